What follows belongs to an exercise in optimizing a design on an open flow for small area; a production flow would make more cautious choices. Where RTL was checked, it was by simulation tests only, not by an equivalence proof against the original. Order is by start time. A run may have started before the one above it ended, and the first run may already hold edits. Not every run is shown, and edits may drop behaviour that the tests do not exercise. No functional check of the RTL was part of run 12. The clock cells of runs 8 to 18 come from the design's own scripts or RTL, not from TritonCTS. No driver is modelled on the clock port, so clock power and skew are understated where the tree is cut down; a real chip needs a root buffer or a tree. Power and IR drop assume default switching activity.

`flow/design.v`:
```
module clk_slow (
    input  logic clk_in,
    input  logic rst,
    output logic tick_380,
    output logic tick_190,
    output logic tick_95,
    output logic tick_48
);
logic [7:0] clk_cntr;
always_ff @(posedge clk_in) begin
    if (rst) begin
        clk_cntr <= 8'h00;
    end else begin
        clk_cntr <= clk_cntr + 1;
    end
end
assign tick_380 = ~rst & (clk_cntr[4:0] == 5'b01111);
assign tick_190 = ~rst & (clk_cntr[5:0] == 6'b011111);
assign tick_95  = ~rst & (clk_cntr[6:0] == 7'b0111111);
assign tick_48  = ~rst & (clk_cntr[7:0] == 8'b01111111);
endmodule
module distortion (
    input  logic [31:0] x,
    output logic [31:0] y,
    input  logic clk_48,
    input  logic rst,
    input  logic [3:0] options,
    input  logic [3:0] en
);
always_ff @(posedge clk_48) begin
    if (rst) begin
        y <= 32'h00000000;
    end else if (en[0] == 1'b1) begin
        case (options)
            4'b1000: begin  
                if (signed'(x[23:0]) >= 70000) begin
                    y <= 32'(signed'(70000));
                end else if (signed'(x[23:0]) <= -70000) begin
                    y <= 32'(signed'(-70000));
                end else begin
                    y <= x;
                end
            end
            4'b0100: begin  
                if (signed'(x[23:0]) >= 70000) begin
                    y <= 32'(signed'(90000));
                end else if (signed'(x[23:0]) <= -70000) begin
                    y <= 32'(signed'(-90000));
                end else begin
                    y <= x;
                end
            end
            4'b0010: begin  
                if (signed'(x[23:0]) >= 50000) begin
                    y <= 32'(signed'(50000));
                end else if (signed'(x[23:0]) <= -50000) begin
                    y <= 32'(signed'(-50000));
                end else begin
                    y <= x;
                end
            end
            4'b0001: begin  
                if (signed'(x[23:0]) >= 0 && signed'(x[23:0]) < 50) begin
                    y <= 32'(signed'(200));
                end else if (signed'(x[23:0]) >= 50 && signed'(x[23:0]) < 100) begin
                    y <= 32'(signed'(500));
                end else if (signed'(x[23:0]) >= 100 && signed'(x[23:0]) < 200) begin
                    y <= 32'(signed'(1000));
                end else if (signed'(x[23:0]) >= 200 && signed'(x[23:0]) < 500) begin
                    y <= 32'(signed'(2000));
                end else if (signed'(x[23:0]) >= 500 && signed'(x[23:0]) < 1000) begin
                    y <= 32'(signed'(3000));
                end else if (signed'(x[23:0]) >= 1000 && signed'(x[23:0]) < 2000) begin
                    y <= 32'(signed'(4000));
                end else if (signed'(x[23:0]) >= 2000 && signed'(x[23:0]) < 3000) begin
                    y <= 32'(signed'(5000));
                end else if (signed'(x[23:0]) >= 3000 && signed'(x[23:0]) < 4500) begin
                    y <= 32'(signed'(5500));
                end else if (signed'(x[23:0]) >= 4000 && signed'(x[23:0]) < 5000) begin
                    y <= 32'(signed'(6000));
                end else if (signed'(x[23:0]) >= 5000 && signed'(x[23:0]) < 5500) begin
                    y <= 32'(signed'(7000));
                end else if (signed'(x[23:0]) >= 5500 && signed'(x[23:0]) < 6000) begin
                    y <= 32'(signed'(8000));
                end else if (signed'(x[23:0]) >= 6000 && signed'(x[23:0]) < 6500) begin
                    y <= 32'(signed'(9000));
                end else if (signed'(x[23:0]) >= 6500 && signed'(x[23:0]) < 7000) begin
                    y <= 32'(signed'(10000));
                end else if (signed'(x[23:0]) >= 7000 && signed'(x[23:0]) < 7500) begin
                    y <= 32'(signed'(20000));
                end else if (signed'(x[23:0]) >= 7500 && signed'(x[23:0]) < 8000) begin
                    y <= 32'(signed'(30000));
                end else if (signed'(x[23:0]) >= 8000 && signed'(x[23:0]) < 8500) begin
                    y <= 32'(signed'(50000));
                end else if (signed'(x[23:0]) >= 8500 && signed'(x[23:0]) < 9000) begin
                    y <= 32'(signed'(70000));
                end else if (signed'(x[23:0]) >= 9000 && signed'(x[23:0]) < 9500) begin
                    y <= 32'(signed'(95000));
                end else if (signed'(x[23:0]) >= 9500 && signed'(x[23:0]) < 10000) begin
                    y <= 32'(signed'(105000));
                end else if (signed'(x[23:0]) >= 10000 && signed'(x[23:0]) < 15000) begin
                    y <= 32'(signed'(110000));
                end else if (signed'(x[23:0]) >= 15000 && signed'(x[23:0]) < 20000) begin
                    y <= 32'(signed'(115000));
                end else if (signed'(x[23:0]) >= 20000 && signed'(x[23:0]) < 25000) begin
                    y <= 32'(signed'(120000));
                end else if (signed'(x[23:0]) >= 25000 && signed'(x[23:0]) < 30000) begin
                    y <= 32'(signed'(125000));
                end else if (signed'(x[23:0]) >= 30000 && signed'(x[23:0]) < 35000) begin
                    y <= 32'(signed'(130000));
                end else if (signed'(x[23:0]) >= 35000 && signed'(x[23:0]) < 40000) begin
                    y <= 32'(signed'(135000));
                end else if (signed'(x[23:0]) >= 40000 && signed'(x[23:0]) < 45000) begin
                    y <= 32'(signed'(140000));
                end else if (signed'(x[23:0]) >= 45000 && signed'(x[23:0]) < 50000) begin
                    y <= 32'(signed'(145000));
                end else if (signed'(x[23:0]) >= 50000 && signed'(x[23:0]) < 60000) begin
                    y <= 32'(signed'(150000));
                end else if (signed'(x[23:0]) >= 60000 && signed'(x[23:0]) < 70000) begin
                    y <= 32'(signed'(160000));
                end else if (signed'(x[23:0]) >= 70000 && signed'(x[23:0]) < 80000) begin
                    y <= 32'(signed'(170000));
                end else if (signed'(x[23:0]) >= 80000 && signed'(x[23:0]) < 90000) begin
                    y <= 32'(signed'(180000));
                end else if (signed'(x[23:0]) >= 90000 && signed'(x[23:0]) < 100000) begin
                    y <= 32'(signed'(190000));
                end else if (signed'(x[23:0]) >= 100000 && signed'(x[23:0]) < 120000) begin
                    y <= 32'(signed'(200000));
                end else if (signed'(x[23:0]) >= 120000 && signed'(x[23:0]) < 140000) begin
                    y <= 32'(signed'(220000));
                end else if (signed'(x[23:0]) >= 140000 && signed'(x[23:0]) < 160000) begin
                    y <= 32'(signed'(240000));
                end else if (signed'(x[23:0]) >= 160000 && signed'(x[23:0]) < 170000) begin
                    y <= 32'(signed'(260000));
                end else if (signed'(x[23:0]) >= 170000 && signed'(x[23:0]) < 190000) begin
                    y <= 32'(signed'(270000));
                end else if (signed'(x[23:0]) >= 190000 && signed'(x[23:0]) < 200000) begin
                    y <= 32'(signed'(290000));
                end else if (signed'(x[23:0]) >= 200000 && signed'(x[23:0]) < 220000) begin
                    y <= 32'(signed'(300000));
                end else if (signed'(x[23:0]) >= 220000 && signed'(x[23:0]) < 240000) begin
                    y <= 32'(signed'(320000));
                end else if (signed'(x[23:0]) >= 240000 && signed'(x[23:0]) < 260000) begin
                    y <= 32'(signed'(340000));
                end else if (signed'(x[23:0]) >= 260000 && signed'(x[23:0]) < 280000) begin
                    y <= 32'(signed'(360000));
                end else if (signed'(x[23:0]) >= 280000 && signed'(x[23:0]) < 300000) begin
                    y <= 32'(signed'(380000));
                end else if (signed'(x[23:0]) >= 300000) begin
                    y <= 32'(signed'(400000));
                end else if (signed'(x[23:0]) <= 0 && signed'(x[23:0]) > -50) begin
                    y <= 32'(signed'(-200));
                end else if (signed'(x[23:0]) <= -50 && signed'(x[23:0]) > -100) begin
                    y <= 32'(signed'(-500));
                end else if (signed'(x[23:0]) <= -100 && signed'(x[23:0]) > -200) begin
                    y <= 32'(signed'(-1000));
                end else if (signed'(x[23:0]) <= -200 && signed'(x[23:0]) > -500) begin
                    y <= 32'(signed'(-2000));
                end else if (signed'(x[23:0]) <= -500 && signed'(x[23:0]) > -1000) begin
                    y <= 32'(signed'(-3000));
                end else if (signed'(x[23:0]) <= -1000 && signed'(x[23:0]) > -2000) begin
                    y <= 32'(signed'(-4000));
                end else if (signed'(x[23:0]) <= -2000 && signed'(x[23:0]) > -3000) begin
                    y <= 32'(signed'(-5000));
                end else if (signed'(x[23:0]) <= -3000 && signed'(x[23:0]) > -4500) begin
                    y <= 32'(signed'(-5500));
                end else if (signed'(x[23:0]) <= -4000 && signed'(x[23:0]) > -5000) begin
                    y <= 32'(signed'(-6000));
                end else if (signed'(x[23:0]) <= -5000 && signed'(x[23:0]) > -5500) begin
                    y <= 32'(signed'(-7000));
                end else if (signed'(x[23:0]) <= -5500 && signed'(x[23:0]) > -6000) begin
                    y <= 32'(signed'(-8000));
                end else if (signed'(x[23:0]) <= -6000 && signed'(x[23:0]) > -6500) begin
                    y <= 32'(signed'(-9000));
                end else if (signed'(x[23:0]) <= -6500 && signed'(x[23:0]) > -7000) begin
                    y <= 32'(signed'(-10000));
                end else if (signed'(x[23:0]) <= -7000 && signed'(x[23:0]) > -7500) begin
                    y <= 32'(signed'(-20000));
                end else if (signed'(x[23:0]) <= -7500 && signed'(x[23:0]) > -8000) begin
                    y <= 32'(signed'(-30000));
                end else if (signed'(x[23:0]) <= -8000 && signed'(x[23:0]) > -8500) begin
                    y <= 32'(signed'(-50000));
                end else if (signed'(x[23:0]) <= -8500 && signed'(x[23:0]) > -9000) begin
                    y <= 32'(signed'(-70000));
                end else if (signed'(x[23:0]) <= -9000 && signed'(x[23:0]) > -9500) begin
                    y <= 32'(signed'(-95000));
                end else if (signed'(x[23:0]) <= -9500 && signed'(x[23:0]) > -10000) begin
                    y <= 32'(signed'(-105000));
                end else if (signed'(x[23:0]) <= -10000 && signed'(x[23:0]) > -15000) begin
                    y <= 32'(signed'(-110000));
                end else if (signed'(x[23:0]) <= -15000 && signed'(x[23:0]) > -20000) begin
                    y <= 32'(signed'(-115000));
                end else if (signed'(x[23:0]) <= -20000 && signed'(x[23:0]) > -25000) begin
                    y <= 32'(signed'(-120000));
                end else if (signed'(x[23:0]) <= -25000 && signed'(x[23:0]) > -30000) begin
                    y <= 32'(signed'(-125000));
                end else if (signed'(x[23:0]) <= -30000 && signed'(x[23:0]) > -35000) begin
                    y <= 32'(signed'(-130000));
                end else if (signed'(x[23:0]) <= -35000 && signed'(x[23:0]) > -40000) begin
                    y <= 32'(signed'(-135000));
                end else if (signed'(x[23:0]) <= -40000 && signed'(x[23:0]) > -45000) begin
                    y <= 32'(signed'(-140000));
                end else if (signed'(x[23:0]) <= -45000 && signed'(x[23:0]) > -50000) begin
                    y <= 32'(signed'(-145000));
                end else if (signed'(x[23:0]) <= -50000 && signed'(x[23:0]) > -60000) begin
                    y <= 32'(signed'(-150000));
                end else if (signed'(x[23:0]) <= -60000 && signed'(x[23:0]) > -70000) begin
                    y <= 32'(signed'(-160000));
                end else if (signed'(x[23:0]) <= -70000 && signed'(x[23:0]) > -80000) begin
                    y <= 32'(signed'(-170000));
                end else if (signed'(x[23:0]) <= -80000 && signed'(x[23:0]) > -90000) begin
                    y <= 32'(signed'(-180000));
                end else if (signed'(x[23:0]) <= -90000 && signed'(x[23:0]) > -100000) begin
                    y <= 32'(signed'(-190000));
                end else if (signed'(x[23:0]) <= -100000 && signed'(x[23:0]) > -120000) begin
                    y <= 32'(signed'(-200000));
                end else if (signed'(x[23:0]) <= -120000 && signed'(x[23:0]) > -140000) begin
                    y <= 32'(signed'(-240000));
                end else if (signed'(x[23:0]) <= -140000 && signed'(x[23:0]) > -160000) begin
                    y <= 32'(signed'(-240000));
                end else if (signed'(x[23:0]) <= -160000 && signed'(x[23:0]) > -170000) begin
                    y <= 32'(signed'(-260000));
                end else if (signed'(x[23:0]) <= -170000 && signed'(x[23:0]) > -190000) begin
                    y <= 32'(signed'(-270000));
                end else if (signed'(x[23:0]) <= -190000 && signed'(x[23:0]) > -200000) begin
                    y <= 32'(signed'(-290000));
                end else if (signed'(x[23:0]) <= -200000 && signed'(x[23:0]) > -220000) begin
                    y <= 32'(signed'(-300000));
                end else if (signed'(x[23:0]) <= -220000 && signed'(x[23:0]) > -240000) begin
                    y <= 32'(signed'(-320000));
                end else if (signed'(x[23:0]) <= -240000 && signed'(x[23:0]) > -260000) begin
                    y <= 32'(signed'(-340000));
                end else if (signed'(x[23:0]) <= -260000 && signed'(x[23:0]) > -280000) begin
                    y <= 32'(signed'(-360000));
                end else if (signed'(x[23:0]) <= -280000 && signed'(x[23:0]) > -300000) begin
                    y <= 32'(signed'(-380000));
                end else if (signed'(x[23:0]) <= -300000) begin
                    y <= 32'(signed'(-400000));
                end else begin
                    y <= x;
                end
            end
            default: y <= x;
        endcase
    end else begin
        y <= x;
    end
end
endmodule
module trem (
    input  logic [31:0] x,
    output logic [31:0] y,
    input  logic clk_48,
    input  logic rst,
    input  logic clk_190,
    input  logic clk_380,
    input  logic clk_95,
    input  logic clk_48hz,
    input  logic [3:0] options,
    input  logic [3:0] en
);
logic [63:0] temp_vec_64;
int count_int;
int count_int2;
int count_int4;
int count_int6;
logic direction_q;
logic direction_s2_q;
logic direction_s4_q;
logic direction_s6_q;
logic direction;
logic direction_s2;
logic direction_s4;
logic direction_s6;
always_comb begin
    if (count_int == 30) begin
        direction = 1'b1;
    end else if (count_int == 1) begin
        direction = 1'b0;
    end else begin
        direction = direction_q;
    end
end
always_ff @(posedge clk_48) begin
    if (rst) begin
        count_int <= 0;
        direction_q <= 1'b0;
    end else if (clk_95) begin
        direction_q <= direction;
        if (direction == 1'b0) begin
            count_int <= count_int + 1;
        end else begin
            count_int <= count_int - 1;
        end
    end
end
always_comb begin
    if (count_int2 == 30) begin
        direction_s2 = 1'b1;
    end else if (count_int2 == 1) begin
        direction_s2 = 1'b0;
    end else begin
        direction_s2 = direction_s2_q;
    end
end
always_ff @(posedge clk_48) begin
    if (rst) begin
        count_int2 <= 0;
        direction_s2_q <= 1'b0;
    end else if (clk_190) begin
        direction_s2_q <= direction_s2;
        if (direction_s2 == 1'b0) begin
            count_int2 <= count_int2 + 1;
        end else begin
            count_int2 <= count_int2 - 1;
        end
    end
end
always_comb begin
    if (count_int4 == 30) begin
        direction_s4 = 1'b1;
    end else if (count_int4 == 1) begin
        direction_s4 = 1'b0;
    end else begin
        direction_s4 = direction_s4_q;
    end
end
always_ff @(posedge clk_48) begin
    if (rst) begin
        count_int4 <= 0;
        direction_s4_q <= 1'b0;
    end else if (clk_380) begin
        direction_s4_q <= direction_s4;
        if (direction_s4 == 1'b0) begin
            count_int4 <= count_int4 + 1;
        end else begin
            count_int4 <= count_int4 - 1;
        end
    end
end
always_comb begin
    if (count_int6 == 30) begin
        direction_s6 = 1'b1;
    end else if (count_int6 == 1) begin
        direction_s6 = 1'b0;
    end else begin
        direction_s6 = direction_s6_q;
    end
end
always_ff @(posedge clk_48) begin
    if (rst) begin
        count_int6 <= 0;
        direction_s6_q <= 1'b0;
    end else if (clk_48hz) begin
        direction_s6_q <= direction_s6;
        if (direction_s6 == 1'b0) begin
            count_int6 <= count_int6 + 1;
        end else begin
            count_int6 <= count_int6 - 1;
        end
    end
end
always_ff @(posedge clk_48) begin
    if (rst) begin
        temp_vec_64 <= 64'h0;
        y <= 32'h00000000;
    end else if (en[2] == 1'b1) begin
        case (options)
            4'b1000: begin  
                temp_vec_64 <= signed'(x) * count_int;
                y <= {8'h00, temp_vec_64[23:0] >>> 4};
            end
            4'b0100: begin  
                temp_vec_64 <= signed'(x) * count_int2;
                y <= {8'h00, temp_vec_64[23:0] >>> 4};
            end
            4'b0010: begin  
                temp_vec_64 <= signed'(x) * count_int4;
                y <= {8'h00, temp_vec_64[23:0] >>> 4};
            end
            4'b0001: begin  
                temp_vec_64 <= signed'(x) * count_int6;
                y <= {8'h00, temp_vec_64[23:0] >>> 4};
            end
            default: y <= x;
        endcase
    end else begin
        y <= x;
    end
end
endmodule
module pedal (
    input  logic        clk,
    input  logic        rst,
    input  logic [31:0] x,
    input  logic [1:0]  en,
    input  logic [3:0]  dist_options,
    input  logic [3:0]  trem_options,
    output logic [31:0] y
);
logic [31:0] y_dist;
logic tick_380, tick_190, tick_95, tick_48;
clk_slow u_clk_slow (
    .clk_in   (clk),
    .rst      (rst),
    .tick_380 (tick_380),
    .tick_190 (tick_190),
    .tick_95  (tick_95),
    .tick_48  (tick_48)
);
distortion u_distortion (
    .x       (x),
    .y       (y_dist),
    .clk_48  (clk),
    .rst     (rst),
    .options (dist_options),
    .en      ({3'b000, en[0]})
);
trem u_trem (
    .x        (y_dist),
    .y        (y),
    .clk_48   (clk),
    .rst      (rst),
    .clk_190  (tick_190),
    .clk_380  (tick_380),
    .clk_95   (tick_95),
    .clk_48hz (tick_48),
    .options  (trem_options),
    .en       ({1'b0, en[1], 2'b00})
);
endmodule
```
`flow/run.sh`:
```
#!/bin/bash
# synth_recipe.tcl (not shown) runs the flow's synth.tcl, then flattens the netlist and writes it again
# the make line also repeats each setting of config.mk as NAME=value (left out here)
make -C /OpenROAD-flow-scripts/flow DESIGN_CONFIG=/design/flow/config.mk WORK_HOME=/design/flow/orfs CLKGATE_MAP_FILE= SYNTH_SCRIPT=/design/flow/synth_recipe.tcl finish
```
`flow/config.mk`:
```
export PLATFORM = sky130hd
export DESIGN_NAME = pedal
export DESIGN_NICKNAME = pedal
export VERILOG_FILES = /design/flow/design.v
export SDC_FILE = /design/flow/constraint.sdc
export NUM_CORES = 4
export LEC_CHECK = 0
export CAP_MARGIN = 20
export CORE_MARGIN = 2
export CORE_UTILIZATION = 40
export SLEW_MARGIN = 20
```
`flow/constraint.sdc`:
```
create_clock -name core_clock -period 10.0 [get_ports {clk}]
set_input_delay 2.0000 -clock core_clock [delete_from_list [all_inputs] [get_ports {clk}]]
set_output_delay 2.0000 -clock core_clock [all_outputs]
set_load 0.01 [all_outputs]
```
==> results of run 1 <==
## worst max path at each step
stage	slack, ps	startpoint	to
after CTS	2420	u_distortion.y[4]$_SDFF_PP0_	u_trem.temp_vec_64[23]$_SDFFE_PP0P_
after detailed placement	2440	u_distortion.y[4]$_SDFF_PP0_	u_trem.temp_vec_64[23]$_SDFFE_PP0P_
final	2360	u_distortion.y[4]$_SDFF_PP0_	u_trem.temp_vec_64[23]$_SDFFE_PP0P_
after global routing	1940	u_distortion.y[9]$_SDFF_PP0_	u_trem.temp_vec_64[22]$_SDFFE_PP0P_
after floorplan	3130	u_distortion.y[6]$_SDFF_PP0_	u_trem.temp_vec_64[22]$_SDFFE_PP0P_
after global placement	2540	u_distortion.y[9]$_SDFF_PP0_	u_trem.temp_vec_64[22]$_SDFFE_PP0P_
## final cells by class
cell class	count	area, µm²	area share [%]
inverters	998	3750	6.36
clock buffers	35	810	1.37
flip-flops and latches	224	4520	7.67
clock inverters	17	170	0.289
repair buffers	215	1820	3.09
diodes	8	20.0	0.0340
multi-input cells	5261	45600	77.4
well taps	1794	2240	3.81
## cells in the final DEF (no fill, tap or decap), types with 18 or more instances in the layout
master and n:
nor4b_1 19, nand4b_1 22, o31ai_1 25, a21oi_1 227
nor3_1 137, xnor2_1 252, or4_1 41, nor2b_1 35
nand4_1 86, nand2_1 947, fa_1 848, a221oi_1 21
and4_1 23, xor2_1 116, clkbuf_16 30, a31oi_1 39
and2_1 578, ha_1 414, or3_1 75, nor4_1 96
clkdlybuf4s50_1 67, nand3_1 107, nor2_1 350, o21a_1 25
or2_2 28, dfxtp_1 207, nand2b_1 41, buf_4 136
a21o_1 35, nand3b_1 18, o21ai_0 176, a211oi_1 33
and3_1 58, inv_1 996, o211ai_1 24
## per-layer routing
metal | vias up | global-route usage (%) | routed length, µm
li1 | 22000 | - | -
met1 | 25200 | 38.2 | 85800
met2 | 2293 | 47.7 | 95300
met3 | 576 | 4.08 | 15600
met4 | 10 | 13.2 | 10900
met5 | - | 0 | 82
## state kept, by name, indices dropped and copies added, names as in the netlist
signal,flops
u_trem.direction_s2_q,1
u_trem.count_int2,32
u_trem.temp_vec_64,20
u_trem.direction_q,1
u_trem.count_int,32
u_trem.y,32
u_trem.direction_s6_q,1
u_trem.direction_s4_q,1
u_clk_slow.clk_cntr,8
u_trem.count_int6,32
u_trem.count_int4,32
u_distortion.y,32
## worst max-delay path: stages, from the launching register on
cell      delay (ps)
dfxtp_4          770
buf_4            660
nand2_1          170
fa_1             580
inv_1             50
fa_1             480
fa_1             520
ha_1             150
inv_1             50
fa_1             540
fa_1             440
fa_1             550
inv_1             40
ha_1             220
or4_1            560
a221o_1          380
a311oi_1         380
o31ai_1          160
o22ai_1          390
xnor2_1          170
nand2_1           70
a41oi_1          180
## where the power goes
group / switching (mW) / total [mW] / internal, mW / leakage [nW]
Clock: 0.483 / 1.11 / 0.632 / 0.485
Combinational: 0.465 / 0.617 / 0.153 / 25.0
Sequential: 0.0709 / 0.987 / 0.916 / 1.83
## metrics by stage
stage                     util (%)  setup WS, ps  cell area (µm²)
final                         42.8          2360            58900
after global routing          42.7          1940            58900
after CTS                     42.7          2420            58900
after detailed placement      42.0          2440            57900
after global placement        42.0          2540            57900
after floorplan                  -          3130            55700
## kinds of logic (layout without fill, tap and decap cells)
family | after synthesis | count (layout) | share of synthesized area [%]
multiplexers | 8 | 8 | 0.166
adder cells (fa/ha/maj) | 1262 | 1262 | 39.8
AO/OA/AOI/OAI | 864 | 864 | 10.3
flip-flops | 224 | 224 | 8.06
buffers and inverters | 1462 | 1265 | 10.1
XOR/XNOR | 368 | 368 | 5.79
AND/OR/NAND/NOR | 2759 | 2759 | 25.7
other | 0 | 8 | 0
==> impl_results.md, run 1 <==
* Reg2reg setup slack at 2360 ps
* Skew-Pair Late Insertion Delay at 640 ps
* Port Buffer Count at 75
* Post-synth EDFFs at 0
* RR Endpoint: u_trem.temp_vec_64[23]$_SDFFE_PP0P_
* Layout cells sized above 1 at ~4.7%
* Setup Fix Bufs, Post-CTS at 0
* Layout Nets at ~8k
* Sequential element share of the synthesized area at under 10%
* Crit path required time at 10550 ps
* Total grt overflow at 0
* Number of antenna-violating nets in the routed design at 0
* Vias in the first global route at 51.0k
* Hold path start: u_distortion.y[30]$_SDFF_PP0_
* Gr usage total at 29.2%
* Area growth syn-to-layout at 5.85%
* Largest net degree at the start of global routing at 68
* Yosys top cell by area: fa_1
* Vias at 50.1k
* Worst-path clk slew at roughly 80 ps
* Top cells by area, synth: fa_1 30%, ha_1 9.3%, dfxtp_1 8.1%
* Arrival time of the worst setup path at 8190 ps
* DRC at 0
* Total power at around 2.7 mW
* Post-CTS Resized at 0
* Initial antenna violation count at 10
* # rows at approximately 140
* Root Buffer: clkbuf_16
* Max-slew violation count at 0
* Peak supply drop at around 0.13 mV
* Synth async-reset ratio at 0%
* Final Hold Fails at 0
* Ports at 76
* Core Area at around 140000 µm²
* Leakage at 27.3 nW
* Avg WL per Cell at around 24 µm
* Area of the mapped netlist at ~56000 µm²
* FF+latch count, synth at ~220
* RSZ-0062 raised after global routing: false
* Top-area cell type share of the netlist area at a little under a third
* Setup crit end kind: flop
* Maximum buffer depth of the clock tree at 3
* Min cycle time layout at ~7600 ps
* Worst Skew at between 50 and 60 ps
* Cts bufs inserted at 28
* Reg-to-reg startpoint: u_distortion.y[4]$_SDFF_PP0_
* Die area at between 100000 and 150000 µm²
* Routed vias/inst at between 5 and 6
* Status: finished clean
* CTS Hold Bufs at 0
* Initial Util at between 40% and 50%
* Count leader, synth: inv_1
* Synth unique cells at about 110
* Power Density at 46.1 nW/µm²
* FF-to-FF path depth at 21
* Final WL at between 200 and 250 mm
* Hold WS at around 450 ps
* Fmax at between 100 and 150 MHz
* Die X at approximately 380 µm
* Synth Flop Type: dfxtp_1
* Placed insts at 8492
* Hold Crit Endpoint: u_trem.y[30]$_SDFF_PP0_
* First-pass DRT Iterations at 6
* Placer congestion estimate at around 1.0
* # clock sinks at 224
* Htree depth at 1
* Syn avg cell area at 8.01 µm²
* First DRT Iteration DRCs at between 4k and 5k
* Crit Path Class: reg -> reg
* FILL cells at ~14k
* Synth top cells by count: 997 x inv_1, 947 x nand2_1, 848 x fa_1, 578 x and2_1, 414 x ha_1
* Max cap viols at 0
* Cell count after synthesis at between 6k and 7k
* Worst Max-Slew Pin Slew at roughly 1200 ps
* Syn nets at ~8.3k
* Crit-path max FO at 45
* Final setup fails at 0
* HPWL after detailed placement at 159 mm
* Synthesis warning total at 3
* Die height at ~380 µm
* Fin crit share at about 76%
* TNS Setup at 0 ps
* Slew HR at 21.8%
* First-pass GRT wire length at ~320 mm
* Worst Hold Class: reg -> reg
* Critical Path Start Type: flop
* Post-Layout Cell Count at 8552
* Worst hold path depth at 1
* CTS tree: done
==> run 2, diff against run 1 <==
==> flow/design.v (replaced) <==
module clk_slow (
    input  logic clk_in,
    input  logic rst,
    output logic tick_380,
    output logic tick_190,
    output logic tick_95,
    output logic tick_48
);
logic [7:0] clk_cntr;
always_ff @(posedge clk_in) begin
    if (rst) clk_cntr <= 8'h00;
    else     clk_cntr <= clk_cntr + 8'd1;
end
assign tick_380 = (clk_cntr[4:0] == 5'b01111);
assign tick_190 = (clk_cntr[5:0] == 6'b011111);
assign tick_95  = (clk_cntr[6:0] == 7'b0111111);
assign tick_48  = (clk_cntr[7:0] == 8'b01111111);
endmodule
module distortion (
    input  logic [31:0] x,
    output logic [31:0] y,
    input  logic clk_48,
    input  logic rst,
    input  logic [3:0] options,
    input  logic en
);
function automatic logic [31:0] dist_table(input logic signed [23:0] s);
    logic [31:0] v;
    if (!s[23]) begin
        if      (s < 50)     v = 200;
        else if (s < 100)    v = 500;
        else if (s < 200)    v = 1000;
        else if (s < 500)    v = 2000;
        else if (s < 1000)   v = 3000;
        else if (s < 2000)   v = 4000;
        else if (s < 3000)   v = 5000;
        else if (s < 4500)   v = 5500;
        else if (s < 5000)   v = 6000;
        else if (s < 5500)   v = 7000;
        else if (s < 6000)   v = 8000;
        else if (s < 6500)   v = 9000;
        else if (s < 7000)   v = 10000;
        else if (s < 7500)   v = 20000;
        else if (s < 8000)   v = 30000;
        else if (s < 8500)   v = 50000;
        else if (s < 9000)   v = 70000;
        else if (s < 9500)   v = 95000;
        else if (s < 10000)  v = 105000;
        else if (s < 15000)  v = 110000;
        else if (s < 20000)  v = 115000;
        else if (s < 25000)  v = 120000;
        else if (s < 30000)  v = 125000;
        else if (s < 35000)  v = 130000;
        else if (s < 40000)  v = 135000;
        else if (s < 45000)  v = 140000;
        else if (s < 50000)  v = 145000;
        else if (s < 60000)  v = 150000;
        else if (s < 70000)  v = 160000;
        else if (s < 80000)  v = 170000;
        else if (s < 90000)  v = 180000;
        else if (s < 100000) v = 190000;
        else if (s < 120000) v = 200000;
        else if (s < 140000) v = 220000;
        else if (s < 160000) v = 240000;
        else if (s < 170000) v = 260000;
        else if (s < 190000) v = 270000;
        else if (s < 200000) v = 290000;
        else if (s < 220000) v = 300000;
        else if (s < 240000) v = 320000;
        else if (s < 260000) v = 340000;
        else if (s < 280000) v = 360000;
        else if (s < 300000) v = 380000;
        else                 v = 400000;
    end else begin
        if      (s > -50)     v = -200;
        else if (s > -100)    v = -500;
        else if (s > -200)    v = -1000;
        else if (s > -500)    v = -2000;
        else if (s > -1000)   v = -3000;
        else if (s > -2000)   v = -4000;
        else if (s > -3000)   v = -5000;
        else if (s > -4500)   v = -5500;
        else if (s > -5000)   v = -6000;
        else if (s > -5500)   v = -7000;
        else if (s > -6000)   v = -8000;
        else if (s > -6500)   v = -9000;
        else if (s > -7000)   v = -10000;
        else if (s > -7500)   v = -20000;
        else if (s > -8000)   v = -30000;
        else if (s > -8500)   v = -50000;
        else if (s > -9000)   v = -70000;
        else if (s > -9500)   v = -95000;
        else if (s > -10000)  v = -105000;
        else if (s > -15000)  v = -110000;
        else if (s > -20000)  v = -115000;
        else if (s > -25000)  v = -120000;
        else if (s > -30000)  v = -125000;
        else if (s > -35000)  v = -130000;
        else if (s > -40000)  v = -135000;
        else if (s > -45000)  v = -140000;
        else if (s > -50000)  v = -145000;
        else if (s > -60000)  v = -150000;
        else if (s > -70000)  v = -160000;
        else if (s > -80000)  v = -170000;
        else if (s > -90000)  v = -180000;
        else if (s > -100000) v = -190000;
        else if (s > -120000) v = -200000;
        else if (s > -140000) v = -240000;
        else if (s > -160000) v = -240000;
        else if (s > -170000) v = -260000;
        else if (s > -190000) v = -270000;
        else if (s > -200000) v = -290000;
        else if (s > -220000) v = -300000;
        else if (s > -240000) v = -320000;
        else if (s > -260000) v = -340000;
        else if (s > -280000) v = -360000;
        else if (s > -300000) v = -380000;
        else                  v = -400000;
    end
    dist_table = v;
endfunction
logic signed [23:0] s;
assign s = x[23:0];
always_ff @(posedge clk_48) begin
    if (rst) begin
        y <= 32'h00000000;
    end else if (en) begin
        case (options)
            4'b1000: y <= (s >= 70000) ? 32'd70000 : (s <= -70000) ? -32'sd70000 : x;
            4'b0100: y <= (s >= 70000) ? 32'd90000 : (s <= -70000) ? -32'sd90000 : x;
            4'b0010: y <= (s >= 50000) ? 32'd50000 : (s <= -50000) ? -32'sd50000 : x;
            4'b0001: y <= dist_table(s);
            default: y <= x;
        endcase
    end else begin
        y <= x;
    end
end
endmodule
module tri_osc (
    input  logic       clk,
    input  logic       rst,
    input  logic       tick,
    output logic [4:0] count
);
logic dir_q;
logic dir;
assign dir = (count == 5'd30) ? 1'b1 : (count == 5'd1) ? 1'b0 : dir_q;
always_ff @(posedge clk) begin
    if (rst) begin
        count <= 5'd0;
        dir_q <= 1'b0;
    end else if (tick) begin
        dir_q <= dir;
        count <= dir ? count - 5'd1 : count + 5'd1;
    end
end
endmodule
module trem (
    input  logic [31:0] x,
    output logic [31:0] y,
    input  logic clk_48,
    input  logic rst,
    input  logic clk_190,
    input  logic clk_380,
    input  logic clk_95,
    input  logic clk_48hz,
    input  logic [3:0] options,
    input  logic en
);
logic [4:0] count_int, count_int2, count_int4, count_int6;
tri_osc u_osc1 (.clk(clk_48), .rst(rst), .tick(clk_95),   .count(count_int));
tri_osc u_osc2 (.clk(clk_48), .rst(rst), .tick(clk_190),  .count(count_int2));
tri_osc u_osc4 (.clk(clk_48), .rst(rst), .tick(clk_380),  .count(count_int4));
tri_osc u_osc6 (.clk(clk_48), .rst(rst), .tick(clk_48hz), .count(count_int6));
logic [4:0]  c;
logic        active;
logic [23:0] prod;
logic [19:0] p;
always_comb begin
    active = en;
    c = 5'd0;
    case (options)
        4'b1000: c = count_int;
        4'b0100: c = count_int2;
        4'b0010: c = count_int4;
        4'b0001: c = count_int6;
        default: active = 1'b0;
    endcase
end
assign prod = x[23:0] * c;
always_ff @(posedge clk_48) begin
    if (rst) begin
        p <= 20'h0;
        y <= 32'h0;
    end else if (active) begin
        p <= prod[23:4];
        y <= {12'h000, p};
    end else begin
        y <= x;
    end
end
endmodule
module pedal (
    input  logic        clk,
    input  logic        rst,
    input  logic [31:0] x,
    input  logic [1:0]  en,
    input  logic [3:0]  dist_options,
    input  logic [3:0]  trem_options,
    output logic [31:0] y
);
logic [31:0] y_dist;
logic tick_380, tick_190, tick_95, tick_48;
clk_slow u_clk_slow (
    .clk_in   (clk),
    .rst      (rst),
    .tick_380 (tick_380),
    .tick_190 (tick_190),
    .tick_95  (tick_95),
    .tick_48  (tick_48)
);
distortion u_distortion (
    .x       (x),
    .y       (y_dist),
    .clk_48  (clk),
    .rst     (rst),
    .options (dist_options),
    .en      (en[0])
);
trem u_trem (
    .x        (y_dist),
    .y        (y),
    .clk_48   (clk),
    .rst      (rst),
    .clk_190  (tick_190),
    .clk_380  (tick_380),
    .clk_95   (tick_95),
    .clk_48hz (tick_48),
    .options  (trem_options),
    .en       (en[1])
);
endmodule
==> impl_results.md, run 2 <==
* Crit Path Class: in -> reg
* Max-slew violation count at 0 (unchanged)
* Fin crit share at 76.7% (+0.30 points)
* Crit path required time at 10310 ps (-240 ps)
* Die area at 35300 µm² (-75%)
* Post-CTS Resized at 0 (unchanged)
* Largest net degree at the start of global routing at 81 (+19%)
* Vias in the first global route at 15.4k (-70%)
* Gr usage total at 36.8% (+7.6 points)
* CTS tree: done
* Peak supply drop at 0.118 mV (-7.3%)
* First DRT Iteration DRCs at 1952 (-60%)
* Worst stage delay on the critical path at 650 ps (-120 ps)
* Core Area at 33400 µm² (-76%)
* Synth async-reset ratio at 0% (unchanged)
* TNS Setup at 0 ps (unchanged)
* Routed vias/inst at 6.80 (+16%)
* Layout cells sized above 1 at 6.38% (+1.6 points)
* Area growth syn-to-layout at 13.2%
* Synth unique cells at 83 (-24%)
* Cts bufs inserted at 17 (-39%)
* Leakage at 5.80 nW (-79%)
* Die X at 188 µm (-50%)
* Root Buffer: clkbuf_16
* Vias at 16.1k (-68%)
* Status: finished clean
* Setup Fix Bufs, Post-CTS at 0 (unchanged)
* Maximum buffer depth of the clock tree at 2 (-1)
* Yosys top cell by area: dfxtp_1
* Cell count after synthesis at 1906 (-73%)
* Final Hold Fails at 0 (unchanged)
* Arrival time of the worst setup path at 7980 ps (-210 ps)
* Sequential element share of the synthesized area at 17.2% (+9.1 points)
* Area of the mapped netlist at 13500 µm² (-76%)
* DRC at 0 (unchanged)
* Port Buffer Count at 75 (unchanged)
* Synth top cells by count: 225 x nand2_1, 163 x nor2_1, 160 x a21oi_1, 140 x o21ai_0, 126 x clkbuf_1
* Fmax at 130 MHz (-0.38%)
* Slowest stage cell, crit path: clkdlybuf4s50_1
* Commonest non-fill, non-tap cells in the layout: 225 x nand2_1, 163 x nor2_1, 160 x a21oi_1, 139 x o21ai_0, 116 x dfxtp_1
* Crit path top cell by count: fa_1
* Top-area cell type share of the netlist area at 17.2% (-13 points)
* Number of antenna-violating nets in the routed design at 0 (unchanged)
* Synthesis warning total at 4 (+1)
* Critical Path, Cell by Cell: clkdlybuf4s50_1 > nor3b_1 > nand2_1 > a31oi_2 > buf_4 > nand2_1 > fa_1 > inv_1 > fa_1 > fa_1 > ha_1 > a2111oi_0 > buf_4 > nand3_1 > a41o_1 > a21o_1 > a31o_2 > or2_2 > a32o_1
* RSZ-0062 raised after global routing: false
* Count leader, synth: nand2_1
* Worst-path clk slew at 60 ps (-20 ps)
* FILL cells at 3517 (-75%)
* Htree depth at 4 (+3)
* Ports at 76 (unchanged)
* Skew-Pair Late Insertion Delay at 420 ps (-220 ps)
* # rows at 67 (-51%)
* CTS Hold Bufs at 0 (unchanged)
* Power Density at 105 nW/µm² (+130%)
* Worst Skew at 6.03 ps (-51.9 ps)
* First-pass DRT Iterations at 6 (unchanged)
* First-pass GRT wire length at 99.1 mm (-69%)
* Worst Max-Slew Pin Slew at 1190 ps (+22.3 ps)
* FF+latch count, synth at 116 (-48%)
* Placer congestion estimate at 1.07 (+4.6%)
* Largest registers: u_distortion.y (32), u_trem.y (32), u_trem.p (20)
* Total power at 1.60 mW (-41%)
* Synth Flop Type: dfxtp_1
* Slew HR at 19.7% (-2.1 points)
* HPWL after detailed placement at 48.0 mm (-70%)
* Commonest non-fill, non-tap cell in the layout: nand2_1
* Total grt overflow at 0 (unchanged)
* CP Buf/Inv Count at 4 (unchanged)
* Crit-path max FO at 16 (-64%)
* Initial Util at 40.5% (+0.093 points)
* Syn nets at 2050 (-75%)
* Post-synth EDFFs at 0 (unchanged)
* Die height at 188 µm (-50%)
* Min cycle time layout at 7670 ps (+29.5 ps)
* Setup crit end kind: flop
* Syn avg cell area at 7.09 µm² (-12%)
* Critical Path Start Type: input port
* Layout Nets at 2044 (-75%)
* Final WL at 65.5 mm (-68%)
* Initial antenna violation count at 1 (-9)
* Antenna cells at 0 (-8)
* CP top delay family: compound AO/OA/AOI/OAI gates
* Top cells by area, synth: dfxtp_1 17%, fa_1 8.6%, nand2_1 6.3%
* Avg WL per Cell at 27.8 µm (+14%)
* # clock sinks at 116 (-48%)
* Final setup fails at 0 (unchanged)
* Worst Hold Class: reg -> reg
* Max cap viols at 0 (unchanged)
==> run 2: cell count changes after synthesis, sizes merged, moves of 108 or more <==
| cell | previous run | this run |
|---|---|---|
| inv | 997 | 71 |
| fa | 848 | 58 |
| nand2 | 948 | 225 |
| and2 | 580 | 65 |
| ha | 414 | 42 |
| clkbuf | 372 | 126 |
| xnor2 | 252 | 26 |
| nor2 | 352 | 163 |
| dfxtp | 224 | 116 |
==> run 2: where the power goes <==
part | switching (mW) | internal [mW]
Sequential | 0.0182 | 0.483
Combinational | 0.299 | 0.135
Clock | 0.219 | 0.448
==> run 2: worst register-to-register path, stage by stage (launching register included) <==
cell and delay [ps]:
dfxtp_1 480, nand3b_1 140, a21o_1 220, a31oi_2 460, buf_4 320, nand2_1 110
fa_1 510, inv_1 50, fa_1 500, fa_1 490, ha_1 360, a2111oi_0 410
buf_4 220, nand3_1 70, a41o_1 270, a21o_1 200, a31o_2 260, or2_2 270
a32o_1 250
==> run 2: per-layer routing <==
layer	share of wire, %	global-route usage (%)
met5	0.021	0.687
met1	38	43.9
met3	9.3	7.65
met2	45	59.0
met4	8.2	25.9
==> run 2: area by class of cell <==
| type | count | area, µm² | share of cell area (%) |
|---|---|---|---|
| Inverter | 74 | 278 | 1.82 |
| Tap cell | 448 | 561 | 3.67 |
| Multi-Input combinational cell | 1571 | 10400 | 68.1 |
| Timing Repair Buffer | 120 | 1080 | 7.04 |
| Clock buffer | 19 | 443 | 2.90 |
| Clock inverter | 13 | 205 | 1.34 |
| Sequential cell | 116 | 2320 | 15.2 |
==> run 2: cells by family after synthesis <==
| kind of cell | count (synthesis) | share of synthesized area (%) |
|---|---|---|
| and+or+nand+nor | 794 | 29.9 |
| AOI/OAI and AO/OA | 626 | 30.9 |
| buffers and inverters | 219 | 6.16 |
| DFF | 116 | 17.2 |
| adders and majority gates | 100 | 12.5 |
| xor gates and xnor gates | 46 | 2.98 |
| muxes | 5 | 0.380 |
==> run 2: worst paths after layout <==
| check | startpoint | endpoint | slack, ps | cells after the start |
|---|---|---|---|---|
| worst max-delay path | trem_options[2] | u_trem.p[14]$_SDFFE_PP0P_ | 2330 | 19 |
| worst max register to register | u_trem.u_osc6.count[3]$_SDFFE_PP0N_ | u_trem.p[14]$_SDFFE_PP0P_ | 4310 | 18 |
| worst min register to register | u_clk_slow.clk_cntr[0]$_SDFF_PP0_ | u_clk_slow.clk_cntr[0]$_SDFF_PP0_ | 450 | 1 |
| worst min-delay path | u_clk_slow.clk_cntr[0]$_SDFF_PP0_ | u_clk_slow.clk_cntr[0]$_SDFF_PP0_ | 450 | 1 |
==> run 2: stage by stage <==
| stage | instances | utilization, % | hold WS [ps] | setup WS [ps] | instance area (µm²) |
|---|---|---|---|---|---|
| 2_1_floorplan | 1906 | - | 418 | 2070 | 13500 |
| 6_report | 2361 | 45.8 | 450 | 2330 | 15300 |
| 5_1_grt | 2361 | 45.8 | 475 | 1970 | 15300 |
| 4_1_cts | 2360 | 45.8 | 453 | 2340 | 15300 |
| 3_5_place_dp | 2328 | 43.9 | 445 | 1920 | 14600 |
| 3_3_place_gp | 2328 | 43.9 | 428 | 2010 | 14600 |
==> run 3, diff against run 2 <==
==> flow/design.v (replaced) <==
module clk_slow (
    input  logic clk_in,
    input  logic rst,
    output logic tick_380,
    output logic tick_190,
    output logic tick_95,
    output logic tick_48
);
logic [7:0] clk_cntr;
logic [7:0] cntr_n;
logic [3:0] tk;
logic dv_23, dv_24, dv_25, dv_27, dv_28, dv_29, dv_31, dv_32, dv_33, dv_35, dv_36, dv_37, dv_39, dv_40, dv_41, dv_43, dv_44, dv_45, dv_48, dv_49;
assign cntr_n[0] = ~rst & ~clk_cntr[0];
assign dv_23 = clk_cntr[0] & clk_cntr[1];
assign dv_24 = ~clk_cntr[0] & ~clk_cntr[1];
assign dv_25 = ~rst & ~dv_24;
assign cntr_n[1] = ~dv_23 & dv_25;
assign dv_27 = clk_cntr[2] & dv_23;
assign dv_28 = ~clk_cntr[2] & ~dv_23;
assign dv_29 = ~rst & ~dv_28;
assign cntr_n[2] = ~dv_27 & dv_29;
assign dv_31 = clk_cntr[3] & dv_27;
assign dv_32 = ~clk_cntr[3] & ~dv_27;
assign dv_33 = ~rst & ~dv_32;
assign cntr_n[3] = ~dv_31 & dv_33;
assign dv_35 = ~clk_cntr[4] & ~dv_31;
assign dv_36 = clk_cntr[4] & dv_31;
assign dv_37 = ~rst & ~dv_36;
assign cntr_n[4] = ~dv_35 & dv_37;
assign dv_39 = ~clk_cntr[5] & ~dv_36;
assign dv_40 = clk_cntr[5] & dv_36;
assign dv_41 = ~rst & ~dv_40;
assign cntr_n[5] = ~dv_39 & dv_41;
assign dv_43 = ~clk_cntr[6] & ~dv_40;
assign dv_44 = clk_cntr[6] & dv_40;
assign dv_45 = ~rst & ~dv_44;
assign cntr_n[6] = ~dv_43 & dv_45;
assign tk[3] = ~clk_cntr[7] & dv_44;
assign dv_48 = clk_cntr[7] & ~dv_44;
assign dv_49 = ~tk[3] & ~dv_48;
assign cntr_n[7] = ~rst & ~dv_49;
assign tk[0] = ~clk_cntr[4] & dv_31;
assign tk[1] = ~clk_cntr[5] & dv_36;
assign tk[2] = ~clk_cntr[6] & dv_40;
always_ff @(posedge clk_in) begin
    clk_cntr <= cntr_n;
end
assign tick_380 = tk[0];
assign tick_190 = tk[1];
assign tick_95  = tk[2];
assign tick_48  = tk[3];
endmodule
module distortion (
    input  logic [31:0] x,
    output logic [31:0] y,
    input  logic clk_48,
    input  logic rst,
    input  logic [3:0] options,
    input  logic en
);
logic [31:0] nxt;
logic ds_70, ds_71, ds_72, ds_73, ds_74, ds_75, ds_76, ds_77, ds_78, ds_79, ds_80, ds_81, ds_82, ds_83, ds_84, ds_85, ds_86, ds_87, ds_88, ds_89, ds_90, ds_91, ds_92, ds_93, ds_94, ds_95, ds_96, ds_97, ds_98, ds_99, ds_100, ds_101, ds_102, ds_103, ds_104, ds_105, ds_106, ds_107, ds_108, ds_109, ds_110, ds_111, ds_112, ds_113, ds_114, ds_115, ds_116, ds_117, ds_118, ds_119, ds_120, ds_121, ds_122, ds_123, ds_124, ds_125, ds_126, ds_127, ds_128, ds_129, ds_130, ds_131, ds_132, ds_133, ds_134, ds_135, ds_136, ds_137, ds_138, ds_139, ds_140, ds_141, ds_142, ds_143, ds_144, ds_145, ds_146, ds_147, ds_148, ds_149, ds_150, ds_151, ds_152, ds_153, ds_154, ds_155, ds_156, ds_157, ds_158, ds_159, ds_160, ds_161, ds_162, ds_163, ds_164, ds_165, ds_166, ds_167, ds_168, ds_169, ds_170, ds_171, ds_172, ds_173, ds_174, ds_175, ds_176, ds_177, ds_178, ds_179, ds_180, ds_181, ds_182, ds_183, ds_184, ds_185, ds_186, ds_187, ds_188, ds_189, ds_190, ds_191, ds_192, ds_193, ds_194, ds_195, ds_196, ds_197, ds_198, ds_199, ds_200, ds_201, ds_202, ds_203, ds_204, ds_205, ds_206, ds_207, ds_208, ds_209, ds_210, ds_211, ds_214, ds_215, ds_216, ds_217, ds_218, ds_219, ds_220, ds_221, ds_222, ds_223, ds_224, ds_225, ds_226, ds_227, ds_228, ds_229, ds_230, ds_231, ds_232, ds_233, ds_234, ds_235, ds_236, ds_237, ds_238, ds_239, ds_240, ds_241, ds_242, ds_243, ds_244, ds_245, ds_246, ds_247, ds_248, ds_249, ds_250, ds_251, ds_252, ds_253, ds_254, ds_255, ds_256, ds_257, ds_258, ds_259, ds_260, ds_261, ds_262, ds_263, ds_264, ds_265, ds_266, ds_267, ds_268, ds_269, ds_270, ds_271, ds_272, ds_273, ds_274, ds_275, ds_276, ds_277, ds_278, ds_279, ds_280, ds_281, ds_282, ds_283, ds_284, ds_285, ds_286, ds_287, ds_288, ds_289, ds_290, ds_291, ds_292, ds_293, ds_294, ds_295, ds_296, ds_297, ds_298, ds_299, ds_300, ds_301, ds_302, ds_303, ds_304, ds_305, ds_306, ds_307, ds_308, ds_309, ds_310, ds_311, ds_312, ds_313, ds_314, ds_315, ds_316, ds_317, ds_318, ds_319, ds_320, ds_321, ds_322, ds_323, ds_324, ds_325, ds_326, ds_327, ds_328, ds_329, ds_330, ds_331, ds_332, ds_333, ds_334, ds_335, ds_336, ds_337, ds_338, ds_339, ds_340, ds_341, ds_342, ds_343, ds_344, ds_345, ds_346, ds_347, ds_348, ds_349, ds_350, ds_351, ds_352, ds_353, ds_354, ds_355, ds_356, ds_357, ds_358, ds_359, ds_360, ds_361, ds_362, ds_363, ds_364, ds_365, ds_366, ds_367, ds_368, ds_369, ds_370, ds_371, ds_372, ds_373, ds_374, ds_375, ds_376, ds_377, ds_378, ds_379, ds_380, ds_381, ds_382, ds_383, ds_384, ds_385, ds_386, ds_387, ds_388, ds_389, ds_390, ds_391, ds_392, ds_393, ds_394, ds_395, ds_396, ds_397, ds_398, ds_399, ds_400, ds_401, ds_402, ds_403, ds_404, ds_405, ds_406, ds_407, ds_408, ds_409, ds_410, ds_411, ds_412, ds_413, ds_414, ds_415, ds_416, ds_417, ds_418, ds_419, ds_420, ds_421, ds_422, ds_423, ds_424, ds_425, ds_426, ds_427, ds_428, ds_429, ds_430, ds_431, ds_432, ds_433, ds_434, ds_435, ds_436, ds_437, ds_438, ds_439, ds_440, ds_441, ds_442, ds_443, ds_444, ds_445, ds_446, ds_447, ds_448, ds_449, ds_450, ds_451, ds_452, ds_453, ds_454, ds_455, ds_456, ds_457, ds_458, ds_459, ds_460, ds_461, ds_462, ds_463, ds_464, ds_465, ds_466, ds_467, ds_468, ds_469, ds_470, ds_471, ds_472, ds_473, ds_474, ds_475, ds_476, ds_477, ds_478, ds_479, ds_480, ds_481, ds_482, ds_483, ds_484, ds_485, ds_486, ds_487, ds_488, ds_489, ds_490, ds_491, ds_492, ds_493, ds_494, ds_495, ds_496, ds_497, ds_498, ds_499, ds_500, ds_501, ds_502, ds_503, ds_504, ds_505, ds_506, ds_508, ds_509, ds_510, ds_511, ds_512, ds_513, ds_514, ds_515, ds_516, ds_517, ds_518, ds_519, ds_520, ds_521, ds_522, ds_523, ds_524, ds_525, ds_526, ds_527, ds_528, ds_529, ds_530, ds_531, ds_532, ds_533, ds_534, ds_535, ds_536, ds_537, ds_538, ds_539, ds_540, ds_541, ds_542, ds_543, ds_544, ds_545, ds_546, ds_547, ds_548, ds_549, ds_550, ds_551, ds_552, ds_553, ds_554, ds_555, ds_556, ds_557, ds_558, ds_559, ds_560, ds_561, ds_562, ds_563, ds_564, ds_565, ds_566, ds_567, ds_568, ds_569, ds_571, ds_572, ds_573, ds_574, ds_575, ds_576, ds_577, ds_578, ds_579, ds_580, ds_581, ds_582, ds_583, ds_584, ds_585, ds_586, ds_587, ds_588, ds_589, ds_590, ds_591, ds_592, ds_593, ds_594, ds_595, ds_596, ds_598, ds_599, ds_600, ds_601, ds_602, ds_603, ds_604, ds_605, ds_606, ds_607, ds_608, ds_609, ds_610, ds_611, ds_612, ds_613, ds_614, ds_615, ds_616, ds_617, ds_618, ds_619, ds_620, ds_621, ds_622, ds_623, ds_624, ds_625, ds_626, ds_627, ds_628, ds_629, ds_630, ds_632, ds_633, ds_634, ds_635, ds_636, ds_637, ds_638, ds_639, ds_640, ds_641, ds_642, ds_643, ds_644, ds_645, ds_646, ds_647, ds_648, ds_649, ds_650, ds_651, ds_652, ds_653, ds_654, ds_655, ds_656, ds_657, ds_658, ds_659, ds_660, ds_661, ds_662, ds_663, ds_664, ds_665, ds_666, ds_668, ds_669, ds_670, ds_671, ds_672, ds_673, ds_674, ds_675, ds_676, ds_677, ds_678, ds_679, ds_680, ds_681, ds_682, ds_683, ds_684, ds_685, ds_686, ds_687, ds_688, ds_689, ds_690, ds_691, ds_692, ds_693, ds_694, ds_695, ds_696, ds_697, ds_698, ds_699, ds_700, ds_701, ds_703, ds_704, ds_705, ds_706, ds_707, ds_708, ds_709, ds_710, ds_711, ds_712, ds_713, ds_714, ds_715, ds_716, ds_718, ds_719, ds_720, ds_721, ds_722, ds_723, ds_724, ds_725, ds_726, ds_727, ds_728, ds_729, ds_730, ds_731, ds_732, ds_733, ds_734, ds_735, ds_736, ds_737, ds_738, ds_739, ds_740, ds_742, ds_743, ds_744, ds_745, ds_746, ds_747, ds_748, ds_749, ds_750, ds_752, ds_753, ds_754, ds_755, ds_756, ds_757, ds_758, ds_759, ds_760, ds_761, ds_762, ds_763, ds_764, ds_765, ds_766, ds_767, ds_768, ds_769, ds_770, ds_771, ds_773, ds_774, ds_775, ds_776, ds_777, ds_778, ds_779, ds_780, ds_782, ds_783, ds_784, ds_785, ds_786, ds_787, ds_788, ds_789, ds_790, ds_791, ds_792, ds_793, ds_794, ds_795, ds_796, ds_797, ds_798, ds_799, ds_800, ds_801, ds_803, ds_804, ds_805, ds_806, ds_807, ds_808, ds_809, ds_810, ds_811, ds_812, ds_813, ds_814, ds_815, ds_816, ds_817, ds_818, ds_819, ds_820, ds_821, ds_823, ds_824, ds_825, ds_826, ds_827, ds_828, ds_829, ds_830, ds_831, ds_832, ds_833, ds_834, ds_835, ds_836, ds_837, ds_838, ds_839, ds_840, ds_841, ds_842, ds_843, ds_845, ds_846, ds_847, ds_848, ds_849, ds_850, ds_851, ds_852, ds_854, ds_855, ds_856, ds_857, ds_858, ds_859, ds_861, ds_862, ds_863, ds_864, ds_865, ds_866, ds_868, ds_869, ds_871, ds_873, ds_875, ds_877, ds_879, ds_881, ds_883, ds_885, ds_887, ds_889, ds_891;
assign ds_70 = x[21] & x[22];
assign ds_71 = x[23] & ds_70;
assign ds_72 = ~x[17] & ~x[18];
assign ds_73 = x[19] & x[20];
assign ds_74 = ~ds_72 & ds_73;
assign ds_75 = ds_71 & ds_74;
assign ds_76 = ~x[19] & ~x[20];
assign ds_77 = ~x[21] & ~x[22];
assign ds_78 = ~x[23] & ds_77;
assign ds_79 = ds_76 & ds_78;
assign ds_80 = ~ds_75 & ~ds_79;
assign ds_81 = ~x[0] & ~x[1];
assign ds_82 = ~x[2] & ~x[3];
assign ds_83 = ds_81 & ds_82;
assign ds_84 = ~x[4] & ds_83;
assign ds_85 = ~x[5] & ds_84;
assign ds_86 = ~x[6] & ds_85;
assign ds_87 = x[23] & ~ds_86;
assign ds_88 = x[7] & x[23];
assign ds_89 = ~ds_87 & ~ds_88;
assign ds_90 = ~x[8] & ds_89;
assign ds_91 = ~x[9] & ds_90;
assign ds_92 = ~x[10] & ds_91;
assign ds_93 = ~x[11] & ds_92;
assign ds_94 = ~x[11] & ~x[23];
assign ds_95 = x[11] & x[23];
assign ds_96 = ~ds_94 & ~ds_95;
assign ds_97 = ~ds_92 & ~ds_96;
assign ds_98 = ~ds_93 & ~ds_97;
assign ds_99 = x[23] & ~ds_91;
assign ds_100 = ~x[10] & ds_99;
assign ds_101 = x[10] & ~ds_99;
assign ds_102 = ~ds_100 & ~ds_101;
assign ds_103 = ~ds_98 & ds_102;
assign ds_104 = x[23] & ~ds_90;
assign ds_105 = ~x[9] & ds_104;
assign ds_106 = x[9] & ~ds_104;
assign ds_107 = ~ds_105 & ~ds_106;
assign ds_108 = ds_103 & ds_107;
assign ds_109 = x[23] & ~ds_93;
assign ds_110 = ~x[12] & ds_109;
assign ds_111 = x[12] & ~ds_109;
assign ds_112 = ~ds_110 & ~ds_111;
assign ds_113 = ds_108 & ds_112;
assign ds_114 = ~x[9] & ds_113;
assign ds_115 = x[23] & ~ds_114;
assign ds_116 = x[13] & x[23];
assign ds_117 = ~ds_115 & ~ds_116;
assign ds_118 = ~x[14] & ds_117;
assign ds_119 = x[23] & ~ds_118;
assign ds_120 = ~x[15] & ~ds_119;
assign ds_121 = x[23] & ~ds_120;
assign ds_122 = ~x[16] & ~ds_121;
assign ds_123 = x[23] & ~ds_122;
assign ds_124 = ~x[17] & ~ds_123;
assign ds_125 = x[18] & x[23];
assign ds_126 = ~ds_124 & ds_125;
assign ds_127 = ~x[18] & ~x[23];
assign ds_128 = ~ds_126 & ~ds_127;
assign ds_129 = ~ds_80 & ~ds_128;
assign ds_130 = x[17] & ds_123;
assign ds_131 = ~ds_124 & ~ds_130;
assign ds_132 = ds_129 & ~ds_131;
assign ds_133 = x[15] & ds_119;
assign ds_134 = ~ds_120 & ~ds_133;
assign ds_135 = ~x[6] & ~x[23];
assign ds_136 = x[6] & x[23];
assign ds_137 = ~ds_135 & ~ds_136;
assign ds_138 = ~ds_85 & ~ds_137;
assign ds_139 = ~ds_86 & ~ds_138;
assign ds_140 = x[7] & ds_87;
assign ds_141 = ~x[7] & ~ds_87;
assign ds_142 = ~ds_140 & ~ds_141;
assign ds_143 = ~ds_139 & ~ds_142;
assign ds_144 = x[8] & ~ds_89;
assign ds_145 = ~ds_90 & ~ds_144;
assign ds_146 = ~ds_143 & ds_145;
assign ds_147 = x[23] & ~ds_84;
assign ds_148 = ~x[5] & ds_147;
assign ds_149 = x[5] & ~ds_147;
assign ds_150 = ~ds_148 & ~ds_149;
assign ds_151 = x[23] & ~ds_83;
assign ds_152 = ~x[4] & ds_151;
assign ds_153 = x[4] & ~ds_151;
assign ds_154 = ~ds_152 & ~ds_153;
assign ds_155 = ~ds_150 & ~ds_154;
assign ds_156 = ~ds_142 & ~ds_155;
assign ds_157 = ds_146 & ~ds_156;
assign ds_158 = ds_107 & ~ds_157;
assign ds_159 = x[14] & ~ds_117;
assign ds_160 = ~ds_118 & ~ds_159;
assign ds_161 = ~x[13] & ~ds_115;
assign ds_162 = x[13] & ds_115;
assign ds_163 = ~ds_161 & ~ds_162;
assign ds_164 = ~ds_160 & ~ds_163;
assign ds_165 = ds_103 & ds_164;
assign ds_166 = ds_158 & ds_165;
assign ds_167 = ds_112 & ds_164;
assign ds_168 = ~ds_166 & ~ds_167;
assign ds_169 = ~ds_134 & ~ds_168;
assign ds_170 = x[16] & ds_121;
assign ds_171 = ~ds_122 & ~ds_170;
assign ds_172 = ~ds_169 & ds_171;
assign ds_173 = ds_132 & ~ds_172;
assign ds_174 = ~options[2] & ~options[3];
assign ds_175 = ds_173 & ~ds_174;
assign ds_176 = ~ds_80 & ~ds_171;
assign ds_177 = ~ds_131 & ds_176;
assign ds_178 = x[17] & x[18];
assign ds_179 = ~ds_72 & ~ds_178;
assign ds_180 = ds_177 & ~ds_179;
assign ds_181 = ds_134 & ds_160;
assign ds_182 = ds_150 & ds_154;
assign ds_183 = ds_137 & ~ds_182;
assign ds_184 = ~ds_102 & ~ds_107;
assign ds_185 = ds_142 & ds_145;
assign ds_186 = ds_184 & ds_185;
assign ds_187 = ds_183 & ds_186;
assign ds_188 = ~ds_98 & ds_112;
assign ds_189 = ~ds_163 & ds_188;
assign ds_190 = ~ds_187 & ds_189;
assign ds_191 = ds_102 & ~ds_142;
assign ds_192 = ~ds_183 & ds_191;
assign ds_193 = ds_102 & ds_107;
assign ds_194 = ds_102 & ~ds_145;
assign ds_195 = ~ds_193 & ~ds_194;
assign ds_196 = ~ds_192 & ds_195;
assign ds_197 = ds_190 & ~ds_196;
assign ds_198 = ds_181 & ~ds_197;
assign ds_199 = ds_180 & ~ds_198;
assign ds_200 = options[1] & ds_199;
assign ds_201 = ~ds_175 & ~ds_200;
assign ds_202 = ~options[1] & ds_174;
assign ds_203 = options[0] & ds_202;
assign ds_204 = options[1] & ~ds_174;
assign ds_205 = options[2] & options[3];
assign ds_206 = ~options[0] & ~ds_205;
assign ds_207 = ~ds_202 & ds_206;
assign ds_208 = ~ds_204 & ds_207;
assign ds_209 = ~ds_203 & ~ds_208;
assign ds_210 = en & ~ds_209;
assign ds_211 = ds_201 & ds_210;
assign nxt[0] = x[0] & ~ds_211;
assign nxt[1] = x[1] & ~ds_211;
assign ds_214 = x[2] & ~ds_211;
assign ds_215 = ~ds_112 & ds_163;
assign ds_216 = ~ds_139 & ds_156;
assign ds_217 = ds_145 & ~ds_216;
assign ds_218 = ds_107 & ~ds_217;
assign ds_219 = ~ds_98 & ds_218;
assign ds_220 = ~ds_103 & ~ds_219;
assign ds_221 = ds_215 & ds_220;
assign ds_222 = ~ds_134 & ~ds_160;
assign ds_223 = ds_180 & ds_222;
assign ds_224 = ~ds_163 & ds_223;
assign ds_225 = ds_98 & ds_184;
assign ds_226 = ds_146 & ds_225;
assign ds_227 = ds_224 & ~ds_226;
assign ds_228 = ds_145 & ds_184;
assign ds_229 = ds_143 & ds_182;
assign ds_230 = ds_228 & ~ds_229;
assign ds_231 = ~ds_139 & ds_150;
assign ds_232 = ~x[2] & ds_81;
assign ds_233 = x[23] & ~ds_232;
assign ds_234 = ~x[3] & ds_233;
assign ds_235 = x[3] & ~ds_233;
assign ds_236 = ~ds_234 & ~ds_235;
assign ds_237 = ds_154 & ds_236;
assign ds_238 = ~ds_139 & ds_237;
assign ds_239 = ~ds_231 & ~ds_238;
assign ds_240 = ds_191 & ~ds_239;
assign ds_241 = ds_195 & ~ds_240;
assign ds_242 = ds_188 & ds_241;
assign ds_243 = ~ds_230 & ds_242;
assign ds_244 = ds_163 & ds_243;
assign ds_245 = ~ds_227 & ~ds_244;
assign ds_246 = ds_98 & ~ds_112;
assign ds_247 = ds_196 & ds_246;
assign ds_248 = ~ds_236 & ds_247;
assign ds_249 = ds_137 & ~ds_150;
assign ds_250 = ds_191 & ~ds_249;
assign ds_251 = ds_247 & ~ds_250;
assign ds_252 = ~ds_163 & ~ds_251;
assign ds_253 = ~ds_248 & ds_252;
assign ds_254 = ds_223 & ds_253;
assign ds_255 = ds_157 & ds_184;
assign ds_256 = ds_150 & ds_237;
assign ds_257 = ~ds_139 & ds_256;
assign ds_258 = ds_185 & ~ds_257;
assign ds_259 = ds_102 & ~ds_258;
assign ds_260 = ~ds_193 & ~ds_259;
assign ds_261 = ~ds_112 & ds_260;
assign ds_262 = ~ds_255 & ds_261;
assign ds_263 = ds_98 & ~ds_193;
assign ds_264 = ~x[7] & ~x[23];
assign ds_265 = ~ds_88 & ~ds_264;
assign ds_266 = ds_139 & ds_265;
assign ds_267 = ~ds_154 & ~ds_236;
assign ds_268 = ds_142 & ds_267;
assign ds_269 = ~ds_231 & ds_268;
assign ds_270 = ~ds_266 & ~ds_269;
assign ds_271 = ds_102 & ds_270;
assign ds_272 = ~ds_194 & ~ds_271;
assign ds_273 = ds_263 & ds_272;
assign ds_274 = ds_112 & ~ds_273;
assign ds_275 = ~ds_231 & ds_265;
assign ds_276 = ~ds_145 & ~ds_275;
assign ds_277 = ~ds_268 & ds_276;
assign ds_278 = ~ds_107 & ~ds_277;
assign ds_279 = ds_249 & ds_278;
assign ds_280 = ds_185 & ds_279;
assign ds_281 = ~ds_237 & ds_280;
assign ds_282 = ds_107 & ~ds_145;
assign ds_283 = x[23] & ~ds_81;
assign ds_284 = x[2] & x[3];
assign ds_285 = ds_283 & ~ds_284;
assign ds_286 = ~ds_82 & ~ds_283;
assign ds_287 = ~ds_285 & ~ds_286;
assign ds_288 = ds_143 & ds_287;
assign ds_289 = x[0] & x[23];
assign ds_290 = ~x[1] & ds_289;
assign ds_291 = x[1] & ~ds_289;
assign ds_292 = ~ds_290 & ~ds_291;
assign ds_293 = ds_288 & ds_292;
assign ds_294 = ~ds_256 & ds_266;
assign ds_295 = ~ds_216 & ~ds_294;
assign ds_296 = ~ds_293 & ds_295;
assign ds_297 = ds_282 & ds_296;
assign ds_298 = ds_103 & ~ds_297;
assign ds_299 = ~ds_281 & ds_298;
assign ds_300 = ds_274 & ~ds_299;
assign ds_301 = ~ds_262 & ~ds_300;
assign ds_302 = ds_254 & ds_301;
assign ds_303 = ~ds_245 & ~ds_302;
assign ds_304 = ds_112 & ~ds_163;
assign ds_305 = ~ds_142 & ds_231;
assign ds_306 = ~ds_145 & ds_305;
assign ds_307 = ds_225 & ~ds_306;
assign ds_308 = ds_304 & ~ds_307;
assign ds_309 = ds_160 & ~ds_308;
assign ds_310 = ~ds_303 & ~ds_309;
assign ds_311 = ~ds_221 & ~ds_310;
assign ds_312 = ds_143 & ds_282;
assign ds_313 = ~ds_102 & ~ds_312;
assign ds_314 = ds_246 & ds_313;
assign ds_315 = ds_164 & ~ds_314;
assign ds_316 = ds_134 & ~ds_315;
assign ds_317 = ~ds_311 & ~ds_316;
assign ds_318 = ds_199 & ~ds_317;
assign ds_319 = ds_131 & ds_171;
assign ds_320 = ds_228 & ds_275;
assign ds_321 = ~ds_98 & ~ds_320;
assign ds_322 = ds_215 & ~ds_321;
assign ds_323 = ds_160 & ~ds_252;
assign ds_324 = ~ds_322 & ds_323;
assign ds_325 = ds_319 & ds_324;
assign ds_326 = ds_129 & ~ds_325;
assign ds_327 = ds_165 & ~ds_280;
assign ds_328 = ds_134 & ~ds_167;
assign ds_329 = ~ds_327 & ds_328;
assign ds_330 = ds_177 & ~ds_329;
assign ds_331 = ~ds_326 & ~ds_330;
assign ds_332 = ds_108 & ~ds_145;
assign ds_333 = ds_215 & ~ds_332;
assign ds_334 = ~ds_134 & ~ds_333;
assign ds_335 = ~ds_145 & ds_216;
assign ds_336 = ds_184 & ~ds_335;
assign ds_337 = ds_188 & ~ds_336;
assign ds_338 = ds_163 & ds_181;
assign ds_339 = ~ds_337 & ds_338;
assign ds_340 = ~ds_334 & ~ds_339;
assign ds_341 = ds_131 & ds_340;
assign ds_342 = ~ds_98 & ~ds_266;
assign ds_343 = ds_282 & ds_342;
assign ds_344 = ~ds_103 & ~ds_112;
assign ds_345 = ~ds_343 & ds_344;
assign ds_346 = ~ds_163 & ~ds_345;
assign ds_347 = ds_181 & ~ds_346;
assign ds_348 = ~ds_139 & ds_182;
assign ds_349 = ds_246 & ~ds_348;
assign ds_350 = ds_186 & ds_349;
assign ds_351 = ~ds_163 & ~ds_350;
assign ds_352 = ~ds_134 & ds_351;
assign ds_353 = ds_171 & ~ds_352;
assign ds_354 = ~ds_347 & ds_353;
assign ds_355 = ~ds_341 & ~ds_354;
assign ds_356 = ~ds_222 & ~ds_355;
assign ds_357 = ~ds_173 & ~ds_356;
assign ds_358 = ~ds_331 & ds_357;
assign ds_359 = ~ds_318 & ~ds_358;
assign ds_360 = ds_145 & ds_266;
assign ds_361 = ~ds_102 & ds_360;
assign ds_362 = ~ds_184 & ~ds_361;
assign ds_363 = ds_189 & ds_362;
assign ds_364 = ds_160 & ~ds_363;
assign ds_365 = ~ds_134 & ~ds_364;
assign ds_366 = ds_177 & ds_365;
assign ds_367 = ~ds_129 & ~ds_366;
assign ds_368 = ds_191 & ds_282;
assign ds_369 = ds_246 & ~ds_368;
assign ds_370 = ds_163 & ds_369;
assign ds_371 = ~ds_131 & ~ds_370;
assign ds_372 = ds_107 & ~ds_146;
assign ds_373 = ds_96 & ~ds_102;
assign ds_374 = ~ds_372 & ds_373;
assign ds_375 = ds_304 & ~ds_374;
assign ds_376 = ds_171 & ds_375;
assign ds_377 = ~ds_371 & ~ds_376;
assign ds_378 = ds_222 & ~ds_377;
assign ds_379 = ~ds_195 & ~ds_279;
assign ds_380 = ds_188 & ds_379;
assign ds_381 = ds_163 & ~ds_380;
assign ds_382 = ds_222 & ~ds_381;
assign ds_383 = ~ds_171 & ~ds_382;
assign ds_384 = ~ds_378 & ~ds_383;
assign ds_385 = x[2] & ~ds_81;
assign ds_386 = ds_234 & ~ds_385;
assign ds_387 = ~x[23] & ds_284;
assign ds_388 = ~ds_386 & ~ds_387;
assign ds_389 = ~ds_154 & ~ds_388;
assign ds_390 = ds_305 & ~ds_389;
assign ds_391 = ds_107 & ds_390;
assign ds_392 = ~ds_102 & ~ds_282;
assign ds_393 = ~ds_391 & ds_392;
assign ds_394 = ds_163 & ds_393;
assign ds_395 = ~ds_190 & ~ds_394;
assign ds_396 = ds_154 & ds_287;
assign ds_397 = ds_249 & ~ds_396;
assign ds_398 = ds_368 & ~ds_397;
assign ds_399 = ~ds_395 & ~ds_398;
assign ds_400 = ~ds_142 & ds_388;
assign ds_401 = ds_107 & ds_400;
assign ds_402 = ~ds_102 & ~ds_158;
assign ds_403 = ~ds_401 & ds_402;
assign ds_404 = ~ds_246 & ~ds_403;
assign ds_405 = ~ds_163 & ds_404;
assign ds_406 = ~ds_183 & ds_401;
assign ds_407 = ds_374 & ~ds_406;
assign ds_408 = ~ds_188 & ~ds_407;
assign ds_409 = ~ds_405 & ds_408;
assign ds_410 = ~ds_160 & ~ds_409;
assign ds_411 = ~ds_399 & ds_410;
assign ds_412 = ~ds_134 & ~ds_411;
assign ds_413 = ds_96 & ds_294;
assign ds_414 = ds_228 & ds_413;
assign ds_415 = ds_112 & ~ds_414;
assign ds_416 = ds_163 & ds_415;
assign ds_417 = ~ds_164 & ~ds_416;
assign ds_418 = ~ds_412 & ~ds_417;
assign ds_419 = ds_185 & ds_239;
assign ds_420 = ds_113 & ~ds_419;
assign ds_421 = ds_163 & ~ds_420;
assign ds_422 = ds_160 & ds_421;
assign ds_423 = ~ds_418 & ~ds_422;
assign ds_424 = ds_199 & ~ds_423;
assign ds_425 = ds_129 & ~ds_424;
assign ds_426 = ~ds_384 & ds_425;
assign ds_427 = ~ds_367 & ~ds_426;
assign ds_428 = ~ds_185 & ds_193;
assign ds_429 = ds_98 & ~ds_428;
assign ds_430 = ds_112 & ~ds_429;
assign ds_431 = ds_163 & ~ds_430;
assign ds_432 = ds_134 & ds_431;
assign ds_433 = ~ds_181 & ~ds_432;
assign ds_434 = ds_319 & ~ds_433;
assign ds_435 = ds_129 & ~ds_434;
assign ds_436 = ~ds_154 & ~ds_287;
assign ds_437 = ds_231 & ~ds_436;
assign ds_438 = ds_185 & ~ds_437;
assign ds_439 = ds_108 & ~ds_438;
assign ds_440 = ~ds_112 & ~ds_439;
assign ds_441 = ds_224 & ~ds_440;
assign ds_442 = ds_271 & ds_282;
assign ds_443 = ds_98 & ~ds_442;
assign ds_444 = ds_167 & ~ds_443;
assign ds_445 = ds_134 & ~ds_444;
assign ds_446 = ds_180 & ~ds_445;
assign ds_447 = ~ds_441 & ds_446;
assign ds_448 = ds_435 & ~ds_447;
assign ds_449 = ds_217 & ~ds_288;
assign ds_450 = ds_113 & ~ds_449;
assign ds_451 = ds_223 & ds_450;
assign ds_452 = ~ds_224 & ~ds_451;
assign ds_453 = ds_448 & ds_452;
assign ds_454 = ~ds_427 & ~ds_453;
assign ds_455 = ~ds_349 & ~ds_369;
assign ds_456 = ds_164 & ds_455;
assign ds_457 = ds_134 & ~ds_456;
assign ds_458 = ~ds_171 & ~ds_457;
assign ds_459 = ds_131 & ~ds_458;
assign ds_460 = ds_129 & ~ds_459;
assign ds_461 = ~ds_145 & ds_250;
assign ds_462 = ds_263 & ~ds_461;
assign ds_463 = ds_112 & ~ds_462;
assign ds_464 = ds_338 & ~ds_463;
assign ds_465 = ds_180 & ~ds_464;
assign ds_466 = ds_102 & ~ds_278;
assign ds_467 = ds_370 & ~ds_466;
assign ds_468 = ds_145 & ds_397;
assign ds_469 = ds_428 & ~ds_468;
assign ds_470 = ds_246 & ~ds_469;
assign ds_471 = ds_249 & ds_436;
assign ds_472 = ds_185 & ds_471;
assign ds_473 = ds_113 & ~ds_472;
assign ds_474 = ~ds_470 & ~ds_473;
assign ds_475 = ~ds_163 & ds_474;
assign ds_476 = ~ds_467 & ~ds_475;
assign ds_477 = ds_222 & ds_476;
assign ds_478 = ds_465 & ~ds_477;
assign ds_479 = ds_460 & ~ds_478;
assign ds_480 = ds_427 & ds_479;
assign ds_481 = ~ds_448 & ~ds_452;
assign ds_482 = ~ds_480 & ~ds_481;
assign ds_483 = ds_427 & ds_452;
assign ds_484 = ds_482 & ~ds_483;
assign ds_485 = ~ds_454 & ds_484;
assign ds_486 = ~ds_359 & ds_485;
assign ds_487 = ds_359 & ~ds_482;
assign ds_488 = ~ds_448 & ds_452;
assign ds_489 = ds_479 & ds_488;
assign ds_490 = ~ds_452 & ds_479;
assign ds_491 = ds_452 & ~ds_479;
assign ds_492 = ~ds_490 & ~ds_491;
assign ds_493 = ds_448 & ~ds_492;
assign ds_494 = ~ds_427 & ~ds_493;
assign ds_495 = ~ds_489 & ds_494;
assign ds_496 = ~ds_448 & ~ds_492;
assign ds_497 = ds_427 & ~ds_496;
assign ds_498 = ~ds_495 & ~ds_497;
assign ds_499 = ~ds_487 & ~ds_498;
assign ds_500 = ~ds_486 & ds_499;
assign ds_501 = ~ds_359 & ~ds_479;
assign ds_502 = ~ds_427 & ~ds_479;
assign ds_503 = ds_441 & ~ds_502;
assign ds_504 = ~ds_501 & ds_503;
assign ds_505 = ds_211 & ds_504;
assign ds_506 = ds_500 & ds_505;
assign nxt[2] = ds_214 | ds_506;
assign ds_508 = ds_184 & ~ds_276;
assign ds_509 = ds_189 & ~ds_508;
assign ds_510 = ds_134 & ~ds_509;
assign ds_511 = ~ds_181 & ~ds_510;
assign ds_512 = ds_171 & ~ds_511;
assign ds_513 = ds_132 & ~ds_512;
assign ds_514 = ~ds_359 & ds_479;
assign ds_515 = ~ds_480 & ~ds_514;
assign ds_516 = ds_441 & ~ds_515;
assign ds_517 = ds_479 & ds_485;
assign ds_518 = ds_359 & ds_427;
assign ds_519 = ~ds_359 & ~ds_427;
assign ds_520 = ~ds_518 & ~ds_519;
assign ds_521 = ~ds_479 & ds_520;
assign ds_522 = ~ds_517 & ~ds_521;
assign ds_523 = ~ds_516 & ds_522;
assign ds_524 = ds_513 & ~ds_523;
assign ds_525 = ~ds_427 & ~ds_448;
assign ds_526 = ds_359 & ds_525;
assign ds_527 = ~ds_460 & ~ds_526;
assign ds_528 = ~ds_446 & ~ds_527;
assign ds_529 = ds_427 & ~ds_528;
assign ds_530 = ~ds_514 & ~ds_529;
assign ds_531 = ~ds_488 & ~ds_513;
assign ds_532 = ~ds_227 & ds_513;
assign ds_533 = ~ds_448 & ds_532;
assign ds_534 = ~ds_531 & ~ds_533;
assign ds_535 = ~ds_530 & ~ds_534;
assign ds_536 = ~ds_524 & ~ds_535;
assign ds_537 = ds_479 & ds_536;
assign ds_538 = ds_513 & ~ds_537;
assign ds_539 = ~ds_427 & ~ds_538;
assign ds_540 = ds_427 & ~ds_479;
assign ds_541 = ds_513 & ds_540;
assign ds_542 = ~ds_441 & ~ds_541;
assign ds_543 = ~ds_359 & ds_542;
assign ds_544 = ~ds_539 & ds_543;
assign ds_545 = ds_488 & ds_518;
assign ds_546 = ~ds_452 & ds_540;
assign ds_547 = ~ds_358 & ~ds_427;
assign ds_548 = ~ds_318 & ds_547;
assign ds_549 = ~ds_465 & ds_548;
assign ds_550 = ~ds_546 & ~ds_549;
assign ds_551 = ~ds_545 & ds_550;
assign ds_552 = ~ds_544 & ds_551;
assign ds_553 = x[23] & ds_359;
assign ds_554 = ~ds_552 & ~ds_553;
assign ds_555 = ~x[23] & ~ds_412;
assign ds_556 = ~ds_359 & ds_555;
assign ds_557 = ds_552 & ~ds_556;
assign ds_558 = ~ds_554 & ~ds_557;
assign ds_559 = ds_359 & ds_448;
assign ds_560 = ~ds_514 & ~ds_559;
assign ds_561 = ~ds_453 & ~ds_520;
assign ds_562 = ds_560 & ds_561;
assign ds_563 = ds_453 & ds_520;
assign ds_564 = ds_180 & ds_211;
assign ds_565 = ~ds_563 & ds_564;
assign ds_566 = ~ds_562 & ds_565;
assign ds_567 = ~ds_537 & ds_566;
assign ds_568 = ~ds_558 & ds_567;
assign ds_569 = x[3] & ~ds_211;
assign nxt[3] = ds_568 | ds_569;
assign ds_571 = ~x[23] & ds_203;
assign ds_572 = ds_359 & ds_480;
assign ds_573 = ~ds_501 & ~ds_519;
assign ds_574 = ~ds_572 & ds_573;
assign ds_575 = x[16] & ~ds_574;
assign ds_576 = ~ds_441 & ~ds_491;
assign ds_577 = ~x[16] & ~ds_502;
assign ds_578 = ~ds_519 & ds_577;
assign ds_579 = ds_576 & ~ds_578;
assign ds_580 = ~ds_575 & ds_579;
assign ds_581 = ~ds_574 & ~ds_576;
assign ds_582 = ~ds_464 & ~ds_581;
assign ds_583 = ~ds_580 & ds_582;
assign ds_584 = ds_513 & ~ds_583;
assign ds_585 = ds_571 & ~ds_584;
assign ds_586 = x[23] & ds_203;
assign ds_587 = ~ds_500 & ds_586;
assign ds_588 = ~ds_585 & ~ds_587;
assign ds_589 = ds_448 & ds_502;
assign ds_590 = ~ds_513 & ~ds_589;
assign ds_591 = ~ds_588 & ~ds_590;
assign ds_592 = x[4] & ~ds_211;
assign ds_593 = ~options[0] & ds_211;
assign ds_594 = ~ds_592 & ~ds_593;
assign ds_595 = ~ds_591 & ds_594;
assign ds_596 = ~x[4] & ~ds_210;
assign nxt[4] = ~ds_595 & ~ds_596;
assign ds_598 = x[5] & ~ds_211;
assign ds_599 = ~x[23] & ds_531;
assign ds_600 = ~ds_460 & ~ds_599;
assign ds_601 = ~ds_520 & ds_600;
assign ds_602 = ds_520 & ds_531;
assign ds_603 = ds_203 & ~ds_602;
assign ds_604 = ~ds_601 & ds_603;
assign ds_605 = ds_359 & ~ds_479;
assign ds_606 = ~ds_514 & ~ds_605;
assign ds_607 = ds_531 & ds_586;
assign ds_608 = ~ds_606 & ds_607;
assign ds_609 = ~ds_604 & ~ds_608;
assign ds_610 = ds_500 & ~ds_583;
assign ds_611 = ~x[23] & ~ds_610;
assign ds_612 = ds_359 & ~ds_491;
assign ds_613 = ~ds_424 & ~ds_448;
assign ds_614 = ~ds_612 & ~ds_613;
assign ds_615 = ~ds_424 & ds_491;
assign ds_616 = ~ds_490 & ~ds_615;
assign ds_617 = ds_614 & ds_616;
assign ds_618 = ds_490 & ~ds_614;
assign ds_619 = ~ds_617 & ~ds_618;
assign ds_620 = ds_611 & ~ds_619;
assign ds_621 = ~ds_611 & ds_619;
assign ds_622 = ds_513 & ~ds_621;
assign ds_623 = ~ds_620 & ds_622;
assign ds_624 = ~ds_609 & ~ds_623;
assign ds_625 = ~x[23] & ~options[3];
assign ds_626 = x[23] & options[3];
assign ds_627 = ~ds_625 & ~ds_626;
assign ds_628 = ~ds_203 & ~ds_627;
assign ds_629 = ds_211 & ~ds_628;
assign ds_630 = ~ds_624 & ds_629;
assign nxt[5] = ds_598 | ds_630;
assign ds_632 = ~x[6] & ~ds_210;
assign ds_633 = ~ds_448 & ds_501;
assign ds_634 = ~ds_493 & ~ds_518;
assign ds_635 = ~ds_633 & ds_634;
assign ds_636 = ds_180 & ~ds_635;
assign ds_637 = ~ds_454 & ds_636;
assign ds_638 = ds_359 & ~ds_540;
assign ds_639 = ds_531 & ~ds_638;
assign ds_640 = ds_453 & ds_513;
assign ds_641 = ds_548 & ds_640;
assign ds_642 = ~ds_367 & ds_586;
assign ds_643 = ~ds_641 & ds_642;
assign ds_644 = ~ds_504 & ds_643;
assign ds_645 = ~ds_639 & ds_644;
assign ds_646 = ~ds_637 & ds_645;
assign ds_647 = ds_448 & ~ds_480;
assign ds_648 = ~ds_502 & ds_647;
assign ds_649 = ~ds_359 & ~ds_648;
assign ds_650 = ~ds_513 & ds_649;
assign ds_651 = ~ds_502 & ds_531;
assign ds_652 = ~ds_605 & ds_651;
assign ds_653 = ds_427 & ds_652;
assign ds_654 = ~ds_650 & ~ds_653;
assign ds_655 = ~ds_636 & ds_654;
assign ds_656 = ds_571 & ~ds_655;
assign ds_657 = x[6] & ~ds_201;
assign ds_658 = ~x[23] & options[1];
assign ds_659 = ~ds_199 & ds_658;
assign ds_660 = ds_210 & ~ds_659;
assign ds_661 = ~ds_174 & ds_627;
assign ds_662 = ds_201 & ds_661;
assign ds_663 = ds_660 & ~ds_662;
assign ds_664 = ~ds_657 & ds_663;
assign ds_665 = ~ds_656 & ds_664;
assign ds_666 = ~ds_646 & ds_665;
assign nxt[6] = ~ds_632 & ~ds_666;
assign ds_668 = ~x[7] & ~ds_210;
assign ds_669 = ds_515 & ~ds_521;
assign ds_670 = ds_488 & ds_669;
assign ds_671 = ds_224 & ds_274;
assign ds_672 = ds_513 & ~ds_671;
assign ds_673 = ~ds_670 & ds_672;
assign ds_674 = ~ds_590 & ~ds_673;
assign ds_675 = ~ds_518 & ~ds_649;
assign ds_676 = ~ds_674 & ~ds_675;
assign ds_677 = ~ds_636 & ds_673;
assign ds_678 = ds_571 & ~ds_677;
assign ds_679 = ~ds_676 & ds_678;
assign ds_680 = ds_448 & ds_520;
assign ds_681 = ~ds_651 & ~ds_680;
assign ds_682 = ds_515 & ~ds_681;
assign ds_683 = ds_586 & ~ds_682;
assign ds_684 = ~ds_674 & ds_683;
assign ds_685 = ~options[2] & ~ds_626;
assign ds_686 = options[2] & ~ds_625;
assign ds_687 = ~ds_685 & ~ds_686;
assign ds_688 = ds_201 & ~ds_687;
assign ds_689 = x[7] & ~ds_688;
assign ds_690 = ~options[0] & ~options[1];
assign ds_691 = ~ds_627 & ds_690;
assign ds_692 = ~ds_173 & ds_691;
assign ds_693 = x[23] & ~options[0];
assign ds_694 = options[1] & ~options[2];
assign ds_695 = ds_693 & ds_694;
assign ds_696 = ~ds_199 & ds_695;
assign ds_697 = ds_210 & ~ds_696;
assign ds_698 = ~ds_692 & ds_697;
assign ds_699 = ~ds_689 & ds_698;
assign ds_700 = ~ds_684 & ds_699;
assign ds_701 = ~ds_679 & ds_700;
assign nxt[7] = ~ds_668 & ~ds_701;
assign ds_703 = x[8] & ~ds_211;
assign ds_704 = ~ds_254 & ~ds_573;
assign ds_705 = ds_480 & ds_559;
assign ds_706 = ds_513 & ~ds_705;
assign ds_707 = ~ds_704 & ds_706;
assign ds_708 = ~ds_517 & ds_707;
assign ds_709 = ds_203 & ~ds_708;
assign ds_710 = x[23] & ~ds_709;
assign ds_711 = ds_571 & ~ds_652;
assign ds_712 = x[23] & ds_651;
assign ds_713 = ~ds_711 & ~ds_712;
assign ds_714 = ~ds_707 & ~ds_713;
assign ds_715 = ds_211 & ~ds_714;
assign ds_716 = ~ds_710 & ds_715;
assign nxt[8] = ds_703 | ds_716;
assign ds_718 = ~x[9] & ~ds_210;
assign ds_719 = ds_532 & ds_548;
assign ds_720 = ~ds_483 & ~ds_547;
assign ds_721 = ~ds_560 & ds_720;
assign ds_722 = ~ds_719 & ~ds_721;
assign ds_723 = ~ds_586 & ~ds_722;
assign ds_724 = ds_203 & ds_651;
assign ds_725 = ~ds_606 & ds_724;
assign ds_726 = ~ds_571 & ~ds_725;
assign ds_727 = ds_722 & ds_726;
assign ds_728 = ~ds_513 & ~ds_520;
assign ds_729 = ds_488 & ds_513;
assign ds_730 = ds_606 & ds_729;
assign ds_731 = ~ds_728 & ~ds_730;
assign ds_732 = ~ds_725 & ~ds_731;
assign ds_733 = ~ds_727 & ~ds_732;
assign ds_734 = ~ds_723 & ds_733;
assign ds_735 = ds_586 & ~ds_731;
assign ds_736 = ~x[9] & ~ds_692;
assign ds_737 = ~ds_688 & ~ds_736;
assign ds_738 = ds_660 & ~ds_737;
assign ds_739 = ~ds_735 & ds_738;
assign ds_740 = ~ds_734 & ds_739;
assign nxt[9] = ~ds_718 & ~ds_740;
assign ds_742 = ~x[10] & ~ds_210;
assign ds_743 = ds_359 & ~ds_435;
assign ds_744 = ds_536 & ~ds_743;
assign ds_745 = ds_586 & ~ds_744;
assign ds_746 = ds_571 & ds_744;
assign ds_747 = x[10] & ~ds_688;
assign ds_748 = ds_698 & ~ds_747;
assign ds_749 = ~ds_746 & ds_748;
assign ds_750 = ~ds_745 & ds_749;
assign nxt[10] = ~ds_742 & ~ds_750;
assign ds_752 = ~ds_528 & ~ds_589;
assign ds_753 = ~ds_446 & ds_606;
assign ds_754 = ~ds_728 & ds_753;
assign ds_755 = ~ds_752 & ~ds_754;
assign ds_756 = ~ds_573 & ds_674;
assign ds_757 = ds_573 & ~ds_674;
assign ds_758 = ~ds_448 & ~ds_757;
assign ds_759 = ~ds_756 & ds_758;
assign ds_760 = ~ds_755 & ~ds_759;
assign ds_761 = ds_586 & ds_760;
assign ds_762 = ds_571 & ~ds_760;
assign ds_763 = ~x[11] & ~ds_692;
assign ds_764 = ~ds_688 & ds_763;
assign ds_765 = x[11] & ~ds_210;
assign ds_766 = ~ds_695 & ~ds_765;
assign ds_767 = ds_688 & ds_766;
assign ds_768 = ~ds_764 & ~ds_767;
assign ds_769 = ~ds_762 & ~ds_768;
assign ds_770 = ~ds_761 & ds_769;
assign ds_771 = ~x[11] & ~en;
assign nxt[11] = ~ds_770 & ~ds_771;
assign ds_773 = ~x[12] & ~ds_211;
assign ds_774 = ~ds_552 & ~ds_726;
assign ds_775 = ds_552 & ds_586;
assign ds_776 = ~x[23] & ~ds_174;
assign ds_777 = ~ds_695 & ~ds_776;
assign ds_778 = ds_211 & ds_777;
assign ds_779 = ~ds_775 & ds_778;
assign ds_780 = ~ds_774 & ds_779;
assign nxt[12] = ~ds_773 & ~ds_780;
assign ds_782 = ds_452 & ds_605;
assign ds_783 = ~ds_453 & ~ds_782;
assign ds_784 = ~ds_524 & ~ds_783;
assign ds_785 = ~ds_520 & ~ds_784;
assign ds_786 = ds_224 & ~ds_677;
assign ds_787 = ~ds_518 & ~ds_783;
assign ds_788 = ~ds_640 & ~ds_787;
assign ds_789 = ds_605 & ~ds_788;
assign ds_790 = ~ds_653 & ~ds_789;
assign ds_791 = ~ds_786 & ds_790;
assign ds_792 = ~ds_785 & ds_791;
assign ds_793 = x[23] & ds_211;
assign ds_794 = ~ds_725 & ds_793;
assign ds_795 = ~ds_792 & ds_794;
assign ds_796 = ~x[23] & ~ds_203;
assign ds_797 = ~ds_586 & ~ds_796;
assign ds_798 = ds_211 & ds_797;
assign ds_799 = ds_792 & ds_798;
assign ds_800 = x[13] & ~ds_211;
assign ds_801 = ~ds_799 & ~ds_800;
assign nxt[13] = ds_795 | ~ds_801;
assign ds_803 = ~x[14] & ~ds_210;
assign ds_804 = ~x[14] & ~ds_692;
assign ds_805 = ~ds_688 & ~ds_804;
assign ds_806 = ~ds_571 & ~ds_805;
assign ds_807 = ds_651 & ds_669;
assign ds_808 = ds_489 & ~ds_614;
assign ds_809 = ds_453 & ~ds_638;
assign ds_810 = ~ds_254 & ds_513;
assign ds_811 = ~ds_809 & ds_810;
assign ds_812 = ~ds_808 & ds_811;
assign ds_813 = ds_203 & ~ds_812;
assign ds_814 = ~ds_807 & ds_813;
assign ds_815 = ~ds_650 & ds_814;
assign ds_816 = ~ds_806 & ~ds_815;
assign ds_817 = ~ds_479 & ds_650;
assign ds_818 = ds_806 & ~ds_817;
assign ds_819 = ds_814 & ds_818;
assign ds_820 = ds_660 & ~ds_819;
assign ds_821 = ~ds_816 & ds_820;
assign nxt[14] = ~ds_803 & ~ds_821;
assign ds_823 = ~ds_488 & ds_515;
assign ds_824 = ds_480 & ds_488;
assign ds_825 = ds_532 & ~ds_824;
assign ds_826 = ~ds_823 & ds_825;
assign ds_827 = ds_460 & ds_518;
assign ds_828 = ds_651 & ~ds_827;
assign ds_829 = ~ds_435 & ds_519;
assign ds_830 = ~ds_828 & ~ds_829;
assign ds_831 = ~ds_480 & ~ds_830;
assign ds_832 = ~ds_826 & ~ds_831;
assign ds_833 = ds_571 & ~ds_832;
assign ds_834 = ds_586 & ~ds_826;
assign ds_835 = ds_830 & ds_834;
assign ds_836 = x[23] & ~ds_174;
assign ds_837 = ds_201 & ds_836;
assign ds_838 = x[15] & ~ds_201;
assign ds_839 = ds_660 & ~ds_838;
assign ds_840 = ~ds_837 & ds_839;
assign ds_841 = ~ds_835 & ds_840;
assign ds_842 = ~ds_833 & ds_841;
assign ds_843 = ~x[15] & ~ds_210;
assign nxt[15] = ~ds_842 & ~ds_843;
assign ds_845 = ds_528 & ~ds_531;
assign ds_846 = ~ds_488 & ~ds_528;
assign ds_847 = ~ds_845 & ~ds_846;
assign ds_848 = ds_571 & ds_847;
assign ds_849 = ds_586 & ~ds_847;
assign ds_850 = ds_778 & ~ds_849;
assign ds_851 = ~ds_848 & ds_850;
assign ds_852 = ~x[16] & ~ds_211;
assign nxt[16] = ~ds_851 & ~ds_852;
assign ds_854 = x[17] & ~ds_210;
assign ds_855 = ds_203 & ds_528;
assign ds_856 = ~x[23] & ~ds_855;
assign ds_857 = ds_528 & ds_586;
assign ds_858 = ds_210 & ~ds_857;
assign ds_859 = ~ds_856 & ds_858;
assign nxt[17] = ds_854 | ds_859;
assign ds_861 = ds_210 & ~ds_460;
assign ds_862 = ~x[18] & ~ds_861;
assign ds_863 = ~x[23] & ds_202;
assign ds_864 = x[23] & ~ds_202;
assign ds_865 = ~ds_863 & ~ds_864;
assign ds_866 = ds_861 & ds_865;
assign nxt[18] = ~ds_862 & ~ds_866;
assign ds_868 = x[23] & ds_210;
assign ds_869 = x[19] & ~ds_210;
assign nxt[19] = ds_868 | ds_869;
assign ds_871 = x[20] & ~ds_210;
assign nxt[20] = ds_868 | ds_871;
assign ds_873 = x[21] & ~ds_210;
assign nxt[21] = ds_868 | ds_873;
assign ds_875 = x[22] & ~ds_210;
assign nxt[22] = ds_868 | ds_875;
assign ds_877 = x[24] & ~ds_211;
assign nxt[24] = ds_793 | ds_877;
assign ds_879 = x[25] & ~ds_211;
assign nxt[25] = ds_793 | ds_879;
assign ds_881 = x[26] & ~ds_211;
assign nxt[26] = ds_793 | ds_881;
assign ds_883 = x[27] & ~ds_211;
assign nxt[27] = ds_793 | ds_883;
assign ds_885 = x[28] & ~ds_211;
assign nxt[28] = ds_793 | ds_885;
assign ds_887 = x[29] & ~ds_211;
assign nxt[29] = ds_793 | ds_887;
assign ds_889 = x[30] & ~ds_211;
assign nxt[30] = ds_793 | ds_889;
assign ds_891 = x[31] & ~ds_211;
assign nxt[31] = ds_793 | ds_891;
assign nxt[23] = x[23];
always_ff @(posedge clk_48) begin
    if (rst) y <= 32'h00000000;
    else     y <= nxt;
end
endmodule
module trem (
    input  logic [31:0] x,
    output logic [31:0] y,
    input  logic clk_48,
    input  logic rst,
    input  logic clk_190,
    input  logic clk_380,
    input  logic clk_95,
    input  logic clk_48hz,
    input  logic [3:0] options,
    input  logic en
);
logic [4:0] count_int4, count_int2, count_int, count_int6;
logic       dir_s4_q, dir_s2_q, dir_q, dir_s6_q;
logic [4:0] c0_n, c1_n, c2_n, c3_n;
logic       d0_n, d1_n, d2_n, d3_n;
logic [3:0] tk;
logic [4:0] c0, c1, c2, c3;
logic       d0, d1, d2, d3;
assign tk = {clk_48hz, clk_95, clk_190, clk_380};
assign c0 = count_int4;  assign d0 = dir_s4_q;
assign c1 = count_int2;  assign d1 = dir_s2_q;
assign c2 = count_int;   assign d2 = dir_q;
assign c3 = count_int6;  assign d3 = dir_s6_q;
logic os_54, os_55, os_56, os_57, os_58, os_59, os_60, os_61, os_62, os_63, os_64, os_66, os_67, os_68, os_69, os_70, os_71, os_72, os_73, os_74, os_75, os_76, os_77, os_78, os_79, os_80, os_81, os_82, os_83, os_84, os_85, os_86, os_87, os_88, os_89, os_90, os_91, os_92, os_93, os_94, os_95, os_96, os_97, os_98, os_99, os_100, os_101, os_102, os_103, os_104, os_105, os_106, os_107, os_108, os_109, os_110, os_111, os_112, os_113, os_114, os_115, os_116, os_118, os_119, os_120, os_121, os_122, os_123, os_124, os_125, os_127, os_128, os_129, os_130, os_131, os_132, os_133, os_135, os_136, os_137, os_138, os_139, os_140, os_142, os_143, os_144, os_145, os_147, os_148, os_150, os_151, os_153, os_154, os_156, os_157, os_159, os_160, os_161, os_162, os_164, os_165, os_167, os_168, os_170, os_171, os_173, os_174, os_176, os_177, os_178, os_179, os_181, os_182, os_184, os_185, os_187, os_188, os_190, os_191, os_193, os_194, os_196, os_197, os_199, os_200, os_202, os_203;
assign os_54 = ~rst & tk[0];
assign os_55 = tk[2] & c2[0];
assign os_56 = tk[1] & c1[0];
assign os_57 = ~os_55 & ~os_56;
assign os_58 = tk[3] & c3[0];
assign os_59 = tk[0] & c0[0];
assign os_60 = ~os_58 & ~os_59;
assign os_61 = os_57 & os_60;
assign os_62 = os_54 & os_61;
assign os_63 = ~rst & ~tk[0];
assign os_64 = c0[0] & os_63;
assign c0_n[0] = os_62 | os_64;
assign os_66 = tk[1] & c1[1];
assign os_67 = tk[0] & c0[1];
assign os_68 = ~os_66 & ~os_67;
assign os_69 = tk[3] & c3[1];
assign os_70 = tk[2] & c2[1];
assign os_71 = ~os_69 & ~os_70;
assign os_72 = os_68 & os_71;
assign os_73 = os_61 & os_72;
assign os_74 = ~os_61 & ~os_72;
assign os_75 = ~os_73 & ~os_74;
assign os_76 = tk[2] & d2;
assign os_77 = tk[0] & d0;
assign os_78 = ~os_76 & ~os_77;
assign os_79 = tk[3] & d3;
assign os_80 = tk[1] & d1;
assign os_81 = ~os_79 & ~os_80;
assign os_82 = os_78 & os_81;
assign os_83 = tk[1] & c1[2];
assign os_84 = tk[0] & c0[2];
assign os_85 = ~os_83 & ~os_84;
assign os_86 = tk[3] & c3[2];
assign os_87 = tk[2] & c2[2];
assign os_88 = ~os_86 & ~os_87;
assign os_89 = os_85 & os_88;
assign os_90 = tk[1] & c1[3];
assign os_91 = tk[0] & c0[3];
assign os_92 = ~os_90 & ~os_91;
assign os_93 = tk[3] & c3[3];
assign os_94 = tk[2] & c2[3];
assign os_95 = ~os_93 & ~os_94;
assign os_96 = os_92 & os_95;
assign os_97 = os_89 & os_96;
assign os_98 = tk[1] & c1[4];
assign os_99 = tk[0] & c0[4];
assign os_100 = ~os_98 & ~os_99;
assign os_101 = tk[3] & c3[4];
assign os_102 = tk[2] & c2[4];
assign os_103 = ~os_101 & ~os_102;
assign os_104 = os_100 & os_103;
assign os_105 = os_72 & os_104;
assign os_106 = os_97 & os_105;
assign os_107 = ~os_82 & ~os_106;
assign os_108 = ~os_89 & ~os_96;
assign os_109 = ~os_72 & ~os_104;
assign os_110 = os_108 & os_109;
assign os_111 = ~os_107 & ~os_110;
assign os_112 = os_75 & ~os_111;
assign os_113 = ~os_75 & os_111;
assign os_114 = ~os_112 & ~os_113;
assign os_115 = os_54 & os_114;
assign os_116 = c0[1] & os_63;
assign c0_n[1] = os_115 | os_116;
assign os_118 = os_73 & ~os_111;
assign os_119 = os_74 & os_111;
assign os_120 = ~os_118 & ~os_119;
assign os_121 = os_89 & ~os_120;
assign os_122 = ~os_89 & os_120;
assign os_123 = ~os_121 & ~os_122;
assign os_124 = os_54 & ~os_123;
assign os_125 = c0[2] & os_63;
assign c0_n[2] = os_124 | os_125;
assign os_127 = ~os_118 & ~os_122;
assign os_128 = ~os_97 & ~os_108;
assign os_129 = ~os_127 & os_128;
assign os_130 = os_127 & ~os_128;
assign os_131 = ~os_129 & ~os_130;
assign os_132 = os_54 & os_131;
assign os_133 = c0[3] & os_63;
assign c0_n[3] = os_132 | os_133;
assign os_135 = os_108 & os_119;
assign os_136 = os_104 & ~os_135;
assign os_137 = os_97 & os_118;
assign os_138 = ~os_136 & ~os_137;
assign os_139 = os_54 & os_138;
assign os_140 = c0[4] & os_63;
assign c0_n[4] = os_139 | os_140;
assign os_142 = ~rst & tk[1];
assign os_143 = os_61 & os_142;
assign os_144 = ~rst & ~tk[1];
assign os_145 = c1[0] & os_144;
assign c1_n[0] = os_143 | os_145;
assign os_147 = os_114 & os_142;
assign os_148 = c1[1] & os_144;
assign c1_n[1] = os_147 | os_148;
assign os_150 = ~os_123 & os_142;
assign os_151 = c1[2] & os_144;
assign c1_n[2] = os_150 | os_151;
assign os_153 = os_131 & os_142;
assign os_154 = c1[3] & os_144;
assign c1_n[3] = os_153 | os_154;
assign os_156 = os_138 & os_142;
assign os_157 = c1[4] & os_144;
assign c1_n[4] = os_156 | os_157;
assign os_159 = ~rst & tk[2];
assign os_160 = os_61 & os_159;
assign os_161 = ~rst & ~tk[2];
assign os_162 = c2[0] & os_161;
assign c2_n[0] = os_160 | os_162;
assign os_164 = os_114 & os_159;
assign os_165 = c2[1] & os_161;
assign c2_n[1] = os_164 | os_165;
assign os_167 = ~os_123 & os_159;
assign os_168 = c2[2] & os_161;
assign c2_n[2] = os_167 | os_168;
assign os_170 = os_131 & os_159;
assign os_171 = c2[3] & os_161;
assign c2_n[3] = os_170 | os_171;
assign os_173 = os_138 & os_159;
assign os_174 = c2[4] & os_161;
assign c2_n[4] = os_173 | os_174;
assign os_176 = ~rst & tk[3];
assign os_177 = os_61 & os_176;
assign os_178 = ~rst & ~tk[3];
assign os_179 = c3[0] & os_178;
assign c3_n[0] = os_177 | os_179;
assign os_181 = os_114 & os_176;
assign os_182 = c3[1] & os_178;
assign c3_n[1] = os_181 | os_182;
assign os_184 = ~os_123 & os_176;
assign os_185 = c3[2] & os_178;
assign c3_n[2] = os_184 | os_185;
assign os_187 = os_131 & os_176;
assign os_188 = c3[3] & os_178;
assign c3_n[3] = os_187 | os_188;
assign os_190 = os_138 & os_176;
assign os_191 = c3[4] & os_178;
assign c3_n[4] = os_190 | os_191;
assign os_193 = os_54 & ~os_111;
assign os_194 = d0 & os_63;
assign d0_n = os_193 | os_194;
assign os_196 = ~os_111 & os_142;
assign os_197 = d1 & os_144;
assign d1_n = os_196 | os_197;
assign os_199 = ~os_111 & os_159;
assign os_200 = d2 & os_161;
assign d2_n = os_199 | os_200;
assign os_202 = ~os_111 & os_176;
assign os_203 = d3 & os_178;
assign d3_n = os_202 | os_203;
always_ff @(posedge clk_48) begin
    count_int4 <= c0_n;  dir_s4_q <= d0_n;
    count_int2 <= c1_n;  dir_s2_q <= d1_n;
    count_int  <= c2_n;  dir_q    <= d2_n;
    count_int6 <= c3_n;  dir_s6_q <= d3_n;
end
logic       active;
logic [4:0] c;
assign active = en & (options == 4'b1000 | options == 4'b0100 |
                      options == 4'b0010 | options == 4'b0001);
assign c = ({5{options[3]}} & count_int)  | ({5{options[2]}} & count_int2) |
           ({5{options[1]}} & count_int4) | ({5{options[0]}} & count_int6);
logic [23:0] prod;
logic m1, m2, m3, m4, m5, m6, m7, m8, m9, m10, m11, m12, m13, m14, m15, m16, m17, m18, m19, m20, m21, m22, m23, m24, m25, m26, m27, m28, m29, m30, m31, m32, m33, m34, m35, m36, m37, m38, m39, m40, m41, m42, m43, m44, m45, m46, m47, m48, m49, m50, m51, m52, m53, m54, m55, m56, m57, m58, m59, m60, m61, m62, m63, m64, m65, m66, m67, m68, m69, m70, m71, m72, m73, m74, m75, m76, m77, m78, m79, m80, m81, m82, m83, m84, m85, m86, m87, m88, m89, m90, m91, m92, m93, m94, m95, m96, m97, m98, m99, m100, m101, m102, m103, m104, m105, m106, m107, m108, m109, m110, m111, m112, m113, m114, m115, m116, m117, m118, m119, m120, m121, m122, m123, m124, m125, m126, m127, m128, m129, m130, m131, m132, m133, m134, m135, m136, m137, m138, m139, m140, m141, m142, m143, m144, m145, m146, m147, m148, m149, m150, m151, m152, m153, m154, m155, m156, m157, m158, m159, m160, m161, m162, m163, m164, m165, m166, m167, m168;
assign m1 = (c[0] & x[1]) ^ (c[1] & x[0]);
assign m2 = (c[0] & x[1]) & (c[1] & x[0]);
assign m3 = (c[0] & x[2]) ^ (c[1] & x[1]) ^ m2;
assign m4 = ((c[0] & x[2]) & (c[1] & x[1])) | (m2 & ((c[0] & x[2]) ^ (c[1] & x[1])));
assign m5 = (c[0] & x[3]) ^ (c[1] & x[2]) ^ m4;
assign m6 = ((c[0] & x[3]) & (c[1] & x[2])) | (m4 & ((c[0] & x[3]) ^ (c[1] & x[2])));
assign m7 = (c[0] & x[4]) ^ (c[1] & x[3]) ^ m6;
assign m8 = ((c[0] & x[4]) & (c[1] & x[3])) | (m6 & ((c[0] & x[4]) ^ (c[1] & x[3])));
assign m9 = (c[0] & x[5]) ^ (c[1] & x[4]) ^ m8;
assign m10 = ((c[0] & x[5]) & (c[1] & x[4])) | (m8 & ((c[0] & x[5]) ^ (c[1] & x[4])));
assign m11 = (c[0] & x[6]) ^ (c[1] & x[5]) ^ m10;
assign m12 = ((c[0] & x[6]) & (c[1] & x[5])) | (m10 & ((c[0] & x[6]) ^ (c[1] & x[5])));
assign m13 = (c[0] & x[7]) ^ (c[1] & x[6]) ^ m12;
assign m14 = ((c[0] & x[7]) & (c[1] & x[6])) | (m12 & ((c[0] & x[7]) ^ (c[1] & x[6])));
assign m15 = (c[0] & x[8]) ^ (c[1] & x[7]) ^ m14;
assign m16 = ((c[0] & x[8]) & (c[1] & x[7])) | (m14 & ((c[0] & x[8]) ^ (c[1] & x[7])));
assign m17 = (c[0] & x[9]) ^ (c[1] & x[8]) ^ m16;
assign m18 = ((c[0] & x[9]) & (c[1] & x[8])) | (m16 & ((c[0] & x[9]) ^ (c[1] & x[8])));
assign m19 = (c[0] & x[10]) ^ (c[1] & x[9]) ^ m18;
assign m20 = ((c[0] & x[10]) & (c[1] & x[9])) | (m18 & ((c[0] & x[10]) ^ (c[1] & x[9])));
assign m21 = (c[0] & x[11]) ^ (c[1] & x[10]) ^ m20;
assign m22 = ((c[0] & x[11]) & (c[1] & x[10])) | (m20 & ((c[0] & x[11]) ^ (c[1] & x[10])));
assign m23 = (c[0] & x[12]) ^ (c[1] & x[11]) ^ m22;
assign m24 = ((c[0] & x[12]) & (c[1] & x[11])) | (m22 & ((c[0] & x[12]) ^ (c[1] & x[11])));
assign m25 = (c[0] & x[13]) ^ (c[1] & x[12]) ^ m24;
assign m26 = ((c[0] & x[13]) & (c[1] & x[12])) | (m24 & ((c[0] & x[13]) ^ (c[1] & x[12])));
assign m27 = (c[0] & x[14]) ^ (c[1] & x[13]) ^ m26;
assign m28 = ((c[0] & x[14]) & (c[1] & x[13])) | (m26 & ((c[0] & x[14]) ^ (c[1] & x[13])));
assign m29 = (c[0] & x[15]) ^ (c[1] & x[14]) ^ m28;
assign m30 = ((c[0] & x[15]) & (c[1] & x[14])) | (m28 & ((c[0] & x[15]) ^ (c[1] & x[14])));
assign m31 = (c[0] & x[16]) ^ (c[1] & x[15]) ^ m30;
assign m32 = ((c[0] & x[16]) & (c[1] & x[15])) | (m30 & ((c[0] & x[16]) ^ (c[1] & x[15])));
assign m33 = (c[0] & x[17]) ^ (c[1] & x[16]) ^ m32;
assign m34 = ((c[0] & x[17]) & (c[1] & x[16])) | (m32 & ((c[0] & x[17]) ^ (c[1] & x[16])));
assign m35 = (c[0] & x[18]) ^ (c[1] & x[17]) ^ m34;
assign m36 = ((c[0] & x[18]) & (c[1] & x[17])) | (m34 & ((c[0] & x[18]) ^ (c[1] & x[17])));
assign m37 = (c[0] & x[19]) ^ (c[1] & x[18]) ^ m36;
assign m38 = ((c[0] & x[19]) & (c[1] & x[18])) | (m36 & ((c[0] & x[19]) ^ (c[1] & x[18])));
assign m39 = (c[0] & x[20]) ^ (c[1] & x[19]) ^ m38;
assign m40 = ((c[0] & x[20]) & (c[1] & x[19])) | (m38 & ((c[0] & x[20]) ^ (c[1] & x[19])));
assign m41 = (c[0] & x[21]) ^ (c[1] & x[20]) ^ m40;
assign m42 = ((c[0] & x[21]) & (c[1] & x[20])) | (m40 & ((c[0] & x[21]) ^ (c[1] & x[20])));
assign m43 = (c[0] & x[22]) ^ (c[1] & x[21]) ^ m42;
assign m44 = ((c[0] & x[22]) & (c[1] & x[21])) | (m42 & ((c[0] & x[22]) ^ (c[1] & x[21])));
assign m45 = ((c[0] & x[23]) ^ (c[1] & x[22]) ^ m44);
assign m46 = m3 ^ (c[2] & x[0]);
assign m47 = m3 & (c[2] & x[0]);
assign m48 = m5 ^ (c[2] & x[1]) ^ m47;
assign m49 = (m5 & (c[2] & x[1])) | (m47 & (m5 ^ (c[2] & x[1])));
assign m50 = m7 ^ (c[2] & x[2]) ^ m49;
assign m51 = (m7 & (c[2] & x[2])) | (m49 & (m7 ^ (c[2] & x[2])));
assign m52 = m9 ^ (c[2] & x[3]) ^ m51;
assign m53 = (m9 & (c[2] & x[3])) | (m51 & (m9 ^ (c[2] & x[3])));
assign m54 = m11 ^ (c[2] & x[4]) ^ m53;
assign m55 = (m11 & (c[2] & x[4])) | (m53 & (m11 ^ (c[2] & x[4])));
assign m56 = m13 ^ (c[2] & x[5]) ^ m55;
assign m57 = (m13 & (c[2] & x[5])) | (m55 & (m13 ^ (c[2] & x[5])));
assign m58 = m15 ^ (c[2] & x[6]) ^ m57;
assign m59 = (m15 & (c[2] & x[6])) | (m57 & (m15 ^ (c[2] & x[6])));
assign m60 = m17 ^ (c[2] & x[7]) ^ m59;
assign m61 = (m17 & (c[2] & x[7])) | (m59 & (m17 ^ (c[2] & x[7])));
assign m62 = m19 ^ (c[2] & x[8]) ^ m61;
assign m63 = (m19 & (c[2] & x[8])) | (m61 & (m19 ^ (c[2] & x[8])));
assign m64 = m21 ^ (c[2] & x[9]) ^ m63;
assign m65 = (m21 & (c[2] & x[9])) | (m63 & (m21 ^ (c[2] & x[9])));
assign m66 = m23 ^ (c[2] & x[10]) ^ m65;
assign m67 = (m23 & (c[2] & x[10])) | (m65 & (m23 ^ (c[2] & x[10])));
assign m68 = m25 ^ (c[2] & x[11]) ^ m67;
assign m69 = (m25 & (c[2] & x[11])) | (m67 & (m25 ^ (c[2] & x[11])));
assign m70 = m27 ^ (c[2] & x[12]) ^ m69;
assign m71 = (m27 & (c[2] & x[12])) | (m69 & (m27 ^ (c[2] & x[12])));
assign m72 = m29 ^ (c[2] & x[13]) ^ m71;
assign m73 = (m29 & (c[2] & x[13])) | (m71 & (m29 ^ (c[2] & x[13])));
assign m74 = m31 ^ (c[2] & x[14]) ^ m73;
assign m75 = (m31 & (c[2] & x[14])) | (m73 & (m31 ^ (c[2] & x[14])));
assign m76 = m33 ^ (c[2] & x[15]) ^ m75;
assign m77 = (m33 & (c[2] & x[15])) | (m75 & (m33 ^ (c[2] & x[15])));
assign m78 = m35 ^ (c[2] & x[16]) ^ m77;
assign m79 = (m35 & (c[2] & x[16])) | (m77 & (m35 ^ (c[2] & x[16])));
assign m80 = m37 ^ (c[2] & x[17]) ^ m79;
assign m81 = (m37 & (c[2] & x[17])) | (m79 & (m37 ^ (c[2] & x[17])));
assign m82 = m39 ^ (c[2] & x[18]) ^ m81;
assign m83 = (m39 & (c[2] & x[18])) | (m81 & (m39 ^ (c[2] & x[18])));
assign m84 = m41 ^ (c[2] & x[19]) ^ m83;
assign m85 = (m41 & (c[2] & x[19])) | (m83 & (m41 ^ (c[2] & x[19])));
assign m86 = m43 ^ (c[2] & x[20]) ^ m85;
assign m87 = (m43 & (c[2] & x[20])) | (m85 & (m43 ^ (c[2] & x[20])));
assign m88 = (m45 ^ (c[2] & x[21]) ^ m87);
assign m89 = m48 ^ (c[3] & x[0]);
assign m90 = m48 & (c[3] & x[0]);
assign m91 = m50 ^ (c[3] & x[1]) ^ m90;
assign m92 = (m50 & (c[3] & x[1])) | (m90 & (m50 ^ (c[3] & x[1])));
assign m93 = m52 ^ (c[3] & x[2]) ^ m92;
assign m94 = (m52 & (c[3] & x[2])) | (m92 & (m52 ^ (c[3] & x[2])));
assign m95 = m54 ^ (c[3] & x[3]) ^ m94;
assign m96 = (m54 & (c[3] & x[3])) | (m94 & (m54 ^ (c[3] & x[3])));
assign m97 = m56 ^ (c[3] & x[4]) ^ m96;
assign m98 = (m56 & (c[3] & x[4])) | (m96 & (m56 ^ (c[3] & x[4])));
assign m99 = m58 ^ (c[3] & x[5]) ^ m98;
assign m100 = (m58 & (c[3] & x[5])) | (m98 & (m58 ^ (c[3] & x[5])));
assign m101 = m60 ^ (c[3] & x[6]) ^ m100;
assign m102 = (m60 & (c[3] & x[6])) | (m100 & (m60 ^ (c[3] & x[6])));
assign m103 = m62 ^ (c[3] & x[7]) ^ m102;
assign m104 = (m62 & (c[3] & x[7])) | (m102 & (m62 ^ (c[3] & x[7])));
assign m105 = m64 ^ (c[3] & x[8]) ^ m104;
assign m106 = (m64 & (c[3] & x[8])) | (m104 & (m64 ^ (c[3] & x[8])));
assign m107 = m66 ^ (c[3] & x[9]) ^ m106;
assign m108 = (m66 & (c[3] & x[9])) | (m106 & (m66 ^ (c[3] & x[9])));
assign m109 = m68 ^ (c[3] & x[10]) ^ m108;
assign m110 = (m68 & (c[3] & x[10])) | (m108 & (m68 ^ (c[3] & x[10])));
assign m111 = m70 ^ (c[3] & x[11]) ^ m110;
assign m112 = (m70 & (c[3] & x[11])) | (m110 & (m70 ^ (c[3] & x[11])));
assign m113 = m72 ^ (c[3] & x[12]) ^ m112;
assign m114 = (m72 & (c[3] & x[12])) | (m112 & (m72 ^ (c[3] & x[12])));
assign m115 = m74 ^ (c[3] & x[13]) ^ m114;
assign m116 = (m74 & (c[3] & x[13])) | (m114 & (m74 ^ (c[3] & x[13])));
assign m117 = m76 ^ (c[3] & x[14]) ^ m116;
assign m118 = (m76 & (c[3] & x[14])) | (m116 & (m76 ^ (c[3] & x[14])));
assign m119 = m78 ^ (c[3] & x[15]) ^ m118;
assign m120 = (m78 & (c[3] & x[15])) | (m118 & (m78 ^ (c[3] & x[15])));
assign m121 = m80 ^ (c[3] & x[16]) ^ m120;
assign m122 = (m80 & (c[3] & x[16])) | (m120 & (m80 ^ (c[3] & x[16])));
assign m123 = m82 ^ (c[3] & x[17]) ^ m122;
assign m124 = (m82 & (c[3] & x[17])) | (m122 & (m82 ^ (c[3] & x[17])));
assign m125 = m84 ^ (c[3] & x[18]) ^ m124;
assign m126 = (m84 & (c[3] & x[18])) | (m124 & (m84 ^ (c[3] & x[18])));
assign m127 = m86 ^ (c[3] & x[19]) ^ m126;
assign m128 = (m86 & (c[3] & x[19])) | (m126 & (m86 ^ (c[3] & x[19])));
assign m129 = (m88 ^ (c[3] & x[20]) ^ m128);
assign m130 = m91 ^ (c[4] & x[0]);
assign m131 = m91 & (c[4] & x[0]);
assign m132 = m93 ^ (c[4] & x[1]) ^ m131;
assign m133 = (m93 & (c[4] & x[1])) | (m131 & (m93 ^ (c[4] & x[1])));
assign m134 = m95 ^ (c[4] & x[2]) ^ m133;
assign m135 = (m95 & (c[4] & x[2])) | (m133 & (m95 ^ (c[4] & x[2])));
assign m136 = m97 ^ (c[4] & x[3]) ^ m135;
assign m137 = (m97 & (c[4] & x[3])) | (m135 & (m97 ^ (c[4] & x[3])));
assign m138 = m99 ^ (c[4] & x[4]) ^ m137;
assign m139 = (m99 & (c[4] & x[4])) | (m137 & (m99 ^ (c[4] & x[4])));
assign m140 = m101 ^ (c[4] & x[5]) ^ m139;
assign m141 = (m101 & (c[4] & x[5])) | (m139 & (m101 ^ (c[4] & x[5])));
assign m142 = m103 ^ (c[4] & x[6]) ^ m141;
assign m143 = (m103 & (c[4] & x[6])) | (m141 & (m103 ^ (c[4] & x[6])));
assign m144 = m105 ^ (c[4] & x[7]) ^ m143;
assign m145 = (m105 & (c[4] & x[7])) | (m143 & (m105 ^ (c[4] & x[7])));
assign m146 = m107 ^ (c[4] & x[8]) ^ m145;
assign m147 = (m107 & (c[4] & x[8])) | (m145 & (m107 ^ (c[4] & x[8])));
assign m148 = m109 ^ (c[4] & x[9]) ^ m147;
assign m149 = (m109 & (c[4] & x[9])) | (m147 & (m109 ^ (c[4] & x[9])));
assign m150 = m111 ^ (c[4] & x[10]) ^ m149;
assign m151 = (m111 & (c[4] & x[10])) | (m149 & (m111 ^ (c[4] & x[10])));
assign m152 = m113 ^ (c[4] & x[11]) ^ m151;
assign m153 = (m113 & (c[4] & x[11])) | (m151 & (m113 ^ (c[4] & x[11])));
assign m154 = m115 ^ (c[4] & x[12]) ^ m153;
assign m155 = (m115 & (c[4] & x[12])) | (m153 & (m115 ^ (c[4] & x[12])));
assign m156 = m117 ^ (c[4] & x[13]) ^ m155;
assign m157 = (m117 & (c[4] & x[13])) | (m155 & (m117 ^ (c[4] & x[13])));
assign m158 = m119 ^ (c[4] & x[14]) ^ m157;
assign m159 = (m119 & (c[4] & x[14])) | (m157 & (m119 ^ (c[4] & x[14])));
assign m160 = m121 ^ (c[4] & x[15]) ^ m159;
assign m161 = (m121 & (c[4] & x[15])) | (m159 & (m121 ^ (c[4] & x[15])));
assign m162 = m123 ^ (c[4] & x[16]) ^ m161;
assign m163 = (m123 & (c[4] & x[16])) | (m161 & (m123 ^ (c[4] & x[16])));
assign m164 = m125 ^ (c[4] & x[17]) ^ m163;
assign m165 = (m125 & (c[4] & x[17])) | (m163 & (m125 ^ (c[4] & x[17])));
assign m166 = m127 ^ (c[4] & x[18]) ^ m165;
assign m167 = (m127 & (c[4] & x[18])) | (m165 & (m127 ^ (c[4] & x[18])));
assign m168 = (m129 ^ (c[4] & x[19]) ^ m167);
assign prod = {m168, m166, m164, m162, m160, m158, m156, m154, m152, m150, m148, m146, m144, m142, m140, m138, m136, m134, m132, m130, m89, m46, m1, (c[0] & x[0])};
logic [19:0] p;
always_ff @(posedge clk_48) begin
    if (rst) begin
        p <= 20'h0;
        y <= 32'h0;
    end else if (active) begin
        p <= prod[23:4];
        y <= {12'h000, p};
    end else begin
        y <= x;
    end
end
endmodule
module pedal (
    input  logic        clk,
    input  logic        rst,
    input  logic [31:0] x,
    input  logic [1:0]  en,
    input  logic [3:0]  dist_options,
    input  logic [3:0]  trem_options,
    output logic [31:0] y
);
logic [31:0] y_dist;
logic tick_380, tick_190, tick_95, tick_48;
clk_slow u_clk_slow (
    .clk_in   (clk),
    .rst      (rst),
    .tick_380 (tick_380),
    .tick_190 (tick_190),
    .tick_95  (tick_95),
    .tick_48  (tick_48)
);
distortion u_distortion (
    .x       (x),
    .y       (y_dist),
    .clk_48  (clk),
    .rst     (rst),
    .options (dist_options),
    .en      (en[0])
);
trem u_trem (
    .x        (y_dist),
    .y        (y),
    .clk_48   (clk),
    .rst      (rst),
    .clk_190  (tick_190),
    .clk_380  (tick_380),
    .clk_95   (tick_95),
    .clk_48hz (tick_48),
    .options  (trem_options),
    .en       (en[1])
);
endmodule
==> impl_results.md, run 3 <==
* Status: complete, but fails checks
* Layout Check Fails: negative setup slack
* Post-synth EDFFs at 0 (unchanged)
* Skew-Pair Late Insertion Delay at 420 ps (about the same)
* Top cells by area, synth: dfxtp_1 22%, fa_1 15%, nand2_1 7.2%
* Post-Layout Cell Count at 1809 (-23%)
* Syn nets at 1480 (-28%)
* Root Buffer: clkbuf_16
* Layout Nets at 1609 (-21%)
* Worst-path clk slew at 60 ps (about the same)
* Worst Skew at 13.3 ps (+7.25 ps)
* Worst Hold Class: reg -> reg
* Yosys top cell by area: dfxtp_1
* Count leader, synth: nand2_1
* Area of the multi-input gates at 7760 µm² (-25%)
* Die X at 166 µm (-11%)
* Htree depth at 4 (unchanged)
* Ports at 76 (unchanged)
* Synth unique cells at 99 (+19%)
* Vias in the first global route at 10.3k (-33%)
* Synth async-reset ratio at 0% (unchanged)
* Placed insts at 1774 (-24%)
* First DRT Iteration DRCs at 933 (-52%)
* Crit path required time at 10340 ps (+30 ps)
* Worst stage delay on the critical path at 540 ps (-110 ps)
* Syn avg cell area at 7.91 µm² (+12%)
* HPWL after detailed placement at 26.9 mm (-44%)
* Synth top cells by count: 202 x nand2_1, 116 x dfxtp_1, 111 x nor2_1, 90 x a21oi_1, 78 x fa_1
* Sequential element share of the synthesized area at 22.1% (+4.9 points)
* Final setup fails at 6 (+6)
* Max-slew violation count at 0 (unchanged)
* # clock sinks at 116 (unchanged)
* Number of antenna-violating nets in the routed design at 0 (unchanged)
* First-pass DRT Iterations at 5 (-1)
* Final setup margin at -2170 ps (-4500 ps)
* CTS Hold Bufs at 0 (unchanged)
* Initial antenna violation count at 0 (-1)
* Total power at 1.43 mW (-11%)
* Place WS at -3510 ps (-5430 ps)
* CP top delay family: adder cells
* Area of the mapped netlist at 10500 µm² (-22%)
* FILL cells at 2496 (-29%)
* Max cap viols at 0 (unchanged)
* Largest net degree at the start of global routing at 74 (-8.6%)
* Vias at 10.5k (-35%)
* RSZ-0062 raised after global routing: true
* Power Density at 109 nW/µm² (+3.7%)
* Crit-path max FO at 3 (-13)
* FF+latch count, synth at 116 (unchanged)
* CP Buf/Inv Count at 3 (-1)
* Die height at 166 µm (-11%)
* Crit path top cell by count: fa_2
* Synth Flop Type: dfxtp_1
* Largest registers: u_distortion.y (32), u_trem.y (32), u_trem.p (20)
* Slew HR at 31.1% (+11 points)
* Commonest non-fill, non-tap cell in the layout: nand2_1
* CTS tree: done
* Gr usage total at 25.5% (-11 points)
* Die area at 27600 µm² (-22%)
* Peak supply drop at 0.127 mV (+7.1%)
* Top-area cell type share of the netlist area at 22.1% (+4.9 points)
* Antenna cells at 0 (unchanged)
* Min cycle time layout at 12170 ps (+4500 ps)
* Final Hold Fails at 0 (unchanged)
* Hold WS at 426 ps (-24.4 ps)
* Leakage at 4.97 nW (-14%)
* Routed vias/inst at 5.81 (-15%)
* Register Area at 2320 µm² (unchanged)
* Port Buffer Count at 75 (unchanged)
* Synthesis warning total at 3 (-1)
* Post-route core utilization at 50.5% (+4.7 points)
* Fmax at 82.2 MHz (-37%)
* Fin crit share at 122% (+45 points)
* Initial Util at 40.5% (+0.042 points)
* Core Area at 26000 µm² (-22%)
* First-pass GRT wire length at 56.3 mm (-43%)
* Crit Path Class: in -> reg
* Commonest non-fill, non-tap cells in the layout: 198 x nand2_1, 133 x buf_4, 116 x dfxtp_1, 111 x nor2_1, 89 x a21oi_1
* Worst Max-Slew Pin Slew at 1030 ps (-163 ps)
* Design Area, Final at 13100 µm² (-14%)
* # rows at 59 (-12%)
* TNS Setup at -6970 ps (-6970 ps)
* Final WL at 35.4 mm (-46%)
* Arrival time of the worst setup path at 12500 ps (+4520 ps)
* Avg WL per Cell at 19.6 µm (-30%)
* DRC at 0 (unchanged)
* Total grt overflow at 0 (unchanged)
* Maximum buffer depth of the clock tree at 2 (unchanged)
* Critical Path Start Type: input port
* Layout cells sized above 1 at 19.9% (+14 points)
* Placed instance area at 12400 µm² (-15%)
* Area growth syn-to-layout at 24.6%
* Cts bufs inserted at 17 (unchanged)
* Slowest stage cell, crit path: fa_2
* Cell count after synthesis at 1332 (-30%)
* Setup crit end kind: flop
* Placer congestion estimate at 0.953 (-11%)
## run 3: cell types whose count changed after synthesis, moves of 17 or more
cell,delta
o21ai_0,-96
nor3_1,-25
nor2_1,-52
mux2i_1,+17
a21oi_1,-70
clkbuf_1,-62
and3_1,-23
nor4_1,-34
nand2_1,-23
nand3_1,-26
nand4_1,-18
a21o_1,-18
fa_1,+20
## run 3: routing by layer
| metal | GRT usage (%) | vias up | routed length (µm) |
|---|---|---|---|
| met5 | 0 | - | 0 |
| met4 | 10.9 | 0 | 1320 |
| met3 | 2.43 | 81 | 1750 |
| met2 | 43.6 | 358 | 17200 |
| met1 | 33.0 | 5097 | 15100 |
| li1 | - | 4980 | - |
## run 3: logic make-up after synthesis
| family | share of synthesized area (%) |
|---|---|
| AOI/OAI and AO/OA | 25.0 |
| xor gates and xnor gates | 2.33 |
| adders and majority gates | 17.9 |
| buffers and inverters | 6.51 |
| DFF | 22.1 |
| muxes | 2.10 |
| and+or+nand+nor | 24.1 |
## run 3: path summary, 6_finish.rpt
check / slack (ps) / endpoint / depth (start not counted) / from
max: -2170 / u_trem.p[19]$_SDFFE_PP0P_ / 36 / trem_options[1]
min: 430 / u_trem.y[30]$_SDFF_PP0_ / 1 / u_distortion.y[30]$_SDFF_PP0_
max reg2reg: -890 / u_trem.p[19]$_SDFFE_PP0P_ / 35 / u_trem.count_int[0]$_DFF_P_
min reg2reg: 430 / u_trem.y[30]$_SDFF_PP0_ / 1 / u_distortion.y[30]$_SDFF_PP0_
## run 3: what timing repair did
item / in CTS / in global routing
resized for setup: 42 / 4
setup endpoints to repair: 8 / 7
buffers inserted: 3 / 0
pin swaps: 28 / 11
## run 3: worst reg2reg max path: cells and delay by family (launching register included)
| family | cells | cell delay [ps] |
|---|---|---|
| AO/OA/AOI/OAI | 2 | 240 |
| AND/OR/NAND/NOR | 3 | 330 |
| flip-flops | 1 | 380 |
| buffers and inverters | 2 | 110 |
| XOR/XNOR | 4 | 600 |
| adder cells (fa/ha/maj) | 24 | 9160 |
## run 3: cell type report
class | count | share of cell area [%]
sequential | 116 | 17.7
inverter | 72 | 2.08
timing repair buffer | 206 | 13.2
multi-input combinational | 1048 | 59.1
clock inverter | 15 | 1.47
clock buffer | 17 | 3.24
tap | 335 | 3.19
## run 3: report_power, final
part           switching [mW]  internal, mW
Sequential             0.0161         0.484
Clock                   0.241         0.400
Combinational           0.174         0.110
Total                   0.431         0.994
==> run 4, diff against run 3 <==
--- a/flow/design.v
+++ b/flow/design.v
@@ -1077,185 +1077,202 @@
                       options == 4'b0010 | options == 4'b0001);
 assign c = ({5{options[3]}} & count_int)  | ({5{options[2]}} & count_int2) |
            ({5{options[1]}} & count_int4) | ({5{options[0]}} & count_int6);
-logic [23:0] prod;
+logic [23:0] mpp0; assign mpp0 = {24{c[0]}} & x[23:0];
+logic [23:0] mpp1; assign mpp1 = {24{c[1]}} & x[23:0];
+logic [23:0] mpp2; assign mpp2 = {24{c[2]}} & x[23:0];
+logic [23:0] mpp3; assign mpp3 = {24{c[3]}} & x[23:0];
+logic [23:0] mpp4; assign mpp4 = {24{c[4]}} & x[23:0];
 logic m1, m2, m3, m4, m5, m6, m7, m8, m9, m10, m11, m12, m13, m14, m15, m16, m17, m18, m19, m20, m21, m22, m23, m24, m25, m26, m27, m28, m29, m30, m31, m32, m33, m34, m35, m36, m37, m38, m39, m40, m41, m42, m43, m44, m45, m46, m47, m48, m49, m50, m51, m52, m53, m54, m55, m56, m57, m58, m59, m60, m61, m62, m63, m64, m65, m66, m67, m68, m69, m70, m71, m72, m73, m74, m75, m76, m77, m78, m79, m80, m81, m82, m83, m84, m85, m86, m87, m88, m89, m90, m91, m92, m93, m94, m95, m96, m97, m98, m99, m100, m101, m102, m103, m104, m105, m106, m107, m108, m109, m110, m111, m112, m113, m114, m115, m116, m117, m118, m119, m120, m121, m122, m123, m124, m125, m126, m127, m128, m129, m130, m131, m132, m133, m134, m135, m136, m137, m138, m139, m140, m141, m142, m143, m144, m145, m146, m147, m148, m149, m150, m151, m152, m153, m154, m155, m156, m157, m158, m159, m160, m161, m162, m163, m164, m165, m166, m167, m168;
-assign m1 = (c[0] & x[1]) ^ (c[1] & x[0]);
-assign m2 = (c[0] & x[1]) & (c[1] & x[0]);
-assign m3 = (c[0] & x[2]) ^ (c[1] & x[1]) ^ m2;
-assign m4 = ((c[0] & x[2]) & (c[1] & x[1])) | (m2 & ((c[0] & x[2]) ^ (c[1] & x[1])));
-assign m5 = (c[0] & x[3]) ^ (c[1] & x[2]) ^ m4;
-assign m6 = ((c[0] & x[3]) & (c[1] & x[2])) | (m4 & ((c[0] & x[3]) ^ (c[1] & x[2])));
-assign m7 = (c[0] & x[4]) ^ (c[1] & x[3]) ^ m6;
-assign m8 = ((c[0] & x[4]) & (c[1] & x[3])) | (m6 & ((c[0] & x[4]) ^ (c[1] & x[3])));
-assign m9 = (c[0] & x[5]) ^ (c[1] & x[4]) ^ m8;
-assign m10 = ((c[0] & x[5]) & (c[1] & x[4])) | (m8 & ((c[0] & x[5]) ^ (c[1] & x[4])));
-assign m11 = (c[0] & x[6]) ^ (c[1] & x[5]) ^ m10;
-assign m12 = ((c[0] & x[6]) & (c[1] & x[5])) | (m10 & ((c[0] & x[6]) ^ (c[1] & x[5])));
-assign m13 = (c[0] & x[7]) ^ (c[1] & x[6]) ^ m12;
-assign m14 = ((c[0] & x[7]) & (c[1] & x[6])) | (m12 & ((c[0] & x[7]) ^ (c[1] & x[6])));
-assign m15 = (c[0] & x[8]) ^ (c[1] & x[7]) ^ m14;
-assign m16 = ((c[0] & x[8]) & (c[1] & x[7])) | (m14 & ((c[0] & x[8]) ^ (c[1] & x[7])));
-assign m17 = (c[0] & x[9]) ^ (c[1] & x[8]) ^ m16;
-assign m18 = ((c[0] & x[9]) & (c[1] & x[8])) | (m16 & ((c[0] & x[9]) ^ (c[1] & x[8])));
-assign m19 = (c[0] & x[10]) ^ (c[1] & x[9]) ^ m18;
-assign m20 = ((c[0] & x[10]) & (c[1] & x[9])) | (m18 & ((c[0] & x[10]) ^ (c[1] & x[9])));
-assign m21 = (c[0] & x[11]) ^ (c[1] & x[10]) ^ m20;
-assign m22 = ((c[0] & x[11]) & (c[1] & x[10])) | (m20 & ((c[0] & x[11]) ^ (c[1] & x[10])));
-assign m23 = (c[0] & x[12]) ^ (c[1] & x[11]) ^ m22;
-assign m24 = ((c[0] & x[12]) & (c[1] & x[11])) | (m22 & ((c[0] & x[12]) ^ (c[1] & x[11])));
-assign m25 = (c[0] & x[13]) ^ (c[1] & x[12]) ^ m24;
-assign m26 = ((c[0] & x[13]) & (c[1] & x[12])) | (m24 & ((c[0] & x[13]) ^ (c[1] & x[12])));
-assign m27 = (c[0] & x[14]) ^ (c[1] & x[13]) ^ m26;
-assign m28 = ((c[0] & x[14]) & (c[1] & x[13])) | (m26 & ((c[0] & x[14]) ^ (c[1] & x[13])));
-assign m29 = (c[0] & x[15]) ^ (c[1] & x[14]) ^ m28;
-assign m30 = ((c[0] & x[15]) & (c[1] & x[14])) | (m28 & ((c[0] & x[15]) ^ (c[1] & x[14])));
-assign m31 = (c[0] & x[16]) ^ (c[1] & x[15]) ^ m30;
-assign m32 = ((c[0] & x[16]) & (c[1] & x[15])) | (m30 & ((c[0] & x[16]) ^ (c[1] & x[15])));
-assign m33 = (c[0] & x[17]) ^ (c[1] & x[16]) ^ m32;
-assign m34 = ((c[0] & x[17]) & (c[1] & x[16])) | (m32 & ((c[0] & x[17]) ^ (c[1] & x[16])));
-assign m35 = (c[0] & x[18]) ^ (c[1] & x[17]) ^ m34;
-assign m36 = ((c[0] & x[18]) & (c[1] & x[17])) | (m34 & ((c[0] & x[18]) ^ (c[1] & x[17])));
-assign m37 = (c[0] & x[19]) ^ (c[1] & x[18]) ^ m36;
-assign m38 = ((c[0] & x[19]) & (c[1] & x[18])) | (m36 & ((c[0] & x[19]) ^ (c[1] & x[18])));
-assign m39 = (c[0] & x[20]) ^ (c[1] & x[19]) ^ m38;
-assign m40 = ((c[0] & x[20]) & (c[1] & x[19])) | (m38 & ((c[0] & x[20]) ^ (c[1] & x[19])));
-assign m41 = (c[0] & x[21]) ^ (c[1] & x[20]) ^ m40;
-assign m42 = ((c[0] & x[21]) & (c[1] & x[20])) | (m40 & ((c[0] & x[21]) ^ (c[1] & x[20])));
-assign m43 = (c[0] & x[22]) ^ (c[1] & x[21]) ^ m42;
-assign m44 = ((c[0] & x[22]) & (c[1] & x[21])) | (m42 & ((c[0] & x[22]) ^ (c[1] & x[21])));
-assign m45 = ((c[0] & x[23]) ^ (c[1] & x[22]) ^ m44);
-assign m46 = m3 ^ (c[2] & x[0]);
-assign m47 = m3 & (c[2] & x[0]);
-assign m48 = m5 ^ (c[2] & x[1]) ^ m47;
-assign m49 = (m5 & (c[2] & x[1])) | (m47 & (m5 ^ (c[2] & x[1])));
-assign m50 = m7 ^ (c[2] & x[2]) ^ m49;
-assign m51 = (m7 & (c[2] & x[2])) | (m49 & (m7 ^ (c[2] & x[2])));
-assign m52 = m9 ^ (c[2] & x[3]) ^ m51;
-assign m53 = (m9 & (c[2] & x[3])) | (m51 & (m9 ^ (c[2] & x[3])));
-assign m54 = m11 ^ (c[2] & x[4]) ^ m53;
-assign m55 = (m11 & (c[2] & x[4])) | (m53 & (m11 ^ (c[2] & x[4])));
-assign m56 = m13 ^ (c[2] & x[5]) ^ m55;
-assign m57 = (m13 & (c[2] & x[5])) | (m55 & (m13 ^ (c[2] & x[5])));
-assign m58 = m15 ^ (c[2] & x[6]) ^ m57;
-assign m59 = (m15 & (c[2] & x[6])) | (m57 & (m15 ^ (c[2] & x[6])));
-assign m60 = m17 ^ (c[2] & x[7]) ^ m59;
-assign m61 = (m17 & (c[2] & x[7])) | (m59 & (m17 ^ (c[2] & x[7])));
-assign m62 = m19 ^ (c[2] & x[8]) ^ m61;
-assign m63 = (m19 & (c[2] & x[8])) | (m61 & (m19 ^ (c[2] & x[8])));
-assign m64 = m21 ^ (c[2] & x[9]) ^ m63;
-assign m65 = (m21 & (c[2] & x[9])) | (m63 & (m21 ^ (c[2] & x[9])));
-assign m66 = m23 ^ (c[2] & x[10]) ^ m65;
-assign m67 = (m23 & (c[2] & x[10])) | (m65 & (m23 ^ (c[2] & x[10])));
-assign m68 = m25 ^ (c[2] & x[11]) ^ m67;
-assign m69 = (m25 & (c[2] & x[11])) | (m67 & (m25 ^ (c[2] & x[11])));
-assign m70 = m27 ^ (c[2] & x[12]) ^ m69;
-assign m71 = (m27 & (c[2] & x[12])) | (m69 & (m27 ^ (c[2] & x[12])));
-assign m72 = m29 ^ (c[2] & x[13]) ^ m71;
-assign m73 = (m29 & (c[2] & x[13])) | (m71 & (m29 ^ (c[2] & x[13])));
-assign m74 = m31 ^ (c[2] & x[14]) ^ m73;
-assign m75 = (m31 & (c[2] & x[14])) | (m73 & (m31 ^ (c[2] & x[14])));
-assign m76 = m33 ^ (c[2] & x[15]) ^ m75;
-assign m77 = (m33 & (c[2] & x[15])) | (m75 & (m33 ^ (c[2] & x[15])));
-assign m78 = m35 ^ (c[2] & x[16]) ^ m77;
-assign m79 = (m35 & (c[2] & x[16])) | (m77 & (m35 ^ (c[2] & x[16])));
-assign m80 = m37 ^ (c[2] & x[17]) ^ m79;
-assign m81 = (m37 & (c[2] & x[17])) | (m79 & (m37 ^ (c[2] & x[17])));
-assign m82 = m39 ^ (c[2] & x[18]) ^ m81;
-assign m83 = (m39 & (c[2] & x[18])) | (m81 & (m39 ^ (c[2] & x[18])));
-assign m84 = m41 ^ (c[2] & x[19]) ^ m83;
-assign m85 = (m41 & (c[2] & x[19])) | (m83 & (m41 ^ (c[2] & x[19])));
-assign m86 = m43 ^ (c[2] & x[20]) ^ m85;
-assign m87 = (m43 & (c[2] & x[20])) | (m85 & (m43 ^ (c[2] & x[20])));
-assign m88 = (m45 ^ (c[2] & x[21]) ^ m87);
-assign m89 = m48 ^ (c[3] & x[0]);
-assign m90 = m48 & (c[3] & x[0]);
-assign m91 = m50 ^ (c[3] & x[1]) ^ m90;
-assign m92 = (m50 & (c[3] & x[1])) | (m90 & (m50 ^ (c[3] & x[1])));
-assign m93 = m52 ^ (c[3] & x[2]) ^ m92;
-assign m94 = (m52 & (c[3] & x[2])) | (m92 & (m52 ^ (c[3] & x[2])));
-assign m95 = m54 ^ (c[3] & x[3]) ^ m94;
-assign m96 = (m54 & (c[3] & x[3])) | (m94 & (m54 ^ (c[3] & x[3])));
-assign m97 = m56 ^ (c[3] & x[4]) ^ m96;
-assign m98 = (m56 & (c[3] & x[4])) | (m96 & (m56 ^ (c[3] & x[4])));
-assign m99 = m58 ^ (c[3] & x[5]) ^ m98;
-assign m100 = (m58 & (c[3] & x[5])) | (m98 & (m58 ^ (c[3] & x[5])));
-assign m101 = m60 ^ (c[3] & x[6]) ^ m100;
-assign m102 = (m60 & (c[3] & x[6])) | (m100 & (m60 ^ (c[3] & x[6])));
-assign m103 = m62 ^ (c[3] & x[7]) ^ m102;
-assign m104 = (m62 & (c[3] & x[7])) | (m102 & (m62 ^ (c[3] & x[7])));
-assign m105 = m64 ^ (c[3] & x[8]) ^ m104;
-assign m106 = (m64 & (c[3] & x[8])) | (m104 & (m64 ^ (c[3] & x[8])));
-assign m107 = m66 ^ (c[3] & x[9]) ^ m106;
-assign m108 = (m66 & (c[3] & x[9])) | (m106 & (m66 ^ (c[3] & x[9])));
-assign m109 = m68 ^ (c[3] & x[10]) ^ m108;
-assign m110 = (m68 & (c[3] & x[10])) | (m108 & (m68 ^ (c[3] & x[10])));
-assign m111 = m70 ^ (c[3] & x[11]) ^ m110;
-assign m112 = (m70 & (c[3] & x[11])) | (m110 & (m70 ^ (c[3] & x[11])));
-assign m113 = m72 ^ (c[3] & x[12]) ^ m112;
-assign m114 = (m72 & (c[3] & x[12])) | (m112 & (m72 ^ (c[3] & x[12])));
-assign m115 = m74 ^ (c[3] & x[13]) ^ m114;
-assign m116 = (m74 & (c[3] & x[13])) | (m114 & (m74 ^ (c[3] & x[13])));
-assign m117 = m76 ^ (c[3] & x[14]) ^ m116;
-assign m118 = (m76 & (c[3] & x[14])) | (m116 & (m76 ^ (c[3] & x[14])));
-assign m119 = m78 ^ (c[3] & x[15]) ^ m118;
-assign m120 = (m78 & (c[3] & x[15])) | (m118 & (m78 ^ (c[3] & x[15])));
-assign m121 = m80 ^ (c[3] & x[16]) ^ m120;
-assign m122 = (m80 & (c[3] & x[16])) | (m120 & (m80 ^ (c[3] & x[16])));
-assign m123 = m82 ^ (c[3] & x[17]) ^ m122;
-assign m124 = (m82 & (c[3] & x[17])) | (m122 & (m82 ^ (c[3] & x[17])));
-assign m125 = m84 ^ (c[3] & x[18]) ^ m124;
-assign m126 = (m84 & (c[3] & x[18])) | (m124 & (m84 ^ (c[3] & x[18])));
-assign m127 = m86 ^ (c[3] & x[19]) ^ m126;
-assign m128 = (m86 & (c[3] & x[19])) | (m126 & (m86 ^ (c[3] & x[19])));
-assign m129 = (m88 ^ (c[3] & x[20]) ^ m128);
-assign m130 = m91 ^ (c[4] & x[0]);
-assign m131 = m91 & (c[4] & x[0]);
-assign m132 = m93 ^ (c[4] & x[1]) ^ m131;
-assign m133 = (m93 & (c[4] & x[1])) | (m131 & (m93 ^ (c[4] & x[1])));
-assign m134 = m95 ^ (c[4] & x[2]) ^ m133;
-assign m135 = (m95 & (c[4] & x[2])) | (m133 & (m95 ^ (c[4] & x[2])));
-assign m136 = m97 ^ (c[4] & x[3]) ^ m135;
-assign m137 = (m97 & (c[4] & x[3])) | (m135 & (m97 ^ (c[4] & x[3])));
-assign m138 = m99 ^ (c[4] & x[4]) ^ m137;
-assign m139 = (m99 & (c[4] & x[4])) | (m137 & (m99 ^ (c[4] & x[4])));
-assign m140 = m101 ^ (c[4] & x[5]) ^ m139;
-assign m141 = (m101 & (c[4] & x[5])) | (m139 & (m101 ^ (c[4] & x[5])));
-assign m142 = m103 ^ (c[4] & x[6]) ^ m141;
-assign m143 = (m103 & (c[4] & x[6])) | (m141 & (m103 ^ (c[4] & x[6])));
-assign m144 = m105 ^ (c[4] & x[7]) ^ m143;
-assign m145 = (m105 & (c[4] & x[7])) | (m143 & (m105 ^ (c[4] & x[7])));
-assign m146 = m107 ^ (c[4] & x[8]) ^ m145;
-assign m147 = (m107 & (c[4] & x[8])) | (m145 & (m107 ^ (c[4] & x[8])));
-assign m148 = m109 ^ (c[4] & x[9]) ^ m147;
-assign m149 = (m109 & (c[4] & x[9])) | (m147 & (m109 ^ (c[4] & x[9])));
-assign m150 = m111 ^ (c[4] & x[10]) ^ m149;
-assign m151 = (m111 & (c[4] & x[10])) | (m149 & (m111 ^ (c[4] & x[10])));
-assign m152 = m113 ^ (c[4] & x[11]) ^ m151;
-assign m153 = (m113 & (c[4] & x[11])) | (m151 & (m113 ^ (c[4] & x[11])));
-assign m154 = m115 ^ (c[4] & x[12]) ^ m153;
-assign m155 = (m115 & (c[4] & x[12])) | (m153 & (m115 ^ (c[4] & x[12])));
-assign m156 = m117 ^ (c[4] & x[13]) ^ m155;
-assign m157 = (m117 & (c[4] & x[13])) | (m155 & (m117 ^ (c[4] & x[13])));
-assign m158 = m119 ^ (c[4] & x[14]) ^ m157;
-assign m159 = (m119 & (c[4] & x[14])) | (m157 & (m119 ^ (c[4] & x[14])));
-assign m160 = m121 ^ (c[4] & x[15]) ^ m159;
-assign m161 = (m121 & (c[4] & x[15])) | (m159 & (m121 ^ (c[4] & x[15])));
-assign m162 = m123 ^ (c[4] & x[16]) ^ m161;
-assign m163 = (m123 & (c[4] & x[16])) | (m161 & (m123 ^ (c[4] & x[16])));
-assign m164 = m125 ^ (c[4] & x[17]) ^ m163;
-assign m165 = (m125 & (c[4] & x[17])) | (m163 & (m125 ^ (c[4] & x[17])));
-assign m166 = m127 ^ (c[4] & x[18]) ^ m165;
-assign m167 = (m127 & (c[4] & x[18])) | (m165 & (m127 ^ (c[4] & x[18])));
-assign m168 = (m129 ^ (c[4] & x[19]) ^ m167);
-assign prod = {m168, m166, m164, m162, m160, m158, m156, m154, m152, m150, m148, m146, m144, m142, m140, m138, m136, m134, m132, m130, m89, m46, m1, (c[0] & x[0])};
-logic [19:0] p;
+assign m1 = mpp0[4] ^ mpp1[3];
+assign m2 = mpp0[4] & mpp1[3];
+assign m3 = mpp0[5] ^ mpp1[4] ^ mpp2[3];
+assign m4 = (mpp0[5] & mpp1[4]) | (mpp2[3] & (mpp0[5] ^ mpp1[4]));
+assign m5 = mpp0[6] ^ mpp1[5] ^ mpp2[4];
+assign m6 = (mpp0[6] & mpp1[5]) | (mpp2[4] & (mpp0[6] ^ mpp1[5]));
+assign m7 = mpp0[7] ^ mpp1[6] ^ mpp2[5];
+assign m8 = (mpp0[7] & mpp1[6]) | (mpp2[5] & (mpp0[7] ^ mpp1[6]));
+assign m9 = mpp0[8] ^ mpp1[7] ^ mpp2[6];
+assign m10 = (mpp0[8] & mpp1[7]) | (mpp2[6] & (mpp0[8] ^ mpp1[7]));
+assign m11 = mpp0[9] ^ mpp1[8] ^ mpp2[7];
+assign m12 = (mpp0[9] & mpp1[8]) | (mpp2[7] & (mpp0[9] ^ mpp1[8]));
+assign m13 = mpp0[10] ^ mpp1[9] ^ mpp2[8];
+assign m14 = (mpp0[10] & mpp1[9]) | (mpp2[8] & (mpp0[10] ^ mpp1[9]));
+assign m15 = mpp0[11] ^ mpp1[10] ^ mpp2[9];
+assign m16 = (mpp0[11] & mpp1[10]) | (mpp2[9] & (mpp0[11] ^ mpp1[10]));
+assign m17 = mpp0[12] ^ mpp1[11] ^ mpp2[10];
+assign m18 = (mpp0[12] & mpp1[11]) | (mpp2[10] & (mpp0[12] ^ mpp1[11]));
+assign m19 = mpp0[13] ^ mpp1[12] ^ mpp2[11];
+assign m20 = (mpp0[13] & mpp1[12]) | (mpp2[11] & (mpp0[13] ^ mpp1[12]));
+assign m21 = mpp0[14] ^ mpp1[13] ^ mpp2[12];
+assign m22 = (mpp0[14] & mpp1[13]) | (mpp2[12] & (mpp0[14] ^ mpp1[13]));
+assign m23 = mpp0[15] ^ mpp1[14] ^ mpp2[13];
+assign m24 = (mpp0[15] & mpp1[14]) | (mpp2[13] & (mpp0[15] ^ mpp1[14]));
+assign m25 = mpp0[16] ^ mpp1[15] ^ mpp2[14];
+assign m26 = (mpp0[16] & mpp1[15]) | (mpp2[14] & (mpp0[16] ^ mpp1[15]));
+assign m27 = mpp0[17] ^ mpp1[16] ^ mpp2[15];
+assign m28 = (mpp0[17] & mpp1[16]) | (mpp2[15] & (mpp0[17] ^ mpp1[16]));
+assign m29 = mpp0[18] ^ mpp1[17] ^ mpp2[16];
+assign m30 = (mpp0[18] & mpp1[17]) | (mpp2[16] & (mpp0[18] ^ mpp1[17]));
+assign m31 = mpp0[19] ^ mpp1[18] ^ mpp2[17];
+assign m32 = (mpp0[19] & mpp1[18]) | (mpp2[17] & (mpp0[19] ^ mpp1[18]));
+assign m33 = mpp0[20] ^ mpp1[19] ^ mpp2[18];
+assign m34 = (mpp0[20] & mpp1[19]) | (mpp2[18] & (mpp0[20] ^ mpp1[19]));
+assign m35 = mpp0[21] ^ mpp1[20] ^ mpp2[19];
+assign m36 = (mpp0[21] & mpp1[20]) | (mpp2[19] & (mpp0[21] ^ mpp1[20]));
+assign m37 = mpp0[22] ^ mpp1[21] ^ mpp2[20];
+assign m38 = (mpp0[22] & mpp1[21]) | (mpp2[20] & (mpp0[22] ^ mpp1[21]));
+assign m39 = mpp0[23] ^ mpp1[22] ^ mpp2[21];
+assign m40 = mpp0[3] ^ mpp1[2];
+assign m41 = mpp0[3] & mpp1[2];
+assign m42 = mpp2[2] ^ mpp3[1] ^ mpp4[0];
+assign m43 = (mpp2[2] & mpp3[1]) | (mpp4[0] & (mpp2[2] ^ mpp3[1]));
+assign m44 = m2 ^ mpp3[2] ^ mpp4[1];
+assign m45 = (m2 & mpp3[2]) | (mpp4[1] & (m2 ^ mpp3[2]));
+assign m46 = m4 ^ mpp3[3] ^ mpp4[2];
+assign m47 = (m4 & mpp3[3]) | (mpp4[2] & (m4 ^ mpp3[3]));
+assign m48 = m6 ^ mpp3[4] ^ mpp4[3];
+assign m49 = (m6 & mpp3[4]) | (mpp4[3] & (m6 ^ mpp3[4]));
+assign m50 = m8 ^ mpp3[5] ^ mpp4[4];
+assign m51 = (m8 & mpp3[5]) | (mpp4[4] & (m8 ^ mpp3[5]));
+assign m52 = m10 ^ mpp3[6] ^ mpp4[5];
+assign m53 = (m10 & mpp3[6]) | (mpp4[5] & (m10 ^ mpp3[6]));
+assign m54 = m12 ^ mpp3[7] ^ mpp4[6];
+assign m55 = (m12 & mpp3[7]) | (mpp4[6] & (m12 ^ mpp3[7]));
+assign m56 = m14 ^ mpp3[8] ^ mpp4[7];
+assign m57 = (m14 & mpp3[8]) | (mpp4[7] & (m14 ^ mpp3[8]));
+assign m58 = m16 ^ mpp3[9] ^ mpp4[8];
+assign m59 = (m16 & mpp3[9]) | (mpp4[8] & (m16 ^ mpp3[9]));
+assign m60 = m18 ^ mpp3[10] ^ mpp4[9];
+assign m61 = (m18 & mpp3[10]) | (mpp4[9] & (m18 ^ mpp3[10]));
+assign m62 = m20 ^ mpp3[11] ^ mpp4[10];
+assign m63 = (m20 & mpp3[11]) | (mpp4[10] & (m20 ^ mpp3[11]));
+assign m64 = m22 ^ mpp3[12] ^ mpp4[11];
+assign m65 = (m22 & mpp3[12]) | (mpp4[11] & (m22 ^ mpp3[12]));
+assign m66 = m24 ^ mpp3[13] ^ mpp4[12];
+assign m67 = (m24 & mpp3[13]) | (mpp4[12] & (m24 ^ mpp3[13]));
+assign m68 = m26 ^ mpp3[14] ^ mpp4[13];
+assign m69 = (m26 & mpp3[14]) | (mpp4[13] & (m26 ^ mpp3[14]));
+assign m70 = m28 ^ mpp3[15] ^ mpp4[14];
+assign m71 = (m28 & mpp3[15]) | (mpp4[14] & (m28 ^ mpp3[15]));
+assign m72 = m30 ^ mpp3[16] ^ mpp4[15];
+assign m73 = (m30 & mpp3[16]) | (mpp4[15] & (m30 ^ mpp3[16]));
+assign m74 = m32 ^ mpp3[17] ^ mpp4[16];
+assign m75 = (m32 & mpp3[17]) | (mpp4[16] & (m32 ^ mpp3[17]));
+assign m76 = m34 ^ mpp3[18] ^ mpp4[17];
+assign m77 = (m34 & mpp3[18]) | (mpp4[17] & (m34 ^ mpp3[18]));
+assign m78 = m36 ^ mpp3[19] ^ mpp4[18];
+assign m79 = (m36 & mpp3[19]) | (mpp4[18] & (m36 ^ mpp3[19]));
+assign m80 = m38 ^ m39 ^ mpp3[20];
+assign m81 = mpp0[2] ^ mpp1[1];
+assign m82 = mpp0[2] & mpp1[1];
+assign m83 = mpp2[1] ^ mpp3[0] ^ m40;
+assign m84 = (mpp2[1] & mpp3[0]) | (m40 & (mpp2[1] ^ mpp3[0]));
+assign m85 = m41 ^ m1 ^ m42;
+assign m86 = (m41 & m1) | (m42 & (m41 ^ m1));
+assign m87 = m43 ^ m3 ^ m44;
+assign m88 = (m43 & m3) | (m44 & (m43 ^ m3));
+assign m89 = m45 ^ m5 ^ m46;
+assign m90 = (m45 & m5) | (m46 & (m45 ^ m5));
+assign m91 = m47 ^ m7 ^ m48;
+assign m92 = (m47 & m7) | (m48 & (m47 ^ m7));
+assign m93 = m49 ^ m9 ^ m50;
+assign m94 = (m49 & m9) | (m50 & (m49 ^ m9));
+assign m95 = m51 ^ m11 ^ m52;
+assign m96 = (m51 & m11) | (m52 & (m51 ^ m11));
+assign m97 = m53 ^ m13 ^ m54;
+assign m98 = (m53 & m13) | (m54 & (m53 ^ m13));
+assign m99 = m55 ^ m15 ^ m56;
+assign m100 = (m55 & m15) | (m56 & (m55 ^ m15));
+assign m101 = m57 ^ m17 ^ m58;
+assign m102 = (m57 & m17) | (m58 & (m57 ^ m17));
+assign m103 = m59 ^ m19 ^ m60;
+assign m104 = (m59 & m19) | (m60 & (m59 ^ m19));
+assign m105 = m61 ^ m21 ^ m62;
+assign m106 = (m61 & m21) | (m62 & (m61 ^ m21));
+assign m107 = m63 ^ m23 ^ m64;
+assign m108 = (m63 & m23) | (m64 & (m63 ^ m23));
+assign m109 = m65 ^ m25 ^ m66;
+assign m110 = (m65 & m25) | (m66 & (m65 ^ m25));
+assign m111 = m67 ^ m27 ^ m68;
+assign m112 = (m67 & m27) | (m68 & (m67 ^ m27));
+assign m113 = m69 ^ m29 ^ m70;
+assign m114 = (m69 & m29) | (m70 & (m69 ^ m29));
+assign m115 = m71 ^ m31 ^ m72;
+assign m116 = (m71 & m31) | (m72 & (m71 ^ m31));
+assign m117 = m73 ^ m33 ^ m74;
+assign m118 = (m73 & m33) | (m74 & (m73 ^ m33));
+assign m119 = m75 ^ m35 ^ m76;
+assign m120 = (m75 & m35) | (m76 & (m75 ^ m35));
+assign m121 = m77 ^ m37 ^ m78;
+assign m122 = (m77 & m37) | (m78 & (m77 ^ m37));
+assign m123 = m79 ^ m80 ^ mpp4[19];
+assign m124 = mpp0[1] ^ mpp1[0];
+assign m125 = mpp0[1] & mpp1[0];
+assign m126 = mpp2[0] ^ m81 ^ m125;
+assign m127 = (mpp2[0] & m81) | (m125 & (mpp2[0] ^ m81));
+assign m128 = m82 ^ m83 ^ m127;
+assign m129 = (m82 & m83) | (m127 & (m82 ^ m83));
+assign m130 = m84 ^ m85 ^ m129;
+assign m131 = (m84 & m85) | (m129 & (m84 ^ m85));
+assign m132 = m86 ^ m87 ^ m131;
+assign m133 = (m86 & m87) | (m131 & (m86 ^ m87));
+assign m134 = m88 ^ m89 ^ m133;
+assign m135 = (m88 & m89) | (m133 & (m88 ^ m89));
+assign m136 = m90 ^ m91 ^ m135;
+assign m137 = (m90 & m91) | (m135 & (m90 ^ m91));
+assign m138 = m92 ^ m93 ^ m137;
+assign m139 = (m92 & m93) | (m137 & (m92 ^ m93));
+assign m140 = m94 ^ m95 ^ m139;
+assign m141 = (m94 & m95) | (m139 & (m94 ^ m95));
+assign m142 = m96 ^ m97 ^ m141;
+assign m143 = (m96 & m97) | (m141 & (m96 ^ m97));
+assign m144 = m98 ^ m99 ^ m143;
+assign m145 = (m98 & m99) | (m143 & (m98 ^ m99));
+assign m146 = m100 ^ m101;
+assign m147 = m100 & m101;
+assign m148 = m102 ^ m103 ^ m147;
+assign m149 = (m102 & m103) | (m147 & (m102 ^ m103));
+assign m150 = m104 ^ m105 ^ m149;
+assign m151 = (m104 & m105) | (m149 & (m104 ^ m105));
+assign m152 = m106 ^ m107 ^ m151;
+assign m153 = (m106 & m107) | (m151 & (m106 ^ m107));
+assign m154 = m108 ^ m109 ^ m153;
+assign m155 = (m108 & m109) | (m153 & (m108 ^ m109));
+assign m156 = m110 ^ m111 ^ m155;
+assign m157 = (m110 & m111) | (m155 & (m110 ^ m111));
+assign m158 = m112 ^ m113 ^ m157;
+assign m159 = (m112 & m113) | (m157 & (m112 ^ m113));
+assign m160 = m114 ^ m115 ^ m159;
+assign m161 = (m114 & m115) | (m159 & (m114 ^ m115));
+assign m162 = m116 ^ m117 ^ m161;
+assign m163 = (m116 & m117) | (m161 & (m116 ^ m117));
+assign m164 = m118 ^ m119 ^ m163;
+assign m165 = (m118 & m119) | (m163 & (m118 ^ m119));
+assign m166 = m120 ^ m121 ^ m165;
+assign m167 = (m120 & m121) | (m165 & (m120 ^ m121));
+assign m168 = m122 ^ m123 ^ m167;
+logic [7:0]  p_lo;
+logic [11:0] p_hi;
+logic        p_c;
+logic [11:0] p_hi_sum;   
+logic [12:0] inc_c;
+assign inc_c[0] = p_c;
+genvar gi;
+for (gi = 0; gi < 12; gi = gi + 1) begin : g_inc
+    assign p_hi_sum[gi]  = p_hi[gi] ^ inc_c[gi];
+    assign inc_c[gi + 1] = p_hi[gi] & inc_c[gi];
+end
 always_ff @(posedge clk_48) begin
     if (rst) begin
-        p <= 20'h0;
-        y <= 32'h0;
+        p_lo <= 8'h0;
+        p_hi <= 12'h0;
+        p_c  <= 1'b0;
+        y    <= 32'h0;
     end else if (active) begin
-        p <= prod[23:4];
-        y <= {12'h000, p};
+        p_lo <= {m144, m142, m140, m138, m136, m134, m132, m130};
+        p_hi <= {m168, m166, m164, m162, m160, m158, m156, m154, m152, m150, m148, m146};
+        p_c  <= m145;
+        y    <= {12'h000, p_hi_sum, p_lo};
     end else begin
         y <= x;
     end
==> impl_results.md, run 4 <==
* Final setup margin at 952 ps (+3120 ps)
* Setup crit end kind: flop
* Placed insts at 1821 (+2.6%)
* Switching share of power at 29.8% (-0.44 points)
* Hold path start: u_distortion.y[27]$_SDFF_PP0_
* Initial Util at 40.3% (-0.18 points)
* Sequential element share of the synthesized area at 21.0% (-1.0 points)
* Cell count after synthesis at 1424 (+6.9%)
* Antenna cells at 0 (unchanged)
* Top cells by area, synth: dfxtp_1 21%, fa_1 13%, nand2_1 7.1%
* Synthesis warning total at 3 (unchanged)
* Yosys top cell by area: dfxtp_1
* Synth top cells by count: 211 x nand2_1, 122 x nor2_1, 117 x dfxtp_1, 105 x a21oi_1, 100 x inv_1
* Worst Hold Class: reg -> reg
* Reg-to-reg startpoint: u_trem.count_int[0]$_DFF_P_
* FF+latch count, synth at 117 (+0.86%)
* Min cycle time layout at 9050 ps (-3120 ps)
* Status: finished clean
* TNS Setup at 0 ps (+6970 ps)
* First DRT Iteration DRCs at 790 (-15%)
* Die X at 171 µm (+2.8%)
* Syn avg cell area at 7.83 µm² (-0.99%)
* Crit Path Class: in -> reg
* Commonest non-fill, non-tap cell in the layout: nand2_1
* Max-slew violation count at 0 (unchanged)
* Die area at 29200 µm² (+5.7%)
* CTS Hold Bufs at 0 (unchanged)
* RSZ-0062 raised after global routing: false
* Top-area cell type share of the netlist area at 21.0% (-1.0 points)
* Skew-Pair Late Insertion Delay at 420 ps (about the same)
* Crit path required time at 10330 ps (about the same)
* CTS tree: done
* Ports at 76 (unchanged)
* Synth Flop Type: dfxtp_1
* Post-CTS Resized at 0 (-100%)
* Number of antenna-violating nets in the routed design at 0 (unchanged)
* Crit-path max FO at 22 (+19)
* Area of the mapped netlist at 11100 µm² (+5.8%)
* Placer congestion estimate at 0.979 (+2.8%)
* Leakage at 5.08 nW (+2.1%)
* Slew HR at 35.3% (+4.2 points)
* HPWL after detailed placement at 26.5 mm (-1.7%)
* Worst stage delay on the critical path at 650 ps (+110 ps)
* First-pass DRT Iterations at 6 (+1)
* Post-Layout Cell Count at 1853 (+2.4%)
* Peak supply drop at 0.0875 mV (-31%)
* Place WS at 471 ps (+3990 ps)
* Syn nets at 1585 (+7.1%)
* Synth async-reset ratio at 0% (unchanged)
* Cts bufs inserted at 17 (unchanged)
* First-pass GRT wire length at 55.0 mm (-2.4%)
* Total power at 1.39 mW (-2.3%)
* Gr usage total at 24.0% (-1.5 points)
* Power Density at 109 nW/µm² (about the same)
* Worst Max-Slew Pin Slew at 966 ps (-63.5 ps)
* Count leader, synth: nand2_1
* Maximum buffer depth of the clock tree at 2 (unchanged)
* Commonest non-fill, non-tap cells in the layout: 211 x nand2_1, 122 x nor2_1, 117 x dfxtp_1, 105 x a21oi_1, 100 x inv_1
* Total grt overflow at 0 (unchanged)
* Worst Skew at 8.79 ps (-4.49 ps)
* Routed vias/inst at 5.67 (-2.4%)
* Setup Fix Bufs, Post-CTS at 0 (-3)
* Vias in the first global route at 10.2k (-1.2%)
* Root Buffer: clkbuf_16
* Area growth syn-to-layout at 15.1%
* Avg WL per Cell at 18.5 µm (-5.3%)
* Max cap viols at 0 (unchanged)
* Largest net degree at the start of global routing at 48 (-35%)
* DRC at 0 (unchanged)
* Arrival time of the worst setup path at 9380 ps (-3120 ps)
* Fin crit share at 90.5% (-31 points)
* Die height at 171 µm (+2.8%)
* Share of total power in the clock network at 44.8% (-0.2 points)
* Worst setup startpoint: trem_options[1]
* Synth unique cells at 109 (+10%)
* Initial antenna violation count at 0 (unchanged)
* Final Hold Fails at 0 (unchanged)
* Critical Path Start Type: input port
* # rows at 61 (+3.4%)
* Core Area at 27600 µm² (+6.3%)
* Layout cells sized above 1 at 8.88% (-11 points)
* Slowest stage cell, crit path: clkdlybuf4s50_1
* Final WL at 34.3 mm (-3.0%)
* Port Buffer Count at 75 (unchanged)
* Switching power at 0.415 mW (-3.7%)
* Layout Nets at 1623 (+0.87%)
* CP Buf/Inv Count at 6 (+3)
* Post-synth EDFFs at 0 (unchanged)
* Htree depth at 4 (unchanged)
* Seq pwr share at 35.9% (+0.8 points)
* Fmax at 111 MHz (+34%)
* Worst-path clk slew at 60 ps (about the same)
* Largest registers: u_distortion.y (32), u_trem.y (32), u_trem.p_hi (12)
* Vias at 10.5k (-0.067%)
* CP top delay family: adder cells
* Final setup fails at 0 (-6)
* # clock sinks at 117 (+0.86%)
* Hold WS at 424 ps (-1.66 ps)
* Crit path top cell by count: fa_1
* P_int at 0.977 mW (-1.7%)
* Logic pwr share at 19.3% (-0.6 points)
==> run 4: final cells by class <==
class                      count  area, µm²
fill                        2775      14800
tap                          378        473
inverter                     104        390
sequential                   117       2340
multi-input combinational   1104       7960
clock buffer                  18        429
clock inverter                14        178
timing repair buffer         118       1070
==> run 4: metrics by stage <==
step	utilization, %	area [µm²]
after global routing	46.4	12800
final	46.4	12800
after global placement	44.3	12200
after floorplan	-	11100
after detailed placement	44.3	12200
after CTS	46.4	12800
==> run 4: cell families after synthesis <==
kind of cell	share of synthesized area [%]
AOI/OAI and AO/OA	24.8
and+or+nand+nor	24.4
muxes	1.56
DFF	21.0
xor gates and xnor gates	2.28
adders and majority gates	18.3
buffers and inverters	7.64
==> run 4: worst paths after layout <==
kind	cells after the start	endpoint	slack, ps
max reg2reg	27	u_trem.p_hi[11]$_SDFFE_PP0P_	2820
max	28	u_trem.p_hi[11]$_SDFFE_PP0P_	950
min reg2reg	1	u_trem.y[27]$_SDFF_PP0_	420
min	1	u_trem.y[27]$_SDFF_PP0_	420
==> run 4: metal layers <==
metal,track usage (%),wire (µm)
met1,31.2,15000
met2,40.4,16400
met3,3.17,1800
met4,9.47,1100
met5,0,0
==> run 4: worst reg2reg max path: stages, from the launching register on <==
cell and delay [ps]:
dfxtp_1 390, a22oi_1 110, nand2_1 110, buf_4 230
and2_1 190, fa_1 180, inv_1 60, fa_1 450
fa_1 540, inv_1 40, ha_1 160, inv_1 60
fa_1 160, inv_1 50, fa_1 380, fa_1 410
fa_1 400, fa_1 390, fa_1 400, fa_1 390
fa_1 380, fa_1 390, fa_1 390, xnor2_1 190
xnor2_1 150, xnor2_1 150, xnor2_1 90, a211oi_1 230
==> run 4: power by group through the flow <==
| stage | logic, mW | registers, mW | clock network [mW] |
|---|---|---|---|
| after floorplan | 0.168 | 0.506 | 0 |
| after global placement | 0.265 | 0.510 | 0 |
| after detailed placement | 0.263 | 0.510 | 0 |
| after CTS | 0.265 | 0.500 | 0.637 |
| after global routing | 0.290 | 0.502 | 0.656 |
| final | 0.269 | 0.500 | 0.624 |
==> run 5, diff against run 4 <==
==> flow/flow/run.sh (new file) <==
#!/bin/bash
# The standard layout (standard synthesis unchanged), with the port
# buffers made of the smallest buffer cell. Tool output goes to standard.log.
set -euo pipefail
bash standard.sh "BUFFER_PORTS_ARGS=-buffer_cell sky130_fd_sc_hd__buf_1" finish > standard.log 2>&1
==> flow/standard.sh (new file) <==
#!/bin/bash
# synth_recipe.tcl (not shown) runs the flow's synth.tcl, then flattens the netlist and writes it again
# the make line also repeats each setting of config.mk as NAME=value (left out here)
make -C /OpenROAD-flow-scripts/flow DESIGN_CONFIG=/design/flow/config.mk WORK_HOME=/design/flow/orfs CLKGATE_MAP_FILE= SYNTH_SCRIPT=/design/flow/synth_recipe.tcl "${@:-finish}"
==> flow/config.mk (replaced) <==
export PLATFORM = sky130hd
export DESIGN_NAME = pedal
export DESIGN_NICKNAME = pedal
export VERILOG_FILES = /design/flow/design.v
export SDC_FILE = /design/flow/constraint.sdc
export NUM_CORES = 4
export LEC_CHECK = 0
export ABC_AREA = 1
export CAP_MARGIN = 0
export CORE_MARGIN = 2
export CORE_UTILIZATION = 60
export CTS_BUF_LIST = sky130_fd_sc_hd__clkbuf_8
export CTS_CLUSTER_SIZE = 30
export SLEW_MARGIN = 0
removed: flow/run.sh
==> impl_results.md, run 5 <==
* Crit Path Class: in -> reg
* Antenna cells at 0 (unchanged)
* Crit-path max FO at 20 (-9.1%)
* Number of antenna-violating nets in the routed design at 0 (unchanged)
* Layout cells sized above 1 at 7.83% (-1.0 points)
* Placed instance area at 10400 µm² (-15%)
* Post-Layout Cell Count at 1739 (-6.2%)
* Commonest non-fill, non-tap cell in the layout: inv_1
* Worst Max-Slew Pin Slew at 751 ps (-215 ps)
* FF+latch count, synth at 117 (unchanged)
* Sequential element share of the synthesized area at 23.5% (+2.5 points)
* Worst stage delay on the critical path at 460 ps (-190 ps)
* Worst-path clk slew at 70 ps (about the same)
* HPWL after detailed placement at 23.3 mm (-12%)
* Area of the multi-input gates at 6480 µm² (-19%)
* Arrival time of the worst setup path at 9050 ps (-330 ps)
* CTS Hold Bufs at 0 (unchanged)
* Die X at 133 µm (-22%)
* # clock sinks at 117 (unchanged)
* Area growth syn-to-layout at 8.54%
* Top-area cell type share of the netlist area at 23.5% (+2.5 points)
* Slew HR at 49.9% (+15 points)
* Fin crit share at 87.4% (-3.1 points)
* Root Buffer: clkbuf_8
* Area of the mapped netlist at 9960 µm² (-11%)
* First-pass DRT Iterations at 6 (unchanged)
* Die height at 133 µm (-22%)
* Final Hold Fails at 0 (unchanged)
* Post-route core utilization at 65.9% (+19 points)
* Synth Flop Type: dfxtp_1
* Crit path required time at 10310 ps (-20 ps)
* First DRT Iteration DRCs at 992 (+26%)
* Max-slew violation count at 0 (unchanged)
* Setup Fix Bufs, Post-CTS at 0 (unchanged)
* Synth unique cells at 56 (-49%)
* First-pass GRT wire length at 47.7 mm (-13%)
* Top cells by area, synth: dfxtp_1 24%, fa_1 15%, inv_1 9.0%
* Min cycle time layout at 8740 ps (-312 ps)
* Count leader, synth: inv_1
* Port Buffer Count at 75 (unchanged)
* Max cap viols at 0 (unchanged)
* RSZ-0062 raised after global routing: false
* # rows at 47 (-23%)
* Synth async-reset ratio at 0% (unchanged)
* Syn nets at 1601 (+1.0%)
* Setup crit end kind: flop
* Peak supply drop at 0.0771 mV (-12%)
* Final setup fails at 0 (unchanged)
* Initial Util at 60.7% (+20 points)
* Vias in the first global route at 9449 (-7.5%)
* Cell count after synthesis at 1440 (+1.1%)
* Place WS at 859 ps (+388 ps)
* Initial antenna violation count at 0 (unchanged)
* Skew-Pair Late Insertion Delay at 440 ps (+20 ps)
* Design Area, Final at 10800 µm² (-16%)
* Die area at 17700 µm² (-40%)
* Avg WL per Cell at 17.1 µm (-7.7%)
* Commonest non-fill, non-tap cells in the layout: 240 x inv_1, 239 x nand2_1, 225 x nor2_1, 117 x dfxtp_1, 98 x o21ai_0
* Leakage at 4.99 nW (-1.6%)
* Htree depth at 4 (unchanged)
* Routed vias/inst at 5.74 (+1.1%)
* Status: finished clean
* Total grt overflow at 0 (unchanged)
* CTS tree: done
* Maximum buffer depth of the clock tree at 2 (unchanged)
* Critical Path Start Type: input port
* DRC at 0 (unchanged)
* Reg2reg setup slack at 2650 ps (-170 ps)
* Layout Nets at 1670 (+2.9%)
* TNS Setup at 0 ps (unchanged)
* Largest registers: u_distortion.y (32), u_trem.y (32), u_trem.p_hi (12)
* Yosys top cell by area: dfxtp_1
* Synth top cells by count: 240 x inv_1, 239 x nand2_1, 225 x nor2_1, 117 x dfxtp_1, 98 x o21ai_0
* Power Density at 106 nW/µm² (-2.2%)
* Vias at 9975 (-5.1%)
* FILL cells at 1526 (-45%)
* Placed insts at 1710 (-6.1%)
* Final setup margin at 1260 ps (+312 ps)
* Largest net degree at the start of global routing at 73 (+52%)
* Crit path top cell by count: fa_1
* Slowest stage cell, crit path: fa_1
* Placer congestion estimate at 1.06 (+8.2%)
* Worst Skew at 7.57 ps (-1.23 ps)
* Post-synth EDFFs at 0 (unchanged)
* Fmax at 114 MHz (+3.6%)
* Gr usage total at 34.1% (+10 points)
* Synthesis warning total at 3 (unchanged)
* Ports at 76 (unchanged)
* Register Area at 2340 µm² (unchanged)
* Post-CTS Resized at 0 (unchanged)
* Core Area at 16400 µm² (-41%)
* Worst Hold Class: reg -> reg
* Final WL at 29.7 mm (-13%)
* Syn avg cell area at 6.92 µm² (-12%)
* Cts bufs inserted at 17 (unchanged)
[run 5: changes by cell type in the layout (fill, tap and decap cells not counted), sizes merged, moves of 16 or more]
cell           before  now
o21ai              57  112
clkdlybuf4s50      73    0
nand3              18   84
nor3               29   11
xnor2              23    4
buf                45   88
nor2              122  237
o22ai               8   30
a21oi             109   81
a211oi             32    3
nand2b             16    0
nand2             213  261
and2               93    1
inv               106  259
[run 5: worst paths after layout]
path	startpoint	end	depth (start not counted)
worst max register to register	u_trem.count_int6[0]$_DFF_P_	u_trem.p_hi[11]$_SDFFE_PP0P_	28
worst min-delay path	u_distortion.y[27]$_SDFF_PP0_	u_trem.y[27]$_SDFF_PP0_	2
worst min register to register	u_distortion.y[27]$_SDFF_PP0_	u_trem.y[27]$_SDFF_PP0_	2
worst max-delay path	trem_options[0]	u_trem.p_hi[11]$_SDFFE_PP0P_	29
[run 5: per-layer routing]
metal,vias up,global-route usage (%),wire length [µm]
li1,4726,-,-
met1,4598,42.7,11800
met2,517,57.1,14000
met3,134,4.48,2110
met4,0,19.1,1770
met5,-,0,0
[run 5: critical path: cells and delay by family]
kind	cells	cell delay (ps)
and+or+nand+nor	2	350
buffers and inverters	7	820
xor gates and xnor gates	4	740
AOI/OAI and AO/OA	2	180
adders and majority gates	14	4940
[run 5: cell families (layout without fill, tap and decap cells)]
logic type	after synthesis	after routing	share of synthesized area, %
simple gates	613	613	26.6
xor+xnor	15	15	1.32
flops	117	117	23.5
fa+ha+maj	117	117	20.3
compound gates	279	279	16.5
mux	2	2	0.213
buf+inv	297	376	11.5
[run 5: per-stage QoR]
stage,hold slack (ps),total power [mW]
after floorplan,394,0.666
after global placement,395,0.741
after detailed placement,399,0.740
after CTS,406,1.15
after global routing,425,1.20
final,407,1.15
[run 5: area by class of cell]
| type | count | share of cell area, % |
|---|---|---|
| Multi-Input combinational cell | 1026 | 59.9 |
| Sequential cell | 117 | 21.7 |
| Inverter | 259 | 8.99 |
| Timing Repair Buffer | 88 | 3.51 |
| Tap cell | 220 | 2.55 |
| Clock buffer | 17 | 2.16 |
| Clock inverter | 12 | 1.25 |
[run 5: power by group]
| part | switching, mW | internal, mW | total (mW) |
|---|---|---|---|
| clock network | 0.192 | 0.217 | 0.409 |
| logic | 0.172 | 0.0652 | 0.237 |
| registers | 0.0116 | 0.490 | 0.502 |
| total | 0.375 | 0.772 | 1.15 |
==> run 6, diff against run 5 <==
==> flow/flow/run.sh (replaced) <==
#!/bin/bash
# The standard layout (standard synthesis unchanged), with the port
# buffers made of the smallest buffer cell and a clock tree of clkbuf_4 with
# no dummy loads. Tool output goes to standard.log.
set -euo pipefail
bash standard.sh "BUFFER_PORTS_ARGS=-buffer_cell sky130_fd_sc_hd__buf_1" \
  "CTS_ARGS=-sink_clustering_enable -repair_clock_nets -buf_list sky130_fd_sc_hd__clkbuf_4 -dont_use_dummy_load" \
  finish > standard.log 2>&1
==> impl_results.md, run 6 <==
* Reg-to-reg startpoint: u_trem.count_int6[0]$_DFF_P_
* Hold path start: u_distortion.y[27]$_SDFF_PP0_
* Die area at 17700 µm² (unchanged)
* Final setup fails at 0 (unchanged)
* Top-area cell type share of the netlist area at 23.5% (unchanged)
* Count leader, synth: inv_1
* Syn avg cell area at 6.92 µm² (unchanged)
* First-pass GRT wire length at 46.9 mm (-1.5%)
* Post-Synth Adder-Cell Area at 20.3% (unchanged)
* Largest family of logic cells by synthesized area: simple AND/OR/NAND/NOR gates
* Simple-gate share of the synthesized area at 26.6% (unchanged)
* Worst-path clk slew at 110 ps (+40 ps)
* Post-CTS Resized at 0 (unchanged)
* Total grt overflow at 0 (unchanged)
* Synth unique cells at 56 (unchanged)
* DRC at 0 (unchanged)
* Wl on met1 at 11.7 mm (-1.3%)
* Slew HR at 50.1% (+0.13 points)
* Initial Util at 60.7% (unchanged)
* Worst Max-Slew Pin Slew at 749 ps (-1.92 ps)
* Post-Synth XOR/XNOR Area at 1.32% (unchanged)
* Skew-Pair Late Insertion Delay at 530 ps (+90 ps)
* Vias in the first global route at 9310 (-1.5%)
* Avg WL per Cell at 16.9 µm (-1.1%)
* Top cells by area, synth: dfxtp_1 24%, fa_1 15%, inv_1 9.0%
* Yosys top cell by area: dfxtp_1
* Leakage at 4.89 nW (-2.0%)
* Root Buffer: clkbuf_4
* Sequential element share of the synthesized area at 23.5% (unchanged)
* # rows at 47 (unchanged)
* HPWL after detailed placement at 23.3 mm (unchanged)
* Final WL at 29.2 mm (-1.7%)
* Synth Flop Type: dfxtp_1
* Htree depth at 4 (unchanged)
* Setup Fix Bufs, Post-CTS at 0 (unchanged)
* First-pass DRT Iterations at 6 (unchanged)
* Die X at 133 µm (unchanged)
* Largest registers: u_distortion.y (32), u_trem.y (32), u_trem.p_hi (12)
* Worst setup startpoint: trem_options[0]
* Routed vias/inst at 5.74 (+0.15%)
* Maximum buffer depth of the clock tree at 2 (unchanged)
* Ports at 76 (unchanged)
* Core Area at 16400 µm² (unchanged)
* CTS Hold Bufs at 0 (unchanged)
* Min cycle time layout at 8660 ps (-72.5 ps)
* Post-synth EDFFs at 0 (unchanged)
* Crit Path Class: in -> reg
* TNS Setup at 0 ps (unchanged)
* # clock sinks at 117 (unchanged)
* Worst Hold Class: reg -> reg
* Synth async-reset ratio at 0% (unchanged)
* Worst stage delay on the critical path at 520 ps (+60 ps)
* Peak supply drop at 0.0619 mV (-20%)
* Crit path top cell by count: fa_1
* Setup crit end kind: flop
* Area growth syn-to-layout at 6.14%
* Gr usage total at 33.6% (-0.57 points)
* Synthesis warning total at 3 (unchanged)
* Fin crit share at 86.6% (-0.72 points)
* Largest net degree at the start of global routing at 73 (unchanged)
* Placer congestion estimate at 1.06 (unchanged)
* Cts bufs inserted at 17 (unchanged)
* Number of antenna-violating nets in the routed design at 0 (unchanged)
* Syn nets at 1601 (unchanged)
* Port Buffer Count at 75 (unchanged)
* Post-synthesis mux area share at 0.213% (unchanged)
* Cell count after synthesis at 1440 (unchanged)
* Layout Nets at 1670 (unchanged)
* Crit path required time at 10360 ps (+50 ps)
* Slowest stage cell, crit path: fa_1
* Commonest non-fill, non-tap cells in the layout: 240 x inv_1, 239 x nand2_1, 225 x nor2_1, 117 x dfxtp_1, 98 x o21ai_0
* Post-route core utilization at 64.5% (-1.5 points)
* Initial antenna violation count at 1 (+1)
* Layout cells sized above 1 at 7.10% (-0.73 points)
* CTS tree: done
* DR top layer: met4
* Arrival time of the worst setup path at 9020 ps (-30 ps)
* Synth top cells by count: 240 x inv_1, 239 x nand2_1, 225 x nor2_1, 117 x dfxtp_1, 98 x o21ai_0
* Area of the mapped netlist at 9960 µm² (unchanged)
* First DRT Iteration DRCs at 1070 (+7.9%)
* Die height at 133 µm (unchanged)
* Met2 WL at 13.8 mm (-1.4%)
* Crit-path max FO at 20 (unchanged)
* Commonest non-fill, non-tap cell in the layout: inv_1
* Fmax at 115 MHz (+0.84%)
* Final Hold Fails at 0 (unchanged)
* Max cap viols at 0 (unchanged)
* Critical Path Start Type: input port
* Worst Skew at 44.0 ps (+36.4 ps)
* Post-synthesis compound-gate area fraction at 16.5% (unchanged)
* RSZ-0062 raised after global routing: false
* Max-slew violation count at 0 (unchanged)
* Vias at 9927 (-0.48%)
* Status: finished clean
* Power Density at 90.3 nW/µm² (-15%)
* FF+latch count, synth at 117 (unchanged)
* Detail Route met3 WL at 2.11 mm (about the same)
[run 6: worst max-delay path, delay by kind of cell]
kind / cells / cell delay (ps)
adder cells (fa/ha/maj): 13 / 5020
XOR/XNOR: 4 / 740
buffers and inverters: 5 / 700
AND/OR/NAND/NOR: 2 / 360
AO/OA/AOI/OAI: 2 / 180
[run 6: path summary, 6_finish.rpt]
| check | endpoint | slack [ps] | cells after the start |
|---|---|---|---|
| setup / recovery | u_trem.p_hi[11]$_SDFFE_PP0P_ | 1340 | 26 |
| hold / removal | u_trem.y[27]$_SDFF_PP0_ | 410 | 2 |
| setup reg to reg | u_trem.p_hi[11]$_SDFFE_PP0P_ | 2640 | 25 |
| hold reg to reg | u_trem.y[27]$_SDFF_PP0_ | 410 | 2 |
[run 6: per-stage QoR]
stage / hold slack [ps] / power [mW] / std cells / setup slack, ps / cell area, µm²
finish: 410 / 0.955 / 1728 / 1340 / 10600
global route: 431 / 1.00 / 1728 / 953 / 10600
CTS: 406 / 0.954 / 1727 / 1380 / 10600
detailed placement: 399 / 0.740 / 1710 / 859 / 10400
global placement: 395 / 0.741 / 1710 / 966 / 10400
floorplan: 394 / 0.666 / 1440 / 920 / 9960
[run 6: per-layer routing]
layer | track usage [%] | vias to the layer above
met5 | 0 | -
met4 | 18.3 | 0
met3 | 4.44 | 112
met2 | 56.0 | 507
met1 | 42.4 | 4590
li1 | - | 4718
[run 6: cell families after synthesis]
logic type               after synthesis
flip-flops                           117
multiplexers                           2
XOR/XNOR                              15
adder cells (fa/ha/maj)              117
buffers and inverters                297
AO/OA/AOI/OAI                        279
AND/OR/NAND/NOR                      613
[run 6: power breakdown]
part,leakage [nW],total [mW],switching (mW),internal [mW]
Combinational,3.86,0.236,0.171,0.0651
Sequential,0.960,0.501,0.0112,0.490
Clock,0.0782,0.217,0.140,0.0773
Total,4.89,0.955,0.322,0.632
[run 6: layout make-up]
class	count	area [µm²]
multi-input cells	1026	6480
diodes	1	2.50
flip-flops and latches	117	2340
well taps	220	275
inverters	259	972
fillers	1574	5830
clock buffers	17	128
repair buffers	88	379
==> run 7, diff against run 6 <==
==> flow/flow/run.sh (replaced) <==
#!/bin/bash
# The standard layout with three changes, none to the synthesis:
#  - the port buffers are the smallest buffer cell (buf_1);
#  - the clock tree is built of clkbuf_4 with no dummy loads;
#  - between synthesis and floorplan, flow/fixinv2.py picks the polarity of
#    each full adder so that the netlist needs the fewest inverters (the logic
#    function and the registers are unchanged).
# Each tool's output goes to a log here.
set -euo pipefail
ARGS=("BUFFER_PORTS_ARGS=-buffer_cell sky130_fd_sc_hd__buf_1"
      "CTS_ARGS=-sink_clustering_enable -repair_clock_nets -buf_list sky130_fd_sc_hd__clkbuf_4 -dont_use_dummy_load")
R=orfs/results/sky130hd/pedal/base
bash standard.sh "${ARGS[@]}" synth > synth.log 2>&1
cp $R/1_2_yosys.v 1_2_yosys.synth.v
python3 flow/fixinv2.py 1_2_yosys.synth.v $R/1_2_yosys.v > fixinv.log 2>&1
rm -f $R/1_synth.odb
bash standard.sh "${ARGS[@]}" finish > standard.log 2>&1
==> flow/flow/fixinv2.py (new file) <==
#!/usr/bin/env python3
"""Chooses the polarity of every full adder in a gate-level netlist written by
yosys (write_verilog -noattr) so that the fewest inverters are needed.

A full adder with all three inputs inverted gives both outputs inverted, so
each adder may work on the true or the inverted signals. The netlist's
inverters are first folded into polarity marks on the pins they feed; then a
local search picks each adder's polarity; then one inverter is added for each
signal that some pin needs inverted. The logic function is unchanged. Signals
that touch a port or an assign are left as they are.

usage: fixinv2.py IN.v OUT.v"""
import re, sys, random

INV = {"sky130_fd_sc_hd__inv_1", "sky130_fd_sc_hd__inv_2", "sky130_fd_sc_hd__inv_4",
       "sky130_fd_sc_hd__inv_6", "sky130_fd_sc_hd__inv_8",
       "sky130_fd_sc_hd__clkinv_1", "sky130_fd_sc_hd__clkinv_2", "sky130_fd_sc_hd__clkinv_4"}
FA = {"sky130_fd_sc_hd__fa_1", "sky130_fd_sc_hd__fa_2", "sky130_fd_sc_hd__fa_4"}
OUTPINS = {"X", "Y", "Q", "Q_N", "SUM", "COUT"}

text = open(sys.argv[1]).read()
m = re.search(r'^module\s+(\S+)\s*\((.*?)\);', text, re.S | re.M)
head_end = m.end()
endm = text.rindex("endmodule")
body = text[head_end:endm]
inst_re = re.compile(r'^\s*(sky130_fd_sc_hd__\w+)\s+(\S+)\s*\((.*?)\);\s*$', re.S | re.M)
insts = []
for mm in inst_re.finditer(body):
    conns = {}
    for p, n in re.findall(r'\.(\w+)\(([^()]*)\)', mm.group(3)):
        conns[p] = n.strip()
    insts.append({"type": mm.group(1), "name": mm.group(2), "conns": conns})
decl = inst_re.sub("", body)
ports = set()
for kind in ("input", "output", "inout"):
    for mm in re.finditer(r'^\s*%s\s+(?:\[[^\]]*\]\s*)?(.*?);' % kind, decl, re.M):
        for n in mm.group(1).split(","):
            ports.add(n.strip())
assign_nets = set()
for l, r in re.findall(r'^\s*assign\s+(.*?)\s*=\s*(.*?);', decl, re.M):
    for tok in re.findall(r'(\\\S+|[A-Za-z_][\w$.]*)', l + " " + r):
        assign_nets.add(tok)
def base(n):
    return re.sub(r'\s*\[\d+\]$', '', n).strip()
def protected(n):
    return base(n) in ports or base(n) in assign_nets or base(n + " ") in assign_nets or "'" in n

drv = {}
for i in insts:
    for p, n in i["conns"].items():
        if p in OUTPINS:
            drv[n] = (i, p)
def is_inv(i):
    return i["type"] in INV

# fold inverter chains: net -> (root net, parity)
memo = {}
def root(n):
    if n in memo:
        return memo[n]
    d = drv.get(n)
    if d and is_inv(d[0]) and not protected(n):
        r, par = root(d[0]["conns"]["A"])
        memo[n] = (r, par ^ 1)
    else:
        memo[n] = (n, 0)
    return memo[n]

# every signal: consumers (inst, pin, parity needed relative to root)
cons = {}
for i in insts:
    if is_inv(i) and not protected(i["conns"]["Y"]):
        continue
    for p, n in i["conns"].items():
        if p in OUTPINS:
            continue
        r, par = root(n)
        cons.setdefault(r, []).append((i, p, par))
# frozen signals: any protected net in the fold (root protected, or inverter chain via protected)
frozen = set()
for n, (r, par) in list(memo.items()):
    if protected(n) or protected(r):
        frozen.add(r)
for r in cons:
    if protected(r):
        frozen.add(r)

fas = [i for i in insts if i["type"] in FA]
for idx, f in enumerate(fas):
    f["id"] = idx
fixed_fa = set()
for f in fas:
    for p, n in f["conns"].items():
        r = root(n)[0] if p not in OUTPINS else n
        if r in frozen:
            fixed_fa.add(f["id"])
# the signals each adder touches
sig_of = {f["id"]: set() for f in fas}
for r, lst in cons.items():
    for (i, p, par) in lst:
        if i["type"] in FA:
            sig_of[i["id"]].add(r)
src_fa = {}
for f in fas:
    for p in ("SUM", "COUT"):
        src_fa[f["conns"][p]] = f["id"]
        sig_of[f["id"]].add(f["conns"][p])

x = [0] * len(fas)
def cost(r):
    if r in frozen:
        return 0
    sp = x[src_fa[r]] if r in src_fa else 0
    for (i, p, par) in cons.get(r, []):
        need = par ^ (x[i["id"]] if i["type"] in FA else 0)
        if need != sp:
            return 1
    return 0
def total():
    return sum(cost(r) for r in set(cons) | set(src_fa))
best_x, best = list(x), total()
random.seed(1)
for restart in range(30):
    if restart:
        x = [random.randint(0, 1) if j not in fixed_fa else 0 for j in range(len(fas))]
    improved = True
    while improved:
        improved = False
        for j in range(len(fas)):
            if j in fixed_fa:
                continue
            sigs = sig_of[j]
            before = sum(cost(r) for r in sigs)
            x[j] ^= 1
            after = sum(cost(r) for r in sigs)
            if after < before:
                improved = True
            else:
                x[j] ^= 1
    t = total()
    if t < best:
        best, best_x = t, list(x)
x = best_x
init_x = [0] * len(fas)

# rebuild: one inverter per signal that some pin needs inverted
newcnt = [0]
wires = []
out_insts = []
inv_of = {}
def inverted(r, sp):
    # net carrying ~(polarity sp of r)
    key = r
    if key not in inv_of:
        newcnt[0] += 1
        y = "_pol_n%d_" % newcnt[0]
        wires.append(y)
        out_insts.append({"type": "sky130_fd_sc_hd__inv_1", "name": "_pol_i%d_" % newcnt[0],
                          "conns": {"A": r, "Y": y}})
        inv_of[key] = y
    return inv_of[key]
nflip = 0
for i in insts:
    if is_inv(i) and not protected(i["conns"]["Y"]):
        r, par = root(i["conns"]["Y"])
        if r in frozen:
            out_insts.append(i)
        continue
    c = dict(i["conns"])
    if i["type"] in FA and x[i["id"]]:
        nflip += 1
    for p, n in i["conns"].items():
        if p in OUTPINS:
            continue
        r, par = root(n)
        if r in frozen:
            continue
        sp = x[src_fa[r]] if r in src_fa else 0
        need = par ^ (x[i["id"]] if i["type"] in FA else 0)
        c[p] = r if need == sp else inverted(r, sp)
    i2 = dict(i); i2["conns"] = c
    out_insts.append(i2)
out = [text[:head_end], decl.rstrip("\n") + "\n"]
for w in wires:
    out.append("  wire %s;\n" % w)
fmt = lambda n: n + " " if n.startswith("\\") else n
for i in out_insts:
    out.append("  %s %s (\n%s\n  );\n" % (i["type"], i["name"],
               ",\n".join("    .%s(%s)" % (p, fmt(n)) for p, n in i["conns"].items())))
out.append(text[endm:])
open(sys.argv[2], "w").write("".join(out))
old = sum(1 for i in insts if is_inv(i))
new = sum(1 for i in out_insts if is_inv(i))
print("fixinv2: inverters %d -> %d, adders flipped %d of %d" % (old, new, nflip, len(fas)))
==> impl_results.md, run 7 <==
* Worst-path clk slew at 90 ps (-20 ps)
* CTS tree: done
* Initial Util at 61.7% (+0.99 points)
* Fmax at 113 MHz (-1.7%)
* Syn nets at 1568 (-2.1%)
* Final setup fails at 0 (unchanged)
* Die area at 17400 µm² (-1.2%)
* Power Density at 91.3 nW/µm² (+1.1%)
* Arrival time of the worst setup path at 9160 ps (+140 ps)
* Reg-to-reg startpoint: u_trem.count_int4[2]$_DFF_P_
* Peak supply drop at 0.0638 mV (+3.1%)
* Number of antenna-violating nets in the routed design at 0 (unchanged)
* First-pass DRT Iterations at 8 (+2)
* Final Hold Fails at 0 (unchanged)
* Worst Max-Slew Pin Slew at 1100 ps (+354 ps)
* Commonest non-fill, non-tap cell in the layout: nand2_1
* Die height at 132 µm (-0.60%)
* Setup Fix Bufs, Post-CTS at 0 (unchanged)
* DRC at 0 (unchanged)
* Htree depth at 4 (unchanged)
* Switching power at 0.321 mW (-0.41%)
* Reg2reg setup slack at 2500 ps (-140 ps)
* First DRT Iteration DRCs at 944 (-12%)
* Post-route core utilization at 65.5% (+1.1 points)
* Hold Crit Endpoint: u_trem.y[31]$_SDFF_PP0_
* Min cycle time layout at 8810 ps (+147 ps)
* Worst Skew at 41.9 ps (-2.10 ps)
* Area of the mapped netlist at 9840 µm² (-1.2%)
* Initial antenna violation count at 1 (unchanged)
* Final WL at 28.1 mm (-3.7%)
* Worst hold path depth at 2 (unchanged)
* Worst setup startpoint: trem_options[3]
* Layout Nets at 1637 (-2.0%)
* Port Buffer Count at 75 (unchanged)
* Synthesis warning total at 3 (unchanged)
* # rows at 46 (-2.1%)
* Maximum buffer depth of the clock tree at 2 (unchanged)
* Setup crit end kind: flop
* Largest net degree at the start of global routing at 74 (+1.4%)
* Placer congestion estimate at 1.00 (-5.3%)
* Crit-path max FO at 22 (+10%)
* Vias at 9747 (-1.8%)
* RR Endpoint: u_trem.p_hi[11]$_SDFFE_PP0P_
* Logic pwr share at 24.2% (-0.5 points)
* Leakage at 5.17 nW (+5.6%)
* First-pass GRT wire length at 46.6 mm (-0.62%)
* Total grt overflow at 0 (unchanged)
* Cts bufs inserted at 17 (unchanged)
* Seq pwr share at 52.5% (about the same)
* RSZ-0062 raised after global routing: false
* Hold path start: u_distortion.y[31]$_SDFF_PP0_
* Fin crit share at 88.1% (+1.5 points)
* Max cap viols at 0 (unchanged)
* Syn avg cell area at 6.99 µm² (+1.1%)
* Ports at 76 (unchanged)
* Share of total power in the clock network at 23.3% (+0.5 points)
* Gr usage total at 33.1% (-0.51 points)
* TNS Setup at 0 ps (unchanged)
* Root Buffer: clkbuf_4
* Core Area at 15900 µm² (-2.8%)
* Avg WL per Cell at 16.6 µm (-1.6%)
* Routed vias/inst at 5.76 (+0.34%)
* Vias in the first global route at 9480 (+1.8%)
* Layout cells sized above 1 at 6.17% (-0.93 points)
* Max-slew violation count at 0 (unchanged)
* Critical Path Start Type: input port
* FF-to-FF path depth at 23 (-8.0%)
* P_int at 0.632 mW (about the same)
* Largest registers: u_distortion.y (32), u_trem.y (32), u_trem.p_hi (12)
* Status: finished clean
* Crit path required time at 10350 ps (about the same)
* Worst Hold Class: reg -> reg
* HPWL after detailed placement at 22.3 mm (-4.2%)
* CTS Hold Bufs at 0 (unchanged)
* Cell count after synthesis at 1407 (-2.3%)
* Skew-Pair Late Insertion Delay at 510 ps (-20 ps)
* Crit Path Class: in -> reg
* Commonest non-fill, non-tap cells in the layout: 239 x nand2_1, 225 x nor2_1, 224 x inv_1, 117 x dfxtp_1, 98 x o21ai_0
* # clock sinks at 117 (unchanged)
* Switching share of power at 33.7% (-0.092 points)
* Die X at 132 µm (-0.60%)
* Post-CTS Resized at 0 (unchanged)
* Slew HR at 26.5% (-24 points)
* Area growth syn-to-layout at 6.17% (about the same)
[run 7: cell count changes in the layout (fill, tap and decap cells not counted), sizes merged]
cell,before,now
clkinv,1,0
inv,258,226
[run 7: layer usage]
metal,vias to the layer above,track usage (%),part of all wire [%]
met5,-,0,0
met4,0,15.3,4.4
met1,4488,42.0,42
met3,94,4.58,7.0
li1,4658,-,-
met2,507,56.0,47
[run 7: worst max-delay path by stage]
stage	end	slack, ps	cells after the start
floorplan	u_trem.p_hi[11]$_SDFFE_PP0P_	740	25
global placement	u_trem.p_hi[11]$_SDFFE_PP0P_	780	25
detailed placement	u_trem.p_hi[11]$_SDFFE_PP0P_	670	25
CTS	u_trem.p_hi[11]$_SDFFE_PP0P_	1230	24
global route	u_distortion.y[13]$_SDFF_PP0_	810	44
finish	u_trem.p_hi[11]$_SDFFE_PP0P_	1190	25
[run 7: critical path, stage by stage]
cell     delay (ps)
buf_1           100
inv_1           140
o22ai_1         110
nor2_1           90
buf_4           280
nor2_1          100
fa_1            450
fa_1            560
fa_1            410
ha_1            210
fa_1            380
fa_1            390
fa_1            380
fa_1            380
fa_1            390
fa_1            390
fa_1            380
fa_1            390
fa_1            400
fa_1            390
xnor2_1         190
xor2_1          190
xor2_1          180
xor2_1          160
a21oi_1          70
[run 7: power by group through the flow]
stage	registers (mW)	clock network (mW)	logic, mW
2_1_floorplan	0.513	0	0.152
3_3_place_gp	0.510	0	0.226
3_5_place_dp	0.511	0	0.224
4_1_cts	0.500	0.225	0.226
5_1_grt	0.503	0.243	0.256
6_report	0.500	0.222	0.231
[run 7: per-stage QoR]
stage | instances | area, µm² | total power, mW | hold WS, ps | worst slack [ps]
3_5_place_dp | 1673 | 10300 | 0.736 | 401 | 671
6_report | 1691 | 10400 | 0.953 | 417 | 1190
5_1_grt | 1691 | 10400 | 1.00 | 431 | 811
2_1_floorplan | 1407 | 9840 | 0.665 | 394 | 739
3_3_place_gp | 1673 | 10300 | 0.737 | 397 | 776
4_1_cts | 1690 | 10400 | 0.951 | 418 | 1230
[run 7: layout make-up]
class,count,area (µm²)
inverters,226,848
fillers,1481,5500
repair buffers,88,379
clock buffers,17,128
well taps,216,270
flip-flops and latches,117,2340
multi-input cells,1026,6480
diodes,1,2.50
==> run 8, diff against run 7 <==
==> flow/flow/run.sh (replaced) <==
#!/bin/bash
# The standard layout with these changes, none to the synthesis:
#  - the port buffers are the smallest buffer cell (buf_1);
#  - between synthesis and floorplan, flow/fixinv2.py picks the polarity of
#    each full adder so that the netlist needs the fewest inverters, and sets
#    each logic cell to the smallest drive of its kind (placement-time repair
#    sizes up what needs it); the logic function and registers are unchanged;
#  - the clock tree is built by flow/mycts.tcl (run as the CTS step's PRE hook):
#    the clock port drives four clkbuf_16, each at the centre of a cluster of
#    flip-flops, so every flip-flop is one buffer from the port;
#  - after global routing, non-critical cells are sized down (RECOVER_POWER).
# Each tool's output goes to a log here.
set -euo pipefail
HERE=$(pwd)
ARGS=("BUFFER_PORTS_ARGS=-buffer_cell sky130_fd_sc_hd__buf_1"
      "PRE_CTS_TCL=$HERE/flow/mycts.tcl"
      "RECOVER_POWER=100")
R=orfs/results/sky130hd/pedal/base
bash standard.sh "${ARGS[@]}" synth > synth.log 2>&1
cp $R/1_2_yosys.v 1_2_yosys.synth.v
python3 flow/fixinv2.py 1_2_yosys.synth.v $R/1_2_yosys.v --downsize > fixinv.log 2>&1
rm -f $R/1_synth.odb
bash standard.sh "${ARGS[@]}" finish > standard.log 2>&1
--- a/flow/flow/fixinv2.py
+++ b/flow/flow/fixinv2.py
@@ -180,6 +180,38 @@
         c[p] = r if need == sp else inverted(r, sp)
     i2 = dict(i); i2["conns"] = c
     out_insts.append(i2)
+# optional: every logic cell to the smallest cell of its family (same pins);
+# placement-time repair sizes up what timing, slew or load needs
+ndown = 0
+if "--downsize" in sys.argv:
+    LIB = "/OpenROAD-flow-scripts/flow/platforms/sky130hd/lib/sky130_fd_sc_hd__tt_025C_1v80.lib"
+    import os
+    if "FLOW_HOME" in os.environ:
+        LIB = os.path.join(os.environ["FLOW_HOME"], "platforms/sky130hd/lib/sky130_fd_sc_hd__tt_025C_1v80.lib")
+    area = {}
+    cur = None
+    for line in open(LIB):
+        mm = re.match(r'\s*cell\s*\(\s*"?(\w+)"?\s*\)', line)
+        if mm:
+            cur = mm.group(1)
+        mm = re.match(r'\s*area\s*:\s*([\d.]+)', line)
+        if mm and cur:
+            area[cur] = float(mm.group(1)); cur = None
+    fam = {}
+    for c in area:
+        mm = re.match(r'(sky130_fd_sc_hd__[a-z0-9]+?)_(\d+)$', c)
+        if mm and "lpflow" not in c and "probe" not in c:
+            fam.setdefault(mm.group(1), []).append((area[c], c))
+    for i in out_insts:
+        mm = re.match(r'(sky130_fd_sc_hd__[a-z0-9]+?)_(\d+)$', i["type"])
+        if not mm or "buf" in i["type"] or i["type"].startswith("sky130_fd_sc_hd__df") \
+                or "clk" in i["type"] or "dly" in i["type"]:
+            continue
+        best = min(fam[mm.group(1)])[1]
+        if best != i["type"]:
+            i["type"] = best
+            ndown += 1
+print("fixinv2: %d cells downsized" % ndown)
 out = [text[:head_end], decl.rstrip("\n") + "\n"]
 for w in wires:
     out.append("  wire %s;\n" % w)
==> flow/flow/mycts.tcl (new file) <==
# PRE_CTS hook: a clock tree built by hand. The clock port drives NBUF
# clock buffers (clkbuf_16), each placed at the centre of a cluster of flip-flops (k-means
# on their places) and driving that cluster's clock pins; all flip-flops are
# one buffer from the port. TritonCTS is then skipped.
set nbuf 4
if { [info exists ::env(MYCTS_NBUF)] } { set nbuf $::env(MYCTS_NBUF) }
set block [ord::get_db_block]
set clknet [$block findNet clk]
set sinks {}
set xs {}
set ys {}
foreach it [$clknet getITerms] {
  set inst [$it getInst]
  set bb [$inst getBBox]
  lappend sinks $it
  lappend xs [expr {([$bb xMin] + [$bb xMax]) / 2.0}]
  lappend ys [expr {([$bb yMin] + [$bb yMax]) / 2.0}]
}
set n [llength $sinks]
puts "mycts: $n clock sinks, $nbuf buffers"
# k-means, seeded by sorting on x then y
set order [lsort -indices -real $xs]
set cx {}
set cy {}
for {set k 0} {$k < $nbuf} {incr k} {
  set i [lindex $order [expr {int(($k + 0.5) * $n / $nbuf)}]]
  lappend cx [lindex $xs $i]
  lappend cy [lindex $ys $i]
}
set assign [lrepeat $n 0]
for {set iter 0} {$iter < 50} {incr iter} {
  for {set i 0} {$i < $n} {incr i} {
    set best 0
    set bd 1e30
    for {set k 0} {$k < $nbuf} {incr k} {
      set d [expr {abs([lindex $xs $i] - [lindex $cx $k]) + abs([lindex $ys $i] - [lindex $cy $k])}]
      if {$d < $bd} { set bd $d; set best $k }
    }
    lset assign $i $best
  }
  for {set k 0} {$k < $nbuf} {incr k} {
    set sx 0.0; set sy 0.0; set c 0
    for {set i 0} {$i < $n} {incr i} {
      if {[lindex $assign $i] == $k} { set sx [expr {$sx + [lindex $xs $i]}]; set sy [expr {$sy + [lindex $ys $i]}]; incr c }
    }
    if {$c > 0} { lset cx $k [expr {$sx / $c}]; lset cy $k [expr {$sy / $c}] }
  }
}
set cell sky130_fd_sc_hd__clkbuf_16
if { [info exists ::env(MYCTS_CELL)] } { set cell $::env(MYCTS_CELL) }
set master [[ord::get_db] findMaster $cell]
for {set k 0} {$k < $nbuf} {incr k} {
  set inst [odb::dbInst_create $block $master "clkbuf_m$k"]
  $inst setLocation [expr {int([lindex $cx $k])}] [expr {int([lindex $cy $k])}]
  $inst setPlacementStatus PLACED
  set net [odb::dbNet_create $block "clknet_m$k"]
  $net setSigType CLOCK
  [$inst findITerm A] connect $clknet
  [$inst findITerm X] connect $net
  set c 0
  for {set i 0} {$i < $n} {incr i} {
    if {[lindex $assign $i] == $k} {
      set it [lindex $sinks $i]
      $it disconnect
      $it connect $net
      incr c
    }
  }
  puts "mycts: clkbuf_m$k drives $c sinks"
}
$clknet setSigType CLOCK
set_propagated_clock [all_clocks]
rename clock_tree_synthesis orig_clock_tree_synthesis
proc clock_tree_synthesis { args } {
  puts "mycts: clock tree built by hand, TritonCTS skipped"
}
==> impl_results.md, run 8 <==
* HPWL after detailed placement at 23.3 mm (+4.6%)
* Worst Max-Slew Pin Slew at 2280 ps (+1170 ps)
* CTS Hold Bufs at 0 (unchanged)
* Ports at 76 (unchanged)
* Post-Layout Cell Count at 1690 (-0.059%)
* Layout Check Fails: max-capacitance violations, max-slew violations
* Port Buffer Count at 75 (unchanged)
* Worst hold path depth at 2 (unchanged)
* Crit Path Class: in -> reg
* Share of total power in the clock network at 20.8% (-2.5 points)
* Largest net degree at the start of global routing at 60 (-19%)
* Gr usage total at 34.5% (+1.4 points)
* Crit path required time at 10050 ps (-300 ps)
* First-pass DRT Iterations at 5 (-3)
* Core Area at 15800 µm² (-1.1%)
* First-pass GRT wire length at 46.7 mm (+0.15%)
* Arrival time of the worst setup path at 9480 ps (+320 ps)
* Die height at 130 µm (-1.2%)
* Max-slew violation count at 60 (+60)
* Worst Skew at 24.5 ps (-17.4 ps)
* First DRT Iteration DRCs at 1162 (+23%)
* Power Density at 89.5 nW/µm² (-1.9%)
* Fin crit share at 94.3% (+6.2 points)
* Synthesis warning total at 3 (unchanged)
* Switching power at 0.290 mW (-9.6%)
* Switching share of power at 31.6% (-2.1 points)
* Hold Crit Endpoint: u_trem.y[25]$_SDFF_PP0_
* Setup crit end kind: flop
* Antenna cells at 0 (-1)
* Worst Hold Class: reg -> reg
* Total grt overflow at 0 (unchanged)
* Area of the mapped netlist at 9590 µm² (-2.5%)
* Routed vias/inst at 5.85 (+1.6%)
* RSZ-0062 raised after global routing: false
* Die area at 17000 µm² (-2.4%)
* Seq pwr share at 54.6% (+2.1 points)
* Hold path start: u_distortion.y[25]$_SDFF_PP0_
* Reg2reg setup slack at 2190 ps (-310 ps)
* Placer congestion estimate at 1.00 (-0.21%)
* Final setup fails at 0 (unchanged)
* Critical Path Start Type: input port
* Reg-to-reg startpoint: u_trem.count_int4[1]$_DFF_P_
* Final WL at 29.5 mm (+4.7%)
* Area growth syn-to-layout at 6.91%
* Design Area, Final at 10300 µm² (-1.8%)
* P_int at 0.628 mW (-0.64%)
* Critical Path, Cell by Cell: buf_1 > inv_1 > o22ai_1 > nor2_1 > clkbuf_1 > nor2_1 > fa_1 > fa_1 > fa_1 > fa_1 > fa_1 > fa_1 > fa_1 > fa_1 > fa_1 > fa_1 > fa_1 > fa_1 > xnor2_1 > xor2_1 > xor2_1 > xor2_1 > a21oi_1
* Place WS at 583 ps (-87.4 ps)
* Hold WS at 414 ps (-2.26 ps)
* Leakage at 5.14 nW (-0.60%)
* CP Buf/Inv Count at 3 (unchanged)
* Worst-path clk slew at 120 ps (+30 ps)
* Total power at 0.919 mW (-3.6%)
* DRC at 0 (unchanged)
* Crit path top cell by count: fa_1
* CP top delay family: adder cells
* Cell count after synthesis at 1407 (unchanged)
* Setup Fix Bufs, Post-CTS at 0 (unchanged)
* Vias in the first global route at 9260 (-2.3%)
* Slowest stage cell, crit path: clkbuf_1
* Final setup margin at 571 ps (-618 ps)
* Post-CTS Resized at 0 (unchanged)
* Crit-path max FO at 17 (-23%)
* Largest registers: u_distortion.y (32), u_trem.y (32), u_trem.p_hi (12)
* Syn nets at 1568 (unchanged)
* Syn avg cell area at 6.82 µm² (-2.5%)
* Post-route core utilization at 65.0% (-0.48 points)
* Critical path depth at 23 (-8.0%)
* Commonest non-fill, non-tap cell in the layout: nand2_1
* Placed instance area at 10200 µm² (-1.4%)
* Logic pwr share at 24.6% (+0.4 points)
* Fmax at 106 MHz (-6.6%)
* Layout Nets at 1637 (unchanged)
* Avg WL per Cell at 17.4 µm (+4.8%)
* Worst stage delay on the critical path at 720 ps (+160 ps)
* Slew HR at -51.8% (-78 points)
* Peak supply drop at 0.148 mV (+130%)
* Layout cells sized above 1 at 1.83% (-4.3 points)
* Die X at 130 µm (-1.2%)
* TNS Setup at 0 ps (unchanged)
* Skew-Pair Late Insertion Delay at 180 ps (-330 ps)
* Placed insts at 1686 (+0.78%)
* Status: complete, but fails checks
* Commonest non-fill, non-tap cells in the layout: 261 x nand2_1, 237 x nor2_1, 226 x inv_1, 117 x dfxtp_1, 112 x o21ai_0
* Min cycle time layout at 9430 ps (+618 ps)
* RR Endpoint: u_trem.p_hi[11]$_SDFFE_PP0P_
* Vias at 9894 (+1.5%)
* Number of antenna-violating nets in the routed design at 0 (unchanged)
* Max cap viols at 1 (+1)
* FF-to-FF path depth at 22 (-4.3%)
* Initial Util at 60.8% (-0.88 points)
* Final Hold Fails at 0 (unchanged)
* # rows at 46 (unchanged)
* Initial antenna violation count at 0 (-1)
==> run 8: cell type report <==
cell class / count / area [µm²]
multi-input combinational: 1026 / 6230
fill: 1426 / 5510
sequential: 117 / 2340
inverter: 226 / 848
timing repair buffer: 101 / 465
tap: 216 / 270
buffer: 4 / 100
==> run 8: tightest hold or removal path: cells and delay by family, from the launching register on <==
family	cells	cell delay (ps)
buffers and inverters	1	40
flip-flops	1	310
AND/OR/NAND/NOR	1	30
==> run 8: layer usage <==
| metal | vias up | share of wire [%] | global-route usage [%] | routed length, µm |
|---|---|---|---|---|
| met1 | 4610 | 40 | 45.0 | 11900 |
| met5 | - | 0 | 0 | 0 |
| met3 | 101 | 7.7 | 3.34 | 2270 |
| met2 | 536 | 48 | 59.8 | 14000 |
| met4 | 0 | 4.3 | 12.7 | 1280 |
| li1 | 4647 | - | - | - |
==> run 8: worst max path at each step <==
stage	startpoint	endpoint
after global routing	x[1]	u_distortion.y[13]$_SDFF_PP0_
after detailed placement	trem_options[0]	u_trem.p_hi[11]$_SDFFE_PP0P_
after CTS	trem_options[0]	u_trem.p_hi[11]$_SDFFE_PP0P_
after floorplan	trem_options[2]	u_trem.p_hi[11]$_SDFFE_PP0P_
after global placement	trem_options[0]	u_trem.p_hi[11]$_SDFFE_PP0P_
final	trem_options[2]	u_trem.p_hi[11]$_SDFFE_PP0P_
==> run 8: power groups by stage <==
stage               Clock (mW)  Sequential [mW]  Combinational [mW]
floorplan                    0            0.513               0.142
detailed placement           0            0.512               0.218
global placement             0            0.510               0.218
CTS                      0.193            0.501               0.219
finish                   0.191            0.501               0.226
global route             0.205            0.504               0.251
==> run 9, diff against run 8 <==
--- a/flow/design.v
+++ b/flow/design.v
@@ -1,47 +1,39 @@
 module clk_slow (
     input  logic clk_in,
     input  logic rst,
+    input  logic [2:0] par,
     output logic tick_380,
     output logic tick_190,
     output logic tick_95,
     output logic tick_48
 );
-logic [7:0] clk_cntr;
-logic [7:0] cntr_n;
+logic [4:0] clk_cntr;
+logic [4:0] cntr_n;
 logic [3:0] tk;
-logic dv_23, dv_24, dv_25, dv_27, dv_28, dv_29, dv_31, dv_32, dv_33, dv_35, dv_36, dv_37, dv_39, dv_40, dv_41, dv_43, dv_44, dv_45, dv_48, dv_49;
+logic dv_20, dv_21, dv_22, dv_24, dv_25, dv_26, dv_28, dv_29, dv_30, dv_32, dv_33, dv_34, dv_38, dv_40;
 assign cntr_n[0] = ~rst & ~clk_cntr[0];
-assign dv_23 = clk_cntr[0] & clk_cntr[1];
-assign dv_24 = ~clk_cntr[0] & ~clk_cntr[1];
-assign dv_25 = ~rst & ~dv_24;
-assign cntr_n[1] = ~dv_23 & dv_25;
-assign dv_27 = clk_cntr[2] & dv_23;
-assign dv_28 = ~clk_cntr[2] & ~dv_23;
-assign dv_29 = ~rst & ~dv_28;
-assign cntr_n[2] = ~dv_27 & dv_29;
-assign dv_31 = clk_cntr[3] & dv_27;
-assign dv_32 = ~clk_cntr[3] & ~dv_27;
-assign dv_33 = ~rst & ~dv_32;
-assign cntr_n[3] = ~dv_31 & dv_33;
-assign dv_35 = ~clk_cntr[4] & ~dv_31;
-assign dv_36 = clk_cntr[4] & dv_31;
-assign dv_37 = ~rst & ~dv_36;
-assign cntr_n[4] = ~dv_35 & dv_37;
-assign dv_39 = ~clk_cntr[5] & ~dv_36;
-assign dv_40 = clk_cntr[5] & dv_36;
-assign dv_41 = ~rst & ~dv_40;
-assign cntr_n[5] = ~dv_39 & dv_41;
-assign dv_43 = ~clk_cntr[6] & ~dv_40;
-assign dv_44 = clk_cntr[6] & dv_40;
-assign dv_45 = ~rst & ~dv_44;
-assign cntr_n[6] = ~dv_43 & dv_45;
-assign tk[3] = ~clk_cntr[7] & dv_44;
-assign dv_48 = clk_cntr[7] & ~dv_44;
-assign dv_49 = ~tk[3] & ~dv_48;
-assign cntr_n[7] = ~rst & ~dv_49;
-assign tk[0] = ~clk_cntr[4] & dv_31;
-assign tk[1] = ~clk_cntr[5] & dv_36;
-assign tk[2] = ~clk_cntr[6] & dv_40;
+assign dv_20 = ~clk_cntr[0] & ~clk_cntr[1];
+assign dv_21 = clk_cntr[0] & clk_cntr[1];
+assign dv_22 = ~rst & ~dv_21;
+assign cntr_n[1] = ~dv_20 & dv_22;
+assign dv_24 = ~clk_cntr[2] & ~dv_21;
+assign dv_25 = clk_cntr[2] & dv_21;
+assign dv_26 = ~rst & ~dv_25;
+assign cntr_n[2] = ~dv_24 & dv_26;
+assign dv_28 = ~clk_cntr[3] & ~dv_25;
+assign dv_29 = clk_cntr[3] & dv_25;
+assign dv_30 = ~rst & ~dv_29;
+assign cntr_n[3] = ~dv_28 & dv_30;
+assign dv_32 = ~clk_cntr[4] & ~dv_29;
+assign dv_33 = clk_cntr[4] & dv_29;
+assign dv_34 = ~rst & ~dv_33;
+assign cntr_n[4] = ~dv_32 & dv_34;
+assign tk[0] = ~clk_cntr[4] & dv_29;
+assign tk[1] = par[0] & dv_33;
+assign dv_38 = ~par[0] & dv_33;
+assign tk[2] = par[1] & dv_38;
+assign dv_40 = ~par[1] & par[2];
+assign tk[3] = dv_38 & dv_40;
 always_ff @(posedge clk_in) begin
     clk_cntr <= cntr_n;
 end
@@ -899,7 +891,8 @@
     input  logic clk_95,
     input  logic clk_48hz,
     input  logic [3:0] options,
-    input  logic en
+    input  logic en,
+    output logic [2:0] par    
 );
 logic [4:0] count_int4, count_int2, count_int, count_int6;
 logic       dir_s4_q, dir_s2_q, dir_q, dir_s6_q;
@@ -913,6 +906,7 @@
 assign c1 = count_int2;  assign d1 = dir_s2_q;
 assign c2 = count_int;   assign d2 = dir_q;
 assign c3 = count_int6;  assign d3 = dir_s6_q;
+assign par = {count_int[0], count_int2[0], count_int4[0]};
 logic os_54, os_55, os_56, os_57, os_58, os_59, os_60, os_61, os_62, os_63, os_64, os_66, os_67, os_68, os_69, os_70, os_71, os_72, os_73, os_74, os_75, os_76, os_77, os_78, os_79, os_80, os_81, os_82, os_83, os_84, os_85, os_86, os_87, os_88, os_89, os_90, os_91, os_92, os_93, os_94, os_95, os_96, os_97, os_98, os_99, os_100, os_101, os_102, os_103, os_104, os_105, os_106, os_107, os_108, os_109, os_110, os_111, os_112, os_113, os_114, os_115, os_116, os_118, os_119, os_120, os_121, os_122, os_123, os_124, os_125, os_127, os_128, os_129, os_130, os_131, os_132, os_133, os_135, os_136, os_137, os_138, os_139, os_140, os_142, os_143, os_144, os_145, os_147, os_148, os_150, os_151, os_153, os_154, os_156, os_157, os_159, os_160, os_161, os_162, os_164, os_165, os_167, os_168, os_170, os_171, os_173, os_174, os_176, os_177, os_178, os_179, os_181, os_182, os_184, os_185, os_187, os_188, os_190, os_191, os_193, os_194, os_196, os_197, os_199, os_200, os_202, os_203;
 assign os_54 = ~rst & tk[0];
 assign os_55 = tk[2] & c2[0];
@@ -1075,8 +1069,8 @@
 logic [4:0] c;
 assign active = en & (options == 4'b1000 | options == 4'b0100 |
                       options == 4'b0010 | options == 4'b0001);
-assign c = ({5{options[3]}} & count_int)  | ({5{options[2]}} & count_int2) |
-           ({5{options[1]}} & count_int4) | ({5{options[0]}} & count_int6);
+assign c = (({5{options[3]}} & count_int)  | ({5{options[2]}} & count_int2) |
+            ({5{options[1]}} & count_int4) | ({5{options[0]}} & count_int6));
 logic [23:0] mpp0; assign mpp0 = {24{c[0]}} & x[23:0];
 logic [23:0] mpp1; assign mpp1 = {24{c[1]}} & x[23:0];
 logic [23:0] mpp2; assign mpp2 = {24{c[2]}} & x[23:0];
@@ -1289,9 +1283,11 @@
 );
 logic [31:0] y_dist;
 logic tick_380, tick_190, tick_95, tick_48;
+logic [2:0] par;    
 clk_slow u_clk_slow (
     .clk_in   (clk),
     .rst      (rst),
+    .par      (par),
     .tick_380 (tick_380),
     .tick_190 (tick_190),
     .tick_95  (tick_95),
@@ -1315,6 +1311,7 @@
     .clk_95   (tick_95),
     .clk_48hz (tick_48),
     .options  (trem_options),
-    .en       (en[1])
+    .en       (en[1]),
+    .par      (par)
 );
 endmodule
--- a/flow/flow/run.sh
+++ b/flow/flow/run.sh
@@ -8,13 +8,13 @@
 #  - the clock tree is built by flow/mycts.tcl (run as the CTS step's PRE hook):
 #    the clock port drives four clkbuf_16, each at the centre of a cluster of
 #    flip-flops, so every flip-flop is one buffer from the port;
-#  - after global routing, non-critical cells are sized down (RECOVER_POWER).
+#  - after CTS, flow/recover.tcl sizes down cells off the critical paths.
 # Each tool's output goes to a log here.
 set -euo pipefail
 HERE=$(pwd)
 ARGS=("BUFFER_PORTS_ARGS=-buffer_cell sky130_fd_sc_hd__buf_1"
       "PRE_CTS_TCL=$HERE/flow/mycts.tcl"
-      "RECOVER_POWER=100")
+      "POST_CTS_TCL=$HERE/flow/recover.tcl")
 R=orfs/results/sky130hd/pedal/base
 bash standard.sh "${ARGS[@]}" synth > synth.log 2>&1
 cp $R/1_2_yosys.v 1_2_yosys.synth.v
==> flow/flow/recover.tcl (new file) <==
# POST_CTS hook: size down cells off the critical paths (repair_timing
# -recover_power) with placement parasitics; the global-route stage's
# repair_design and repair_timing then fix any slew, load or timing this leaves.
estimate_parasitics -placement
repair_timing -recover_power 100 -verbose
detailed_placement
==> impl_results.md, run 9 <==
* Die area at 16800 µm² (-1.4%)
* Final Hold Fails at 0 (unchanged)
* Crit path top cell by count: fa_1
* Core Area at 15300 µm² (-2.9%)
* Gr usage total at 33.9% (-0.59 points)
* Cell count after synthesis at 1385 (-1.6%)
* Leakage at 5.06 nW (-1.5%)
* Min cycle time layout at 9300 ps (-133 ps)
* Worst Skew at 18.7 ps (-5.85 ps)
* Register Area at 2280 µm² (-2.6%)
* Setup crit end kind: flop
* # rows at 45 (-2.2%)
* Place WS at 498 ps (-85.2 ps)
* DRC at 0 (unchanged)
* Worst Max-Slew Pin Slew at 998 ps (-1280 ps)
* Skew-Pair Late Insertion Delay at 180 ps (about the same)
* Slowest stage cell, crit path: fa_1
* Layout cells sized above 1 at 1.25% (-0.59 points)
* Arrival time of the worst setup path at 9320 ps (-160 ps)
* Antenna cells at 0 (unchanged)
* Die X at 130 µm (-0.68%)
* Synthesis warning total at 3 (unchanged)
* Largest net degree at the start of global routing at 70 (+17%)
* Die height at 130 µm (-0.68%)
* Worst-path clk slew at 120 ps (about the same)
* Vias at 9670 (-2.3%)
* First-pass DRT Iterations at 6 (+1)
* Commonest non-fill, non-tap cell in the layout: nand2_1
* Initial antenna violation count at 0 (unchanged)
* Final setup margin at 704 ps (+133 ps)
* Max cap viols at 0 (-1)
* Commonest non-fill, non-tap cells in the layout: 261 x nand2_1, 224 x nor2_1, 221 x inv_1, 114 x dfxtp_1, 107 x o21ai_0
* Ports at 76 (unchanged)
* Placed instance area at 9970 µm² (-1.9%)
* FILL cells at 1443 (+1.2%)
* Avg WL per Cell at 17.1 µm (-1.9%)
* Syn avg cell area at 6.83 µm² (+0.16%)
* Max-slew violation count at 0 (-100%)
* Fin crit share at 93.0% (-1.3 points)
* Layout Nets at 1607 (-1.8%)
* Port Buffer Count at 75 (unchanged)
* CP top delay family: adder cells
* Peak supply drop at 0.141 mV (-4.5%)
* Worst stage delay on the critical path at 560 ps (-160 ps)
* Crit-path max FO at 6 (-11)
* Syn nets at 1545 (-1.5%)
* TNS Setup at 0 ps (unchanged)
* Area growth syn-to-layout at 6.44%
* Vias in the first global route at 8993 (-2.9%)
* Crit Path Class: in -> reg
* RSZ-0062 raised after global routing: false
* Design Area, Final at 10100 µm² (-1.8%)
* Critical Path Start Type: input port
* Critical Path, Cell by Cell: buf_1 > inv_1 > o22ai_1 > nor2_1 > nor2_1 > fa_1 > fa_1 > fa_1 > ha_1 > fa_1 > fa_1 > fa_1 > fa_1 > fa_1 > fa_1 > fa_1 > fa_1 > fa_1 > fa_1 > xor2_1 > xor2_1 > xor2_1 > xor2_1 > a21oi_1
* Initial Util at 61.8% (+0.93 points)
* Largest registers: u_distortion.y (32), u_trem.y (32), u_trem.p_hi (12)
* First-pass GRT wire length at 45.4 mm (-2.8%)
* CP Buf/Inv Count at 2 (-1)
* Total grt overflow at 0 (unchanged)
* Power Density at 89.4 nW/µm² (-0.20%)
* Fmax at 108 MHz (+1.4%)
* Area of the mapped netlist at 9460 µm² (-1.4%)
* Status: finished clean
* Slew HR at 33.5% (+85 points)
* First DRT Iteration DRCs at 1153 (-0.77%)
* Final WL at 28.3 mm (-3.9%)
* Number of antenna-violating nets in the routed design at 0 (unchanged)
* Routed vias/inst at 5.84 (-0.26%)
* HPWL after detailed placement at 22.4 mm (-3.8%)
* Placer congestion estimate at 1.04 (+3.5%)
* Area of the multi-input gates at 6180 µm² (-0.78%)
* Crit path required time at 10030 ps (-20 ps)
* Worst Hold Class: reg -> reg
* Final setup fails at 0 (unchanged)
==> run 9: final cells by class <==
cell class	instances	share of cell area (%)
multi-input combinational	1012	61.4
sequential	114	22.7
inverter	222	8.28
timing repair buffer	93	4.04
tap	211	2.62
buffer	4	0.994
==> run 9: through the flow <==
stage	hold slack, ps	total power [mW]	util [%]	cells
floorplan	394	0.643	-	1385
global placement	395	0.716	65.1	1651
detailed placement	400	0.716	65.1	1651
global route	435	0.946	65.7	1656
finish	417	0.900	65.7	1656
==> run 9: per-layer routing <==
metal	vias up	global-route usage [%]	wire length (µm)
li1	4573	-	-
met1	4416	45.4	11400
met2	573	57.5	13200
met3	108	3.63	2410
met4	0	11.3	1220
met5	-	0	0
==> run 9: tightest hold or removal path, cell delays in order, from the launching register on <==
cell     delay (ps)
dfxtp_1         320
inv_1            40
nor2_1           30
==> run 9: path summary, 6_finish.rpt <==
kind                                  from                           end  slack (ps)  cells after the start
min reg2reg  u_distortion.y[29]$_SDFF_PP0_       u_trem.y[29]$_SDFF_PP0_         420                      2
max                        trem_options[2]  u_trem.p_hi[11]$_SDFFE_PP0P_         700                     24
min          u_distortion.y[29]$_SDFF_PP0_       u_trem.y[29]$_SDFF_PP0_         420                      2
max reg2reg   u_trem.count_int2[0]$_DFF_P_  u_trem.p_hi[11]$_SDFFE_PP0P_        2340                     23
==> run 9: power breakdown <==
| group | leakage, nW | switching [mW] | total, mW | internal (mW) |
|---|---|---|---|---|
| clock | 0.0493 | 0.112 | 0.186 | 0.0741 |
| sequential | 0.936 | 0.0111 | 0.489 | 0.478 |
| combinational | 4.08 | 0.162 | 0.225 | 0.0627 |
| total | 5.06 | 0.285 | 0.900 | 0.615 |
==> run 10, diff against run 9 <==
--- a/flow/flow/run.sh
+++ b/flow/flow/run.sh
@@ -7,14 +7,12 @@
 #    sizes up what needs it); the logic function and registers are unchanged;
 #  - the clock tree is built by flow/mycts.tcl (run as the CTS step's PRE hook):
 #    the clock port drives four clkbuf_16, each at the centre of a cluster of
-#    flip-flops, so every flip-flop is one buffer from the port;
-#  - after CTS, flow/recover.tcl sizes down cells off the critical paths.
+#    flip-flops, so every flip-flop is one buffer from the port.
 # Each tool's output goes to a log here.
 set -euo pipefail
 HERE=$(pwd)
 ARGS=("BUFFER_PORTS_ARGS=-buffer_cell sky130_fd_sc_hd__buf_1"
-      "PRE_CTS_TCL=$HERE/flow/mycts.tcl"
-      "POST_CTS_TCL=$HERE/flow/recover.tcl")
+      "PRE_CTS_TCL=$HERE/flow/mycts.tcl")
 R=orfs/results/sky130hd/pedal/base
 bash standard.sh "${ARGS[@]}" synth > synth.log 2>&1
 cp $R/1_2_yosys.v 1_2_yosys.synth.v
removed: flow/flow/recover.tcl
==> impl_results.md, run 10 <==
* Port Buffer Count at 75 (unchanged)
* Fin crit share at 92.9% (about the same)
* Place WS at 498 ps (unchanged)
* Hold Crit Endpoint: u_trem.y[29]$_SDFF_PP0_
* CTS Hold Bufs at 0
* RR Endpoint: u_trem.p_hi[11]$_SDFFE_PP0P_
* Critical Path, Cell by Cell: buf_1 > inv_1 > o22ai_1 > nor2_1 > nor2_1 > fa_1 > fa_1 > fa_1 > ha_1 > fa_1 > fa_1 > fa_1 > fa_1 > fa_1 > fa_1 > fa_1 > fa_1 > fa_1 > fa_1 > xor2_1 > xor2_1 > xor2_1 > xor2_1 > a21oi_1
* Syn avg cell area at 6.83 µm² (unchanged)
* Die area at 16800 µm² (unchanged)
* Max-slew violation count at 0 (unchanged)
* Status: finished clean
* Reg2reg setup slack at 2340 ps (about the same)
* Die X at 130 µm (unchanged)
* Worst Skew at 18.2 ps (-0.449 ps)
* Worst-path clk slew at 120 ps (about the same)
* Initial antenna violation count at 0 (unchanged)
* Placer congestion estimate at 1.04 (unchanged)
* Antenna cells at 0 (unchanged)
* Die height at 130 µm (unchanged)
* Max cap viols at 0 (unchanged)
* Setup crit end kind: flop
* Slew HR at 32.3% (-1.2 points)
* Area of the multi-input gates at 6180 µm² (unchanged)
* First-pass GRT wire length at 45.3 mm (about the same)
* # rows at 45 (unchanged)
* Synthesis warning total at 3 (unchanged)
* Final WL at 28.3 mm (-0.11%)
* Worst hold path depth at 2 (unchanged)
* Critical Path Start Type: input port
* DRC at 0 (unchanged)
* Final Hold Fails at 0 (unchanged)
* Crit path required time at 10030 ps (about the same)
* Final setup margin at 708 ps (+4.16 ps)
* CP Buf/Inv Count at 2 (unchanged)
* Crit path top cell by count: fa_1
* Register Area at 2280 µm² (unchanged)
* Initial Util at 61.8% (unchanged)
* First-pass DRT Iterations at 8 (+2)
* Routed vias/inst at 5.82 (-0.37%)
* Setup Fix Bufs, Post-CTS at 0
* Total grt overflow at 0 (unchanged)
* Crit-path max FO at 6 (unchanged)
* Worst setup startpoint: trem_options[2]
* Worst Max-Slew Pin Slew at 1020 ps (+17.4 ps)
* Post-CTS Resized at 0
* Min cycle time layout at 9290 ps (-4.16 ps)
* Gr usage total at 33.9% (about the same)
* Layout cells sized above 1 at 1.52% (+0.28 points)
* Power Density at 89.3 nW/µm² (-0.11%)
* Reg-to-reg startpoint: u_trem.count_int4[0]$_DFF_P_
* Leakage at 5.07 nW (+0.19%)
* Worst Hold Class: reg -> reg
* Area growth syn-to-layout at 6.47% (about the same)
* Slowest stage cell, crit path: fa_1
* Skew-Pair Late Insertion Delay at 180 ps (about the same)
* CP top delay family: adder cells
* FILL cells at 1441 (-0.14%)
* Number of antenna-violating nets in the routed design at 0 (unchanged)
* Avg WL per Cell at 17.1 µm (about the same)
* RSZ-0062 raised after global routing: false
* Total power at 0.899 mW (about the same)
* Final setup fails at 0 (unchanged)
* Syn nets at 1545 (unchanged)
* First DRT Iteration DRCs at 1062 (-7.9%)
* Vias at 9628 (-0.43%)
* Ports at 76 (unchanged)
* FF-to-FF path depth at 23 (unchanged)
* Vias in the first global route at 8993 (unchanged)
* Hold path start: u_distortion.y[29]$_SDFF_PP0_
* Arrival time of the worst setup path at 9320 ps (about the same)
* TNS Setup at 0 ps (unchanged)
* Area of the mapped netlist at 9460 µm² (unchanged)
* Largest net degree at the start of global routing at 70 (unchanged)
* Cell count after synthesis at 1385 (unchanged)
* Core Area at 15300 µm² (unchanged)
* Commonest non-fill, non-tap cell in the layout: nand2_1
* Crit Path Class: in -> reg
* Largest registers: u_distortion.y (32), u_trem.y (32), u_trem.p_hi (12)
* HPWL after detailed placement at 22.4 mm (unchanged)
* Peak supply drop at 0.140 mV (-1.2%)
* Commonest non-fill, non-tap cells in the layout: 261 x nand2_1, 224 x nor2_1, 221 x inv_1, 114 x dfxtp_1, 107 x o21ai_0
* Layout Nets at 1606 (-0.062%)
* Worst stage delay on the critical path at 560 ps (about the same)
* Fmax at 108 MHz (about the same)
-- run 10: how the worst max path moves through the flow --
stage | end | slack, ps | depth (start not counted)
after floorplan | u_trem.p_hi[11]$_SDFFE_PP0P_ | 750 | 25
after global placement | u_trem.p_hi[11]$_SDFFE_PP0P_ | 770 | 24
after global routing | u_distortion.y[11]$_SDFF_PP0_ | 240 | 49
after detailed placement | u_trem.p_hi[11]$_SDFFE_PP0P_ | 500 | 24
after CTS | u_trem.p_hi[11]$_SDFFE_PP0P_ | 700 | 24
final | u_trem.p_hi[11]$_SDFFE_PP0P_ | 710 | 24
-- run 10: layer usage --
metal | vias up | share of wire, % | global-route usage [%] | wire (µm)
li1 | 4582 | - | - | -
met1 | 4361 | 40 | 45.3 | 11300
met2 | 587 | 47 | 57.5 | 13300
met3 | 98 | 8.8 | 3.63 | 2480
met4 | 0 | 4.1 | 11.3 | 1150
met5 | - | 0 | 0 | 0
-- run 10: per-stage QoR --
stage               util (%)  hold WS (ps)  instance area [µm²]  instances
floorplan                  -           394                 9460       1385
global route            65.8           435                10100       1655
finish                  65.8           416                10100       1655
detailed placement      65.1           400                 9970       1651
CTS                     65.8           418                10100       1655
global placement        65.1           395                 9970       1651
-- run 10: final cells by class --
type	instances	share of cell area (%)
buffer	4	0.994
inverter	222	8.27
multi-input combinational	1012	61.4
sequential	114	22.7
tap	211	2.62
timing repair buffer	92	4.06
-- run 10: worst register-to-register path, stage by stage (launching register included) --
cell	delay [ps]
dfxtp_1	350
inv_1	140
o22ai_1	130
nor2_1	380
nor2_1	130
fa_1	470
fa_1	560
fa_1	430
ha_1	230
fa_1	400
fa_1	390
fa_1	390
fa_1	390
fa_1	390
fa_1	390
fa_1	390
fa_1	390
fa_1	400
fa_1	390
xor2_1	180
xor2_1	200
xor2_1	180
xor2_1	160
a21oi_1	80
-- run 10: power breakdown --
group	internal, mW	total, mW	switching, mW
combinational	0.0624	0.224	0.162
sequential	0.478	0.489	0.0111
clock	0.0741	0.186	0.112
total	0.614	0.899	0.285
==> run 11, diff against run 10 <==
--- a/flow/config.mk
+++ b/flow/config.mk
@@ -8,7 +8,6 @@
 export ABC_AREA = 1
 export CAP_MARGIN = 0
 export CORE_MARGIN = 2
-export CORE_UTILIZATION = 60
-export CTS_BUF_LIST = sky130_fd_sc_hd__clkbuf_8
-export CTS_CLUSTER_SIZE = 30
+export CORE_UTILIZATION = 75
+export PLACE_DENSITY = 0.8
 export SLEW_MARGIN = 0
==> impl_results.md, run 11 <==
* P_int at 0.614 mW (-0.13%)
* FF-to-FF path depth at 23 (unchanged)
* Number of antenna-violating nets in the routed design at 0 (unchanged)
* Final Hold Fails at 0 (unchanged)
* Leakage at 5.05 nW (-0.47%)
* First DRT Iteration DRCs at 1252 (+18%)
* Slew HR at 39.5% (+7.2 points)
* Placed insts at 1608 (-2.6%)
* Power Density at 89.7 nW/µm² (+0.44%)
* Max cap viols at 0 (unchanged)
* Total grt overflow at 0 (unchanged)
* RSZ-0062 raised after global routing: false
* First-pass GRT wire length at 45.0 mm (-0.85%)
* Initial antenna violation count at 0 (unchanged)
* Worst hold path depth at 2 (unchanged)
* Largest net degree at the start of global routing at 58 (-17%)
* Syn nets at 1545 (unchanged)
* Post-Layout Cell Count at 1612 (-2.6%)
* Worst Skew at 26.4 ps (+8.17 ps)
* Vias at 9964 (+3.5%)
* Worst Max-Slew Pin Slew at 906 ps (-109 ps)
* First-pass DRT Iterations at 9 (+1)
* Layout cells sized above 1 at 1.18% (-0.34 points)
* Largest registers: u_distortion.y (32), u_trem.y (32), u_trem.p_hi (12)
* Skew-Pair Late Insertion Delay at 180 ps (about the same)
* Peak supply drop at 0.0946 mV (-32%)
* Reg2reg setup slack at 2230 ps (-110 ps)
* Total power at 0.896 mW (-0.35%)
* Cell count after synthesis at 1385 (unchanged)
* Ports at 76 (unchanged)
* Core Area at 12500 µm² (-19%)
* Antenna cells at 0 (unchanged)
* Post-CTS Resized at 0 (unchanged)
* Status: finished clean
* Commonest non-fill, non-tap cells in the layout: 261 x nand2_1, 224 x nor2_1, 221 x inv_1, 114 x dfxtp_1, 107 x o21ai_0
* Max-slew violation count at 0 (unchanged)
* Routed vias/inst at 6.18 (+6.3%)
* Gr usage total at 41.8% (+8.0 points)
* Crit-path max FO at 6 (unchanged)
* Logic pwr share at 24.6% (-0.3 points)
* Syn avg cell area at 6.83 µm² (unchanged)
* Final WL at 28.1 mm (-0.77%)
* Switching share of power at 31.5% (-0.15 points)
* TNS Setup at 0 ps (unchanged)
* Die X at 116 µm (-10%)
* Initial Util at 75.9% (+14 points)
* Port Buffer Count at 75 (unchanged)
* Hold Crit Endpoint: u_trem.y[27]$_SDFF_PP0_
* Setup crit end kind: flop
* Crit Path Class: in -> reg
* FILL cells at 897 (-38%)
* Final setup fails at 0 (unchanged)
* Area growth syn-to-layout at 5.63%
* Vias in the first global route at 9474 (+5.3%)
* Crit path required time at 10040 ps (about the same)
* Reg-to-reg startpoint: u_trem.count_int2[0]$_DFF_P_
* # rows at 41 (-8.9%)
* Arrival time of the worst setup path at 9410 ps (+90 ps)
* Critical Path Start Type: input port
* Share of total power in the clock network at 20.6% (about the same)
* Fmax at 107 MHz (-0.81%)
* Layout Nets at 1602 (-0.25%)
* Area of the mapped netlist at 9460 µm² (unchanged)
* Fin crit share at 93.7% (+0.76 points)
* Hold path start: u_distortion.y[27]$_SDFF_PP0_
* Min cycle time layout at 9370 ps (+76.3 ps)
* Placer congestion estimate at 1.11 (+7.0%)
* RR Endpoint: u_trem.p_hi[11]$_SDFFE_PP0P_
* Die height at 116 µm (-10%)
* Setup Fix Bufs, Post-CTS at 0 (unchanged)
* Avg WL per Cell at 17.4 µm (+1.9%)
* DRC at 0 (unchanged)
* Seq pwr share at 54.7% (+0.3 points)
* Die area at 13500 µm² (-19%)
* Worst-path clk slew at 120 ps (about the same)
* Synthesis warning total at 3 (unchanged)
* Switching power at 0.282 mW (-0.82%)
* Worst Hold Class: reg -> reg
* CTS Hold Bufs at 0 (unchanged)
* Commonest non-fill, non-tap cell in the layout: nand2_1
* HPWL after detailed placement at 21.8 mm (-2.8%)
-- run 11: area by class of cell --
cell class                      count  area (µm²)  share of cell area, %
Sequential cell                   114        2280                   22.8
Multi-Input combinational cell   1012        6180                   61.9
Buffer                              4         100                   1.00
Timing Repair Buffer               88         379                   3.79
Tap cell                          172         215                   2.15
Inverter                          222         833                   8.34
-- run 11: per-stage QoR --
step           hold slack, ps  util (%)  worst slack [ps]  instance area [µm²]
2_1_floorplan             394         -               747                 9460
3_3_place_gp              396      79.4               814                 9890
3_5_place_dp              401      79.4               538                 9890
4_1_cts                   416      80.2               724                 9990
5_1_grt                   426      80.2               225                 9990
6_report                  415      80.2               632                 9990
-- run 11: power by group through the flow --
stage | registers, mW | logic [mW] | clock network, mW
2_1_floorplan | 0.501 | 0.143 | 0
3_3_place_gp | 0.498 | 0.206 | 0
3_5_place_dp | 0.500 | 0.211 | 0
4_1_cts | 0.490 | 0.213 | 0.183
5_1_grt | 0.493 | 0.244 | 0.200
6_report | 0.490 | 0.221 | 0.185
-- run 11: routing by layer --
layer	vias up	part of all wire, %	track usage (%)
li1	4571	-	-
met1	4442	36	52.5
met2	758	47	69.5
met3	193	11	6.59
met4	0	6.8	22.9
met5	-	0	0
-- run 11: worst max-delay path: stages --
cell	delay (ps)
buf_1	130
inv_1	150
o22ai_1	110
nor2_1	420
nor2_1	170
fa_1	500
fa_1	470
fa_1	440
ha_1	230
fa_1	390
fa_1	390
fa_1	390
fa_1	390
fa_1	400
fa_1	390
fa_1	400
fa_1	390
fa_1	390
fa_1	380
xor2_1	200
xor2_1	220
xor2_1	190
xor2_1	170
a21oi_1	90
-- run 11: worst max path at each step --
stage                     from                      endpoint  cells past startpoint
6_report       trem_options[0]  u_trem.p_hi[11]$_SDFFE_PP0P_                     24
3_3_place_gp   trem_options[2]  u_trem.p_hi[11]$_SDFFE_PP0P_                     24
5_1_grt                   x[0]  u_distortion.y[5]$_SDFF_PP0_                     49
4_1_cts        trem_options[0]  u_trem.p_hi[11]$_SDFFE_PP0P_                     24
3_5_place_dp   trem_options[3]  u_trem.p_hi[11]$_SDFFE_PP0P_                     24
2_1_floorplan  trem_options[2]  u_trem.p_hi[11]$_SDFFE_PP0P_                     25
==> run 12, diff against run 11 <==
--- a/flow/design.v
+++ b/flow/design.v
@@ -1222,8 +1222,8 @@
 assign m143 = (m96 & m97) | (m141 & (m96 ^ m97));
 assign m144 = m98 ^ m99 ^ m143;
 assign m145 = (m98 & m99) | (m143 & (m98 ^ m99));
-assign m146 = m100 ^ m101;
-assign m147 = m100 & m101;
+assign m146 = m100 ^ m101 ^ m145;
+assign m147 = (m100 & m101) | (m145 & (m100 ^ m101));
 assign m148 = m102 ^ m103 ^ m147;
 assign m149 = (m102 & m103) | (m147 & (m102 ^ m103));
 assign m150 = m104 ^ m105 ^ m149;
@@ -1234,8 +1234,8 @@
 assign m155 = (m108 & m109) | (m153 & (m108 ^ m109));
 assign m156 = m110 ^ m111 ^ m155;
 assign m157 = (m110 & m111) | (m155 & (m110 ^ m111));
-assign m158 = m112 ^ m113 ^ m157;
-assign m159 = (m112 & m113) | (m157 & (m112 ^ m113));
+assign m158 = m112 ^ m113;
+assign m159 = m112 & m113;
 assign m160 = m114 ^ m115 ^ m159;
 assign m161 = (m114 & m115) | (m159 & (m114 ^ m115));
 assign m162 = m116 ^ m117 ^ m161;
@@ -1245,27 +1245,27 @@
 assign m166 = m120 ^ m121 ^ m165;
 assign m167 = (m120 & m121) | (m165 & (m120 ^ m121));
 assign m168 = m122 ^ m123 ^ m167;
-logic [7:0]  p_lo;
-logic [11:0] p_hi;
+logic [13:0]  p_lo;
+logic [5:0] p_hi;
 logic        p_c;
-logic [11:0] p_hi_sum;   
-logic [12:0] inc_c;
+logic [5:0] p_hi_sum;   
+logic [6:0] inc_c;
 assign inc_c[0] = p_c;
 genvar gi;
-for (gi = 0; gi < 12; gi = gi + 1) begin : g_inc
+for (gi = 0; gi < 6; gi = gi + 1) begin : g_inc
     assign p_hi_sum[gi]  = p_hi[gi] ^ inc_c[gi];
     assign inc_c[gi + 1] = p_hi[gi] & inc_c[gi];
 end
 always_ff @(posedge clk_48) begin
     if (rst) begin
-        p_lo <= 8'h0;
-        p_hi <= 12'h0;
+        p_lo <= 14'h0;
+        p_hi <= 6'h0;
         p_c  <= 1'b0;
         y    <= 32'h0;
     end else if (active) begin
-        p_lo <= {m144, m142, m140, m138, m136, m134, m132, m130};
-        p_hi <= {m168, m166, m164, m162, m160, m158, m156, m154, m152, m150, m148, m146};
-        p_c  <= m145;
+        p_lo <= {m156, m154, m152, m150, m148, m146, m144, m142, m140, m138, m136, m134, m132, m130};
+        p_hi <= {m168, m166, m164, m162, m160, m158};
+        p_c  <= m157;
         y    <= {12'h000, p_hi_sum, p_lo};
     end else begin
         y <= x;
--- a/flow/flow/mycts.tcl
+++ b/flow/flow/mycts.tcl
@@ -1,6 +1,7 @@
 # PRE_CTS hook: a clock tree built by hand. The clock port drives NBUF
 # clock buffers (clkbuf_16), each placed at the centre of a cluster of flip-flops (k-means
-# on their places) and driving that cluster's clock pins; all flip-flops are
+# on their places, at most ceil(sinks/NBUF) per cluster) and driving that
+# cluster's clock pins; all flip-flops are
 # one buffer from the port. TritonCTS is then skipped.
 set nbuf 4
 if { [info exists ::env(MYCTS_NBUF)] } { set nbuf $::env(MYCTS_NBUF) }
@@ -28,15 +29,25 @@
   lappend cy [lindex $ys $i]
 }
 set assign [lrepeat $n 0]
+# capacity-limited k-means: each cluster takes at most cap sinks, nearest first
+set cap [expr {($n + $nbuf - 1) / $nbuf}]
 for {set iter 0} {$iter < 50} {incr iter} {
+  set pairs {}
   for {set i 0} {$i < $n} {incr i} {
-    set best 0
-    set bd 1e30
     for {set k 0} {$k < $nbuf} {incr k} {
       set d [expr {abs([lindex $xs $i] - [lindex $cx $k]) + abs([lindex $ys $i] - [lindex $cy $k])}]
-      if {$d < $bd} { set bd $d; set best $k }
+      lappend pairs [list $d $i $k]
     }
-    lset assign $i $best
+  }
+  set pairs [lsort -real -index 0 $pairs]
+  set done [lrepeat $n 0]
+  set cnt [lrepeat $nbuf 0]
+  foreach p $pairs {
+    lassign $p d i k
+    if {[lindex $done $i] || [lindex $cnt $k] >= $cap} { continue }
+    lset assign $i $k
+    lset done $i 1
+    lset cnt $k [expr {[lindex $cnt $k] + 1}]
   }
   for {set k 0} {$k < $nbuf} {incr k} {
     set sx 0.0; set sy 0.0; set c 0
--- a/flow/config.mk
+++ b/flow/config.mk
@@ -8,6 +8,7 @@
 export ABC_AREA = 1
 export CAP_MARGIN = 0
 export CORE_MARGIN = 2
-export CORE_UTILIZATION = 75
-export PLACE_DENSITY = 0.8
+export CORE_UTILIZATION = 60
+export CTS_BUF_LIST = sky130_fd_sc_hd__clkbuf_8
+export CTS_CLUSTER_SIZE = 30
 export SLEW_MARGIN = 0
==> impl_results.md, run 12 <==
* Final Hold Fails at 0 (unchanged)
* CTS Hold Bufs at 0 (unchanged)
* Status: finished clean
* Area of the multi-input gates at 6080 µm² (-1.6%)
* Min cycle time layout at 9500 ps (+128 ps)
* First-pass DRT Iterations at 6 (-3)
* HPWL after detailed placement at 22.1 mm (+1.2%)
* Largest registers: u_distortion.y (32), u_trem.y (32), u_trem.p_lo (14)
* CP top delay family: adder cells
* Crit-path max FO at 5 (-1)
* Die area at 16600 µm² (+22%)
* DRC at 0 (unchanged)
* Syn avg cell area at 6.83 µm² (about the same)
* First-pass GRT wire length at 45.2 mm (+0.58%)
* Worst Max-Slew Pin Slew at 847 ps (-59.3 ps)
* Commonest non-fill, non-tap cell in the layout: nand2_1
* Crit path top cell by count: fa_1
* Gr usage total at 33.7% (-8.1 points)
* Setup crit end kind: flop
* Syn nets at 1520 (-1.6%)
* Critical Path Start Type: input port
* Worst-path clk slew at 120 ps (about the same)
* Synthesis warning total at 3 (unchanged)
* FILL cells at 1367 (+52%)
* Place WS at 378 ps (-159 ps)
* Die height at 129 µm (+11%)
* Setup Fix Bufs, Post-CTS at 0 (unchanged)
* Largest net degree at the start of global routing at 58 (unchanged)
* Ports at 76 (unchanged)
* Initial antenna violation count at 0 (unchanged)
* Met1 usage at 44.2% (-8.2 points)
* Peak supply drop at 0.130 mV (+37%)
* Met2 usage at 57.5% (-12 points)
* Layout cells sized above 1 at 1.96% (+0.77 points)
* Post-route core utilization at 65.5% (-15 points)
* Commonest non-fill, non-tap cells in the layout: 253 x nand2_1, 228 x nor2_1, 212 x inv_1, 114 x dfxtp_1, 106 x o21ai_0
* Initial Util at 61.4% (-15 points)
* Placer congestion estimate at 1.01 (-9.2%)
* Reg2reg setup slack at 2100 ps (-130 ps)
* First DRT Iteration DRCs at 1033 (-17%)
* Layout Nets at 1588 (-0.87%)
* Crit Path Class: in -> reg
* Post-CTS Resized at 0 (unchanged)
* Routed vias/inst at 5.90 (-4.5%)
* Vias in the first global route at 9023 (-4.8%)
* CP Buf/Inv Count at 5 (+3)
* Final setup fails at 0 (unchanged)
* Power Density at 90.7 nW/µm² (+1.2%)
* Fmax at 105 MHz (-1.3%)
* Total power at 0.904 mW (+0.90%)
* Max cap viols at 0 (unchanged)
* Arrival time of the worst setup path at 9560 ps (+150 ps)
* Worst Hold Class: reg -> reg
* Final setup margin at 504 ps (-128 ps)
* Crit path required time at 10070 ps (+30 ps)
* Slowest stage cell, crit path: fa_1
* Antenna cells at 0 (unchanged)
* Worst stage delay on the critical path at 470 ps (-30 ps)
* Fin crit share at 95.0% (+1.3 points)
* Leakage at 4.93 nW (-2.2%)
* Total grt overflow at 0 (unchanged)
* Slew HR at 43.5% (+4.0 points)
* Max-slew violation count at 0 (unchanged)
* Core Area at 15200 µm² (+22%)
* Register Area at 2280 µm² (unchanged)
* Area of the mapped netlist at 9330 µm² (-1.4%)
* Vias at 9562 (-4.0%)
* Cell count after synthesis at 1366 (-1.4%)
* Met3 Usage GRT at 3.20% (-3.4 points)
* # rows at 45 (+9.8%)
* Die X at 129 µm (+11%)
* Top Usage Layer GRT: met2
* Number of antenna-violating nets in the routed design at 0 (unchanged)
* TNS Setup at 0 ps (unchanged)
* Skew-Pair Late Insertion Delay at 180 ps (about the same)
* Worst Skew at 21.7 ps (-4.67 ps)
* RSZ-0062 raised after global routing: false
* Avg WL per Cell at 17.0 µm (-2.0%)
* Area growth syn-to-layout at 6.81%
* Port Buffer Count at 75 (unchanged)
* Final WL at 27.6 mm (-1.6%)
[run 12: worst reg2reg max path: cells and delay by family (launching register included)]
| family | cells | cell delay, ps |
|---|---|---|
| fa+ha+maj | 17 | 6370 |
| compound gates | 3 | 520 |
| flops | 1 | 340 |
| simple gates | 3 | 290 |
| buf+inv | 4 | 270 |
[run 12: metal layers]
metal,wire length [µm],share of wire (%),vias to the layer above
met1,11300,41,4399
li1,-,-,4552
met2,12900,47,507
met4,1400,5.1,0
met3,2090,7.6,104
met5,0,0,-
[run 12: final timing paths]
| kind | startpoint | endpoint | cells past startpoint |
|---|---|---|---|
| worst max-delay path | trem_options[3] | u_trem.p_lo[13]$_SDFFE_PP0P_ | 28 |
| worst min-delay path | u_distortion.y[28]$_SDFF_PP0_ | u_trem.y[28]$_SDFF_PP0_ | 2 |
| worst max register to register | u_trem.count_int2[0]$_DFF_P_ | u_trem.p_lo[13]$_SDFFE_PP0P_ | 27 |
| worst min register to register | u_distortion.y[28]$_SDFF_PP0_ | u_trem.y[28]$_SDFF_PP0_ | 2 |
[run 12: through the flow]
stage	cell area [µm²]	hold WS (ps)	cells
global placement	9860	396	1616
floorplan	9330	394	1366
global route	9960	430	1620
finish	9960	400	1620
detailed placement	9860	401	1616
CTS	9960	415	1620
[run 12: layout make-up]
class | instances | area share, %
tap | 188 | 2.36
multi-input combinational | 1002 | 61.1
inverter | 213 | 8.02
buffer | 4 | 1.00
timing repair buffer | 99 | 4.63
sequential | 114 | 22.9
[run 12: power breakdown]
group          switching, mW  internal, mW
Clock                  0.119        0.0744
Sequential           0.00897         0.478
Combinational          0.160        0.0637
==> run 13, diff against run 12 <==
--- a/flow/design.v
+++ b/flow/design.v
@@ -1230,12 +1230,12 @@
 assign m151 = (m104 & m105) | (m149 & (m104 ^ m105));
 assign m152 = m106 ^ m107 ^ m151;
 assign m153 = (m106 & m107) | (m151 & (m106 ^ m107));
-assign m154 = m108 ^ m109 ^ m153;
-assign m155 = (m108 & m109) | (m153 & (m108 ^ m109));
+assign m154 = m108 ^ m109;
+assign m155 = m108 & m109;
 assign m156 = m110 ^ m111 ^ m155;
 assign m157 = (m110 & m111) | (m155 & (m110 ^ m111));
-assign m158 = m112 ^ m113;
-assign m159 = m112 & m113;
+assign m158 = m112 ^ m113 ^ m157;
+assign m159 = (m112 & m113) | (m157 & (m112 ^ m113));
 assign m160 = m114 ^ m115 ^ m159;
 assign m161 = (m114 & m115) | (m159 & (m114 ^ m115));
 assign m162 = m116 ^ m117 ^ m161;
@@ -1245,27 +1245,27 @@
 assign m166 = m120 ^ m121 ^ m165;
 assign m167 = (m120 & m121) | (m165 & (m120 ^ m121));
 assign m168 = m122 ^ m123 ^ m167;
-logic [13:0]  p_lo;
-logic [5:0] p_hi;
+logic [11:0]  p_lo;
+logic [7:0] p_hi;
 logic        p_c;
-logic [5:0] p_hi_sum;   
-logic [6:0] inc_c;
+logic [7:0] p_hi_sum;   
+logic [8:0] inc_c;
 assign inc_c[0] = p_c;
 genvar gi;
-for (gi = 0; gi < 6; gi = gi + 1) begin : g_inc
+for (gi = 0; gi < 8; gi = gi + 1) begin : g_inc
     assign p_hi_sum[gi]  = p_hi[gi] ^ inc_c[gi];
     assign inc_c[gi + 1] = p_hi[gi] & inc_c[gi];
 end
 always_ff @(posedge clk_48) begin
     if (rst) begin
-        p_lo <= 14'h0;
-        p_hi <= 6'h0;
+        p_lo <= 12'h0;
+        p_hi <= 8'h0;
         p_c  <= 1'b0;
         y    <= 32'h0;
     end else if (active) begin
-        p_lo <= {m156, m154, m152, m150, m148, m146, m144, m142, m140, m138, m136, m134, m132, m130};
-        p_hi <= {m168, m166, m164, m162, m160, m158};
-        p_c  <= m157;
+        p_lo <= {m152, m150, m148, m146, m144, m142, m140, m138, m136, m134, m132, m130};
+        p_hi <= {m168, m166, m164, m162, m160, m158, m156, m154};
+        p_c  <= m153;
         y    <= {12'h000, p_hi_sum, p_lo};
     end else begin
         y <= x;
==> impl_results.md, run 13 <==
* Status: finished clean
* Fmax at 109 MHz (+3.5%)
* Syn avg cell area at 6.84 µm² (+0.15%)
* First DRT Iteration DRCs at 1212 (+17%)
* Max-slew violation count at 0 (unchanged)
* Number of antenna-violating nets in the routed design at 0 (unchanged)
* Total power at 0.900 mW (-0.49%)
* Crit Path Class: in -> reg
* Commonest non-fill, non-tap cells in the layout: 260 x nand2_1, 224 x nor2_1, 202 x inv_1, 114 x dfxtp_1, 108 x o21ai_0
* Die X at 129 µm (+0.14%)
* Layout cells sized above 1 at 1.34% (-0.62 points)
* Die height at 129 µm (+0.14%)
* HPWL after detailed placement at 22.7 mm (+3.0%)
* Syn nets at 1524 (+0.26%)
* Die area at 16600 µm² (+0.29%)
* Commonest non-fill, non-tap cell in the layout: nand2_1
* Post-Layout Cell Count at 1611 (-0.56%)
* Avg WL per Cell at 17.9 µm (+5.2%)
* DR top layer: met4
* Worst Max-Slew Pin Slew at 1040 ps (+190 ps)
* Power Density at 90.8 nW/µm² (about the same)
* Worst Skew at 12.3 ps (-9.47 ps)
* Area of the multi-input gates at 6140 µm² (+0.95%)
* Placer congestion estimate at 1.13 (+12%)
* Met2 WL at 13.3 mm (+3.5%)
* Critical Path Start Type: input port
* Setup crit end kind: flop
* Area of the mapped netlist at 9360 µm² (+0.30%)
* Initial Util at 61.5% (+0.18 points)
* Total grt overflow at 0 (unchanged)
* Arrival time of the worst setup path at 9240 ps (-320 ps)
* Antenna cells at 0 (unchanged)
* First-pass DRT Iterations at 9 (+3)
* Area growth syn-to-layout at 5.91%
* FILL cells at 1375 (+0.59%)
* Register Area at 2280 µm² (unchanged)
* Final Hold Fails at 0 (unchanged)
* CP Buf/Inv Count at 7 (+2)
* Final WL at 28.9 mm (+4.6%)
* Worst Hold Class: reg -> reg
* Fin crit share at 91.7% (-3.2 points)
* Crit-path max FO at 12 (+7)
* Synthesis warning total at 3 (unchanged)
* Vias in the first global route at 8947 (-0.84%)
* Vias at 9719 (+1.6%)
* Slew HR at 30.8% (-13 points)
* # rows at 45 (unchanged)
* RSZ-0062 raised after global routing: false
* Slowest stage cell, crit path: a211oi_1
* Initial antenna violation count at 0 (unchanged)
* Peak supply drop at 0.123 mV (-5.1%)
* TNS Setup at 0 ps (unchanged)
* First-pass GRT wire length at 45.8 mm (+1.3%)
* Leakage at 4.87 nW (-1.4%)
* Core Area at 15200 µm² (unchanged)
* Min cycle time layout at 9170 ps (-323 ps)
* Largest registers: u_distortion.y (32), u_trem.y (32), u_trem.p_lo (12)
* DRC at 0 (unchanged)
* Detail Route met3 WL at 2.53 mm (+21%)
* Routed vias/inst at 6.03 (+2.2%)
* Final setup fails at 0 (unchanged)
* Crit path top cell by count: nand2_1
* Placed insts at 1607 (-0.56%)
* Crit path required time at 10070 ps (about the same)
* Largest net degree at the start of global routing at 70 (+21%)
* Max cap viols at 0 (unchanged)
* Skew-Pair Late Insertion Delay at 170 ps (about the same)
* Ports at 76 (unchanged)
* Layout Nets at 1581 (-0.44%)
* Wl on met1 at 11.4 mm (+1.0%)
* Port Buffer Count at 75 (unchanged)
* CP top delay family: simple AND/OR/NAND/NOR gates
* Gr usage total at 34.7% (+0.97 points)
* Worst-path clk slew at 110 ps (about the same)
* Setup Fix Bufs, Post-CTS at 0 (unchanged)
* Worst stage delay on the critical path at 370 ps (-100 ps)
* Cell count after synthesis at 1368 (+0.15%)
## run 13: report_power, final
| part | total [mW] | switching (mW) | internal (mW) | leakage [nW] |
|---|---|---|---|---|
| Sequential | 0.489 | 0.0110 | 0.478 | 0.936 |
| Combinational | 0.224 | 0.163 | 0.0615 | 3.88 |
| Clock | 0.186 | 0.112 | 0.0741 | 0.0493 |
| Total | 0.900 | 0.286 | 0.613 | 4.87 |
## run 13: repair_timing
action                     CTS  global route
setup endpoints to repair    0             1
gates resized for setup      0             1
hold buffers                 0             0
## run 13: through the flow
stage,hold slack (ps),cell area [µm²],utilization [%],setup slack [ps]
2_1_floorplan,394,9360,-,1310
3_3_place_gp,394,9810,64.5,826
3_5_place_dp,404,9810,64.5,714
4_1_cts,417,9910,65.2,864
5_1_grt,432,9910,65.2,73.6
6_report,419,9910,65.2,827
## run 13: worst paths after layout
path | from | end | slack, ps | cells past startpoint
hold / removal | u_distortion.y[29]$_SDFF_PP0_ | u_trem.y[29]$_SDFF_PP0_ | 420 | 2
hold reg to reg | u_distortion.y[29]$_SDFF_PP0_ | u_trem.y[29]$_SDFF_PP0_ | 420 | 2
setup / recovery | x[0] | u_distortion.y[13]$_SDFF_PP0_ | 830 | 49
setup reg to reg | u_trem.count_int2[0]$_DFF_P_ | u_trem.p_lo[11]$_SDFFE_PP0P_ | 2640 | 26
## run 13: metal layers
layer	vias up	GRT usage [%]
li1	4538	-
met1	4424	45.8
met2	621	58.5
met3	136	2.91
met4	0	15.3
met5	-	0
## run 13: final cells by class
class	instances	share of cell area [%]
repair buffers	89	3.90
well taps	188	2.37
multi-input cells	1013	62.0
flip-flops and latches	114	23.0
inverters	203	7.69
plain buffers	4	1.01
## run 13: worst reg2reg max path: stages (launching register included)
cell	delay [ps]
dfxtp_1	340
inv_1	140
o22ai_1	140
nor2_1	120
buf_4	260
nor2_1	80
ha_1	270
inv_1	50
fa_1	470
inv_1	40
ha_1	260
a21oi_1	190
fa_1	190
inv_1	50
fa_1	380
fa_1	400
fa_1	400
fa_1	400
fa_1	410
fa_1	400
fa_1	390
fa_1	390
fa_1	380
fa_1	400
fa_1	510
o21ai_0	80
nor2_1	140
==> run 14, diff against run 13 <==
--- a/flow/flow/run.sh
+++ b/flow/flow/run.sh
@@ -7,7 +7,8 @@
 #    sizes up what needs it); the logic function and registers are unchanged;
 #  - the clock tree is built by flow/mycts.tcl (run as the CTS step's PRE hook):
 #    the clock port drives four clkbuf_16, each at the centre of a cluster of
-#    flip-flops, so every flip-flop is one buffer from the port.
+#    flip-flops (k-means with equal-sized clusters), so every flip-flop is one
+#    buffer from the port.
 # Each tool's output goes to a log here.
 set -euo pipefail
 HERE=$(pwd)
==> impl_results.md, run 14 <==
* Crit path required time at 10070 ps (about the same)
* Arrival time of the worst setup path at 9240 ps (about the same)
* Initial Util at 61.5% (unchanged)
* Critical Path Start Type: input port
* Avg WL per Cell at 17.9 µm (unchanged)
* Gr usage total at 34.7% (unchanged)
* Hold path start: u_distortion.y[29]$_SDFF_PP0_
* Status: finished clean
* Worst stage delay on the critical path at 370 ps (about the same)
* Syn avg cell area at 6.84 µm² (unchanged)
* Commonest non-fill, non-tap cells in the layout: 260 x nand2_1, 224 x nor2_1, 202 x inv_1, 114 x dfxtp_1, 108 x o21ai_0
* Antenna cells at 0 (unchanged)
* Fin crit share at 91.7% (unchanged)
* Core Area at 15200 µm² (unchanged)
* Slew HR at 30.8% (unchanged)
* HPWL after detailed placement at 22.7 mm (unchanged)
* Crit Path Class: in -> reg
* Initial antenna violation count at 0 (unchanged)
* Final WL at 28.9 mm (unchanged)
* Syn nets at 1524 (unchanged)
* Synthesis warning total at 3 (unchanged)
* Slowest stage cell, crit path: a211oi_1
* Total power at 0.900 mW (unchanged)
* CP top delay family: simple AND/OR/NAND/NOR gates
* RSZ-0062 raised after global routing: false
* Min cycle time layout at 9170 ps (unchanged)
* Crit path top cell by count: nand2_1
* Post-route core utilization at 65.2% (unchanged)
* Setup crit end kind: flop
* Worst Hold Class: reg -> reg
* Leakage at 4.87 nW (unchanged)
* Area of the mapped netlist at 9360 µm² (unchanged)
* First-pass DRT Iterations at 9 (unchanged)
* Commonest non-fill, non-tap cell in the layout: nand2_1
* Worst setup startpoint: x[0]
* Setup Fix Bufs, Post-CTS at 0 (unchanged)
* Cell count after synthesis at 1368 (unchanged)
* Vias in the first global route at 8947 (unchanged)
* Largest registers: u_distortion.y (32), u_trem.y (32), u_trem.p_lo (12)
* Vias at 9719 (unchanged)
* Peak supply drop at 0.123 mV (unchanged)
* First-pass GRT wire length at 45.8 mm (unchanged)
* Worst Max-Slew Pin Slew at 1040 ps (unchanged)
* Skew-Pair Late Insertion Delay at 170 ps (about the same)
* TNS Setup at 0 ps (unchanged)
* Layout cells sized above 1 at 1.34% (unchanged)
* Largest net degree at the start of global routing at 70 (unchanged)
* Layout Nets at 1581 (unchanged)
* Max-slew violation count at 0 (unchanged)
* Ports at 76 (unchanged)
* Final Hold Fails at 0 (unchanged)
* Area growth syn-to-layout at 5.91% (unchanged)
* Power Density at 90.8 nW/µm² (unchanged)
* Total grt overflow at 0 (unchanged)
* Max cap viols at 0 (unchanged)
* # rows at 45 (unchanged)
* Port Buffer Count at 75 (unchanged)
* CP Buf/Inv Count at 7 (unchanged)
* Worst-path clk slew at 110 ps (about the same)
* Reg-to-reg startpoint: u_trem.count_int2[0]$_DFF_P_
* DRC at 0 (unchanged)
* Crit-path max FO at 12 (unchanged)
* Fmax at 109 MHz (unchanged)
* Die height at 129 µm (unchanged)
* Die area at 16600 µm² (unchanged)
* First DRT Iteration DRCs at 1212 (unchanged)
* Placer congestion estimate at 1.13 (unchanged)
* Final setup fails at 0 (unchanged)
* Worst Skew at 12.3 ps (unchanged)
* Routed vias/inst at 6.03 (unchanged)
* Number of antenna-violating nets in the routed design at 0 (unchanged)
* Die X at 129 µm (unchanged)
==> run 14: stage by stage <==
step / std cells / instance area (µm²) / hold WS (ps) / worst slack (ps)
4_1_cts: 1611 / 9910 / 417 / 864
2_1_floorplan: 1368 / 9360 / 394 / 1310
5_1_grt: 1611 / 9910 / 432 / 73.6
3_5_place_dp: 1607 / 9810 / 404 / 714
3_3_place_gp: 1607 / 9810 / 394 / 826
6_report: 1611 / 9910 / 419 / 827
==> run 14: final timing paths <==
kind                                                 endpoint  slack, ps  cells after the start
worst min register to register        u_trem.y[29]$_SDFF_PP0_        420                      2
worst max-delay path            u_distortion.y[13]$_SDFF_PP0_        830                     49
worst max register to register   u_trem.p_lo[11]$_SDFFE_PP0P_       2640                     26
worst min-delay path                  u_trem.y[29]$_SDFF_PP0_        420                      2
==> run 14: power by group <==
group / total, mW / switching, mW / internal, mW
combinational: 0.224 / 0.163 / 0.0615
sequential: 0.489 / 0.0110 / 0.478
clock: 0.186 / 0.112 / 0.0741
==> run 14: area by class of cell <==
| cell class | count | area (µm²) |
|---|---|---|
| Multi-Input combinational cell | 1013 | 6140 |
| Fill cell | 1375 | 5290 |
| Buffer | 4 | 100 |
| Timing Repair Buffer | 89 | 387 |
| Sequential cell | 114 | 2280 |
| Inverter | 203 | 762 |
| Tap cell | 188 | 235 |
==> run 14: worst min-delay path, stage by stage, from the launching register on <==
cell,delay [ps]
dfxtp_1,310
inv_1,40
nor2_1,40
==> run 14: what timing repair did <==
item                                    CTS  global route
resized for setup                         0             1
hold buffers                              0             0
endpoints found under the setup margin    0             1
==> run 14: routing by layer <==
| layer | vias to the layer above | GRT usage [%] | routed length, µm |
|---|---|---|---|
| met5 | - | 0 | 0 |
| met4 | 0 | 15.3 | 1680 |
| met3 | 136 | 2.91 | 2530 |
| met2 | 621 | 58.5 | 13300 |
| met1 | 4424 | 45.8 | 11400 |
| li1 | 4538 | - | - |
==> run 15, diff against run 14 <==
==> flow/design.v (replaced) <==
module clk_slow (
    input  logic clk_in,
    input  logic rst,
    input  logic [2:0] par,
    output logic tick_380,
    output logic tick_190,
    output logic tick_95,
    output logic tick_48
);
logic [4:0] clk_cntr;
logic [4:0] cntr_n;
logic [3:0] tk;
logic dv_20, dv_21, dv_22, dv_24, dv_25, dv_26, dv_28, dv_29, dv_30, dv_32, dv_33, dv_34, dv_38, dv_40;
assign cntr_n[0] = ~rst & ~clk_cntr[0];
assign dv_20 = ~clk_cntr[0] & ~clk_cntr[1];
assign dv_21 = clk_cntr[0] & clk_cntr[1];
assign dv_22 = ~rst & ~dv_21;
assign cntr_n[1] = ~dv_20 & dv_22;
assign dv_24 = ~clk_cntr[2] & ~dv_21;
assign dv_25 = clk_cntr[2] & dv_21;
assign dv_26 = ~rst & ~dv_25;
assign cntr_n[2] = ~dv_24 & dv_26;
assign dv_28 = ~clk_cntr[3] & ~dv_25;
assign dv_29 = clk_cntr[3] & dv_25;
assign dv_30 = ~rst & ~dv_29;
assign cntr_n[3] = ~dv_28 & dv_30;
assign dv_32 = ~clk_cntr[4] & ~dv_29;
assign dv_33 = clk_cntr[4] & dv_29;
assign dv_34 = ~rst & ~dv_33;
assign cntr_n[4] = ~dv_32 & dv_34;
assign tk[0] = ~clk_cntr[4] & dv_29;
assign tk[1] = par[0] & dv_33;
assign dv_38 = ~par[0] & dv_33;
assign tk[2] = par[1] & dv_38;
assign dv_40 = ~par[1] & par[2];
assign tk[3] = dv_38 & dv_40;
always_ff @(posedge clk_in) begin
    clk_cntr <= cntr_n;
end
assign tick_380 = tk[0];
assign tick_190 = tk[1];
assign tick_95  = tk[2];
assign tick_48  = tk[3];
endmodule
module distortion (
    input  logic [31:0] x,
    output logic [31:0] y,
    input  logic clk_48,
    input  logic rst,
    input  logic [3:0] options,
    input  logic en
);
logic [31:0] nxt;
logic [5:0] step;
logic ge70, ge50;
logic da_33, da_34, da_35, da_36, da_37, da_38, da_39, da_40, da_41, da_42, da_43, da_44, da_45, da_46, da_47, da_48, da_49, da_50, da_51, da_52, da_53, da_54, da_55, da_56, da_57, da_58, da_59, da_60, da_61, da_62, da_63, da_64, da_65, da_66, da_67, da_68, da_69, da_70, da_71, da_72, da_73, da_74, da_75, da_76, da_77, da_78, da_79, da_80, da_81, da_82, da_83, da_84, da_85, da_86, da_87, da_88, da_89, da_90, da_91, da_92, da_93, da_94, da_95, da_96, da_97, da_98, da_99, da_100, da_101, da_102, da_103, da_104, da_105, da_106, da_107, da_108, da_109, da_110, da_111, da_112, da_113, da_114, da_115, da_116, da_117, da_118, da_119, da_120, da_121, da_122, da_123, da_124, da_125, da_126, da_127, da_128, da_129, da_130, da_131, da_132, da_133, da_134, da_135, da_136, da_137, da_138, da_139, da_140, da_141, da_142, da_143, da_144, da_145, da_146, da_147, da_148, da_149, da_150, da_151, da_152, da_153, da_154, da_155, da_156, da_157, da_158, da_159, da_160, da_161, da_162, da_163, da_164, da_165, da_166, da_167, da_168, da_169, da_170, da_171, da_172, da_173, da_174, da_175, da_176, da_177, da_178, da_179, da_180, da_181, da_182, da_183, da_184, da_185, da_186, da_187, da_188, da_189, da_190, da_191, da_192, da_193, da_194, da_195, da_196, da_197, da_198, da_199, da_200, da_201, da_202, da_203, da_204, da_205, da_206, da_207, da_208, da_209, da_210, da_211, da_212, da_213, da_214, da_215, da_216, da_217, da_218, da_219, da_220, da_221, da_222, da_223, da_224, da_225, da_227, da_228, da_229, da_230, da_231, da_232, da_233, da_234, da_236, da_237, da_238, da_239, da_240, da_241, da_242, da_243, da_244, da_245, da_246, da_247, da_248, da_249, da_250, da_251, da_252, da_253, da_254, da_255, da_256, da_257, da_258, da_259, da_260, da_261, da_262, da_263, da_264, da_265, da_266, da_267, da_268, da_269, da_270, da_271, da_272, da_273, da_274, da_275, da_276, da_277, da_278, da_279, da_280, da_281, da_282, da_283, da_284, da_285, da_286, da_287, da_288, da_290, da_291, da_292, da_293, da_294, da_295, da_296, da_297, da_298, da_299, da_300, da_301, da_302, da_303, da_304, da_305, da_306, da_307, da_308, da_309, da_310, da_311, da_312, da_313, da_314, da_315, da_316, da_317, da_318, da_319, da_320, da_321, da_322, da_323, da_324, da_325, da_326, da_327, da_328, da_329, da_330, da_331, da_332, da_333, da_334, da_335, da_336, da_337, da_338, da_339, da_340, da_341, da_342, da_343, da_344, da_345, da_346, da_347, da_348, da_349, da_350, da_351, da_352, da_353, da_354, da_355, da_356, da_357, da_358, da_359, da_360, da_361, da_362, da_363, da_364, da_365, da_366, da_367, da_368, da_369, da_370, da_371, da_372, da_374, da_375, da_376, da_377, da_378, da_379, da_380, da_381, da_382, da_383, da_384, da_385, da_386, da_387, da_388, da_389, da_390, da_391, da_392, da_393, da_394, da_395, da_396, da_397, da_398, da_399, da_400, da_401, da_402, da_403, da_405, da_406, da_407, da_408, da_409, da_410, da_411, da_412, da_413, da_414, da_415, da_416, da_417, da_418, da_419, da_420, da_421, da_423, da_424, da_425, da_427, da_428, da_429;
assign da_33 = x[18] & ~x[23];
assign da_34 = ~x[18] & x[23];
assign da_35 = ~da_33 & ~da_34;
assign da_36 = ~x[19] & ~x[20];
assign da_37 = ~x[21] & ~x[22];
assign da_38 = ~x[23] & da_37;
assign da_39 = da_36 & da_38;
assign da_40 = x[19] & x[20];
assign da_41 = x[21] & x[22];
assign da_42 = x[23] & da_41;
assign da_43 = da_40 & da_42;
assign da_44 = ~da_39 & ~da_43;
assign da_45 = da_35 & ~da_44;
assign da_46 = ~x[11] & ~x[23];
assign da_47 = x[11] & x[23];
assign da_48 = ~da_46 & ~da_47;
assign da_49 = ~x[8] & ~x[23];
assign da_50 = x[8] & x[23];
assign da_51 = ~da_49 & ~da_50;
assign da_52 = x[9] & ~x[23];
assign da_53 = ~x[9] & x[23];
assign da_54 = ~da_52 & ~da_53;
assign da_55 = ~x[10] & ~x[23];
assign da_56 = x[10] & x[23];
assign da_57 = ~da_55 & ~da_56;
assign da_58 = ~da_54 & da_57;
assign da_59 = ~x[7] & ~x[23];
assign da_60 = x[7] & x[23];
assign da_61 = ~da_59 & ~da_60;
assign da_62 = ~x[6] & ~x[23];
assign da_63 = x[6] & x[23];
assign da_64 = ~da_62 & ~da_63;
assign da_65 = da_61 & da_64;
assign da_66 = ~x[0] & ~x[1];
assign da_67 = ~x[2] & da_66;
assign da_68 = ~x[3] & x[23];
assign da_69 = da_67 & da_68;
assign da_70 = ~x[4] & da_69;
assign da_71 = ~x[5] & ~x[23];
assign da_72 = x[5] & x[23];
assign da_73 = ~da_71 & ~da_72;
assign da_74 = ~da_70 & ~da_73;
assign da_75 = da_61 & ~da_74;
assign da_76 = ~da_65 & ~da_75;
assign da_77 = da_58 & ~da_76;
assign da_78 = da_51 & da_77;
assign da_79 = ~da_48 & ~da_78;
assign da_80 = ~x[15] & ~x[23];
assign da_81 = x[15] & x[23];
assign da_82 = ~da_80 & ~da_81;
assign da_83 = ~x[16] & ~x[23];
assign da_84 = x[16] & x[23];
assign da_85 = ~da_83 & ~da_84;
assign da_86 = da_82 & da_85;
assign da_87 = ~x[13] & ~x[23];
assign da_88 = x[13] & x[23];
assign da_89 = ~da_87 & ~da_88;
assign da_90 = ~x[14] & ~x[23];
assign da_91 = x[14] & x[23];
assign da_92 = ~da_90 & ~da_91;
assign da_93 = da_89 & da_92;
assign da_94 = ~x[12] & ~x[23];
assign da_95 = x[12] & x[23];
assign da_96 = ~da_94 & ~da_95;
assign da_97 = ~x[17] & ~x[23];
assign da_98 = x[17] & x[23];
assign da_99 = ~da_97 & ~da_98;
assign da_100 = da_96 & da_99;
assign da_101 = da_93 & da_100;
assign da_102 = da_86 & da_101;
assign da_103 = ~da_79 & da_102;
assign da_104 = da_45 & ~da_103;
assign da_105 = da_48 & da_96;
assign da_106 = da_57 & da_105;
assign da_107 = ~x[5] & da_70;
assign da_108 = ~da_61 & ~da_64;
assign da_109 = ~da_107 & da_108;
assign da_110 = da_106 & ~da_109;
assign da_111 = ~da_89 & ~da_92;
assign da_112 = ~da_51 & da_54;
assign da_113 = da_106 & ~da_112;
assign da_114 = da_111 & ~da_113;
assign da_115 = ~da_110 & da_114;
assign da_116 = da_82 & ~da_115;
assign da_117 = ~da_61 & ~da_73;
assign da_118 = ~x[4] & ~x[23];
assign da_119 = x[4] & x[23];
assign da_120 = ~da_118 & ~da_119;
assign da_121 = ~da_69 & ~da_120;
assign da_122 = ~da_61 & da_121;
assign da_123 = ~da_117 & ~da_122;
assign da_124 = da_51 & ~da_108;
assign da_125 = da_96 & da_124;
assign da_126 = da_123 & da_125;
assign da_127 = da_58 & da_126;
assign da_128 = da_51 & ~da_54;
assign da_129 = da_61 & da_128;
assign da_130 = ~x[3] & ~x[23];
assign da_131 = x[3] & x[23];
assign da_132 = ~da_67 & da_131;
assign da_133 = ~da_130 & ~da_132;
assign da_134 = ~da_120 & ~da_133;
assign da_135 = ~da_73 & da_134;
assign da_136 = ~da_64 & da_135;
assign da_137 = da_129 & ~da_136;
assign da_138 = ~da_57 & ~da_137;
assign da_139 = da_96 & ~da_138;
assign da_140 = da_73 & ~da_134;
assign da_141 = da_64 & da_75;
assign da_142 = da_128 & da_141;
assign da_143 = da_140 & da_142;
assign da_144 = ~da_48 & ~da_57;
assign da_145 = da_65 & ~da_135;
assign da_146 = x[2] & ~da_66;
assign da_147 = da_131 & da_146;
assign da_148 = x[0] & x[1];
assign da_149 = da_147 & da_148;
assign da_150 = ~x[2] & da_130;
assign da_151 = ~x[1] & da_150;
assign da_152 = da_73 & da_120;
assign da_153 = ~da_151 & da_152;
assign da_154 = ~da_149 & da_153;
assign da_155 = da_108 & ~da_154;
assign da_156 = da_54 & ~da_57;
assign da_157 = ~da_51 & da_156;
assign da_158 = ~da_155 & da_157;
assign da_159 = ~da_145 & da_158;
assign da_160 = da_144 & ~da_159;
assign da_161 = ~da_143 & da_160;
assign da_162 = da_120 & da_133;
assign da_163 = ~da_64 & ~da_162;
assign da_164 = ~da_64 & ~da_73;
assign da_165 = da_61 & ~da_164;
assign da_166 = ~da_163 & da_165;
assign da_167 = da_128 & da_166;
assign da_168 = ~da_57 & ~da_167;
assign da_169 = da_48 & ~da_168;
assign da_170 = ~da_96 & ~da_169;
assign da_171 = ~da_161 & da_170;
assign da_172 = ~da_139 & ~da_171;
assign da_173 = ~da_127 & ~da_172;
assign da_174 = da_117 & ~da_162;
assign da_175 = da_105 & da_128;
assign da_176 = ~da_108 & da_175;
assign da_177 = ~da_174 & da_176;
assign da_178 = ~da_173 & ~da_177;
assign da_179 = ~da_82 & da_111;
assign da_180 = da_110 & da_128;
assign da_181 = da_179 & ~da_180;
assign da_182 = ~da_178 & da_181;
assign da_183 = ~da_89 & ~da_96;
assign da_184 = ~da_61 & da_74;
assign da_185 = ~da_51 & ~da_64;
assign da_186 = da_184 & da_185;
assign da_187 = da_48 & da_58;
assign da_188 = ~da_186 & da_187;
assign da_189 = da_183 & ~da_188;
assign da_190 = da_92 & ~da_189;
assign da_191 = ~da_64 & ~da_140;
assign da_192 = ~da_57 & ~da_61;
assign da_193 = da_191 & da_192;
assign da_194 = da_57 & da_128;
assign da_195 = ~da_73 & da_121;
assign da_196 = da_108 & da_195;
assign da_197 = da_194 & ~da_196;
assign da_198 = ~da_48 & ~da_96;
assign da_199 = ~da_96 & da_144;
assign da_200 = ~da_128 & da_199;
assign da_201 = da_89 & ~da_200;
assign da_202 = da_198 & da_201;
assign da_203 = ~da_197 & da_202;
assign da_204 = ~da_193 & da_203;
assign da_205 = ~da_190 & ~da_204;
assign da_206 = ~da_182 & da_205;
assign da_207 = ~da_48 & da_54;
assign da_208 = ~da_64 & ~da_123;
assign da_209 = da_207 & da_208;
assign da_210 = da_89 & da_96;
assign da_211 = da_57 & ~da_112;
assign da_212 = ~da_48 & ~da_211;
assign da_213 = da_210 & ~da_212;
assign da_214 = ~da_209 & da_213;
assign da_215 = ~da_206 & ~da_214;
assign da_216 = ~da_116 & ~da_215;
assign da_217 = da_45 & ~da_99;
assign da_218 = ~da_85 & da_217;
assign da_219 = da_64 & da_128;
assign da_220 = ~da_195 & da_219;
assign da_221 = da_144 & da_183;
assign da_222 = ~da_129 & da_221;
assign da_223 = ~da_220 & da_222;
assign da_224 = da_82 & da_92;
assign da_225 = ~da_223 & da_224;
assign ge50 = ~da_218 | da_225;
assign da_227 = ~da_216 & ~ge50;
assign da_228 = ~da_57 & da_207;
assign da_229 = da_179 & da_228;
assign da_230 = ~da_96 & da_111;
assign da_231 = ~da_82 & da_230;
assign da_232 = ~da_229 & ~da_231;
assign da_233 = ~da_126 & ~da_232;
assign da_234 = da_85 & ~da_233;
assign ge70 = ~da_217 | da_234;
assign da_236 = da_121 & da_164;
assign da_237 = da_57 & da_61;
assign da_238 = da_175 & da_237;
assign da_239 = ~da_236 & da_238;
assign da_240 = ~da_89 & ~da_239;
assign da_241 = da_92 & ~da_240;
assign da_242 = ~da_82 & ~da_241;
assign da_243 = ~da_194 & da_198;
assign da_244 = da_58 & ~da_208;
assign da_245 = da_243 & ~da_244;
assign da_246 = da_82 & da_93;
assign da_247 = ~da_217 & da_246;
assign da_248 = ~da_245 & da_247;
assign da_249 = ~da_242 & ~da_248;
assign da_250 = ge70 & ~da_249;
assign da_251 = ~da_64 & ~da_107;
assign da_252 = da_237 & ~da_251;
assign da_253 = da_212 & ~da_252;
assign da_254 = da_96 & ~da_253;
assign da_255 = ~da_89 & ~da_254;
assign da_256 = da_86 & da_92;
assign da_257 = ~da_255 & da_256;
assign da_258 = da_217 & ~da_257;
assign da_259 = ~da_82 & ~da_85;
assign da_260 = da_99 & ~da_259;
assign da_261 = ~x[6] & da_107;
assign da_262 = ~x[7] & da_261;
assign da_263 = ~da_51 & ~da_57;
assign da_264 = da_207 & da_263;
assign da_265 = ~da_262 & da_264;
assign da_266 = da_101 & ~da_265;
assign da_267 = ~da_260 & ~da_266;
assign da_268 = ~da_258 & da_267;
assign da_269 = ~da_250 & ~da_268;
assign da_270 = ~da_227 & da_269;
assign da_271 = ~da_108 & ~da_184;
assign da_272 = da_175 & da_271;
assign da_273 = ~da_82 & ~da_106;
assign da_274 = ~da_272 & da_273;
assign da_275 = da_85 & da_99;
assign da_276 = ~da_82 & ~da_92;
assign da_277 = da_275 & ~da_276;
assign da_278 = ~da_274 & da_277;
assign da_279 = ~da_270 & ~da_278;
assign da_280 = da_104 & ~da_279;
assign da_281 = da_111 & da_144;
assign da_282 = ~da_142 & da_281;
assign da_283 = da_82 & ~da_230;
assign da_284 = ~da_282 & da_283;
assign da_285 = ~da_44 & ~da_99;
assign da_286 = ~da_85 & da_285;
assign da_287 = ~da_284 & da_286;
assign da_288 = ~da_45 & ~da_287;
assign step[0] = ~da_280 & ~da_288;
assign da_290 = da_54 & da_109;
assign da_291 = da_48 & da_211;
assign da_292 = ~da_290 & da_291;
assign da_293 = da_231 & ~da_292;
assign da_294 = da_275 & ~da_293;
assign da_295 = ~da_61 & ~da_261;
assign da_296 = da_157 & da_295;
assign da_297 = da_48 & da_210;
assign da_298 = ~da_296 & da_297;
assign da_299 = da_217 & da_276;
assign da_300 = ~da_298 & da_299;
assign da_301 = ~da_218 & ~da_300;
assign da_302 = ~da_92 & ~da_210;
assign da_303 = da_48 & da_89;
assign da_304 = da_194 & da_303;
assign da_305 = da_145 & da_304;
assign da_306 = da_302 & ~da_305;
assign da_307 = da_82 & ~da_306;
assign da_308 = ~da_147 & ~da_150;
assign da_309 = ~da_61 & ~da_120;
assign da_310 = ~da_308 & da_309;
assign da_311 = ~da_108 & ~da_117;
assign da_312 = ~da_310 & da_311;
assign da_313 = da_157 & ~da_312;
assign da_314 = da_220 & da_237;
assign da_315 = da_198 & ~da_314;
assign da_316 = ~da_313 & da_315;
assign da_317 = da_68 & ~da_146;
assign da_318 = x[2] & x[3];
assign da_319 = ~x[23] & da_318;
assign da_320 = ~da_317 & ~da_319;
assign da_321 = da_120 & ~da_320;
assign da_322 = da_51 & da_73;
assign da_323 = da_64 & da_322;
assign da_324 = da_321 & da_323;
assign da_325 = da_51 & da_61;
assign da_326 = da_207 & ~da_325;
assign da_327 = ~da_324 & da_326;
assign da_328 = da_96 & ~da_144;
assign da_329 = ~da_327 & da_328;
assign da_330 = ~da_316 & ~da_329;
assign da_331 = da_117 & ~da_120;
assign da_332 = da_320 & da_331;
assign da_333 = da_124 & ~da_332;
assign da_334 = da_54 & ~da_333;
assign da_335 = da_106 & ~da_334;
assign da_336 = da_179 & ~da_335;
assign da_337 = ~da_330 & da_336;
assign da_338 = ~da_73 & da_108;
assign da_339 = ~da_321 & da_338;
assign da_340 = da_51 & ~da_339;
assign da_341 = ~da_96 & da_207;
assign da_342 = ~da_340 & da_341;
assign da_343 = da_89 & ~da_199;
assign da_344 = ~da_342 & da_343;
assign da_345 = ~da_85 & da_276;
assign da_346 = da_217 & da_345;
assign da_347 = ~da_344 & da_346;
assign da_348 = ~da_337 & da_347;
assign da_349 = ~da_191 & da_325;
assign da_350 = da_156 & da_198;
assign da_351 = ~da_349 & da_350;
assign da_352 = da_93 & ~da_351;
assign da_353 = ~da_82 & ~da_352;
assign da_354 = ~da_348 & da_353;
assign da_355 = ~da_307 & ~da_354;
assign da_356 = ~da_301 & ~da_355;
assign da_357 = ~da_54 & da_89;
assign da_358 = da_141 & da_357;
assign da_359 = ~da_201 & da_345;
assign da_360 = ~da_358 & da_359;
assign da_361 = da_99 & ~da_360;
assign da_362 = ~da_356 & ~da_361;
assign da_363 = ~da_294 & ~da_362;
assign da_364 = da_45 & ~da_363;
assign da_365 = ~da_112 & da_252;
assign da_366 = ~da_58 & ~da_89;
assign da_367 = da_198 & da_259;
assign da_368 = da_366 & da_367;
assign da_369 = ~da_365 & da_368;
assign da_370 = ~da_345 & ~da_369;
assign da_371 = ~da_35 & da_285;
assign da_372 = ~da_370 & da_371;
assign step[1] = ~da_364 & ~da_372;
assign da_374 = da_51 & da_312;
assign da_375 = da_156 & ~da_374;
assign da_376 = da_105 & ~da_375;
assign da_377 = da_120 & da_308;
assign da_378 = da_322 & da_377;
assign da_379 = da_65 & da_378;
assign da_380 = da_350 & ~da_379;
assign da_381 = da_111 & ~da_380;
assign da_382 = ~da_376 & da_381;
assign da_383 = ~da_162 & da_164;
assign da_384 = da_61 & ~da_383;
assign da_385 = da_263 & ~da_384;
assign da_386 = da_48 & ~da_156;
assign da_387 = da_210 & da_386;
assign da_388 = ~da_385 & da_387;
assign da_389 = da_346 & ~da_388;
assign da_390 = ~da_382 & da_389;
assign da_391 = da_263 & ~da_271;
assign da_392 = da_246 & da_386;
assign da_393 = ~da_391 & da_392;
assign da_394 = da_96 & da_246;
assign da_395 = da_218 & ~da_394;
assign da_396 = ~da_393 & da_395;
assign da_397 = ~da_390 & da_396;
assign da_398 = da_157 & da_196;
assign da_399 = da_105 & ~da_398;
assign da_400 = ~da_85 & da_111;
assign da_401 = ~da_399 & da_400;
assign da_402 = da_260 & ~da_401;
assign da_403 = da_45 & ~da_402;
assign step[2] = da_397 | ~da_403;
assign da_405 = da_157 & ~da_166;
assign da_406 = da_48 & ~da_405;
assign da_407 = da_230 & ~da_406;
assign da_408 = da_82 & ~da_407;
assign da_409 = da_164 & ~da_377;
assign da_410 = da_325 & ~da_409;
assign da_411 = da_229 & ~da_410;
assign da_412 = da_218 & ~da_231;
assign da_413 = ~da_411 & da_412;
assign da_414 = ~da_408 & da_413;
assign da_415 = da_156 & da_295;
assign da_416 = ~da_157 & da_303;
assign da_417 = ~da_415 & da_416;
assign da_418 = da_302 & ~da_417;
assign da_419 = da_82 & da_275;
assign da_420 = ~da_418 & da_419;
assign da_421 = da_104 & ~da_420;
assign step[3] = da_414 | ~da_421;
assign da_423 = ~da_124 & da_350;
assign da_424 = ~da_378 & da_423;
assign da_425 = da_89 & ~da_424;
assign step[4] = ~da_346 | da_425;
assign da_427 = da_111 & da_243;
assign da_428 = ~da_77 & da_427;
assign da_429 = da_86 & ~da_428;
assign step[5] = ~da_258 | da_429;
logic db_78, db_79, db_80, db_81, db_82, db_83, db_84, db_85, db_86, db_87, db_88, db_89, db_90, db_93, db_94, db_95, db_96, db_97, db_98, db_99, db_100, db_101, db_103, db_104, db_105, db_106, db_107, db_108, db_109, db_110, db_111, db_112, db_113, db_114, db_115, db_116, db_117, db_118, db_119, db_120, db_121, db_122, db_123, db_124, db_125, db_126, db_127, db_128, db_129, db_130, db_132, db_133, db_134, db_135, db_136, db_137, db_138, db_139, db_140, db_141, db_142, db_143, db_144, db_145, db_146, db_147, db_148, db_149, db_150, db_151, db_152, db_153, db_154, db_155, db_156, db_157, db_158, db_159, db_160, db_161, db_162, db_163, db_164, db_165, db_166, db_167, db_169, db_170, db_171, db_172, db_173, db_174, db_175, db_176, db_177, db_178, db_179, db_180, db_181, db_182, db_183, db_184, db_185, db_186, db_187, db_188, db_189, db_190, db_191, db_192, db_193, db_194, db_195, db_196, db_197, db_198, db_199, db_200, db_201, db_202, db_203, db_205, db_206, db_207, db_208, db_209, db_210, db_211, db_212, db_213, db_214, db_215, db_216, db_217, db_218, db_219, db_221, db_222, db_223, db_224, db_225, db_226, db_227, db_228, db_229, db_230, db_231, db_232, db_233, db_234, db_235, db_236, db_237, db_238, db_239, db_240, db_241, db_242, db_243, db_244, db_245, db_246, db_247, db_248, db_249, db_250, db_251, db_252, db_253, db_254, db_255, db_256, db_257, db_258, db_259, db_260, db_261, db_262, db_263, db_264, db_265, db_266, db_267, db_269, db_270, db_271, db_272, db_273, db_275, db_276, db_277, db_278, db_279, db_280, db_281, db_282, db_283, db_284, db_285, db_286, db_287, db_288, db_289, db_290, db_291, db_292, db_293, db_295, db_296, db_297, db_298, db_300, db_301, db_302, db_303, db_304, db_306, db_307, db_308, db_309, db_310, db_311, db_312, db_313, db_314, db_315, db_316, db_317, db_318, db_319, db_320, db_321, db_322, db_323, db_325, db_326, db_327, db_328, db_329, db_330, db_331, db_332, db_333, db_334, db_335, db_336, db_337, db_338, db_339, db_340, db_341, db_343, db_344, db_345, db_346, db_347, db_348, db_349, db_350, db_351, db_352, db_353, db_354, db_355, db_356, db_357, db_358, db_359, db_360, db_361, db_363, db_364, db_365, db_366, db_367, db_368, db_369, db_370, db_371, db_372, db_373, db_374, db_375, db_377, db_378, db_379, db_380, db_381, db_382, db_384, db_385, db_386, db_387, db_388, db_389, db_390, db_392, db_393, db_394, db_395, db_396, db_398, db_399, db_401, db_403, db_405, db_407, db_409, db_411, db_413, db_415, db_417, db_419, db_421;
assign db_78 = ~options[2] & ~options[3];
assign db_79 = ge50 & db_78;
assign db_80 = ge70 & ~options[1];
assign db_81 = ~db_79 & ~db_80;
assign db_82 = ~options[1] & db_78;
assign db_83 = options[2] & options[3];
assign db_84 = en & ~options[0];
assign db_85 = ~db_83 & db_84;
assign db_86 = ~db_82 & db_85;
assign db_87 = ~db_81 & db_86;
assign db_88 = en & options[0];
assign db_89 = db_82 & db_88;
assign db_90 = ~db_87 & ~db_89;
assign nxt[0] = x[0] & db_90;
assign nxt[1] = x[1] & db_90;
assign db_93 = ~step[4] & ~step[5];
assign db_94 = ~step[1] & db_93;
assign db_95 = ~step[3] & db_94;
assign db_96 = step[0] & step[2];
assign db_97 = ~step[0] & ~step[2];
assign db_98 = ~db_96 & ~db_97;
assign db_99 = db_95 & db_98;
assign db_100 = db_89 & db_99;
assign db_101 = x[2] & db_90;
assign nxt[2] = db_100 | db_101;
assign db_103 = x[3] & db_90;
assign db_104 = ~x[23] & db_99;
assign db_105 = step[4] & ~step[5];
assign db_106 = ~step[3] & db_105;
assign db_107 = ~step[5] & ~db_106;
assign db_108 = ~step[0] & ~step[1];
assign db_109 = step[0] & step[1];
assign db_110 = ~db_108 & ~db_109;
assign db_111 = step[2] & db_110;
assign db_112 = ~step[2] & ~step[3];
assign db_113 = ~step[0] & step[1];
assign db_114 = db_112 & ~db_113;
assign db_115 = ~db_111 & ~db_114;
assign db_116 = db_107 & ~db_115;
assign db_117 = step[2] & step[3];
assign db_118 = db_105 & db_112;
assign db_119 = ~db_107 & ~db_118;
assign db_120 = ~db_117 & ~db_119;
assign db_121 = ~db_98 & db_120;
assign db_122 = db_105 & db_117;
assign db_123 = ~db_121 & ~db_122;
assign db_124 = db_105 & db_115;
assign db_125 = db_123 & db_124;
assign db_126 = ~db_116 & ~db_125;
assign db_127 = db_104 & ~db_126;
assign db_128 = ~db_104 & db_126;
assign db_129 = db_89 & ~db_128;
assign db_130 = ~db_127 & db_129;
assign nxt[3] = db_103 | db_130;
assign db_132 = ~db_95 & db_126;
assign db_133 = ~x[23] & db_89;
assign db_134 = ~db_132 & db_133;
assign db_135 = ~step[1] & ~db_123;
assign db_136 = ~step[1] & step[2];
assign db_137 = ~step[3] & step[5];
assign db_138 = db_136 & db_137;
assign db_139 = step[5] & ~db_112;
assign db_140 = ~db_138 & db_139;
assign db_141 = ~step[5] & db_108;
assign db_142 = db_112 & db_141;
assign db_143 = ~step[2] & step[3];
assign db_144 = ~db_105 & ~db_143;
assign db_145 = ~db_96 & ~db_109;
assign db_146 = ~db_144 & ~db_145;
assign db_147 = ~db_142 & ~db_146;
assign db_148 = ~db_140 & db_147;
assign db_149 = step[1] & ~step[3];
assign db_150 = ~db_148 & db_149;
assign db_151 = ~db_112 & ~db_117;
assign db_152 = step[1] & db_105;
assign db_153 = db_151 & db_152;
assign db_154 = ~step[1] & db_143;
assign db_155 = ~step[0] & step[3];
assign db_156 = step[1] & db_112;
assign db_157 = ~db_155 & ~db_156;
assign db_158 = ~db_154 & db_157;
assign db_159 = db_93 & ~db_158;
assign db_160 = ~db_153 & ~db_159;
assign db_161 = ~db_150 & db_160;
assign db_162 = ~db_135 & db_161;
assign db_163 = db_89 & db_162;
assign db_164 = ~db_134 & db_163;
assign db_165 = db_134 & ~db_162;
assign db_166 = ~x[4] & db_90;
assign db_167 = ~db_165 & ~db_166;
assign nxt[4] = ~db_164 & db_167;
assign db_169 = ~db_112 & db_152;
assign db_170 = db_98 & ~db_105;
assign db_171 = db_97 & db_105;
assign db_172 = ~db_170 & ~db_171;
assign db_173 = ~db_169 & db_172;
assign db_174 = db_133 & db_173;
assign db_175 = x[23] & db_89;
assign db_176 = ~db_173 & db_175;
assign db_177 = ~db_174 & ~db_176;
assign db_178 = ~step[0] & step[2];
assign db_179 = step[5] & db_178;
assign db_180 = db_105 & db_156;
assign db_181 = x[23] & ~db_180;
assign db_182 = ~db_179 & ~db_181;
assign db_183 = db_148 & ~db_182;
assign db_184 = db_126 & ~db_183;
assign db_185 = db_162 & db_184;
assign db_186 = ~db_177 & ~db_185;
assign db_187 = step[5] & db_110;
assign db_188 = ~step[5] & db_109;
assign db_189 = db_117 & db_188;
assign db_190 = ~db_187 & ~db_189;
assign db_191 = ~step[3] & ~db_190;
assign db_192 = ~db_137 & ~db_156;
assign db_193 = db_190 & db_192;
assign db_194 = ~db_191 & ~db_193;
assign db_195 = db_163 & db_194;
assign db_196 = ~x[5] & db_90;
assign db_197 = x[23] & db_87;
assign db_198 = options[3] & ~db_197;
assign db_199 = ~x[23] & db_87;
assign db_200 = ~options[3] & ~db_199;
assign db_201 = ~db_198 & ~db_200;
assign db_202 = ~db_196 & ~db_201;
assign db_203 = ~db_195 & db_202;
assign nxt[5] = ~db_186 & db_203;
assign db_205 = x[6] & db_90;
assign db_206 = options[2] & ~db_197;
assign db_207 = ~options[2] & ~db_199;
assign db_208 = ~db_206 & ~db_207;
assign db_209 = ~db_133 & ~db_208;
assign db_210 = ~db_195 & db_209;
assign db_211 = db_157 & ~db_179;
assign db_212 = ~db_120 & db_211;
assign db_213 = ~db_108 & ~db_112;
assign db_214 = db_107 & ~db_213;
assign db_215 = db_89 & ~db_214;
assign db_216 = ~db_212 & db_215;
assign db_217 = db_210 & ~db_216;
assign db_218 = ~db_210 & db_216;
assign db_219 = ~db_217 & ~db_218;
assign nxt[6] = db_205 | db_219;
assign db_221 = ~db_95 & ~db_138;
assign db_222 = db_117 & db_152;
assign db_223 = db_96 & db_106;
assign db_224 = ~db_222 & ~db_223;
assign db_225 = db_221 & db_224;
assign db_226 = ~db_105 & db_155;
assign db_227 = ~db_154 & ~db_226;
assign db_228 = ~db_187 & ~db_227;
assign db_229 = ~db_93 & ~db_113;
assign db_230 = ~db_141 & db_229;
assign db_231 = db_112 & ~db_230;
assign db_232 = ~db_228 & ~db_231;
assign db_233 = db_225 & db_232;
assign db_234 = db_113 & db_233;
assign db_235 = ~db_152 & ~db_178;
assign db_236 = ~db_113 & ~db_235;
assign db_237 = db_122 & db_236;
assign db_238 = step[1] & step[5];
assign db_239 = ~db_93 & ~db_238;
assign db_240 = ~step[2] & db_239;
assign db_241 = ~step[3] & ~db_240;
assign db_242 = ~db_236 & db_241;
assign db_243 = ~db_237 & ~db_242;
assign db_244 = ~db_234 & db_243;
assign db_245 = db_89 & ~db_244;
assign db_246 = ~x[7] & db_90;
assign db_247 = db_210 & ~db_246;
assign db_248 = ~step[2] & db_94;
assign db_249 = step[3] & step[5];
assign db_250 = ~db_248 & ~db_249;
assign db_251 = ~step[0] & ~db_250;
assign db_252 = ~step[5] & db_111;
assign db_253 = step[3] & ~db_105;
assign db_254 = step[0] & ~step[2];
assign db_255 = ~db_106 & db_254;
assign db_256 = ~db_253 & db_255;
assign db_257 = ~step[1] & step[3];
assign db_258 = db_105 & db_257;
assign db_259 = ~db_138 & ~db_258;
assign db_260 = ~db_180 & db_259;
assign db_261 = ~db_256 & db_260;
assign db_262 = ~db_252 & db_261;
assign db_263 = ~db_251 & db_262;
assign db_264 = db_175 & db_263;
assign db_265 = ~db_247 & ~db_264;
assign db_266 = db_245 & ~db_265;
assign db_267 = ~db_245 & db_265;
assign nxt[7] = ~db_266 & ~db_267;
assign db_269 = db_89 & ~db_183;
assign db_270 = ~x[23] & ~db_148;
assign db_271 = db_269 & ~db_270;
assign db_272 = x[8] & db_90;
assign db_273 = ~db_199 & ~db_272;
assign nxt[8] = db_271 | ~db_273;
assign db_275 = step[5] & db_112;
assign db_276 = step[0] & db_275;
assign db_277 = db_175 & ~db_276;
assign db_278 = db_141 & ~db_143;
assign db_279 = ~step[0] & ~db_239;
assign db_280 = ~db_278 & ~db_279;
assign db_281 = ~db_95 & ~db_280;
assign db_282 = ~db_180 & ~db_238;
assign db_283 = step[0] & ~db_122;
assign db_284 = ~db_248 & db_283;
assign db_285 = db_282 & db_284;
assign db_286 = ~db_281 & ~db_285;
assign db_287 = db_277 & db_286;
assign db_288 = db_269 & db_286;
assign db_289 = db_89 & ~db_277;
assign db_290 = x[9] & db_90;
assign db_291 = ~db_289 & ~db_290;
assign db_292 = ~db_201 & db_291;
assign db_293 = ~db_288 & ~db_292;
assign nxt[9] = db_287 | db_293;
assign db_295 = db_133 & ~db_263;
assign db_296 = ~x[10] & db_90;
assign db_297 = ~db_208 & ~db_296;
assign db_298 = ~db_264 & db_297;
assign nxt[10] = ~db_295 & db_298;
assign db_300 = ~x[11] & db_90;
assign db_301 = ~db_208 & ~db_300;
assign db_302 = db_133 & ~db_233;
assign db_303 = db_175 & db_233;
assign db_304 = ~db_302 & ~db_303;
assign nxt[11] = db_301 & db_304;
assign db_306 = x[12] & db_90;
assign db_307 = db_93 & db_136;
assign db_308 = ~db_180 & ~db_307;
assign db_309 = db_190 & db_308;
assign db_310 = step[0] & db_105;
assign db_311 = db_257 & ~db_310;
assign db_312 = ~db_279 & db_311;
assign db_313 = ~db_136 & db_239;
assign db_314 = db_283 & db_313;
assign db_315 = ~db_312 & ~db_314;
assign db_316 = db_309 & db_315;
assign db_317 = db_289 & ~db_316;
assign db_318 = ~db_306 & ~db_317;
assign db_319 = db_175 & db_316;
assign db_320 = db_78 & ~db_197;
assign db_321 = ~db_78 & ~db_199;
assign db_322 = ~db_320 & ~db_321;
assign db_323 = ~db_319 & ~db_322;
assign nxt[12] = ~db_318 | ~db_323;
assign db_325 = ~step[5] & ~db_226;
assign db_326 = step[0] & db_143;
assign db_327 = ~db_179 & ~db_249;
assign db_328 = ~db_326 & db_327;
assign db_329 = ~db_325 & db_328;
assign db_330 = step[1] & ~db_171;
assign db_331 = ~db_329 & db_330;
assign db_332 = db_105 & ~db_151;
assign db_333 = ~step[1] & ~db_332;
assign db_334 = db_328 & db_333;
assign db_335 = ~db_331 & ~db_334;
assign db_336 = ~db_223 & ~db_335;
assign db_337 = db_133 & ~db_336;
assign db_338 = db_277 & db_336;
assign db_339 = x[13] & db_90;
assign db_340 = ~db_197 & ~db_339;
assign db_341 = ~db_338 & db_340;
assign nxt[13] = db_337 | ~db_341;
assign db_343 = step[5] & ~db_156;
assign db_344 = ~db_138 & db_343;
assign db_345 = step[5] & ~db_344;
assign db_346 = db_106 & ~db_136;
assign db_347 = ~db_345 & ~db_346;
assign db_348 = ~step[0] & ~db_347;
assign db_349 = ~db_258 & ~db_344;
assign db_350 = step[0] & ~db_349;
assign db_351 = ~step[4] & db_326;
assign db_352 = db_155 & db_248;
assign db_353 = ~db_122 & ~db_352;
assign db_354 = ~db_351 & db_353;
assign db_355 = ~db_350 & db_354;
assign db_356 = ~db_348 & db_355;
assign db_357 = db_175 & db_356;
assign db_358 = db_289 & ~db_356;
assign db_359 = x[14] & db_90;
assign db_360 = ~db_201 & ~db_359;
assign db_361 = ~db_358 & db_360;
assign nxt[14] = db_357 | ~db_361;
assign db_363 = db_113 & db_249;
assign db_364 = step[3] & ~db_93;
assign db_365 = ~db_363 & db_364;
assign db_366 = step[1] & db_365;
assign db_367 = ~db_113 & db_118;
assign db_368 = ~db_366 & ~db_367;
assign db_369 = ~db_345 & db_368;
assign db_370 = db_353 & db_369;
assign db_371 = db_289 & db_370;
assign db_372 = db_175 & ~db_370;
assign db_373 = ~x[15] & db_90;
assign db_374 = ~db_322 & ~db_373;
assign db_375 = ~db_372 & db_374;
assign nxt[15] = ~db_371 & db_375;
assign db_377 = x[16] & db_90;
assign db_378 = ~db_275 & ~db_365;
assign db_379 = db_133 & ~db_378;
assign db_380 = db_175 & db_378;
assign db_381 = ~db_379 & ~db_380;
assign db_382 = ~db_377 & db_381;
assign nxt[16] = db_322 | ~db_382;
assign db_384 = ~x[17] & db_90;
assign db_385 = ~db_106 & ~db_275;
assign db_386 = ~db_363 & db_385;
assign db_387 = db_133 & db_386;
assign db_388 = db_175 & ~db_386;
assign db_389 = ~db_199 & ~db_388;
assign db_390 = ~db_387 & db_389;
assign nxt[17] = ~db_384 & db_390;
assign db_392 = ~x[18] & db_90;
assign db_393 = db_139 & db_175;
assign db_394 = db_133 & ~db_139;
assign db_395 = ~db_199 & ~db_394;
assign db_396 = ~db_393 & db_395;
assign nxt[18] = ~db_392 & db_396;
assign db_398 = x[23] & ~db_90;
assign db_399 = x[19] & db_90;
assign nxt[19] = db_398 | db_399;
assign db_401 = x[20] & db_90;
assign nxt[20] = db_398 | db_401;
assign db_403 = x[21] & db_90;
assign nxt[21] = db_398 | db_403;
assign db_405 = x[22] & db_90;
assign nxt[22] = db_398 | db_405;
assign db_407 = x[24] & db_90;
assign nxt[24] = db_398 | db_407;
assign db_409 = x[25] & db_90;
assign nxt[25] = db_398 | db_409;
assign db_411 = x[26] & db_90;
assign nxt[26] = db_398 | db_411;
assign db_413 = x[27] & db_90;
assign nxt[27] = db_398 | db_413;
assign db_415 = x[28] & db_90;
assign nxt[28] = db_398 | db_415;
assign db_417 = x[29] & db_90;
assign nxt[29] = db_398 | db_417;
assign db_419 = x[30] & db_90;
assign nxt[30] = db_398 | db_419;
assign db_421 = x[31] & db_90;
assign nxt[31] = db_398 | db_421;
assign nxt[23] = x[23];
always_ff @(posedge clk_48) begin
    if (rst) y <= 32'h00000000;
    else     y <= nxt;
end
endmodule
module trem (
    input  logic [31:0] x,
    output logic [31:0] y,
    input  logic clk_48,
    input  logic rst,
    input  logic clk_190,
    input  logic clk_380,
    input  logic clk_95,
    input  logic clk_48hz,
    input  logic [3:0] options,
    input  logic en,
    output logic [2:0] par    
);
logic [4:0] count_int4, count_int2, count_int, count_int6;
logic       dir_s4_q, dir_s2_q, dir_q, dir_s6_q;
logic [4:0] c0_n, c1_n, c2_n, c3_n;
logic       d0_n, d1_n, d2_n, d3_n;
logic [3:0] tk;
logic [4:0] c0, c1, c2, c3;
logic       d0, d1, d2, d3;
assign tk = {clk_48hz, clk_95, clk_190, clk_380};
assign c0 = count_int4;  assign d0 = dir_s4_q;
assign c1 = count_int2;  assign d1 = dir_s2_q;
assign c2 = count_int;   assign d2 = dir_q;
assign c3 = count_int6;  assign d3 = dir_s6_q;
assign par = {count_int[0], count_int2[0], count_int4[0]};
logic os_54, os_55, os_56, os_57, os_58, os_59, os_60, os_61, os_62, os_63, os_64, os_66, os_67, os_68, os_69, os_70, os_71, os_72, os_73, os_74, os_75, os_76, os_77, os_78, os_79, os_80, os_81, os_82, os_83, os_84, os_85, os_86, os_87, os_88, os_89, os_90, os_91, os_92, os_93, os_94, os_95, os_96, os_97, os_98, os_99, os_100, os_101, os_102, os_103, os_104, os_105, os_106, os_107, os_108, os_109, os_110, os_111, os_112, os_113, os_114, os_115, os_116, os_118, os_119, os_120, os_121, os_122, os_123, os_124, os_125, os_127, os_128, os_129, os_130, os_131, os_132, os_133, os_135, os_136, os_137, os_138, os_139, os_140, os_142, os_143, os_144, os_145, os_147, os_148, os_150, os_151, os_153, os_154, os_156, os_157, os_159, os_160, os_161, os_162, os_164, os_165, os_167, os_168, os_170, os_171, os_173, os_174, os_176, os_177, os_178, os_179, os_181, os_182, os_184, os_185, os_187, os_188, os_190, os_191, os_193, os_194, os_196, os_197, os_199, os_200, os_202, os_203;
assign os_54 = ~rst & tk[0];
assign os_55 = tk[2] & c2[0];
assign os_56 = tk[1] & c1[0];
assign os_57 = ~os_55 & ~os_56;
assign os_58 = tk[3] & c3[0];
assign os_59 = tk[0] & c0[0];
assign os_60 = ~os_58 & ~os_59;
assign os_61 = os_57 & os_60;
assign os_62 = os_54 & os_61;
assign os_63 = ~rst & ~tk[0];
assign os_64 = c0[0] & os_63;
assign c0_n[0] = os_62 | os_64;
assign os_66 = tk[1] & c1[1];
assign os_67 = tk[0] & c0[1];
assign os_68 = ~os_66 & ~os_67;
assign os_69 = tk[3] & c3[1];
assign os_70 = tk[2] & c2[1];
assign os_71 = ~os_69 & ~os_70;
assign os_72 = os_68 & os_71;
assign os_73 = os_61 & os_72;
assign os_74 = ~os_61 & ~os_72;
assign os_75 = ~os_73 & ~os_74;
assign os_76 = tk[2] & d2;
assign os_77 = tk[0] & d0;
assign os_78 = ~os_76 & ~os_77;
assign os_79 = tk[3] & d3;
assign os_80 = tk[1] & d1;
assign os_81 = ~os_79 & ~os_80;
assign os_82 = os_78 & os_81;
assign os_83 = tk[1] & c1[2];
assign os_84 = tk[0] & c0[2];
assign os_85 = ~os_83 & ~os_84;
assign os_86 = tk[3] & c3[2];
assign os_87 = tk[2] & c2[2];
assign os_88 = ~os_86 & ~os_87;
assign os_89 = os_85 & os_88;
assign os_90 = tk[1] & c1[3];
assign os_91 = tk[0] & c0[3];
assign os_92 = ~os_90 & ~os_91;
assign os_93 = tk[3] & c3[3];
assign os_94 = tk[2] & c2[3];
assign os_95 = ~os_93 & ~os_94;
assign os_96 = os_92 & os_95;
assign os_97 = os_89 & os_96;
assign os_98 = tk[1] & c1[4];
assign os_99 = tk[0] & c0[4];
assign os_100 = ~os_98 & ~os_99;
assign os_101 = tk[3] & c3[4];
assign os_102 = tk[2] & c2[4];
assign os_103 = ~os_101 & ~os_102;
assign os_104 = os_100 & os_103;
assign os_105 = os_72 & os_104;
assign os_106 = os_97 & os_105;
assign os_107 = ~os_82 & ~os_106;
assign os_108 = ~os_89 & ~os_96;
assign os_109 = ~os_72 & ~os_104;
assign os_110 = os_108 & os_109;
assign os_111 = ~os_107 & ~os_110;
assign os_112 = os_75 & ~os_111;
assign os_113 = ~os_75 & os_111;
assign os_114 = ~os_112 & ~os_113;
assign os_115 = os_54 & os_114;
assign os_116 = c0[1] & os_63;
assign c0_n[1] = os_115 | os_116;
assign os_118 = os_73 & ~os_111;
assign os_119 = os_74 & os_111;
assign os_120 = ~os_118 & ~os_119;
assign os_121 = os_89 & ~os_120;
assign os_122 = ~os_89 & os_120;
assign os_123 = ~os_121 & ~os_122;
assign os_124 = os_54 & ~os_123;
assign os_125 = c0[2] & os_63;
assign c0_n[2] = os_124 | os_125;
assign os_127 = ~os_118 & ~os_122;
assign os_128 = ~os_97 & ~os_108;
assign os_129 = ~os_127 & os_128;
assign os_130 = os_127 & ~os_128;
assign os_131 = ~os_129 & ~os_130;
assign os_132 = os_54 & os_131;
assign os_133 = c0[3] & os_63;
assign c0_n[3] = os_132 | os_133;
assign os_135 = os_108 & os_119;
assign os_136 = os_104 & ~os_135;
assign os_137 = os_97 & os_118;
assign os_138 = ~os_136 & ~os_137;
assign os_139 = os_54 & os_138;
assign os_140 = c0[4] & os_63;
assign c0_n[4] = os_139 | os_140;
assign os_142 = ~rst & tk[1];
assign os_143 = os_61 & os_142;
assign os_144 = ~rst & ~tk[1];
assign os_145 = c1[0] & os_144;
assign c1_n[0] = os_143 | os_145;
assign os_147 = os_114 & os_142;
assign os_148 = c1[1] & os_144;
assign c1_n[1] = os_147 | os_148;
assign os_150 = ~os_123 & os_142;
assign os_151 = c1[2] & os_144;
assign c1_n[2] = os_150 | os_151;
assign os_153 = os_131 & os_142;
assign os_154 = c1[3] & os_144;
assign c1_n[3] = os_153 | os_154;
assign os_156 = os_138 & os_142;
assign os_157 = c1[4] & os_144;
assign c1_n[4] = os_156 | os_157;
assign os_159 = ~rst & tk[2];
assign os_160 = os_61 & os_159;
assign os_161 = ~rst & ~tk[2];
assign os_162 = c2[0] & os_161;
assign c2_n[0] = os_160 | os_162;
assign os_164 = os_114 & os_159;
assign os_165 = c2[1] & os_161;
assign c2_n[1] = os_164 | os_165;
assign os_167 = ~os_123 & os_159;
assign os_168 = c2[2] & os_161;
assign c2_n[2] = os_167 | os_168;
assign os_170 = os_131 & os_159;
assign os_171 = c2[3] & os_161;
assign c2_n[3] = os_170 | os_171;
assign os_173 = os_138 & os_159;
assign os_174 = c2[4] & os_161;
assign c2_n[4] = os_173 | os_174;
assign os_176 = ~rst & tk[3];
assign os_177 = os_61 & os_176;
assign os_178 = ~rst & ~tk[3];
assign os_179 = c3[0] & os_178;
assign c3_n[0] = os_177 | os_179;
assign os_181 = os_114 & os_176;
assign os_182 = c3[1] & os_178;
assign c3_n[1] = os_181 | os_182;
assign os_184 = ~os_123 & os_176;
assign os_185 = c3[2] & os_178;
assign c3_n[2] = os_184 | os_185;
assign os_187 = os_131 & os_176;
assign os_188 = c3[3] & os_178;
assign c3_n[3] = os_187 | os_188;
assign os_190 = os_138 & os_176;
assign os_191 = c3[4] & os_178;
assign c3_n[4] = os_190 | os_191;
assign os_193 = os_54 & ~os_111;
assign os_194 = d0 & os_63;
assign d0_n = os_193 | os_194;
assign os_196 = ~os_111 & os_142;
assign os_197 = d1 & os_144;
assign d1_n = os_196 | os_197;
assign os_199 = ~os_111 & os_159;
assign os_200 = d2 & os_161;
assign d2_n = os_199 | os_200;
assign os_202 = ~os_111 & os_176;
assign os_203 = d3 & os_178;
assign d3_n = os_202 | os_203;
always_ff @(posedge clk_48) begin
    count_int4 <= c0_n;  dir_s4_q <= d0_n;
    count_int2 <= c1_n;  dir_s2_q <= d1_n;
    count_int  <= c2_n;  dir_q    <= d2_n;
    count_int6 <= c3_n;  dir_s6_q <= d3_n;
end
logic       active;
logic [4:0] c;
assign active = en & (options == 4'b1000 | options == 4'b0100 |
                      options == 4'b0010 | options == 4'b0001);
assign c = (({5{options[3]}} & count_int)  | ({5{options[2]}} & count_int2) |
            ({5{options[1]}} & count_int4) | ({5{options[0]}} & count_int6));
logic [23:0] mpp0; assign mpp0 = {24{c[0]}} & x[23:0];
logic [23:0] mpp1; assign mpp1 = {24{c[1]}} & x[23:0];
logic [23:0] mpp2; assign mpp2 = {24{c[2]}} & x[23:0];
logic [23:0] mpp3; assign mpp3 = {24{c[3]}} & x[23:0];
logic [23:0] mpp4; assign mpp4 = {24{c[4]}} & x[23:0];
logic m1, m2, m3, m4, m5, m6, m7, m8, m9, m10, m11, m12, m13, m14, m15, m16, m17, m18, m19, m20, m21, m22, m23, m24, m25, m26, m27, m28, m29, m30, m31, m32, m33, m34, m35, m36, m37, m38, m39, m40, m41, m42, m43, m44, m45, m46, m47, m48, m49, m50, m51, m52, m53, m54, m55, m56, m57, m58, m59, m60, m61, m62, m63, m64, m65, m66, m67, m68, m69, m70, m71, m72, m73, m74, m75, m76, m77, m78, m79, m80, m81, m82, m83, m84, m85, m86, m87, m88, m89, m90, m91, m92, m93, m94, m95, m96, m97, m98, m99, m100, m101, m102, m103, m104, m105, m106, m107, m108, m109, m110, m111, m112, m113, m114, m115, m116, m117, m118, m119, m120, m121, m122, m123, m124, m125, m126, m127, m128, m129, m130, m131, m132, m133, m134, m135, m136, m137, m138, m139, m140, m141, m142, m143, m144, m145, m146, m147, m148, m149, m150, m151, m152, m153, m154, m155, m156, m157, m158, m159, m160, m161, m162, m163, m164, m165, m166, m167, m168;
assign m1 = mpp0[4] ^ mpp1[3];
assign m2 = mpp0[4] & mpp1[3];
assign m3 = mpp0[5] ^ mpp1[4] ^ mpp2[3];
assign m4 = (mpp0[5] & mpp1[4]) | (mpp2[3] & (mpp0[5] ^ mpp1[4]));
assign m5 = mpp0[6] ^ mpp1[5] ^ mpp2[4];
assign m6 = (mpp0[6] & mpp1[5]) | (mpp2[4] & (mpp0[6] ^ mpp1[5]));
assign m7 = mpp0[7] ^ mpp1[6] ^ mpp2[5];
assign m8 = (mpp0[7] & mpp1[6]) | (mpp2[5] & (mpp0[7] ^ mpp1[6]));
assign m9 = mpp0[8] ^ mpp1[7] ^ mpp2[6];
assign m10 = (mpp0[8] & mpp1[7]) | (mpp2[6] & (mpp0[8] ^ mpp1[7]));
assign m11 = mpp0[9] ^ mpp1[8] ^ mpp2[7];
assign m12 = (mpp0[9] & mpp1[8]) | (mpp2[7] & (mpp0[9] ^ mpp1[8]));
assign m13 = mpp0[10] ^ mpp1[9] ^ mpp2[8];
assign m14 = (mpp0[10] & mpp1[9]) | (mpp2[8] & (mpp0[10] ^ mpp1[9]));
assign m15 = mpp0[11] ^ mpp1[10] ^ mpp2[9];
assign m16 = (mpp0[11] & mpp1[10]) | (mpp2[9] & (mpp0[11] ^ mpp1[10]));
assign m17 = mpp0[12] ^ mpp1[11] ^ mpp2[10];
assign m18 = (mpp0[12] & mpp1[11]) | (mpp2[10] & (mpp0[12] ^ mpp1[11]));
assign m19 = mpp0[13] ^ mpp1[12] ^ mpp2[11];
assign m20 = (mpp0[13] & mpp1[12]) | (mpp2[11] & (mpp0[13] ^ mpp1[12]));
assign m21 = mpp0[14] ^ mpp1[13] ^ mpp2[12];
assign m22 = (mpp0[14] & mpp1[13]) | (mpp2[12] & (mpp0[14] ^ mpp1[13]));
assign m23 = mpp0[15] ^ mpp1[14] ^ mpp2[13];
assign m24 = (mpp0[15] & mpp1[14]) | (mpp2[13] & (mpp0[15] ^ mpp1[14]));
assign m25 = mpp0[16] ^ mpp1[15] ^ mpp2[14];
assign m26 = (mpp0[16] & mpp1[15]) | (mpp2[14] & (mpp0[16] ^ mpp1[15]));
assign m27 = mpp0[17] ^ mpp1[16] ^ mpp2[15];
assign m28 = (mpp0[17] & mpp1[16]) | (mpp2[15] & (mpp0[17] ^ mpp1[16]));
assign m29 = mpp0[18] ^ mpp1[17] ^ mpp2[16];
assign m30 = (mpp0[18] & mpp1[17]) | (mpp2[16] & (mpp0[18] ^ mpp1[17]));
assign m31 = mpp0[19] ^ mpp1[18] ^ mpp2[17];
assign m32 = (mpp0[19] & mpp1[18]) | (mpp2[17] & (mpp0[19] ^ mpp1[18]));
assign m33 = mpp0[20] ^ mpp1[19] ^ mpp2[18];
assign m34 = (mpp0[20] & mpp1[19]) | (mpp2[18] & (mpp0[20] ^ mpp1[19]));
assign m35 = mpp0[21] ^ mpp1[20] ^ mpp2[19];
assign m36 = (mpp0[21] & mpp1[20]) | (mpp2[19] & (mpp0[21] ^ mpp1[20]));
assign m37 = mpp0[22] ^ mpp1[21] ^ mpp2[20];
assign m38 = (mpp0[22] & mpp1[21]) | (mpp2[20] & (mpp0[22] ^ mpp1[21]));
assign m39 = mpp0[23] ^ mpp1[22] ^ mpp2[21];
assign m40 = mpp0[3] ^ mpp1[2];
assign m41 = mpp0[3] & mpp1[2];
assign m42 = mpp2[2] ^ mpp3[1] ^ mpp4[0];
assign m43 = (mpp2[2] & mpp3[1]) | (mpp4[0] & (mpp2[2] ^ mpp3[1]));
assign m44 = m2 ^ mpp3[2] ^ mpp4[1];
assign m45 = (m2 & mpp3[2]) | (mpp4[1] & (m2 ^ mpp3[2]));
assign m46 = m4 ^ mpp3[3] ^ mpp4[2];
assign m47 = (m4 & mpp3[3]) | (mpp4[2] & (m4 ^ mpp3[3]));
assign m48 = m6 ^ mpp3[4] ^ mpp4[3];
assign m49 = (m6 & mpp3[4]) | (mpp4[3] & (m6 ^ mpp3[4]));
assign m50 = m8 ^ mpp3[5] ^ mpp4[4];
assign m51 = (m8 & mpp3[5]) | (mpp4[4] & (m8 ^ mpp3[5]));
assign m52 = m10 ^ mpp3[6] ^ mpp4[5];
assign m53 = (m10 & mpp3[6]) | (mpp4[5] & (m10 ^ mpp3[6]));
assign m54 = m12 ^ mpp3[7] ^ mpp4[6];
assign m55 = (m12 & mpp3[7]) | (mpp4[6] & (m12 ^ mpp3[7]));
assign m56 = m14 ^ mpp3[8] ^ mpp4[7];
assign m57 = (m14 & mpp3[8]) | (mpp4[7] & (m14 ^ mpp3[8]));
assign m58 = m16 ^ mpp3[9] ^ mpp4[8];
assign m59 = (m16 & mpp3[9]) | (mpp4[8] & (m16 ^ mpp3[9]));
assign m60 = m18 ^ mpp3[10] ^ mpp4[9];
assign m61 = (m18 & mpp3[10]) | (mpp4[9] & (m18 ^ mpp3[10]));
assign m62 = m20 ^ mpp3[11] ^ mpp4[10];
assign m63 = (m20 & mpp3[11]) | (mpp4[10] & (m20 ^ mpp3[11]));
assign m64 = m22 ^ mpp3[12] ^ mpp4[11];
assign m65 = (m22 & mpp3[12]) | (mpp4[11] & (m22 ^ mpp3[12]));
assign m66 = m24 ^ mpp3[13] ^ mpp4[12];
assign m67 = (m24 & mpp3[13]) | (mpp4[12] & (m24 ^ mpp3[13]));
assign m68 = m26 ^ mpp3[14] ^ mpp4[13];
assign m69 = (m26 & mpp3[14]) | (mpp4[13] & (m26 ^ mpp3[14]));
assign m70 = m28 ^ mpp3[15] ^ mpp4[14];
assign m71 = (m28 & mpp3[15]) | (mpp4[14] & (m28 ^ mpp3[15]));
assign m72 = m30 ^ mpp3[16] ^ mpp4[15];
assign m73 = (m30 & mpp3[16]) | (mpp4[15] & (m30 ^ mpp3[16]));
assign m74 = m32 ^ mpp3[17] ^ mpp4[16];
assign m75 = (m32 & mpp3[17]) | (mpp4[16] & (m32 ^ mpp3[17]));
assign m76 = m34 ^ mpp3[18] ^ mpp4[17];
assign m77 = (m34 & mpp3[18]) | (mpp4[17] & (m34 ^ mpp3[18]));
assign m78 = m36 ^ mpp3[19] ^ mpp4[18];
assign m79 = (m36 & mpp3[19]) | (mpp4[18] & (m36 ^ mpp3[19]));
assign m80 = m38 ^ m39 ^ mpp3[20];
assign m81 = mpp0[2] ^ mpp1[1];
assign m82 = mpp0[2] & mpp1[1];
assign m83 = mpp2[1] ^ mpp3[0] ^ m40;
assign m84 = (mpp2[1] & mpp3[0]) | (m40 & (mpp2[1] ^ mpp3[0]));
assign m85 = m41 ^ m1 ^ m42;
assign m86 = (m41 & m1) | (m42 & (m41 ^ m1));
assign m87 = m43 ^ m3 ^ m44;
assign m88 = (m43 & m3) | (m44 & (m43 ^ m3));
assign m89 = m45 ^ m5 ^ m46;
assign m90 = (m45 & m5) | (m46 & (m45 ^ m5));
assign m91 = m47 ^ m7 ^ m48;
assign m92 = (m47 & m7) | (m48 & (m47 ^ m7));
assign m93 = m49 ^ m9 ^ m50;
assign m94 = (m49 & m9) | (m50 & (m49 ^ m9));
assign m95 = m51 ^ m11 ^ m52;
assign m96 = (m51 & m11) | (m52 & (m51 ^ m11));
assign m97 = m53 ^ m13 ^ m54;
assign m98 = (m53 & m13) | (m54 & (m53 ^ m13));
assign m99 = m55 ^ m15 ^ m56;
assign m100 = (m55 & m15) | (m56 & (m55 ^ m15));
assign m101 = m57 ^ m17 ^ m58;
assign m102 = (m57 & m17) | (m58 & (m57 ^ m17));
assign m103 = m59 ^ m19 ^ m60;
assign m104 = (m59 & m19) | (m60 & (m59 ^ m19));
assign m105 = m61 ^ m21 ^ m62;
assign m106 = (m61 & m21) | (m62 & (m61 ^ m21));
assign m107 = m63 ^ m23 ^ m64;
assign m108 = (m63 & m23) | (m64 & (m63 ^ m23));
assign m109 = m65 ^ m25 ^ m66;
assign m110 = (m65 & m25) | (m66 & (m65 ^ m25));
assign m111 = m67 ^ m27 ^ m68;
assign m112 = (m67 & m27) | (m68 & (m67 ^ m27));
assign m113 = m69 ^ m29 ^ m70;
assign m114 = (m69 & m29) | (m70 & (m69 ^ m29));
assign m115 = m71 ^ m31 ^ m72;
assign m116 = (m71 & m31) | (m72 & (m71 ^ m31));
assign m117 = m73 ^ m33 ^ m74;
assign m118 = (m73 & m33) | (m74 & (m73 ^ m33));
assign m119 = m75 ^ m35 ^ m76;
assign m120 = (m75 & m35) | (m76 & (m75 ^ m35));
assign m121 = m77 ^ m37 ^ m78;
assign m122 = (m77 & m37) | (m78 & (m77 ^ m37));
assign m123 = m79 ^ m80 ^ mpp4[19];
assign m124 = mpp0[1] ^ mpp1[0];
assign m125 = mpp0[1] & mpp1[0];
assign m126 = mpp2[0] ^ m81 ^ m125;
assign m127 = (mpp2[0] & m81) | (m125 & (mpp2[0] ^ m81));
assign m128 = m82 ^ m83 ^ m127;
assign m129 = (m82 & m83) | (m127 & (m82 ^ m83));
assign m130 = m84 ^ m85 ^ m129;
assign m131 = (m84 & m85) | (m129 & (m84 ^ m85));
assign m132 = m86 ^ m87 ^ m131;
assign m133 = (m86 & m87) | (m131 & (m86 ^ m87));
assign m134 = m88 ^ m89 ^ m133;
assign m135 = (m88 & m89) | (m133 & (m88 ^ m89));
assign m136 = m90 ^ m91 ^ m135;
assign m137 = (m90 & m91) | (m135 & (m90 ^ m91));
assign m138 = m92 ^ m93 ^ m137;
assign m139 = (m92 & m93) | (m137 & (m92 ^ m93));
assign m140 = m94 ^ m95 ^ m139;
assign m141 = (m94 & m95) | (m139 & (m94 ^ m95));
assign m142 = m96 ^ m97 ^ m141;
assign m143 = (m96 & m97) | (m141 & (m96 ^ m97));
assign m144 = m98 ^ m99 ^ m143;
assign m145 = (m98 & m99) | (m143 & (m98 ^ m99));
assign m146 = m100 ^ m101 ^ m145;
assign m147 = (m100 & m101) | (m145 & (m100 ^ m101));
assign m148 = m102 ^ m103 ^ m147;
assign m149 = (m102 & m103) | (m147 & (m102 ^ m103));
assign m150 = m104 ^ m105 ^ m149;
assign m151 = (m104 & m105) | (m149 & (m104 ^ m105));
assign m152 = m106 ^ m107 ^ m151;
assign m153 = (m106 & m107) | (m151 & (m106 ^ m107));
assign m154 = m108 ^ m109;
assign m155 = m108 & m109;
assign m156 = m110 ^ m111 ^ m155;
assign m157 = (m110 & m111) | (m155 & (m110 ^ m111));
assign m158 = m112 ^ m113 ^ m157;
assign m159 = (m112 & m113) | (m157 & (m112 ^ m113));
assign m160 = m114 ^ m115 ^ m159;
assign m161 = (m114 & m115) | (m159 & (m114 ^ m115));
assign m162 = m116 ^ m117 ^ m161;
assign m163 = (m116 & m117) | (m161 & (m116 ^ m117));
assign m164 = m118 ^ m119 ^ m163;
assign m165 = (m118 & m119) | (m163 & (m118 ^ m119));
assign m166 = m120 ^ m121 ^ m165;
assign m167 = (m120 & m121) | (m165 & (m120 ^ m121));
assign m168 = m122 ^ m123 ^ m167;
logic [11:0]  p_lo;
logic [7:0] p_hi;
logic        p_c;
logic [7:0] p_hi_sum;   
logic [8:0] inc_c;
assign inc_c[0] = p_c;
genvar gi;
for (gi = 0; gi < 8; gi = gi + 1) begin : g_inc
    assign p_hi_sum[gi]  = p_hi[gi] ^ inc_c[gi];
    assign inc_c[gi + 1] = p_hi[gi] & inc_c[gi];
end
always_ff @(posedge clk_48) begin
    if (rst) begin
        p_lo <= 12'h0;
        p_hi <= 8'h0;
        p_c  <= 1'b0;
        y    <= 32'h0;
    end else if (active) begin
        p_lo <= {m152, m150, m148, m146, m144, m142, m140, m138, m136, m134, m132, m130};
        p_hi <= {m168, m166, m164, m162, m160, m158, m156, m154};
        p_c  <= m153;
        y    <= {12'h000, p_hi_sum, p_lo};
    end else begin
        y <= x;
    end
end
endmodule
module pedal (
    input  logic        clk,
    input  logic        rst,
    input  logic [31:0] x,
    input  logic [1:0]  en,
    input  logic [3:0]  dist_options,
    input  logic [3:0]  trem_options,
    output logic [31:0] y
);
logic [31:0] y_dist;
logic tick_380, tick_190, tick_95, tick_48;
logic [2:0] par;    
clk_slow u_clk_slow (
    .clk_in   (clk),
    .rst      (rst),
    .par      (par),
    .tick_380 (tick_380),
    .tick_190 (tick_190),
    .tick_95  (tick_95),
    .tick_48  (tick_48)
);
distortion u_distortion (
    .x       (x),
    .y       (y_dist),
    .clk_48  (clk),
    .rst     (rst),
    .options (dist_options),
    .en      (en[0])
);
trem u_trem (
    .x        (y_dist),
    .y        (y),
    .clk_48   (clk),
    .rst      (rst),
    .clk_190  (tick_190),
    .clk_380  (tick_380),
    .clk_95   (tick_95),
    .clk_48hz (tick_48),
    .options  (trem_options),
    .en       (en[1]),
    .par      (par)
);
endmodule
==> impl_results.md, run 15 <==
* Min cycle time layout at 8910 ps (-264 ps)
* Die area at 16000 µm² (-3.4%)
* Setup crit end kind: flop
* DRC at 0 (unchanged)
* Final setup fails at 0 (unchanged)
* Reg-to-reg startpoint: u_trem.count_int2[0]$_DFF_P_
* RSZ-0062 raised after global routing: false
* Area growth syn-to-layout at 5.63%
* Setup Fix Bufs, Post-CTS at 0 (unchanged)
* Core Area at 14600 µm² (-4.0%)
* Crit Path Class: in -> reg
* Final WL at 26.8 mm (-7.3%)
* Ports at 76 (unchanged)
* Worst Hold Class: reg -> reg
* Syn avg cell area at 6.91 µm² (+0.99%)
* Vias at 9192 (-5.4%)
* Number of antenna-violating nets in the routed design at 0 (unchanged)
* Die height at 127 µm (-1.7%)
* Slew HR at 33.9% (+3.1 points)
* Worst Skew at 8.72 ps (-3.54 ps)
* Largest registers: u_distortion.y (32), u_trem.y (32), u_trem.p_lo (12)
* Fmax at 112 MHz (+3.0%)
* Antenna cells at 0 (unchanged)
* Reg2reg setup slack at 2660 ps (+20 ps)
* Max cap viols at 0 (unchanged)
* First-pass GRT wire length at 43.4 mm (-5.3%)
* Commonest non-fill, non-tap cell in the layout: nor2_1
* First DRT Iteration DRCs at 1048 (-14%)
* Syn nets at 1454 (-4.6%)
* Layout cells sized above 1 at 1.18% (-0.16 points)
* Power Density at 93.5 nW/µm² (+3.0%)
* Post-CTS Resized at 0 (unchanged)
* Synthesis warning total at 3 (unchanged)
* Worst setup startpoint: trem_options[1]
* Placer congestion estimate at 1.03 (-8.3%)
* # rows at 44 (-2.2%)
* Area of the mapped netlist at 9030 µm² (-3.5%)
* Status: finished clean
* HPWL after detailed placement at 21.0 mm (-7.7%)
* Port Buffer Count at 75 (unchanged)
* Max-slew violation count at 0 (unchanged)
* Post-route core utilization at 65.4% (+0.17 points)
* Crit path required time at 10070 ps (about the same)
* Final Hold Fails at 0 (unchanged)
* FF-to-FF path depth at 25 (-3.8%)
* Place WS at 983 ps (+269 ps)
* Gr usage total at 33.1% (-1.6 points)
* Total grt overflow at 0 (unchanged)
* Final setup margin at 1090 ps (+264 ps)
* Layout Nets at 1509 (-4.6%)
* Skew-Pair Late Insertion Delay at 170 ps (about the same)
* Worst Max-Slew Pin Slew at 984 ps (-52.8 ps)
* Routed vias/inst at 5.95 (-1.3%)
* Crit path to: u_trem.p_lo[11]$_SDFFE_PP0P_
* Largest net degree at the start of global routing at 65 (-7.1%)
* TNS Setup at 0 ps (unchanged)
* Avg WL per Cell at 17.3 µm (-3.3%)
* Fin crit share at 89.1% (-2.6 points)
* Die X at 127 µm (-1.7%)
* Initial Util at 61.9% (+0.33 points)
* Leakage at 4.66 nW (-4.3%)
* First-pass DRT Iterations at 6 (-3)
* Arrival time of the worst setup path at 8970 ps (-270 ps)
* Critical Path Start Type: input port
* CTS Hold Bufs at 0 (unchanged)
* Vias in the first global route at 8672 (-3.1%)
* RR Endpoint: u_trem.p_lo[11]$_SDFFE_PP0P_
* Initial antenna violation count at 0 (unchanged)
* Crit-path max FO at 5 (-7)
* Peak supply drop at 0.0892 mV (-27%)
* Worst-path clk slew at 100 ps (about the same)
* Commonest non-fill, non-tap cells in the layout: 253 x nor2_1, 246 x nand2_1, 188 x inv_1, 114 x dfxtp_1, 88 x o21ai_0
* FILL cells at 1294 (-5.9%)
* Cell count after synthesis at 1307 (-4.5%)
[run 15: changes by cell type in the layout (fill, tap and decap cells not counted), moves of 9 or more]
cell / previous run / this run
nand3_1: 89 / 63
o21ai_0: 108 / 88
a21oi_1: 83 / 71
inv_1: 202 / 188
xnor2_1: 3 / 12
ha_1: 37 / 28
nor2_1: 224 / 253
nand2_1: 260 / 246
[run 15: cell type report]
type	instances	area (µm²)	share of cell area [%]
inverter	188	706	7.40
timing repair buffer	87	372	3.90
buffer	4	100	1.05
tap	184	230	2.41
multi-input combinational	967	5840	61.3
sequential	114	2280	23.9
[run 15: power breakdown]
part	switching [mW]	internal (mW)	leakage (nW)
registers	0.0107	0.478	0.936
logic	0.156	0.0582	3.67
clock network	0.115	0.0742	0.0493
[run 15: worst min-delay path by stage]
stage	slack (ps)	cells past startpoint	endpoint	start
after detailed placement	400	2	u_trem.y[28]$_SDFF_PP0_	u_distortion.y[28]$_SDFF_PP0_
after floorplan	390	2	u_trem.y[24]$_SDFF_PP0_	u_distortion.y[24]$_SDFF_PP0_
final	410	2	u_trem.y[29]$_SDFF_PP0_	u_distortion.y[29]$_SDFF_PP0_
after CTS	420	2	u_trem.y[31]$_SDFF_PP0_	u_distortion.y[31]$_SDFF_PP0_
after global placement	390	2	u_trem.y[24]$_SDFF_PP0_	u_distortion.y[24]$_SDFF_PP0_
after global routing	430	2	u_trem.y[31]$_SDFF_PP0_	u_distortion.y[31]$_SDFF_PP0_
[run 15: per-stage QoR]
| stage | area (µm²) | std cells | total power, mW | hold WS, ps |
|---|---|---|---|---|
| global placement | 9430 | 1540 | 0.707 | 395 |
| finish | 9530 | 1544 | 0.892 | 414 |
| CTS | 9530 | 1544 | 0.887 | 415 |
| floorplan | 9030 | 1307 | 0.636 | 394 |
| global route | 9530 | 1544 | 0.932 | 433 |
| detailed placement | 9430 | 1540 | 0.706 | 401 |
[run 15: routing by layer]
metal	share of wire (%)	vias to the layer above	wire, µm	track usage, %
li1	-	4297	-	-
met1	40	4231	10800	45.5
met2	47	591	12500	55.7
met3	9.2	73	2470	2.53
met4	3.7	0	993	10.7
met5	0	-	0	0
[run 15: critical path, stage by stage]
cell	delay, ps
buf_1	130
inv_1	110
o21ai_0	280
nor2_1	110
nor2_1	100
ha_1	240
fa_1	440
ha_1	290
a21oi_1	170
inv_1	70
fa_1	380
fa_1	400
fa_1	400
fa_1	390
fa_1	400
fa_1	420
fa_1	400
fa_1	390
fa_1	390
fa_1	380
fa_1	380
fa_1	440
o21ai_0	200
nor2_1	60
==> run 16, diff against run 15 <==
--- a/flow/design.v
+++ b/flow/design.v
@@ -53,9 +53,9 @@
 logic [31:0] nxt;
 logic [5:0] step;
 logic ge70, ge50;
-logic da_33, da_34, da_35, da_36, da_37, da_38, da_39, da_40, da_41, da_42, da_43, da_44, da_45, da_46, da_47, da_48, da_49, da_50, da_51, da_52, da_53, da_54, da_55, da_56, da_57, da_58, da_59, da_60, da_61, da_62, da_63, da_64, da_65, da_66, da_67, da_68, da_69, da_70, da_71, da_72, da_73, da_74, da_75, da_76, da_77, da_78, da_79, da_80, da_81, da_82, da_83, da_84, da_85, da_86, da_87, da_88, da_89, da_90, da_91, da_92, da_93, da_94, da_95, da_96, da_97, da_98, da_99, da_100, da_101, da_102, da_103, da_104, da_105, da_106, da_107, da_108, da_109, da_110, da_111, da_112, da_113, da_114, da_115, da_116, da_117, da_118, da_119, da_120, da_121, da_122, da_123, da_124, da_125, da_126, da_127, da_128, da_129, da_130, da_131, da_132, da_133, da_134, da_135, da_136, da_137, da_138, da_139, da_140, da_141, da_142, da_143, da_144, da_145, da_146, da_147, da_148, da_149, da_150, da_151, da_152, da_153, da_154, da_155, da_156, da_157, da_158, da_159, da_160, da_161, da_162, da_163, da_164, da_165, da_166, da_167, da_168, da_169, da_170, da_171, da_172, da_173, da_174, da_175, da_176, da_177, da_178, da_179, da_180, da_181, da_182, da_183, da_184, da_185, da_186, da_187, da_188, da_189, da_190, da_191, da_192, da_193, da_194, da_195, da_196, da_197, da_198, da_199, da_200, da_201, da_202, da_203, da_204, da_205, da_206, da_207, da_208, da_209, da_210, da_211, da_212, da_213, da_214, da_215, da_216, da_217, da_218, da_219, da_220, da_221, da_222, da_223, da_224, da_225, da_227, da_228, da_229, da_230, da_231, da_232, da_233, da_234, da_236, da_237, da_238, da_239, da_240, da_241, da_242, da_243, da_244, da_245, da_246, da_247, da_248, da_249, da_250, da_251, da_252, da_253, da_254, da_255, da_256, da_257, da_258, da_259, da_260, da_261, da_262, da_263, da_264, da_265, da_266, da_267, da_268, da_269, da_270, da_271, da_272, da_273, da_274, da_275, da_276, da_277, da_278, da_279, da_280, da_281, da_282, da_283, da_284, da_285, da_286, da_287, da_288, da_290, da_291, da_292, da_293, da_294, da_295, da_296, da_297, da_298, da_299, da_300, da_301, da_302, da_303, da_304, da_305, da_306, da_307, da_308, da_309, da_310, da_311, da_312, da_313, da_314, da_315, da_316, da_317, da_318, da_319, da_320, da_321, da_322, da_323, da_324, da_325, da_326, da_327, da_328, da_329, da_330, da_331, da_332, da_333, da_334, da_335, da_336, da_337, da_338, da_339, da_340, da_341, da_342, da_343, da_344, da_345, da_346, da_347, da_348, da_349, da_350, da_351, da_352, da_353, da_354, da_355, da_356, da_357, da_358, da_359, da_360, da_361, da_362, da_363, da_364, da_365, da_366, da_367, da_368, da_369, da_370, da_371, da_372, da_374, da_375, da_376, da_377, da_378, da_379, da_380, da_381, da_382, da_383, da_384, da_385, da_386, da_387, da_388, da_389, da_390, da_391, da_392, da_393, da_394, da_395, da_396, da_397, da_398, da_399, da_400, da_401, da_402, da_403, da_405, da_406, da_407, da_408, da_409, da_410, da_411, da_412, da_413, da_414, da_415, da_416, da_417, da_418, da_419, da_420, da_421, da_423, da_424, da_425, da_427, da_428, da_429;
-assign da_33 = x[18] & ~x[23];
-assign da_34 = ~x[18] & x[23];
+logic da_33, da_34, da_35, da_36, da_37, da_38, da_39, da_40, da_41, da_42, da_43, da_44, da_45, da_46, da_47, da_48, da_49, da_50, da_51, da_52, da_53, da_54, da_55, da_56, da_57, da_58, da_59, da_60, da_61, da_62, da_63, da_64, da_65, da_66, da_67, da_68, da_69, da_70, da_71, da_72, da_73, da_74, da_75, da_76, da_77, da_78, da_79, da_80, da_81, da_82, da_83, da_84, da_85, da_86, da_87, da_88, da_89, da_90, da_91, da_92, da_93, da_94, da_95, da_96, da_97, da_98, da_99, da_100, da_101, da_102, da_103, da_104, da_105, da_106, da_107, da_108, da_109, da_110, da_111, da_112, da_113, da_114, da_115, da_116, da_117, da_118, da_119, da_120, da_121, da_122, da_123, da_124, da_125, da_126, da_127, da_128, da_129, da_130, da_131, da_132, da_133, da_134, da_135, da_136, da_137, da_138, da_139, da_140, da_141, da_142, da_143, da_144, da_145, da_147, da_148, da_149, da_150, da_151, da_152, da_153, da_154, da_155, da_156, da_157, da_158, da_159, da_160, da_161, da_162, da_163, da_164, da_165, da_166, da_167, da_168, da_169, da_170, da_171, da_172, da_173, da_174, da_175, da_176, da_177, da_178, da_179, da_180, da_181, da_182, da_183, da_184, da_185, da_186, da_187, da_188, da_189, da_190, da_191, da_192, da_193, da_194, da_195, da_196, da_197, da_198, da_199, da_200, da_201, da_202, da_203, da_204, da_205, da_206, da_207, da_208, da_209, da_210, da_211, da_212, da_213, da_214, da_215, da_216, da_217, da_218, da_219, da_220, da_221, da_222, da_223, da_224, da_225, da_226, da_227, da_228, da_229, da_230, da_231, da_232, da_233, da_234, da_235, da_236, da_237, da_238, da_239, da_240, da_241, da_242, da_243, da_244, da_245, da_246, da_247, da_248, da_249, da_250, da_251, da_252, da_253, da_254, da_255, da_256, da_257, da_258, da_259, da_260, da_261, da_262, da_263, da_264, da_265, da_266, da_267, da_268, da_269, da_270, da_271, da_272, da_273, da_274, da_275, da_276, da_277, da_278, da_279, da_280, da_281, da_282, da_283, da_284, da_285, da_286, da_287, da_288, da_289, da_290, da_291, da_292, da_293, da_294, da_295, da_296, da_297, da_299, da_300, da_301, da_302, da_303, da_304, da_305, da_306, da_307, da_308, da_309, da_310, da_311, da_312, da_313, da_314, da_315, da_316, da_317, da_318, da_319, da_320, da_321, da_322, da_323, da_324, da_325, da_326, da_327, da_328, da_329, da_330, da_331, da_332, da_333, da_334, da_335, da_336, da_337, da_338, da_339, da_340, da_341, da_342, da_343, da_344, da_345, da_346, da_347, da_348, da_349, da_350, da_351, da_352, da_353, da_354, da_355, da_356, da_357, da_358, da_359, da_360, da_361, da_362, da_363, da_364, da_365, da_366, da_367, da_368, da_369, da_370, da_371, da_372, da_373, da_374, da_375, da_376, da_377, da_378, da_379, da_380, da_381, da_382, da_384, da_385, da_386, da_387, da_388, da_389, da_390, da_391, da_392, da_393, da_394, da_395, da_396, da_397, da_398, da_399, da_400, da_401, da_402, da_403, da_404, da_405, da_406, da_407, da_409, da_410, da_411, da_412, da_413, da_414, da_415, da_416, da_417, da_418, da_419, da_420, da_421, da_422, da_423, da_424, da_425, da_427, da_428, da_429, da_431, da_432, da_433, da_434;
+assign da_33 = ~x[18] & ~x[23];
+assign da_34 = x[18] & x[23];
 assign da_35 = ~da_33 & ~da_34;
 assign da_36 = ~x[19] & ~x[20];
 assign da_37 = ~x[21] & ~x[22];
@@ -66,392 +66,398 @@
 assign da_42 = x[23] & da_41;
 assign da_43 = da_40 & da_42;
 assign da_44 = ~da_39 & ~da_43;
-assign da_45 = da_35 & ~da_44;
-assign da_46 = ~x[11] & ~x[23];
-assign da_47 = x[11] & x[23];
+assign da_45 = ~da_35 & ~da_44;
+assign da_46 = ~x[15] & ~x[23];
+assign da_47 = x[15] & x[23];
 assign da_48 = ~da_46 & ~da_47;
-assign da_49 = ~x[8] & ~x[23];
-assign da_50 = x[8] & x[23];
+assign da_49 = ~x[13] & ~x[23];
+assign da_50 = x[13] & x[23];
 assign da_51 = ~da_49 & ~da_50;
-assign da_52 = x[9] & ~x[23];
-assign da_53 = ~x[9] & x[23];
+assign da_52 = ~x[14] & ~x[23];
+assign da_53 = x[14] & x[23];
 assign da_54 = ~da_52 & ~da_53;
-assign da_55 = ~x[10] & ~x[23];
-assign da_56 = x[10] & x[23];
-assign da_57 = ~da_55 & ~da_56;
-assign da_58 = ~da_54 & da_57;
-assign da_59 = ~x[7] & ~x[23];
-assign da_60 = x[7] & x[23];
+assign da_55 = ~da_51 & ~da_54;
+assign da_56 = ~x[12] & ~x[23];
+assign da_57 = x[12] & x[23];
+assign da_58 = ~da_56 & ~da_57;
+assign da_59 = ~x[11] & ~x[23];
+assign da_60 = x[11] & x[23];
 assign da_61 = ~da_59 & ~da_60;
-assign da_62 = ~x[6] & ~x[23];
-assign da_63 = x[6] & x[23];
+assign da_62 = x[10] & ~x[23];
+assign da_63 = ~x[10] & x[23];
 assign da_64 = ~da_62 & ~da_63;
-assign da_65 = da_61 & da_64;
-assign da_66 = ~x[0] & ~x[1];
-assign da_67 = ~x[2] & da_66;
+assign da_65 = ~da_61 & da_64;
+assign da_66 = ~x[1] & ~x[2];
+assign da_67 = ~x[0] & da_66;
 assign da_68 = ~x[3] & x[23];
 assign da_69 = da_67 & da_68;
 assign da_70 = ~x[4] & da_69;
-assign da_71 = ~x[5] & ~x[23];
-assign da_72 = x[5] & x[23];
-assign da_73 = ~da_71 & ~da_72;
-assign da_74 = ~da_70 & ~da_73;
-assign da_75 = da_61 & ~da_74;
-assign da_76 = ~da_65 & ~da_75;
-assign da_77 = da_58 & ~da_76;
-assign da_78 = da_51 & da_77;
-assign da_79 = ~da_48 & ~da_78;
-assign da_80 = ~x[15] & ~x[23];
-assign da_81 = x[15] & x[23];
+assign da_71 = ~x[6] & da_70;
+assign da_72 = ~x[6] & ~x[23];
+assign da_73 = x[6] & x[23];
+assign da_74 = ~da_72 & ~da_73;
+assign da_75 = x[5] & ~x[23];
+assign da_76 = ~x[5] & x[23];
+assign da_77 = ~da_75 & ~da_76;
+assign da_78 = da_74 & ~da_77;
+assign da_79 = ~da_71 & ~da_78;
+assign da_80 = x[9] & ~x[23];
+assign da_81 = ~x[9] & x[23];
 assign da_82 = ~da_80 & ~da_81;
-assign da_83 = ~x[16] & ~x[23];
-assign da_84 = x[16] & x[23];
+assign da_83 = ~x[8] & ~x[23];
+assign da_84 = x[8] & x[23];
 assign da_85 = ~da_83 & ~da_84;
-assign da_86 = da_82 & da_85;
-assign da_87 = ~x[13] & ~x[23];
-assign da_88 = x[13] & x[23];
-assign da_89 = ~da_87 & ~da_88;
-assign da_90 = ~x[14] & ~x[23];
-assign da_91 = x[14] & x[23];
-assign da_92 = ~da_90 & ~da_91;
-assign da_93 = da_89 & da_92;
-assign da_94 = ~x[12] & ~x[23];
-assign da_95 = x[12] & x[23];
-assign da_96 = ~da_94 & ~da_95;
-assign da_97 = ~x[17] & ~x[23];
-assign da_98 = x[17] & x[23];
-assign da_99 = ~da_97 & ~da_98;
-assign da_100 = da_96 & da_99;
-assign da_101 = da_93 & da_100;
-assign da_102 = da_86 & da_101;
-assign da_103 = ~da_79 & da_102;
-assign da_104 = da_45 & ~da_103;
-assign da_105 = da_48 & da_96;
-assign da_106 = da_57 & da_105;
-assign da_107 = ~x[5] & da_70;
-assign da_108 = ~da_61 & ~da_64;
-assign da_109 = ~da_107 & da_108;
-assign da_110 = da_106 & ~da_109;
-assign da_111 = ~da_89 & ~da_92;
-assign da_112 = ~da_51 & da_54;
-assign da_113 = da_106 & ~da_112;
-assign da_114 = da_111 & ~da_113;
-assign da_115 = ~da_110 & da_114;
-assign da_116 = da_82 & ~da_115;
-assign da_117 = ~da_61 & ~da_73;
-assign da_118 = ~x[4] & ~x[23];
-assign da_119 = x[4] & x[23];
-assign da_120 = ~da_118 & ~da_119;
-assign da_121 = ~da_69 & ~da_120;
-assign da_122 = ~da_61 & da_121;
-assign da_123 = ~da_117 & ~da_122;
-assign da_124 = da_51 & ~da_108;
-assign da_125 = da_96 & da_124;
-assign da_126 = da_123 & da_125;
-assign da_127 = da_58 & da_126;
-assign da_128 = da_51 & ~da_54;
-assign da_129 = da_61 & da_128;
-assign da_130 = ~x[3] & ~x[23];
-assign da_131 = x[3] & x[23];
-assign da_132 = ~da_67 & da_131;
-assign da_133 = ~da_130 & ~da_132;
-assign da_134 = ~da_120 & ~da_133;
-assign da_135 = ~da_73 & da_134;
-assign da_136 = ~da_64 & da_135;
-assign da_137 = da_129 & ~da_136;
-assign da_138 = ~da_57 & ~da_137;
-assign da_139 = da_96 & ~da_138;
-assign da_140 = da_73 & ~da_134;
-assign da_141 = da_64 & da_75;
-assign da_142 = da_128 & da_141;
-assign da_143 = da_140 & da_142;
-assign da_144 = ~da_48 & ~da_57;
-assign da_145 = da_65 & ~da_135;
-assign da_146 = x[2] & ~da_66;
-assign da_147 = da_131 & da_146;
-assign da_148 = x[0] & x[1];
-assign da_149 = da_147 & da_148;
-assign da_150 = ~x[2] & da_130;
-assign da_151 = ~x[1] & da_150;
-assign da_152 = da_73 & da_120;
-assign da_153 = ~da_151 & da_152;
-assign da_154 = ~da_149 & da_153;
-assign da_155 = da_108 & ~da_154;
-assign da_156 = da_54 & ~da_57;
-assign da_157 = ~da_51 & da_156;
-assign da_158 = ~da_155 & da_157;
-assign da_159 = ~da_145 & da_158;
-assign da_160 = da_144 & ~da_159;
-assign da_161 = ~da_143 & da_160;
-assign da_162 = da_120 & da_133;
-assign da_163 = ~da_64 & ~da_162;
-assign da_164 = ~da_64 & ~da_73;
-assign da_165 = da_61 & ~da_164;
-assign da_166 = ~da_163 & da_165;
-assign da_167 = da_128 & da_166;
-assign da_168 = ~da_57 & ~da_167;
-assign da_169 = da_48 & ~da_168;
-assign da_170 = ~da_96 & ~da_169;
-assign da_171 = ~da_161 & da_170;
-assign da_172 = ~da_139 & ~da_171;
-assign da_173 = ~da_127 & ~da_172;
-assign da_174 = da_117 & ~da_162;
-assign da_175 = da_105 & da_128;
-assign da_176 = ~da_108 & da_175;
-assign da_177 = ~da_174 & da_176;
-assign da_178 = ~da_173 & ~da_177;
-assign da_179 = ~da_82 & da_111;
-assign da_180 = da_110 & da_128;
-assign da_181 = da_179 & ~da_180;
-assign da_182 = ~da_178 & da_181;
-assign da_183 = ~da_89 & ~da_96;
-assign da_184 = ~da_61 & da_74;
-assign da_185 = ~da_51 & ~da_64;
-assign da_186 = da_184 & da_185;
-assign da_187 = da_48 & da_58;
-assign da_188 = ~da_186 & da_187;
-assign da_189 = da_183 & ~da_188;
-assign da_190 = da_92 & ~da_189;
-assign da_191 = ~da_64 & ~da_140;
-assign da_192 = ~da_57 & ~da_61;
-assign da_193 = da_191 & da_192;
-assign da_194 = da_57 & da_128;
-assign da_195 = ~da_73 & da_121;
-assign da_196 = da_108 & da_195;
-assign da_197 = da_194 & ~da_196;
-assign da_198 = ~da_48 & ~da_96;
-assign da_199 = ~da_96 & da_144;
-assign da_200 = ~da_128 & da_199;
-assign da_201 = da_89 & ~da_200;
-assign da_202 = da_198 & da_201;
-assign da_203 = ~da_197 & da_202;
-assign da_204 = ~da_193 & da_203;
-assign da_205 = ~da_190 & ~da_204;
-assign da_206 = ~da_182 & da_205;
-assign da_207 = ~da_48 & da_54;
-assign da_208 = ~da_64 & ~da_123;
-assign da_209 = da_207 & da_208;
-assign da_210 = da_89 & da_96;
-assign da_211 = da_57 & ~da_112;
-assign da_212 = ~da_48 & ~da_211;
-assign da_213 = da_210 & ~da_212;
-assign da_214 = ~da_209 & da_213;
-assign da_215 = ~da_206 & ~da_214;
-assign da_216 = ~da_116 & ~da_215;
-assign da_217 = da_45 & ~da_99;
-assign da_218 = ~da_85 & da_217;
-assign da_219 = da_64 & da_128;
-assign da_220 = ~da_195 & da_219;
-assign da_221 = da_144 & da_183;
-assign da_222 = ~da_129 & da_221;
-assign da_223 = ~da_220 & da_222;
-assign da_224 = da_82 & da_92;
-assign da_225 = ~da_223 & da_224;
-assign ge50 = ~da_218 | da_225;
-assign da_227 = ~da_216 & ~ge50;
-assign da_228 = ~da_57 & da_207;
-assign da_229 = da_179 & da_228;
-assign da_230 = ~da_96 & da_111;
-assign da_231 = ~da_82 & da_230;
-assign da_232 = ~da_229 & ~da_231;
-assign da_233 = ~da_126 & ~da_232;
-assign da_234 = da_85 & ~da_233;
-assign ge70 = ~da_217 | da_234;
-assign da_236 = da_121 & da_164;
-assign da_237 = da_57 & da_61;
-assign da_238 = da_175 & da_237;
-assign da_239 = ~da_236 & da_238;
-assign da_240 = ~da_89 & ~da_239;
-assign da_241 = da_92 & ~da_240;
-assign da_242 = ~da_82 & ~da_241;
-assign da_243 = ~da_194 & da_198;
-assign da_244 = da_58 & ~da_208;
-assign da_245 = da_243 & ~da_244;
-assign da_246 = da_82 & da_93;
-assign da_247 = ~da_217 & da_246;
-assign da_248 = ~da_245 & da_247;
-assign da_249 = ~da_242 & ~da_248;
-assign da_250 = ge70 & ~da_249;
-assign da_251 = ~da_64 & ~da_107;
-assign da_252 = da_237 & ~da_251;
-assign da_253 = da_212 & ~da_252;
-assign da_254 = da_96 & ~da_253;
-assign da_255 = ~da_89 & ~da_254;
-assign da_256 = da_86 & da_92;
-assign da_257 = ~da_255 & da_256;
-assign da_258 = da_217 & ~da_257;
-assign da_259 = ~da_82 & ~da_85;
-assign da_260 = da_99 & ~da_259;
-assign da_261 = ~x[6] & da_107;
-assign da_262 = ~x[7] & da_261;
-assign da_263 = ~da_51 & ~da_57;
-assign da_264 = da_207 & da_263;
-assign da_265 = ~da_262 & da_264;
-assign da_266 = da_101 & ~da_265;
-assign da_267 = ~da_260 & ~da_266;
-assign da_268 = ~da_258 & da_267;
-assign da_269 = ~da_250 & ~da_268;
-assign da_270 = ~da_227 & da_269;
-assign da_271 = ~da_108 & ~da_184;
-assign da_272 = da_175 & da_271;
-assign da_273 = ~da_82 & ~da_106;
-assign da_274 = ~da_272 & da_273;
-assign da_275 = da_85 & da_99;
-assign da_276 = ~da_82 & ~da_92;
-assign da_277 = da_275 & ~da_276;
-assign da_278 = ~da_274 & da_277;
-assign da_279 = ~da_270 & ~da_278;
-assign da_280 = da_104 & ~da_279;
-assign da_281 = da_111 & da_144;
-assign da_282 = ~da_142 & da_281;
-assign da_283 = da_82 & ~da_230;
-assign da_284 = ~da_282 & da_283;
-assign da_285 = ~da_44 & ~da_99;
-assign da_286 = ~da_85 & da_285;
-assign da_287 = ~da_284 & da_286;
-assign da_288 = ~da_45 & ~da_287;
-assign step[0] = ~da_280 & ~da_288;
-assign da_290 = da_54 & da_109;
-assign da_291 = da_48 & da_211;
-assign da_292 = ~da_290 & da_291;
-assign da_293 = da_231 & ~da_292;
-assign da_294 = da_275 & ~da_293;
-assign da_295 = ~da_61 & ~da_261;
-assign da_296 = da_157 & da_295;
-assign da_297 = da_48 & da_210;
-assign da_298 = ~da_296 & da_297;
-assign da_299 = da_217 & da_276;
-assign da_300 = ~da_298 & da_299;
-assign da_301 = ~da_218 & ~da_300;
-assign da_302 = ~da_92 & ~da_210;
-assign da_303 = da_48 & da_89;
-assign da_304 = da_194 & da_303;
-assign da_305 = da_145 & da_304;
-assign da_306 = da_302 & ~da_305;
-assign da_307 = da_82 & ~da_306;
-assign da_308 = ~da_147 & ~da_150;
-assign da_309 = ~da_61 & ~da_120;
-assign da_310 = ~da_308 & da_309;
-assign da_311 = ~da_108 & ~da_117;
-assign da_312 = ~da_310 & da_311;
-assign da_313 = da_157 & ~da_312;
-assign da_314 = da_220 & da_237;
-assign da_315 = da_198 & ~da_314;
-assign da_316 = ~da_313 & da_315;
-assign da_317 = da_68 & ~da_146;
-assign da_318 = x[2] & x[3];
-assign da_319 = ~x[23] & da_318;
-assign da_320 = ~da_317 & ~da_319;
-assign da_321 = da_120 & ~da_320;
-assign da_322 = da_51 & da_73;
-assign da_323 = da_64 & da_322;
-assign da_324 = da_321 & da_323;
-assign da_325 = da_51 & da_61;
-assign da_326 = da_207 & ~da_325;
-assign da_327 = ~da_324 & da_326;
-assign da_328 = da_96 & ~da_144;
-assign da_329 = ~da_327 & da_328;
-assign da_330 = ~da_316 & ~da_329;
-assign da_331 = da_117 & ~da_120;
-assign da_332 = da_320 & da_331;
-assign da_333 = da_124 & ~da_332;
-assign da_334 = da_54 & ~da_333;
-assign da_335 = da_106 & ~da_334;
-assign da_336 = da_179 & ~da_335;
-assign da_337 = ~da_330 & da_336;
-assign da_338 = ~da_73 & da_108;
-assign da_339 = ~da_321 & da_338;
-assign da_340 = da_51 & ~da_339;
-assign da_341 = ~da_96 & da_207;
-assign da_342 = ~da_340 & da_341;
-assign da_343 = da_89 & ~da_199;
-assign da_344 = ~da_342 & da_343;
-assign da_345 = ~da_85 & da_276;
-assign da_346 = da_217 & da_345;
-assign da_347 = ~da_344 & da_346;
-assign da_348 = ~da_337 & da_347;
-assign da_349 = ~da_191 & da_325;
-assign da_350 = da_156 & da_198;
-assign da_351 = ~da_349 & da_350;
-assign da_352 = da_93 & ~da_351;
-assign da_353 = ~da_82 & ~da_352;
-assign da_354 = ~da_348 & da_353;
-assign da_355 = ~da_307 & ~da_354;
-assign da_356 = ~da_301 & ~da_355;
-assign da_357 = ~da_54 & da_89;
-assign da_358 = da_141 & da_357;
-assign da_359 = ~da_201 & da_345;
-assign da_360 = ~da_358 & da_359;
-assign da_361 = da_99 & ~da_360;
-assign da_362 = ~da_356 & ~da_361;
-assign da_363 = ~da_294 & ~da_362;
-assign da_364 = da_45 & ~da_363;
-assign da_365 = ~da_112 & da_252;
-assign da_366 = ~da_58 & ~da_89;
-assign da_367 = da_198 & da_259;
-assign da_368 = da_366 & da_367;
-assign da_369 = ~da_365 & da_368;
-assign da_370 = ~da_345 & ~da_369;
-assign da_371 = ~da_35 & da_285;
-assign da_372 = ~da_370 & da_371;
-assign step[1] = ~da_364 & ~da_372;
-assign da_374 = da_51 & da_312;
-assign da_375 = da_156 & ~da_374;
-assign da_376 = da_105 & ~da_375;
-assign da_377 = da_120 & da_308;
-assign da_378 = da_322 & da_377;
-assign da_379 = da_65 & da_378;
-assign da_380 = da_350 & ~da_379;
-assign da_381 = da_111 & ~da_380;
-assign da_382 = ~da_376 & da_381;
-assign da_383 = ~da_162 & da_164;
-assign da_384 = da_61 & ~da_383;
-assign da_385 = da_263 & ~da_384;
-assign da_386 = da_48 & ~da_156;
-assign da_387 = da_210 & da_386;
-assign da_388 = ~da_385 & da_387;
-assign da_389 = da_346 & ~da_388;
-assign da_390 = ~da_382 & da_389;
-assign da_391 = da_263 & ~da_271;
-assign da_392 = da_246 & da_386;
-assign da_393 = ~da_391 & da_392;
-assign da_394 = da_96 & da_246;
-assign da_395 = da_218 & ~da_394;
-assign da_396 = ~da_393 & da_395;
-assign da_397 = ~da_390 & da_396;
-assign da_398 = da_157 & da_196;
-assign da_399 = da_105 & ~da_398;
-assign da_400 = ~da_85 & da_111;
-assign da_401 = ~da_399 & da_400;
-assign da_402 = da_260 & ~da_401;
-assign da_403 = da_45 & ~da_402;
-assign step[2] = da_397 | ~da_403;
-assign da_405 = da_157 & ~da_166;
-assign da_406 = da_48 & ~da_405;
-assign da_407 = da_230 & ~da_406;
-assign da_408 = da_82 & ~da_407;
-assign da_409 = da_164 & ~da_377;
-assign da_410 = da_325 & ~da_409;
-assign da_411 = da_229 & ~da_410;
-assign da_412 = da_218 & ~da_231;
-assign da_413 = ~da_411 & da_412;
-assign da_414 = ~da_408 & da_413;
-assign da_415 = da_156 & da_295;
-assign da_416 = ~da_157 & da_303;
+assign da_86 = ~x[7] & ~x[23];
+assign da_87 = x[7] & x[23];
+assign da_88 = ~da_86 & ~da_87;
+assign da_89 = da_85 & da_88;
+assign da_90 = ~da_82 & da_89;
+assign da_91 = ~da_79 & da_90;
+assign da_92 = da_65 & ~da_91;
+assign da_93 = da_58 & ~da_92;
+assign da_94 = da_55 & ~da_93;
+assign da_95 = da_48 & ~da_94;
+assign da_96 = ~x[16] & ~x[23];
+assign da_97 = x[16] & x[23];
+assign da_98 = ~da_96 & ~da_97;
+assign da_99 = ~x[17] & ~x[23];
+assign da_100 = x[17] & x[23];
+assign da_101 = ~da_99 & ~da_100;
+assign da_102 = ~da_44 & ~da_101;
+assign da_103 = ~da_98 & da_102;
+assign da_104 = ~da_95 & da_103;
+assign da_105 = ~da_45 & ~da_104;
+assign da_106 = ~da_74 & da_77;
+assign da_107 = ~da_70 & da_106;
+assign da_108 = ~da_64 & ~da_82;
+assign da_109 = da_88 & da_108;
+assign da_110 = ~da_107 & da_109;
+assign da_111 = da_85 & da_110;
+assign da_112 = ~da_61 & ~da_111;
+assign da_113 = da_51 & da_54;
+assign da_114 = da_58 & da_113;
+assign da_115 = da_98 & da_101;
+assign da_116 = da_48 & da_115;
+assign da_117 = da_114 & da_116;
+assign da_118 = ~da_112 & da_117;
+assign da_119 = da_45 & ~da_118;
+assign da_120 = ~x[5] & da_71;
+assign da_121 = ~x[7] & da_120;
+assign da_122 = da_64 & ~da_85;
+assign da_123 = ~da_61 & da_82;
+assign da_124 = da_122 & da_123;
+assign da_125 = ~da_121 & da_124;
+assign da_126 = da_114 & ~da_125;
+assign da_127 = ~da_48 & ~da_126;
+assign da_128 = da_101 & ~da_127;
+assign da_129 = ~da_35 & da_102;
+assign da_130 = ~da_98 & da_129;
+assign da_131 = da_48 & da_54;
+assign da_132 = ~da_82 & da_85;
+assign da_133 = ~x[4] & x[23];
+assign da_134 = x[4] & ~x[23];
+assign da_135 = ~da_133 & ~da_134;
+assign da_136 = ~da_69 & da_135;
+assign da_137 = da_74 & ~da_136;
+assign da_138 = ~da_78 & ~da_137;
+assign da_139 = ~da_88 & da_138;
+assign da_140 = da_132 & ~da_139;
+assign da_141 = ~da_51 & ~da_58;
+assign da_142 = ~da_61 & da_141;
+assign da_143 = da_64 & da_142;
+assign da_144 = ~da_140 & da_143;
+assign da_145 = da_131 & ~da_144;
+assign ge50 = ~da_130 | da_145;
+assign da_147 = da_82 & ~da_85;
+assign da_148 = ~x[5] & da_70;
+assign da_149 = ~da_74 & ~da_148;
+assign da_150 = ~da_88 & da_149;
+assign da_151 = da_147 & da_150;
+assign da_152 = da_58 & da_61;
+assign da_153 = ~da_64 & da_152;
+assign da_154 = ~da_151 & da_153;
+assign da_155 = da_55 & ~da_154;
+assign da_156 = da_48 & ~da_155;
+assign da_157 = ~da_85 & ~da_88;
+assign da_158 = da_107 & da_157;
+assign da_159 = da_61 & da_108;
+assign da_160 = ~da_158 & da_159;
+assign da_161 = da_141 & ~da_160;
+assign da_162 = da_54 & ~da_161;
+assign da_163 = ~x[3] & ~x[23];
+assign da_164 = x[3] & ~da_67;
+assign da_165 = x[4] & da_164;
+assign da_166 = ~da_163 & ~da_165;
+assign da_167 = ~da_134 & ~da_166;
+assign da_168 = ~da_77 & ~da_167;
+assign da_169 = ~da_74 & ~da_168;
+assign da_170 = da_51 & ~da_169;
+assign da_171 = ~da_74 & ~da_88;
+assign da_172 = da_133 & ~da_164;
+assign da_173 = x[3] & da_134;
+assign da_174 = ~da_172 & ~da_173;
+assign da_175 = da_77 & ~da_88;
+assign da_176 = da_174 & da_175;
+assign da_177 = ~da_171 & ~da_176;
+assign da_178 = ~da_170 & ~da_177;
+assign da_179 = da_132 & ~da_178;
+assign da_180 = da_64 & ~da_179;
+assign da_181 = da_85 & da_108;
+assign da_182 = ~da_150 & da_181;
+assign da_183 = da_152 & ~da_182;
+assign da_184 = ~da_51 & ~da_183;
+assign da_185 = ~da_180 & ~da_184;
+assign da_186 = da_77 & da_167;
+assign da_187 = ~da_74 & da_186;
+assign da_188 = da_90 & ~da_187;
+assign da_189 = da_65 & ~da_188;
+assign da_190 = da_58 & ~da_189;
+assign da_191 = da_74 & da_88;
+assign da_192 = ~da_186 & da_191;
+assign da_193 = x[3] & x[23];
+assign da_194 = x[0] & x[1];
+assign da_195 = x[2] & da_194;
+assign da_196 = da_193 & da_195;
+assign da_197 = da_66 & da_163;
+assign da_198 = ~da_77 & ~da_135;
+assign da_199 = ~da_197 & da_198;
+assign da_200 = ~da_196 & da_199;
+assign da_201 = da_171 & ~da_200;
+assign da_202 = da_82 & da_122;
+assign da_203 = ~da_201 & da_202;
+assign da_204 = ~da_192 & da_203;
+assign da_205 = da_91 & da_168;
+assign da_206 = da_65 & ~da_205;
+assign da_207 = ~da_204 & da_206;
+assign da_208 = da_88 & ~da_174;
+assign da_209 = ~da_77 & da_208;
+assign da_210 = ~da_191 & ~da_209;
+assign da_211 = da_61 & da_132;
+assign da_212 = ~da_210 & da_211;
+assign da_213 = da_61 & ~da_64;
+assign da_214 = da_141 & ~da_213;
+assign da_215 = ~da_212 & da_214;
+assign da_216 = ~da_207 & da_215;
+assign da_217 = ~da_190 & ~da_216;
+assign da_218 = ~da_77 & da_85;
+assign da_219 = da_137 & da_218;
+assign da_220 = ~da_89 & ~da_219;
+assign da_221 = da_58 & ~da_220;
+assign da_222 = da_108 & da_221;
+assign da_223 = ~da_152 & ~da_222;
+assign da_224 = ~da_217 & da_223;
+assign da_225 = ~da_185 & ~da_224;
+assign da_226 = ~da_58 & ~da_61;
+assign da_227 = da_106 & da_136;
+assign da_228 = ~da_88 & da_227;
+assign da_229 = da_181 & ~da_228;
+assign da_230 = da_226 & ~da_229;
+assign da_231 = da_51 & ~da_230;
+assign da_232 = ~da_48 & ~da_54;
+assign da_233 = ~da_98 & da_232;
+assign da_234 = da_129 & da_233;
+assign da_235 = da_88 & ~da_106;
+assign da_236 = da_122 & ~da_235;
+assign da_237 = ~da_208 & da_236;
+assign da_238 = da_64 & da_82;
+assign da_239 = da_51 & da_58;
+assign da_240 = da_61 & da_239;
+assign da_241 = ~da_238 & da_240;
+assign da_242 = ~da_237 & da_241;
+assign da_243 = da_234 & ~da_242;
+assign da_244 = ~da_231 & da_243;
+assign da_245 = ~da_225 & da_244;
+assign da_246 = ~da_162 & ~da_245;
+assign da_247 = ~da_77 & ~da_136;
+assign da_248 = da_171 & ~da_247;
+assign da_249 = da_123 & da_248;
+assign da_250 = ~da_61 & da_147;
+assign da_251 = ~da_65 & ~da_250;
+assign da_252 = da_114 & da_251;
+assign da_253 = ~da_249 & da_252;
+assign da_254 = ~da_246 & ~da_253;
+assign da_255 = ~da_156 & ~da_254;
+assign da_256 = ~ge50 & ~da_255;
+assign da_257 = da_64 & da_123;
+assign da_258 = da_58 & ~da_257;
+assign da_259 = ~da_51 & da_232;
+assign da_260 = ~da_258 & da_259;
+assign da_261 = ~da_221 & da_260;
+assign da_262 = da_98 & ~da_261;
+assign da_263 = da_89 & da_108;
+assign da_264 = da_152 & da_263;
+assign da_265 = ~da_227 & da_264;
+assign da_266 = ~da_51 & ~da_265;
+assign da_267 = da_54 & ~da_266;
+assign da_268 = ~da_48 & ~da_267;
+assign da_269 = da_262 & da_268;
+assign da_270 = ~da_64 & ~da_149;
+assign da_271 = da_88 & da_270;
+assign da_272 = ~da_51 & ~da_251;
+assign da_273 = ~da_271 & da_272;
+assign da_274 = da_98 & da_131;
+assign da_275 = ~da_141 & da_274;
+assign da_276 = ~da_273 & da_275;
+assign da_277 = da_129 & ~da_276;
+assign da_278 = ~da_269 & da_277;
+assign da_279 = ~da_256 & da_278;
+assign da_280 = ~da_128 & ~da_279;
+assign da_281 = ~da_181 & da_226;
+assign da_282 = da_108 & ~da_248;
+assign da_283 = da_281 & ~da_282;
+assign da_284 = da_48 & da_113;
+assign da_285 = da_101 & da_284;
+assign da_286 = ~da_283 & da_285;
+assign da_287 = ~da_280 & ~da_286;
+assign da_288 = da_79 & ~da_88;
+assign da_289 = ~da_82 & ~da_288;
+assign da_290 = da_85 & da_152;
+assign da_291 = da_289 & da_290;
+assign da_292 = ~da_51 & ~da_153;
+assign da_293 = ~da_291 & da_292;
+assign da_294 = da_115 & ~da_232;
+assign da_295 = ~da_293 & da_294;
+assign da_296 = ~da_287 & ~da_295;
+assign da_297 = da_119 & ~da_296;
+assign step[0] = ~da_105 & ~da_297;
+assign da_299 = da_89 & da_270;
+assign da_300 = ~da_108 & da_142;
+assign da_301 = ~da_299 & da_300;
+assign da_302 = da_54 & ~da_301;
+assign da_303 = ~da_48 & da_103;
+assign da_304 = ~da_302 & da_303;
+assign da_305 = ~da_45 & ~da_304;
+assign da_306 = da_85 & ~da_171;
+assign da_307 = ~da_163 & ~da_193;
+assign da_308 = ~x[0] & ~x[1];
+assign da_309 = x[23] & ~da_308;
+assign da_310 = x[2] & ~da_309;
+assign da_311 = ~x[2] & x[23];
+assign da_312 = ~da_310 & ~da_311;
+assign da_313 = da_307 & ~da_312;
+assign da_314 = da_139 & ~da_313;
+assign da_315 = da_306 & ~da_314;
+assign da_316 = da_82 & ~da_315;
+assign da_317 = da_213 & ~da_316;
+assign da_318 = da_85 & ~da_135;
+assign da_319 = da_313 & da_318;
+assign da_320 = da_78 & da_319;
+assign da_321 = ~da_89 & da_123;
+assign da_322 = ~da_320 & da_321;
+assign da_323 = da_58 & ~da_65;
+assign da_324 = ~da_322 & da_323;
+assign da_325 = ~da_317 & da_324;
+assign da_326 = ~da_307 & da_312;
+assign da_327 = da_135 & da_326;
+assign da_328 = da_78 & ~da_327;
+assign da_329 = ~da_88 & ~da_328;
+assign da_330 = da_202 & da_329;
+assign da_331 = ~da_138 & da_263;
+assign da_332 = da_142 & ~da_331;
+assign da_333 = ~da_330 & da_332;
+assign da_334 = da_82 & ~da_218;
+assign da_335 = da_226 & da_334;
+assign da_336 = ~da_306 & da_335;
+assign da_337 = ~da_319 & da_336;
+assign da_338 = da_64 & da_226;
+assign da_339 = da_51 & ~da_338;
+assign da_340 = ~da_337 & da_339;
+assign da_341 = da_234 & ~da_340;
+assign da_342 = ~da_333 & da_341;
+assign da_343 = ~da_325 & da_342;
+assign da_344 = da_89 & ~da_169;
+assign da_345 = da_226 & da_238;
+assign da_346 = ~da_344 & da_345;
+assign da_347 = ~da_48 & da_113;
+assign da_348 = ~da_346 & da_347;
+assign da_349 = da_51 & da_61;
+assign da_350 = da_181 & da_349;
+assign da_351 = da_192 & da_350;
+assign da_352 = ~da_54 & ~da_239;
+assign da_353 = da_48 & da_352;
+assign da_354 = ~da_351 & da_353;
+assign da_355 = da_103 & ~da_354;
+assign da_356 = ~da_348 & da_355;
+assign da_357 = ~da_343 & da_356;
+assign da_358 = ~da_82 & da_88;
+assign da_359 = ~da_79 & da_358;
+assign da_360 = ~da_58 & ~da_132;
+assign da_361 = da_65 & da_360;
+assign da_362 = ~da_359 & da_361;
+assign da_363 = da_51 & ~da_362;
+assign da_364 = da_233 & ~da_363;
+assign da_365 = da_101 & ~da_364;
+assign da_366 = ~da_88 & da_238;
+assign da_367 = ~da_120 & da_366;
+assign da_368 = ~da_85 & da_367;
+assign da_369 = da_240 & ~da_368;
+assign da_370 = ~da_103 & da_232;
+assign da_371 = da_129 & da_370;
+assign da_372 = ~da_369 & da_371;
+assign da_373 = ~da_365 & ~da_372;
+assign da_374 = ~da_357 & da_373;
+assign da_375 = da_85 & ~da_150;
+assign da_376 = da_82 & ~da_375;
+assign da_377 = da_213 & ~da_376;
+assign da_378 = da_141 & da_232;
+assign da_379 = ~da_377 & da_378;
+assign da_380 = da_115 & ~da_379;
+assign da_381 = ~da_35 & ~da_380;
+assign da_382 = ~da_374 & da_381;
+assign step[1] = da_305 | da_382;
+assign da_384 = da_290 & ~da_329;
+assign da_385 = ~da_135 & ~da_326;
+assign da_386 = da_218 & da_385;
+assign da_387 = da_191 & da_386;
+assign da_388 = da_345 & ~da_387;
+assign da_389 = da_152 & ~da_238;
+assign da_390 = ~da_51 & ~da_389;
+assign da_391 = ~da_388 & da_390;
+assign da_392 = ~da_384 & da_391;
+assign da_393 = da_243 & ~da_392;
+assign da_394 = da_64 & da_360;
+assign da_395 = ~da_289 & da_394;
+assign da_396 = ~da_226 & da_284;
+assign da_397 = ~da_395 & da_396;
+assign da_398 = da_130 & ~da_397;
+assign da_399 = ~da_393 & da_398;
+assign da_400 = da_202 & da_228;
+assign da_401 = da_152 & ~da_400;
+assign da_402 = da_55 & ~da_98;
+assign da_403 = ~da_401 & da_402;
+assign da_404 = ~da_48 & ~da_98;
+assign da_405 = da_101 & ~da_404;
+assign da_406 = ~da_403 & da_405;
+assign da_407 = da_45 & ~da_406;
+assign step[2] = da_399 | ~da_407;
+assign da_409 = da_55 & ~da_58;
+assign da_410 = da_202 & da_409;
+assign da_411 = da_210 & da_410;
+assign da_412 = da_55 & da_226;
+assign da_413 = da_48 & ~da_412;
+assign da_414 = ~da_411 & da_413;
+assign da_415 = da_106 & ~da_385;
+assign da_416 = da_58 & da_89;
 assign da_417 = ~da_415 & da_416;
-assign da_418 = da_302 & ~da_417;
-assign da_419 = da_82 & da_275;
-assign da_420 = ~da_418 & da_419;
-assign da_421 = da_104 & ~da_420;
-assign step[3] = da_414 | ~da_421;
-assign da_423 = ~da_124 & da_350;
-assign da_424 = ~da_378 & da_423;
-assign da_425 = da_89 & ~da_424;
-assign step[4] = ~da_346 | da_425;
-assign da_427 = da_111 & da_243;
-assign da_428 = ~da_77 & da_427;
-assign da_429 = da_86 & ~da_428;
-assign step[5] = ~da_258 | da_429;
+assign da_418 = da_260 & ~da_417;
+assign da_419 = da_130 & ~da_418;
+assign da_420 = ~da_414 & da_419;
+assign da_421 = ~da_202 & da_349;
+assign da_422 = ~da_367 & da_421;
+assign da_423 = da_352 & ~da_422;
+assign da_424 = da_116 & ~da_423;
+assign da_425 = da_119 & ~da_424;
+assign step[3] = da_420 | ~da_425;
+assign da_427 = ~da_306 & da_345;
+assign da_428 = ~da_386 & da_427;
+assign da_429 = da_51 & ~da_428;
+assign step[4] = ~da_234 | da_429;
+assign da_431 = da_55 & da_281;
+assign da_432 = ~da_110 & da_431;
+assign da_433 = da_48 & da_98;
+assign da_434 = ~da_432 & da_433;
+assign step[5] = ~da_277 | da_434;
+assign ge70 = ~da_129 | da_262;
 logic db_78, db_79, db_80, db_81, db_82, db_83, db_84, db_85, db_86, db_87, db_88, db_89, db_90, db_93, db_94, db_95, db_96, db_97, db_98, db_99, db_100, db_101, db_103, db_104, db_105, db_106, db_107, db_108, db_109, db_110, db_111, db_112, db_113, db_114, db_115, db_116, db_117, db_118, db_119, db_120, db_121, db_122, db_123, db_124, db_125, db_126, db_127, db_128, db_129, db_130, db_132, db_133, db_134, db_135, db_136, db_137, db_138, db_139, db_140, db_141, db_142, db_143, db_144, db_145, db_146, db_147, db_148, db_149, db_150, db_151, db_152, db_153, db_154, db_155, db_156, db_157, db_158, db_159, db_160, db_161, db_162, db_163, db_164, db_165, db_166, db_167, db_169, db_170, db_171, db_172, db_173, db_174, db_175, db_176, db_177, db_178, db_179, db_180, db_181, db_182, db_183, db_184, db_185, db_186, db_187, db_188, db_189, db_190, db_191, db_192, db_193, db_194, db_195, db_196, db_197, db_198, db_199, db_200, db_201, db_202, db_203, db_205, db_206, db_207, db_208, db_209, db_210, db_211, db_212, db_213, db_214, db_215, db_216, db_217, db_218, db_219, db_221, db_222, db_223, db_224, db_225, db_226, db_227, db_228, db_229, db_230, db_231, db_232, db_233, db_234, db_235, db_236, db_237, db_238, db_239, db_240, db_241, db_242, db_243, db_244, db_245, db_246, db_247, db_248, db_249, db_250, db_251, db_252, db_253, db_254, db_255, db_256, db_257, db_258, db_259, db_260, db_261, db_262, db_263, db_264, db_265, db_266, db_267, db_269, db_270, db_271, db_272, db_273, db_275, db_276, db_277, db_278, db_279, db_280, db_281, db_282, db_283, db_284, db_285, db_286, db_287, db_288, db_289, db_290, db_291, db_292, db_293, db_295, db_296, db_297, db_298, db_300, db_301, db_302, db_303, db_304, db_306, db_307, db_308, db_309, db_310, db_311, db_312, db_313, db_314, db_315, db_316, db_317, db_318, db_319, db_320, db_321, db_322, db_323, db_325, db_326, db_327, db_328, db_329, db_330, db_331, db_332, db_333, db_334, db_335, db_336, db_337, db_338, db_339, db_340, db_341, db_343, db_344, db_345, db_346, db_347, db_348, db_349, db_350, db_351, db_352, db_353, db_354, db_355, db_356, db_357, db_358, db_359, db_360, db_361, db_363, db_364, db_365, db_366, db_367, db_368, db_369, db_370, db_371, db_372, db_373, db_374, db_375, db_377, db_378, db_379, db_380, db_381, db_382, db_384, db_385, db_386, db_387, db_388, db_389, db_390, db_392, db_393, db_394, db_395, db_396, db_398, db_399, db_401, db_403, db_405, db_407, db_409, db_411, db_413, db_415, db_417, db_419, db_421;
 assign db_78 = ~options[2] & ~options[3];
 assign db_79 = ge50 & db_78;
--- a/flow/config.mk
+++ b/flow/config.mk
@@ -8,7 +8,5 @@
 export ABC_AREA = 1
 export CAP_MARGIN = 0
 export CORE_MARGIN = 2
-export CORE_UTILIZATION = 60
-export CTS_BUF_LIST = sky130_fd_sc_hd__clkbuf_8
-export CTS_CLUSTER_SIZE = 30
+export CORE_UTILIZATION = 70
 export SLEW_MARGIN = 0
==> impl_results.md, run 16 <==
* Slowest stage cell, crit path: fa_1
* Setup Fix Bufs, Post-CTS at 0 (unchanged)
* Commonest non-fill, non-tap cell in the layout: nor2_1
* DRC at 0 (unchanged)
* Area of the mapped netlist at 8960 µm² (-0.68%)
* Worst Hold Class: reg -> reg
* Crit path top cell by count: fa_1
* Commonest non-fill, non-tap cells in the layout: 237 x nor2_1, 221 x nand2_1, 180 x inv_1, 114 x dfxtp_1, 101 x o21ai_0
* Worst setup startpoint: trem_options[0]
* First DRT Iteration DRCs at 1130 (+7.8%)
* Skew-Pair Late Insertion Delay at 180 ps (about the same)
* Die height at 117 µm (-7.5%)
* P_int at 0.610 mW (-0.10%)
* Hold path start: u_distortion.y[31]$_SDFF_PP0_
* Logic pwr share at 23.2% (-0.8 points)
* Synthesis warning total at 3 (unchanged)
* Min cycle time layout at 8950 ps (+42.1 ps)
* Die area at 13700 µm² (-14%)
* Reg-to-reg startpoint: u_trem.count_int6[1]$_DFF_P_
* Hold WS at 416 ps (+2.50 ps)
* Crit Path Class: in -> reg
* Share of total power in the clock network at 21.6% (+0.4 points)
* Final Hold Fails at 0 (unchanged)
* RSZ-0062 raised after global routing: false
* Post-route core utilization at 75.4% (+10 points)
* # rows at 41 (-6.8%)
* HPWL after detailed placement at 20.4 mm (-2.6%)
* Peak supply drop at 0.0767 mV (-14%)
* Layout cells sized above 1 at 1.28% (+0.10 points)
* Worst stage delay on the critical path at 590 ps (+150 ps)
* Largest registers: u_distortion.y (32), u_trem.y (32), u_trem.p_lo (12)
* Worst Max-Slew Pin Slew at 849 ps (-135 ps)
* Status: finished clean
* Max-slew violation count at 0 (unchanged)
* Switching share of power at 31.2% (-0.32 points)
* Core Area at 12600 µm² (-14%)
* Arrival time of the worst setup path at 9050 ps (+80 ps)
* Crit-path max FO at 9 (+4)
* Gr usage total at 38.2% (+5.1 points)
* Vias in the first global route at 8475 (-2.3%)
* Routed vias/inst at 6.08 (+2.2%)
* Vias at 9117 (-0.82%)
* Final WL at 26.2 mm (-2.3%)
* Syn avg cell area at 7.05 µm² (+2.1%)
* Die X at 117 µm (-7.5%)
* Fmax at 112 MHz (-0.47%)
* Crit path required time at 10090 ps (+20 ps)
* Post-CTS Resized at 0 (unchanged)
* First-pass GRT wire length at 41.2 mm (-5.0%)
* Number of antenna-violating nets in the routed design at 0 (unchanged)
* TNS Setup at 0 ps (unchanged)
* Leakage at 4.54 nW (-2.6%)
* Worst-path clk slew at 100 ps (about the same)
* Critical Path Start Type: input port
* Antenna cells at 0 (unchanged)
* Worst Skew at 19.3 ps (+10.6 ps)
* Avg WL per Cell at 17.5 µm (+0.67%)
* Layout Nets at 1481 (-1.9%)
* Ports at 76 (unchanged)
* Setup crit end kind: flop
* Critical Path, Cell by Cell: buf_1 > inv_1 > o22ai_1 > nor2_1 > nor2_1 > fa_1 > fa_1 > inv_1 > fa_1 > inv_1 > fa_1 > fa_1 > fa_1 > fa_1 > fa_1 > fa_1 > fa_1 > fa_1 > fa_1 > fa_1 > fa_1 > inv_1 > a21oi_1
* Total power at 0.887 mW (-0.57%)
* Final setup fails at 0 (unchanged)
* Fin crit share at 89.5% (+0.42 points)
* Port Buffer Count at 75 (unchanged)
* Slew HR at 43.3% (+9.4 points)
* Cell count after synthesis at 1271 (-2.8%)
* Power Density at 93.6 nW/µm² (about the same)
* Max cap viols at 0 (unchanged)
* Initial antenna violation count at 0 (unchanged)
* Placer congestion estimate at 1.04 (+0.57%)
* Syn nets at 1423 (-2.1%)
* Initial Util at 71.3% (+9.5 points)
* FILL cells at 958 (-26%)
* First-pass DRT Iterations at 6 (unchanged)
* CTS Hold Bufs at 0 (unchanged)
* Largest net degree at the start of global routing at 59 (-9.2%)
* Seq pwr share at 55.2% (+0.4 points)
* Total grt overflow at 0 (unchanged)
* Area growth syn-to-layout at 5.71% (about the same)
* Switching power at 0.277 mW (-1.6%)
[run 16: critical path, delay by kind of cell]
kind,cells,cell delay (ps)
adder cells (fa/ha/maj),14,5680
AND/OR/NAND/NOR,2,710
buffers and inverters,5,440
AO/OA/AOI/OAI,2,210
[run 16: layout make-up]
cell class                 instances  area [µm²]  area share, %
multi-input combinational        941        5820           61.5
sequential                       114        2280           24.1
inverter                         180         676           7.13
timing repair buffer              88         379           4.00
tap                              172         215           2.27
buffer                             4         100           1.06
[run 16: path summary, 6_finish.rpt]
path / cells past startpoint / end / slack (ps)
worst max register to register: 26 / u_trem.p_lo[11]$_SDFFE_PP0P_ / 2700
worst min-delay path: 2 / u_trem.y[31]$_SDFF_PP0_ / 420
worst max-delay path: 23 / u_trem.p_lo[11]$_SDFFE_PP0P_ / 1050
worst min register to register: 2 / u_trem.y[31]$_SDFF_PP0_ / 420
[run 16: metrics by stage]
| step | instance area (µm²) | std cells | setup slack [ps] |
|---|---|---|---|
| 3_5_place_dp | 9380 | 1495 | 961 |
| 5_1_grt | 9480 | 1499 | 805 |
| 4_1_cts | 9480 | 1499 | 1120 |
| 3_3_place_gp | 9380 | 1495 | 1130 |
| 2_1_floorplan | 8960 | 1271 | 1390 |
| 6_report | 9480 | 1499 | 1050 |
[run 16: routing by layer]
metal / up-vias / global-route usage (%) / routed length (µm)
met3: 102 / 4.48 / 2740
met1: 4174 / 50.6 / 10000
met4: 0 / 16.9 / 1260
met2: 628 / 63.3 / 12100
li1: 4213 / - / -
met5: - / 0 / 0
[run 16: power by group through the flow]
stage | Combinational, mW | Sequential, mW | Clock [mW]
floorplan | 0.131 | 0.500 | 0
global placement | 0.196 | 0.498 | 0
detailed placement | 0.197 | 0.499 | 0
CTS | 0.199 | 0.489 | 0.187
global route | 0.227 | 0.492 | 0.202
finish | 0.206 | 0.489 | 0.191
==> run 17, diff against run 16 <==
--- a/flow/design.v
+++ b/flow/design.v
@@ -1009,170 +1009,170 @@
 assign m1 = mpp0[4] ^ mpp1[3];
 assign m2 = mpp0[4] & mpp1[3];
 assign m3 = mpp0[5] ^ mpp1[4] ^ mpp2[3];
-assign m4 = (mpp0[5] & mpp1[4]) | (mpp2[3] & (mpp0[5] ^ mpp1[4]));
+assign m4 = (mpp0[5] & mpp1[4]) | (mpp0[5] & mpp2[3]) | (mpp1[4] & mpp2[3]);
 assign m5 = mpp0[6] ^ mpp1[5] ^ mpp2[4];
-assign m6 = (mpp0[6] & mpp1[5]) | (mpp2[4] & (mpp0[6] ^ mpp1[5]));
+assign m6 = (mpp0[6] & mpp1[5]) | (mpp0[6] & mpp2[4]) | (mpp1[5] & mpp2[4]);
 assign m7 = mpp0[7] ^ mpp1[6] ^ mpp2[5];
-assign m8 = (mpp0[7] & mpp1[6]) | (mpp2[5] & (mpp0[7] ^ mpp1[6]));
+assign m8 = (mpp0[7] & mpp1[6]) | (mpp0[7] & mpp2[5]) | (mpp1[6] & mpp2[5]);
 assign m9 = mpp0[8] ^ mpp1[7] ^ mpp2[6];
-assign m10 = (mpp0[8] & mpp1[7]) | (mpp2[6] & (mpp0[8] ^ mpp1[7]));
+assign m10 = (mpp0[8] & mpp1[7]) | (mpp0[8] & mpp2[6]) | (mpp1[7] & mpp2[6]);
 assign m11 = mpp0[9] ^ mpp1[8] ^ mpp2[7];
-assign m12 = (mpp0[9] & mpp1[8]) | (mpp2[7] & (mpp0[9] ^ mpp1[8]));
+assign m12 = (mpp0[9] & mpp1[8]) | (mpp0[9] & mpp2[7]) | (mpp1[8] & mpp2[7]);
 assign m13 = mpp0[10] ^ mpp1[9] ^ mpp2[8];
-assign m14 = (mpp0[10] & mpp1[9]) | (mpp2[8] & (mpp0[10] ^ mpp1[9]));
+assign m14 = (mpp0[10] & mpp1[9]) | (mpp0[10] & mpp2[8]) | (mpp1[9] & mpp2[8]);
 assign m15 = mpp0[11] ^ mpp1[10] ^ mpp2[9];
-assign m16 = (mpp0[11] & mpp1[10]) | (mpp2[9] & (mpp0[11] ^ mpp1[10]));
+assign m16 = (mpp0[11] & mpp1[10]) | (mpp0[11] & mpp2[9]) | (mpp1[10] & mpp2[9]);
 assign m17 = mpp0[12] ^ mpp1[11] ^ mpp2[10];
-assign m18 = (mpp0[12] & mpp1[11]) | (mpp2[10] & (mpp0[12] ^ mpp1[11]));
+assign m18 = (mpp0[12] & mpp1[11]) | (mpp0[12] & mpp2[10]) | (mpp1[11] & mpp2[10]);
 assign m19 = mpp0[13] ^ mpp1[12] ^ mpp2[11];
-assign m20 = (mpp0[13] & mpp1[12]) | (mpp2[11] & (mpp0[13] ^ mpp1[12]));
+assign m20 = (mpp0[13] & mpp1[12]) | (mpp0[13] & mpp2[11]) | (mpp1[12] & mpp2[11]);
 assign m21 = mpp0[14] ^ mpp1[13] ^ mpp2[12];
-assign m22 = (mpp0[14] & mpp1[13]) | (mpp2[12] & (mpp0[14] ^ mpp1[13]));
+assign m22 = (mpp0[14] & mpp1[13]) | (mpp0[14] & mpp2[12]) | (mpp1[13] & mpp2[12]);
 assign m23 = mpp0[15] ^ mpp1[14] ^ mpp2[13];
-assign m24 = (mpp0[15] & mpp1[14]) | (mpp2[13] & (mpp0[15] ^ mpp1[14]));
+assign m24 = (mpp0[15] & mpp1[14]) | (mpp0[15] & mpp2[13]) | (mpp1[14] & mpp2[13]);
 assign m25 = mpp0[16] ^ mpp1[15] ^ mpp2[14];
-assign m26 = (mpp0[16] & mpp1[15]) | (mpp2[14] & (mpp0[16] ^ mpp1[15]));
+assign m26 = (mpp0[16] & mpp1[15]) | (mpp0[16] & mpp2[14]) | (mpp1[15] & mpp2[14]);
 assign m27 = mpp0[17] ^ mpp1[16] ^ mpp2[15];
-assign m28 = (mpp0[17] & mpp1[16]) | (mpp2[15] & (mpp0[17] ^ mpp1[16]));
+assign m28 = (mpp0[17] & mpp1[16]) | (mpp0[17] & mpp2[15]) | (mpp1[16] & mpp2[15]);
 assign m29 = mpp0[18] ^ mpp1[17] ^ mpp2[16];
-assign m30 = (mpp0[18] & mpp1[17]) | (mpp2[16] & (mpp0[18] ^ mpp1[17]));
+assign m30 = (mpp0[18] & mpp1[17]) | (mpp0[18] & mpp2[16]) | (mpp1[17] & mpp2[16]);
 assign m31 = mpp0[19] ^ mpp1[18] ^ mpp2[17];
-assign m32 = (mpp0[19] & mpp1[18]) | (mpp2[17] & (mpp0[19] ^ mpp1[18]));
+assign m32 = (mpp0[19] & mpp1[18]) | (mpp0[19] & mpp2[17]) | (mpp1[18] & mpp2[17]);
 assign m33 = mpp0[20] ^ mpp1[19] ^ mpp2[18];
-assign m34 = (mpp0[20] & mpp1[19]) | (mpp2[18] & (mpp0[20] ^ mpp1[19]));
+assign m34 = (mpp0[20] & mpp1[19]) | (mpp0[20] & mpp2[18]) | (mpp1[19] & mpp2[18]);
 assign m35 = mpp0[21] ^ mpp1[20] ^ mpp2[19];
-assign m36 = (mpp0[21] & mpp1[20]) | (mpp2[19] & (mpp0[21] ^ mpp1[20]));
+assign m36 = (mpp0[21] & mpp1[20]) | (mpp0[21] & mpp2[19]) | (mpp1[20] & mpp2[19]);
 assign m37 = mpp0[22] ^ mpp1[21] ^ mpp2[20];
-assign m38 = (mpp0[22] & mpp1[21]) | (mpp2[20] & (mpp0[22] ^ mpp1[21]));
+assign m38 = (mpp0[22] & mpp1[21]) | (mpp0[22] & mpp2[20]) | (mpp1[21] & mpp2[20]);
 assign m39 = mpp0[23] ^ mpp1[22] ^ mpp2[21];
 assign m40 = mpp0[3] ^ mpp1[2];
 assign m41 = mpp0[3] & mpp1[2];
 assign m42 = mpp2[2] ^ mpp3[1] ^ mpp4[0];
-assign m43 = (mpp2[2] & mpp3[1]) | (mpp4[0] & (mpp2[2] ^ mpp3[1]));
+assign m43 = (mpp2[2] & mpp3[1]) | (mpp2[2] & mpp4[0]) | (mpp3[1] & mpp4[0]);
 assign m44 = m2 ^ mpp3[2] ^ mpp4[1];
-assign m45 = (m2 & mpp3[2]) | (mpp4[1] & (m2 ^ mpp3[2]));
+assign m45 = (m2 & mpp3[2]) | (m2 & mpp4[1]) | (mpp3[2] & mpp4[1]);
 assign m46 = m4 ^ mpp3[3] ^ mpp4[2];
-assign m47 = (m4 & mpp3[3]) | (mpp4[2] & (m4 ^ mpp3[3]));
+assign m47 = (m4 & mpp3[3]) | (m4 & mpp4[2]) | (mpp3[3] & mpp4[2]);
 assign m48 = m6 ^ mpp3[4] ^ mpp4[3];
-assign m49 = (m6 & mpp3[4]) | (mpp4[3] & (m6 ^ mpp3[4]));
+assign m49 = (m6 & mpp3[4]) | (m6 & mpp4[3]) | (mpp3[4] & mpp4[3]);
 assign m50 = m8 ^ mpp3[5] ^ mpp4[4];
-assign m51 = (m8 & mpp3[5]) | (mpp4[4] & (m8 ^ mpp3[5]));
+assign m51 = (m8 & mpp3[5]) | (m8 & mpp4[4]) | (mpp3[5] & mpp4[4]);
 assign m52 = m10 ^ mpp3[6] ^ mpp4[5];
-assign m53 = (m10 & mpp3[6]) | (mpp4[5] & (m10 ^ mpp3[6]));
+assign m53 = (m10 & mpp3[6]) | (m10 & mpp4[5]) | (mpp3[6] & mpp4[5]);
 assign m54 = m12 ^ mpp3[7] ^ mpp4[6];
-assign m55 = (m12 & mpp3[7]) | (mpp4[6] & (m12 ^ mpp3[7]));
+assign m55 = (m12 & mpp3[7]) | (m12 & mpp4[6]) | (mpp3[7] & mpp4[6]);
 assign m56 = m14 ^ mpp3[8] ^ mpp4[7];
-assign m57 = (m14 & mpp3[8]) | (mpp4[7] & (m14 ^ mpp3[8]));
+assign m57 = (m14 & mpp3[8]) | (m14 & mpp4[7]) | (mpp3[8] & mpp4[7]);
 assign m58 = m16 ^ mpp3[9] ^ mpp4[8];
-assign m59 = (m16 & mpp3[9]) | (mpp4[8] & (m16 ^ mpp3[9]));
+assign m59 = (m16 & mpp3[9]) | (m16 & mpp4[8]) | (mpp3[9] & mpp4[8]);
 assign m60 = m18 ^ mpp3[10] ^ mpp4[9];
-assign m61 = (m18 & mpp3[10]) | (mpp4[9] & (m18 ^ mpp3[10]));
+assign m61 = (m18 & mpp3[10]) | (m18 & mpp4[9]) | (mpp3[10] & mpp4[9]);
 assign m62 = m20 ^ mpp3[11] ^ mpp4[10];
-assign m63 = (m20 & mpp3[11]) | (mpp4[10] & (m20 ^ mpp3[11]));
+assign m63 = (m20 & mpp3[11]) | (m20 & mpp4[10]) | (mpp3[11] & mpp4[10]);
 assign m64 = m22 ^ mpp3[12] ^ mpp4[11];
-assign m65 = (m22 & mpp3[12]) | (mpp4[11] & (m22 ^ mpp3[12]));
+assign m65 = (m22 & mpp3[12]) | (m22 & mpp4[11]) | (mpp3[12] & mpp4[11]);
 assign m66 = m24 ^ mpp3[13] ^ mpp4[12];
-assign m67 = (m24 & mpp3[13]) | (mpp4[12] & (m24 ^ mpp3[13]));
+assign m67 = (m24 & mpp3[13]) | (m24 & mpp4[12]) | (mpp3[13] & mpp4[12]);
 assign m68 = m26 ^ mpp3[14] ^ mpp4[13];
-assign m69 = (m26 & mpp3[14]) | (mpp4[13] & (m26 ^ mpp3[14]));
+assign m69 = (m26 & mpp3[14]) | (m26 & mpp4[13]) | (mpp3[14] & mpp4[13]);
 assign m70 = m28 ^ mpp3[15] ^ mpp4[14];
-assign m71 = (m28 & mpp3[15]) | (mpp4[14] & (m28 ^ mpp3[15]));
+assign m71 = (m28 & mpp3[15]) | (m28 & mpp4[14]) | (mpp3[15] & mpp4[14]);
 assign m72 = m30 ^ mpp3[16] ^ mpp4[15];
-assign m73 = (m30 & mpp3[16]) | (mpp4[15] & (m30 ^ mpp3[16]));
+assign m73 = (m30 & mpp3[16]) | (m30 & mpp4[15]) | (mpp3[16] & mpp4[15]);
 assign m74 = m32 ^ mpp3[17] ^ mpp4[16];
-assign m75 = (m32 & mpp3[17]) | (mpp4[16] & (m32 ^ mpp3[17]));
+assign m75 = (m32 & mpp3[17]) | (m32 & mpp4[16]) | (mpp3[17] & mpp4[16]);
 assign m76 = m34 ^ mpp3[18] ^ mpp4[17];
-assign m77 = (m34 & mpp3[18]) | (mpp4[17] & (m34 ^ mpp3[18]));
+assign m77 = (m34 & mpp3[18]) | (m34 & mpp4[17]) | (mpp3[18] & mpp4[17]);
 assign m78 = m36 ^ mpp3[19] ^ mpp4[18];
-assign m79 = (m36 & mpp3[19]) | (mpp4[18] & (m36 ^ mpp3[19]));
+assign m79 = (m36 & mpp3[19]) | (m36 & mpp4[18]) | (mpp3[19] & mpp4[18]);
 assign m80 = m38 ^ m39 ^ mpp3[20];
 assign m81 = mpp0[2] ^ mpp1[1];
 assign m82 = mpp0[2] & mpp1[1];
 assign m83 = mpp2[1] ^ mpp3[0] ^ m40;
-assign m84 = (mpp2[1] & mpp3[0]) | (m40 & (mpp2[1] ^ mpp3[0]));
+assign m84 = (mpp2[1] & mpp3[0]) | (mpp2[1] & m40) | (mpp3[0] & m40);
 assign m85 = m41 ^ m1 ^ m42;
-assign m86 = (m41 & m1) | (m42 & (m41 ^ m1));
+assign m86 = (m41 & m1) | (m41 & m42) | (m1 & m42);
 assign m87 = m43 ^ m3 ^ m44;
-assign m88 = (m43 & m3) | (m44 & (m43 ^ m3));
+assign m88 = (m43 & m3) | (m43 & m44) | (m3 & m44);
 assign m89 = m45 ^ m5 ^ m46;
-assign m90 = (m45 & m5) | (m46 & (m45 ^ m5));
+assign m90 = (m45 & m5) | (m45 & m46) | (m5 & m46);
 assign m91 = m47 ^ m7 ^ m48;
-assign m92 = (m47 & m7) | (m48 & (m47 ^ m7));
+assign m92 = (m47 & m7) | (m47 & m48) | (m7 & m48);
 assign m93 = m49 ^ m9 ^ m50;
-assign m94 = (m49 & m9) | (m50 & (m49 ^ m9));
+assign m94 = (m49 & m9) | (m49 & m50) | (m9 & m50);
 assign m95 = m51 ^ m11 ^ m52;
-assign m96 = (m51 & m11) | (m52 & (m51 ^ m11));
+assign m96 = (m51 & m11) | (m51 & m52) | (m11 & m52);
 assign m97 = m53 ^ m13 ^ m54;
-assign m98 = (m53 & m13) | (m54 & (m53 ^ m13));
+assign m98 = (m53 & m13) | (m53 & m54) | (m13 & m54);
 assign m99 = m55 ^ m15 ^ m56;
-assign m100 = (m55 & m15) | (m56 & (m55 ^ m15));
+assign m100 = (m55 & m15) | (m55 & m56) | (m15 & m56);
 assign m101 = m57 ^ m17 ^ m58;
-assign m102 = (m57 & m17) | (m58 & (m57 ^ m17));
+assign m102 = (m57 & m17) | (m57 & m58) | (m17 & m58);
 assign m103 = m59 ^ m19 ^ m60;
-assign m104 = (m59 & m19) | (m60 & (m59 ^ m19));
+assign m104 = (m59 & m19) | (m59 & m60) | (m19 & m60);
 assign m105 = m61 ^ m21 ^ m62;
-assign m106 = (m61 & m21) | (m62 & (m61 ^ m21));
+assign m106 = (m61 & m21) | (m61 & m62) | (m21 & m62);
 assign m107 = m63 ^ m23 ^ m64;
-assign m108 = (m63 & m23) | (m64 & (m63 ^ m23));
+assign m108 = (m63 & m23) | (m63 & m64) | (m23 & m64);
 assign m109 = m65 ^ m25 ^ m66;
-assign m110 = (m65 & m25) | (m66 & (m65 ^ m25));
+assign m110 = (m65 & m25) | (m65 & m66) | (m25 & m66);
 assign m111 = m67 ^ m27 ^ m68;
-assign m112 = (m67 & m27) | (m68 & (m67 ^ m27));
+assign m112 = (m67 & m27) | (m67 & m68) | (m27 & m68);
 assign m113 = m69 ^ m29 ^ m70;
-assign m114 = (m69 & m29) | (m70 & (m69 ^ m29));
+assign m114 = (m69 & m29) | (m69 & m70) | (m29 & m70);
 assign m115 = m71 ^ m31 ^ m72;
-assign m116 = (m71 & m31) | (m72 & (m71 ^ m31));
+assign m116 = (m71 & m31) | (m71 & m72) | (m31 & m72);
 assign m117 = m73 ^ m33 ^ m74;
-assign m118 = (m73 & m33) | (m74 & (m73 ^ m33));
+assign m118 = (m73 & m33) | (m73 & m74) | (m33 & m74);
 assign m119 = m75 ^ m35 ^ m76;
-assign m120 = (m75 & m35) | (m76 & (m75 ^ m35));
+assign m120 = (m75 & m35) | (m75 & m76) | (m35 & m76);
 assign m121 = m77 ^ m37 ^ m78;
-assign m122 = (m77 & m37) | (m78 & (m77 ^ m37));
+assign m122 = (m77 & m37) | (m77 & m78) | (m37 & m78);
 assign m123 = m79 ^ m80 ^ mpp4[19];
 assign m124 = mpp0[1] ^ mpp1[0];
 assign m125 = mpp0[1] & mpp1[0];
 assign m126 = mpp2[0] ^ m81 ^ m125;
-assign m127 = (mpp2[0] & m81) | (m125 & (mpp2[0] ^ m81));
+assign m127 = (mpp2[0] & m81) | (mpp2[0] & m125) | (m81 & m125);
 assign m128 = m82 ^ m83 ^ m127;
-assign m129 = (m82 & m83) | (m127 & (m82 ^ m83));
+assign m129 = (m82 & m83) | (m82 & m127) | (m83 & m127);
 assign m130 = m84 ^ m85 ^ m129;
-assign m131 = (m84 & m85) | (m129 & (m84 ^ m85));
+assign m131 = (m84 & m85) | (m84 & m129) | (m85 & m129);
 assign m132 = m86 ^ m87 ^ m131;
-assign m133 = (m86 & m87) | (m131 & (m86 ^ m87));
+assign m133 = (m86 & m87) | (m86 & m131) | (m87 & m131);
 assign m134 = m88 ^ m89 ^ m133;
-assign m135 = (m88 & m89) | (m133 & (m88 ^ m89));
+assign m135 = (m88 & m89) | (m88 & m133) | (m89 & m133);
 assign m136 = m90 ^ m91 ^ m135;
-assign m137 = (m90 & m91) | (m135 & (m90 ^ m91));
+assign m137 = (m90 & m91) | (m90 & m135) | (m91 & m135);
 assign m138 = m92 ^ m93 ^ m137;
-assign m139 = (m92 & m93) | (m137 & (m92 ^ m93));
+assign m139 = (m92 & m93) | (m92 & m137) | (m93 & m137);
 assign m140 = m94 ^ m95 ^ m139;
-assign m141 = (m94 & m95) | (m139 & (m94 ^ m95));
+assign m141 = (m94 & m95) | (m94 & m139) | (m95 & m139);
 assign m142 = m96 ^ m97 ^ m141;
-assign m143 = (m96 & m97) | (m141 & (m96 ^ m97));
+assign m143 = (m96 & m97) | (m96 & m141) | (m97 & m141);
 assign m144 = m98 ^ m99 ^ m143;
-assign m145 = (m98 & m99) | (m143 & (m98 ^ m99));
+assign m145 = (m98 & m99) | (m98 & m143) | (m99 & m143);
 assign m146 = m100 ^ m101 ^ m145;
-assign m147 = (m100 & m101) | (m145 & (m100 ^ m101));
+assign m147 = (m100 & m101) | (m100 & m145) | (m101 & m145);
 assign m148 = m102 ^ m103 ^ m147;
-assign m149 = (m102 & m103) | (m147 & (m102 ^ m103));
+assign m149 = (m102 & m103) | (m102 & m147) | (m103 & m147);
 assign m150 = m104 ^ m105 ^ m149;
-assign m151 = (m104 & m105) | (m149 & (m104 ^ m105));
+assign m151 = (m104 & m105) | (m104 & m149) | (m105 & m149);
 assign m152 = m106 ^ m107 ^ m151;
-assign m153 = (m106 & m107) | (m151 & (m106 ^ m107));
+assign m153 = (m106 & m107) | (m106 & m151) | (m107 & m151);
 assign m154 = m108 ^ m109;
 assign m155 = m108 & m109;
 assign m156 = m110 ^ m111 ^ m155;
-assign m157 = (m110 & m111) | (m155 & (m110 ^ m111));
+assign m157 = (m110 & m111) | (m110 & m155) | (m111 & m155);
 assign m158 = m112 ^ m113 ^ m157;
-assign m159 = (m112 & m113) | (m157 & (m112 ^ m113));
+assign m159 = (m112 & m113) | (m112 & m157) | (m113 & m157);
 assign m160 = m114 ^ m115 ^ m159;
-assign m161 = (m114 & m115) | (m159 & (m114 ^ m115));
+assign m161 = (m114 & m115) | (m114 & m159) | (m115 & m159);
 assign m162 = m116 ^ m117 ^ m161;
-assign m163 = (m116 & m117) | (m161 & (m116 ^ m117));
+assign m163 = (m116 & m117) | (m116 & m161) | (m117 & m161);
 assign m164 = m118 ^ m119 ^ m163;
-assign m165 = (m118 & m119) | (m163 & (m118 ^ m119));
+assign m165 = (m118 & m119) | (m118 & m163) | (m119 & m163);
 assign m166 = m120 ^ m121 ^ m165;
-assign m167 = (m120 & m121) | (m165 & (m120 ^ m121));
+assign m167 = (m120 & m121) | (m120 & m165) | (m121 & m165);
 assign m168 = m122 ^ m123 ^ m167;
 logic [11:0]  p_lo;
 logic [7:0] p_hi;
==> impl_results.md, run 17 <==
* Initial Util at 71.3% (about the same)
* Commonest non-fill, non-tap cell in the layout: nor2_1
* Max-slew violation count at 0 (unchanged)
* Seq pwr share at 54.7% (-0.5 points)
* Power Density at 94.1 nW/µm² (+0.54%)
* First-pass GRT wire length at 43.0 mm (+4.5%)
* Switching power at 0.281 mW (+1.5%)
* Number of antenna-violating nets in the routed design at 0 (unchanged)
* HPWL after detailed placement at 20.9 mm (+2.1%)
* Largest registers: u_distortion.y (32), u_trem.y (32), u_trem.p_lo (12)
* Initial antenna violation count at 1 (+1)
* Met2 WL at 12.9 mm (+6.2%)
* Crit Path Class: in -> reg
* Slew HR at 36.3% (-7.0 points)
* Arrival time of the worst setup path at 9270 ps (+220 ps)
* Setup Fix Bufs, Post-CTS at 0 (unchanged)
* First-pass DRT Iterations at 6 (unchanged)
* Final setup fails at 0 (unchanged)
* Ports at 76 (unchanged)
* Die area at 13700 µm² (about the same)
* Switching share of power at 31.5% (+0.31 points)
* Port Buffer Count at 75 (unchanged)
* Layout Nets at 1489 (+0.54%)
* Worst stage delay on the critical path at 550 ps (-40 ps)
* Crit-path max FO at 18 (+9)
* Fmax at 109 MHz (-2.7%)
* Routed vias/inst at 6.18 (+1.6%)
* Status: finished clean
* CTS Hold Bufs at 0 (unchanged)
* Area of the mapped netlist at 8970 µm² (about the same)
* Detail Route met3 WL at 2.52 mm (-8.2%)
* First DRT Iteration DRCs at 1277 (+13%)
* Placer congestion estimate at 1.09 (+4.5%)
* Share of total power in the clock network at 21.4% (-0.2 points)
* DRC at 0 (unchanged)
* Antenna cells at 0 (unchanged)
* Die height at 117 µm (about the same)
* Skew-Pair Late Insertion Delay at 170 ps (about the same)
* Worst Hold Class: reg -> reg
* Logic pwr share at 23.8% (+0.6 points)
* # rows at 41 (unchanged)
* Commonest non-fill, non-tap cells in the layout: 259 x nor2_1, 219 x nand2_1, 178 x inv_1, 114 x dfxtp_1, 100 x o21ai_0
* Vias in the first global route at 8713 (+2.8%)
* Vias at 9327 (+2.3%)
* Syn nets at 1430 (+0.49%)
* Min cycle time layout at 9200 ps (+245 ps)
* Max cap viols at 0 (unchanged)
* Worst Max-Slew Pin Slew at 952 ps (+103 ps)
* P_int at 0.610 mW (+0.11%)
* Slowest stage cell, crit path: fa_1
* Synthesis warning total at 3 (unchanged)
* TNS Setup at 0 ps (unchanged)
* Total grt overflow at 0 (unchanged)
* Leakage at 4.48 nW (-1.3%)
* Cell count after synthesis at 1280 (+0.71%)
* Die X at 117 µm (about the same)
* DR top layer: met5
* Gr usage total at 40.0% (+1.8 points)
* Syn avg cell area at 7.00 µm² (-0.69%)
* Core Area at 12600 µm² (unchanged)
* Final WL at 27.3 mm (+4.3%)
* Avg WL per Cell at 18.1 µm (+3.6%)
* Fin crit share at 92.0% (+2.5 points)
* Worst-path clk slew at 100 ps (about the same)
* Crit path top cell by count: fa_1
* Layout cells sized above 1 at 1.20% (-0.084 points)
* Critical Path Start Type: input port
* Hold WS at 415 ps (-1.06 ps)
* Peak supply drop at 0.0877 mV (+14%)
* Crit path required time at 10070 ps (-20 ps)
* Area growth syn-to-layout at 5.71% (about the same)
* Reg2reg setup slack at 2490 ps (-210 ps)
* Worst Skew at 16.5 ps (-2.83 ps)
* Largest net degree at the start of global routing at 58 (-1.7%)
* Final Hold Fails at 0 (unchanged)
* Setup crit end kind: flop
* Post-CTS Resized at 0 (unchanged)
* Wl on met1 at 9.98 mm (-0.68%)
* RSZ-0062 raised after global routing: false
[run 17: cell count changes in the layout (fill, tap and decap cells not counted), moves of 3 or more]
cell	previous run	this run
nor2_1	237	259
o2111ai_1	2	6
o31ai_1	9	3
nand3b_1	1	4
a21oi_1	81	76
nand3_1	47	56
[run 17: per-layer routing]
metal  vias up  GRT usage [%]
li1       4247              -
met1      4219           48.6
met2       681           67.7
met3       178           6.75
met4         2           22.0
met5         -              0
[run 17: layout make-up]
type,instances,area [µm²]
Tap cell,172,215
Sequential cell,114,2280
Fill cell,931,3090
Timing Repair Buffer,87,372
Inverter,178,668
Buffer,4,100
Multi-Input combinational cell,954,5840
[run 17: path summary, 6_finish.rpt]
check / end / cells past startpoint / start
setup / recovery: u_trem.p_lo[11]$_SDFFE_PP0P_ / 26 / trem_options[0]
hold / removal: u_trem.y[27]$_SDFF_PP0_ / 2 / u_distortion.y[27]$_SDFF_PP0_
setup reg to reg: u_trem.p_lo[11]$_SDFFE_PP0P_ / 25 / u_trem.count_int4[2]$_DFF_P_
hold reg to reg: u_trem.y[27]$_SDFF_PP0_ / 2 / u_distortion.y[27]$_SDFF_PP0_
[run 17: worst max-delay path, delay by kind of cell]
kind / cells / cell delay, ps
AOI/OAI and AO/OA: 2 / 260
buffers and inverters: 6 / 860
adders and majority gates: 14 / 5820
and+or+nand+nor: 4 / 330
[run 17: power by group through the flow]
stage	registers, mW	logic, mW	clock network [mW]
after floorplan	0.500	0.133	0
after global placement	0.497	0.203	0
after detailed placement	0.498	0.204	0
after CTS	0.488	0.206	0.189
after global routing	0.491	0.232	0.204
final	0.488	0.213	0.191
[run 17: through the flow]
stage                     util, %  worst slack [ps]  total power, mW  instances  instance area [µm²]
after detailed placement     74.6               835            0.702       1505                 9380
after global placement       74.6              1040            0.700       1505                 9380
after global routing         75.4               562            0.927       1509                 9480
after floorplan                 -              1200            0.633       1280                 8970
final                        75.4               804            0.892       1509                 9480
after CTS                    75.4               871            0.882       1509                 9480
==> run 18, diff against run 17 <==
--- a/flow/config.mk
+++ b/flow/config.mk
@@ -8,5 +8,5 @@
 export ABC_AREA = 1
 export CAP_MARGIN = 0
 export CORE_MARGIN = 2
-export CORE_UTILIZATION = 70
+export CORE_UTILIZATION = 80
 export SLEW_MARGIN = 0
==> impl_results.md, run 18 <==
* Leakage at 4.46 nW (-0.32%)
* DRC at 0 (unchanged)
* Fin crit share at 90.0% (-2.0 points)
* Final Hold Fails at 0 (unchanged)
* Detail Route met3 WL at 3.15 mm (+25%)
* Number of antenna-violating nets in the routed design at 0 (unchanged)
* Die X at 110 µm (-6.2%)
* Gr usage total at 42.3% (+2.3 points)
* Place WS at 929 ps (+94.7 ps)
* Hold path start: u_distortion.y[28]$_SDFF_PP0_
* Max cap viols at 0 (unchanged)
* Max-slew violation count at 0 (unchanged)
* CP top delay family: adder cells
* Reg2reg setup slack at 2740 ps (+250 ps)
* Arrival time of the worst setup path at 9070 ps (-200 ps)
* Antenna cells at 0 (unchanged)
* First-pass GRT wire length at 40.5 mm (-5.8%)
* Min cycle time layout at 9000 ps (-196 ps)
* Commonest non-fill, non-tap cell in the layout: nor2_1
* HPWL after detailed placement at 19.0 mm (-9.0%)
* Worst Hold Class: reg -> reg
* Power Density at 94.2 nW/µm² (+0.15%)
* Syn avg cell area at 7.00 µm² (unchanged)
* Crit Path Class: in -> reg
* Setup crit end kind: flop
* CTS Hold Bufs at 0 (unchanged)
* First-pass DRT Iterations at 13 (+7)
* Total grt overflow at 0 (unchanged)
* Layout cells sized above 1 at 0.975% (-0.22 points)
* CP Buf/Inv Count at 6 (unchanged)
* Worst hold path depth at 2 (unchanged)
* Synthesis warning total at 3 (unchanged)
* Vias in the first global route at 8836 (+1.4%)
* Status: finished clean
* Slowest stage cell, crit path: fa_1
* Skew-Pair Late Insertion Delay at 180 ps (about the same)
* # rows at 38 (-7.3%)
* Worst stage delay on the critical path at 540 ps (about the same)
* Setup Fix Bufs, Post-CTS at 0 (unchanged)
* Final setup fails at 0 (unchanged)
* Crit path top cell by count: fa_1
* Cell count after synthesis at 1280 (unchanged)
* Avg WL per Cell at 17.2 µm (-4.9%)
* TNS Setup at 0 ps (unchanged)
* Syn nets at 1430 (unchanged)
* Largest registers: u_distortion.y (32), u_trem.y (32), u_trem.p_lo (12)
* Die area at 12100 µm² (-12%)
* Vias at 9465 (+1.5%)
* Reg-to-reg startpoint: u_trem.count_int6[2]$_DFF_P_
* Crit-path max FO at 18 (unchanged)
* Layout Nets at 1486 (-0.20%)
* Port Buffer Count at 75 (unchanged)
* Final WL at 25.4 mm (-7.1%)
* Slew HR at 25.6% (-11 points)
* Area growth syn-to-layout at 5.01%
* Worst-path clk slew at 110 ps (about the same)
* Initial antenna violation count at 0 (-1)
* Hold WS at 416 ps (+1.16 ps)
* First DRT Iteration DRCs at 1431 (+12%)
* Core Area at 10900 µm² (-13%)
* Largest net degree at the start of global routing at 58 (unchanged)
* Worst Max-Slew Pin Slew at 1110 ps (+156 ps)
* RSZ-0062 raised after global routing: false
* Post-CTS Resized at 0 (unchanged)
* RR Endpoint: u_trem.p_lo[11]$_SDFFE_PP0P_
* FF-to-FF path depth at 25 (unchanged)
* Worst Skew at 22.5 ps (+6.06 ps)
* Routed vias/inst at 6.42 (+3.9%)
* Commonest non-fill, non-tap cells in the layout: 259 x nor2_1, 219 x nand2_1, 178 x inv_1, 114 x dfxtp_1, 100 x o21ai_0
* Die height at 110 µm (-6.2%)
* Met2 WL at 11.6 mm (-10%)
* Crit path required time at 10070 ps (about the same)
* Area of the mapped netlist at 8970 µm² (unchanged)
* Final setup margin at 1000 ps (+196 ps)
* Fmax at 111 MHz (+2.2%)
* Placer congestion estimate at 1.16 (+7.1%)
* Initial Util at 82.3% (+11 points)
* Critical Path Start Type: input port
* Hold Crit Endpoint: u_trem.y[28]$_SDFF_PP0_
* Ports at 76 (unchanged)
* Peak supply drop at 0.160 mV (+83%)
* DR top layer: met4
* Wl on met1 at 8.96 mm (-10%)
[run 18: worst max-delay path by stage]
stage,slack [ps],startpoint,to,depth (start not counted)
floorplan,1200,trem_options[3],u_trem.p_lo[11]$_SDFFE_PP0P_,27
global placement,1120,trem_options[3],u_trem.p_lo[11]$_SDFFE_PP0P_,26
detailed placement,930,trem_options[1],u_trem.p_lo[11]$_SDFFE_PP0P_,26
CTS,1060,trem_options[0],u_trem.p_lo[11]$_SDFFE_PP0P_,26
global route,740,trem_options[0],u_trem.p_lo[11]$_SDFFE_PP0P_,26
finish,1000,trem_options[0],u_trem.p_lo[11]$_SDFFE_PP0P_,26
[run 18: through the flow]
| stage | cells | util, % | cell area, µm² | total power, mW |
|---|---|---|---|---|
| after floorplan | 1280 | - | 8970 | 0.633 |
| after global placement | 1470 | 85.6 | 9320 | 0.686 |
| after detailed placement | 1470 | 85.6 | 9320 | 0.692 |
| after CTS | 1474 | 86.5 | 9420 | 0.875 |
| after global routing | 1474 | 86.5 | 9420 | 0.918 |
| final | 1474 | 86.5 | 9420 | 0.887 |
[run 18: metal layers]
metal,global-route usage [%],vias up
met5,0,-
met4,20.6,0
met1,53.1,4200
li1,-,4233
met2,70.4,820
met3,7.59,212
[run 18: layout make-up]
type | count | area (µm²)
Inverter | 178 | 668
Fill cell | 659 | 1470
Multi-Input combinational cell | 954 | 5840
Tap cell | 140 | 175
Timing Repair Buffer | 84 | 349
Buffer | 4 | 100
Sequential cell | 114 | 2280
[run 18: where the power goes]
part | leakage [nW] | internal (mW) | switching [mW] | total (mW)
registers | 0.936 | 0.478 | 0.0101 | 0.488
clock network | 0.0493 | 0.0744 | 0.119 | 0.193
logic | 3.48 | 0.0566 | 0.149 | 0.206
total | 4.46 | 0.609 | 0.278 | 0.887
[run 18: worst register-to-register path, cell delays in order, from the launching register on]
cell and delay [ps]:
dfxtp_1 390, nand2_1 90, o21ai_0 100, nor2_1 70
buf_4 200, inv_1 200, nand2_1 110, fa_1 540
inv_1 50, fa_1 430, inv_1 90, fa_1 160
inv_1 50, fa_1 400, fa_1 400, fa_1 410
fa_1 390, fa_1 380, fa_1 410, fa_1 460
fa_1 390, fa_1 390, fa_1 390, fa_1 440
o21ai_0 160, nor2_1 50

-- port drivers added, routing unchanged --
The results above use ideal ports. As a check the final layouts listed here were re-extracted and re-timed, cells and wires unchanged. Step 1: set_driving_cell puts a clkbuf_16 on clk and a buf_2 on each other input, an assumption about the parent block. Step 2, shift: input delay + t, output delay - t, t = (earliest + latest rising clock arrival at the registers) / 2. This alone moves slack from input paths to output paths. a / b / c = ideal ports / drivers / drivers and shift; a / b = the first two.
run | t (ns) | setup slack, ns | slew at the worst register clock pin (ns) | worst data-port slew with drivers (ns) | pins driven straight from the clock port
run 1 | 0.680 | 2.359 / 2.359 / 2.359 | 0.08 / 0.08 | 0.08 | 1
run 2 | 0.458 | 2.329 / 2.344 / 1.886 | 0.06 / 0.06 | 0.04 | 1
run 3 | 0.458 | -2.168 / -2.162 / -2.620 | 0.06 / 0.06 | 0.07 | 1
run 4 | 0.468 | 0.952 / 0.966 / 0.498 | 0.06 / 0.06 | 0.05 | 1
run 5 | 0.470 | 1.264 / 1.277 / 0.807 | 0.07 / 0.07 | 0.03 | 1
run 6 | 0.542 | 1.336 / 1.349 / 0.807 | 0.11 / 0.11 | 0.03 | 1
run 7 | 0.531 | 1.189 / 1.206 / 0.675 | 0.12 / 0.12 | 0.04 | 1
run 8 | 0.261 | 0.571 / 0.641 / 0.381 | 0.12 / 0.12 | 0.04 | 4
run 9 | 0.266 | 0.704 / 0.781 / 0.515 | 0.12 / 0.12 | 0.03 | 4
run 10 | 0.266 | 0.708 / 0.786 / 0.520 | 0.12 / 0.12 | 0.03 | 4
run 11 | 0.259 | 0.632 / 0.702 / 0.443 | 0.12 / 0.12 | 0.05 | 4
run 12 | 0.269 | 0.504 / 0.579 / 0.309 | 0.12 / 0.12 | 0.03 | 4
run 13 | 0.256 | 0.827 / 0.895 / 0.639 | 0.11 / 0.11 | 0.05 | 4
run 14 | 0.256 | 0.827 / 0.895 / 0.639 | 0.11 / 0.11 | 0.05 | 4
run 15 | 0.255 | 1.091 / 1.156 / 0.902 | 0.11 / 0.11 | 0.04 | 4
run 16 | 0.255 | 1.049 / 1.116 / 0.861 | 0.12 / 0.12 | 0.06 | 4
run 17 | 0.258 | 0.804 / 0.851 / 0.593 | 0.11 / 0.11 | 0.04 | 4
run 18 | 0.257 | 1.000 / 1.057 / 0.800 | 0.12 / 0.12 | 0.04 | 4
For run 6, which loses most, drivers alone change the setup slack by +0.013 ns; drivers and shift together by -0.529 ns.
